This is an optimization exercise on Yosys and OpenROAD, whose aim is a short achievable clock period and few clock cycles, not a production implementation. Only simulation tests tie the RTL to the original design; equivalence was not proved. Runs are listed by start time; runs that overlapped did not see each other's results, and the first one shown may already differ from the original design. Not every run is shown, and edits may drop behaviour that the tests do not exercise.

==> flow/config.mk <==
export PLATFORM = sky130hd
export DESIGN_NAME = black_bean
export DESIGN_NICKNAME = black_bean
export VERILOG_FILES = /design/flow/design.v
export SDC_FILE = /design/flow/constraint.sdc
export NUM_CORES = 4
export LEC_CHECK = 0
export CAP_MARGIN = 20
export CORE_MARGIN = 2
export CORE_UTILIZATION = 40
export SLEW_MARGIN = 20
==> flow/constraint.sdc <==
create_clock -name core_clock -period 5.5 [get_ports {clk}]
set_input_delay 1.1000 -clock core_clock [delete_from_list [all_inputs] [get_ports {clk}]]
set_output_delay 1.1000 -clock core_clock [all_outputs]
set_load 0.01 [all_outputs]
==> flow/design.v <==
`timescale 1ns/1ps
module mem_controller(
    clk,
    rst_n,
    i_ren,
    i_wen,
    i_address,
    i_data,
    o_data,
    mem_r_data,
    mem_w_data,
    mem_addr,
    mem_r_en,
    mem_w_en
);
input clk, rst_n;
input i_ren, i_wen;
input [8-1:0] i_address ;
input [8-1:0] i_data ;
output [8-1:0] o_data ;
input [8-1:0] mem_r_data;
output [8-1:0] mem_w_data;
output [8-1:0] mem_addr;
output mem_r_en;
output mem_w_en;
assign mem_r_en = i_ren;
assign mem_w_en = i_wen;
assign mem_w_data = i_data;
assign mem_addr = i_address;
assign o_data = mem_r_data ;
endmodule
`timescale 1ns/1ps
module skin(
    clk,
    rst_n,
    i_mem_oen,
    i_mem_ien,
    i_mem_addr,
    i_mem_pc,
    i_mem_data,
    o_mem_data,
    o_mem_interrupt,
    i_mem_r_data,
    o_mem_w_data,
    o_mem_addr,
    o_mem_r_en,
    o_mem_w_en
);
input  clk, rst_n;
input  [1:0] i_mem_oen;
input  [1:0] i_mem_ien;
input  [8-1:0] i_mem_addr;
input  [8-1:0] i_mem_pc  ;
input  [8-1:0] i_mem_data;
output [8-1:0] o_mem_data;
output [8-1:0] o_mem_interrupt;
input  [8-1:0] i_mem_r_data;
output [8-1:0] o_mem_w_data;
output [8-1:0] o_mem_addr;
output o_mem_r_en;
output o_mem_w_en;
wire [8-1:0] mem_addr;
assign o_mem_interrupt = 8'h0;
assign mem_addr = (i_mem_ien[0]|i_mem_oen[0]) ? i_mem_pc:i_mem_addr;
mem_controller mem_controller_0(
    .clk (clk),
    .rst_n (rst_n),
    .i_ren (|i_mem_oen),
    .i_wen (|i_mem_ien),
    .i_address (mem_addr),
    .i_data (i_mem_data),
    .o_data (o_mem_data),
    .mem_r_data (i_mem_r_data),
    .mem_w_data (o_mem_w_data),
    .mem_addr   (o_mem_addr  ),
    .mem_r_en   (o_mem_r_en  ),
    .mem_w_en   (o_mem_w_en  )
);
endmodule
`timescale 1ns/1ps
module adder(
    clk,
    rst_n,
    i_operand0,
    i_operand1,
    o_adder_sum,
    o_adder_carry
);
input  clk, rst_n;
input [8-1:0] i_operand0, i_operand1;
output [8-1:0] o_adder_sum, o_adder_carry;
assign {o_adder_carry, o_adder_sum} = i_operand0+i_operand1;
endmodule
`timescale 1ns/1ps
module comparer(
    clk,
    rst_n,
    i_data0,
    i_data1,
    o_relation
);
input clk, rst_n;
input [8-1:0] i_data0;
input [8-1:0] i_data1;
output [8-1:0] o_relation;
assign o_relation = 
    ((i_data0 <  i_data1) ? 8'h3c : 8'h00) |
    ((i_data0 == i_data1) ? 8'h3d : 8'h00) |
    ((i_data0 >  i_data1) ? 8'h3e : 8'h00) ;
endmodule
`timescale 1ns/1ps
module jump_condition(
    clk,
    rst_n,
    i_operand0,
    i_operand1,
    i_direct_addr,
    i_program_addr,
    o_addr
);
input clk, rst_n;
input [8-1:0] i_operand0, i_operand1, i_direct_addr, i_program_addr;
output [8-1:0] o_addr;
assign o_addr = (i_operand0 == i_operand1) ? i_direct_addr : i_program_addr;
endmodule
`timescale 1ns/1ps
module alu(
    clk,
    rst_n,
    i_alu_re_oen,
    i_alu_ad_oen,
    i_operand0,
    i_operand1,
    i_address_reg,
    i_program_count,
    i_config,
    o_alu_result
);
input clk, rst_n;
input i_alu_re_oen, i_alu_ad_oen;
input [8-1:0] i_operand0, i_operand1, i_address_reg, i_program_count, i_config;
output [8-1:0] o_alu_result;
wire [8-1:0] adder_result, comparer_result, jump_result;
wire [8-1:0] adder_except, comparer_except, jump_except;
reg [8-1:0] o_result, o_except;
assign comparer_except = 8'h0;
assign jump_except = 8'h0;
always @(*) begin
    case (i_config)
        8'h11: begin
            o_result = adder_result;
            o_except = adder_except;
        end
        8'h01: begin
            o_result = comparer_result;
            o_except = comparer_except;
        end
        8'h10: begin
            o_result = jump_result;
            o_except = jump_except;
        end
        default: begin
            o_result = 8'h0;
            o_except = 8'h0;
        end
    endcase
end
assign o_alu_result = (i_alu_re_oen ? o_result : 8'h0) |
        (i_alu_ad_oen ? o_except : 8'h0);
adder adder_0(
    .clk    (clk),
    .rst_n    (rst_n),
    .i_operand0    (i_operand0),
    .i_operand1    (i_operand1),
    .o_adder_sum    (adder_result),
    .o_adder_carry    (adder_except)
);
comparer comparer_0(
    .clk (clk),
    .rst_n (rst_n),
    .i_data0 (i_operand0),
    .i_data1 (i_operand1),
    .o_relation (comparer_result)
);
jump_condition jump_condition_0(
    .clk (clk),
    .rst_n (rst_n),
    .i_operand0 (i_operand0),
    .i_operand1 (i_operand1),
    .i_direct_addr (i_address_reg),
    .i_program_addr (i_program_count),
    .o_addr (jump_result)
);
endmodule
`timescale 1ns/1ps
module brancher(
    clk,
    rst_n,
    i_program_count,
    i_address_reg,
    i_operand0,
    i_operand1,
    i_config_reg,
    o_branch_addr
);
input  clk, rst_n;
input [8-1:0] i_program_count, i_address_reg, i_operand0, i_operand1, i_config_reg;
output [8-1:0] o_branch_addr;
reg [8-1:0] o_branch_addr;
always @(*) begin
    case (i_config_reg)
        8'h01: begin
            o_branch_addr = (i_operand0< i_operand1) ? i_program_count:i_address_reg;
        end                                                                         
        8'h02: begin                                                               
            o_branch_addr = (i_operand0==i_operand1) ? i_program_count:i_address_reg;
        end                                                                         
        8'h03: begin                                                              
            o_branch_addr = (i_operand0> i_operand1) ? i_program_count:i_address_reg;
        end                                                                         
        8'h04: begin                                                            
            o_branch_addr = !(i_operand0<i_operand1) ? i_program_count:i_address_reg;
        end                                                                         
        8'h05: begin                                                              
            o_branch_addr = (i_operand0!=i_operand1) ? i_program_count:i_address_reg;
        end                                                                         
        8'h06: begin                                                             
            o_branch_addr = !(i_operand0>i_operand1) ? i_program_count:i_address_reg;
        end
        default: begin
            o_branch_addr = i_program_count;
        end
    endcase
end
endmodule
`timescale 1ns/1ps
module decoder(
    clk,
    rst_n,
    i_ins,
    o_unit_ien,
    o_unit_oen
);
input clk, rst_n;
input [8-1:0] i_ins;
output [15:0] o_unit_ien, o_unit_oen;
reg [4:0] reg_state;
reg [4:0] next_state;
reg [3:0] unit_source, unit_target;
reg [15:0] n_unit_ien, n_unit_oen;
always @(posedge clk) begin
    if (!rst_n) begin
        reg_state       <= 5'b00000;
    end else begin
        reg_state       <= next_state;
    end
end
always @(reg_state, unit_source, unit_target) begin
    case (reg_state)
        5'h00: begin
            next_state = 5'h02;
        end
        5'h01: begin
            next_state = 5'h01;
        end
        5'h03: begin
            next_state = 5'h02;
        end
        5'h02: begin
            if (unit_source == 4'h0 && unit_target == 4'h0) begin
                next_state = 5'h01;
            end else if (unit_target == 4'h1) begin
                next_state = 5'h02;
            end else begin
                next_state = 5'h03;
            end
        end
        default: begin
            next_state = 5'h01;
        end
    endcase
end
always @(reg_state, i_ins) begin
    case (reg_state)
        5'h00: begin
            unit_source = 4'hc;
            unit_target = 4'h1;
        end
        5'h01: begin
            unit_source = 4'hc;
            unit_target = 4'h1;
        end
        5'h02: begin
            unit_source = i_ins[7:4];
            unit_target = i_ins[3:0];
        end
        5'h03: begin
            unit_source = 4'hc;
            unit_target = 4'h1;
        end
        default: begin
            unit_source = 4'h0;
            unit_target = 4'h0;
        end
    endcase
end
always @(unit_target) begin
    case (unit_target)
        4'h0: begin
            n_unit_ien = 16'b0000000000000001;
        end
        4'h1: begin
            n_unit_ien = 16'b0000000000000010;
        end
        4'h2: begin
            n_unit_ien = 16'b0000000000000100;
        end
        4'h3: begin
            n_unit_ien = 16'b0000000000001000;
        end
        4'h4: begin
            n_unit_ien = 16'b0000000000010000;
        end
        4'h5: begin
            n_unit_ien = 16'b0000000000100000;
        end
        4'h6: begin
            n_unit_ien = 16'b0000000001000000;
        end
        4'h7: begin
            n_unit_ien = 16'b0000000010000000;
        end
        4'h8: begin
            n_unit_ien = 16'b0000000100000000;
        end
        4'h9: begin
            n_unit_ien = 16'b0000001000000000;
        end
        4'ha: begin
            n_unit_ien = 16'b0000010000000000;
        end
        4'hb: begin
            n_unit_ien = 16'b0000100000000000;
        end
        4'hc: begin
            n_unit_ien = 16'b0001000000000000;
        end
        4'hd: begin
            n_unit_ien = 16'b0010000000000000;
        end
        4'he: begin
            n_unit_ien = 16'b0100000000000000;
        end
        4'hf: begin
            n_unit_ien = 16'b1000000000000000;
        end
        default: begin
            n_unit_ien = 16'b0000000000000001;
        end
    endcase
end
always @(unit_source) begin
    case (unit_source)
        4'h0: begin
            n_unit_oen = 16'b0000000000000001;
        end
        4'h1: begin
            n_unit_oen = 16'b0000000000000010;
        end
        4'h2: begin
            n_unit_oen = 16'b0000000000000100;
        end
        4'h3: begin
            n_unit_oen = 16'b0000000000001000;
        end
        4'h4: begin
            n_unit_oen = 16'b0000000000010000;
        end
        4'h5: begin
            n_unit_oen = 16'b0000000000100000;
        end
        4'h6: begin
            n_unit_oen = 16'b0000000001000000;
        end
        4'h7: begin
            n_unit_oen = 16'b0000000010000000;
        end
        4'h8: begin
            n_unit_oen = 16'b0000000100000000;
        end
        4'h9: begin
            n_unit_oen = 16'b0000001000000000;
        end
        4'ha: begin
            n_unit_oen = 16'b0000010000000000;
        end
        4'hb: begin
            n_unit_oen = 16'b0000100000000000;
        end
        4'hc: begin
            n_unit_oen = 16'b0001000000000000;
        end
        4'hd: begin
            n_unit_oen = 16'b0010000000000000;
        end
        4'he: begin
            n_unit_oen = 16'b0100000000000000;
        end
        4'hf: begin
            n_unit_oen = 16'b1000000000000000;
        end
        default: begin
            n_unit_oen = 16'b0000000000000001;
        end
    endcase
end
assign o_unit_ien = n_unit_ien;
assign o_unit_oen = n_unit_oen;
endmodule
`timescale 1ns/1ps
module common_register(
    clk,
    rst_n,
    i_skin_data,
    i_core_data,
    i_unit_ien,
    i_unit_oen,
    i_branch_addr,
    o_address_reg,
    o_operand0,
    o_operand1,
    o_config_reg,
    o_program_count,
    o_instruction,
    o_reg_value
);
input clk, rst_n;
input [8-1:0] i_skin_data, i_core_data;
input [15:0] i_unit_ien ;
input [15:0] i_unit_oen;
input [8-1:0] i_branch_addr;
output [8-1:0] o_address_reg, o_operand0, o_operand1, o_config_reg, o_program_count, o_instruction;
output [8-1:0] o_reg_value;
reg [8-1:0] reg_AR, reg_DR0, reg_DR1, reg_CR, reg_DR2, reg_IR, reg_PC;
wire [8-1:0] cr_data_in;  
always @(posedge clk) begin
    if (!rst_n) begin
        reg_AR  <= 8'h0;
        reg_DR0 <= 8'h0;
        reg_DR1 <= 8'h0;
        reg_DR2 <= 8'h0;
        reg_CR  <= 8'h0;
        reg_IR  <= 8'h0;
        reg_PC  <= 8'h0;
    end else begin
        reg_IR  <= i_unit_ien[1] ? cr_data_in : reg_IR ;
        reg_AR  <= i_unit_ien[3] ? cr_data_in : reg_AR ;
        reg_DR0 <= i_unit_ien[4] ? cr_data_in : reg_DR0;
        reg_DR1 <= i_unit_ien[5] ? cr_data_in : reg_DR1;
        reg_CR  <= i_unit_ien[6] ? cr_data_in : reg_CR ;
        reg_DR2 <= i_unit_ien[7] ? cr_data_in : reg_DR2;
        reg_PC  <= i_unit_ien[2] ? cr_data_in :
                (i_unit_oen[12]) ? reg_PC+1 : reg_PC;
    end
end
assign cr_data_in = (|i_unit_oen[14:12]) ? i_skin_data :
        (|i_unit_oen[11:1]) ? i_core_data : 8'h0;
assign o_reg_value = 
    (i_unit_oen[4] ? ( i_unit_ien[4] ? reg_DR0+1     : reg_DR0 ) : 8'h0) |
    (i_unit_oen[6]  ? ( i_unit_ien[2]  ? i_branch_addr : reg_CR  ) : 8'h0) |
    (i_unit_oen[1]  ? reg_IR        : 8'h0) |
    (i_unit_oen[2]  ? reg_PC        : 8'h0) |
    (i_unit_oen[3]  ? reg_AR        : 8'h0) |
    (i_unit_oen[5] ? reg_DR1       : 8'h0) |
    (i_unit_oen[7] ? reg_DR2       : 8'h0) ;
assign o_instruction    = reg_IR;
assign o_program_count  = reg_PC;
assign o_address_reg    = reg_AR;
assign o_operand0       = reg_DR0;
assign o_operand1       = reg_DR1;
assign o_config_reg     = reg_CR;
endmodule
`timescale 1ns/1ps
module bb_core(
    clk,
    rst_n,
    i_mem_data,
    o_mem_oen,
    o_mem_ien,
    o_mem_addr,
    o_mem_pc,
    o_mem_data,
    i_oth_data,
    o_oth_oen,
    o_oth_ien,
    o_oth_addr,
    o_oth_data
);
input  clk,  rst_n;
input  [8-1:0] i_mem_data;
output [1:0] o_mem_oen;
output [1:0] o_mem_ien;
output [8-1:0] o_mem_addr, o_mem_pc;
output [8-1:0] o_mem_data;
input  [8-1:0] i_oth_data;
output o_oth_oen, o_oth_ien;
output [8-1:0] o_oth_addr;
output [8-1:0] o_oth_data;
wire [8-1:0] alu_output, register_output ;
wire [8-1:0] address_reg, config_reg ;
wire [8-1:0] operand0, operand1, program_count;
wire [8-1:0] device_data, ins;
wire [8-1:0] branch_addr;
wire [15:0] unit_oen, unit_ien;
assign device_data = unit_oen[14] ? i_oth_data : i_mem_data;
assign o_mem_oen  = {unit_oen[13], unit_oen[12]};
assign o_mem_ien  = {unit_ien[13], unit_ien[12]};
assign o_mem_data = alu_output | register_output;
assign o_mem_addr = address_reg;
assign o_mem_pc   = program_count;
assign o_oth_oen  = unit_oen[14];
assign o_oth_ien  = unit_ien[14];
assign o_oth_addr = address_reg;
assign o_oth_data = alu_output | register_output;
decoder decoder_0(
    .clk (clk),
    .rst_n (rst_n),
    .i_ins (ins),
    .o_unit_ien (unit_ien),
    .o_unit_oen (unit_oen)
);
brancher brancher_0(
    .clk                (clk),
    .rst_n              (rst_n),
    .i_program_count    (program_count),
    .i_address_reg      (address_reg),
    .i_operand0         (operand0),
    .i_operand1         (operand1),
    .i_config_reg       (config_reg),
    .o_branch_addr      (branch_addr)
);
common_register common_register_0(
    .clk (clk),
    .rst_n (rst_n),
    .i_skin_data (device_data),
    .i_core_data (o_mem_data),
    .i_unit_ien (unit_ien),
    .i_unit_oen (unit_oen),
    .i_branch_addr      (branch_addr),
    .o_address_reg (address_reg),
    .o_operand0 (operand0),
    .o_operand1 (operand1),
    .o_config_reg (config_reg),
    .o_program_count (program_count),
    .o_instruction(ins),
    .o_reg_value (register_output)
);
alu alu_0(
    .clk (clk),
    .rst_n (rst_n),
    .i_alu_re_oen (unit_oen[8]),
    .i_alu_ad_oen (unit_oen[9]),
    .i_operand0 (operand0),
    .i_operand1 (operand1),
    .i_address_reg (address_reg),
    .i_program_count (program_count),
    .i_config (config_reg),
    .o_alu_result (alu_output)
);
endmodule
`timescale 1ns/1ps
module black_bean(
    clk,
    rst_n,
    IO_MEM_R_DATA,
    IO_MEM_W_DATA,
    IO_MEM_ADDR,
    IO_MEM_R_EN,
    IO_MEM_W_EN
);
input clk, rst_n;
input  [8-1:0]   IO_MEM_R_DATA;
output [8-1:0]   IO_MEM_W_DATA;
output [8-1:0]   IO_MEM_ADDR;
output    IO_MEM_R_EN;
output    IO_MEM_W_EN;
wire [8-1:0] mem_address, mem_data_read_in, mem_data_to_write;
wire [1:0] mem_oen;
wire [1:0] mem_ien;
wire [8-1:0] mem_interrupt;
wire [8-1:0] mem_addr, mem_pc, data_to_mem, data_from_mem;
wire mem_sc_oen, mem_sc_ien;
wire [8-1:0] mem_sc_in_data, mem_sc_addr, mem_sc_out_data;
wire [8-1:0] mem_sc_interrupt;
wire oth_oen, oth_ien;
wire [8-1:0] oth_in_data, oth_addr, oth_out_data;
assign oth_out_data = 8'h0;  
wire mem_r_en_unused;
assign IO_MEM_R_EN = 1'b1;  
bb_core bb_core_0(
    .clk (clk),
    .rst_n (rst_n),
    .i_mem_data (data_from_mem),
    .o_mem_oen (mem_oen),
    .o_mem_ien (mem_ien),
    .o_mem_addr (mem_addr),
    .o_mem_pc   (mem_pc  ),
    .o_mem_data (data_to_mem),
    .i_oth_data (oth_out_data),
    .o_oth_oen (oth_oen),
    .o_oth_ien (oth_ien),
    .o_oth_addr (oth_addr),
    .o_oth_data (oth_in_data)
);
skin skin_0(
    .clk    (clk),
    .rst_n    (rst_n),
    .i_mem_oen    (mem_oen),
    .i_mem_ien    (mem_ien),
    .i_mem_addr    (mem_addr),
    .i_mem_pc    (mem_pc),
    .i_mem_data    (data_to_mem),
    .o_mem_data    (data_from_mem),
    .o_mem_interrupt    (mem_interrupt),
    .i_mem_r_data  (IO_MEM_R_DATA),
    .o_mem_w_data  (IO_MEM_W_DATA),
    .o_mem_addr    (IO_MEM_ADDR),
    .o_mem_r_en    (mem_r_en_unused),
    .o_mem_w_en    (IO_MEM_W_EN)
);
endmodule
==> flow/run.sh <==
#!/bin/bash
# synth_recipe.tcl (not shown) runs the flow's synth.tcl, then flattens the netlist and writes it again
# the make line also repeats each setting of config.mk as NAME=value (left out here)
make -C /OpenROAD-flow-scripts/flow DESIGN_CONFIG=/design/flow/config.mk WORK_HOME=/design/flow/orfs CLKGATE_MAP_FILE= SYNTH_SCRIPT=/design/flow/synth_recipe.tcl finish
==> results of run 1 <==
-- metal layers --
| layer | vias up | global-route usage (%) | wire, um |
|---|---|---|---|
| li1 | 2225 | - | - |
| met1 | 2231 | 39.4 | 7650 |
| met4 | 0 | 15.3 | 873 |
| met3 | 57 | 6.04 | 1580 |
| met5 | - | 0 | 0 |
| met2 | 255 | 43.9 | 7670 |
-- through the flow --
| step | hold slack (ns) | utilization [%] | cell area, um^2 | instances |
|---|---|---|---|---|
| floorplan | 0.473 | - | 4550 | 592 |
| global placement | 0.498 | 44.6 | 4900 | 728 |
| detailed placement | 0.516 | 44.6 | 4900 | 728 |
| CTS | 0.537 | 47.1 | 5180 | 744 |
| global route | 0.562 | 47.2 | 5180 | 744 |
| finish | 0.536 | 47.2 | 5180 | 745 |
-- worst reg2reg max path, stage by stage, from the launching register on --
cell and delay, ns:
dfxtp_1 0.44, inv_1 0.08, ha_1 0.33, nor2b_1 0.15, o211ai_1 0.29, a21o_1 0.40
nand4b_1 0.26, a21o_2 0.31, a31o_2 0.27, a2111oi_4 0.80, a211oi_1 0.17
-- placed cells by master, fill, tap and decap left out, drive strengths merged, types with 9 or more instances in the layout --
| cell | netlist | final |
|---|---|---|
| o21ai | 73 | 73 |
| dfxtp | 58 | 58 |
| a21oi | 55 | 55 |
| nand2 | 47 | 47 |
| nor2 | 45 | 45 |
| inv | 30 | 31 |
| clkdlybuf4s50 | 0 | 26 |
| ha | 20 | 20 |
| a31oi | 16 | 16 |
| nor3 | 14 | 14 |
| a211oi | 13 | 13 |
| xnor2 | 11 | 11 |
| mux2 | 10 | 10 |
| buf | 9 | 10 |
| clkbuf | 31 | 10 |
| nand3 | 9 | 9 |
| nand4 | 9 | 9 |
-- layout make-up --
type | count | area [um^2] | share of cell area, %
diodes | 1 | 2.50 | 0.0483
repair buffers | 36 | 335 | 6.47
clock buffers | 10 | 239 | 4.61
well taps | 140 | 175 | 3.38
multi-input cells | 463 | 3110 | 60.0
inverters | 31 | 116 | 2.25
clock inverters | 6 | 41.3 | 0.797
flip-flops and latches | 58 | 1160 | 22.4
-- logic make-up after synthesis --
kind of cell             count (synthesis)
flip-flops                              58
AO/OA/AOI/OAI                          225
AND/OR/NAND/NOR                        176
adder cells (fa/ha/maj)                 21
XOR/XNOR                                19
multiplexers                            21
other                                    1
buffers and inverters                   71
-- path summary, 6_finish.rpt --
path                                                    endpoint  slack (ns)  depth (start not counted)
min          bb_core_0.common_register_0.reg_DR2[0]$_SDFFE_PN0P_        0.54                          2
max                                             IO_MEM_W_DATA[5]        0.52                         12
max reg2reg   bb_core_0.common_register_0.reg_IR[1]$_SDFFE_PN0P_        1.85                         10
min reg2reg  bb_core_0.common_register_0.reg_DR2[0]$_SDFFE_PN0P_        0.54                          2
==> metrics.cfg, run 1 <==
[critical_path]
crit_buf_inv=4
rr_startpoint=bb_core_0.common_register_0.reg_DR1[1]$_SDFFE_PN0P_
max_stage_delay_ns=0.47
cp.arrival_ns=3.88
critPathKind=register to output pin
critical_path_required_ns=4.40
worst_path_most_repeated_cell=inv_1
cp_slowest_cell=clkdlybuf4s50_1
path_cells=inv_1, ha_1, nor2b_1, o211ai_1, a21o_1, nand4b_1, a211o_2, a221o_1, a21oi_2, buf_4, inv_1, clkdlybuf4s50_1
startpoint=bb_core_0.common_register_0.reg_DR1[1]$_SDFFE_PN0P_
cp-start-kind=register
cp-end-kind=output pin
cp_top_family=compound AO/OA/AOI/OAI gates
crit_path_max_fanout=11

[clocking]
htree_num_levels=3
root_buffer=clkbuf_16
clk_latency_ns=0.34
cts.sink_count=58
post-cts-setup-buffers=0
holdBufCountCts=0
cts_buffer_depth=2
clk_pin_slew_ns=0.06
cts_buffers=9
cts_tree=built
cts.repair.resized=0

[drt]
post-route-drc-count=0
ant_nets=0
drtIter0Drc=465
wl_mm=17.8
routed_via_density=6.40
drt-wirelength-per-cell_um=23.8
dr.pass1.iters=8
vias=4768

[logic_synthesis]
yosys.area_share.xor_xnor_pct=3.66
synth-main-ff-cell=dfxtp_1
synth-compound-area-share_pct=32.4
synth-edff-count=0
synth_fa_ha_area_share_pct=5.94
synth_area_leaders=dfxtp_1 26%, o21ai_0 7.7%, a21oi_1 5.9%
synthCells=592
ys_seq_area_share_pct=25.5
synthMuxAreaShare_pct=6.00
syn_area_um2=4550
synth_seq_cells=58
synth_area_leader_cell=dfxtp_1
synthArstFlopShare_pct=0
yosys_warnings=4
yosysMostFrequentCell=o21ai_0
ys_types=85
synth-simple-area-share_pct=20.2
synth_common_cells=70 x o21ai_0, 58 x dfxtp_1, 54 x a21oi_1
syn_area_per_cell_um2=7.68
synth_top_area_share_pct=25.5
synth_top_family_by_area=compound AO/OA/AOI/OAI gates

[timing]
drv_slew=0
setup_slack_ns=0.516
finalHoldViolations=0
relSlewSlack_pct=36.9
worst_pin_slew_ns=0.942
setup_viol=0
fin_crit_sh_pct=90.6
finalCriticalPeriod_ns=4.98
finalClockSkew_ns=0.00893
fmax_mhz=201
final.setup.tns_ns=0
rsz0062_at_grt=false

[min_path]
hp-start=bb_core_0.common_register_0.reg_DR2[0]$_SDFFE_PN0P_
hold_path_class=register to register

[job]
cap_violations=0

[place]
gp_congestion=0.966
place_ws_ns=0.976
dp_hpwl_mm=13.0
port_buffers=26

[die]
coreArea_um2=11000
rows=38
ios=28
die_area_um2=12200
start_util_pct=41.4
die_y_um=111
die_x_um=111

[layout]
nFillCells=1098
drive_above_1_share_pct=10.1
layout.nets=630
area_delta_synth_final_pct=13.9

[grt]
grt_pass1_wl_mm=27.6
antenna_found_initial=1
grt_max_degree=50
grt_pass1_vias=4661
grt_remaining_overflow=0
grt_usage_pct=29.2

[outcome]
outcome=no timing/DRC/antenna violations

Power of run 1 is not shown: the default activity estimate is doubtful for this run.
==> run 2, diff against run 1 <==
==> flow/design.v (replaced) <==
`timescale 1ns/1ps
module black_bean(
    clk,
    rst_n,
    IO_MEM_R_DATA,
    IO_MEM_W_DATA,
    IO_MEM_ADDR,
    IO_MEM_R_EN,
    IO_MEM_W_EN
);
input clk, rst_n;
input  [7:0] IO_MEM_R_DATA;
output [7:0] IO_MEM_W_DATA;
output [7:0] IO_MEM_ADDR;
output       IO_MEM_R_EN;
output       IO_MEM_W_EN;
reg [7:0] pc;     
reg [7:0] ar, dr0, dr1, dr2, cr, ir;
reg [7:0] addr_q, wdata_q;
reg       wen_q;
reg       m_mem;    
reg       m_irx;    
reg       m_halt;   
reg [3:0] mt;       
reg       msc;      
assign IO_MEM_R_EN   = 1'b1;
assign IO_MEM_ADDR   = addr_q;
assign IO_MEM_W_DATA = wdata_q;
assign IO_MEM_W_EN   = wen_q;
wire [7:0] rd = IO_MEM_R_DATA;
wire [7:0] pc1 = pc + 8'd1;
wire [7:0] pc2 = pc + 8'd2;
wire [7:0] pcx = m_irx ? pc : pc1;         
wire [7:0] pcx1 = m_irx ? pc1 : pc2;       
wire [8:0] sum = {1'b0, dr0} + {1'b0, dr1};
wire       lt = dr0 < dr1;
wire       eq = dr0 == dr1;
wire       gt = dr0 > dr1;
reg  [7:0] re;
always @(*) begin
    case (cr)
        8'h11: re = sum[7:0];
        8'h01: re = lt ? 8'h3c : eq ? 8'h3d : 8'h3e;
        8'h10: re = eq ? ar : pcx;
        default: re = 8'h00;
    endcase
end
wire [7:0] ad = (cr == 8'h11) ? {7'd0, sum[8]} : 8'h00;
reg br_hold;   
always @(*) begin
    case (cr)
        8'h01: br_hold = lt;
        8'h02: br_hold = eq;
        8'h03: br_hold = gt;
        8'h04: br_hold = !lt;
        8'h05: br_hold = !eq;
        8'h06: br_hold = !gt;
        default: br_hold = 1'b1;
    endcase
end
wire [7:0] br = br_hold ? pcx : ar;
wire [7:0] dr0_inc = dr0 + 8'd1;
wire [7:0] b = m_irx ? ir : rd;
wire [3:0] s = b[7:4];
wire [3:0] t = b[3:0];
reg [7:0] v;   
always @(*) begin
    case (s)
        4'h1: v = b;
        4'h2: v = pcx;
        4'h3: v = ar;
        4'h4: v = (t == 4'h4) ? dr0_inc : dr0;
        4'h5: v = dr1;
        4'h6: v = (t == 4'h2) ? br : cr;
        4'h7: v = dr2;
        4'h8: v = re;
        4'h9: v = ad;
        default: v = 8'h00;
    endcase
end
wire s_c    = (s == 4'hc);
wire s_mem  = (s == 4'hc) || (s == 4'hd);
wire t_mem  = (t == 4'hc) || (t == 4'hd);
wire t_reg  = (t != 4'h0) && (t[3] == 1'b0);    
wire halt   = (b == 8'h00);
wire needbus = t_mem || (s_mem && t_reg);
wire exec   = !m_mem && !m_halt;
wire ex_wr  = exec && !s_mem;
always @(posedge clk) begin
    if (!rst_n) begin
        pc      <= 8'h00;
        ar      <= 8'h00;
        dr0     <= 8'h00;
        dr1     <= 8'h00;
        dr2     <= 8'h00;
        cr      <= 8'h00;
        ir      <= 8'h00;
        addr_q  <= 8'h00;
        wdata_q <= 8'h00;
        wen_q   <= 1'b0;
        m_mem   <= 1'b0;
        m_irx   <= 1'b0;
        m_halt  <= 1'b0;
        mt      <= 4'h0;
        msc     <= 1'b0;
    end else if (m_halt) begin
        wen_q   <= 1'b0;
    end else if (m_mem) begin
        wen_q <= 1'b0;
        if (mt == 4'h1) ir  <= rd;
        if (mt == 4'h3) ar  <= rd;
        if (mt == 4'h4) dr0 <= rd;
        if (mt == 4'h5) dr1 <= rd;
        if (mt == 4'h6) cr  <= rd;
        if (mt == 4'h7) dr2 <= rd;
        m_mem <= 1'b0;
        m_irx <= (mt == 4'h1);
        if (mt == 4'h2) begin
            pc     <= rd;
            addr_q <= rd;
        end else if (msc) begin
            pc     <= pc1;
            addr_q <= pc1;
        end else begin
            addr_q <= pc;
        end
    end else begin
        if (ex_wr && t == 4'h3) ar  <= v;
        if (ex_wr && t == 4'h4) dr0 <= v;
        if (ex_wr && t == 4'h5) dr1 <= v;
        if (ex_wr && t == 4'h6) cr  <= v;
        if (ex_wr && t == 4'h7) dr2 <= v;
        if (ex_wr && t == 4'h1) ir  <= v;
        wdata_q <= v;
        mt      <= t;
        msc     <= s_c;
        if (halt) begin
            m_halt <= 1'b1;
            m_irx  <= 1'b0;
            wen_q  <= 1'b0;
        end else if (needbus) begin
            m_mem  <= 1'b1;
            m_irx  <= 1'b0;
            wen_q  <= t_mem;
            pc     <= pcx;
            addr_q <= (s_c || t == 4'hc) ? pcx : ar;
        end else begin
            wen_q  <= 1'b0;
            m_irx  <= (t == 4'h1);
            if (t == 4'h2) begin
                pc     <= v;
                addr_q <= v;
            end else if (s_c) begin
                pc     <= pcx1;
                addr_q <= pcx1;
            end else begin
                pc     <= pcx;
                addr_q <= pcx;
            end
        end
    end
end
endmodule
==> run 2 against run 1 <==
Still clean on timing, DRC and antenna. Register-to-register slack got worse by 0.48 ns. Critical endpoint is now ar[5]$_SDFFE_PN0P_. Fmax rose by 21%. Final cell count up 42%. Clock skew grew 0.0042 ns.
==> metrics.cfg, run 2 <==
[timing]
worst_pin_slew_ns=1.07  ; was 0.942 ns
final.setup.tns_ns=0  ; unchanged
relSlewSlack_pct=28.3  ; was 36.9%
finalClockSkew_ns=0.0131  ; was 0.00893 ns
finalHoldViolations=0  ; unchanged
rsz0062_at_grt=false  ; unchanged
fin_crit_sh_pct=75.1  ; was 90.6%
finalCriticalPeriod_ns=4.13  ; was 4.98 ns
setup_viol=0  ; unchanged
fmax_mhz=242  ; was 201 MHz
drv_slew=0  ; unchanged

[layout]
num_antenna_cells=0  ; was 1
final_cell_mix=105 x nand2_1, 85 x nor2_1, 80 x dfxtp_1  ; was 70 x o21ai_0, 58 x dfxtp_1, 54 x a21oi_1
area_delta_synth_final_pct=11.1  ; was 13.9%
layout.nets=874  ; was 630
seq_area_um2=1620  ; was 1160 um^2
fin_cells=1060  ; was 745
final_common_cell=nand2_1  ; was o21ai_0
drive_above_1_share_pct=6.36  ; was 10.1%
nFillCells=1559  ; was 1098
multi_input_area_um2=4300  ; was 3110 um^2

[logic_synthesis]
synthCells=850  ; was 592
ys_seq_area_share_pct=26.0  ; was 25.5%
synth_area_leader_cell=dfxtp_1  ; unchanged
yosysMostFrequentCell=nand2_1  ; was o21ai_0
syn_area_um2=6250  ; was 4550 um^2
synth_top_area_share_pct=26.0  ; was 25.5%
yosys_warnings=1  ; was 4
synth_seq_cells=81  ; was 58
synth-main-ff-cell=dfxtp_1  ; unchanged
syn_area_per_cell_um2=7.35  ; was 7.68 um^2
synth_area_leaders=dfxtp_1 26%, nand2_1 6.3%, o21ai_0 5.2%  ; was dfxtp_1 26%, o21ai_0 7.7%, a21oi_1 5.9%
ys_types=76  ; was 85
synth_common_cells=105 x nand2_1, 85 x nor2_1, 81 x dfxtp_1  ; was 70 x o21ai_0, 58 x dfxtp_1, 54 x a21oi_1
synthArstFlopShare_pct=0  ; unchanged
synth-edff-count=0  ; unchanged

[critical_path]
rr_startpoint=dr1[5]$_SDFFE_PN0P_  ; was bb_core_0.common_register_0.reg_DR1[1]$_SDFFE_PN0P_
cp-start-kind=register  ; unchanged
critical_path_required_ns=5.80  ; was 4.40 ns
startpoint=dr1[5]$_SDFFE_PN0P_  ; was bb_core_0.common_register_0.reg_DR1[1]$_SDFFE_PN0P_
cp_slowest_cell=nor3_1  ; was clkdlybuf4s50_1
cp.arrival_ns=4.43  ; was 3.88 ns
path_cells=inv_1, ha_1, nand4_1, nor3_1, nor2_1, o311a_1, a211oi_1, o31ai_1, a31oi_1, a22o_1  ; was inv_1, ha_1, nor2b_1, o211ai_1, a21o_1, nand4b_1, a211o_2, a221o_1, a21oi_2, buf_4, inv_1, clkdlybuf4s50_1
max_stage_delay_ns=0.74  ; was 0.47 ns
crit_path_max_fanout=9  ; was 11
critPathKind=register to register  ; was register to output pin
cp-end-kind=register  ; was output pin

[clocking]
cts_buffers=9  ; unchanged
root_buffer=clkbuf_16  ; unchanged
htree_num_levels=3  ; unchanged
cts.sink_count=81  ; was 58
post-cts-setup-buffers=0  ; unchanged
clk_latency_ns=0.36  ; was 0.34 ns
clk_pin_slew_ns=0.07  ; was 0.06 ns
cts_buffer_depth=2  ; unchanged
cts.repair.resized=0  ; unchanged
cts_tree=built  ; unchanged
holdBufCountCts=0  ; unchanged

[drt]
ant_nets=0  ; unchanged
vias=6964  ; was 4768
dr.pass1.iters=8  ; unchanged
drtIter0Drc=905  ; was 465
post-route-drc-count=0  ; unchanged
wl_mm=24.5  ; was 17.8 mm
routed_via_density=6.57  ; was 6.40
drt-wirelength-per-cell_um=23.1  ; was 23.8 um

[die]
start_util_pct=41.0  ; was 41.4%
coreArea_um2=15300  ; was 11000 um^2
ios=28  ; unchanged
die_area_um2=16600  ; was 12200 um^2
rows=45  ; was 38
die_y_um=129  ; was 111 um
die_x_um=129  ; was 111 um

[place]
dp_hpwl_mm=18.1  ; was 13.0 mm
placed_cells=1044  ; was 728
port_buffers=26  ; unchanged
gp_congestion=0.994  ; was 0.966

[grt]
grt_usage_pct=29.6  ; was 29.2%
grt_pass1_wl_mm=37.3  ; was 27.6 mm
grt_pass1_vias=6177  ; was 4661
grt_remaining_overflow=0  ; unchanged
antenna_found_initial=0  ; was 1
grt_max_degree=54  ; was 50

[outcome]
outcome=no timing/DRC/antenna violations  ; unchanged

[min_path]
hold_path_class=register to register  ; unchanged
hp-start=dr2[7]$_SDFFE_PN0P_  ; was bb_core_0.common_register_0.reg_DR2[0]$_SDFFE_PN0P_

[job]
cap_violations=0  ; unchanged

[run 2: logic make-up after synthesis]
| family | count (synthesis) | share of synthesized area (%) |
|---|---|---|
| buf+inv | 81 | 5.27 |
| fa+ha+maj | 22 | 4.45 |
| simple gates | 340 | 26.1 |
| other cells | 1 | 0.0600 |
| mux | 15 | 2.52 |
| flops | 81 | 26.0 |
| compound gates | 281 | 31.6 |
| xor+xnor | 29 | 4.06 |
[run 2: layout make-up]
class	count	share of cell area, %
well taps	211	3.80
clock buffers	9	3.24
inverters	26	1.41
flip-flops and latches	81	23.4
clock inverters	7	1.14
multi-input cells	688	62.0
repair buffers	38	5.05
[run 2: worst max-delay path: cells and delay by family (launching register included)]
kind                       cells  cell delay [ns]
and+or+nand+nor                3             1.16
buffers and inverters          1             0.07
adders and majority gates      1             0.38
AOI/OAI and AO/OA              5             2.03
DFF                            1             0.45
[run 2: routing by layer]
layer	track usage [%]	vias to the layer above	routed length, um	share of wire [%]
li1	-	3168	-	-
met1	41.5	3270	10600	43
met2	45.0	464	10600	43
met3	7.15	59	2610	11
met4	8.31	3	653	2.7
met5	2.65	-	57	0.23
[run 2: final timing paths]
check	to	slack [ns]	cells past startpoint
max	ar[5]$_SDFFE_PN0P_	1.37	10
min	dr2[7]$_SDFFE_PN0P_	0.48	2
max reg2reg	ar[5]$_SDFFE_PN0P_	1.37	10
min reg2reg	dr2[7]$_SDFFE_PN0P_	0.48	2
[run 2: metrics by stage]
| step | util [%] | hold WS [ns] | area, um^2 | worst slack, ns |
|---|---|---|---|---|
| floorplan | - | 0.425 | 6250 | 2.05 |
| global placement | 43.5 | 0.457 | 6640 | 1.16 |
| detailed placement | 43.5 | 0.460 | 6640 | 1.14 |
| CTS | 45.5 | 0.477 | 6940 | 1.47 |
| global route | 45.5 | 0.520 | 6940 | 1.19 |
| finish | 45.5 | 0.478 | 6940 | 1.37 |
Testbench counts for the RTL of run 2, summed over its fixed seeds: cycles 318,156.
Power of run 2 is not shown: the default activity estimate is doubtful for this run.
==> run 3, diff against run 2 <==
--- a/flow/config.mk
+++ b/flow/config.mk
@@ -7,2 +7,3 @@
 export LEC_CHECK = 0
+export ABC_CLOCK_PERIOD_IN_PS = 1500
 export CAP_MARGIN = 20
@@ -10,2 +11,4 @@
 export CORE_UTILIZATION = 40
+export SETUP_SLACK_MARGIN = 4
 export SLEW_MARGIN = 20
+export TNS_END_PERCENT = 100
==> run 3 against run 2 <==
Synthesized cell count is the same. Count of clock-buffer cells in the layout stayed put. Worst setup slack gained 0.89 ns. Core utilization is 14 points higher. Fmax rose by 27%. Highest routed layer is now met4. Global-route usage grew 5.1 points. Final area rose by 30%. Via count rose by 11%. Non-clock buffer count is 89 higher. Register-to-register slack better by 1.0 ns.
==> metrics.cfg, run 3 <==
[outcome]
outcome=no timing/DRC/antenna violations  ; unchanged

[drt]
wl_mm=29.1  ; was 24.5 mm
drtIter0Drc=963  ; was 905
dr.pass1.iters=5  ; was 8
ant_nets=0  ; unchanged
routed_via_density=6.72  ; was 6.57
vias=7723  ; was 6964
drt-wirelength-per-cell_um=25.3  ; was 23.1 um
post-route-drc-count=0  ; unchanged

[min_path]
hp-start=dr2[0]$_SDFFE_PN0P_  ; was dr2[7]$_SDFFE_PN0P_
hold_path_class=register to register  ; unchanged
hold_depth=2  ; unchanged
hold-path-endpoint=dr2[0]$_SDFFE_PN0P_  ; was dr2[7]$_SDFFE_PN0P_

[logic_synthesis]
synth-edff-count=0  ; unchanged
syn_area_um2=6250  ; unchanged
synthCells=850  ; unchanged
yosys_warnings=1  ; unchanged
synth_area_leaders=dfxtp_1 26%, nand2_1 6.3%, o21ai_0 5.2%  ; unchanged
synth_seq_cells=81  ; unchanged
synth_common_cells=105 x nand2_1, 85 x nor2_1, 81 x dfxtp_1  ; unchanged
ys_seq_area_share_pct=26.0  ; unchanged
synth-main-ff-cell=dfxtp_1  ; unchanged
synth_top_area_share_pct=26.0  ; unchanged
ys_types=76  ; unchanged
synthArstFlopShare_pct=0  ; unchanged
syn_area_per_cell_um2=7.35  ; unchanged
synth_area_leader_cell=dfxtp_1  ; unchanged
yosysMostFrequentCell=nand2_1  ; unchanged

[layout]
num_antenna_cells=0  ; unchanged
drive_above_1_share_pct=35.6  ; was 6.36%
multi_input_area_um2=5340  ; was 4300 um^2
area_delta_synth_final_pct=44.2  ; was 11.1%
layout.nets=964  ; was 874
nFillCells=1362  ; was 1559
seq_area_um2=1690  ; was 1620 um^2
final_cell_mix=99 x nand2_1, 73 x nor2_1, 65 x buf_4  ; was 105 x nand2_1, 85 x nor2_1, 80 x dfxtp_1
final_common_cell=nand2_1  ; unchanged

[die]
die_y_um=129  ; unchanged
die_area_um2=16600  ; unchanged
die_x_um=129  ; unchanged
coreArea_um2=15300  ; unchanged
start_util_pct=41.0  ; unchanged
ios=28  ; unchanged
rows=45  ; unchanged

[timing]
finalHoldViolations=0  ; unchanged
fin_crit_sh_pct=59.0  ; was 75.1%
final.setup.tns_ns=0  ; unchanged
fmax_mhz=308  ; was 242 MHz
relSlewSlack_pct=44.7  ; was 28.3%
rsz0062_at_grt=true  ; was false
finalClockSkew_ns=0.0128  ; was 0.0131 ns
setup_viol=0  ; unchanged
drv_slew=0  ; unchanged
worst_pin_slew_ns=0.826  ; was 1.07 ns
finalCriticalPeriod_ns=3.24  ; was 4.13 ns

[critical_path]
critPathKind=input port to register  ; was register to register
startpoint=IO_MEM_R_DATA[3]  ; was dr1[5]$_SDFFE_PN0P_
ff2ff_setup_slack_ns=2.39  ; was 1.37 ns
cp_slowest_cell=a222oi_1  ; was nor3_1
worst-path-stages=10  ; unchanged
r2r_end=cr[0]$_SDFFE_PN0P_  ; was ar[5]$_SDFFE_PN0P_
critical_path_required_ns=5.72  ; was 5.80 ns
cp.arrival_ns=3.46  ; was 4.43 ns
worstRegToRegCells=11  ; was 10
crit_buf_inv=2  ; was 1
cp_top_family=compound AO/OA/AOI/OAI gates  ; unchanged
path_cells=buf_12, or3b_4, o2bb2ai_4, xnor2_2, a222oi_1, o31ai_1, a311o_2, a221oi_4, buf_12, o22ai_2  ; was inv_1, ha_1, nand4_1, nor3_1, nor2_1, o311a_1, a211oi_1, o31ai_1, a31oi_1, a22o_1
crit_path_max_fanout=6  ; was 9
cp-start-kind=input port  ; was register
max_stage_delay_ns=0.42  ; was 0.74 ns
worst_path_most_repeated_cell=buf_12
cp-end-kind=register  ; unchanged
rr_startpoint=dr0[0]$_SDFFE_PN0P_  ; was dr1[5]$_SDFFE_PN0P_

[job]
cap_violations=0  ; unchanged

[clocking]
cts.sink_count=81  ; unchanged
root_buffer=clkbuf_16  ; unchanged
clk_pin_slew_ns=0.06  ; was 0.07 ns
cts_buffer_depth=2  ; unchanged
htree_num_levels=3  ; unchanged
clk_latency_ns=0.36  ; about the same
holdBufCountCts=0  ; unchanged
cts_buffers=9  ; unchanged
cts_tree=built  ; unchanged

[place]
gp_congestion=1.02  ; was 0.994
dp_hpwl_mm=19.6  ; was 18.1 mm
port_buffers=26  ; unchanged

[grt]
antenna_found_initial=0  ; unchanged
grt_pass1_vias=7139  ; was 6177
grt_pass1_wl_mm=43.4  ; was 37.3 mm
grt_max_degree=30  ; was 54
grt_usage_pct=34.7  ; was 29.6%
grt_remaining_overflow=0  ; unchanged

[run 3: cell types whose count changed in the layout (fill, tap and decap cells not counted), moves of 9 or more]
| cell | previous run | this run |
|---|---|---|
| o21ai_0 | 65 | 46 |
| clkdlybuf4s50_1 | 26 | 0 |
| nor2_1 | 85 | 73 |
| buf_4 | 12 | 65 |
| buf_12 | 0 | 9 |
| dfxtp_1 | 80 | 43 |
| o21ai_1 | 5 | 17 |
| buf_6 | 0 | 45 |
| nor3_1 | 33 | 24 |
| dfxtp_2 | 1 | 31 |
[run 3: logic make-up after synthesis]
logic type / Yosys count / synth area share (%)
flops: 81 / 26.0
compound gates: 281 / 31.6
simple gates: 340 / 26.1
other cells: 1 / 0.0600
buf+inv: 81 / 5.27
mux: 15 / 2.52
xor+xnor: 29 / 4.06
fa+ha+maj: 22 / 4.45
[run 3: stage by stage]
step                util [%]  instances  area (um^2)  worst slack, ns  hold slack (ns)
floorplan                  -        850         6580             2.31            0.426
global placement        45.0       1041         6860            0.947            0.440
detailed placement      45.0       1041         6860            0.841            0.445
CTS                     56.7       1130         8660             2.23            0.454
global route            59.1       1150         9010             2.21            0.471
finish                  59.1       1150         9010             2.26            0.454
[run 3: layout make-up]
class                      instances  share of cell area [%]
multi-input combinational        689                    59.3
sequential                        81                    18.7
timing repair buffer             127                    14.6
tap                              211                    2.93
clock buffer                       9                    2.50
inverter                          26                    1.26
clock inverter                     7                   0.680
[run 3: worst max-delay path by stage]
stage	slack (ns)	to
2_1_floorplan	2.31	cr[0]$_SDFFE_PN0P_
3_3_place_gp	0.95	ar[1]$_SDFFE_PN0P_
3_5_place_dp	0.84	ar[1]$_SDFFE_PN0P_
4_1_cts	2.23	cr[0]$_SDFFE_PN0P_
5_1_grt	2.21	cr[0]$_SDFFE_PN0P_
6_report	2.26	cr[0]$_SDFFE_PN0P_
[run 3: worst min-delay path, delay by kind of cell, from the launching register on]
kind / cells / cell delay (ns)
AOI/OAI and AO/OA: 1 / 0.05
DFF: 1 / 0.31
and+or+nand+nor: 1 / 0.05
[run 3: repair_timing]
| item | 4_1_cts | 5_1_grt |
|---|---|---|
| gates resized for setup | 343 | 47 |
| pin swaps | 58 | 39 |
| setup endpoints to repair | 98 | 98 |
| setup buffers | 70 | 20 |
| gates cloned | 3 | 0 |
[run 3: layer usage]
metal  GRT usage, %  vias up  wire length (um)
li1               -     3364                 -
met4           12.5        0              1050
met2           54.1      482             13000
met1           47.8     3786             12100
met5              0        -                 0
met3           6.69       91              2900
Power of run 3 is not shown: the default activity estimate is doubtful for this run.
==> run 4, diff against run 3 <==
--- a/flow/design.v
+++ b/flow/design.v
@@ -34,6 +34,5 @@
 wire [7:0] pcx1 = m_irx ? pc1 : pc2;       
-wire [8:0] sum = {1'b0, dr0} + {1'b0, dr1};
-wire       lt = dr0 < dr1;
-wire       eq = dr0 == dr1;
-wire       gt = dr0 > dr1;
+reg  [8:0] sum;
+reg        lt, eq, gt;
+reg        alu_stale;    
 reg  [7:0] re;
@@ -86,4 +85,19 @@
 wire needbus = t_mem || (s_mem && t_reg);
+wire stall  = alu_stale && ((s == 4'h8) || (s == 4'h9) || (s == 4'h6 && t == 4'h2));
 wire exec   = !m_mem && !m_halt;
 wire ex_wr  = exec && !s_mem;
+always @(posedge clk) begin
+    sum <= {1'b0, dr0} + {1'b0, dr1};
+    lt  <= dr0 < dr1;
+    eq  <= dr0 == dr1;
+    gt  <= dr0 > dr1;
+    if (!rst_n)
+        alu_stale <= 1'b1;
+    else if (m_halt)
+        alu_stale <= 1'b0;
+    else if (m_mem)
+        alu_stale <= (mt == 4'h4) || (mt == 4'h5);
+    else
+        alu_stale <= !stall && !s_mem && ((t == 4'h4) || (t == 4'h5));
+end
 always @(posedge clk) begin
@@ -126,2 +140,4 @@
         end
+    end else if (stall) begin
+        wen_q <= 1'b0;
     end else begin
==> run 4 against run 3 <==
Count of clock-buffer cells in the layout unchanged. Fmax increased by 5.0%. Sequential share of layout area increased by 1.7 points. First-iteration DRC count decreased by 12%. Still clean on timing, DRC and antenna. Die area increased by 4.0%. Routed wire length decreased by 2.8%. Register-to-register slack improved by 0.13 ns. Critical endpoint is now cr[6]$_SDFFE_PN0P_. Clock skew about the same. Final cell count increased by 0.52%. Highest routed layer unchanged. Area after synthesis increased by 4.1%.
==> metrics.cfg, run 4 <==
[outcome]
outcome=no timing/DRC/antenna violations  ; unchanged

[place]
placed_cells=1035  ; was 1041
gp_congestion=1.01  ; was 1.02
dp_hpwl_mm=18.3  ; was 19.6 mm
port_buffers=26  ; unchanged
place_ws_ns=1.09  ; was 0.841 ns

[timing]
setup_slack_ns=2.41  ; was 2.26 ns
fmax_mhz=324  ; was 308 MHz
finalHoldViolations=0  ; unchanged
finalCriticalPeriod_ns=3.09  ; was 3.24 ns
fin_crit_sh_pct=56.2  ; was 59.0%
worst_pin_slew_ns=1.22  ; was 0.826 ns
setup_viol=0  ; unchanged
final.setup.tns_ns=0  ; unchanged
drv_slew=0  ; unchanged
rsz0062_at_grt=true  ; unchanged
relSlewSlack_pct=18.3  ; was 44.7%
finalClockSkew_ns=0.0126  ; was 0.0128 ns

[critical_path]
r2r_end=addr_q[7]$_SDFFE_PN0P_  ; was cr[0]$_SDFFE_PN0P_
cp-start-kind=input port  ; unchanged
critPathKind=input port to register  ; unchanged
worstRegToRegCells=11  ; unchanged
path_cells=buf_12, or4b_4, a2111o_1, nand2b_4, a21oi_2, a211o_1, buf_6, buf_6, o311ai_4, buf_12, mux2i_1  ; was buf_12, or3b_4, o2bb2ai_4, xnor2_2, a222oi_1, o31ai_1, a311o_2, a221oi_4, buf_12, o22ai_2
cp_slowest_cell=or4b_4  ; was a222oi_1
startpoint=IO_MEM_R_DATA[5]  ; was IO_MEM_R_DATA[3]
cp.arrival_ns=3.39  ; was 3.46 ns
ff2ff_setup_slack_ns=2.52  ; was 2.39 ns
critical_path_required_ns=5.80  ; was 5.72 ns
max_stage_delay_ns=0.54  ; was 0.42 ns
cp-end-kind=register  ; unchanged
crit_path_max_fanout=6  ; unchanged
rr_startpoint=m_irx$_SDFFE_PN0P_  ; was dr0[0]$_SDFFE_PN0P_

[layout]
drive_above_1_share_pct=39.8  ; was 35.6%
final_common_cell=buf_4  ; was nand2_1
final_util_pct=59.7  ; was 59.1%
final_cell_mix=79 x buf_4, 67 x dfxtp_1, 64 x nand2_1  ; was 99 x nand2_1, 73 x nor2_1, 65 x buf_4
largest_register=sum
layout.nets=965  ; was 964
num_antenna_cells=0  ; unchanged
largest_reg_flops=9
area_delta_synth_final_pct=45.7  ; was 44.2%
fin_cells=1156  ; was 1150

[clocking]
cts_buffers=9  ; unchanged
cts.sink_count=94  ; was 81
cts_tree=built  ; unchanged
clk_latency_ns=0.37  ; was 0.36 ns
cts_buffer_depth=2  ; unchanged
clk_pin_slew_ns=0.08  ; was 0.06 ns
htree_num_levels=3  ; unchanged
root_buffer=clkbuf_16  ; unchanged

[logic_synthesis]
synthCells=836  ; was 850
synth-edff-count=0  ; unchanged
synth_area_leaders=dfxtp_1 29%, mux2i_1 5.4%, nor2_1 4.5%  ; was dfxtp_1 26%, nand2_1 6.3%, o21ai_0 5.2%
ys_types=79  ; was 76
synth_seq_cells=94  ; was 81
syn_area_um2=6500  ; was 6250 um^2
syn_area_per_cell_um2=7.78  ; was 7.35 um^2
ys_seq_area_share_pct=28.9  ; was 26.0%
synth_common_cells=94 x dfxtp_1, 78 x nor2_1, 73 x nand2_1  ; was 105 x nand2_1, 85 x nor2_1, 81 x dfxtp_1
synth-main-ff-cell=dfxtp_1  ; unchanged
yosys_warnings=1  ; unchanged
yosysMostFrequentCell=dfxtp_1  ; was nand2_1
synth_top_area_share_pct=28.9  ; was 26.0%
synthArstFlopShare_pct=0  ; unchanged
synth_area_leader_cell=dfxtp_1  ; unchanged

[grt]
grt_pass1_wl_mm=42.4  ; was 43.4 mm
grt_remaining_overflow=0  ; unchanged
grt_usage_pct=31.8  ; was 34.7%
antenna_found_initial=0  ; unchanged
grt_pass1_vias=7064  ; was 7139
grt_max_degree=53  ; was 30

[min_path]
hold_depth=2  ; unchanged
hold-path-endpoint=dr2[7]$_SDFFE_PN0P_  ; was dr2[0]$_SDFFE_PN0P_
hp-start=dr2[7]$_SDFFE_PN0P_  ; was dr2[0]$_SDFFE_PN0P_
hold_path_class=register to register  ; unchanged

[drt]
routed_via_density=6.35  ; was 6.72
drt-wirelength-per-cell_um=24.5  ; was 25.3 um
wl_mm=28.3  ; was 29.1 mm
drtIter0Drc=849  ; was 963
dr.pass1.iters=6  ; was 5
vias=7345  ; was 7723
ant_nets=0  ; unchanged
post-route-drc-count=0  ; unchanged

[die]
die_area_um2=17300  ; was 16600 um^2
rows=46  ; was 45
coreArea_um2=15900  ; was 15300 um^2
ios=28  ; unchanged
start_util_pct=40.9  ; was 41.0%
die_x_um=132  ; was 129 um
die_y_um=132  ; was 129 um

[job]
cap_violations=0  ; unchanged

==> run 4: kinds of logic (layout without fill, tap and decap cells) <==
logic type      Yosys count  count (layout)  synth area share, %
compound gates          246             247                 25.7
xor+xnor                 28              28                 3.77
fa+ha+maj                20              20                 3.96
buf+inv                  88             191                 5.37
flops                    94              94                 28.9
mux                      45              45                 7.12
other cells               1               1               0.0577
simple gates            314             314                 25.1
==> run 4: what timing repair did <==
| action | in CTS | in global routing |
|---|---|---|
| hold buffers | 0 | 0 |
| pin swaps | 70 | 57 |
| gates cloned | 7 | 0 |
| setup buffers | 69 | 29 |
| gates resized for setup | 273 | 75 |
| endpoints found under the setup margin | 106 | 106 |
==> run 4: layout make-up <==
class                      instances  area, um^2
clock buffer                       9         225
clock inverter                     7        73.8
fill                            1368        6410
inverter                          28         109
multi-input combinational        655        5400
sequential                        94        1930
tap                              216         270
timing repair buffer             147        1470
==> run 4: per-layer routing <==
layer | routed length (um) | global-route usage, % | up-vias
met5 | 0 | 0 | -
li1 | - | - | 3302
met2 | 12700 | 49.7 | 428
met3 | 2210 | 5.05 | 106
met1 | 11600 | 41.7 | 3509
met4 | 1730 | 17.7 | 0
==> run 4: worst max path at each step <==
stage	to	slack, ns	cells after the start
5_1_grt	dr2[6]$_SDFFE_PN0P_	2.35	11
6_report	cr[6]$_SDFFE_PN0P_	2.41	11
2_1_floorplan	addr_q[6]$_SDFFE_PN0P_	2.33	9
3_5_place_dp	pc[1]$_SDFFE_PN0P_	1.09	9
3_3_place_gp	dr0[1]$_SDFFE_PN0P_	1.18	9
4_1_cts	addr_q[5]$_SDFFE_PN0P_	2.44	9
==> run 4: critical path, delay by kind of cell <==
family	cells	cell delay, ns
and+or+nand+nor	2	0.75
buffers and inverters	4	0.53
AOI/OAI and AO/OA	4	0.88
muxes	1	0.13
==> run 4: per-stage QoR <==
stage               area, um^2  hold WS (ns)
floorplan                 7120         0.434
global placement          7390         0.458
detailed placement        7390         0.470
CTS                       8920         0.482
global route              9480         0.500
finish                    9480         0.490
Testbench counts for the RTL of run 4, summed over its fixed seeds: cycles 318,900.
Power of run 4 is not shown: the default activity estimate is doubtful for this run.
==> run 5, diff against run 4 <==
==> flow/design.v (replaced) <==
`timescale 1ns/1ps
module black_bean(
    clk,
    rst_n,
    IO_MEM_R_DATA,
    IO_MEM_W_DATA,
    IO_MEM_ADDR,
    IO_MEM_R_EN,
    IO_MEM_W_EN
);
input clk, rst_n;
input  [7:0] IO_MEM_R_DATA;
output [7:0] IO_MEM_W_DATA;
output [7:0] IO_MEM_ADDR;
output       IO_MEM_R_EN;
output       IO_MEM_W_EN;
reg [7:0] pc;     
reg [7:0] ar, dr0, dr1, dr2, cr;
reg [7:0] ir;     
reg [7:0] v_q;
reg       wb_ar, wb_dr0, wb_dr1, wb_cr, wb_dr2;
reg [7:0] addr_q, wdata_q;
reg       wen_q;
reg       m_mem;    
reg       m_irx;    
reg       m_jmp;    
reg       m_halt;   
reg [3:0] mt;       
reg       msc;      
assign IO_MEM_R_EN   = 1'b1;
assign IO_MEM_ADDR   = addr_q;
assign IO_MEM_W_DATA = wdata_q;
assign IO_MEM_W_EN   = wen_q;
wire [7:0] rd = IO_MEM_R_DATA;
wire [7:0] ar_e  = wb_ar  ? v_q : ar;
wire [7:0] dr0_e = wb_dr0 ? v_q : dr0;
wire [7:0] dr1_e = wb_dr1 ? v_q : dr1;
wire [7:0] cr_e  = wb_cr  ? v_q : cr;
wire [7:0] dr2_e = wb_dr2 ? v_q : dr2;
wire [7:0] pc1 = pc + 8'd1;
wire [7:0] pc2 = pc + 8'd2;
wire [7:0] pcx  = m_irx ? pc : pc1;        
wire [7:0] pcx1 = m_irx ? pc1 : pc2;       
wire [7:0] dr0_inc = wb_dr0 ? (v_q + 8'd1) : (dr0 + 8'd1);
reg  [8:0] sum;
reg        lt, eq, gt;
reg        alu_stale;
reg  [7:0] re;
always @(*) begin
    case (cr_e)
        8'h11: re = sum[7:0];
        8'h01: re = lt ? 8'h3c : eq ? 8'h3d : 8'h3e;
        8'h10: re = eq ? ar_e : pcx;
        default: re = 8'h00;
    endcase
end
wire [7:0] ad = (cr_e == 8'h11) ? {7'd0, sum[8]} : 8'h00;
reg br_hold;   
always @(*) begin
    case (cr_e)
        8'h01: br_hold = lt;
        8'h02: br_hold = eq;
        8'h03: br_hold = gt;
        8'h04: br_hold = !lt;
        8'h05: br_hold = !eq;
        8'h06: br_hold = !gt;
        default: br_hold = 1'b1;
    endcase
end
wire [7:0] br = br_hold ? pcx : ar_e;
wire [7:0] b = m_irx ? ir : rd;
wire [3:0] s = b[7:4];
wire [3:0] t = b[3:0];
reg [7:0] v;   
always @(*) begin
    case (s)
        4'h1: v = b;
        4'h2: v = pcx;
        4'h3: v = ar_e;
        4'h4: v = (t == 4'h4) ? dr0_inc : dr0_e;
        4'h5: v = dr1_e;
        4'h6: v = (t == 4'h2) ? br : cr_e;
        4'h7: v = dr2_e;
        4'h8: v = re;
        4'h9: v = ad;
        default: v = 8'h00;
    endcase
end
wire s_c     = (s == 4'hc);
wire s_mem   = (s == 4'hc) || (s == 4'hd);
wire t_mem   = (t == 4'hc) || (t == 4'hd);
wire t_reg   = (t != 4'h0) && (t[3] == 1'b0);    
wire halt    = (b == 8'h00);
wire needbus = t_mem || (s_mem && t_reg);
wire is_br   = (s == 4'h6) && (t == 4'h2);
wire stall   = alu_stale && ((s == 4'h8) || (s == 4'h9) || is_br);
wire exec    = !m_mem && !m_halt && !m_jmp;
wire go      = exec && !stall && !halt && !needbus;
always @(posedge clk) begin
    sum <= {1'b0, dr0_e} + {1'b0, dr1_e};
    lt  <= dr0_e < dr1_e;
    eq  <= dr0_e == dr1_e;
    gt  <= dr0_e > dr1_e;
    v_q <= v;
    wdata_q <= v;
    if (!rst_n) begin
        alu_stale <= 1'b1;
        wb_ar  <= 1'b0;
        wb_dr0 <= 1'b0;
        wb_dr1 <= 1'b0;
        wb_cr  <= 1'b0;
        wb_dr2 <= 1'b0;
    end else begin
        alu_stale <= m_mem ? ((mt == 4'h4) || (mt == 4'h5))
                           : (go && ((t == 4'h4) || (t == 4'h5)));
        wb_ar  <= go && (t == 4'h3);
        wb_dr0 <= go && (t == 4'h4);
        wb_dr1 <= go && (t == 4'h5);
        wb_cr  <= go && (t == 4'h6);
        wb_dr2 <= go && (t == 4'h7);
    end
end
always @(posedge clk) begin
    if (!rst_n) begin
        ar  <= 8'h00;
        dr0 <= 8'h00;
        dr1 <= 8'h00;
        dr2 <= 8'h00;
        cr  <= 8'h00;
    end else begin
        if (m_mem && mt == 4'h3) ar <= rd; else if (wb_ar) ar <= v_q;
        if (m_mem && mt == 4'h4) dr0 <= rd; else if (wb_dr0) dr0 <= v_q;
        if (m_mem && mt == 4'h5) dr1 <= rd; else if (wb_dr1) dr1 <= v_q;
        if (m_mem && mt == 4'h6) cr <= rd; else if (wb_cr) cr <= v_q;
        if (m_mem && mt == 4'h7) dr2 <= rd; else if (wb_dr2) dr2 <= v_q;
    end
end
always @(posedge clk) begin
    if (!rst_n) begin
        pc      <= 8'h00;
        ir      <= 8'h00;
        addr_q  <= 8'h00;
        wen_q   <= 1'b0;
        m_mem   <= 1'b0;
        m_irx   <= 1'b0;
        m_jmp   <= 1'b0;
        m_halt  <= 1'b0;
        mt      <= 4'h0;
        msc     <= 1'b0;
    end else if (m_halt) begin
        wen_q   <= 1'b0;
    end else if (m_jmp) begin
        m_jmp  <= 1'b0;
        pc     <= v_q;
        addr_q <= v_q;
    end else if (m_mem) begin
        wen_q <= 1'b0;
        ir    <= rd;
        m_mem <= 1'b0;
        m_irx <= (mt == 4'h1);
        if (mt == 4'h2) begin
            pc     <= rd;
            addr_q <= rd;
        end else if (msc) begin
            pc     <= pc1;
            addr_q <= pc1;
        end else begin
            addr_q <= pc;
        end
    end else if (stall) begin
        wen_q <= 1'b0;
    end else begin
        ir  <= v;
        mt  <= t;
        msc <= s_c;
        if (halt) begin
            m_halt <= 1'b1;
            m_irx  <= 1'b0;
            wen_q  <= 1'b0;
        end else if (needbus) begin
            m_mem  <= 1'b1;
            m_irx  <= 1'b0;
            wen_q  <= t_mem;
            pc     <= pcx;
            addr_q <= (s_c || t == 4'hc) ? pcx : ar_e;
        end else begin
            wen_q  <= 1'b0;
            m_irx  <= (t == 4'h1);
            if (is_br) begin
                pc     <= br;
                addr_q <= br;
            end else if (t == 4'h2) begin
                m_jmp  <= 1'b1;
            end else if (s_c) begin
                pc     <= pcx1;
                addr_q <= pcx1;
            end else begin
                pc     <= pcx;
                addr_q <= pcx;
            end
        end
    end
end
endmodule
==> run 5 against run 4 <==
Still clean. Synthesized cell count rose by 11%. Via count rose by 24%. Final area rose by 24%. Sequential share of layout area fell by 2.8 points. Critical path depth fell by 2. Final cell count rose by 16%. Register-to-register slack improved by 0.21 ns. Die area rose by 14%. Non-clock buffer count rose by 92. Largest cell class unchanged.
==> metrics.cfg, run 5 <==
[outcome]
outcome=no timing/DRC/antenna violations  ; unchanged

[die]
rows=49  ; was 46
coreArea_um2=18100  ; was 15900 um^2
die_y_um=140  ; was 132 um
start_util_pct=41.1  ; was 40.9%
die_x_um=140  ; was 132 um
die_area_um2=19700  ; was 17300 um^2
ios=28  ; unchanged

[timing]
finalCriticalPeriod_ns=2.85  ; was 3.09 ns
fmax_mhz=350  ; was 324 MHz
finalClockSkew_ns=0.0196  ; was 0.0126 ns
fin_crit_sh_pct=51.9  ; was 56.2%
worst_pin_slew_ns=0.900  ; was 1.22 ns
drv_slew=0  ; unchanged
relSlewSlack_pct=39.9  ; was 18.3%
finalHoldViolations=0  ; unchanged
setup_viol=0  ; unchanged
rsz0062_at_grt=true  ; unchanged
final.setup.tns_ns=0  ; unchanged

[critical_path]
worstRegToRegCells=8  ; was 11
cp-end-kind=register  ; unchanged
critical_path_required_ns=5.77  ; was 5.80 ns
cp.arrival_ns=3.13  ; was 3.39 ns
ff2ff_setup_slack_ns=2.73  ; was 2.52 ns
cp-start-kind=input port  ; unchanged
critPathKind=input port to register  ; unchanged
startpoint=IO_MEM_R_DATA[2]  ; was IO_MEM_R_DATA[5]
crit_path_max_fanout=5  ; was 6
rr_startpoint=wb_cr$_SDFF_PN0_  ; was m_irx$_SDFFE_PN0P_

[grt]
grt_pass1_vias=8187  ; was 7064
antenna_found_initial=0  ; unchanged
grt_max_degree=56  ; was 53
grt_usage_pct=33.2  ; was 31.8%
grt_pass1_wl_mm=49.6  ; was 42.4 mm
grt_remaining_overflow=0  ; unchanged

[drt]
routed_via_density=6.78  ; was 6.35
ant_nets=0  ; unchanged
dr.pass1.iters=8  ; was 6
drtIter0Drc=1245  ; was 849
wl_mm=35.3  ; was 28.3 mm
post-route-drc-count=0  ; unchanged
vias=9101  ; was 7345
drt-wirelength-per-cell_um=26.3  ; was 24.5 um

[logic_synthesis]
yosysMostFrequentCell=dfxtp_1  ; unchanged
ys_seq_area_share_pct=26.9  ; was 28.9%
synthCells=924  ; was 836
syn_area_per_cell_um2=8.05  ; was 7.78 um^2
synth_seq_cells=100  ; was 94
syn_area_um2=7440  ; was 6500 um^2
synth_area_leader_cell=dfxtp_1  ; unchanged
synth-main-ff-cell=dfxtp_1  ; unchanged
synthMuxAreaShare_pct=9.73  ; was 7.12%
synth-compound-area-share_pct=26.7  ; was 25.7%
synth-edff-count=0  ; unchanged
synth_area_leaders=dfxtp_1 27%, mux2i_1 7.3%, nor2_1 4.9%  ; was dfxtp_1 29%, mux2i_1 5.4%, nor2_1 4.5%
yosys.area_share.xor_xnor_pct=3.06  ; was 3.77%
yosys_warnings=1  ; unchanged
ys_types=99  ; was 79
synth_top_family_by_area=compound AO/OA/AOI/OAI gates  ; unchanged
synth_fa_ha_area_share_pct=3.47  ; was 3.96%
synth_top_area_share_pct=26.9  ; was 28.9%
synthArstFlopShare_pct=0  ; unchanged
synth_common_cells=100 x dfxtp_1, 97 x nor2_1, 54 x mux2i_1  ; was 94 x dfxtp_1, 78 x nor2_1, 73 x nand2_1
synth-simple-area-share_pct=23.8  ; was 25.1%

[layout]
num_antenna_cells=0  ; unchanged
final_util_pct=64.9  ; was 59.7%
final_cell_mix=142 x buf_4, 73 x dfxtp_1, 71 x nor2_1, 71 x buf_6, 47 x nand2_1  ; was 79 x buf_4, 67 x dfxtp_1, 64 x nand2_1
multi_input_area_um2=6500  ; was 5400 um^2
area_delta_synth_final_pct=57.8  ; was 45.7%
largest_reg_flops=9  ; unchanged
layout.nets=1138  ; was 965
fin_cells=1342  ; was 1156
final_common_cell=buf_4  ; unchanged
drive_above_1_share_pct=49.1  ; was 39.8%
nFillCells=1364  ; was 1368
largest_register=sum  ; unchanged
seq_area_um2=2060  ; was 1930 um^2

[clocking]
cts_tree=built  ; unchanged
cts.sink_count=100  ; was 94
cts_buffers=9  ; unchanged
cts_buffer_depth=2  ; unchanged
clk_latency_ns=0.38  ; was 0.37 ns
clk_pin_slew_ns=0.08  ; about the same
root_buffer=clkbuf_16  ; unchanged
htree_num_levels=3  ; unchanged

[place]
gp_congestion=0.939  ; was 1.01
placed_cells=1129  ; was 1035
port_buffers=26  ; unchanged
dp_hpwl_mm=20.9  ; was 18.3 mm

[min_path]
hold_path_class=register to register  ; unchanged
hp-start=addr_q[2]$_SDFFE_PN0P_  ; was dr2[7]$_SDFFE_PN0P_
hold_depth=2  ; unchanged

[job]
cap_violations=0  ; unchanged

==> run 5: cell types whose count changed in the layout (fill, tap and decap cells not counted), sizes merged, moves of 17 or more <==
cell | previous run | this run
mux2i | 35 | 55
nor2 | 78 | 101
a211oi | 21 | 43
nand2 | 73 | 50
nand2b | 22 | 5
buf | 145 | 235
==> run 5: path summary, 6_finish.rpt <==
kind | end
worst max-delay path | ir[4]$_SDFFE_PN0P_
worst min-delay path | addr_q[2]$_SDFFE_PN0P_
worst max register to register | ir[6]$_SDFFE_PN0P_
worst min register to register | addr_q[2]$_SDFFE_PN0P_
==> run 5: what timing repair did <==
| item | 4_1_cts | 5_1_grt |
|---|---|---|
| hold endpoints to repair | 0 | 0 |
| hold buffers | 0 | 0 |
| buffers inserted | 141 | 46 |
| cloned | 6 | 4 |
| endpoints found under the setup margin | 117 | 117 |
| pin swaps | 75 | 73 |
| resized for setup | 345 | 142 |
==> run 5: routing by layer <==
metal,track usage [%],up-vias,part of all wire (%)
li1,-,3865,-
met1,43.7,4380,39
met2,50.9,657,44
met3,8.58,199,11
met4,15.9,0,6.3
met5,0,-,0
==> run 5: area by class of cell <==
class	instances	area share (%)
Inverter	36	1.48
Sequential cell	100	17.6
Multi-Input combinational cell	721	55.4
Clock inverter	7	0.704
Clock buffer	9	1.92
Timing Repair inverter	1	0.139
Timing Repair Buffer	239	20.3
Tap cell	229	2.44
==> run 5: through the flow <==
step,hold slack [ns],area (um^2),setup WS (ns)
floorplan,0.467,8060,2.36
global placement,0.490,8220,1.05
detailed placement,0.492,8220,0.935
CTS,0.506,10700,2.73
global route,0.564,11700,2.59
finish,0.536,11700,2.65
==> run 5: cell families after synthesis <==
kind of cell	after synthesis
muxes	70
and+or+nand+nor	332
other	1
AOI/OAI and AO/OA	268
buffers and inverters	107
adders and majority gates	20
xor gates and xnor gates	26
DFF	100
==> run 5: worst max-delay path, cell delays in order <==
cell,delay (ns)
buf_12,0.11
buf_6,0.12
nor3b_2,0.17
o22ai_1,0.52
nor3_2,0.11
xnor2_1,0.29
nor2_1,0.08
or3_4,0.43
a21o_1,0.17
Testbench counts for the RTL of run 5, summed over its fixed seeds: cycles 318,900.
Power of run 5 is not shown: the default activity estimate is doubtful for this run.
==> run 6, diff against run 5 <==
==> flow/design.v (replaced) <==
`timescale 1ns/1ps
module bb_dec(
    input  [7:0] b,
    input        en,          
    input        m_irx,
    input        alu_stale,
    output       vs1, vs2, vs3, vs4i, vs4, vs5, vs6b, vs6, vs7, vs8, vs9,
    output       a_hold, a_pcx, a_pcx1, a_ar, a_br,
    output       p_pcx,
    output       mem_n, halt_n, jmp_n, irx_n, wen_n, stale_n,
    output       wb3, wb4, wb5, wb6, wb7
);
wire [3:0] s = b[7:4];
wire [3:0] t = b[3:0];
wire s_c     = (s == 4'hc);
wire s_mem   = (s == 4'hc) || (s == 4'hd);
wire t_c     = (t == 4'hc);
wire t_mem   = (t == 4'hc) || (t == 4'hd);
wire t_reg   = (t != 4'h0) && (t[3] == 1'b0);    
wire halt    = (b == 8'h00);
wire needbus = t_mem || (s_mem && t_reg);
wire is_br   = (s == 4'h6) && (t == 4'h2);
wire stall   = alu_stale && ((s == 4'h8) || (s == 4'h9) || is_br);
wire go      = !stall && !halt && !needbus;
wire jo      = (t == 4'h2) && !is_br;            
wire seq     = go && !is_br && !jo;              
assign vs1  = (s == 4'h1);
assign vs2  = (s == 4'h2);
assign vs3  = (s == 4'h3);
assign vs4i = (s == 4'h4) && (t == 4'h4);
assign vs4  = (s == 4'h4) && (t != 4'h4);
assign vs5  = (s == 4'h5);
assign vs6b = is_br;
assign vs6  = (s == 4'h6) && (t != 4'h2);
assign vs7  = (s == 4'h7);
assign vs8  = (s == 4'h8);
assign vs9  = (s == 4'h9);
assign a_hold = en && (stall || halt || (go && jo));
assign a_pcx  = en && ((!stall && needbus && (s_c || t_c)) || (seq && !s_c));
assign a_pcx1 = en && seq && s_c;
assign a_ar   = en && !stall && needbus && !(s_c || t_c);
assign a_br   = en && go && is_br;
assign p_pcx  = en && ((!stall && needbus) || (seq && !s_c));
assign mem_n   = en && !stall && needbus;
assign halt_n  = en && halt;
assign jmp_n   = en && go && jo;
assign irx_n   = en && go && (t == 4'h1);
assign wen_n   = en && !stall && t_mem;
assign stale_n = en && go && ((t == 4'h4) || (t == 4'h5));
assign wb3 = en && go && (t == 4'h3);
assign wb4 = en && go && (t == 4'h4);
assign wb5 = en && go && (t == 4'h5);
assign wb6 = en && go && (t == 4'h6);
assign wb7 = en && go && (t == 4'h7);
endmodule
module bb_vsel(
    input        vs1, vs2, vs3, vs4i, vs4, vs5, vs6b, vs6, vs7, vs8, vs9,
    input  [3:0] t,
    input  [7:0] pcx, ar, dr0_inc, dr0, dr1, br, cr, dr2, re, ad,
    output [7:0] v
);
assign v = ({8{vs1 }} & {4'h1, t}) |
           ({8{vs2 }} & pcx)       |
           ({8{vs3 }} & ar)        |
           ({8{vs4i}} & dr0_inc)   |
           ({8{vs4 }} & dr0)       |
           ({8{vs5 }} & dr1)       |
           ({8{vs6b}} & br)        |
           ({8{vs6 }} & cr)        |
           ({8{vs7 }} & dr2)       |
           ({8{vs8 }} & re)        |
           ({8{vs9 }} & ad);
endmodule
module bb_asel(
    input        s0, s1, s2, s3, s4, s5, s6, s7, s8, s9, s10,
    input  [7:0] d0, d1, d2, d3, d4, d5, d6, d7, d8, d9, d10,
    output [7:0] y
);
assign y = ({8{s0}} & d0) | ({8{s1}} & d1) | ({8{s2}} & d2) |
           ({8{s3}} & d3) | ({8{s4}} & d4) | ({8{s5}} & d5) |
           ({8{s6}} & d6) | ({8{s7}} & d7) | ({8{s8}} & d8) |
           ({8{s9}} & d9) | ({8{s10}} & d10);
endmodule
module black_bean(
    clk,
    rst_n,
    IO_MEM_R_DATA,
    IO_MEM_W_DATA,
    IO_MEM_ADDR,
    IO_MEM_R_EN,
    IO_MEM_W_EN
);
input clk, rst_n;
input  [7:0] IO_MEM_R_DATA;
output [7:0] IO_MEM_W_DATA;
output [7:0] IO_MEM_ADDR;
output       IO_MEM_R_EN;
output       IO_MEM_W_EN;
reg [7:0] pc;     
reg [7:0] ar, dr0, dr1, dr2, cr;
reg [7:0] ir_m;   
reg [7:0] v_q;
reg       wb_ar, wb_dr0, wb_dr1, wb_cr, wb_dr2;
reg [7:0] addr_q, wdata_q;
reg       wen_q;
reg       m_mem;    
reg       m_irx;    
reg       m_irm;    
reg       m_jmp;    
reg       m_halt;   
reg [3:0] mt;       
reg       msc;      
assign IO_MEM_R_EN   = 1'b1;
assign IO_MEM_ADDR   = addr_q;
assign IO_MEM_W_DATA = wdata_q;
assign IO_MEM_W_EN   = wen_q;
wire [7:0] rd = IO_MEM_R_DATA;
wire [7:0] ar_e  = wb_ar  ? v_q : ar;
wire [7:0] dr0_e = wb_dr0 ? v_q : dr0;
wire [7:0] dr1_e = wb_dr1 ? v_q : dr1;
wire [7:0] cr_e  = wb_cr  ? v_q : cr;
wire [7:0] dr2_e = wb_dr2 ? v_q : dr2;
wire [7:0] pc1 = pc + 8'd1;
wire [7:0] pc2 = pc + 8'd2;
wire [7:0] pcx  = m_irx ? pc : pc1;        
wire [7:0] pcx1 = m_irx ? pc1 : pc2;       
wire [7:0] dr0_inc = wb_dr0 ? (v_q + 8'd1) : (dr0 + 8'd1);
reg  [8:0] sum;
reg        lt, eq, gt;
reg        alu_stale;
reg  [7:0] re;
always @(*) begin
    case (cr_e)
        8'h11: re = sum[7:0];
        8'h01: re = lt ? 8'h3c : eq ? 8'h3d : 8'h3e;
        8'h10: re = eq ? ar_e : pcx;
        default: re = 8'h00;
    endcase
end
wire [7:0] ad = (cr_e == 8'h11) ? {7'd0, sum[8]} : 8'h00;
reg br_hold;   
always @(*) begin
    case (cr_e)
        8'h01: br_hold = lt;
        8'h02: br_hold = eq;
        8'h03: br_hold = gt;
        8'h04: br_hold = !lt;
        8'h05: br_hold = !eq;
        8'h06: br_hold = !gt;
        default: br_hold = 1'b1;
    endcase
end
wire [7:0] br = br_hold ? pcx : ar_e;
wire [7:0] b = m_irx ? (m_irm ? ir_m : v_q) : rd;
wire exec = !m_mem && !m_halt && !m_jmp;
wire vs1, vs2, vs3, vs4i, vs4, vs5, vs6b, vs6, vs7, vs8, vs9;
wire a_hold, a_pcx, a_pcx1, a_ar, a_br, p_pcx;
wire mem_n, halt_n, jmp_n, irx_n, wen_n, stale_n;
wire wb3, wb4, wb5, wb6, wb7;
bb_dec dec(
    .b(b), .en(exec && rst_n), .m_irx(m_irx), .alu_stale(alu_stale),
    .vs1(vs1), .vs2(vs2), .vs3(vs3), .vs4i(vs4i), .vs4(vs4), .vs5(vs5),
    .vs6b(vs6b), .vs6(vs6), .vs7(vs7), .vs8(vs8), .vs9(vs9),
    .a_hold(a_hold), .a_pcx(a_pcx), .a_pcx1(a_pcx1), .a_ar(a_ar), .a_br(a_br),
    .p_pcx(p_pcx),
    .mem_n(mem_n), .halt_n(halt_n), .jmp_n(jmp_n), .irx_n(irx_n),
    .wen_n(wen_n), .stale_n(stale_n),
    .wb3(wb3), .wb4(wb4), .wb5(wb5), .wb6(wb6), .wb7(wb7)
);
wire [7:0] v;
bb_vsel vsel(
    .vs1(vs1), .vs2(vs2), .vs3(vs3), .vs4i(vs4i), .vs4(vs4), .vs5(vs5),
    .vs6b(vs6b), .vs6(vs6), .vs7(vs7), .vs8(vs8), .vs9(vs9),
    .t(b[3:0]),
    .pcx(pcx), .ar(ar_e), .dr0_inc(dr0_inc), .dr0(dr0_e), .dr1(dr1_e),
    .br(br), .cr(cr_e), .dr2(dr2_e), .re(re), .ad(ad),
    .v(v)
);
wire live    = rst_n;
wire k_jmp   = live && m_jmp;
wire k_halt  = live && m_halt;
wire mem_rd  = live && m_mem && (mt == 4'h2);
wire mem_pc1 = live && m_mem && (mt != 4'h2) && msc;
wire mem_pc  = live && m_mem && (mt != 4'h2) && !msc;
wire [7:0] addr_n, pc_n;
bb_asel asel(
    .s0(a_hold),           .d0(addr_q),
    .s1(a_pcx),            .d1(pcx),
    .s2(a_pcx1),           .d2(pcx1),
    .s3(a_ar),             .d3(ar_e),
    .s4(a_br),             .d4(br),
    .s5(k_jmp),            .d5(v_q),
    .s6(mem_rd),           .d6(rd),
    .s7(mem_pc1),          .d7(pc1),
    .s8(mem_pc),           .d8(pc),
    .s9(k_halt),           .d9(addr_q),
    .s10(1'b0),            .d10(8'h00),
    .y(addr_n)
);
bb_asel psel(
    .s0(a_hold),           .d0(pc),
    .s1(p_pcx),            .d1(pcx),
    .s2(a_pcx1),           .d2(pcx1),
    .s3(1'b0),             .d3(ar_e),
    .s4(a_br),             .d4(br),
    .s5(k_jmp),            .d5(v_q),
    .s6(mem_rd),           .d6(rd),
    .s7(mem_pc1),          .d7(pc1),
    .s8(mem_pc),           .d8(pc),
    .s9(k_halt),           .d9(pc),
    .s10(1'b0),            .d10(8'h00),
    .y(pc_n)
);
always @(posedge clk) begin
    sum <= {1'b0, dr0_e} + {1'b0, dr1_e};
    lt  <= dr0_e < dr1_e;
    eq  <= dr0_e == dr1_e;
    gt  <= dr0_e > dr1_e;
    v_q     <= v;
    wdata_q <= v;
    ir_m    <= rd;
    addr_q  <= addr_n;
    pc      <= pc_n;
    mt      <= b[3:0];
    msc     <= (b[7:4] == 4'hc);
    wb_ar   <= wb3;
    wb_dr0  <= wb4;
    wb_dr1  <= wb5;
    wb_cr   <= wb6;
    wb_dr2  <= wb7;
    wen_q   <= wen_n;
    m_mem   <= mem_n;
    m_jmp   <= jmp_n;
    m_halt  <= halt_n || k_halt;
    m_irx   <= irx_n || (live && m_mem && (mt == 4'h1));
    m_irm   <= live && m_mem && (mt == 4'h1);
    alu_stale <= !live || stale_n || (m_mem && ((mt == 4'h4) || (mt == 4'h5)));
end
always @(posedge clk) begin
    if (!rst_n) begin
        ar  <= 8'h00;
        dr0 <= 8'h00;
        dr1 <= 8'h00;
        dr2 <= 8'h00;
        cr  <= 8'h00;
    end else begin
        if (m_mem && mt == 4'h3) ar <= rd; else if (wb_ar) ar <= v_q;
        if (m_mem && mt == 4'h4) dr0 <= rd; else if (wb_dr0) dr0 <= v_q;
        if (m_mem && mt == 4'h5) dr1 <= rd; else if (wb_dr1) dr1 <= v_q;
        if (m_mem && mt == 4'h6) cr <= rd; else if (wb_cr) cr <= v_q;
        if (m_mem && mt == 4'h7) dr2 <= rd; else if (wb_dr2) dr2 <= v_q;
    end
end
endmodule
--- a/flow/config.mk
+++ b/flow/config.mk
@@ -13,2 +13,4 @@
 export SLEW_MARGIN = 20
+export SYNTH_HIERARCHICAL = 1
+export SYNTH_MINIMUM_KEEP_SIZE = 0
 export TNS_END_PERCENT = 100
==> run 6 against run 5 <==
Worst setup slack got worse by 0.032 ns. Critical path depth is 5 higher. Clock skew fell by 0.0049 ns. First-iteration DRC count down 3.7%. Routed wire length fell by 15%. Final area decreased by 14%. Still clean. Via count down 18%. Core utilization decreased by 5.9 points. Sequential share of layout area rose by 3.1 points.
==> metrics.cfg, run 6 <==
[drt]
post-route-drc-count=0  ; unchanged
dr.pass1.iters=9  ; was 8
routed_via_density=6.42  ; was 6.78
drtIter0Drc=1199  ; was 1245
wl_mm=29.9  ; was 35.3 mm
ant_nets=0  ; unchanged
vias=7423  ; was 9101
drt-wirelength-per-cell_um=25.8  ; was 26.3 um

[clocking]
clk_pin_slew_ns=0.08  ; about the same
cts_buffer_depth=2  ; unchanged
cts.sink_count=101  ; was 100
htree_num_levels=3  ; unchanged
cts_buffers=9  ; unchanged
root_buffer=clkbuf_16  ; unchanged
clk_latency_ns=0.37  ; was 0.38 ns
cts_tree=built  ; unchanged

[logic_synthesis]
yosysMostFrequentCell=dfxtp_1  ; unchanged
synth_common_cells=101 x dfxtp_1, 55 x nand2_1, 53 x mux2i_1  ; was 100 x dfxtp_1, 97 x nor2_1, 54 x mux2i_1
yosys_warnings=7  ; was 1
syn_area_per_cell_um2=8.88  ; was 8.05 um^2
synth_area_leader_cell=dfxtp_1  ; unchanged
synthArstFlopShare_pct=0  ; unchanged
syn_area_um2=6920  ; was 7440 um^2
synth-main-ff-cell=dfxtp_1  ; unchanged
synth-edff-count=0  ; unchanged
ys_types=73  ; was 99
ys_seq_area_share_pct=29.2  ; was 26.9%
synthCells=779  ; was 924
synth_area_leaders=dfxtp_1 29%, mux2i_1 7.7%, a22o_1 4.9%  ; was dfxtp_1 27%, mux2i_1 7.3%, nor2_1 4.9%
synth_seq_cells=101  ; was 100
synth_top_area_share_pct=29.2  ; was 26.9%

[layout]
multi_input_area_um2=5440  ; was 6500 um^2
largest_reg_flops=9  ; unchanged
final_util_pct=59.0  ; was 64.9%
area_delta_synth_final_pct=45.9  ; was 57.8%
largest_register=sum  ; unchanged
layout.nets=956  ; was 1138
final_common_cell=buf_4  ; unchanged
nFillCells=1390  ; was 1364
final_cell_mix=93 x buf_4, 75 x dfxtp_1, 61 x buf_6  ; was 142 x buf_4, 73 x dfxtp_1, 71 x nor2_1, 71 x buf_6, 47 x nand2_1
num_antenna_cells=0  ; unchanged
seq_area_um2=2080  ; was 2060 um^2
drive_above_1_share_pct=42.2  ; was 49.1%

[place]
port_buffers=26  ; unchanged
place_ws_ns=1.06  ; was 0.935 ns
gp_congestion=0.955  ; was 0.939
dp_hpwl_mm=17.8  ; was 20.9 mm

[die]
die_x_um=136  ; was 140 um
die_area_um2=18400  ; was 19700 um^2
coreArea_um2=17100  ; was 18100 um^2
die_y_um=136  ; was 140 um
ios=28  ; unchanged
start_util_pct=40.4  ; was 41.1%
rows=48  ; was 49

[timing]
rsz0062_at_grt=true  ; unchanged
fmax_mhz=346  ; was 350 MHz
setup_viol=0  ; unchanged
relSlewSlack_pct=41.5  ; was 39.9%
fin_crit_sh_pct=52.5  ; was 51.9%
finalClockSkew_ns=0.0148  ; was 0.0196 ns
drv_slew=0  ; unchanged
setup_slack_ns=2.61  ; was 2.65 ns
finalHoldViolations=0  ; unchanged
worst_pin_slew_ns=0.870  ; was 0.900 ns
holdWs_ns=0.557  ; was 0.536 ns
finalCriticalPeriod_ns=2.89  ; was 2.85 ns
final.setup.tns_ns=0  ; unchanged

[min_path]
hold_depth=3  ; was 2
hold_path_class=register to register  ; unchanged

[critical_path]
r2r_end=addr_q[6]$_DFF_P_  ; was ir[6]$_SDFFE_PN0P_
critPathKind=input port to register  ; unchanged
cp-end-kind=register  ; unchanged
rr_startpoint=m_irm$_DFF_P_  ; was wb_cr$_SDFF_PN0_
endpoint=pc[6]$_DFF_P_  ; was ir[4]$_SDFFE_PN0P_
startpoint=IO_MEM_R_DATA[7]  ; was IO_MEM_R_DATA[2]
ff2ff_setup_slack_ns=2.72  ; was 2.73 ns
cp-start-kind=input port  ; unchanged
cp.arrival_ns=3.13  ; about the same
worstRegToRegCells=9  ; was 8
critical_path_required_ns=5.74  ; was 5.77 ns
crit_path_max_fanout=8  ; was 5

[grt]
grt_pass1_wl_mm=43.4  ; was 49.6 mm
grt_pass1_vias=7048  ; was 8187
grt_max_degree=27  ; was 56
grt_util_met3_pct=9.54  ; was 8.58%
use_met1_pct=40.3  ; was 43.7%
grt_usage_pct=32.1  ; was 33.2%
grt.busiest_layer=met2  ; unchanged
grtUsageMet2_pct=51.0  ; was 50.9%
grt_remaining_overflow=0  ; unchanged
antenna_found_initial=1  ; was 0

[outcome]
outcome=no timing/DRC/antenna violations  ; unchanged

[job]
cap_violations=0  ; unchanged

[run 6: cell count changes in the layout (fill, tap and decap cells not counted), sizes merged, moves of 19 or more]
cell,change
o21ai,-41
conb,+26
a221oi,+32
a222oi,+19
buf,-59
a22o,+44
a211oi,-42
nor2,-57
[run 6: cell families after synthesis]
group | Yosys count | share of synthesized area [%]
AOI/OAI and AO/OA | 204 | 25.4
xor gates and xnor gates | 30 | 3.80
adders and majority gates | 20 | 3.72
buffers and inverters | 112 | 7.86
DFF | 101 | 29.2
muxes | 76 | 11.4
other | 2 | 0.109
and+or+nand+nor | 234 | 18.5
[run 6: per-module statistics from Yosys, one instance, submodules excluded]
module / area [um^2] / cells inside / times used
bb_dec: 454 / 70 / 1
bb_vsel: 510 / 58 / 1
black_bean: 5010 / 531 / 1
bb_asel: 474 / 60 / 2
[run 6: worst max-delay path: stages]
cell      delay [ns]
buf_6           0.09
buf_6           0.12
nor2_4          0.15
a21oi_4         0.07
buf_12          0.16
nor4_4          0.19
buf_4           0.19
nand2_4         0.08
a31oi_4         0.25
nor2_4          0.12
a22o_1          0.20
a221oi_2        0.17
and3_1          0.18
nand2_1         0.06
[run 6: worst min path at each step]
stage,from,end,slack [ns]
2_1_floorplan,mt[3]$_DFF_P_,m_irm$_DFF_P_,0.48
3_3_place_gp,addr_q[4]$_DFF_P_,addr_q[4]$_DFF_P_,0.50
3_5_place_dp,addr_q[6]$_DFF_P_,addr_q[6]$_DFF_P_,0.50
4_1_cts,addr_q[1]$_DFF_P_,addr_q[1]$_DFF_P_,0.53
5_1_grt,addr_q[5]$_DFF_P_,addr_q[5]$_DFF_P_,0.59
6_report,mt[2]$_DFF_P_,m_irm$_DFF_P_,0.56
[run 6: final cells by class]
cell class	instances	area share, %
clock buffer	12	2.64
timing repair buffer	178	17.9
multi-input combinational	594	53.9
inverter	42	1.59
sequential	101	20.6
clock inverter	4	0.545
tap	225	2.79
[run 6: per-layer routing]
metal  up-vias  part of all wire (%)
li1       3222                     -
met1      3557                    38
met2       520                    45
met3       122                    11
met4         2                   5.8
met5         -                 0.054
[run 6: through the flow]
| step | cell area (um^2) | instances |
|---|---|---|
| final | 10100 | 1156 |
| after detailed placement | 7680 | 1005 |
| after floorplan | 7540 | 804 |
| after global routing | 10100 | 1156 |
| after global placement | 7680 | 1005 |
| after CTS | 9720 | 1132 |
[run 6: what timing repair did]
action,in CTS,in global routing
endpoints found under the setup margin,116,95
pin swaps,62,35
hold buffers,0,0
cloned,7,0
setup buffers,104,24
gates resized for setup,295,47
Testbench counts for the RTL of run 6, summed over its fixed seeds: cycles 318,900.
Power of run 6 is not shown: the default activity estimate is doubtful for this run.
==> run 7, diff against run 6 <==
--- a/flow/design.v
+++ b/flow/design.v
@@ -6,4 +6,5 @@
     input        alu_stale,
-    output       vs1, vs2, vs3, vs4i, vs4, vs5, vs6b, vs6, vs7, vs8, vs9,
-    output       a_hold, a_pcx, a_pcx1, a_ar, a_br,
+    input        imm_hit,     
+    output       vsc, vs1, vs2, vs3, vs4i, vs4, vs5, vs6b, vs6, vs7, vs8, vs9,
+    output       a_hold, a_pcx, a_pcx1, a_ar, a_br, a_imm,
     output       p_pcx,
@@ -20,3 +21,4 @@
 wire halt    = (b == 8'h00);
-wire needbus = t_mem || (s_mem && t_reg);
+wire cimm    = s_c && imm_hit;
+wire needbus = t_mem || (s_mem && t_reg && !cimm);
 wire is_br   = (s == 4'h6) && (t == 4'h2);
@@ -24,4 +26,6 @@
 wire go      = !stall && !halt && !needbus;
-wire jo      = (t == 4'h2) && !is_br;            
-wire seq     = go && !is_br && !jo;              
+wire jimm    = cimm && (t == 4'h2);              
+wire jo      = (t == 4'h2) && !is_br && !jimm;   
+wire seq     = go && !is_br && !jo && !jimm;     
+assign vsc  = cimm && !t_mem;
 assign vs1  = (s == 4'h1);
@@ -42,2 +46,3 @@
 assign a_br   = en && go && is_br;
+assign a_imm  = en && go && jimm;
 assign p_pcx  = en && ((!stall && needbus) || (seq && !s_c));
@@ -56,8 +61,9 @@
 module bb_vsel(
-    input        vs1, vs2, vs3, vs4i, vs4, vs5, vs6b, vs6, vs7, vs8, vs9,
+    input        vsc, vs1, vs2, vs3, vs4i, vs4, vs5, vs6b, vs6, vs7, vs8, vs9,
     input  [3:0] t,
-    input  [7:0] pcx, ar, dr0_inc, dr0, dr1, br, cr, dr2, re, ad,
+    input  [7:0] imm, pcx, ar, dr0_inc, dr0, dr1, br, cr, dr2, re, ad,
     output [7:0] v
 );
-assign v = ({8{vs1 }} & {4'h1, t}) |
+assign v = ({8{vsc }} & imm)       |
+           ({8{vs1 }} & {4'h1, t}) |
            ({8{vs2 }} & pcx)       |
@@ -153,6 +159,40 @@
 wire [7:0] br = br_hold ? pcx : ar_e;
+localparam NIC = 8;
+reg  [7:0] ic_tag [0:NIC-1];    
+reg  [7:0] ic_op  [0:NIC-1];    
+reg  [7:0] ic_val [0:NIC-1];
+reg  [NIC-1:0] ic_v;
+reg  [2:0] ic_rr;               
+reg        imm_hit;
+reg  [7:0] imm_val;
+integer ie;
+always @(*) begin
+    imm_hit = 1'b0;
+    imm_val = 8'h00;
+    for (ie = 0; ie < NIC; ie = ie + 1) begin
+        if (ic_v[ie] && ic_op[ie] == pc) begin
+            imm_hit = !m_irx;
+            imm_val = imm_val | ic_val[ie];
+        end
+    end
+end
+always @(posedge clk) begin
+    if (!rst_n) begin
+        ic_v  <= {NIC{1'b0}};
+        ic_rr <= 3'd0;
+    end else if (m_mem && msc && !wen_q) begin
+        ic_tag[ic_rr] <= addr_q;
+        ic_op[ic_rr]  <= addr_q - 8'd1;
+        ic_val[ic_rr] <= rd;
+        ic_v[ic_rr]   <= 1'b1;
+        ic_rr         <= ic_rr + 3'd1;
+    end else if (wen_q) begin
+        for (ie = 0; ie < NIC; ie = ie + 1)
+            if (ic_tag[ie] == addr_q) ic_val[ie] <= wdata_q;
+    end
+end
 wire [7:0] b = m_irx ? (m_irm ? ir_m : v_q) : rd;
 wire exec = !m_mem && !m_halt && !m_jmp;
-wire vs1, vs2, vs3, vs4i, vs4, vs5, vs6b, vs6, vs7, vs8, vs9;
-wire a_hold, a_pcx, a_pcx1, a_ar, a_br, p_pcx;
+wire vsc, vs1, vs2, vs3, vs4i, vs4, vs5, vs6b, vs6, vs7, vs8, vs9;
+wire a_hold, a_pcx, a_pcx1, a_ar, a_br, a_imm, p_pcx;
 wire mem_n, halt_n, jmp_n, irx_n, wen_n, stale_n;
@@ -161,5 +201,7 @@
     .b(b), .en(exec && rst_n), .m_irx(m_irx), .alu_stale(alu_stale),
-    .vs1(vs1), .vs2(vs2), .vs3(vs3), .vs4i(vs4i), .vs4(vs4), .vs5(vs5),
+    .imm_hit(imm_hit),
+    .vsc(vsc), .vs1(vs1), .vs2(vs2), .vs3(vs3), .vs4i(vs4i), .vs4(vs4), .vs5(vs5),
     .vs6b(vs6b), .vs6(vs6), .vs7(vs7), .vs8(vs8), .vs9(vs9),
     .a_hold(a_hold), .a_pcx(a_pcx), .a_pcx1(a_pcx1), .a_ar(a_ar), .a_br(a_br),
+    .a_imm(a_imm),
     .p_pcx(p_pcx),
@@ -171,6 +213,6 @@
 bb_vsel vsel(
-    .vs1(vs1), .vs2(vs2), .vs3(vs3), .vs4i(vs4i), .vs4(vs4), .vs5(vs5),
+    .vsc(vsc), .vs1(vs1), .vs2(vs2), .vs3(vs3), .vs4i(vs4i), .vs4(vs4), .vs5(vs5),
     .vs6b(vs6b), .vs6(vs6), .vs7(vs7), .vs8(vs8), .vs9(vs9),
     .t(b[3:0]),
-    .pcx(pcx), .ar(ar_e), .dr0_inc(dr0_inc), .dr0(dr0_e), .dr1(dr1_e),
+    .imm(imm_val), .pcx(pcx), .ar(ar_e), .dr0_inc(dr0_inc), .dr0(dr0_e), .dr1(dr1_e),
     .br(br), .cr(cr_e), .dr2(dr2_e), .re(re), .ad(ad),
@@ -196,3 +238,3 @@
     .s9(k_halt),           .d9(addr_q),
-    .s10(1'b0),            .d10(8'h00),
+    .s10(a_imm),           .d10(imm_val),
     .y(addr_n)
@@ -210,3 +252,3 @@
     .s9(k_halt),           .d9(pc),
-    .s10(1'b0),            .d10(8'h00),
+    .s10(a_imm),           .d10(imm_val),
     .y(pc_n)
==> run 7 against run 6 <==
Sequential share of layout area grew 13 points. Count of clock-buffer cells in the layout grew 36. Final area increased by 140%. Register-to-register slack worse by 0.29 ns. Critical path depth grew 2. Non-clock buffer count grew 212. Critical endpoint unchanged. Largest cell class unchanged. Final cell count rose by 100%. Worst setup slack got worse by 0.18 ns. Worst hold slack about the same. Clock skew increased by 0.0088 ns.
==> metrics.cfg, run 7 <==
[clocking]
clk_pin_slew_ns=0.06  ; was 0.08 ns
cts_buffer_depth=3  ; was 2
cts_tree=built  ; unchanged
root_buffer=clkbuf_16  ; unchanged
cts_buffers=35  ; was 9
cts.sink_count=304  ; was 101
htree_num_levels=2  ; was 3
clk_latency_ns=0.57  ; was 0.37 ns

[logic_synthesis]
ys_types=74  ; was 73
synth-edff-count=192  ; was 0
synth_common_cells=192 x edfxtp_1, 140 x xnor2_1, 112 x dfxtp_1  ; was 101 x dfxtp_1, 55 x nand2_1, 53 x mux2i_1
ys_seq_area_share_pct=49.4  ; was 29.2%
syn_area_um2=16200  ; was 6920 um^2
yosysMostFrequentCell=edfxtp_1  ; was dfxtp_1
synth_area_leader_cell=edfxtp_1  ; was dfxtp_1
synth_top_area_share_pct=35.6  ; was 29.2%
synth_area_leaders=edfxtp_1 36%, dfxtp_1 14%, xnor2_1 7.6%  ; was dfxtp_1 29%, mux2i_1 7.7%, a22o_1 4.9%
synth_seq_cells=304  ; was 101
synthCells=1431  ; was 779
yosys_warnings=7  ; unchanged
syn_area_per_cell_um2=11.3  ; was 8.88 um^2
synthArstFlopShare_pct=0  ; unchanged
synth-main-ff-cell=edfxtp_1  ; was dfxtp_1

[place]
dp_hpwl_mm=33.7  ; was 17.8 mm
port_buffers=26  ; unchanged
gp_congestion=0.931  ; was 0.955

[timing]
fin_crit_sh_pct=55.8  ; was 52.5%
fmax_mhz=326  ; was 346 MHz
rsz0062_at_grt=true  ; unchanged
finalHoldViolations=0  ; unchanged
final.setup.tns_ns=0  ; unchanged
finalClockSkew_ns=0.0236  ; was 0.0148 ns
setup_viol=0  ; unchanged
drv_slew=0  ; unchanged
worst_pin_slew_ns=0.830  ; was 0.870 ns
finalCriticalPeriod_ns=3.07  ; was 2.89 ns
relSlewSlack_pct=44.3  ; was 41.5%

[grt]
grtUsageMet2_pct=44.3  ; was 51.0%
grt_pass1_vias=13223  ; was 7048
grt_usage_pct=28.6  ; was 32.1%
grt_pass1_wl_mm=88.4  ; was 43.4 mm
grt_util_met3_pct=6.19  ; was 9.54%
grt.busiest_layer=met2  ; unchanged
grt_remaining_overflow=0  ; unchanged
grt_max_degree=18  ; was 27
use_met1_pct=38.7  ; was 40.3%
antenna_found_initial=0  ; was 1

[critical_path]
rr_startpoint=pc[1]$_DFF_P_  ; was m_irm$_DFF_P_
cp.arrival_ns=3.55  ; was 3.13 ns
worst_path_most_repeated_cell=buf_4
cp_slowest_cell=dfxtp_4  ; was a31oi_4
cp-start-kind=register  ; was input port
worstRegToRegCells=16  ; was 9
startpoint=pc[1]$_DFF_P_  ; was IO_MEM_R_DATA[7]
path_cells=buf_6, xnor2_2, nand2_2, nor3_2, buf_4, nor4_2, a21oi_2, inv_2, o211ai_4, nand4_1, buf_4, a21oi_4, a22o_1, a221oi_2, and3_1, nand2_1  ; was buf_6, buf_6, nor2_4, a21oi_4, buf_12, nor4_4, buf_4, nand2_4, a31oi_4, nor2_4, a22o_1, a221oi_2, and3_1, nand2_1
crit_path_max_fanout=7  ; was 8
max_stage_delay_ns=0.36  ; was 0.25 ns
r2r_end=pc[6]$_DFF_P_  ; was addr_q[6]$_DFF_P_
ff2ff_setup_slack_ns=2.43  ; was 2.72 ns
cp-end-kind=register  ; unchanged
critPathKind=register to register  ; was input port to register
critical_path_required_ns=5.98  ; was 5.74 ns

[min_path]
hold-path-endpoint=ic_v[0]$_SDFFE_PN0P_  ; was m_irm$_DFF_P_
hold_depth=2  ; was 3
hp-start=ic_v[0]$_SDFFE_PN0P_  ; was mt[2]$_DFF_P_
hold_path_class=register to register  ; unchanged

[layout]
final_common_cell=buf_4  ; unchanged
reg.largest.list=ic_op (64), ic_tag (64), ic_val (64)
final_cell_mix=210 x buf_4, 192 x edfxtp_1, 106 x buf_6  ; was 93 x buf_4, 75 x dfxtp_1, 61 x buf_6
area_delta_synth_final_pct=49.2  ; was 45.9%
layout.nets=1796  ; was 956
drive_above_1_share_pct=49.4  ; was 42.2%
num_antenna_cells=0  ; unchanged

[drt]
vias=14163  ; was 7423
drtIter0Drc=2037  ; was 1199
post-route-drc-count=0  ; unchanged
routed_via_density=6.13  ; was 6.42
drt-wirelength-per-cell_um=27.4  ; was 25.8 um
ant_nets=0  ; unchanged
dr.pass1.iters=9  ; unchanged
wl_mm=63.2  ; was 29.9 mm

[die]
die_y_um=205  ; was 136 um
start_util_pct=40.7  ; was 40.4%
ios=28  ; unchanged
die_x_um=205  ; was 136 um
coreArea_um2=39800  ; was 17100 um^2
die_area_um2=42100  ; was 18400 um^2
rows=73  ; was 48

[job]
cap_violations=0  ; unchanged

[outcome]
outcome=no timing/DRC/antenna violations  ; unchanged

[run 7: cell count changes after synthesis, sizes merged, moves of 26 or more]
cell	delta
edfxtp	+192
nand4	+29
mux2	+67
xnor2	+121
inv	+26
[run 7: per-module statistics from Yosys (local to each module, per instance)]
module,copies in the design,flip-flops and latches,cells inside
bb_dec,1,0,73
black_bean,1,304,1172
bb_vsel,1,0,66
bb_asel,2,0,60
[run 7: worst max path at each step]
stage,cells past startpoint,endpoint,slack [ns]
after CTS,15,addr_q[6]$_DFF_P_,2.57
after global placement,10,addr_q[6]$_DFF_P_,1.02
after detailed placement,11,addr_q[5]$_DFF_P_,0.98
after floorplan,12,addr_q[7]$_DFF_P_,2.16
final,16,pc[6]$_DFF_P_,2.43
after global routing,16,pc[6]$_DFF_P_,2.38
[run 7: worst max-delay path, delay by kind of cell, from the launching register on]
kind            cells  cell delay (ns)
simple gates        6             0.88
compound gates      5             0.87
buf+inv             4             0.63
flops               1             0.36
xor+xnor            1             0.27
[run 7: area by class of cell]
type,instances,area [um^2]
inverter,68,262
multi-input combinational,962,9830
fill,2998,15600
clock buffer,48,1030
clock inverter,14,85.1
timing repair buffer,390,4180
tap,525,657
sequential,304,8130
[run 7: through the flow]
stage	worst slack (ns)	instance area [um^2]	utilization [%]	hold WS, ns	cells
2_1_floorplan	2.16	17100	-	0.440	1438
3_3_place_gp	1.02	17600	44.2	0.472	1927
3_5_place_dp	0.980	17600	44.2	0.476	1927
4_1_cts	2.57	22900	57.5	0.512	2244
5_1_grt	2.38	24200	60.7	0.575	2311
6_report	2.43	24200	60.7	0.557	2311
[run 7: what timing repair did]
item	4_1_cts	5_1_grt
buffers inserted	249	63
pin swaps	112	83
gates cloned	6	4
hold buffers	0	0
resized for setup	516	156
setup endpoints to repair	434	395
[run 7: logic make-up (layout without fill, tap and decap cells)]
group                      Yosys count  count (layout)  share of synthesized area (%)
buffers and inverters              172             520                           4.83
DFF                                304             304                           49.4
other                                2               9                         0.0463
AOI/OAI and AO/OA                  256             256                           13.0
muxes                              142             142                           9.73
xor gates and xnor gates           167             167                           9.02
and+or+nand+nor                    363             363                           12.0
adders and majority gates           25              25                           1.98
[run 7: routing by layer]
| layer | wire length (um) | vias to the layer above | part of all wire (%) |
|---|---|---|---|
| met5 | 0 | - | 0 |
| met4 | 3550 | 0 | 5.6 |
| met3 | 6870 | 257 | 11 |
| met2 | 28300 | 928 | 45 |
| met1 | 24500 | 6940 | 39 |
| li1 | - | 6038 | - |
Testbench counts for the RTL of run 7, summed over its fixed seeds: cycles 270,027.
Power of run 7 is not shown: the default activity estimate is doubtful for this run.
==> run 8, diff against run 7 <==
==> flow/design.v (replaced) <==
`timescale 1ns/1ps
module black_bean(
    clk,
    rst_n,
    IO_MEM_R_DATA,
    IO_MEM_W_DATA,
    IO_MEM_ADDR,
    IO_MEM_R_EN,
    IO_MEM_W_EN
);
input clk, rst_n;
input  [7:0] IO_MEM_R_DATA;
output [7:0] IO_MEM_W_DATA;
output [7:0] IO_MEM_ADDR;
output       IO_MEM_R_EN;
output       IO_MEM_W_EN;
reg [7:0] ar, dr0, dr1, dr2, cr;
reg [7:0] ir;
reg       ir_v;      
reg [7:0] ir_pcx;    
reg       ir_sk;     
reg       ir_jc;     
reg       ir_ih;     
reg [7:0] ir_iv;
reg       ph;        
reg [7:0] ir2;
reg       ir2_v;
reg [7:0] ir2_a;     
reg [7:0] addr_q, wdata_q;
reg       wen_q;
reg       halted;
assign IO_MEM_R_EN   = 1'b1;
assign IO_MEM_ADDR   = addr_q;
assign IO_MEM_W_DATA = wdata_q;
assign IO_MEM_W_EN   = wen_q;
wire [7:0] rd = IO_MEM_R_DATA;
wire [7:0] fa = addr_q;         
reg  [8:0] sum;
reg        lt, eq, gt;
reg        alu_stale;
reg  [7:0] re;
always @(*) begin
    case (cr)
        8'h11: re = sum[7:0];
        8'h01: re = lt ? 8'h3c : eq ? 8'h3d : 8'h3e;
        8'h10: re = eq ? ar : ir_pcx;
        default: re = 8'h00;
    endcase
end
wire [7:0] ad = (cr == 8'h11) ? {7'd0, sum[8]} : 8'h00;
reg br_hold;   
always @(*) begin
    case (cr)
        8'h01: br_hold = lt;
        8'h02: br_hold = eq;
        8'h03: br_hold = gt;
        8'h04: br_hold = !lt;
        8'h05: br_hold = !eq;
        8'h06: br_hold = !gt;
        default: br_hold = 1'b1;
    endcase
end
wire [7:0] br = br_hold ? ir_pcx : ar;
localparam NIC = 8;
reg  [7:0] ic_tag [0:NIC-1];    
reg  [7:0] ic_op  [0:NIC-1];    
reg  [7:0] ic_val [0:NIC-1];
reg  [NIC-1:0] ic_v;
reg  [2:0] ic_rr;               
reg        ins_v;               
reg  [7:0] ins_tag, ins_val;
reg        hit_f, hit_2;
reg  [7:0] hv_f, hv_2;
integer ie;
always @(*) begin
    hit_f = 1'b0; hv_f = 8'h00;
    hit_2 = 1'b0; hv_2 = 8'h00;
    for (ie = 0; ie < NIC; ie = ie + 1) begin
        if (ic_v[ie] && ic_op[ie] == fa) begin
            hit_f = 1'b1;
            hv_f  = hv_f | ic_val[ie];
        end
        if (ic_v[ie] && ic_op[ie] == ir2_a) begin
            hit_2 = 1'b1;
            hv_2  = hv_2 | ic_val[ie];
        end
    end
end
wire [3:0] s = ir[7:4];
wire [3:0] t = ir[3:0];
wire s_c    = (s == 4'hc);
wire s_d    = (s == 4'hd);
wire t_c    = (t == 4'hc);
wire t_mem  = (t == 4'hc) || (t == 4'hd);
wire t_reg  = (t != 4'h0) && (t[3] == 1'b0);    
wire i_halt = (ir == 8'h00);
wire is_br  = (s == 4'h6) && (t == 4'h2);
wire stall  = alu_stale && ((s == 4'h8) || (s == 4'h9) || is_br);
wire i_load = s_d && t_reg;                      
wire i_wr   = t_mem;                             
wire i_imm  = s_c && t_reg && !ir_ih;            
wire [7:0] npc = s_c ? ir_pcx + 8'd1 : ir_pcx;   
wire [7:0] imm = ir_ih ? ir_iv : rd;
reg [7:0] v;   
always @(*) begin
    case (s)
        4'h1: v = ir;
        4'h2: v = ir_pcx;
        4'h3: v = ar;
        4'h4: v = (t == 4'h4) ? dr0 + 8'd1 : dr0;
        4'h5: v = dr1;
        4'h6: v = (t == 4'h2) ? br : cr;
        4'h7: v = dr2;
        4'h8: v = re;
        4'h9: v = ad;
        4'hc: v = imm;
        default: v = 8'h00;
    endcase
end
wire [7:0] wv = (s[3:2] == 2'b11) ? 8'h00 : v;   
wire run    = !halted && !ph && ir_v && !stall && !i_halt;
wire go_b   = run && (i_load || i_wr);           
wire go_a   = run && !(i_load || i_wr);          
wire jump   = (t == 4'h2) && !(is_br && br_hold) && !ir_jc;
wire a_jump = go_a && jump;
wire a_irx  = go_a && (t == 4'h1);
wire a_imm  = go_a && i_imm && !jump && (t != 4'h1);    
wire a_seq  = go_a && !jump && (t != 4'h1) && !i_imm &&
              !(s_c && !ir_sk);                   
wire a_skp  = go_a && !jump && (t != 4'h1) && !i_imm && (s_c && !ir_sk);
wire b_ld   = ph && !wen_q;
wire b_wr   = ph && wen_q;
wire b_jump = b_ld && (t == 4'h2);
wire b_irx  = b_ld && (t == 4'h1);
wire b_next = ph && !b_jump && !b_irx;
wire i2_ok  = ir2_v && !(b_wr && fa == ir2_a);   
wire [7:0] ir2_a1 = ir2_a + 8'd1;
wire hit_2ok = hit_2 && !(b_wr && fa == ir2_a1);
wire bubble = !halted && !ph && !ir_v;
wire fetch  = bubble || a_seq;
wire xfer   = b_next && i2_ok;
wire refetch = b_next && !i2_ok;
wire [7:0] nb  = xfer ? ir2 : rd;
wire [7:0] na  = xfer ? ir2_a : fa;
wire       nh  = xfer ? hit_2ok : hit_f;
wire [7:0] nhv = xfer ? hv_2 : hv_f;
wire n_sc  = (nb[7:4] == 4'hc);
wire n_tr  = (nb[3:0] != 4'h0) && (nb[3] == 1'b0);
wire n_sk  = n_sc && (!n_tr || nh);
wire n_jc  = n_sc && (nb[3:0] == 4'h2) && nh;
wire [7:0] na1 = xfer ? ir2_a1 : fa + 8'd1;
wire [7:0] na2 = xfer ? ir2_a + 8'd2 : fa + 8'd2;
wire [7:0] jtarget = s_c ? imm : v;
always @(posedge clk) begin
    sum <= {1'b0, dr0} + {1'b0, dr1};
    lt  <= dr0 < dr1;
    eq  <= dr0 == dr1;
    gt  <= dr0 > dr1;
    if (!rst_n) begin
        ar <= 8'h00; dr0 <= 8'h00; dr1 <= 8'h00; dr2 <= 8'h00; cr <= 8'h00;
        ir_v    <= 1'b0;
        ph      <= 1'b0;
        ir2_v   <= 1'b0;
        addr_q  <= 8'h00;
        wen_q   <= 1'b0;
        halted  <= 1'b0;
        alu_stale <= 1'b1;
        ic_v    <= {NIC{1'b0}};
        ic_rr   <= 3'd0;
        ins_v   <= 1'b0;
    end else begin
        alu_stale <= 1'b0;
        if (go_a && t_reg) begin
            if (t == 4'h3) ar  <= v;
            if (t == 4'h4) dr0 <= v;
            if (t == 4'h5) dr1 <= v;
            if (t == 4'h6) cr  <= v;
            if (t == 4'h7) dr2 <= v;
            alu_stale <= (t == 4'h4) || (t == 4'h5);
        end
        if (b_ld) begin
            if (t == 4'h3) ar  <= rd;
            if (t == 4'h4) dr0 <= rd;
            if (t == 4'h5) dr1 <= rd;
            if (t == 4'h6) cr  <= rd;
            if (t == 4'h7) dr2 <= rd;
            alu_stale <= (t == 4'h4) || (t == 4'h5);
        end
        if (run && i_halt)
            halted <= 1'b1;
        if (!halted && !ph && ir_v && !stall && i_halt)
            halted <= 1'b1;
        ins_v   <= !halted && !ph && ir_v && i_imm;
        ins_tag <= fa;
        ins_val <= rd;
        if (ins_v) begin
            ic_tag[ic_rr] <= ins_tag;
            ic_op[ic_rr]  <= ins_tag - 8'd1;
            ic_val[ic_rr] <= ins_val;
            ic_v[ic_rr]   <= 1'b1;
            ic_rr         <= ic_rr + 3'd1;
        end
        if (b_wr) begin
            for (ie = 0; ie < NIC; ie = ie + 1)
                if (ic_tag[ie] == fa) ic_val[ie] <= wdata_q;
        end
        wen_q <= go_b && i_wr;
        ph    <= go_b;
        if (go_b) begin
            ir2    <= rd;
            ir2_a  <= npc;
            ir2_v  <= !(s_c && !ir_sk);
            wdata_q <= wv;
            addr_q <= i_load ? ar : (s_c || t_c) ? ir_pcx : ar;
        end
        if (fetch || xfer) begin
            ir     <= nb;
            ir_v   <= 1'b1;
            ir_pcx <= na1;
            ir_sk  <= n_sk;
            ir_jc  <= n_jc;
            ir_ih  <= nh;
            ir_iv  <= nhv;
            addr_q <= n_jc ? nhv : n_sk ? na2 : na1;
        end
        if (a_jump || b_jump) begin
            ir_v   <= 1'b0;
            addr_q <= b_jump ? rd : jtarget;
        end
        if (a_irx || b_irx) begin
            ir     <= b_irx ? rd : (s_c ? imm : v);
            ir_v   <= 1'b1;
            ir_pcx <= npc;
            ir_sk  <= 1'b0;
            ir_jc  <= 1'b0;
            ir_ih  <= 1'b0;
            addr_q <= npc;
        end
        if (a_imm || a_skp) begin
            ir_v   <= 1'b0;
            addr_q <= npc;
        end
        if (refetch) begin
            ir_v   <= 1'b0;
            addr_q <= ir2_a;
        end
    end
end
endmodule
--- a/flow/config.mk
+++ b/flow/config.mk
@@ -13,4 +13,2 @@
 export SLEW_MARGIN = 20
-export SYNTH_HIERARCHICAL = 1
-export SYNTH_MINIMUM_KEEP_SIZE = 0
 export TNS_END_PERCENT = 100
==> run 8 against run 7 <==
Global-route usage is 0.39 points higher. Routed wire length is 21% higher. Final area is 17% higher. Largest cell class unchanged. Count of clock-buffer cells in the layout stayed put. Sequential share of layout area is 0.46 points lower. Clock skew is 0.0087 ns higher. Fmax is 9.1% lower. Register-to-register slack worse by 0.31 ns. Critical path depth is 7 lower.
==> metrics.cfg, run 8 <==
[clocking]
clk_latency_ns=0.58  ; was 0.57 ns
htree_num_levels=2  ; unchanged
root_buffer=clkbuf_16  ; unchanged
cts_buffers=40  ; was 35
cts_buffer_depth=3  ; unchanged
cts.sink_count=337  ; was 304
clk_pin_slew_ns=0.06  ; about the same
holdBufCountCts=0  ; unchanged
cts_tree=built  ; unchanged

[place]
port_buffers=26  ; unchanged
dp_hpwl_mm=44.2  ; was 33.7 mm
gp_congestion=0.945  ; was 0.931

[die]
coreArea_um2=47500  ; was 39800 um^2
rows=80  ; was 73
ios=28  ; unchanged
die_area_um2=49800  ; was 42100 um^2
die_x_um=223  ; was 205 um
start_util_pct=40.4  ; was 40.7%
die_y_um=223  ; was 205 um

[timing]
finalClockSkew_ns=0.0323  ; was 0.0236 ns
final.setup.tns_ns=0  ; unchanged
finalHoldViolations=0  ; unchanged
holdWs_ns=0.501  ; was 0.557 ns
rsz0062_at_grt=true  ; unchanged
setup_viol=0  ; unchanged
fmax_mhz=296  ; was 326 MHz
relSlewSlack_pct=29.3  ; was 44.3%
finalCriticalPeriod_ns=3.38  ; was 3.07 ns
drv_slew=0  ; unchanged
fin_crit_sh_pct=61.4  ; was 55.8%
worst_pin_slew_ns=1.05  ; was 0.830 ns

[logic_synthesis]
synthArstFlopShare_pct=0  ; unchanged
syn_area_per_cell_um2=10.7  ; was 11.3 um^2
yosys_warnings=1  ; was 7
synth_top_family_by_area=simple AND/OR/NAND/NOR gates  ; was compound AO/OA/AOI/OAI gates
synthCells=1802  ; was 1431
synth_common_cells=259 x edfxtp_1, 179 x xnor2_1, 149 x nor2_1  ; was 192 x edfxtp_1, 140 x xnor2_1, 112 x dfxtp_1
ys_types=87  ; was 74
synth_area_leaders=edfxtp_1 41%, xnor2_1 8.2%, dfxtp_1 8.1%  ; was edfxtp_1 36%, dfxtp_1 14%, xnor2_1 7.6%
synth_top_area_share_pct=40.5  ; was 35.6%
ys_seq_area_share_pct=48.6  ; was 49.4%
yosysMostFrequentCell=edfxtp_1  ; unchanged
synthMuxAreaShare_pct=7.46  ; was 9.73%
synth-edff-count=259  ; was 192
syn_area_um2=19200  ; was 16200 um^2
yosys.area_share.xor_xnor_pct=11.4  ; was 9.02%
synth-compound-area-share_pct=13.0  ; about the same
synth-simple-area-share_pct=14.3  ; was 12.0%
synth_seq_cells=337  ; was 304
synth_fa_ha_area_share_pct=1.86  ; was 1.98%
synth-main-ff-cell=edfxtp_1  ; unchanged
synth_area_leader_cell=edfxtp_1  ; unchanged

[grt]
grt_remaining_overflow=0  ; unchanged
grt_pass1_vias=16942  ; was 13.2k
grt_pass1_wl_mm=109  ; was 88.4 mm
antenna_found_initial=1  ; was 0
grt_max_degree=55  ; was 18
grt_usage_pct=29.0  ; was 28.6%

[layout]
final_common_cell=edfxtp_1  ; was buf_4
area_delta_synth_final_pct=47.6  ; was 49.2%
drive_above_1_share_pct=41.5  ; was 49.4%
num_antenna_cells=0  ; unchanged
layout.nets=2189  ; was 1796
reg.largest.list=ic_op (64), ic_tag (64), ic_val (64)  ; unchanged
final_cell_mix=259 x edfxtp_1, 206 x buf_4, 153 x xnor2_1  ; was 210 x buf_4, 192 x edfxtp_1, 106 x buf_6
nFillCells=3600  ; was 2998

[drt]
drt-wirelength-per-cell_um=27.4  ; about the same
wl_mm=76.6  ; was 63.2 mm
routed_via_density=6.25  ; was 6.13
vias=17483  ; was 14.2k
drtIter0Drc=2492  ; was 2037
ant_nets=0  ; unchanged
post-route-drc-count=0  ; unchanged
dr.pass1.iters=6  ; was 9

[critical_path]
r2r_end=addr_q[6]$_SDFFE_PN0P_  ; was pc[6]$_DFF_P_
critical_path_required_ns=5.94  ; was 5.98 ns
cp.arrival_ns=3.81  ; was 3.55 ns
crit_path_max_fanout=5  ; was 7
critPathKind=register to register  ; unchanged
ff2ff_setup_slack_ns=2.12  ; was 2.43 ns
worstRegToRegCells=9  ; was 16
cp-start-kind=register  ; unchanged
rr_startpoint=cr[6]$_SDFF_PN0_  ; was pc[1]$_DFF_P_
cp-end-kind=register  ; unchanged

[min_path]
hold_depth=1  ; was 2
hp-start=halted$_SDFFE_PN0P_  ; was ic_v[0]$_SDFFE_PN0P_
hold_path_class=register to register  ; unchanged
hold-path-endpoint=halted$_SDFFE_PN0P_  ; was ic_v[0]$_SDFFE_PN0P_

[job]
cap_violations=0  ; unchanged

[outcome]
outcome=no timing/DRC/antenna violations  ; unchanged

run 8: how the worst max path moves through the flow:
| stage | from | to | depth (start not counted) |
|---|---|---|---|
| after floorplan | ir2_a[1]$_DFFE_PP_ | addr_q[7]$_SDFFE_PN0P_ | 17 |
| after global placement | IO_MEM_R_DATA[7] | addr_q[7]$_SDFFE_PN0P_ | 11 |
| after detailed placement | ir2_a[1]$_DFFE_PP_ | addr_q[4]$_SDFFE_PN0P_ | 11 |
| after CTS | ir2_a[1]$_DFFE_PP_ | addr_q[2]$_SDFFE_PN0P_ | 12 |
| after global routing | cr[6]$_SDFF_PN0_ | addr_q[6]$_SDFFE_PN0P_ | 9 |
| final | cr[6]$_SDFF_PN0_ | addr_q[6]$_SDFFE_PN0P_ | 9 |
run 8: critical path: stages, from the launching register on:
cell and delay, ns:
dfxtp_2 0.32, or4_4 0.58, or4_4 0.52, a21o_4 0.26
a2111oi_4 0.50, or2_2 0.24, nor3_2 0.09, a221o_1 0.38
o211ai_1 0.25, o31ai_1 0.11
run 8: through the flow:
step                      setup WS [ns]  cell area (um^2)  cells  util, %
after floorplan                    2.02             20600   1802        -
after global placement             1.25             21100   2373     44.4
after detailed placement           1.29             21100   2374     44.4
after CTS                          2.20             26500   2699     55.8
after global routing               2.03             28300   2798     59.6
final                              2.12             28300   2798     59.6
run 8: final cells by class:
type / instances / area (um^2) / share of cell area, %
clock buffer: 48 / 1060 / 3.75
clock inverter: 26 / 354 / 1.25
inverter: 43 / 183 / 0.645
multi-input combinational: 1311 / 11800 / 41.8
sequential: 337 / 9400 / 33.2
tap: 615 / 769 / 2.72
timing repair buffer: 418 / 4720 / 16.7
run 8: routing by layer:
| layer | share of wire [%] | track usage (%) | vias to the layer above |
|---|---|---|---|
| met5 | 0 | 0 | - |
| met4 | 5.8 | 14.7 | 0 |
| met3 | 10 | 4.62 | 304 |
| met2 | 44 | 45.0 | 1162 |
| met1 | 39 | 39.4 | 8576 |
| li1 | - | - | 7441 |
run 8: cells by family after synthesis:
family / count (synthesis)
AND/OR/NAND/NOR: 540
AO/OA/AOI/OAI: 356
flip-flops: 337
XOR/XNOR: 249
buffers and inverters: 158
multiplexers: 133
adder cells (fa/ha/maj): 28
other: 1
run 8: timing repair:
item | CTS | global route
pin swaps | 113 | 103
setup endpoints to repair | 509 | 483
buffers inserted | 236 | 86
cloned | 15 | 12
gates resized for setup | 419 | 185
endpoints found under the hold margin | 0 | 0
Testbench counts for the RTL of run 8, summed over its fixed seeds: cycles 285,767.
Power of run 8 is not shown: the default activity estimate is doubtful for this run.
==> run 9, diff against run 8 <==
--- a/flow/design.v
+++ b/flow/design.v
@@ -153,2 +153,19 @@
 wire [7:0] jtarget = s_c ? imm : v;
+reg p_hold;
+always @(*) begin
+    case (cr)
+        8'h01: p_hold = dr0 < dr1;
+        8'h02: p_hold = dr0 == dr1;
+        8'h03: p_hold = dr0 > dr1;
+        8'h04: p_hold = !(dr0 < dr1);
+        8'h05: p_hold = dr0 != dr1;
+        8'h06: p_hold = !(dr0 > dr1);
+        default: p_hold = 1'b1;
+    endcase
+end
+wire w_cdd   = go_a && ((t == 4'h4) || (t == 4'h5) || (t == 4'h6));
+wire w_ar    = go_a && (t == 4'h3);
+wire p_known = fetch && !w_cdd;
+wire [7:0] ar_next = w_ar ? v : ar;
+wire p_take  = p_known && (rd == 8'h62) && !p_hold;
 always @(posedge clk) begin
@@ -220,6 +237,6 @@
             ir_sk  <= n_sk;
-            ir_jc  <= n_jc;
+            ir_jc  <= n_jc || p_take;
             ir_ih  <= nh;
             ir_iv  <= nhv;
-            addr_q <= n_jc ? nhv : n_sk ? na2 : na1;
+            addr_q <= p_take ? ar_next : n_jc ? nhv : n_sk ? na2 : na1;
         end
==> run 9 against run 8 <==
Critical path depth is 5 higher. Critical path type unchanged. Routed wire length is 5.5% higher. Global-route usage is 1.6 points higher. Worst setup slack better by 0.12 ns. Fmax is 3.7% higher. Still clean. Core utilization is 1.3 points higher.
==> metrics.cfg, run 9 <==
[drt]
dr_wl_met3_mm=7.59  ; was 7.86 mm
routed_via_density=6.27  ; was 6.25
wl_mm=80.9  ; was 76.6 mm
ant_nets=0  ; unchanged
drt-wirelength-per-cell_um=28.0  ; was 27.4 um
post-route-drc-count=0  ; unchanged
dr.pass1.iters=8  ; was 6
met1_length_mm=32.0  ; was 30.2 mm
top_layer=met4  ; unchanged
drtIter0Drc=2457  ; was 2492
routed-wl-met2_mm=35.7  ; was 34.1 mm
vias=18094  ; was 17.5k

[die]
rows=81  ; was 80
die_y_um=225  ; was 223 um
start_util_pct=40.2  ; was 40.4%
die_x_um=225  ; was 223 um
die_area_um2=50700  ; was 49800 um^2
coreArea_um2=48600  ; was 47500 um^2
ios=28  ; unchanged

[layout]
nFillCells=3585  ; was 3600
multi_input_area_um2=12700  ; was 11800 um^2
seq_area_um2=9430  ; was 9400 um^2
layout.nets=2272  ; was 2189
reg.largest.list=ic_op (64), ic_tag (64), ic_val (64)  ; unchanged
final_cell_mix=259 x edfxtp_1, 235 x buf_4, 124 x buf_6  ; was 259 x edfxtp_1, 206 x buf_4, 153 x xnor2_1
final_common_cell=edfxtp_1  ; unchanged
drive_above_1_share_pct=46.3  ; was 41.5%
area_delta_synth_final_pct=51.5  ; was 47.6%
num_antenna_cells=0  ; unchanged

[grt]
grt_pass1_wl_mm=115  ; was 109 mm
grt_max_degree=52  ; was 55
antenna_found_initial=0  ; was 1
grt_pass1_vias=17555  ; was 16.9k
grt_usage_pct=30.6  ; was 29.0%
grt_remaining_overflow=0  ; unchanged

[timing]
fin_crit_sh_pct=59.2  ; was 61.4%
worst_pin_slew_ns=1.13  ; was 1.05 ns
finalHoldViolations=0  ; unchanged
finalClockSkew_ns=0.0242  ; was 0.0323 ns
setup_viol=0  ; unchanged
rsz0062_at_grt=true  ; unchanged
finalCriticalPeriod_ns=3.25  ; was 3.38 ns
final.setup.tns_ns=0  ; unchanged
relSlewSlack_pct=24.5  ; was 29.3%
fmax_mhz=307  ; was 296 MHz
drv_slew=0  ; unchanged

[logic_synthesis]
synth_fa_ha_area_share_pct=1.77  ; was 1.86%
ys_types=94  ; was 87
synthArstFlopShare_pct=0  ; unchanged
synth-compound-area-share_pct=12.4  ; was 13.0%
synth_common_cells=259 x edfxtp_1, 175 x nor2_1, 151 x xor2_1  ; was 259 x edfxtp_1, 179 x xnor2_1, 149 x nor2_1
yosysMostFrequentCell=edfxtp_1  ; unchanged
synth_top_family_by_area=simple AND/OR/NAND/NOR gates  ; unchanged
synth_area_leader_cell=edfxtp_1  ; unchanged
synth_area_leaders=edfxtp_1 40%, dfxtp_1 8.0%, xor2_1 6.8%  ; was edfxtp_1 41%, xnor2_1 8.2%, dfxtp_1 8.1%
yosys_warnings=1  ; unchanged
synth_top_area_share_pct=39.8  ; was 40.5%
synthMuxAreaShare_pct=7.34  ; was 7.46%
synthCells=1852  ; was 1802
syn_area_um2=19600  ; was 19200 um^2
synth_seq_cells=337  ; unchanged
synth-main-ff-cell=edfxtp_1  ; unchanged
yosys.area_share.xor_xnor_pct=11.3  ; was 11.4%
ys_seq_area_share_pct=47.8  ; was 48.6%
synth-edff-count=259  ; unchanged
synth-simple-area-share_pct=15.4  ; was 14.3%
syn_area_per_cell_um2=10.6  ; was 10.7 um^2

[clocking]
cts.sink_count=337  ; unchanged
htree_num_levels=2  ; unchanged
root_buffer=clkbuf_16  ; unchanged
cts_tree=built  ; unchanged
cts_buffer_depth=3  ; unchanged
cts_buffers=39  ; was 40
clk_latency_ns=0.58  ; about the same
clk_pin_slew_ns=0.06  ; about the same
holdBufCountCts=0  ; unchanged

[job]
cap_violations=0  ; unchanged

[min_path]
hp-start=halted$_SDFFE_PN0P_  ; unchanged
hold_path_class=register to register  ; unchanged

[place]
gp_congestion=0.956  ; was 0.945
port_buffers=26  ; unchanged
dp_hpwl_mm=47.1  ; was 44.2 mm

[critical_path]
critPathKind=register to register  ; unchanged
path_cells=buf_4, buf_4, buf_4, buf_4, and4_4, a22oi_2, nand4_1, nor4_4, o21bai_4, nand3_4, and2_4, mux2_4, a211o_1, a31oi_1  ; was or4_4, or4_4, a21o_4, a2111oi_4, or2_2, nor3_2, a221o_1, o211ai_1, o31ai_1
critical_path_required_ns=5.98  ; was 5.94 ns
cp_top_family=simple AND/OR/NAND/NOR gates  ; was compound AO/OA/AOI/OAI gates
startpoint=ir2_a[4]$_DFFE_PP_  ; was cr[6]$_SDFF_PN0_
rr_startpoint=ir2_a[4]$_DFFE_PP_  ; was cr[6]$_SDFF_PN0_
worst_path_most_repeated_cell=buf_4  ; was or4_4
crit_path_max_fanout=8  ; was 5
cp-start-kind=register  ; unchanged
cp-end-kind=register  ; unchanged
cp.arrival_ns=3.74  ; was 3.81 ns
crit_buf_inv=4  ; was 0
cp_slowest_cell=edfxtp_1  ; was or4_4
max_stage_delay_ns=0.42  ; was 0.58 ns

[outcome]
outcome=no timing/DRC/antenna violations  ; unchanged

## run 9: cell type report
class                      instances  share of cell area [%]
clock buffer                      45                    3.44
clock inverter                    27                   0.933
inverter                          35                   0.587
multi-input combinational       1354                    43.0
sequential                       337                    31.8
tap                              622                    2.63
timing repair buffer             468                    17.6
## run 9: through the flow
stage	hold WS [ns]	utilization, %	cells	setup WS (ns)	area, um^2
after global routing	0.560	60.9	2888	2.13	29600
final	0.513	60.9	2888	2.25	29600
after detailed placement	0.498	43.9	2406	1.38	21300
after floorplan	0.456	-	1852	2.21	21100
after global placement	0.485	43.9	2406	1.34	21300
after CTS	0.513	57.9	2820	2.37	28200
## run 9: timing repair
| item | CTS | global route |
|---|---|---|
| resized for setup | 600 | 169 |
| endpoints found under the hold margin | 0 | 0 |
| pin swaps | 163 | 115 |
| setup endpoints to repair | 525 | 485 |
| cloned | 15 | 4 |
| setup buffers | 327 | 64 |
## run 9: path summary, 6_finish.rpt
| check | depth (start not counted) | slack [ns] | end |
|---|---|---|---|
| worst min register to register | 1 | 0.51 | halted$_SDFFE_PN0P_ |
| worst max register to register | 14 | 2.25 | addr_q[5]$_SDFFE_PN0P_ |
| worst min-delay path | 1 | 0.51 | halted$_SDFFE_PN0P_ |
| worst max-delay path | 14 | 2.25 | addr_q[5]$_SDFFE_PN0P_ |
## run 9: per-layer routing
| layer | track usage (%) | vias up |
|---|---|---|
| met3 | 5.32 | 359 |
| met5 | 0 | - |
| met4 | 17.9 | 0 |
| li1 | - | 7616 |
| met2 | 47.1 | 1193 |
| met1 | 40.7 | 8926 |
## run 9: logic make-up after synthesis
logic type               Yosys count
buffers and inverters            165
other                              1
AO/OA/AOI/OAI                    359
XOR/XNOR                         252
flip-flops                       337
adder cells (fa/ha/maj)           27
multiplexers                     134
AND/OR/NAND/NOR                  577
Testbench counts for the RTL of run 9, summed over its fixed seeds: cycles 271,563.
Power of run 9 is not shown: the default activity estimate is doubtful for this run.
==> run 10, diff against run 9 <==
--- a/flow/design.v
+++ b/flow/design.v
@@ -37,2 +37,4 @@
 wire [7:0] fa = addr_q;         
+wire [7:0] fa1 = fa + 8'd1;
+wire [7:0] ir2_a1 = ir2_a + 8'd1;
 reg  [8:0] sum;
@@ -40,24 +42,10 @@
 reg        alu_stale;
-reg  [7:0] re;
-always @(*) begin
-    case (cr)
-        8'h11: re = sum[7:0];
-        8'h01: re = lt ? 8'h3c : eq ? 8'h3d : 8'h3e;
-        8'h10: re = eq ? ar : ir_pcx;
-        default: re = 8'h00;
-    endcase
-end
-wire [7:0] ad = (cr == 8'h11) ? {7'd0, sum[8]} : 8'h00;
-reg br_hold;   
-always @(*) begin
-    case (cr)
-        8'h01: br_hold = lt;
-        8'h02: br_hold = eq;
-        8'h03: br_hold = gt;
-        8'h04: br_hold = !lt;
-        8'h05: br_hold = !eq;
-        8'h06: br_hold = !gt;
-        default: br_hold = 1'b1;
-    endcase
-end
+reg        c_add, c_cmp, c_jc, c_lt, c_eq, c_gt, c_ge, c_ne, c_le;
+wire [7:0] re = ({8{c_add}} & sum[7:0]) |
+                ({8{c_cmp}} & (lt ? 8'h3c : eq ? 8'h3d : 8'h3e)) |
+                ({8{c_jc}}  & (eq ? ar : ir_pcx));
+wire [7:0] ad = {7'd0, c_add & sum[8]};
+wire br_take = (c_lt & !lt) | (c_eq & !eq) | (c_gt & !gt) |
+               (c_ge & lt)  | (c_ne & eq)  | (c_le & gt);
+wire br_hold = !br_take;
 wire [7:0] br = br_hold ? ir_pcx : ar;
@@ -65,3 +53,2 @@
 reg  [7:0] ic_tag [0:NIC-1];    
-reg  [7:0] ic_op  [0:NIC-1];    
 reg  [7:0] ic_val [0:NIC-1];
@@ -78,3 +65,3 @@
     for (ie = 0; ie < NIC; ie = ie + 1) begin
-        if (ic_v[ie] && ic_op[ie] == fa) begin
+        if (ic_v[ie] && ic_tag[ie] == fa1) begin
             hit_f = 1'b1;
@@ -82,3 +69,3 @@
         end
-        if (ic_v[ie] && ic_op[ie] == ir2_a) begin
+        if (ic_v[ie] && ic_tag[ie] == ir2_a1) begin
             hit_2 = 1'b1;
@@ -136,3 +123,2 @@
 wire i2_ok  = ir2_v && !(b_wr && fa == ir2_a);   
-wire [7:0] ir2_a1 = ir2_a + 8'd1;
 wire hit_2ok = hit_2 && !(b_wr && fa == ir2_a1);
@@ -150,20 +136,13 @@
 wire n_jc  = n_sc && (nb[3:0] == 4'h2) && nh;
-wire [7:0] na1 = xfer ? ir2_a1 : fa + 8'd1;
+wire [7:0] na1 = xfer ? ir2_a1 : fa1;
 wire [7:0] na2 = xfer ? ir2_a + 8'd2 : fa + 8'd2;
 wire [7:0] jtarget = s_c ? imm : v;
-reg p_hold;
-always @(*) begin
-    case (cr)
-        8'h01: p_hold = dr0 < dr1;
-        8'h02: p_hold = dr0 == dr1;
-        8'h03: p_hold = dr0 > dr1;
-        8'h04: p_hold = !(dr0 < dr1);
-        8'h05: p_hold = dr0 != dr1;
-        8'h06: p_hold = !(dr0 > dr1);
-        default: p_hold = 1'b1;
-    endcase
-end
-wire w_cdd   = go_a && ((t == 4'h4) || (t == 4'h5) || (t == 4'h6));
+wire cr_imm = go_a && (t == 4'h6) && s_c;
+wire cr_ld  = b_ld && (t == 4'h6);
+wire cr_reg = go_a && (t == 4'h6) && !s_c;
+wire [7:0] crn = cr_imm ? imm : cr_ld ? rd : cr;
+wire p_hold = br_hold;
+wire w_cdd   = go_a && ((t == 4'h4) || (t == 4'h5) || (t == 4'h6));   
 wire w_ar    = go_a && (t == 4'h3);
-wire p_known = fetch && !w_cdd;
+wire p_known = fetch && !w_cdd && !alu_stale;
 wire [7:0] ar_next = w_ar ? v : ar;
@@ -175,2 +154,11 @@
     gt  <= dr0 > dr1;
+    c_add <= crn == 8'h11;
+    c_cmp <= crn == 8'h01;
+    c_jc  <= crn == 8'h10;
+    c_lt  <= crn == 8'h01;
+    c_eq  <= crn == 8'h02;
+    c_gt  <= crn == 8'h03;
+    c_ge  <= crn == 8'h04;
+    c_ne  <= crn == 8'h05;
+    c_le  <= crn == 8'h06;
     if (!rst_n) begin
@@ -195,3 +183,3 @@
             if (t == 4'h7) dr2 <= v;
-            alu_stale <= (t == 4'h4) || (t == 4'h5);
+            alu_stale <= (t == 4'h4) || (t == 4'h5) || cr_reg;
         end
@@ -214,3 +202,2 @@
             ic_tag[ic_rr] <= ins_tag;
-            ic_op[ic_rr]  <= ins_tag - 8'd1;
             ic_val[ic_rr] <= ins_val;
==> run 10 against run 9 <==
Final cell count shrank 1.1%. Synthesized cell count up 0.86%. Final area down 8.7%. Still clean on timing, DRC and antenna. Via count down 0.13%.
==> metrics.cfg, run 10 <==
[outcome]
outcome=no timing/DRC/antenna violations  ; unchanged

[logic_synthesis]
synth-simple-area-share_pct=17.2  ; was 15.4%
synth-edff-count=195  ; was 259
ys_types=102  ; was 94
synth_area_leaders=edfxtp_1 32%, dfxtp_1 9.3%, xnor2_1 5.7%  ; was edfxtp_1 40%, dfxtp_1 8.0%, xor2_1 6.8%
yosysMostFrequentCell=edfxtp_1  ; unchanged
synthArstFlopShare_pct=0  ; unchanged
synth_fa_ha_area_share_pct=1.86  ; was 1.77%
synth_common_cells=195 x edfxtp_1, 169 x nor2_1, 147 x nand2_1  ; was 259 x edfxtp_1, 175 x nor2_1, 151 x xor2_1
synth_area_leader_cell=edfxtp_1  ; unchanged
synth_top_family_by_area=simple AND/OR/NAND/NOR gates  ; unchanged
syn_area_per_cell_um2=9.88  ; was 10.6 um^2
synth_top_area_share_pct=31.7  ; was 39.8%
yosys.area_share.xor_xnor_pct=12.5  ; was 11.3%
ys_seq_area_share_pct=41.1  ; was 47.8%
synth-compound-area-share_pct=15.3  ; was 12.4%
syn_area_um2=18500  ; was 19600 um^2
synth_seq_cells=281  ; was 337
yosys_warnings=1  ; unchanged
synthMuxAreaShare_pct=8.38  ; was 7.34%
synthCells=1868  ; was 1852
synth-main-ff-cell=edfxtp_1  ; unchanged

[timing]
finalHoldViolations=0  ; unchanged
setup_viol=0  ; unchanged
fin_crit_sh_pct=63.6  ; was 59.2%
relSlewSlack_pct=27.7  ; was 24.5%
rsz0062_at_grt=true  ; unchanged
fmax_mhz=286  ; was 307 MHz
worst_pin_slew_ns=1.08  ; was 1.13 ns
finalClockSkew_ns=0.0426  ; was 0.0242 ns
drv_slew=0  ; unchanged
finalCriticalPeriod_ns=3.50  ; was 3.25 ns
final.setup.tns_ns=0  ; unchanged

[critical_path]
max_stage_delay_ns=0.53  ; was 0.42 ns
crit_buf_inv=1  ; was 4
path_cells=ha_4, and4_4, and2_4, xnor2_4, buf_4, xnor2_2, nor4_4, or4_4, nor4_4, nor3_4, a31oi_1, o2111ai_1, o22ai_2  ; was buf_4, buf_4, buf_4, buf_4, and4_4, a22oi_2, nand4_1, nor4_4, o21bai_4, nand3_4, and2_4, mux2_4, a211o_1, a31oi_1
critical_path_required_ns=6.00  ; was 5.98 ns
cp_top_family=simple AND/OR/NAND/NOR gates  ; unchanged
cp.arrival_ns=3.99  ; was 3.74 ns
worst_path_most_repeated_cell=nor4_4  ; was buf_4
crit_path_max_fanout=7  ; was 8
cp-start-kind=register  ; unchanged
cp_slowest_cell=or4_4  ; was edfxtp_1
cp-end-kind=register  ; unchanged
critPathKind=register to register  ; unchanged

[die]
die_x_um=219  ; was 225 um
start_util_pct=40.6  ; was 40.2%
rows=78  ; was 81
coreArea_um2=45500  ; was 48600 um^2
ios=28  ; unchanged
die_area_um2=47900  ; was 50700 um^2
die_y_um=219  ; was 225 um

[layout]
final_common_cell=buf_4  ; was edfxtp_1
final_cell_mix=233 x buf_4, 195 x edfxtp_1, 132 x buf_6  ; was 259 x edfxtp_1, 235 x buf_4, 124 x buf_6
layout.nets=2265  ; was 2272
drive_above_1_share_pct=43.2  ; was 46.3%
area_delta_synth_final_pct=46.5  ; was 51.5%
reg.largest.list=ic_tag (64), ic_val (64), sum (9)  ; was ic_op (64), ic_tag (64), ic_val (64)

[clocking]
htree_num_levels=2  ; unchanged
cts.sink_count=281  ; was 337
cts_buffer_depth=3  ; unchanged
holdBufCountCts=0  ; unchanged
clk_pin_slew_ns=0.07  ; was 0.06 ns
cts_tree=built  ; unchanged
root_buffer=clkbuf_16  ; unchanged
clk_latency_ns=0.58  ; about the same
cts_buffers=34  ; was 39

[grt]
grt_max_degree=47  ; was 52
grt_usage_pct=33.2  ; was 30.6%
grt_pass1_vias=17473  ; was 17.6k
antenna_found_initial=1  ; was 0
grt_pass1_wl_mm=117  ; was 115 mm
grt_remaining_overflow=0  ; unchanged

[place]
gp_congestion=0.987  ; was 0.956
port_buffers=26  ; unchanged
dp_hpwl_mm=50.6  ; was 47.1 mm

[drt]
post-route-drc-count=0  ; unchanged
routed_via_density=6.33  ; was 6.27
drt-wirelength-per-cell_um=28.4  ; was 28.0 um
drtIter0Drc=2444  ; was 2457
dr.pass1.iters=6  ; was 8
ant_nets=0  ; unchanged
wl_mm=81.1  ; was 80.9 mm
vias=18070  ; about the same

[min_path]
hold_path_class=register to register  ; unchanged

[job]
cap_violations=0  ; unchanged

==> run 10: final timing paths <==
kind	slack [ns]	cells past startpoint	to	start
max	2.00	13	addr_q[0]$_SDFFE_PN0P_	addr_q[1]$_SDFFE_PN0P_
min	0.53	2	halted$_SDFFE_PN0P_	halted$_SDFFE_PN0P_
max reg2reg	2.00	13	addr_q[0]$_SDFFE_PN0P_	addr_q[1]$_SDFFE_PN0P_
min reg2reg	0.53	2	halted$_SDFFE_PN0P_	halted$_SDFFE_PN0P_
==> run 10: logic make-up after synthesis <==
logic type,Yosys count
xor+xnor,237
fa+ha+maj,27
other cells,1
buf+inv,158
flops,281
mux,143
compound gates,415
simple gates,606
==> run 10: repair_timing <==
item	CTS	global route
pin swaps	159	104
endpoints found under the setup margin	411	382
buffers inserted	286	75
gates cloned	16	1
resized for setup	523	135
==> run 10: cell type report <==
cell class,instances,area [um^2]
Inverter,35,156
Tap cell,600,751
Antenna cell,1,2.50
Clock buffer,41,887
Timing Repair Buffer,439,4490
Multi-Input combinational cell,1438,12900
Sequential cell,281,7640
Fill cell,3728,18400
Clock inverter,21,238
==> run 10: worst min-delay path, cell delays in order (launching register included) <==
cell and delay [ns]:
dfxtp_1 0.33, a21oi_2 0.10, nor2_1 0.04
==> run 10: per-stage QoR <==
step                      cells  cell area [um^2]  utilization, %  hold slack (ns)  worst slack (ns)
after detailed placement   2415             20100            44.2            0.520              1.20
final                      2856             27000            59.5            0.527              2.00
after floorplan            1868             19800               -            0.454              2.32
after CTS                  2779             25800            56.8            0.524              2.13
after global routing       2856             27000            59.5            0.552              1.87
after global placement     2415             20100            44.2            0.503              1.15
==> run 10: layer usage <==
metal	vias up	part of all wire, %	track usage, %	wire length, um
met4	0	6.2	17.5	5030
li1	7707	-	-	-
met3	328	10	6.11	8230
met2	1219	44	51.3	35900
met1	8816	39	44.1	32000
met5	-	0	0	0
Testbench counts for the RTL of run 10, summed over its fixed seeds: cycles 272,325.
Power of run 10 is not shown: the default activity estimate is doubtful for this run.
==> run 11, diff against run 10 <==
--- a/flow/design.v
+++ b/flow/design.v
@@ -38,2 +38,3 @@
 wire [7:0] fa1 = fa + 8'd1;
+wire [7:0] fa_m1 = fa - 8'd1;
 wire [7:0] ir2_a1 = ir2_a + 8'd1;
@@ -52,3 +53,3 @@
 localparam NIC = 8;
-reg  [7:0] ic_tag [0:NIC-1];    
+reg  [7:0] ic_op  [0:NIC-1];    
 reg  [7:0] ic_val [0:NIC-1];
@@ -57,3 +58,3 @@
 reg        ins_v;               
-reg  [7:0] ins_tag, ins_val;
+reg  [7:0] ins_op, ins_val;
 reg        hit_f, hit_2;
@@ -65,3 +66,3 @@
     for (ie = 0; ie < NIC; ie = ie + 1) begin
-        if (ic_v[ie] && ic_tag[ie] == fa1) begin
+        if (ic_v[ie] && ic_op[ie] == fa) begin
             hit_f = 1'b1;
@@ -69,3 +70,3 @@
         end
-        if (ic_v[ie] && ic_tag[ie] == ir2_a1) begin
+        if (ic_v[ie] && ic_op[ie] == ir2_a) begin
             hit_2 = 1'b1;
@@ -198,6 +199,6 @@
         ins_v   <= !halted && !ph && ir_v && i_imm;
-        ins_tag <= fa;
+        ins_op  <= fa - 8'd1;
         ins_val <= rd;
         if (ins_v) begin
-            ic_tag[ic_rr] <= ins_tag;
+            ic_op[ic_rr]  <= ins_op;
             ic_val[ic_rr] <= ins_val;
@@ -208,3 +209,3 @@
             for (ie = 0; ie < NIC; ie = ie + 1)
-                if (ic_tag[ie] == fa) ic_val[ie] <= wdata_q;
+                if (ic_op[ie] == fa_m1) ic_val[ie] <= wdata_q;
         end
==> run 11 against run 10 <==
Still clean on timing, DRC and antenna. Sequential share of layout area increased by 0.68 points. Worst setup slack improved by 0.25 ns. Final area decreased by 2.2%. Worst hold slack improved by 0.011 ns. Area after synthesis decreased by 4.4%. Sequential cell count unchanged. Non-clock buffer count increased by 20. Routed wire length decreased by 5.0%. Core utilization increased by 1.7 points. Synthesized cell count decreased by 7.2%. Via count decreased by 3.3%. Final cell count decreased by 4.4%. Critical path type unchanged. Critical endpoint is now addr_q[1]$_SDFFE_PN0P_.
==> metrics.cfg, run 11 <==
[logic_synthesis]
synthArstFlopShare_pct=0  ; unchanged
synth_area_leader_cell=edfxtp_1  ; unchanged
synth-edff-count=195  ; unchanged
synthCells=1734  ; was 1868
synth-main-ff-cell=edfxtp_1  ; unchanged
synth_area_leaders=edfxtp_1 33%, dfxtp_1 9.8%, xnor2_1 6.6%  ; was edfxtp_1 32%, dfxtp_1 9.3%, xnor2_1 5.7%
synth_common_cells=195 x edfxtp_1, 162 x nor2_1, 133 x xnor2_1  ; was 195 x edfxtp_1, 169 x nor2_1, 147 x nand2_1
ys_seq_area_share_pct=43.0  ; was 41.1%
syn_area_per_cell_um2=10.2  ; was 9.88 um^2
yosysMostFrequentCell=edfxtp_1  ; unchanged
yosys_warnings=1  ; unchanged
ys_types=95  ; was 102
synth_top_area_share_pct=33.2  ; was 31.7%
synth_seq_cells=281  ; unchanged
syn_area_um2=17600  ; was 18500 um^2

[die]
die_x_um=214  ; was 219 um
start_util_pct=40.8  ; was 40.6%
die_area_um2=45800  ; was 47900 um^2
rows=76  ; was 78
die_y_um=214  ; was 219 um
ios=28  ; unchanged
coreArea_um2=43300  ; was 45500 um^2

[timing]
worst_pin_slew_ns=0.974  ; was 1.08 ns
setup_viol=0  ; unchanged
final.setup.tns_ns=0  ; unchanged
fmax_mhz=308  ; was 286 MHz
drv_slew=0  ; unchanged
finalClockSkew_ns=0.0163  ; was 0.0426 ns
finalHoldViolations=0  ; unchanged
relSlewSlack_pct=35.1  ; was 27.7%
fin_crit_sh_pct=59.1  ; was 63.6%
finalCriticalPeriod_ns=3.25  ; was 3.50 ns
rsz0062_at_grt=true  ; unchanged

[critical_path]
cp_top_family=simple AND/OR/NAND/NOR gates  ; unchanged
cp.arrival_ns=3.68  ; was 3.99 ns
rr_startpoint=ir[6]$_DFFE_PP_  ; was addr_q[1]$_SDFFE_PN0P_
crit_path_max_fanout=5  ; was 7
crit_buf_inv=2  ; was 1
critPathKind=register to register  ; unchanged
critical_path_required_ns=5.93  ; was 6.00 ns
path_cells=nor4bb_4, buf_4, a2bb2oi_4, o21ai_4, or3_4, nor4_4, buf_6, mux2_4, o211a_1, o31a_1, a211oi_2, nor2_1  ; was ha_4, and4_4, and2_4, xnor2_4, buf_4, xnor2_2, nor4_4, or4_4, nor4_4, nor3_4, a31oi_1, o2111ai_1, o22ai_2
cp_slowest_cell=edfxtp_1  ; was or4_4
cp-end-kind=register  ; unchanged
max_stage_delay_ns=0.53  ; about the same
worstRegToRegCells=12  ; was 13
r2r_end=addr_q[1]$_SDFFE_PN0P_  ; was addr_q[0]$_SDFFE_PN0P_
cp-start-kind=register  ; unchanged
ff2ff_setup_slack_ns=2.25  ; was 2.00 ns

[grt]
grt_max_degree=50  ; was 47
grt_remaining_overflow=0  ; unchanged
grtUsageMet2_pct=48.5  ; was 51.3%
grt_pass1_vias=16550  ; was 17.5k
use_met1_pct=37.6  ; was 44.1%
grt.busiest_layer=met2  ; unchanged
grt_util_met3_pct=7.10  ; was 6.11%
grt_usage_pct=30.7  ; was 33.2%
antenna_found_initial=2  ; was 1
grt_pass1_wl_mm=106  ; was 117 mm

[layout]
area_delta_synth_final_pct=50.0  ; was 46.5%
drive_above_1_share_pct=45.7  ; was 43.2%
final_cell_mix=246 x buf_4, 195 x edfxtp_1, 128 x nor2_1  ; was 233 x buf_4, 195 x edfxtp_1, 132 x buf_6
fin_area_um2=26500  ; was 27000 um^2
layout.nets=2155  ; was 2265
reg.largest.list=ic_op (64), ic_val (64), sum (9)  ; was ic_tag (64), ic_val (64), sum (9)
final_common_cell=buf_4  ; unchanged

[drt]
routed_via_density=6.40  ; was 6.33
post-route-drc-count=0  ; unchanged
wl_mm=77.1  ; was 81.1 mm
ant_nets=0  ; unchanged
drtIter0Drc=2446  ; was 2444
drt-wirelength-per-cell_um=28.2  ; was 28.4 um
vias=17482  ; was 18.1k
dr.pass1.iters=7  ; was 6

[clocking]
clk_pin_slew_ns=0.06  ; was 0.07 ns
clk_latency_ns=0.55  ; was 0.58 ns
holdBufCountCts=0  ; unchanged
cts.sink_count=281  ; unchanged
cts_buffer_depth=3  ; unchanged
htree_num_levels=2  ; unchanged
cts_buffers=34  ; unchanged
root_buffer=clkbuf_16  ; unchanged
cts_tree=built  ; unchanged

[place]
place_area_um2=19100  ; was 20100 um^2
gp_congestion=1.04  ; was 0.987
port_buffers=26  ; unchanged
dp_hpwl_mm=42.5  ; was 50.6 mm

[min_path]
hold-path-endpoint=ic_v[3]$_SDFFE_PN0P_  ; was halted$_SDFFE_PN0P_
hold_path_class=register to register  ; unchanged
hold_depth=2  ; unchanged
hp-start=ic_v[3]$_SDFFE_PN0P_  ; was halted$_SDFFE_PN0P_

[job]
cap_violations=0  ; unchanged

[outcome]
outcome=no timing/DRC/antenna violations  ; unchanged

## run 11: cell types whose count changed after synthesis, moves of 11 or more
cell      previous run  this run
clkbuf_1            72        60
nand2_1            147        89
a21oi_1             91        70
nand3_1             52        35
nand4_1             28        39
xnor2_1            120       133
a221oi_1            19        30
o21ai_0             84        53
a211oi_1            29        15
a22o_1              11        34
## run 11: layout make-up
cell class / instances / area [um^2]
repair buffers: 459 / 4710
multi-input cells: 1301 / 12000
clock buffers: 47 / 985
clock inverters: 14 / 153
flip-flops and latches: 281 / 7650
inverters: 41 / 186
fillers: 3259 / 16800
diodes: 2 / 5.00
well taps: 585 / 732
## run 11: worst register-to-register path: cells and delay by family (launching register included)
family | cells | cell delay, ns
DFF | 1 | 0.53
muxes | 1 | 0.32
and+or+nand+nor | 4 | 1.13
buffers and inverters | 2 | 0.37
AOI/OAI and AO/OA | 5 | 0.78
## run 11: how the worst max path moves through the flow
stage / start / to / slack, ns / cells past startpoint
after floorplan: IO_MEM_R_DATA[6] / addr_q[6]$_SDFFE_PN0P_ / 2.26 / 11
after CTS: ir2_a[1]$_DFFE_PP_ / addr_q[1]$_SDFFE_PN0P_ / 2.35 / 12
after detailed placement: IO_MEM_R_DATA[6] / addr_q[6]$_SDFFE_PN0P_ / 1.44 / 11
after global routing: ir[2]$_DFFE_PP_ / addr_q[0]$_SDFFE_PN0P_ / 2.19 / 11
final: ir[6]$_DFFE_PP_ / addr_q[1]$_SDFFE_PN0P_ / 2.25 / 12
after global placement: IO_MEM_R_DATA[6] / addr_q[6]$_SDFFE_PN0P_ / 1.49 / 11
## run 11: metal layers
layer | vias to the layer above | share of wire (%)
li1 | 7225 | -
met1 | 8418 | 36
met2 | 1344 | 45
met3 | 495 | 11
met4 | 0 | 8.2
met5 | - | 0
## run 11: metrics by stage
step | cells | setup slack, ns | hold WS [ns] | utilization (%)
6_report | 2730 | 2.25 | 0.538 | 61.1
5_1_grt | 2729 | 2.19 | 0.577 | 61.1
4_1_cts | 2596 | 2.35 | 0.532 | 55.9
3_5_place_dp | 2264 | 1.44 | 0.518 | 44.1
3_3_place_gp | 2264 | 1.49 | 0.500 | 44.1
2_1_floorplan | 1734 | 2.26 | 0.454 | -
## run 11: repair_timing
item | CTS | global route
pin swaps | 90 | 124
gates cloned | 10 | 4
resized for setup | 409 | 258
endpoints found under the setup margin | 409 | 390
buffers inserted | 261 | 128
## run 11: kinds of logic after synthesis
family / count (synthesis) / share of synthesized area [%]
AO/OA/AOI/OAI: 358 / 14.4
adder cells (fa/ha/maj): 27 / 1.96
buffers and inverters: 160 / 4.12
multiplexers: 143 / 8.72
XOR/XNOR: 242 / 12.1
AND/OR/NAND/NOR: 522 / 15.7
flip-flops: 281 / 43.0
other: 1 / 0.0213
Testbench counts for the RTL of run 11, summed over its fixed seeds: cycles 272,325.
Power of run 11 is not shown: the default activity estimate is doubtful for this run.
==> run 12, diff against run 11 <==
--- a/flow/design.v
+++ b/flow/design.v
@@ -28,2 +28,4 @@
 reg [7:0] ir2_a;     
+reg       ir2_h;     
+reg [7:0] ir2_hv;
 reg [7:0] addr_q, wdata_q;
@@ -52,2 +54,3 @@
 wire [7:0] br = br_hold ? ir_pcx : ar;
+wire [7:0] npc = (ir[7:4] == 4'hc) ? ir_pcx + 8'd1 : ir_pcx;
 localparam NIC = 8;
@@ -70,3 +73,3 @@
         end
-        if (ic_v[ie] && ic_op[ie] == ir2_a) begin
+        if (ic_v[ie] && ic_op[ie] == npc) begin
             hit_2 = 1'b1;
@@ -89,3 +92,2 @@
 wire i_imm  = s_c && t_reg && !ir_ih;            
-wire [7:0] npc = s_c ? ir_pcx + 8'd1 : ir_pcx;   
 wire [7:0] imm = ir_ih ? ir_iv : rd;
@@ -124,3 +126,3 @@
 wire i2_ok  = ir2_v && !(b_wr && fa == ir2_a);   
-wire hit_2ok = hit_2 && !(b_wr && fa == ir2_a1);
+wire hit_2ok = ir2_h && !(b_wr && fa == ir2_a1);
 wire bubble = !halted && !ph && !ir_v;
@@ -132,3 +134,3 @@
 wire       nh  = xfer ? hit_2ok : hit_f;
-wire [7:0] nhv = xfer ? hv_2 : hv_f;
+wire [7:0] nhv = xfer ? ir2_hv : hv_f;
 wire n_sc  = (nb[7:4] == 4'hc);
@@ -217,2 +219,4 @@
             ir2_v  <= !(s_c && !ir_sk);
+            ir2_h  <= hit_2;
+            ir2_hv <= hv_2;
             wdata_q <= wv;
==> run 12 against run 11 <==
Still clean on timing, DRC and antenna. Clock skew is 0.0040 ns higher. Final area is 6.1% higher. Routed wire length grew 5.5%. Core utilization rose by 2.2 points. Via count increased by 3.4%. Count of clock-buffer cells in the layout unchanged. Worst hold slack worse by 0.011 ns. Sequential share of layout area down 0.73 points. Synthesized cell count rose by 0.69%.
==> metrics.cfg, run 12 <==
[outcome]
outcome=no timing/DRC/antenna violations  ; unchanged

[critical_path]
cp-start-kind=register  ; unchanged
crit_path_max_fanout=6  ; was 5
critPathKind=register to register  ; unchanged
cp.arrival_ns=3.70  ; was 3.68 ns
r2r_end=addr_q[5]$_SDFFE_PN0P_  ; was addr_q[1]$_SDFFE_PN0P_
worstRegToRegCells=11  ; was 12
rr_startpoint=ir[3]$_DFFE_PP_  ; was ir[6]$_DFFE_PP_
ff2ff_setup_slack_ns=2.27  ; was 2.25 ns
critical_path_required_ns=5.97  ; was 5.93 ns
startpoint=ir[3]$_DFFE_PP_  ; was ir[6]$_DFFE_PP_
cp-end-kind=register  ; unchanged

[drt]
drt-wirelength-per-cell_um=28.8  ; was 28.2 um
dr_wl_met3_mm=9.63  ; was 8.61 mm
ant_nets=0  ; unchanged
post-route-drc-count=0  ; unchanged
dr.pass1.iters=8  ; was 7
vias=18084  ; was 17.5k
top_layer=met4  ; unchanged
routed-wl-met2_mm=36.0  ; was 34.4 mm
met1_length_mm=29.7  ; was 27.8 mm
routed_via_density=6.41  ; was 6.40
wl_mm=81.3  ; was 77.1 mm
drtIter0Drc=2740  ; was 2446

[die]
die_y_um=216  ; was 214 um
ios=28  ; unchanged
start_util_pct=40.6  ; was 40.8%
rows=77  ; was 76
die_area_um2=46700  ; was 45800 um^2
coreArea_um2=44300  ; was 43300 um^2
die_x_um=216  ; was 214 um

[clocking]
clk_pin_slew_ns=0.07  ; was 0.06 ns
htree_num_levels=2  ; unchanged
cts_buffer_depth=3  ; unchanged
root_buffer=clkbuf_16  ; unchanged
cts.sink_count=290  ; was 281
holdBufCountCts=0  ; unchanged
cts_buffers=35  ; was 34
cts_tree=built  ; unchanged
clk_latency_ns=0.58  ; was 0.55 ns

[timing]
fin_crit_sh_pct=58.8  ; was 59.1%
fmax_mhz=309  ; was 308 MHz
worst_pin_slew_ns=1.06  ; was 0.974 ns
final.setup.tns_ns=0  ; unchanged
relSlewSlack_pct=28.7  ; was 35.1%
rsz0062_at_grt=true  ; unchanged
finalHoldViolations=0  ; unchanged
drv_slew=0  ; unchanged
finalCriticalPeriod_ns=3.23  ; was 3.25 ns
finalClockSkew_ns=0.0203  ; was 0.0163 ns
setup_viol=0  ; unchanged

[layout]
nFillCells=3245  ; was 3259
final_cell_mix=251 x buf_4, 204 x edfxtp_1, 155 x buf_6  ; was 246 x buf_4, 195 x edfxtp_1, 128 x nor2_1
drive_above_1_share_pct=48.9  ; was 45.7%
final_common_cell=buf_4  ; unchanged
reg.largest.list=ic_op (64), ic_val (64), sum (9)  ; unchanged
area_delta_synth_final_pct=56.2  ; was 50.0%
num_antenna_cells=0  ; was 2
layout.nets=2241  ; was 2155

[min_path]
hold-path-endpoint=cr[3]$_SDFF_PN0_  ; was ic_v[3]$_SDFFE_PN0P_
hold_path_class=register to register  ; unchanged
hp-start=cr[3]$_SDFF_PN0_  ; was ic_v[3]$_SDFFE_PN0P_
hold_depth=2  ; unchanged

[grt]
grt_remaining_overflow=0  ; unchanged
grt_pass1_wl_mm=115  ; was 106 mm
antenna_found_initial=2  ; unchanged
grt_max_degree=54  ; was 50
grt_usage_pct=33.0  ; was 30.7%
grt_pass1_vias=17390  ; was 16.6k

[logic_synthesis]
synth-edff-count=204  ; was 195
yosys_warnings=1  ; unchanged
synth_area_leader_cell=edfxtp_1  ; unchanged
synth-main-ff-cell=edfxtp_1  ; unchanged
ys_types=96  ; was 95
synth_area_leaders=edfxtp_1 34%, dfxtp_1 9.6%, xnor2_1 7.2%  ; was edfxtp_1 33%, dfxtp_1 9.8%, xnor2_1 6.6%
yosysMostFrequentCell=edfxtp_1  ; unchanged
syn_area_per_cell_um2=10.3  ; was 10.2 um^2
syn_area_um2=18000  ; was 17600 um^2
synthArstFlopShare_pct=0  ; unchanged
synth_common_cells=204 x edfxtp_1, 188 x nor2_1, 147 x xnor2_1  ; was 195 x edfxtp_1, 162 x nor2_1, 133 x xnor2_1
synth_seq_cells=290  ; was 281
synth_top_area_share_pct=34.1  ; was 33.2%
ys_seq_area_share_pct=43.6  ; was 43.0%
synthCells=1746  ; was 1734

[place]
port_buffers=26  ; unchanged
gp_congestion=1.02  ; was 1.04
dp_hpwl_mm=46.5  ; was 42.5 mm

[job]
cap_violations=0  ; unchanged

run 12: critical path, stage by stage, from the launching register on:
cell and delay (ns):
edfxtp_1 0.46, buf_6 0.16, buf_6 0.11, or4b_4 0.51
a211o_1 0.34, a41oi_4 0.40, buf_4 0.19, nor4_4 0.05
o211a_1 0.17, a211oi_2 0.26, o221ai_1 0.17, a31oi_1 0.29
run 12: per-layer routing:
layer / vias up / GRT usage (%)
met5: - / 0
met2: 1462 / 52.3
met1: 8718 / 42.0
met4: 0 / 16.4
met3: 459 / 8.33
li1: 7445 / -
run 12: final cells by class:
type	count	area, um^2	area share (%)
Sequential cell	290	7910	28.2
Tap cell	592	741	2.64
Timing Repair Buffer	520	5610	20.0
Multi-Input combinational cell	1302	12400	44.2
Clock buffer	47	992	3.53
Inverter	54	238	0.847
Clock inverter	16	176	0.628
run 12: worst max path at each step:
stage	slack [ns]	to
after floorplan	2.63	addr_q[7]$_SDFFE_PN0P_
after global placement	0.94	addr_q[5]$_SDFFE_PN0P_
after detailed placement	1.0	addr_q[5]$_SDFFE_PN0P_
after CTS	2.49	addr_q[0]$_SDFFE_PN0P_
after global routing	2.23	addr_q[5]$_SDFFE_PN0P_
final	2.27	addr_q[5]$_SDFFE_PN0P_
run 12: stage by stage:
| step | utilization [%] | hold WS [ns] | cells | setup slack, ns | instance area [um^2] |
|---|---|---|---|---|---|
| finish | 63.4 | 0.527 | 2821 | 2.27 | 28100 |
| global route | 63.4 | 0.538 | 2821 | 2.23 | 28100 |
| CTS | 59.4 | 0.510 | 2714 | 2.49 | 26300 |
| detailed placement | 44.7 | 0.501 | 2293 | 0.998 | 19800 |
| global placement | 44.7 | 0.501 | 2293 | 0.943 | 19800 |
| floorplan | - | 0.444 | 1746 | 2.63 | 19400 |
run 12: cell families after synthesis:
| family | count (synthesis) | share of synthesized area (%) |
|---|---|---|
| flops | 290 | 43.6 |
| other cells | 1 | 0.0209 |
| fa+ha+maj | 28 | 1.99 |
| xor+xnor | 247 | 12.5 |
| mux | 138 | 8.39 |
| compound gates | 365 | 14.5 |
| buf+inv | 158 | 3.79 |
| simple gates | 519 | 15.2 |
run 12: what timing repair did:
action | 4_1_cts | 5_1_grt
endpoints found under the setup margin | 435 | 400
resized for setup | 548 | 212
gates cloned | 15 | 4
setup buffers | 343 | 103
pin swaps | 173 | 137
Testbench counts for the RTL of run 12, summed over its fixed seeds: cycles 272,325.
Power of run 12 is not shown: the default activity estimate is doubtful for this run.
==> run 13, diff against run 12 <==
==> flow/design.v (replaced) <==
`timescale 1ns/1ps
module black_bean(
    clk,
    rst_n,
    IO_MEM_R_DATA,
    IO_MEM_W_DATA,
    IO_MEM_ADDR,
    IO_MEM_R_EN,
    IO_MEM_W_EN
);
input clk, rst_n;
input  [7:0] IO_MEM_R_DATA;
output [7:0] IO_MEM_W_DATA;
output [7:0] IO_MEM_ADDR;
output       IO_MEM_R_EN;
output       IO_MEM_W_EN;
reg [7:0] ar, dr0, dr1, dr2, cr;
reg [7:0] ir;
reg       ir_v;      
reg       ir_raw;    
reg [7:0] ir_pcx;    
reg       ir_sk;     
reg       ir_jc;     
reg       ir_ih;     
reg [7:0] ir_iv;
reg       ph;        
reg k_s1, k_s2, k_s3, k_s4i, k_s4, k_s5, k_s6b, k_s6, k_s7, k_s8, k_s9, k_sc;
reg k_sz;            
reg k_t1, k_t2, k_t3, k_t4, k_t5, k_t6, k_t7, k_tc;
reg k_halt, k_rdalu, k_is62, k_load, k_wr, k_imm, k_nsk;
reg [7:0] ir2;
reg       ir2_v;
reg [7:0] ir2_a;     
reg       ir2_h;     
reg [7:0] ir2_hv;
reg [7:0] addr_q, wdata_q;
reg       wen_q;
reg       halted;
assign IO_MEM_R_EN   = 1'b1;
assign IO_MEM_ADDR   = addr_q;
assign IO_MEM_W_DATA = wdata_q;
assign IO_MEM_W_EN   = wen_q;
wire [7:0] rd = IO_MEM_R_DATA;
wire [7:0] fa = addr_q;         
wire [7:0] fa1 = fa + 8'd1;
wire [7:0] fa2 = fa + 8'd2;
wire [7:0] fa_m1 = fa - 8'd1;
wire [7:0] ir2_a1 = ir2_a + 8'd1;
wire [7:0] ir2_a2 = ir2_a + 8'd2;
wire [7:0] npc = k_sc ? ir_pcx + 8'd1 : ir_pcx;
reg  [8:0] sum;
reg        lt, eq, gt;
reg        alu_stale;
reg        c_add, c_cmp, c_jc, c_lt, c_eq, c_gt, c_ge, c_ne, c_le;
wire [7:0] re = ({8{c_add}} & sum[7:0]) |
                ({8{c_cmp}} & (lt ? 8'h3c : eq ? 8'h3d : 8'h3e)) |
                ({8{c_jc}}  & (eq ? ar : ir_pcx));
wire [7:0] ad = {7'd0, c_add & sum[8]};
wire br_take = (c_lt & !lt) | (c_eq & !eq) | (c_gt & !gt) |
               (c_ge & lt)  | (c_ne & eq)  | (c_le & gt);
wire br_hold = !br_take;
wire [7:0] br = br_hold ? ir_pcx : ar;
localparam NIC = 8;
reg  [7:0] ic_op  [0:NIC-1];
reg  [7:0] ic_val [0:NIC-1];
reg  [NIC-1:0] ic_v;
reg  [2:0] ic_rr;               
reg        ins_v;               
reg  [7:0] ins_op, ins_val;
reg        hit_f, hit_2;
reg  [7:0] hv_f, hv_2;
integer ie;
always @(*) begin
    hit_f = 1'b0; hv_f = 8'h00;
    hit_2 = 1'b0; hv_2 = 8'h00;
    for (ie = 0; ie < NIC; ie = ie + 1) begin
        if (ic_v[ie] && ic_op[ie] == fa) begin
            hit_f = 1'b1;
            hv_f  = hv_f | ic_val[ie];
        end
        if (ic_v[ie] && ic_op[ie] == npc) begin
            hit_2 = 1'b1;
            hv_2  = hv_2 | ic_val[ie];
        end
    end
end
wire [7:0] imm = ir_ih ? ir_iv : rd;
wire [7:0] v = ({8{k_s1 }} & ir)         |
               ({8{k_s2 }} & ir_pcx)     |
               ({8{k_s3 }} & ar)         |
               ({8{k_s4i}} & (dr0 + 8'd1)) |
               ({8{k_s4 }} & dr0)        |
               ({8{k_s5 }} & dr1)        |
               ({8{k_s6b}} & br)         |
               ({8{k_s6 }} & cr)         |
               ({8{k_s7 }} & dr2)        |
               ({8{k_s8 }} & re)         |
               ({8{k_s9 }} & ad)         |
               ({8{k_sc }} & imm);
wire [7:0] wv = k_sz ? 8'h00 : v;    
wire live   = !halted && !ph && ir_v && !ir_raw;
wire stall  = alu_stale && k_rdalu;
wire run    = live && !stall && !k_halt;
wire go_b   = run && (k_load || k_wr);          
wire go_a   = run && !(k_load || k_wr);         
wire jump   = k_t2 && !ir_jc && !(k_is62 && br_hold);
wire a_jump = go_a && jump;
wire a_irx  = go_a && k_t1;
wire a_imm  = go_a && k_imm && !k_t1 && !k_t2;   
wire a_skp  = go_a && k_nsk && !k_imm && !k_t1 && !jump;
wire a_seq  = go_a && !jump && !k_t1 && !k_imm && !k_nsk;
wire a_dec  = !halted && !ph && ir_v && ir_raw;   
wire b_ld   = ph && !wen_q;
wire b_wr   = ph && wen_q;
wire b_jump = b_ld && k_t2;
wire b_irx  = b_ld && k_t1;
wire b_next = ph && !b_jump && !b_irx;
wire i2_ok  = ir2_v && !(b_wr && fa == ir2_a);   
wire hit_2ok = ir2_h && !(b_wr && fa == ir2_a1);
wire bubble  = !halted && !ph && !ir_v;
wire fetch   = bubble || a_seq;
wire xfer    = b_next && i2_ok;
wire refetch = b_next && !i2_ok;
wire f_sc  = (rd[7:4] == 4'hc);
wire f_tr  = (rd[3:0] != 4'h0) && (rd[3] == 1'b0);
wire f_sk  = f_sc && (!f_tr || hit_f);
wire f_jc  = f_sc && (rd[3:0] == 4'h2) && hit_f;
wire x_sc  = (ir2[7:4] == 4'hc);
wire x_tr  = (ir2[3:0] != 4'h0) && (ir2[3] == 1'b0);
wire x_sk  = x_sc && (!x_tr || hit_2ok);
wire x_jc  = x_sc && (ir2[3:0] == 4'h2) && hit_2ok;
wire w_cdd   = go_a && (k_t4 || k_t5 || k_t6);
wire [7:0] ar_next = (go_a && k_t3) ? v : ar;
wire p_take  = fetch && !w_cdd && !alu_stale && (rd == 8'h62) && br_take;
wire cr_imm = go_a && k_t6 && k_sc;
wire cr_ld  = b_ld && k_t6;
wire cr_reg = go_a && k_t6 && !k_sc;
wire [7:0] crn = cr_imm ? imm : cr_ld ? rd : cr;
wire [7:0] nb = xfer ? ir2 : a_dec ? ir : rd;
wire       nh = xfer ? hit_2ok : a_dec ? 1'b0 : hit_f;
wire       nsk = xfer ? x_sk : a_dec ? 1'b0 : f_sk;
wire [3:0] ns = nb[7:4];
wire [3:0] nt = nb[3:0];
wire       ntr = (nt != 4'h0) && (nt[3] == 1'b0);
reg [7:0] addr_e;
always @(*) begin
    if (go_b)
        addr_e = k_load ? ar : (k_sc || k_tc) ? ir_pcx : ar;
    else if (xfer)
        addr_e = x_jc ? ir2_hv : x_sk ? ir2_a2 : ir2_a1;
    else if (a_jump)
        addr_e = k_sc ? imm : v;
    else if (b_jump)
        addr_e = rd;
    else if (a_irx || b_irx || a_imm || a_skp)
        addr_e = npc;
    else if (refetch)
        addr_e = ir2_a;
    else if (fetch)
        addr_e = fa1;
    else
        addr_e = fa;
end
wire [7:0] addr_n = (fetch && p_take) ? ar_next :
                    (fetch && f_jc)   ? hv_f :
                    (fetch && f_sk)   ? fa2 : addr_e;
always @(posedge clk) begin
    sum <= {1'b0, dr0} + {1'b0, dr1};
    lt  <= dr0 < dr1;
    eq  <= dr0 == dr1;
    gt  <= dr0 > dr1;
    c_add <= crn == 8'h11;
    c_cmp <= crn == 8'h01;
    c_jc  <= crn == 8'h10;
    c_lt  <= crn == 8'h01;
    c_eq  <= crn == 8'h02;
    c_gt  <= crn == 8'h03;
    c_ge  <= crn == 8'h04;
    c_ne  <= crn == 8'h05;
    c_le  <= crn == 8'h06;
    addr_q <= addr_n;
    if (!rst_n) begin
        ar <= 8'h00; dr0 <= 8'h00; dr1 <= 8'h00; dr2 <= 8'h00; cr <= 8'h00;
        ir_v    <= 1'b0;
        ph      <= 1'b0;
        ir2_v   <= 1'b0;
        addr_q  <= 8'h00;
        wen_q   <= 1'b0;
        halted  <= 1'b0;
        alu_stale <= 1'b1;
        ic_v    <= {NIC{1'b0}};
        ic_rr   <= 3'd0;
        ins_v   <= 1'b0;
    end else begin
        if (go_a) begin
            if (k_t3) ar  <= v;
            if (k_t4) dr0 <= v;
            if (k_t5) dr1 <= v;
            if (k_t6) cr  <= v;
            if (k_t7) dr2 <= v;
        end
        if (b_ld) begin
            if (k_t3) ar  <= rd;
            if (k_t4) dr0 <= rd;
            if (k_t5) dr1 <= rd;
            if (k_t6) cr  <= rd;
            if (k_t7) dr2 <= rd;
        end
        alu_stale <= (go_a && (k_t4 || k_t5 || cr_reg)) || (b_ld && (k_t4 || k_t5));
        if (live && !stall && k_halt)
            halted <= 1'b1;
        ins_v   <= live && k_imm;
        ins_op  <= fa_m1;
        ins_val <= rd;
        if (ins_v) begin
            ic_op[ic_rr]  <= ins_op;
            ic_val[ic_rr] <= ins_val;
            ic_v[ic_rr]   <= 1'b1;
            ic_rr         <= ic_rr + 3'd1;
        end
        if (b_wr) begin
            for (ie = 0; ie < NIC; ie = ie + 1)
                if (ic_op[ie] == fa_m1) ic_val[ie] <= wdata_q;
        end
        wen_q <= go_b && k_wr;
        ph    <= go_b;
        if (go_b) begin
            ir2    <= rd;
            ir2_a  <= npc;
            ir2_v  <= !k_nsk;
            ir2_h  <= hit_2;
            ir2_hv <= hv_2;
            wdata_q <= wv;
        end
        if (fetch || xfer || a_dec) begin
            ir     <= nb;
            ir_v   <= 1'b1;
            ir_raw <= 1'b0;
            if (!a_dec) begin
                ir_pcx <= xfer ? ir2_a1 : fa1;
                ir_sk  <= nsk;
                ir_jc  <= xfer ? x_jc : (f_jc || p_take);
                ir_ih  <= nh;
                ir_iv  <= xfer ? ir2_hv : hv_f;
            end
            k_s1  <= ns == 4'h1;
            k_s2  <= ns == 4'h2;
            k_s3  <= ns == 4'h3;
            k_s4i <= ns == 4'h4 && nt == 4'h4;
            k_s4  <= ns == 4'h4 && nt != 4'h4;
            k_s5  <= ns == 4'h5;
            k_s6b <= ns == 4'h6 && nt == 4'h2;
            k_s6  <= ns == 4'h6 && nt != 4'h2;
            k_s7  <= ns == 4'h7;
            k_s8  <= ns == 4'h8;
            k_s9  <= ns == 4'h9;
            k_sc  <= ns == 4'hc;
            k_sz  <= ns == 4'hc || ns == 4'hd || ns == 4'he;
            k_t1  <= nt == 4'h1;
            k_t2  <= nt == 4'h2;
            k_t3  <= nt == 4'h3;
            k_t4  <= nt == 4'h4;
            k_t5  <= nt == 4'h5;
            k_t6  <= nt == 4'h6;
            k_t7  <= nt == 4'h7;
            k_tc  <= nt == 4'hc;
            k_halt  <= nb == 8'h00;
            k_rdalu <= ns == 4'h8 || ns == 4'h9 || (ns == 4'h6 && nt == 4'h2);
            k_is62  <= ns == 4'h6 && nt == 4'h2;
            k_load  <= ns == 4'hd && ntr;
            k_wr    <= nt == 4'hc || nt == 4'hd;
            k_imm   <= ns == 4'hc && ntr && !nh;
            k_nsk   <= ns == 4'hc && !nsk;
        end
        if (a_jump || b_jump)
            ir_v   <= 1'b0;
        if (a_irx || b_irx) begin
            ir     <= b_irx ? rd : (k_sc ? imm : v);
            ir_v   <= 1'b1;
            ir_raw <= 1'b1;
            ir_pcx <= npc;
            ir_sk  <= 1'b0;
            ir_jc  <= 1'b0;
            ir_ih  <= 1'b0;
        end
        if (a_imm || a_skp || refetch)
            ir_v   <= 1'b0;
    end
end
endmodule
==> run 13 against run 12 <==
Count of clock-buffer cells in the layout up 2. Final area up 2.8%. Clock skew grew 0.025 ns. Via count grew 3.4%. Final cell count increased by 2.1%. Register-to-register slack improved by 0.03 ns. Worst setup slack improved by 0.030 ns.
==> metrics.cfg, run 13 <==
[drt]
routed-wl-met2_mm=39.2  ; was 36.0 mm
dr.pass1.iters=17  ; was 8
met1_length_mm=31.2  ; was 29.7 mm
dr_wl_met3_mm=9.57  ; was 9.63 mm
top_layer=met5  ; was met4
drtIter0Drc=2710  ; was 2740
drt-wirelength-per-cell_um=30.4  ; was 28.8 um
wl_mm=87.4  ; was 81.3 mm
ant_nets=0  ; unchanged
vias=18707  ; was 18.1k
post-route-drc-count=0  ; unchanged
routed_via_density=6.50  ; was 6.41

[place]
gp_congestion=0.954  ; was 1.02
place_ws_ns=1.58  ; was 0.998 ns
dp_hpwl_mm=50.3  ; was 46.5 mm
port_buffers=26  ; unchanged

[layout]
final_common_cell=buf_4  ; unchanged
drive_above_1_share_pct=47.0  ; was 48.9%
reg.largest.list=ic_op (64), ic_val (64), sum (9)  ; unchanged
final_cell_mix=262 x buf_4, 231 x edfxtp_1, 148 x xnor2_1  ; was 251 x buf_4, 204 x edfxtp_1, 155 x buf_6
final_util_pct=61.9  ; was 63.4%
layout.nets=2281  ; was 2241
nFillCells=3476  ; was 3245
area_delta_synth_final_pct=52.1  ; was 56.2%

[critical_path]
path_cells=ha_4, xor2_4, o221a_1, o2111ai_4, o31a_1, o31a_4, buf_4, o21a_4, mux2i_2, a22oi_1, o211ai_1  ; was buf_6, buf_6, or4b_4, a211o_1, a41oi_4, buf_4, nor4_4, o211a_1, a211oi_2, o221ai_1, a31oi_1
startpoint=ir2_a[1]$_DFFE_PP_  ; was ir[3]$_DFFE_PP_
r2r_end=addr_q[5]$_SDFFE_PN0P_  ; unchanged
cp-start-kind=register  ; unchanged
cp_slowest_cell=edfxtp_1  ; was or4b_4
crit_buf_inv=1  ; was 3
cp.arrival_ns=3.68  ; was 3.70 ns
rr_startpoint=ir2_a[1]$_DFFE_PP_  ; was ir[3]$_DFFE_PP_
critPathKind=register to register  ; unchanged
max_stage_delay_ns=0.54  ; was 0.51 ns
worstRegToRegCells=11  ; unchanged
critical_path_required_ns=5.97  ; about the same
crit_path_max_fanout=6  ; unchanged
cp-end-kind=register  ; unchanged
cp_top_family=compound AO/OA/AOI/OAI gates  ; unchanged
ff2ff_setup_slack_ns=2.30  ; was 2.27 ns

[die]
die_area_um2=49200  ; was 46700 um^2
die_y_um=222  ; was 216 um
rows=79  ; was 77
start_util_pct=40.7  ; was 40.6%
die_x_um=222  ; was 216 um
ios=28  ; unchanged
coreArea_um2=46700  ; was 44300 um^2

[logic_synthesis]
ys_seq_area_share_pct=45.6  ; was 43.6%
synthArstFlopShare_pct=0  ; unchanged
yosysMostFrequentCell=edfxtp_1  ; unchanged
synth-main-ff-cell=edfxtp_1  ; unchanged
ys_types=102  ; was 96
syn_area_per_cell_um2=10.6  ; was 10.3 um^2
synth_area_leaders=edfxtp_1 37%, dfxtp_1 9.1%, xnor2_1 7.9%  ; was edfxtp_1 34%, dfxtp_1 9.6%, xnor2_1 7.2%
synth_area_leader_cell=edfxtp_1  ; unchanged
yosys_warnings=1  ; unchanged
syn_area_um2=19000  ; was 18000 um^2
synth-edff-count=231  ; was 204
synth_common_cells=231 x edfxtp_1, 172 x xnor2_1, 132 x nor2_1  ; was 204 x edfxtp_1, 188 x nor2_1, 147 x xnor2_1
synth_seq_cells=317  ; was 290
synth_top_area_share_pct=36.6  ; was 34.1%
synthCells=1797  ; was 1746

[clocking]
cts_buffer_depth=3  ; unchanged
cts_tree=built  ; unchanged
htree_num_levels=2  ; unchanged
clk_latency_ns=0.59  ; was 0.58 ns
cts.sink_count=317  ; was 290
cts_buffers=37  ; was 35
root_buffer=clkbuf_16  ; unchanged
clk_pin_slew_ns=0.07  ; about the same

[job]
cap_violations=0  ; unchanged

[min_path]
hold_depth=2  ; unchanged
hp-start=ic_v[7]$_SDFFE_PN0P_  ; was cr[3]$_SDFF_PN0_
hold-path-endpoint=ic_v[7]$_SDFFE_PN0P_  ; was cr[3]$_SDFF_PN0_
hold_path_class=register to register  ; unchanged

[grt]
antenna_found_initial=2  ; unchanged
grt_max_degree=37  ; was 54
grt_pass1_wl_mm=123  ; was 115 mm
grt_remaining_overflow=0  ; unchanged
grt_usage_pct=33.7  ; was 33.0%
grt_pass1_vias=17781  ; was 17.4k

[timing]
finalHoldViolations=0  ; unchanged
finalCriticalPeriod_ns=3.20  ; was 3.23 ns
setup_viol=0  ; unchanged
relSlewSlack_pct=15.4  ; was 28.7%
rsz0062_at_grt=true  ; unchanged
worst_pin_slew_ns=1.25  ; was 1.06 ns
fin_crit_sh_pct=58.3  ; was 58.8%
setup_slack_ns=2.30  ; was 2.27 ns
drv_slew=0  ; unchanged
fmax_mhz=312  ; was 309 MHz
final.setup.tns_ns=0  ; unchanged
holdWs_ns=0.539  ; was 0.527 ns
finalClockSkew_ns=0.0451  ; was 0.0203 ns

[outcome]
outcome=no timing/DRC/antenna violations  ; unchanged

==> run 13: how the worst max path moves through the flow <==
| stage | endpoint | slack [ns] | cells after the start |
|---|---|---|---|
| after floorplan | addr_q[4]$_SDFFE_PN0P_ | 2.68 | 5 |
| after global placement | addr_q[3]$_SDFFE_PN0P_ | 1.54 | 11 |
| after detailed placement | addr_q[4]$_SDFFE_PN0P_ | 1.58 | 7 |
| after CTS | addr_q[7]$_SDFFE_PN0P_ | 2.38 | 10 |
| after global routing | addr_q[5]$_SDFFE_PN0P_ | 2.23 | 11 |
| final | addr_q[5]$_SDFFE_PN0P_ | 2.30 | 11 |
==> run 13: stage by stage <==
step                      cells  area [um^2]
after global routing       2878        28900
after detailed placement   2364        20700
final                      2880        28900
after floorplan            1797        20200
after CTS                  2763        27000
after global placement     2364        20700
==> run 13: cells by family after synthesis <==
logic type      share of synthesized area [%]
compound gates                           15.6
xor+xnor                                 11.8
fa+ha+maj                                1.95
buf+inv                                  3.99
flops                                    45.6
mux                                      6.78
other cells                            0.0198
simple gates                             14.2
==> run 13: metal layers <==
layer	vias up	GRT usage (%)
met3	480	6.85
met4	2	21.1
met1	9066	42.2
met2	1500	53.6
li1	7659	-
met5	-	0
==> run 13: worst register-to-register path: stages, from the launching register on <==
cell	delay (ns)
edfxtp_1	0.54
ha_4	0.27
xor2_4	0.18
o221a_1	0.25
o2111ai_4	0.18
o31a_1	0.33
o31a_4	0.44
buf_4	0.17
o21a_4	0.22
mux2i_2	0.21
a22oi_1	0.12
o211ai_1	0.20
==> run 13: layout make-up <==
class | instances | area, um^2 | area share [%]
Multi-Input combinational cell | 1332 | 12400 | 42.9
Sequential cell | 317 | 8730 | 30.2
Timing Repair Buffer | 501 | 5450 | 18.9
Clock buffer | 49 | 1050 | 3.65
Tap cell | 607 | 759 | 2.63
Inverter | 53 | 268 | 0.928
Clock inverter | 19 | 223 | 0.772
Antenna cell | 2 | 5.00 | 0.0173
==> run 13: repair_timing <==
item | 4_1_cts | 5_1_grt
setup endpoints to repair | 480 | 454
buffers inserted | 309 | 112
hold buffers | 0 | 0
pin swaps | 151 | 122
cloned | 22 | 3
gates resized for setup | 515 | 186
Testbench counts for the RTL of run 13, summed over its fixed seeds: cycles 272,325.
Power of run 13 is not shown: the default activity estimate is doubtful for this run.
==> run 14, diff against run 13 <==
--- a/flow/design.v
+++ b/flow/design.v
@@ -21,2 +21,3 @@
 reg [7:0] ir_pcx;    
+reg [7:0] ir_pcx1;   
 reg       ir_sk;     
@@ -30,2 +31,3 @@
 reg k_halt, k_rdalu, k_is62, k_load, k_wr, k_imm, k_nsk;
+reg k_war, k_wpc;    
 reg [7:0] ir2;
@@ -35,2 +37,6 @@
 reg [7:0] ir2_hv;
+reg [7:0] ir2_a1;    
+reg [7:0] ir2_nx;    
+reg       ir2_sk, ir2_jc;
+reg [7:0] wa_m1;     
 reg [7:0] addr_q, wdata_q;
@@ -47,5 +53,5 @@
 wire [7:0] fa_m1 = fa - 8'd1;
-wire [7:0] ir2_a1 = ir2_a + 8'd1;
-wire [7:0] ir2_a2 = ir2_a + 8'd2;
-wire [7:0] npc = k_sc ? ir_pcx + 8'd1 : ir_pcx;
+wire [7:0] npc  = k_sc ? ir_pcx1 : ir_pcx;
+wire [7:0] npc1 = npc + 8'd1;
+wire [7:0] npc2 = npc + 8'd2;
 reg  [8:0] sum;
@@ -117,4 +123,3 @@
 wire b_next = ph && !b_jump && !b_irx;
-wire i2_ok  = ir2_v && !(b_wr && fa == ir2_a);   
-wire hit_2ok = ir2_h && !(b_wr && fa == ir2_a1);
+wire i2_ok  = ir2_v && !(b_wr && (fa == ir2_a || (ir2_h && fa == ir2_a1)));
 wire bubble  = !halted && !ph && !ir_v;
@@ -127,6 +132,4 @@
 wire f_jc  = f_sc && (rd[3:0] == 4'h2) && hit_f;
-wire x_sc  = (ir2[7:4] == 4'hc);
-wire x_tr  = (ir2[3:0] != 4'h0) && (ir2[3] == 1'b0);
-wire x_sk  = x_sc && (!x_tr || hit_2ok);
-wire x_jc  = x_sc && (ir2[3:0] == 4'h2) && hit_2ok;
+wire x_sk  = f_sc && (!f_tr || hit_2);
+wire x_jc  = f_sc && (rd[3:0] == 4'h2) && hit_2;
 wire w_cdd   = go_a && (k_t4 || k_t5 || k_t6);
@@ -139,4 +142,4 @@
 wire [7:0] nb = xfer ? ir2 : a_dec ? ir : rd;
-wire       nh = xfer ? hit_2ok : a_dec ? 1'b0 : hit_f;
-wire       nsk = xfer ? x_sk : a_dec ? 1'b0 : f_sk;
+wire       nh = xfer ? ir2_h : a_dec ? 1'b0 : hit_f;
+wire       nsk = xfer ? ir2_sk : a_dec ? 1'b0 : f_sk;
 wire [3:0] ns = nb[7:4];
@@ -144,24 +147,21 @@
 wire       ntr = (nt != 4'h0) && (nt[3] == 1'b0);
-reg [7:0] addr_e;
-always @(*) begin
-    if (go_b)
-        addr_e = k_load ? ar : (k_sc || k_tc) ? ir_pcx : ar;
-    else if (xfer)
-        addr_e = x_jc ? ir2_hv : x_sk ? ir2_a2 : ir2_a1;
-    else if (a_jump)
-        addr_e = k_sc ? imm : v;
-    else if (b_jump)
-        addr_e = rd;
-    else if (a_irx || b_irx || a_imm || a_skp)
-        addr_e = npc;
-    else if (refetch)
-        addr_e = ir2_a;
-    else if (fetch)
-        addr_e = fa1;
-    else
-        addr_e = fa;
-end
-wire [7:0] addr_n = (fetch && p_take) ? ar_next :
-                    (fetch && f_jc)   ? hv_f :
-                    (fetch && f_sk)   ? fa2 : addr_e;
+wire hold   = halted || (!ph && ir_v && (ir_raw || stall || k_halt));
+wire s_fpt  = fetch && p_take;
+wire s_fjc  = fetch && f_jc;
+wire s_fsk  = fetch && f_sk && !f_jc;
+wire s_f1   = fetch && !f_sk && !p_take;
+wire s_npc  = a_irx || b_irx || a_imm || a_skp;
+wire [7:0] addr_n = ({8{go_b && k_war}}     & ar)      |
+                    ({8{go_b && k_wpc}}     & ir_pcx)  |
+                    ({8{xfer}}              & ir2_nx)  |
+                    ({8{a_jump && k_sc}}    & imm)     |
+                    ({8{a_jump && !k_sc}}   & v)       |
+                    ({8{b_jump}}            & rd)      |
+                    ({8{s_npc}}             & npc)     |
+                    ({8{refetch}}           & ir2_a)   |
+                    ({8{s_fpt}}             & ar_next) |
+                    ({8{s_fjc}}             & hv_f)    |
+                    ({8{s_fsk}}             & fa2)     |
+                    ({8{s_f1}}              & fa1)     |
+                    ({8{hold}}              & fa);
 always @(posedge clk) begin
@@ -222,3 +222,3 @@
             for (ie = 0; ie < NIC; ie = ie + 1)
-                if (ic_op[ie] == fa_m1) ic_val[ie] <= wdata_q;
+                if (ic_op[ie] == wa_m1) ic_val[ie] <= wdata_q;
         end
@@ -229,2 +229,3 @@
             ir2_a  <= npc;
+            ir2_a1 <= npc1;
             ir2_v  <= !k_nsk;
@@ -232,3 +233,7 @@
             ir2_hv <= hv_2;
+            ir2_sk <= x_sk;
+            ir2_jc <= x_jc;
+            ir2_nx <= x_jc ? hv_2 : x_sk ? npc2 : npc1;
             wdata_q <= wv;
+            wa_m1  <= k_wpc ? ir_pcx - 8'd1 : ar - 8'd1;
         end
@@ -240,4 +245,5 @@
                 ir_pcx <= xfer ? ir2_a1 : fa1;
+                ir_pcx1 <= xfer ? ir2_a1 + 8'd1 : fa2;
                 ir_sk  <= nsk;
-                ir_jc  <= xfer ? x_jc : (f_jc || p_take);
+                ir_jc  <= xfer ? ir2_jc : (f_jc || p_take);
                 ir_ih  <= nh;
@@ -273,2 +279,5 @@
             k_nsk   <= ns == 4'hc && !nsk;
+            k_war   <= (ns == 4'hd && ntr) ||
+                       ((nt == 4'hd) && (ns != 4'hc));
+            k_wpc   <= (nt == 4'hc) || ((nt == 4'hd) && (ns == 4'hc));
         end
@@ -281,2 +290,3 @@
             ir_pcx <= npc;
+            ir_pcx1 <= npc1;
             ir_sk  <= 1'b0;
==> run 14 against run 13 <==
Core utilization down 0.79 points. Worst hold slack got worse by 0.059 ns. Sequential cell count is 35 higher. Register-to-register slack improved by 0.14 ns. Worst setup slack gained 0.14 ns. Still clean. Die area is 4.8% higher. Clock skew shrank 0.019 ns. First-iteration DRC count rose by 23%. Routed wire length increased by 3.4%. Fmax rose by 4.5%. Highest routed layer is now met4. Synthesized cell count rose by 4.5%. Area after synthesis grew 4.9%.
==> metrics.cfg, run 14 <==
[drt]
post-route-drc-count=0  ; unchanged
drt-wirelength-per-cell_um=30.3  ; was 30.4 um
wl_mm=90.4  ; was 87.4 mm
drtIter0Drc=3331  ; was 2710
ant_nets=0  ; unchanged
vias=19158  ; was 18.7k
routed_via_density=6.43  ; was 6.50
dr.pass1.iters=10  ; was 17

[min_path]
hp-start=k_wr$_DFFE_PP_  ; was ic_v[7]$_SDFFE_PN0P_
hold_path_class=register to register  ; unchanged

[layout]
drive_above_1_share_pct=44.9  ; was 47.0%
area_delta_synth_final_pct=50.4  ; was 52.1%
layout.nets=2322  ; was 2281
final_common_cell=edfxtp_1  ; was buf_4
final_cell_mix=266 x edfxtp_1, 210 x buf_4, 149 x xnor2_1  ; was 262 x buf_4, 231 x edfxtp_1, 148 x xnor2_1

[grt]
antenna_found_initial=2  ; unchanged
grt_pass1_vias=17925  ; was 17.8k
grt_pass1_wl_mm=123  ; about the same
grt_max_degree=61  ; was 37
grt_usage_pct=33.2  ; was 33.7%
grt_remaining_overflow=0  ; unchanged

[logic_synthesis]
synth_area_leader_cell=edfxtp_1  ; unchanged
syn_area_um2=19900  ; was 19000 um^2
synthCells=1877  ; was 1797
syn_area_per_cell_um2=10.6  ; about the same
ys_seq_area_share_pct=48.8  ; was 45.6%
synth_area_leaders=edfxtp_1 40%, dfxtp_1 8.6%, xnor2_1 8.1%  ; was edfxtp_1 37%, dfxtp_1 9.1%, xnor2_1 7.9%
yosys_warnings=1  ; unchanged
synth_common_cells=266 x edfxtp_1, 185 x xnor2_1, 162 x nand2_1  ; was 231 x edfxtp_1, 172 x xnor2_1, 132 x nor2_1
synth-main-ff-cell=edfxtp_1  ; unchanged
ys_types=77  ; was 102
synthArstFlopShare_pct=0  ; unchanged
yosysMostFrequentCell=edfxtp_1  ; unchanged
synth-edff-count=266  ; was 231
synth_seq_cells=352  ; was 317
synth_top_area_share_pct=40.1  ; was 36.6%

[timing]
fmax_mhz=326  ; was 312 MHz
finalClockSkew_ns=0.0265  ; was 0.0451 ns
finalHoldViolations=0  ; unchanged
drv_slew=0  ; unchanged
fin_crit_sh_pct=55.8  ; was 58.3%
setup_viol=0  ; unchanged
rsz0062_at_grt=true  ; unchanged
relSlewSlack_pct=38.7  ; was 15.4%
finalCriticalPeriod_ns=3.07  ; was 3.20 ns
final.setup.tns_ns=0  ; unchanged
worst_pin_slew_ns=0.917  ; was 1.25 ns

[job]
cap_violations=0  ; unchanged

[die]
coreArea_um2=49100  ; was 46700 um^2
die_x_um=227  ; was 222 um
start_util_pct=40.6  ; was 40.7%
rows=81  ; was 79
die_area_um2=51600  ; was 49200 um^2
die_y_um=227  ; was 222 um
ios=28  ; unchanged

[clocking]
htree_num_levels=2  ; unchanged
holdBufCountCts=0  ; unchanged
cts.sink_count=352  ; was 317
cts_tree=built  ; unchanged
cts_buffers=41  ; was 37
cts_buffer_depth=3  ; unchanged
clk_latency_ns=0.58  ; was 0.59 ns
root_buffer=clkbuf_16  ; unchanged
clk_pin_slew_ns=0.07  ; about the same

[critical_path]
startpoint=k_sc$_DFFE_PP_  ; was ir2_a[1]$_DFFE_PP_
rr_startpoint=k_sc$_DFFE_PP_  ; was ir2_a[1]$_DFFE_PP_
cp.arrival_ns=3.50  ; was 3.68 ns
critical_path_required_ns=5.94  ; was 5.97 ns
critPathKind=register to register  ; unchanged
cp-start-kind=register  ; unchanged
cp-end-kind=register  ; unchanged
ff2ff_setup_slack_ns=2.43  ; was 2.30 ns
crit_path_max_fanout=8  ; was 6

[place]
gp_congestion=1.00  ; was 0.954
port_buffers=26  ; unchanged
dp_hpwl_mm=53.3  ; was 50.3 mm

[outcome]
outcome=no timing/DRC/antenna violations  ; unchanged

-- run 14: cell families (layout without fill, tap and decap cells) --
kind of cell | after synthesis | after routing | synth area share, %
DFF | 352 | 352 | 48.8
and+or+nand+nor | 540 | 549 | 13.7
muxes | 123 | 123 | 6.92
xor gates and xnor gates | 262 | 262 | 11.5
adders and majority gates | 31 | 31 | 1.99
other | 1 | 4 | 0.0188
AOI/OAI and AO/OA | 409 | 411 | 13.6
buffers and inverters | 159 | 583 | 3.49
-- run 14: cell type report --
| type | count | area, um^2 |
|---|---|---|
| fillers | 3704 | 19100 |
| multi-input cells | 1377 | 12500 |
| flip-flops and latches | 352 | 9790 |
| repair buffers | 455 | 5120 |
| clock buffers | 55 | 1200 |
| well taps | 664 | 831 |
| inverters | 52 | 295 |
| clock inverters | 19 | 196 |
| repair inverters | 2 | 36.3 |
| diodes | 3 | 7.51 |
-- run 14: critical path, cell delays in order, from the launching register on --
cell and delay [ns]:
edfxtp_1 0.40, buf_12 0.18, mux2i_4 0.30, buf_4 0.24
xor2_1 0.19, nand3_1 0.16, nor3_4 0.37, nor4_2 0.12
a31o_4 0.26, inv_4 0.07, mux2_4 0.30, a211o_1 0.25
nand3_1 0.06
-- run 14: repair_timing --
action | CTS | global route
pin swaps | 170 | 162
buffers inserted | 300 | 88
setup endpoints to repair | 553 | 476
gates resized for setup | 529 | 224
gates cloned | 23 | 5
-- run 14: final timing paths --
check	cells after the start	end
worst max-delay path	12	ir2_nx[4]$_DFFE_PP_
worst min-delay path	1	wen_q$_SDFF_PN0_
worst max register to register	12	ir2_nx[4]$_DFFE_PP_
worst min register to register	1	wen_q$_SDFF_PN0_
-- run 14: layer usage --
layer,part of all wire (%),up-vias,global-route usage [%],routed length [um]
li1,-,7795,-,-
met1,38,9422,45.3,34500
met2,43,1550,49.5,38800
met3,13,391,8.74,11800
met4,5.8,0,14.9,5230
met5,0,-,0,0
-- run 14: stage by stage --
step | utilization (%) | worst slack, ns | hold slack, ns | instance area (um^2) | instances
2_1_floorplan | - | 2.63 | 0.449 | 21400 | 1877
3_5_place_dp | 44.7 | 1.51 | 0.467 | 21900 | 2486
3_3_place_gp | 44.7 | 1.50 | 0.461 | 21900 | 2486
5_1_grt | 61.1 | 2.32 | 0.514 | 30000 | 2977
4_1_cts | 57.3 | 2.52 | 0.480 | 28100 | 2883
6_report | 61.1 | 2.43 | 0.480 | 30000 | 2979
Testbench counts for the RTL of run 14, summed over its fixed seeds: cycles 272,325.
Power of run 14 is not shown: the default activity estimate is doubtful for this run.
==> run 15, diff against run 14 <==
--- a/flow/design.v
+++ b/flow/design.v
@@ -104,3 +104,3 @@
                ({8{k_s9 }} & ad)         |
-               ({8{k_sc }} & imm);
+               ({8{k_sc }} & ir_iv);
 wire [7:0] wv = k_sz ? 8'h00 : v;    
@@ -135,3 +135,3 @@
 wire w_cdd   = go_a && (k_t4 || k_t5 || k_t6);
-wire [7:0] ar_next = (go_a && k_t3) ? v : ar;
+wire [7:0] ar_next = (go_a && k_t3) ? v : ar;    
 wire p_take  = fetch && !w_cdd && !alu_stale && (rd == 8'h62) && br_take;
@@ -194,3 +194,3 @@
     end else begin
-        if (go_a) begin
+        if (go_a && !k_imm) begin
             if (k_t3) ar  <= v;
@@ -201,3 +201,3 @@
         end
-        if (b_ld) begin
+        if (b_ld || (go_a && k_imm)) begin
             if (k_t3) ar  <= rd;
@@ -286,3 +286,3 @@
         if (a_irx || b_irx) begin
-            ir     <= b_irx ? rd : (k_sc ? imm : v);
+            ir     <= (b_irx || k_imm) ? rd : v;
             ir_v   <= 1'b1;
==> run 15 against run 14 <==
Area after synthesis rose by 2.7%. Worst hold slack improved by 0.0090 ns. Highest routed layer unchanged. Clock skew rose by 0.00081 ns.
==> metrics.cfg, run 15 <==
[critical_path]
cp_slowest_cell=edfxtp_1  ; unchanged
rr_startpoint=k_sc$_DFFE_PP_  ; unchanged
path_cells=buf_4, buf_6, mux2i_4, inv_2, xnor2_2, nand3_2, nor4_4, nor4_4, and3_4, nor2_4, mux2_4, mux2_4  ; was buf_12, mux2i_4, buf_4, xor2_1, nand3_1, nor3_4, nor4_2, a31o_4, inv_4, mux2_4, a211o_1, nand3_1
worstRegToRegCells=12  ; unchanged
critPathKind=register to register  ; unchanged
r2r_end=ir2_nx[6]$_DFFE_PP_  ; was ir2_nx[4]$_DFFE_PP_
critical_path_required_ns=5.83  ; was 5.94 ns
ff2ff_setup_slack_ns=2.29  ; was 2.43 ns
crit_path_max_fanout=5  ; was 8
cp.arrival_ns=3.54  ; was 3.50 ns
endpoint=ir2_nx[6]$_DFFE_PP_  ; was ir2_nx[4]$_DFFE_PP_
cp-end-kind=register  ; unchanged
max_stage_delay_ns=0.44  ; was 0.40 ns
startpoint=k_sc$_DFFE_PP_  ; unchanged
cp-start-kind=register  ; unchanged

[die]
die_area_um2=53000  ; was 51600 um^2
rows=82  ; was 81
coreArea_um2=50300  ; was 49100 um^2
die_x_um=230  ; was 227 um
die_y_um=230  ; was 227 um
ios=28  ; unchanged
start_util_pct=40.7  ; was 40.6%

[timing]
relSlewSlack_pct=52.3  ; was 38.7%
drv_slew=0  ; unchanged
finalHoldViolations=0  ; unchanged
finalClockSkew_ns=0.0273  ; was 0.0265 ns
fmax_mhz=312  ; was 326 MHz
setup_viol=0  ; unchanged
worst_pin_slew_ns=0.714  ; was 0.917 ns
final.setup.tns_ns=0  ; unchanged
fin_crit_sh_pct=58.3  ; was 55.8%
rsz0062_at_grt=true  ; unchanged
finalCriticalPeriod_ns=3.21  ; was 3.07 ns

[logic_synthesis]
synth_seq_cells=352  ; unchanged
synth_common_cells=266 x edfxtp_1, 202 x xnor2_1, 166 x nor2_1  ; was 266 x edfxtp_1, 185 x xnor2_1, 162 x nand2_1
synthCells=1951  ; was 1877
synth-edff-count=266  ; unchanged
synth_top_area_share_pct=39.1  ; was 40.1%
ys_types=86  ; was 77
yosysMostFrequentCell=edfxtp_1  ; unchanged
syn_area_per_cell_um2=10.5  ; was 10.6 um^2
ys_seq_area_share_pct=47.5  ; was 48.8%
synth_area_leader_cell=edfxtp_1  ; unchanged
synthArstFlopShare_pct=0  ; unchanged
yosys_warnings=1  ; unchanged
syn_area_um2=20500  ; was 19900 um^2
synth_area_leaders=edfxtp_1 39%, xnor2_1 8.7%, dfxtp_1 8.4%  ; was edfxtp_1 40%, dfxtp_1 8.6%, xnor2_1 8.1%
synth-main-ff-cell=edfxtp_1  ; unchanged

[layout]
final_cell_mix=266 x edfxtp_1, 208 x buf_4, 157 x xnor2_1  ; was 266 x edfxtp_1, 210 x buf_4, 149 x xnor2_1
final_common_cell=edfxtp_1  ; unchanged
area_delta_synth_final_pct=53.3  ; was 50.4%
reg.largest.list=ic_op (64), ic_val (64), sum (9)
nFillCells=3702  ; was 3704
drive_above_1_share_pct=47.4  ; was 44.9%
num_antenna_cells=0  ; was 3
layout.nets=2408  ; was 2322

[grt]
grtUsageMet2_pct=48.6  ; was 49.5%
grt_pass1_wl_mm=125  ; was 123 mm
grt_max_degree=31  ; was 61
grt_remaining_overflow=0  ; unchanged
antenna_found_initial=1  ; was 2
grt_usage_pct=32.2  ; was 33.2%
use_met1_pct=42.8  ; was 45.3%
grt_pass1_vias=18453  ; was 17.9k
grt.busiest_layer=met2  ; unchanged
grt_util_met3_pct=8.73  ; was 8.74%

[drt]
dr.pass1.iters=6  ; was 10
routed_via_density=6.35  ; was 6.43
ant_nets=0  ; unchanged
post-route-drc-count=0  ; unchanged
drtIter0Drc=2547  ; was 3331
wl_mm=92.0  ; was 90.4 mm
vias=19494  ; was 19.2k
drt-wirelength-per-cell_um=30.0  ; was 30.3 um

[clocking]
clk_latency_ns=0.59  ; was 0.58 ns
cts_buffers=41  ; unchanged
cts_buffer_depth=3  ; unchanged
cts.sink_count=352  ; unchanged
root_buffer=clkbuf_16  ; unchanged
clk_pin_slew_ns=0.06  ; was 0.07 ns
htree_num_levels=2  ; unchanged
cts_tree=built  ; unchanged

[outcome]
outcome=no timing/DRC/antenna violations  ; unchanged

[place]
port_buffers=26  ; unchanged
gp_congestion=0.964  ; was 1.00
dp_hpwl_mm=52.3  ; was 53.3 mm

[min_path]
hold_path_class=register to register  ; unchanged

[job]
cap_violations=0  ; unchanged

==> run 15: cell count changes after synthesis, sizes merged, moves of 18 or more <==
cell,delta
a211oi,+18
a21oi,+36
a22o,+22
a22oi,-23
a31oi,-32
nand2,-30
nor2,+65
o21ai,-25
xnor2,+21
xor2,-24
==> run 15: area by class of cell <==
type	instances	area, um^2	share of cell area (%)
repair buffers	487	5740	18.3
well taps	672	841	2.68
clock buffers	54	1190	3.79
inverters	57	307	0.977
flip-flops and latches	352	9780	31.2
multi-input cells	1426	13300	42.3
repair inverters	2	40.0	0.128
clock inverters	18	203	0.646
==> run 15: worst min-delay path by stage <==
stage,startpoint,to,slack (ns),cells after the start
3_3_place_gp,ic_v[6]$_SDFFE_PN0P_,ic_v[6]$_SDFFE_PN0P_,0.46,2
3_5_place_dp,ic_v[6]$_SDFFE_PN0P_,ic_v[6]$_SDFFE_PN0P_,0.47,2
2_1_floorplan,ic_v[6]$_SDFFE_PN0P_,ic_v[6]$_SDFFE_PN0P_,0.44,2
6_report,ic_v[6]$_SDFFE_PN0P_,ic_v[6]$_SDFFE_PN0P_,0.49,2
5_1_grt,k_nsk$_DFFE_PP_,ir2_v$_SDFFE_PN0P_,0.52,1
4_1_cts,ic_v[6]$_SDFFE_PN0P_,ic_v[6]$_SDFFE_PN0P_,0.49,2
==> run 15: repair_timing <==
action                                  4_1_cts  5_1_grt
gates resized for setup                     568      298
hold buffers                                  0        0
pin swaps                                   150      188
buffers inserted                            285      123
endpoints found under the setup margin      548      516
gates cloned                                 25       10
==> run 15: cell families (layout without fill, tap and decap cells) <==
family | after synthesis | in the layout | share of synthesized area (%)
simple gates | 585 | 592 | 14.6
compound gates | 422 | 422 | 14.1
flops | 352 | 352 | 47.5
xor+xnor | 259 | 259 | 11.2
buf+inv | 180 | 618 | 3.86
mux | 121 | 121 | 6.84
fa+ha+maj | 31 | 31 | 1.93
other cells | 1 | 1 | 0.0183
==> run 15: critical path: cells and delay by family (launching register included) <==
kind | cells | cell delay, ns
flops | 1 | 0.44
simple gates | 5 | 0.91
mux | 3 | 0.93
xor+xnor | 1 | 0.19
buf+inv | 3 | 0.46
==> run 15: per-stage QoR <==
step	util, %	cells	worst slack, ns	area [um^2]	hold WS, ns
detailed placement	44.5	2553	1.24	22400	0.474
finish	62.4	3068	2.29	31400	0.489
CTS	57.6	2935	2.39	28900	0.490
global placement	44.5	2553	1.36	22400	0.457
global route	62.4	3068	2.25	31400	0.519
floorplan	-	1951	2.05	22100	0.437
==> run 15: layer usage <==
layer,share of wire [%],up-vias
met3,13,412
met5,0,-
met4,6.2,0
met1,37,9585
li1,-,8045
met2,43,1452
Testbench counts for the RTL of run 15, summed over its fixed seeds: cycles 272,325.
Power of run 15 is not shown: the default activity estimate is doubtful for this run.
==> run 16, diff against run 15 <==
--- a/flow/design.v
+++ b/flow/design.v
@@ -180,3 +180,79 @@
     c_le  <= crn == 8'h06;
-    addr_q <= addr_n;
+    ins_op  <= fa_m1;
+    ins_val <= rd;
+    if (ins_v) begin
+        ic_op[ic_rr]  <= ins_op;
+        ic_val[ic_rr] <= ins_val;
+    end
+    if (b_wr) begin
+        for (ie = 0; ie < NIC; ie = ie + 1)
+            if (ic_op[ie] == wa_m1) ic_val[ie] <= wdata_q;
+    end
+    if (!ph) begin
+        ir2    <= rd;
+        ir2_a  <= npc;
+        ir2_a1 <= npc1;
+        ir2_v  <= !k_nsk;
+        ir2_h  <= hit_2;
+        ir2_hv <= hv_2;
+        ir2_sk <= x_sk;
+        ir2_jc <= x_jc;
+        ir2_nx <= x_jc ? hv_2 : x_sk ? npc2 : npc1;
+        wdata_q <= wv;
+        wa_m1  <= k_wpc ? ir_pcx - 8'd1 : ar - 8'd1;
+    end
+    if (fetch || xfer || a_dec) begin
+        ir     <= nb;
+        ir_raw <= 1'b0;
+        if (!a_dec) begin
+            ir_pcx  <= xfer ? ir2_a1 : fa1;
+            ir_pcx1 <= xfer ? ir2_a1 + 8'd1 : fa2;
+            ir_sk   <= nsk;
+            ir_jc   <= xfer ? ir2_jc : (f_jc || p_take);
+            ir_ih   <= nh;
+            ir_iv   <= xfer ? ir2_hv : hv_f;
+        end
+        k_s1  <= ns == 4'h1;
+        k_s2  <= ns == 4'h2;
+        k_s3  <= ns == 4'h3;
+        k_s4i <= ns == 4'h4 && nt == 4'h4;
+        k_s4  <= ns == 4'h4 && nt != 4'h4;
+        k_s5  <= ns == 4'h5;
+        k_s6b <= ns == 4'h6 && nt == 4'h2;
+        k_s6  <= ns == 4'h6 && nt != 4'h2;
+        k_s7  <= ns == 4'h7;
+        k_s8  <= ns == 4'h8;
+        k_s9  <= ns == 4'h9;
+        k_sc  <= ns == 4'hc;
+        k_sz  <= ns == 4'hc || ns == 4'hd || ns == 4'he;
+        k_t1  <= nt == 4'h1;
+        k_t2  <= nt == 4'h2;
+        k_t3  <= nt == 4'h3;
+        k_t4  <= nt == 4'h4;
+        k_t5  <= nt == 4'h5;
+        k_t6  <= nt == 4'h6;
+        k_t7  <= nt == 4'h7;
+        k_tc  <= nt == 4'hc;
+        k_halt  <= nb == 8'h00;
+        k_rdalu <= ns == 4'h8 || ns == 4'h9 || (ns == 4'h6 && nt == 4'h2);
+        k_is62  <= ns == 4'h6 && nt == 4'h2;
+        k_load  <= ns == 4'hd && ntr;
+        k_wr    <= nt == 4'hc || nt == 4'hd;
+        k_imm   <= ns == 4'hc && ntr && !nh;
+        k_nsk   <= ns == 4'hc && !nsk;
+        k_war   <= (ns == 4'hd && ntr) ||
+                   ((nt == 4'hd) && (ns != 4'hc));
+        k_wpc   <= (nt == 4'hc) || ((nt == 4'hd) && (ns == 4'hc));
+    end
+    if (a_irx || b_irx) begin
+        ir      <= (b_irx || k_imm) ? rd : v;
+        ir_raw  <= 1'b1;
+        ir_pcx  <= npc;
+        ir_pcx1 <= npc1;
+        ir_sk   <= 1'b0;
+        ir_jc   <= 1'b0;
+        ir_ih   <= 1'b0;
+    end
+end
+always @(posedge clk) begin
     if (!rst_n) begin
@@ -185,3 +261,2 @@
         ph      <= 1'b0;
-        ir2_v   <= 1'b0;
         addr_q  <= 8'h00;
@@ -211,88 +286,14 @@
             halted <= 1'b1;
-        ins_v   <= live && k_imm;
-        ins_op  <= fa_m1;
-        ins_val <= rd;
+        ins_v <= live && k_imm;
         if (ins_v) begin
-            ic_op[ic_rr]  <= ins_op;
-            ic_val[ic_rr] <= ins_val;
-            ic_v[ic_rr]   <= 1'b1;
-            ic_rr         <= ic_rr + 3'd1;
-        end
-        if (b_wr) begin
-            for (ie = 0; ie < NIC; ie = ie + 1)
-                if (ic_op[ie] == wa_m1) ic_val[ie] <= wdata_q;
-        end
-        wen_q <= go_b && k_wr;
-        ph    <= go_b;
-        if (go_b) begin
-            ir2    <= rd;
-            ir2_a  <= npc;
-            ir2_a1 <= npc1;
-            ir2_v  <= !k_nsk;
-            ir2_h  <= hit_2;
-            ir2_hv <= hv_2;
-            ir2_sk <= x_sk;
-            ir2_jc <= x_jc;
-            ir2_nx <= x_jc ? hv_2 : x_sk ? npc2 : npc1;
-            wdata_q <= wv;
-            wa_m1  <= k_wpc ? ir_pcx - 8'd1 : ar - 8'd1;
-        end
-        if (fetch || xfer || a_dec) begin
-            ir     <= nb;
-            ir_v   <= 1'b1;
-            ir_raw <= 1'b0;
-            if (!a_dec) begin
-                ir_pcx <= xfer ? ir2_a1 : fa1;
-                ir_pcx1 <= xfer ? ir2_a1 + 8'd1 : fa2;
-                ir_sk  <= nsk;
-                ir_jc  <= xfer ? ir2_jc : (f_jc || p_take);
-                ir_ih  <= nh;
-                ir_iv  <= xfer ? ir2_hv : hv_f;
-            end
-            k_s1  <= ns == 4'h1;
-            k_s2  <= ns == 4'h2;
-            k_s3  <= ns == 4'h3;
-            k_s4i <= ns == 4'h4 && nt == 4'h4;
-            k_s4  <= ns == 4'h4 && nt != 4'h4;
-            k_s5  <= ns == 4'h5;
-            k_s6b <= ns == 4'h6 && nt == 4'h2;
-            k_s6  <= ns == 4'h6 && nt != 4'h2;
-            k_s7  <= ns == 4'h7;
-            k_s8  <= ns == 4'h8;
-            k_s9  <= ns == 4'h9;
-            k_sc  <= ns == 4'hc;
-            k_sz  <= ns == 4'hc || ns == 4'hd || ns == 4'he;
-            k_t1  <= nt == 4'h1;
-            k_t2  <= nt == 4'h2;
-            k_t3  <= nt == 4'h3;
-            k_t4  <= nt == 4'h4;
-            k_t5  <= nt == 4'h5;
-            k_t6  <= nt == 4'h6;
-            k_t7  <= nt == 4'h7;
-            k_tc  <= nt == 4'hc;
-            k_halt  <= nb == 8'h00;
-            k_rdalu <= ns == 4'h8 || ns == 4'h9 || (ns == 4'h6 && nt == 4'h2);
-            k_is62  <= ns == 4'h6 && nt == 4'h2;
-            k_load  <= ns == 4'hd && ntr;
-            k_wr    <= nt == 4'hc || nt == 4'hd;
-            k_imm   <= ns == 4'hc && ntr && !nh;
-            k_nsk   <= ns == 4'hc && !nsk;
-            k_war   <= (ns == 4'hd && ntr) ||
-                       ((nt == 4'hd) && (ns != 4'hc));
-            k_wpc   <= (nt == 4'hc) || ((nt == 4'hd) && (ns == 4'hc));
-        end
-        if (a_jump || b_jump)
-            ir_v   <= 1'b0;
-        if (a_irx || b_irx) begin
-            ir     <= (b_irx || k_imm) ? rd : v;
-            ir_v   <= 1'b1;
-            ir_raw <= 1'b1;
-            ir_pcx <= npc;
-            ir_pcx1 <= npc1;
-            ir_sk  <= 1'b0;
-            ir_jc  <= 1'b0;
-            ir_ih  <= 1'b0;
+            ic_v[ic_rr] <= 1'b1;
+            ic_rr       <= ic_rr + 3'd1;
         end
-        if (a_imm || a_skp || refetch)
-            ir_v   <= 1'b0;
+        addr_q <= addr_n;
+        wen_q  <= go_b && k_wr;
+        ph     <= go_b;
+        if (fetch || xfer || a_dec || a_irx || b_irx)
+            ir_v <= 1'b1;
+        if (a_jump || b_jump || a_imm || a_skp || refetch)
+            ir_v <= 1'b0;
     end
==> run 16 against run 15 <==
Final area fell by 5.0%. First-iteration DRC count fell by 6.6%. Routed wire length fell by 5.8%. Sequential share of layout area rose by 1.1 points. Area after synthesis fell by 1.3%. Non-clock buffer count rose by 1. Sequential cell count did not move. Register-to-register slack improved by 0.12 ns. Die area fell by 1.3%. Global-route usage fell by 0.82 points. Critical path type unchanged. Largest cell class unchanged.
==> metrics.cfg, run 16 <==
[grt]
grt_util_met3_pct=5.96  ; was 8.73%
grt_max_degree=56  ; was 31
grt_usage_pct=31.3  ; was 32.2%
grt_remaining_overflow=0  ; unchanged
antenna_found_initial=0  ; was 1
use_met1_pct=41.8  ; was 42.8%
grt_pass1_vias=17889  ; was 18.5k
grtUsageMet2_pct=49.1  ; was 48.6%
grt_pass1_wl_mm=122  ; was 125 mm
grt.busiest_layer=met2  ; unchanged

[logic_synthesis]
synth-simple-area-share_pct=13.8  ; was 14.6%
yosys.area_share.xor_xnor_pct=11.3  ; was 11.2%
synth-edff-count=248  ; was 266
synth_fa_ha_area_share_pct=1.90  ; was 1.93%
syn_area_per_cell_um2=10.6  ; was 10.5 um^2
ys_seq_area_share_pct=47.2  ; was 47.5%
synth_area_leaders=edfxtp_1 37%, dfxtp_1 10%, xnor2_1 7.2%  ; was edfxtp_1 39%, xnor2_1 8.7%, dfxtp_1 8.4%
yosysMostFrequentCell=edfxtp_1  ; unchanged
synth_seq_cells=352  ; unchanged
synth_area_leader_cell=edfxtp_1  ; unchanged
ys_types=80  ; was 86
synthCells=1910  ; was 1951
synth_top_area_share_pct=36.9  ; was 39.1%
synth-compound-area-share_pct=14.1  ; about the same
syn_area_um2=20200  ; was 20500 um^2
synth_top_family_by_area=compound AO/OA/AOI/OAI gates  ; was simple AND/OR/NAND/NOR gates
synth_common_cells=248 x edfxtp_1, 181 x nor2_1, 165 x xnor2_1  ; was 266 x edfxtp_1, 202 x xnor2_1, 166 x nor2_1
synthArstFlopShare_pct=0  ; unchanged
yosys_warnings=1  ; unchanged
synthMuxAreaShare_pct=8.14  ; was 6.84%
synth-main-ff-cell=edfxtp_1  ; unchanged

[layout]
final_common_cell=buf_4  ; was edfxtp_1
fin_cells=3034  ; was 3068
layout.nets=2369  ; was 2408
final_cell_mix=253 x buf_4, 248 x edfxtp_1, 145 x xnor2_1  ; was 266 x edfxtp_1, 208 x buf_4, 157 x xnor2_1
reg.largest.list=ic_op (64), ic_val (64), sum (9)  ; unchanged
drive_above_1_share_pct=44.9  ; was 47.4%
num_antenna_cells=0  ; unchanged
area_delta_synth_final_pct=47.5  ; was 53.3%

[clocking]
clk_pin_slew_ns=0.07  ; was 0.06 ns
cts_buffer_depth=3  ; unchanged
htree_num_levels=2  ; unchanged
cts.sink_count=352  ; unchanged
cts_buffers=41  ; unchanged
root_buffer=clkbuf_16  ; unchanged
cts_tree=built  ; unchanged
clk_latency_ns=0.58  ; was 0.59 ns

[timing]
finalClockSkew_ns=0.0187  ; was 0.0273 ns
rsz0062_at_grt=true  ; unchanged
finalHoldViolations=0  ; unchanged
setup_viol=0  ; unchanged
worst_pin_slew_ns=0.761  ; was 0.714 ns
finalCriticalPeriod_ns=3.08  ; was 3.21 ns
drv_slew=0  ; unchanged
relSlewSlack_pct=49.3  ; was 52.3%
final.setup.tns_ns=0  ; unchanged
fmax_mhz=324  ; was 312 MHz
fin_crit_sh_pct=56.1  ; was 58.3%

[die]
start_util_pct=40.4  ; was 40.7%
coreArea_um2=50000  ; was 50300 um^2
die_area_um2=52300  ; was 53000 um^2
ios=28  ; unchanged
rows=82  ; unchanged
die_y_um=229  ; was 230 um
die_x_um=229  ; was 230 um

[place]
port_buffers=26  ; unchanged
dp_hpwl_mm=53.3  ; was 52.3 mm
placed_cells=2515  ; was 2553
gp_congestion=0.934  ; was 0.964

[drt]
wl_mm=86.7  ; was 92.0 mm
drt-wirelength-per-cell_um=28.6  ; was 30.0 um
ant_nets=0  ; unchanged
routed_via_density=6.18  ; was 6.35
drtIter0Drc=2379  ; was 2547
vias=18735  ; was 19.5k
post-route-drc-count=0  ; unchanged
dr.pass1.iters=9  ; was 6

[critical_path]
ff2ff_setup_slack_ns=2.42  ; was 2.29 ns
cp-start-kind=register  ; unchanged
path_cells=buf_12, mux2i_4, clkinvlp_4, buf_4, buf_4, xnor2_1, and4_4, nor4_4, buf_4, a211oi_4, buf_4, mux2_2  ; was buf_4, buf_6, mux2i_4, inv_2, xnor2_2, nand3_2, nor4_4, nor4_4, and3_4, nor2_4, mux2_4, mux2_4
critPathKind=register to register  ; unchanged
cp_top_family=buffers and inverters  ; was multiplexers
cp-end-kind=register  ; unchanged
cp_slowest_cell=edfxtp_1  ; unchanged
cp.arrival_ns=3.42  ; was 3.54 ns
crit_path_max_fanout=8  ; was 5
critical_path_required_ns=5.84  ; was 5.83 ns
max_stage_delay_ns=0.41  ; was 0.44 ns
crit_buf_inv=6  ; was 3
worst_path_most_repeated_cell=buf_4

[outcome]
outcome=no timing/DRC/antenna violations  ; unchanged

[job]
cap_violations=0  ; unchanged

[min_path]
hold_path_class=register to register  ; unchanged

## run 16: cell count changes after synthesis, sizes merged, moves of 17 or more
cell | previous run | this run
nand3 | 64 | 43
a22o | 36 | 10
mux2 | 78 | 95
xor2 | 53 | 95
a21oi | 100 | 77
dfxtp | 86 | 104
xnor2 | 206 | 165
edfxtp | 266 | 248
a22oi | 50 | 79
o21ai | 71 | 48
a211oi | 22 | 42
## run 16: layout make-up
class	count	area, um^2
Clock buffer	58	1200
Clock inverter	18	200
Fill cell	3950	20200
Inverter	50	269
Multi-Input combinational cell	1394	12500
Sequential cell	352	9610
Tap cell	672	841
Timing Repair Buffer	488	5130
Timing Repair inverter	2	15.0
## run 16: worst reg2reg max path: stages, from the launching register on
cell,delay (ns)
edfxtp_1,0.41
buf_12,0.19
mux2i_4,0.33
clkinvlp_4,0.16
buf_4,0.16
buf_4,0.13
xnor2_1,0.15
and4_4,0.29
nor4_4,0.07
buf_4,0.16
a211oi_4,0.31
buf_4,0.17
mux2_2,0.31
## run 16: kinds of logic after synthesis
group	count (synthesis)
multiplexers	142
buffers and inverters	167
XOR/XNOR	260
flip-flops	352
other	1
adder cells (fa/ha/maj)	30
AND/OR/NAND/NOR	561
AO/OA/AOI/OAI	397
## run 16: through the flow
step | utilization, % | setup WS [ns] | cell area [um^2] | hold slack, ns
after floorplan | - | 2.50 | 21800 | 0.451
after global placement | 44.1 | 1.25 | 22000 | 0.507
after detailed placement | 44.1 | 1.16 | 22000 | 0.506
after CTS | 55.7 | 2.54 | 27900 | 0.523
after global routing | 59.6 | 2.34 | 29800 | 0.536
final | 59.6 | 2.42 | 29800 | 0.520
## run 16: routing by layer
layer	wire [um]	vias to the layer above
li1	-	7954
met2	39000	1174
met3	8350	321
met4	5130	0
met1	34200	9286
met5	0	-
## run 16: final timing paths
kind,startpoint,to,cells after the start
worst max-delay path,k_sc$_DFFE_PP_,ir2_nx[6]$_DFFE_PN_,12
worst max register to register,k_sc$_DFFE_PP_,ir2_nx[6]$_DFFE_PN_,12
worst min register to register,ir2_hv[4]$_DFFE_PN_,ir_iv[4]$_DFFE_PP_,2
worst min-delay path,ir2_hv[4]$_DFFE_PN_,ir_iv[4]$_DFFE_PP_,2
## run 16: timing repair
item                       4_1_cts  5_1_grt
pin swaps                      132      111
buffers inserted               315      111
gates cloned                     9        8
resized for setup              473      226
setup endpoints to repair      508      427
hold buffers                     0        0
Testbench counts for the RTL of run 16, summed over its fixed seeds: cycles 272,325.
Power of run 16 is not shown: the default activity estimate is doubtful for this run.
==> run 17, diff against run 16 <==
--- a/flow/design.v
+++ b/flow/design.v
@@ -41,3 +41,5 @@
 reg [7:0] wa_m1;     
+reg       ir2_bad;   
 reg [7:0] addr_q, wdata_q;
+reg [7:0] fl;        
 reg       wen_q;
@@ -52,3 +54,3 @@
 wire [7:0] fa2 = fa + 8'd2;
-wire [7:0] fa_m1 = fa - 8'd1;
+wire [7:0] fa_m1 = fl - 8'd1;
 wire [7:0] npc  = k_sc ? ir_pcx1 : ir_pcx;
@@ -56,2 +58,4 @@
 wire [7:0] npc2 = npc + 8'd2;
+wire       hit_2 = k_sc ? hit_b : hit_a;
+wire [7:0] hv_2  = k_sc ? hv_b : hv_a;
 reg  [8:0] sum;
@@ -75,4 +79,4 @@
 reg  [7:0] ins_op, ins_val;
-reg        hit_f, hit_2;
-reg  [7:0] hv_f, hv_2;
+reg        hit_f, hit_a, hit_b;
+reg  [7:0] hv_f, hv_a, hv_b;
 integer ie;
@@ -80,5 +84,6 @@
     hit_f = 1'b0; hv_f = 8'h00;
-    hit_2 = 1'b0; hv_2 = 8'h00;
+    hit_a = 1'b0; hv_a = 8'h00;
+    hit_b = 1'b0; hv_b = 8'h00;
     for (ie = 0; ie < NIC; ie = ie + 1) begin
-        if (ic_v[ie] && ic_op[ie] == fa) begin
+        if (ic_v[ie] && ic_op[ie] == fl) begin
             hit_f = 1'b1;
@@ -86,5 +91,9 @@
         end
-        if (ic_v[ie] && ic_op[ie] == npc) begin
-            hit_2 = 1'b1;
-            hv_2  = hv_2 | ic_val[ie];
+        if (ic_v[ie] && ic_op[ie] == ir_pcx) begin
+            hit_a = 1'b1;
+            hv_a  = hv_a | ic_val[ie];
+        end
+        if (ic_v[ie] && ic_op[ie] == ir_pcx1) begin
+            hit_b = 1'b1;
+            hv_b  = hv_b | ic_val[ie];
         end
@@ -123,3 +132,3 @@
 wire b_next = ph && !b_jump && !b_irx;
-wire i2_ok  = ir2_v && !(b_wr && (fa == ir2_a || (ir2_h && fa == ir2_a1)));
+wire i2_ok  = ir2_v && !(b_wr && ir2_bad);
 wire bubble  = !halted && !ph && !ir_v;
@@ -202,2 +211,4 @@
         wa_m1  <= k_wpc ? ir_pcx - 8'd1 : ar - 8'd1;
+        ir2_bad <= k_wpc ? (ir_pcx == npc || (hit_2 && ir_pcx == npc1))
+                         : (ar == npc || (hit_2 && ar == npc1));
     end
@@ -262,2 +273,3 @@
         addr_q  <= 8'h00;
+        fl      <= 8'h01;
         wen_q   <= 1'b0;
@@ -292,2 +304,3 @@
         addr_q <= addr_n;
+        fl     <= addr_n;
         wen_q  <= go_b && k_wr;
==> run 17 against run 16 <==
Clock skew grew 0.015 ns. Routed wire length grew 26%. Critical path depth shrank 3. Core utilization grew 3.8 points. Fmax grew 5.0%. Die area grew 9.5%. Sequential share of layout area shrank 4.4 points. Final area grew 17%.
==> metrics.cfg, run 17 <==
[outcome]
outcome=no timing/DRC/antenna violations  ; unchanged

[clocking]
cts_buffer_depth=3  ; unchanged
cts_tree=built  ; unchanged
clk_latency_ns=0.60  ; was 0.58 ns
clk_pin_slew_ns=0.06  ; was 0.07 ns
cts.sink_count=354  ; was 352
htree_num_levels=2  ; unchanged
root_buffer=clkbuf_16  ; unchanged
cts_buffers=41  ; unchanged
holdBufCountCts=0  ; unchanged

[critical_path]
endpoint=ir2_nx[2]$_DFFE_PN_  ; was ir2_nx[6]$_DFFE_PN_
critical_path_required_ns=5.85  ; was 5.84 ns
crit_path_max_fanout=10  ; was 8
rr_startpoint=ir_pcx1[5]$_DFFE_PP_  ; was k_sc$_DFFE_PP_
cp-end-kind=register  ; unchanged
startpoint=ir_pcx1[5]$_DFFE_PP_  ; was k_sc$_DFFE_PP_
cp.arrival_ns=3.29  ; was 3.42 ns
critPathKind=register to register  ; unchanged
ff2ff_setup_slack_ns=2.56  ; was 2.42 ns
cp-start-kind=register  ; unchanged
r2r_end=ir2_nx[2]$_DFFE_PN_  ; was ir2_nx[6]$_DFFE_PN_
worstRegToRegCells=9  ; was 12

[logic_synthesis]
ys_seq_area_share_pct=43.3  ; was 47.2%
synthCells=2233  ; was 1910
yosys_warnings=1  ; unchanged
yosys.area_share.xor_xnor_pct=13.2  ; was 11.3%
synth_area_leaders=edfxtp_1 34%, xnor2_1 12%, dfxtp_1 9.5%  ; was edfxtp_1 37%, dfxtp_1 10%, xnor2_1 7.2%
synth_area_leader_cell=edfxtp_1  ; unchanged
syn_area_per_cell_um2=9.92  ; was 10.6 um^2
ys_types=91  ; was 80
syn_area_um2=22100  ; was 20200 um^2
synth-simple-area-share_pct=14.9  ; was 13.8%
synthArstFlopShare_pct=0  ; unchanged
synth-compound-area-share_pct=14.7  ; was 14.1%
synth_fa_ha_area_share_pct=1.79  ; was 1.90%
synth_seq_cells=354  ; was 352
synth-main-ff-cell=edfxtp_1  ; unchanged
synthMuxAreaShare_pct=7.10  ; was 8.14%
synth-edff-count=249  ; was 248
yosysMostFrequentCell=xnor2_1  ; was edfxtp_1
synth_common_cells=292 x xnor2_1, 249 x edfxtp_1, 182 x nor2_1  ; was 248 x edfxtp_1, 181 x nor2_1, 165 x xnor2_1
synth_top_family_by_area=simple AND/OR/NAND/NOR gates  ; was compound AO/OA/AOI/OAI gates
synth_top_area_share_pct=33.8  ; was 36.9%

[die]
die_x_um=239  ; was 229 um
die_area_um2=57300  ; was 52300 um^2
coreArea_um2=54900  ; was 50000 um^2
start_util_pct=40.4  ; about the same
rows=86  ; was 82
die_y_um=239  ; was 229 um
ios=28  ; unchanged

[drt]
drtIter0Drc=3614  ; was 2379
ant_nets=0  ; unchanged
post-route-drc-count=0  ; unchanged
dr.pass1.iters=7  ; was 9
vias=22992  ; was 18.7k
wl_mm=110  ; was 86.7 mm
routed_via_density=6.58  ; was 6.18
drt-wirelength-per-cell_um=31.3  ; was 28.6 um

[layout]
final_common_cell=buf_4  ; unchanged
final_cell_mix=354 x buf_4, 249 x edfxtp_1, 228 x xnor2_1  ; was 253 x buf_4, 248 x edfxtp_1, 145 x xnor2_1
area_delta_synth_final_pct=57.0  ; was 47.5%
reg.largest.list=ic_op (64), ic_val (64), sum (9)  ; unchanged
layout.nets=2800  ; was 2369
num_antenna_cells=0  ; unchanged
drive_above_1_share_pct=50.1  ; was 44.9%

[min_path]
hold_path_class=register to register  ; unchanged
hold_depth=2  ; unchanged

[job]
cap_violations=0  ; unchanged

[timing]
setup_viol=0  ; unchanged
rsz0062_at_grt=true  ; unchanged
finalHoldViolations=0  ; unchanged
finalCriticalPeriod_ns=2.94  ; was 3.08 ns
finalClockSkew_ns=0.0335  ; was 0.0187 ns
drv_slew=0  ; unchanged
fmax_mhz=340  ; was 324 MHz
fin_crit_sh_pct=53.4  ; was 56.1%
final.setup.tns_ns=0  ; unchanged
worst_pin_slew_ns=0.809  ; was 0.761 ns
relSlewSlack_pct=46.0  ; was 49.3%

[grt]
grt_usage_pct=35.9  ; was 31.3%
antenna_found_initial=2  ; was 0
grt_pass1_vias=21401  ; was 17.9k
grt_pass1_wl_mm=149  ; was 122 mm
grt_remaining_overflow=0  ; unchanged
grt_max_degree=63  ; was 56

[place]
gp_congestion=0.973  ; was 0.934
dp_hpwl_mm=61.1  ; was 53.3 mm
port_buffers=26  ; unchanged

==> run 17: worst min path at each step <==
stage	startpoint	to	slack [ns]
2_1_floorplan	k_wr$_DFFE_PP_	wen_q$_SDFF_PN0_	0.44
3_3_place_gp	k_wr$_DFFE_PP_	wen_q$_SDFF_PN0_	0.48
3_5_place_dp	k_wr$_DFFE_PP_	wen_q$_SDFF_PN0_	0.48
4_1_cts	k_wr$_DFFE_PP_	wen_q$_SDFF_PN0_	0.50
5_1_grt	ir_jc$_SDFFE_PN0P_	ir_jc$_SDFFE_PN0P_	0.54
6_report	ir_jc$_SDFFE_PN0P_	ir_jc$_SDFFE_PN0P_	0.53
==> run 17: cell families after synthesis <==
group / count (synthesis)
AO/OA/AOI/OAI: 457
XOR/XNOR: 333
adder cells (fa/ha/maj): 31
buffers and inverters: 264
flip-flops: 354
multiplexers: 144
other: 1
AND/OR/NAND/NOR: 649
==> run 17: cell type report <==
class                   instances  area (um^2)
clock inverters                24          229
inverters                      60          294
fillers                      3985        20100
multi-input cells            1626        15400
repair inverters                2         25.0
clock buffers                  51         1100
repair buffers                674         7190
flip-flops and latches        354         9670
well taps                     704          881
==> run 17: critical path, stage by stage, from the launching register on <==
cell and delay [ns]:
edfxtp_1 0.42, buf_12 0.18, xnor2_1 0.27, nand3_1 0.18, nor3_4 0.40, or4_4 0.21
nor4_4 0.05, nor3_4 0.38, mux2_4 0.35, mux2_4 0.25
==> run 17: stage by stage <==
| stage | setup slack (ns) | cells | hold WS [ns] | util [%] | instance area, um^2 |
|---|---|---|---|---|---|
| after floorplan | 2.51 | 2233 | 0.438 | - | 24500 |
| after global placement | 1.55 | 2790 | 0.480 | 44.2 | 24300 |
| after detailed placement | 1.57 | 2790 | 0.478 | 44.2 | 24300 |
| after CTS | 2.68 | 3330 | 0.504 | 58.5 | 32100 |
| after global routing | 2.57 | 3495 | 0.544 | 63.4 | 34800 |
| final | 2.56 | 3495 | 0.534 | 63.4 | 34800 |
==> run 17: layer usage <==
layer | routed length (um) | vias to the layer above | part of all wire, % | GRT usage, %
met5 | 17 | - | 0.016 | 0
met4 | 7880 | 2 | 7.2 | 18.4
met3 | 15700 | 578 | 14 | 12.3
met2 | 45000 | 1943 | 41 | 51.8
met1 | 40900 | 11200 | 37 | 47.6
li1 | - | 9269 | - | -
==> run 17: what timing repair did <==
item,in CTS,in global routing
gates cloned,19,4
buffers inserted,446,161
setup endpoints to repair,535,437
gates resized for setup,582,303
pin swaps,180,149
Testbench counts for the RTL of run 17, summed over its fixed seeds: cycles 272,325.
Power of run 17 is not shown: the default activity estimate is doubtful for this run.
==> run 18, diff against run 17 <==
--- a/flow/design.v
+++ b/flow/design.v
@@ -38,4 +38,3 @@
 reg [7:0] ir2_a1;    
-reg [7:0] ir2_nx;    
-reg       ir2_sk, ir2_jc;
+reg [7:0] ir2_a2;    
 reg [7:0] wa_m1;     
@@ -141,4 +140,7 @@
 wire f_jc  = f_sc && (rd[3:0] == 4'h2) && hit_f;
-wire x_sk  = f_sc && (!f_tr || hit_2);
-wire x_jc  = f_sc && (rd[3:0] == 4'h2) && hit_2;
+wire x_sc  = (ir2[7:4] == 4'hc);
+wire x_tr  = (ir2[3:0] != 4'h0) && (ir2[3] == 1'b0);
+wire x_sk  = x_sc && (!x_tr || ir2_h);
+wire x_jc  = x_sc && (ir2[3:0] == 4'h2) && ir2_h;
+wire [7:0] ir2_nx = x_jc ? ir2_hv : x_sk ? ir2_a2 : ir2_a1;
 wire w_cdd   = go_a && (k_t4 || k_t5 || k_t6);
@@ -152,3 +154,3 @@
 wire       nh = xfer ? ir2_h : a_dec ? 1'b0 : hit_f;
-wire       nsk = xfer ? ir2_sk : a_dec ? 1'b0 : f_sk;
+wire       nsk = xfer ? x_sk : a_dec ? 1'b0 : f_sk;
 wire [3:0] ns = nb[7:4];
@@ -206,5 +208,3 @@
         ir2_hv <= hv_2;
-        ir2_sk <= x_sk;
-        ir2_jc <= x_jc;
-        ir2_nx <= x_jc ? hv_2 : x_sk ? npc2 : npc1;
+        ir2_a2 <= npc2;
         wdata_q <= wv;
@@ -219,5 +219,5 @@
             ir_pcx  <= xfer ? ir2_a1 : fa1;
-            ir_pcx1 <= xfer ? ir2_a1 + 8'd1 : fa2;
+            ir_pcx1 <= xfer ? ir2_a2 : fa2;
             ir_sk   <= nsk;
-            ir_jc   <= xfer ? ir2_jc : (f_jc || p_take);
+            ir_jc   <= xfer ? x_jc : (f_jc || p_take);
             ir_ih   <= nh;
==> run 18 against run 17 <==
Final cell count decreased by 5.8%. Final area decreased by 6.0%. Non-clock buffer count decreased by 109. Clock skew increased by 0.0027 ns. Sequential cell count decreased by 3. Core utilization decreased by 2.5 points. Largest cell class unchanged. Highest routed layer unchanged. Global-route usage decreased by 2.4 points. Critical path depth decreased by 1. Sequential share of layout area increased by 1.5 points. Register-to-register slack improved by 0.18 ns. Fmax increased by 6.6%.
==> metrics.cfg, run 18 <==
[critical_path]
worstRegToRegCells=8  ; was 9
endpoint=addr_q[5]$_SDFF_PN0_  ; was ir2_nx[2]$_DFFE_PN_
startpoint=ir2[1]$_DFFE_PN_  ; was ir_pcx1[5]$_DFFE_PP_
cp-end-kind=register  ; unchanged
rr_startpoint=ir2[1]$_DFFE_PN_  ; was ir_pcx1[5]$_DFFE_PP_
critical_path_required_ns=5.98  ; was 5.85 ns
cp.arrival_ns=3.24  ; was 3.29 ns
ff2ff_setup_slack_ns=2.74  ; was 2.56 ns
critPathKind=register to register  ; unchanged
r2r_end=addr_q[5]$_SDFF_PN0_  ; was ir2_nx[2]$_DFFE_PN_
cp-start-kind=register  ; unchanged
crit_path_max_fanout=11  ; was 10

[logic_synthesis]
synth_area_leaders=edfxtp_1 34%, xnor2_1 10%, dfxtp_1 9.7%  ; was edfxtp_1 34%, xnor2_1 12%, dfxtp_1 9.5%
ys_types=93  ; was 91
synth-main-ff-cell=edfxtp_1  ; unchanged
synth_top_area_share_pct=34.1  ; was 33.8%
synth_area_leader_cell=edfxtp_1  ; unchanged
syn_area_um2=21600  ; was 22100 um^2
ys_seq_area_share_pct=43.8  ; was 43.3%
synth_common_cells=251 x xnor2_1, 246 x edfxtp_1, 198 x nor2_1  ; was 292 x xnor2_1, 249 x edfxtp_1, 182 x nor2_1
yosysMostFrequentCell=xnor2_1  ; unchanged
synth-edff-count=246  ; was 249
yosys_warnings=1  ; unchanged
synth_seq_cells=351  ; was 354
synthArstFlopShare_pct=0  ; unchanged
synthCells=2131  ; was 2233
syn_area_per_cell_um2=10.2  ; was 9.92 um^2

[place]
gp_congestion=0.953  ; was 0.973
port_buffers=26  ; unchanged
dp_hpwl_mm=56.5  ; was 61.1 mm

[drt]
dr.pass1.iters=7  ; unchanged
routed_via_density=6.51  ; was 6.58
drt-wirelength-per-cell_um=30.3  ; was 31.3 um
drtIter0Drc=3347  ; was 3614
post-route-drc-count=0  ; unchanged
ant_nets=0  ; unchanged
vias=21453  ; was 23.0k
wl_mm=99.9  ; was 110 mm

[grt]
grt_usage_pct=33.6  ; was 35.9%
antenna_found_initial=1  ; was 2
grt_pass1_vias=20085  ; was 21.4k
grt_pass1_wl_mm=138  ; was 149 mm
grt_max_degree=59  ; was 63
grt_remaining_overflow=0  ; unchanged

[layout]
multi_input_area_um2=14300  ; was 15400 um^2
reg.largest.list=ic_op (64), ic_val (64), sum (9)  ; unchanged
area_delta_synth_final_pct=51.0  ; was 57.0%
layout.nets=2605  ; was 2800
final_common_cell=buf_4  ; unchanged
final_cell_mix=276 x buf_4, 246 x edfxtp_1, 213 x xnor2_1  ; was 354 x buf_4, 249 x edfxtp_1, 228 x xnor2_1
nFillCells=4016  ; was 3985
seq_area_um2=9580  ; was 9670 um^2
drive_above_1_share_pct=45.6  ; was 50.1%

[timing]
rsz0062_at_grt=true  ; unchanged
final.setup.tns_ns=0  ; unchanged
finalHoldViolations=0  ; unchanged
worst_pin_slew_ns=0.800  ; was 0.809 ns
fmax_mhz=363  ; was 340 MHz
relSlewSlack_pct=46.5  ; was 46.0%
setup_viol=0  ; unchanged
finalClockSkew_ns=0.0362  ; was 0.0335 ns
fin_crit_sh_pct=50.1  ; was 53.4%
finalCriticalPeriod_ns=2.76  ; was 2.94 ns
drv_slew=0  ; unchanged

[clocking]
root_buffer=clkbuf_16  ; unchanged
clk_latency_ns=0.59  ; was 0.60 ns
cts.sink_count=351  ; was 354
cts_buffer_depth=3  ; unchanged
htree_num_levels=2  ; unchanged
cts_buffers=42  ; was 41
clk_pin_slew_ns=0.07  ; was 0.06 ns
cts_tree=built  ; unchanged
holdBufCountCts=0  ; unchanged

[die]
coreArea_um2=53700  ; was 54900 um^2
rows=85  ; was 86
die_x_um=237  ; was 239 um
die_area_um2=56000  ; was 57300 um^2
start_util_pct=40.3  ; was 40.4%
die_y_um=237  ; was 239 um
ios=28  ; unchanged

[outcome]
outcome=no timing/DRC/antenna violations  ; unchanged

[min_path]
hold_path_class=register to register  ; unchanged

[job]
cap_violations=0  ; unchanged

## run 18: changes by cell type after synthesis, sizes merged, moves of 10 or more
| cell | delta |
|---|---|
| xnor2 | -40 |
| a21oi | +12 |
| buf | +12 |
| nor2 | +19 |
| nand2 | -33 |
| mux2 | -17 |
| clkbuf | -33 |
| xor2 | +36 |
| a22oi | -14 |
| nor3 | -20 |
| nand3 | -10 |
## run 18: cell type report
cell class	instances	share of cell area, %
antenna	1	0.00766
clock buffer	58	3.65
clock inverter	18	0.605
inverter	51	0.777
multi-input combinational	1552	43.7
sequential	351	29.3
tap	696	2.66
timing repair buffer	565	19.3
timing repair inverter	2	0.0574
## run 18: per-stage QoR
step	utilization (%)	instances	area, um^2	setup WS [ns]	hold slack [ns]
after CTS	56.5	3170	30400	2.84	0.504
after global routing	60.8	3293	32700	2.72	0.575
after detailed placement	43.2	2702	23200	1.71	0.466
final	60.9	3294	32700	2.74	0.559
after floorplan	-	2131	23200	2.58	0.444
after global placement	43.1	2701	23200	1.73	0.471
## run 18: cell families after synthesis
| logic type | after synthesis | synth area share (%) |
|---|---|---|
| adders and majority gates | 30 | 1.77 |
| muxes | 128 | 6.48 |
| AOI/OAI and AO/OA | 467 | 15.6 |
| xor gates and xnor gates | 329 | 13.3 |
| and+or+nand+nor | 591 | 14.0 |
| other | 1 | 0.0173 |
| buffers and inverters | 234 | 4.96 |
| DFF | 351 | 43.8 |
## run 18: how the worst min path moves through the flow
stage	slack [ns]	start	endpoint	depth (start not counted)
after floorplan	0.44	ir_jc$_SDFFE_PN0P_	ir_jc$_SDFFE_PN0P_	2
after global placement	0.47	k_wr$_DFFE_PP_	wen_q$_SDFF_PN0_	1
after detailed placement	0.47	k_wr$_DFFE_PP_	wen_q$_SDFF_PN0_	1
after CTS	0.50	k_wr$_DFFE_PP_	wen_q$_SDFF_PN0_	1
after global routing	0.57	k_wr$_DFFE_PP_	wen_q$_SDFF_PN0_	1
final	0.56	k_wr$_DFFE_PP_	wen_q$_SDFF_PN0_	1
## run 18: routing by layer
metal  up-vias  track usage, %  part of all wire [%]
met5         -               0                 0.017
met4         2            15.5                   6.0
met3       434            7.74                    14
met2      1740            50.4                    43
met1     10526            45.9                    37
li1       8751               -                     -
## run 18: repair_timing
action / CTS / global route
resized for setup: 547 / 281
pin swaps: 132 / 139
endpoints found under the setup margin: 526 / 414
cloned: 15 / 5
buffers inserted: 377 / 118
## run 18: critical path, cell delays in order, from the launching register on
cell and delay [ns]:
edfxtp_1 0.50, or3_1 0.40, a21oi_2 0.21, buf_12 0.21, mux2i_1 0.44, o21ai_1 0.10, a221oi_1 0.29, o221ai_1 0.21
o31a_1 0.26
Testbench counts for the RTL of run 18, summed over its fixed seeds: cycles 272,325.
Power of run 18 is not shown: the default activity estimate is doubtful for this run.
==> run 19, diff against run 18 <==
--- a/flow/design.v
+++ b/flow/design.v
@@ -32,2 +32,11 @@
 reg k_war, k_wpc;    
+reg k_ldwr;          
+reg k_seq;           
+reg k_br;            
+reg k_jmp;           
+reg k_irx;           
+reg k_imma;          
+reg k_skp;           
+reg k_w3, k_w4, k_w5, k_w6, k_w7;   
+reg [7:0] ir_npc;    
 reg [7:0] ir2;
@@ -54,3 +63,3 @@
 wire [7:0] fa_m1 = fl - 8'd1;
-wire [7:0] npc  = k_sc ? ir_pcx1 : ir_pcx;
+wire [7:0] npc  = ir_npc;
 wire [7:0] npc1 = npc + 8'd1;
@@ -116,11 +125,10 @@
 wire stall  = alu_stale && k_rdalu;
-wire run    = live && !stall && !k_halt;
-wire go_b   = run && (k_load || k_wr);          
-wire go_a   = run && !(k_load || k_wr);         
-wire jump   = k_t2 && !ir_jc && !(k_is62 && br_hold);
-wire a_jump = go_a && jump;
-wire a_irx  = go_a && k_t1;
-wire a_imm  = go_a && k_imm && !k_t1 && !k_t2;   
-wire a_skp  = go_a && k_nsk && !k_imm && !k_t1 && !jump;
-wire a_seq  = go_a && !jump && !k_t1 && !k_imm && !k_nsk;
+wire go     = live && !stall;
+wire go_b   = go && k_ldwr;                     
+wire br_j   = k_br && br_take;
+wire a_jump = go && (k_jmp || br_j);
+wire a_irx  = go && k_irx;
+wire a_imm  = go && k_imma;                     
+wire a_skp  = go && k_skp;                      
+wire a_seq  = go && k_seq && !br_j;
 wire a_dec  = !halted && !ph && ir_v && ir_raw;   
@@ -145,8 +153,8 @@
 wire [7:0] ir2_nx = x_jc ? ir2_hv : x_sk ? ir2_a2 : ir2_a1;
-wire w_cdd   = go_a && (k_t4 || k_t5 || k_t6);
-wire [7:0] ar_next = (go_a && k_t3) ? v : ar;    
+wire w_cdd   = go && (k_w4 || k_w5 || k_w6);
+wire [7:0] ar_next = (go && k_w3) ? v : ar;      
 wire p_take  = fetch && !w_cdd && !alu_stale && (rd == 8'h62) && br_take;
-wire cr_imm = go_a && k_t6 && k_sc;
+wire cr_imm = go && k_w6 && k_sc;
 wire cr_ld  = b_ld && k_t6;
-wire cr_reg = go_a && k_t6 && !k_sc;
+wire cr_reg = go && k_w6 && !k_sc;
 wire [7:0] crn = cr_imm ? imm : cr_ld ? rd : cr;
@@ -158,2 +166,7 @@
 wire       ntr = (nt != 4'h0) && (nt[3] == 1'b0);
+wire       njc = xfer ? x_jc : a_dec ? 1'b0 : (f_jc || p_take);
+wire       n_ldwr = ((ns == 4'hd) && ntr) || (nt == 4'hc) || (nt == 4'hd);
+wire       n_imm = (ns == 4'hc) && ntr && !nh;
+wire       n_nsk = (ns == 4'hc) && !nsk;
+wire       n_jmp = (nt == 4'h2) && !n_ldwr && !(ns == 4'h6) && !njc;
 wire hold   = halted || (!ph && ir_v && (ir_raw || stall || k_halt));
@@ -256,2 +269,18 @@
         k_wpc   <= (nt == 4'hc) || ((nt == 4'hd) && (ns == 4'hc));
+        k_ldwr  <= n_ldwr;
+        k_seq   <= !n_ldwr && !(nb == 8'h00) && !(nt == 4'h1) && !n_imm &&
+                   !n_nsk && !n_jmp;
+        k_br    <= (ns == 4'h6) && (nt == 4'h2) && !njc;
+        k_jmp   <= n_jmp;
+        k_irx   <= (nt == 4'h1) && !n_ldwr;
+        k_imma  <= n_imm && (nt != 4'h1) && (nt != 4'h2);
+        k_skp   <= n_nsk && !n_imm && (nt != 4'h1) && !n_ldwr;
+        k_w3    <= (nt == 4'h3) && !n_ldwr;
+        k_w4    <= (nt == 4'h4) && !n_ldwr;
+        k_w5    <= (nt == 4'h5) && !n_ldwr;
+        k_w6    <= (nt == 4'h6) && !n_ldwr;
+        k_w7    <= (nt == 4'h7) && !n_ldwr;
+        ir_npc  <= a_dec ? ((ns == 4'hc) ? ir_pcx1 : ir_pcx) :
+                   xfer  ? ((ns == 4'hc) ? ir2_a2 : ir2_a1) :
+                           ((ns == 4'hc) ? fa2 : fa1);
     end
@@ -262,2 +291,3 @@
         ir_pcx1 <= npc1;
+        ir_npc  <= npc;      
         ir_sk   <= 1'b0;
@@ -281,10 +311,17 @@
     end else begin
-        if (go_a && !k_imm) begin
-            if (k_t3) ar  <= v;
-            if (k_t4) dr0 <= v;
-            if (k_t5) dr1 <= v;
-            if (k_t6) cr  <= v;
-            if (k_t7) dr2 <= v;
+        if (go && !k_imm) begin
+            if (k_w3) ar  <= v;
+            if (k_w4) dr0 <= v;
+            if (k_w5) dr1 <= v;
+            if (k_w6) cr  <= v;
+            if (k_w7) dr2 <= v;
         end
-        if (b_ld || (go_a && k_imm)) begin
+        if (go && k_imm) begin
+            if (k_w3) ar  <= rd;
+            if (k_w4) dr0 <= rd;
+            if (k_w5) dr1 <= rd;
+            if (k_w6) cr  <= rd;
+            if (k_w7) dr2 <= rd;
+        end
+        if (b_ld) begin
             if (k_t3) ar  <= rd;
@@ -295,4 +332,4 @@
         end
-        alu_stale <= (go_a && (k_t4 || k_t5 || cr_reg)) || (b_ld && (k_t4 || k_t5));
-        if (live && !stall && k_halt)
+        alu_stale <= (go && (k_w4 || k_w5 || cr_reg)) || (b_ld && (k_t4 || k_t5));
+        if (live && k_halt)
             halted <= 1'b1;
==> run 19 against run 18 <==
Synthesized cell count rose by 4.5%. Count of clock-buffer cells in the layout fell by 3. Final cell count rose by 4.6%. Die area rose by 3.8%. Worst hold slack got worse by 0.061 ns. Highest routed layer is now met4.
==> metrics.cfg, run 19 <==
[timing]
relSlewSlack_pct=41.7  ; was 46.5%
finalCriticalPeriod_ns=2.88  ; was 2.76 ns
final.setup.tns_ns=0  ; unchanged
holdWs_ns=0.498  ; was 0.559 ns
drv_slew=0  ; unchanged
setup_viol=0  ; unchanged
worst_pin_slew_ns=0.873  ; was 0.800 ns
rsz0062_at_grt=true  ; unchanged
fin_crit_sh_pct=52.3  ; was 50.1%
setup_slack_ns=2.62  ; was 2.74 ns
fmax_mhz=348  ; was 363 MHz
finalClockSkew_ns=0.0358  ; was 0.0362 ns
finalHoldViolations=0  ; unchanged

[drt]
ant_nets=0  ; unchanged
post-route-drc-count=0  ; unchanged
dr.pass1.iters=12  ; was 7
drtIter0Drc=3457  ; was 3347
wl_mm=102  ; was 99.9 mm
vias=21795  ; was 21.5k
routed_via_density=6.32  ; was 6.51
drt-wirelength-per-cell_um=29.5  ; was 30.3 um

[clocking]
cts_tree=built  ; unchanged
clk_pin_slew_ns=0.06  ; was 0.07 ns
holdBufCountCts=0  ; unchanged
clk_latency_ns=0.61  ; was 0.59 ns
cts_buffers=43  ; was 42
root_buffer=clkbuf_16  ; unchanged
cts_buffer_depth=3  ; unchanged
htree_num_levels=2  ; unchanged
cts.sink_count=369  ; was 351

[layout]
final_util_pct=60.8  ; was 60.9%
final_cell_mix=278 x buf_4, 265 x edfxtp_1, 215 x xnor2_1  ; was 276 x buf_4, 246 x edfxtp_1, 213 x xnor2_1
area_delta_synth_final_pct=49.5  ; was 51.0%
multi_input_area_um2=14600  ; was 14300 um^2
nFillCells=4307  ; was 4016
final_common_cell=buf_4  ; unchanged
layout.nets=2705  ; was 2605
drive_above_1_share_pct=44.7  ; was 45.6%
num_antenna_cells=0  ; was 1
seq_area_um2=10100  ; was 9580 um^2
reg.largest.list=ic_op (64), ic_val (64), sum (9)  ; unchanged

[logic_synthesis]
synth-main-ff-cell=edfxtp_1  ; unchanged
synth_area_leader_cell=edfxtp_1  ; unchanged
syn_area_per_cell_um2=10.1  ; was 10.2 um^2
syn_area_um2=22500  ; was 21600 um^2
synthArstFlopShare_pct=0  ; unchanged
synth_seq_cells=369  ; was 351
synth_common_cells=265 x edfxtp_1, 250 x xnor2_1, 162 x nor2_1  ; was 251 x xnor2_1, 246 x edfxtp_1, 198 x nor2_1
synth_top_area_share_pct=35.4  ; was 34.1%
ys_seq_area_share_pct=44.7  ; was 43.8%
synth-edff-count=265  ; was 246
ys_types=90  ; was 93
yosys_warnings=1  ; unchanged
synth_area_leaders=edfxtp_1 35%, xnor2_1 9.7%, dfxtp_1 9.3%  ; was edfxtp_1 34%, xnor2_1 10%, dfxtp_1 9.7%
yosysMostFrequentCell=edfxtp_1  ; was xnor2_1
synthCells=2227  ; was 2131

[die]
coreArea_um2=55300  ; was 53700 um^2
ios=28  ; unchanged
start_util_pct=40.6  ; was 40.3%
die_x_um=241  ; was 237 um
die_y_um=241  ; was 237 um
rows=86  ; was 85
die_area_um2=58100  ; was 56000 um^2

[grt]
grt_usage_pct=33.0  ; was 33.6%
antenna_found_initial=1  ; unchanged
grt_pass1_wl_mm=140  ; was 138 mm
grt_max_degree=61  ; was 59
grt_remaining_overflow=0  ; unchanged
grt_pass1_vias=20469  ; was 20.1k

[place]
dp_hpwl_mm=61.2  ; was 56.5 mm
port_buffers=26  ; unchanged
place_ws_ns=1.41  ; was 1.71 ns
gp_congestion=0.989  ; was 0.953

[critical_path]
critical_path_required_ns=5.97  ; was 5.98 ns
crit_buf_inv=2  ; was 1
critPathKind=register to register  ; unchanged
path_cells=buf_4, xor2_1, nor4_2, and3_4, buf_4, nor4_4, a211oi_2, or4b_1, a211oi_2, nand2_1  ; was or3_1, a21oi_2, buf_12, mux2i_1, o21ai_1, a221oi_1, o221ai_1, o31a_1
cp-start-kind=register  ; unchanged
cp_slowest_cell=or4b_1  ; was edfxtp_1
crit_path_max_fanout=4  ; was 11
cp-end-kind=register  ; unchanged
cp.arrival_ns=3.35  ; was 3.24 ns
cp_top_family=simple AND/OR/NAND/NOR gates  ; was compound AO/OA/AOI/OAI gates
max_stage_delay_ns=0.55  ; was 0.50 ns

[min_path]
hold_path_class=register to register  ; unchanged

[outcome]
outcome=no timing/DRC/antenna violations  ; unchanged

[job]
cap_violations=0  ; unchanged

-- run 19: cell count changes after synthesis, moves of 27 or more --
| cell | delta |
|---|---|
| nor2_1 | -36 |
| nand2_1 | +53 |
| mux2i_1 | +40 |
| a21oi_1 | -27 |
| clkbuf_1 | +33 |
-- run 19: kinds of logic after synthesis --
family | count (synthesis) | synth area share [%]
buffers and inverters | 246 | 4.58
adder cells (fa/ha/maj) | 30 | 1.70
other | 1 | 0.0167
AND/OR/NAND/NOR | 629 | 13.8
AO/OA/AOI/OAI | 444 | 13.8
multiplexers | 177 | 8.48
flip-flops | 369 | 44.7
XOR/XNOR | 331 | 12.9
-- run 19: worst paths after layout --
path,startpoint,end,slack [ns],cells past startpoint
setup / recovery,addr_q[4]$_SDFF_PN0_,fl[0]$_SDFF_PN1_,2.62,10
hold / removal,k_wr$_DFFE_PP_,wen_q$_SDFF_PN0_,0.50,1
setup reg to reg,addr_q[4]$_SDFF_PN0_,fl[0]$_SDFF_PN1_,2.62,10
hold reg to reg,k_wr$_DFFE_PP_,wen_q$_SDFF_PN0_,0.50,1
-- run 19: timing repair --
item	4_1_cts	5_1_grt
gates resized for setup	589	293
cloned	17	4
setup buffers	365	137
endpoints found under the setup margin	555	438
pin swaps	150	154
-- run 19: final cells by class --
type	count	share of cell area, %
clock inverters	24	0.674
flip-flops and latches	369	30.1
well taps	748	2.79
clock buffers	55	3.34
repair buffers	579	18.6
repair inverters	4	0.0894
multi-input cells	1614	43.6
inverters	54	0.793
-- run 19: routing by layer --
layer | vias up | track usage [%] | share of wire (%)
li1 | 9070 | - | -
met1 | 10701 | 44.5 | 38
met2 | 1622 | 50.1 | 44
met3 | 402 | 6.59 | 12
met4 | 0 | 17.2 | 6.0
met5 | - | 0 | 0
-- run 19: worst register-to-register path: stages (launching register included) --
cell and delay, ns:
dfxtp_4 0.37, buf_4 0.15, xor2_1 0.20, nor4_2 0.09
and3_4 0.22, buf_4 0.15, nor4_4 0.48, a211oi_2 0.16
or4b_1 0.55, a211oi_2 0.30, nand2_1 0.08
-- run 19: metrics by stage --
| step | area (um^2) | cells |
|---|---|---|
| final | 33600 | 3447 |
| after global routing | 33600 | 3447 |
| after CTS | 31300 | 3306 |
| after detailed placement | 24300 | 2845 |
| after global placement | 24300 | 2845 |
| after floorplan | 24300 | 2227 |
Testbench counts for the RTL of run 19, summed over its fixed seeds: cycles 272,325.
Power of run 19 is not shown: the default activity estimate is doubtful for this run.
==> run 20, diff against run 19 <==
--- a/flow/design.v
+++ b/flow/design.v
@@ -20,2 +20,3 @@
 reg       ir_raw;    
+reg [7:0] irxv;
 reg [7:0] ir_pcx;    
@@ -48,2 +49,3 @@
 reg [7:0] ir2_a2;    
+reg       ir2_sc, ir2_nt, ir2_t2;   
 reg [7:0] wa_m1;     
@@ -148,6 +150,4 @@
 wire f_jc  = f_sc && (rd[3:0] == 4'h2) && hit_f;
-wire x_sc  = (ir2[7:4] == 4'hc);
-wire x_tr  = (ir2[3:0] != 4'h0) && (ir2[3] == 1'b0);
-wire x_sk  = x_sc && (!x_tr || ir2_h);
-wire x_jc  = x_sc && (ir2[3:0] == 4'h2) && ir2_h;
+wire x_sk  = ir2_sc && (ir2_nt || ir2_h);
+wire x_jc  = ir2_sc && ir2_t2 && ir2_h;
 wire [7:0] ir2_nx = x_jc ? ir2_hv : x_sk ? ir2_a2 : ir2_a1;
@@ -160,3 +160,3 @@
 wire [7:0] crn = cr_imm ? imm : cr_ld ? rd : cr;
-wire [7:0] nb = xfer ? ir2 : a_dec ? ir : rd;
+wire [7:0] nb = xfer ? ir2 : a_dec ? irxv : rd;
 wire       nh = xfer ? ir2_h : a_dec ? 1'b0 : hit_f;
@@ -222,2 +222,5 @@
         ir2_a2 <= npc2;
+        ir2_sc <= f_sc;
+        ir2_nt <= !f_tr;
+        ir2_t2 <= (rd[3:0] == 4'h2);
         wdata_q <= wv;
@@ -227,2 +230,3 @@
     end
+    irxv <= (b_irx || k_imm) ? rd : v;
     if (fetch || xfer || a_dec) begin
@@ -287,3 +291,2 @@
     if (a_irx || b_irx) begin
-        ir      <= (b_irx || k_imm) ? rd : v;
         ir_raw  <= 1'b1;
==> run 20 against run 19 <==
Still clean on timing, DRC and antenna. Sequential share of layout area increased by 0.41 points. Routed wire length about the same. Worst hold slack got worse by 0.018 ns. Final cell count down 0.58%. Via count is 0.58% lower. Critical path type unchanged.
==> metrics.cfg, run 20 <==
[clocking]
clk_pin_slew_ns=0.06  ; about the same
holdBufCountCts=0  ; unchanged
cts_tree=built  ; unchanged
cts.sink_count=380  ; was 369
htree_num_levels=2  ; unchanged
clk_latency_ns=0.60  ; was 0.61 ns
cts_buffers=43  ; unchanged
root_buffer=clkbuf_16  ; unchanged
cts_buffer_depth=3  ; unchanged

[grt]
grt_usage_pct=33.7  ; was 33.0%
grt_pass1_vias=20845  ; was 20.5k
antenna_found_initial=1  ; unchanged
grt_max_degree=53  ; was 61
grt_pass1_wl_mm=142  ; was 140 mm
grt_remaining_overflow=0  ; unchanged

[logic_synthesis]
synth_seq_cells=380  ; was 369
synth_common_cells=268 x edfxtp_1, 237 x xnor2_1, 174 x nor2_1  ; was 265 x edfxtp_1, 250 x xnor2_1, 162 x nor2_1
syn_area_per_cell_um2=10.3  ; was 10.1 um^2
synthCells=2181  ; was 2227
ys_seq_area_share_pct=45.7  ; was 44.7%
synthArstFlopShare_pct=0  ; unchanged
synth_area_leaders=edfxtp_1 36%, dfxtp_1 10%, xnor2_1 9.2%  ; was edfxtp_1 35%, xnor2_1 9.7%, dfxtp_1 9.3%
synth_area_leader_cell=edfxtp_1  ; unchanged
yosysMostFrequentCell=edfxtp_1  ; unchanged
yosys_warnings=1  ; unchanged
synth-main-ff-cell=edfxtp_1  ; unchanged
ys_types=95  ; was 90
syn_area_um2=22500  ; about the same
synth_top_area_share_pct=35.8  ; was 35.4%
synth-edff-count=268  ; was 265

[layout]
final_common_cell=buf_4  ; unchanged
area_delta_synth_final_pct=50.8  ; was 49.5%
num_antenna_cells=0  ; unchanged
layout.nets=2685  ; was 2705
final_cell_mix=283 x buf_4, 268 x edfxtp_1, 200 x xnor2_1  ; was 278 x buf_4, 265 x edfxtp_1, 215 x xnor2_1
fin_area_um2=33900  ; was 33600 um^2
reg.largest.list=ic_op (64), ic_val (64), sum (9)  ; unchanged
drive_above_1_share_pct=48.8  ; was 44.7%

[timing]
fin_crit_sh_pct=51.8  ; was 52.3%
relSlewSlack_pct=40.5  ; was 41.7%
finalClockSkew_ns=0.0272  ; was 0.0358 ns
worst_pin_slew_ns=0.892  ; was 0.873 ns
drv_slew=0  ; unchanged
finalCriticalPeriod_ns=2.85  ; was 2.88 ns
rsz0062_at_grt=true  ; unchanged
fmax_mhz=351  ; was 348 MHz
setup_slack_ns=2.65  ; was 2.62 ns
finalHoldViolations=0  ; unchanged
setup_viol=0  ; unchanged
final.setup.tns_ns=0  ; unchanged

[drt]
ant_nets=0  ; unchanged
vias=21668  ; was 21.8k
drtIter0Drc=2892  ; was 3457
dr.pass1.iters=6  ; was 12
post-route-drc-count=0  ; unchanged
drt-wirelength-per-cell_um=29.6  ; was 29.5 um
wl_mm=101  ; was 102 mm
routed_via_density=6.32  ; about the same

[critical_path]
crit_path_max_fanout=9  ; was 4
max_stage_delay_ns=0.52  ; was 0.55 ns
critPathKind=register to register  ; unchanged
cp-start-kind=register  ; unchanged
path_cells=buf_6, xor2_1, nor4_1, and3_2, or4_1, nor3_1, a21oi_4, a311oi_1, a21oi_1  ; was buf_4, xor2_1, nor4_2, and3_4, buf_4, nor4_4, a211oi_2, or4b_1, a211oi_2, nand2_1
cp_slowest_cell=edfxtp_1  ; was or4b_1
critical_path_required_ns=5.82  ; was 5.97 ns
cp-end-kind=register  ; unchanged
cp.arrival_ns=3.16  ; was 3.35 ns

[die]
die_area_um2=58200  ; was 58100 um^2
ios=28  ; unchanged
rows=86  ; unchanged
die_y_um=241  ; about the same
coreArea_um2=55300  ; unchanged
die_x_um=241  ; about the same
start_util_pct=40.7  ; was 40.6%

[place]
gp_congestion=0.948  ; was 0.989
dp_hpwl_mm=58.3  ; was 61.2 mm
place_ws_ns=1.60  ; was 1.41 ns
port_buffers=26  ; unchanged
place_area_um2=24200  ; was 24300 um^2

[job]
cap_violations=0  ; unchanged

[outcome]
outcome=no timing/DRC/antenna violations  ; unchanged

[min_path]
hold_path_class=register to register  ; unchanged

==> run 20: layout make-up <==
| type | instances | area, um^2 |
|---|---|---|
| Timing Repair Buffer | 591 | 6440 |
| Multi-Input combinational cell | 1565 | 14400 |
| Clock inverter | 16 | 170 |
| Sequential cell | 380 | 10400 |
| Timing Repair inverter | 7 | 65.1 |
| Fill cell | 4180 | 21400 |
| Clock buffer | 63 | 1230 |
| Tap cell | 748 | 936 |
| Inverter | 57 | 268 |
==> run 20: logic make-up after synthesis <==
group | synth area share, %
and+or+nand+nor | 12.7
AOI/OAI and AO/OA | 14.6
DFF | 45.7
xor gates and xnor gates | 13.0
buffers and inverters | 4.67
muxes | 7.50
adders and majority gates | 1.70
other | 0.0167
==> run 20: worst max-delay path, delay by kind of cell (launching register included) <==
| kind | cells | cell delay [ns] |
|---|---|---|
| simple gates | 4 | 1.22 |
| flops | 1 | 0.52 |
| buf+inv | 1 | 0.20 |
| compound gates | 3 | 0.47 |
| xor+xnor | 1 | 0.15 |
==> run 20: through the flow <==
step | std cells | hold WS (ns) | utilization [%]
2_1_floorplan | 2181 | 0.421 | -
3_3_place_gp | 2805 | 0.458 | 43.7
5_1_grt | 3427 | 0.535 | 61.3
6_report | 3427 | 0.479 | 61.3
4_1_cts | 3302 | 0.484 | 57.4
3_5_place_dp | 2805 | 0.469 | 43.7
==> run 20: final timing paths <==
check                 startpoint                 to  slack (ns)  depth (start not counted)
max          ir_pcx[6]$_DFFE_PP_  ir2_bad$_DFFE_PN_        2.65                          9
min               k_wr$_DFFE_PP_   wen_q$_SDFF_PN0_        0.48                          1
max reg2reg  ir_pcx[6]$_DFFE_PP_  ir2_bad$_DFFE_PN_        2.65                          9
min reg2reg       k_wr$_DFFE_PP_   wen_q$_SDFF_PN0_        0.48                          1
==> run 20: layer usage <==
metal | part of all wire, % | track usage (%) | vias up | wire length, um
met5 | 0 | 0 | - | 0
met2 | 44 | 52.1 | 1717 | 44600
met1 | 36 | 43.1 | 10513 | 36000
li1 | - | - | 8941 | -
met3 | 12 | 7.23 | 497 | 12500
met4 | 8.2 | 20.9 | 0 | 8300
==> run 20: timing repair <==
| action | CTS | global route |
|---|---|---|
| pin swaps | 195 | 128 |
| gates cloned | 18 | 5 |
| resized for setup | 706 | 250 |
| setup buffers | 400 | 120 |
| endpoints found under the setup margin | 563 | 478 |
Testbench counts for the RTL of run 20, summed over its fixed seeds: cycles 272,325.
Power of run 20 is not shown: the default activity estimate is doubtful for this run.
==> run 21, diff against run 20 <==
--- a/flow/design.v
+++ b/flow/design.v
@@ -214,18 +214,16 @@
     end
-    if (!ph) begin
-        ir2    <= rd;
-        ir2_a  <= npc;
-        ir2_a1 <= npc1;
-        ir2_v  <= !k_nsk;
-        ir2_h  <= hit_2;
-        ir2_hv <= hv_2;
-        ir2_a2 <= npc2;
-        ir2_sc <= f_sc;
-        ir2_nt <= !f_tr;
-        ir2_t2 <= (rd[3:0] == 4'h2);
-        wdata_q <= wv;
-        wa_m1  <= k_wpc ? ir_pcx - 8'd1 : ar - 8'd1;
-        ir2_bad <= k_wpc ? (ir_pcx == npc || (hit_2 && ir_pcx == npc1))
-                         : (ar == npc || (hit_2 && ar == npc1));
-    end
+    ir2    <= rd;
+    ir2_a  <= npc;
+    ir2_a1 <= npc1;
+    ir2_v  <= !k_nsk;
+    ir2_h  <= hit_2;
+    ir2_hv <= hv_2;
+    ir2_a2 <= npc2;
+    ir2_sc <= f_sc;
+    ir2_nt <= !f_tr;
+    ir2_t2 <= (rd[3:0] == 4'h2);
+    wdata_q <= wv;
+    wa_m1  <= k_wpc ? ir_pcx - 8'd1 : ar - 8'd1;
+    ir2_bad <= k_wpc ? (ir_pcx == npc || (hit_2 && ir_pcx == npc1))
+                     : (ar == npc || (hit_2 && ar == npc1));
     irxv <= (b_irx || k_imm) ? rd : v;
==> run 21 against run 20 <==
Worst hold slack worse by 0.0089 ns. Critical path depth is 4 higher. Final area is 2.4% lower. Register-to-register slack worse by 0.05 ns.
==> metrics.cfg, run 21 <==
[timing]
final.setup.tns_ns=0  ; unchanged
holdWs_ns=0.471  ; was 0.479 ns
drv_slew=0  ; unchanged
setup_viol=0  ; unchanged
rsz0062_at_grt=true  ; unchanged
finalHoldViolations=0  ; unchanged
finalCriticalPeriod_ns=2.90  ; was 2.85 ns
fin_crit_sh_pct=52.6  ; was 51.8%
worst_pin_slew_ns=0.944  ; was 0.892 ns
relSlewSlack_pct=37.1  ; was 40.5%
finalClockSkew_ns=0.0198  ; was 0.0272 ns
fmax_mhz=345  ; was 351 MHz

[clocking]
htree_num_levels=2  ; unchanged
cts.sink_count=372  ; was 380
clk_latency_ns=0.59  ; was 0.60 ns
clk_pin_slew_ns=0.07  ; was 0.06 ns
root_buffer=clkbuf_16  ; unchanged
cts_buffers=44  ; was 43
cts_buffer_depth=3  ; unchanged
cts_tree=built  ; unchanged
holdBufCountCts=0  ; unchanged

[place]
place_area_um2=23400  ; was 24200 um^2
gp_congestion=0.962  ; was 0.948
port_buffers=26  ; unchanged
dp_hpwl_mm=57.1  ; was 58.3 mm
placed_cells=2768  ; was 2805

[grt]
grt_remaining_overflow=0  ; unchanged
grt_max_degree=44  ; was 53
antenna_found_initial=1  ; unchanged
grt_usage_pct=33.1  ; was 33.7%
grt_pass1_vias=20257  ; was 20.8k
grt_pass1_wl_mm=137  ; was 142 mm

[logic_synthesis]
ys_seq_area_share_pct=43.8  ; was 45.7%
yosysMostFrequentCell=xnor2_1  ; was edfxtp_1
synth_top_area_share_pct=28.6  ; was 35.8%
synth_common_cells=235 x xnor2_1, 207 x edfxtp_1, 174 x nor2_1  ; was 268 x edfxtp_1, 237 x xnor2_1, 174 x nor2_1
synth-main-ff-cell=edfxtp_1  ; unchanged
synth_seq_cells=372  ; was 380
synth_area_leaders=edfxtp_1 29%, dfxtp_1 15%, xnor2_1 9.5%  ; was edfxtp_1 36%, dfxtp_1 10%, xnor2_1 9.2%
synth-edff-count=207  ; was 268
synth_area_leader_cell=edfxtp_1  ; unchanged
syn_area_um2=21700  ; was 22500 um^2
ys_types=86  ; was 95
yosys_warnings=1  ; unchanged
synthArstFlopShare_pct=0  ; unchanged
synthCells=2196  ; was 2181
syn_area_per_cell_um2=9.90  ; was 10.3 um^2

[critical_path]
cp-end-kind=register  ; unchanged
cp.arrival_ns=3.24  ; was 3.16 ns
worst_path_most_repeated_cell=buf_6
crit_path_max_fanout=5  ; was 9
crit_buf_inv=5  ; was 1
critical_path_required_ns=5.84  ; was 5.82 ns
critPathKind=register to register  ; unchanged
cp-start-kind=register  ; unchanged
max_stage_delay_ns=0.39  ; was 0.52 ns
path_cells=nor4bb_4, buf_4, buf_6, buf_6, nand3_4, a21oi_4, a31oi_4, nor2_4, buf_12, buf_6, xor2_1, nor2_1, o31a_1  ; was buf_6, xor2_1, nor4_1, and3_2, or4_1, nor3_1, a21oi_4, a311oi_1, a21oi_1
cp_top_family=simple AND/OR/NAND/NOR gates  ; unchanged
cp_slowest_cell=nor4bb_4  ; was edfxtp_1

[drt]
wl_mm=102  ; was 101 mm
drtIter0Drc=3250  ; was 2892
dr.pass1.iters=12  ; was 6
ant_nets=0  ; unchanged
routed_via_density=6.44  ; was 6.32
vias=21797  ; was 21.7k
drt-wirelength-per-cell_um=30.1  ; was 29.6 um
post-route-drc-count=0  ; unchanged

[die]
ios=28  ; unchanged
die_area_um2=56200  ; was 58200 um^2
rows=85  ; was 86
die_x_um=237  ; was 241 um
coreArea_um2=53800  ; was 55300 um^2
start_util_pct=40.4  ; was 40.7%
die_y_um=237  ; was 241 um

[layout]
drive_above_1_share_pct=46.7  ; was 48.8%
fin_area_um2=33100  ; was 33900 um^2
final_cell_mix=290 x buf_4, 214 x xnor2_1, 207 x edfxtp_1  ; was 283 x buf_4, 268 x edfxtp_1, 200 x xnor2_1
fin_cells=3384  ; was 3427
reg.largest.list=ic_op (64), ic_val (64), sum (9)  ; unchanged
nFillCells=3942  ; was 4180
layout.nets=2691  ; was 2685
final_common_cell=buf_4  ; unchanged
num_antenna_cells=0  ; unchanged
area_delta_synth_final_pct=52.2  ; was 50.8%

[outcome]
outcome=no timing/DRC/antenna violations  ; unchanged

[job]
cap_violations=0  ; unchanged

[min_path]
hold_path_class=register to register  ; unchanged

-- run 21: cells by family (layout without fill, tap and decap cells) --
kind of cell    count (synthesis)  in the layout  synth area share, %
simple gates                  603            609                 13.8
other cells                     1              1               0.0172
compound gates                460            460                 14.4
xor+xnor                      333            333                 13.4
fa+ha+maj                      29             29                 1.70
buf+inv                       233            719                 4.69
mux                           165            165                 8.22
flops                         372            372                 43.8
-- run 21: layout make-up --
| class | instances | area, um^2 | area share [%] |
|---|---|---|---|
| multi-input combinational | 1597 | 14400 | 43.6 |
| sequential | 372 | 9670 | 29.2 |
| timing repair buffer | 584 | 6320 | 19.1 |
| clock buffer | 68 | 1410 | 4.26 |
| tap | 696 | 871 | 2.63 |
| inverter | 50 | 251 | 0.760 |
| clock inverter | 14 | 135 | 0.408 |
| timing repair inverter | 3 | 22.5 | 0.0681 |
-- run 21: stage by stage --
stage               utilization [%]  setup WS [ns]
floorplan                         -           2.57
global placement               43.5           1.27
detailed placement             43.5           1.26
CTS                            57.0           2.73
global route                   61.5           2.55
finish                         61.5           2.60
-- run 21: what timing repair did --
item	in CTS	in global routing
setup buffers	385	129
pin swaps	160	154
gates cloned	13	7
gates resized for setup	599	288
endpoints found under the setup margin	501	458
-- run 21: routing by layer --
metal	part of all wire [%]	vias up	GRT usage (%)
li1	-	8905	-
met1	36	10502	43.8
met2	43	1841	50.6
met3	13	549	7.58
met4	7.6	0	17.2
met5	0	-	0
-- run 21: worst paths after layout --
path	slack, ns	start	end	cells past startpoint
hold / removal	0.47	k_nsk$_DFFE_PP_	ir2_v$_DFF_P_	1
setup reg to reg	2.60	ir_raw$_SDFFE_PN1P_	ir_npc[0]$_DFFE_PP_	13
hold reg to reg	0.47	k_nsk$_DFFE_PP_	ir2_v$_DFF_P_	1
setup / recovery	2.60	ir_raw$_SDFFE_PN1P_	ir_npc[0]$_DFFE_PP_	13
-- run 21: worst register-to-register path: cells and delay by family, from the launching register on --
family                    cells  cell delay (ns)
DFF                           1             0.37
and+or+nand+nor               4             0.89
buffers and inverters         5             0.70
AOI/OAI and AO/OA             3             0.51
xor gates and xnor gates      1             0.20
Testbench counts for the RTL of run 21, summed over its fixed seeds: cycles 272,325.
Power of run 21 is not shown: the default activity estimate is doubtful for this run.
==> run 22, diff against run 21 <==
--- a/flow/design.v
+++ b/flow/design.v
@@ -153,5 +153,5 @@
 wire [7:0] ir2_nx = x_jc ? ir2_hv : x_sk ? ir2_a2 : ir2_a1;
-wire w_cdd   = go && (k_w4 || k_w5 || k_w6);
+wire w_cdd   = live && (k_w4 || k_w5 || k_w6);
 wire [7:0] ar_next = (go && k_w3) ? v : ar;      
-wire p_take  = fetch && !w_cdd && !alu_stale && (rd == 8'h62) && br_take;
+wire p_take  = !w_cdd && !alu_stale && (rd == 8'h62) && br_take;
 wire cr_imm = go && k_w6 && k_sc;
==> run 22 against run 21 <==
Core utilization up 0.32 points. Synthesized cell count up 0.27%. First-iteration DRC count up 16%. Via count grew 1.6%. Routed wire length is 1.6% higher. Die area increased by 0.82%. Area after synthesis rose by 0.83%. Final cell count grew 0.41%. Non-clock buffer count up 23. Worst hold slack lost 0.076 ns. Sequential share of layout area fell by 0.27 points. Worst setup slack worse by 0.023 ns.
==> metrics.cfg, run 22 <==
[clocking]
cts_tree=built  ; unchanged
cts.sink_count=372  ; unchanged
htree_num_levels=2  ; unchanged
root_buffer=clkbuf_16  ; unchanged
clk_pin_slew_ns=0.06  ; was 0.07 ns
clk_latency_ns=0.61  ; was 0.59 ns
cts_buffers=43  ; was 44
cts_buffer_depth=3  ; unchanged

[timing]
worst_pin_slew_ns=0.931  ; was 0.944 ns
finalCriticalPeriod_ns=2.92  ; was 2.90 ns
holdWs_ns=0.395  ; was 0.471 ns
finalClockSkew_ns=0.0333  ; was 0.0198 ns
setup_viol=0  ; unchanged
relSlewSlack_pct=37.8  ; was 37.1%
fmax_mhz=343  ; was 345 MHz
rsz0062_at_grt=true  ; unchanged
fin_crit_sh_pct=53.1  ; was 52.6%
finalHoldViolations=0  ; unchanged
final.setup.tns_ns=0  ; unchanged
drv_slew=0  ; unchanged

[layout]
nFillCells=3891  ; was 3942
multi_input_area_um2=14600  ; was 14400 um^2
final_cell_mix=291 x buf_4, 248 x xnor2_1, 208 x buf_6  ; was 290 x buf_4, 214 x xnor2_1, 207 x edfxtp_1
area_delta_synth_final_pct=52.3  ; was 52.2%
drive_above_1_share_pct=48.1  ; was 46.7%
final_common_cell=buf_4  ; unchanged
reg.largest.list=ic_op (64), ic_val (64), sum (9)  ; unchanged
seq_area_um2=9670  ; about the same
layout.nets=2706  ; was 2691

[job]
cap_violations=0  ; unchanged

[critical_path]
cp_top_family=simple AND/OR/NAND/NOR gates  ; unchanged
path_cells=nor4bb_4, buf_4, buf_6, buf_6, mux2_4, mux2i_4, buf_4, buf_6, nand4_1, or3_4, buf_4, inv_2  ; was nor4bb_4, buf_4, buf_6, buf_6, nand3_4, a21oi_4, a31oi_4, nor2_4, buf_12, buf_6, xor2_1, nor2_1, o31a_1
worstRegToRegCells=12  ; was 13
startpoint=ir_raw$_SDFFE_PN1P_  ; unchanged
cp_slowest_cell=or3_4  ; was nor4bb_4
r2r_end=k_s6b$_DFFE_PP_  ; was ir_npc[0]$_DFFE_PP_
crit_buf_inv=7  ; was 5
critical_path_required_ns=5.99  ; was 5.84 ns
crit_path_max_fanout=3  ; was 5
cp-end-kind=register  ; unchanged
cp-start-kind=register  ; unchanged
worst-path-stages=12  ; was 13
max_stage_delay_ns=0.51  ; was 0.39 ns
endpoint=k_s6b$_DFFE_PP_  ; was ir_npc[0]$_DFFE_PP_
rr_startpoint=ir_raw$_SDFFE_PN1P_  ; unchanged
cp.arrival_ns=3.41  ; was 3.24 ns
critPathKind=register to register  ; unchanged
ff2ff_setup_slack_ns=2.58  ; was 2.60 ns

[grt]
grt_pass1_wl_mm=141  ; was 137 mm
antenna_found_initial=0  ; was 1
grt_usage_pct=33.9  ; was 33.1%
grt_pass1_vias=20709  ; was 20.3k
grt_max_degree=42  ; was 44
grt_remaining_overflow=0  ; unchanged

[logic_synthesis]
synth-main-ff-cell=edfxtp_1  ; unchanged
synth_top_area_share_pct=28.4  ; was 28.6%
syn_area_um2=21900  ; was 21700 um^2
yosys_warnings=1  ; unchanged
syn_area_per_cell_um2=9.96  ; was 9.90 um^2
synthArstFlopShare_pct=0  ; unchanged
synth-edff-count=207  ; unchanged
synth_area_leaders=edfxtp_1 28%, dfxtp_1 15%, xnor2_1 11%  ; was edfxtp_1 29%, dfxtp_1 15%, xnor2_1 9.5%
synth_area_leader_cell=edfxtp_1  ; unchanged
ys_seq_area_share_pct=43.4  ; was 43.8%
synth_seq_cells=372  ; unchanged
synthCells=2202  ; was 2196
synth_common_cells=280 x xnor2_1, 207 x edfxtp_1, 165 x dfxtp_1  ; was 235 x xnor2_1, 207 x edfxtp_1, 174 x nor2_1
ys_types=90  ; was 86
yosysMostFrequentCell=xnor2_1  ; unchanged

[drt]
ant_nets=0  ; unchanged
vias=22139  ; was 21.8k
drtIter0Drc=3780  ; was 3250
wl_mm=103  ; was 102 mm
drt-wirelength-per-cell_um=30.4  ; was 30.1 um
routed_via_density=6.52  ; was 6.44
post-route-drc-count=0  ; unchanged
dr.pass1.iters=9  ; was 12

[die]
die_x_um=238  ; was 237 um
die_area_um2=56700  ; was 56200 um^2
rows=85  ; unchanged
die_y_um=238  ; was 237 um
coreArea_um2=54000  ; was 53800 um^2
start_util_pct=40.6  ; was 40.4%
ios=28  ; unchanged

[outcome]
outcome=no timing/DRC/antenna violations  ; unchanged

[place]
dp_hpwl_mm=57.5  ; was 57.1 mm
port_buffers=26  ; unchanged
gp_congestion=0.982  ; was 0.962

[min_path]
hold_path_class=register to register  ; unchanged

==> run 22: cell types whose count changed after synthesis, moves of 11 or more <==
cell and delta:
nor2_1 -18, clkbuf_2 +15, xnor2_1 +45, a31oi_1 +11, a21oi_1 -23, nand4_1 +15
o21ai_0 -15, inv_1 +12, nor3_1 +14, xor2_1 -43
==> run 22: layout make-up <==
type / instances / area share (%)
multi-input combinational: 1580 / 43.6
sequential: 372 / 29.0
timing repair buffer: 607 / 19.6
clock buffer: 60 / 3.69
tap: 696 / 2.61
inverter: 59 / 0.862
clock inverter: 19 / 0.600
timing repair inverter: 4 / 0.101
antenna: 1 / 0.00749
==> run 22: logic make-up after synthesis <==
family | share of synthesized area (%)
simple gates | 13.7
compound gates | 14.1
flops | 43.4
xor+xnor | 13.4
buf+inv | 5.30
mux | 8.36
fa+ha+maj | 1.69
other cells | 0.0171
==> run 22: through the flow <==
stage / setup WS [ns] / cell area (um^2) / utilization (%) / std cells
finish: 2.58 / 33400 / 61.8 / 3398
global route: 2.54 / 33400 / 61.8 / 3397
CTS: 2.73 / 31200 / 57.8 / 3267
global placement: 1.56 / 23500 / 43.5 / 2759
floorplan: 2.51 / 23800 / - / 2202
detailed placement: 1.52 / 23500 / 43.5 / 2760
==> run 22: per-layer routing <==
layer | routed length [um] | up-vias | part of all wire (%) | GRT usage [%]
met5 | 0 | - | 0 | 0
met4 | 8860 | 0 | 8.6 | 17.1
met3 | 15000 | 661 | 14 | 10.5
met2 | 43200 | 2003 | 42 | 51.4
met1 | 36400 | 10506 | 35 | 43.8
li1 | - | 8969 | - | -
==> run 22: how the worst min path moves through the flow <==
stage | from | endpoint | slack [ns] | depth (start not counted)
floorplan | ir_npc[4]$_DFFE_PP_ | ir2_a[4]$_DFF_P_ | 0.35 | 0
global placement | k_nsk$_DFFE_PP_ | ir2_v$_DFF_P_ | 0.39 | 1
detailed placement | k_nsk$_DFFE_PP_ | ir2_v$_DFF_P_ | 0.39 | 1
CTS | k_nsk$_DFFE_PP_ | ir2_v$_DFF_P_ | 0.40 | 1
global route | k_nsk$_DFFE_PP_ | ir2_v$_DFF_P_ | 0.43 | 1
finish | k_nsk$_DFFE_PP_ | ir2_v$_DFF_P_ | 0.39 | 1
==> run 22: what timing repair did <==
item,CTS,global route
gates cloned,19,2
pin swaps,180,120
setup endpoints to repair,501,444
gates resized for setup,665,271
hold buffers,0,0
buffers inserted,409,127
==> run 22: worst register-to-register path: stages, from the launching register on <==
cell	delay, ns
dfxtp_4	0.36
nor4bb_4	0.27
buf_4	0.18
buf_6	0.12
buf_6	0.10
mux2_4	0.31
mux2i_4	0.19
buf_4	0.15
buf_6	0.12
nand4_1	0.29
or3_4	0.51
buf_4	0.16
inv_2	0.04
Testbench counts for the RTL of run 22, summed over its fixed seeds: cycles 272,325.
Power of run 22 is not shown: the default activity estimate is doubtful for this run.
==> run 23, diff against run 22 <==
--- a/flow/design.v
+++ b/flow/design.v
@@ -68,2 +68,3 @@
 wire [7:0] npc2 = npc + 8'd2;
+wire [7:0] ar_m1 = ar - 8'd1;
 wire       hit_2 = k_sc ? hit_b : hit_a;
@@ -225,5 +226,4 @@
     wdata_q <= wv;
-    wa_m1  <= k_wpc ? ir_pcx - 8'd1 : ar - 8'd1;
-    ir2_bad <= k_wpc ? (ir_pcx == npc || (hit_2 && ir_pcx == npc1))
-                     : (ar == npc || (hit_2 && ar == npc1));
+    wa_m1  <= k_wpc ? ir_pcx - 8'd1 : ar_m1;
+    ir2_bad <= k_wpc ? !k_sc : (ar == npc || (hit_2 && ar_m1 == npc));
     irxv <= (b_irx || k_imm) ? rd : v;
==> run 23 against run 22 <==
Area after synthesis fell by 0.65%. Critical path depth is 1 lower. Sequential cell count unchanged. Fmax down 1.7%. Worst setup slack worse by 0.052 ns. Count of clock-buffer cells in the layout shrank 1. Sequential share of layout area increased by 0.96 points. Final area decreased by 3.2%. First-iteration DRC count fell by 18%. Global-route usage fell by 0.29 points. Routed wire length shrank 2.9%. Critical path type unchanged.
==> metrics.cfg, run 23 <==
[outcome]
outcome=no timing/DRC/antenna violations  ; unchanged

[place]
dp_hpwl_mm=58.0  ; was 57.5 mm
place_ws_ns=1.47  ; was 1.52 ns
port_buffers=26  ; unchanged
gp_congestion=0.957  ; was 0.982

[logic_synthesis]
ys_seq_area_share_pct=43.7  ; was 43.4%
synth_area_leaders=edfxtp_1 29%, dfxtp_1 15%, xnor2_1 11%  ; was edfxtp_1 28%, dfxtp_1 15%, xnor2_1 11%
synth-edff-count=207  ; unchanged
synthCells=2194  ; was 2202
synth_area_leader_cell=edfxtp_1  ; unchanged
synth_top_area_share_pct=28.5  ; was 28.4%
synth_seq_cells=372  ; unchanged
synth_common_cells=271 x xnor2_1, 207 x edfxtp_1, 190 x nor2_1  ; was 280 x xnor2_1, 207 x edfxtp_1, 165 x dfxtp_1
syn_area_per_cell_um2=9.93  ; was 9.96 um^2
yosys_warnings=1  ; unchanged
synthArstFlopShare_pct=0  ; unchanged
ys_types=90  ; unchanged
synth-main-ff-cell=edfxtp_1  ; unchanged
yosysMostFrequentCell=xnor2_1  ; unchanged
syn_area_um2=21800  ; was 21900 um^2

[drt]
post-route-drc-count=0  ; unchanged
met1_length_mm=38.2  ; was 36.4 mm
ant_nets=0  ; unchanged
drtIter0Drc=3102  ; was 3780
routed-wl-met2_mm=43.6  ; was 43.2 mm
top_layer=met5  ; was met4
vias=21310  ; was 22.1k
dr_wl_met3_mm=12.4  ; was 15.0 mm
drt-wirelength-per-cell_um=30.1  ; was 30.4 um
wl_mm=100  ; was 103 mm
routed_via_density=6.39  ; was 6.52
dr.pass1.iters=10  ; was 9

[critical_path]
critPathKind=register to register  ; unchanged
rr_startpoint=k_t2$_DFFE_PP_  ; was ir_raw$_SDFFE_PN1P_
cp-end-kind=register  ; unchanged
critical_path_required_ns=5.92  ; was 5.99 ns
ff2ff_setup_slack_ns=2.53  ; was 2.58 ns
r2r_end=k_seq$_DFFE_PP_  ; was k_s6b$_DFFE_PP_
worstRegToRegCells=11  ; was 12
cp-start-kind=register  ; unchanged
crit_path_max_fanout=5  ; was 3
cp.arrival_ns=3.39  ; was 3.41 ns

[min_path]
hp-start=k_nsk$_DFFE_PP_  ; unchanged
hold_path_class=register to register  ; unchanged
hold-path-endpoint=ir2_v$_DFF_P_  ; unchanged
hold_depth=1  ; unchanged

[timing]
relSlewSlack_pct=51.6  ; was 37.8%
finalHoldViolations=0  ; unchanged
finalClockSkew_ns=0.0306  ; was 0.0333 ns
setup_viol=0  ; unchanged
setup_slack_ns=2.53  ; was 2.58 ns
rsz0062_at_grt=true  ; unchanged
worst_pin_slew_ns=0.724  ; was 0.931 ns
fin_crit_sh_pct=54.0  ; was 53.1%
drv_slew=0  ; unchanged
finalCriticalPeriod_ns=2.97  ; was 2.92 ns
holdWs_ns=0.410  ; was 0.395 ns
fmax_mhz=337  ; was 343 MHz
final.setup.tns_ns=0  ; unchanged

[grt]
grt_pass1_vias=20109  ; was 20.7k
grt_max_degree=44  ; was 42
grt_remaining_overflow=0  ; unchanged
grt_pass1_wl_mm=139  ; was 141 mm
antenna_found_initial=2  ; was 0
grt_usage_pct=33.6  ; was 33.9%

[die]
die_y_um=237  ; was 238 um
rows=85  ; unchanged
coreArea_um2=53800  ; was 54000 um^2
start_util_pct=40.5  ; was 40.6%
ios=28  ; unchanged
die_area_um2=56300  ; was 56700 um^2
die_x_um=237  ; was 238 um

[clocking]
htree_num_levels=2  ; unchanged
clk_pin_slew_ns=0.07  ; was 0.06 ns
cts_tree=built  ; unchanged
clk_latency_ns=0.60  ; was 0.61 ns
cts.sink_count=372  ; unchanged
holdBufCountCts=0  ; unchanged
root_buffer=clkbuf_16  ; unchanged
cts_buffer_depth=3  ; unchanged
cts_buffers=43  ; unchanged

[layout]
drive_above_1_share_pct=46.7  ; was 48.1%
final_cell_mix=288 x buf_4, 239 x xnor2_1, 207 x edfxtp_1  ; was 291 x buf_4, 248 x xnor2_1, 208 x buf_6
num_antenna_cells=0  ; was 1
reg.largest.list=ic_op (64), ic_val (64), sum (9)  ; unchanged
final_util_pct=60.0  ; was 61.8%
final_common_cell=buf_4  ; unchanged
area_delta_synth_final_pct=48.4  ; was 52.3%
layout.nets=2646  ; was 2706

[job]
cap_violations=0  ; unchanged

## run 23: cell types whose count changed in the layout (fill, tap and decap cells not counted), moves of 8 or more
| cell | before | now |
|---|---|---|
| a221oi_2 | 7 | 15 |
| xnor2_1 | 248 | 239 |
| nor2_1 | 94 | 143 |
| a222oi_1 | 21 | 8 |
| nand4_1 | 61 | 53 |
| nand3_4 | 12 | 2 |
| a22oi_2 | 24 | 15 |
| buf_6 | 208 | 175 |
| a31oi_1 | 26 | 15 |
| buf_12 | 63 | 47 |
| nand2_1 | 115 | 94 |
| buf_16 | 9 | 1 |
| nor2_4 | 38 | 28 |
## run 23: layout make-up
cell class | count | area, um^2
sequential | 372 | 9670
tap | 696 | 871
clock buffer | 59 | 1230
multi-input combinational | 1591 | 14500
timing repair buffer | 545 | 5600
fill | 4187 | 21500
clock inverter | 20 | 199
inverter | 52 | 254
## run 23: worst max-delay path: stages, from the launching register on
cell and delay [ns]:
edfxtp_1 0.43, or3_4 0.40, a21o_4 0.28, mux2i_4 0.22, inv_4 0.11, buf_4 0.12
buf_6 0.09, nand4_1 0.20, or2_4 0.33, a21oi_4 0.26, nor3_4 0.07, nor4_2 0.26
## run 23: stage by stage
| stage | instances | instance area [um^2] |
|---|---|---|
| 3_5_place_dp | 2755 | 23400 |
| 6_report | 3335 | 32300 |
| 4_1_cts | 3216 | 30300 |
| 5_1_grt | 3335 | 32300 |
| 2_1_floorplan | 2194 | 23700 |
| 3_3_place_gp | 2754 | 23400 |
## run 23: routing by layer
metal	up-vias	track usage (%)
met3	424	8.44
met2	1624	51.3
met4	4	15.2
met1	10421	45.1
li1	8837	-
met5	-	0
## run 23: kinds of logic (layout without fill, tap and decap cells)
family | Yosys count | count (layout) | share of synthesized area [%]
other | 1 | 1 | 0.0172
AOI/OAI and AO/OA | 449 | 455 | 14.3
buffers and inverters | 246 | 676 | 4.75
xor gates and xnor gates | 319 | 319 | 12.8
and+or+nand+nor | 601 | 610 | 13.5
DFF | 372 | 372 | 43.7
adders and majority gates | 31 | 31 | 1.82
muxes | 175 | 175 | 9.04
## run 23: how the worst max path moves through the flow
stage	end	from	cells past startpoint
final	k_seq$_DFFE_PP_	k_t2$_DFFE_PP_	11
after CTS	ir_npc[7]$_DFFE_PP_	ph$_SDFF_PN0_	9
after detailed placement	k_seq$_DFFE_PP_	IO_MEM_R_DATA[2]	9
after global placement	k_seq$_DFFE_PP_	IO_MEM_R_DATA[1]	9
after floorplan	ir_npc[3]$_DFFE_PP_	IO_MEM_R_DATA[5]	5
after global routing	k_seq$_DFFE_PP_	k_t2$_DFFE_PP_	11
## run 23: what timing repair did
item	CTS	global route
cloned	17	4
resized for setup	617	253
pin swaps	150	149
endpoints found under the setup margin	502	449
buffers inserted	365	115
Testbench counts for the RTL of run 23, summed over its fixed seeds: cycles 272,325.
Power of run 23 is not shown: the default activity estimate is doubtful for this run.
==> run 24, diff against run 23 <==
--- a/flow/design.v
+++ b/flow/design.v
@@ -161,13 +161,69 @@
 wire [7:0] crn = cr_imm ? imm : cr_ld ? rd : cr;
-wire [7:0] nb = xfer ? ir2 : a_dec ? irxv : rd;
-wire       nh = xfer ? ir2_h : a_dec ? 1'b0 : hit_f;
-wire       nsk = xfer ? x_sk : a_dec ? 1'b0 : f_sk;
-wire [3:0] ns = nb[7:4];
-wire [3:0] nt = nb[3:0];
-wire       ntr = (nt != 4'h0) && (nt[3] == 1'b0);
-wire       njc = xfer ? x_jc : a_dec ? 1'b0 : (f_jc || p_take);
-wire       n_ldwr = ((ns == 4'hd) && ntr) || (nt == 4'hc) || (nt == 4'hd);
-wire       n_imm = (ns == 4'hc) && ntr && !nh;
-wire       n_nsk = (ns == 4'hc) && !nsk;
-wire       n_jmp = (nt == 4'h2) && !n_ldwr && !(ns == 4'h6) && !njc;
+function [41:0] kdec(input [7:0] x, input h, input sk, input jc);
+    reg [3:0] xs, xt;
+    reg tr, ldwr, imm, nsk, jmp;
+    begin
+        xs = x[7:4];
+        xt = x[3:0];
+        tr   = (xt != 4'h0) && (xt[3] == 1'b0);
+        ldwr = ((xs == 4'hd) && tr) || (xt == 4'hc) || (xt == 4'hd);
+        imm  = (xs == 4'hc) && tr && !h;
+        nsk  = (xs == 4'hc) && !sk;
+        jmp  = (xt == 4'h2) && !ldwr && !(xs == 4'h6) && !jc;
+        kdec = {
+            xs == 4'h1,                                   
+            xs == 4'h2,                                   
+            xs == 4'h3,                                   
+            xs == 4'h4 && xt == 4'h4,                     
+            xs == 4'h4 && xt != 4'h4,                     
+            xs == 4'h5,                                   
+            xs == 4'h6 && xt == 4'h2,                     
+            xs == 4'h6 && xt != 4'h2,                     
+            xs == 4'h7,                                   
+            xs == 4'h8,                                   
+            xs == 4'h9,                                   
+            xs == 4'hc,                                   
+            xs == 4'hc || xs == 4'hd || xs == 4'he,       
+            xt == 4'h1,                                   
+            xt == 4'h2,                                   
+            xt == 4'h3,                                   
+            xt == 4'h4,                                   
+            xt == 4'h5,                                   
+            xt == 4'h6,                                   
+            xt == 4'h7,                                   
+            xt == 4'hc,                                   
+            x == 8'h00,                                   
+            xs == 4'h8 || xs == 4'h9 || (xs == 4'h6 && xt == 4'h2),  
+            xs == 4'h6 && xt == 4'h2,                     
+            xs == 4'hd && tr,                             
+            xt == 4'hc || xt == 4'hd,                     
+            imm,                                          
+            nsk,                                          
+            (xs == 4'hd && tr) || ((xt == 4'hd) && (xs != 4'hc)),  
+            (xt == 4'hc) || ((xt == 4'hd) && (xs == 4'hc)),       
+            ldwr,                                         
+            !ldwr && !(x == 8'h00) && !(xt == 4'h1) && !imm && !nsk && !jmp,  
+            (xs == 4'h6) && (xt == 4'h2) && !jc,          
+            jmp,                                          
+            (xt == 4'h1) && !ldwr,                        
+            imm && (xt != 4'h1) && (xt != 4'h2),          
+            nsk && !imm && (xt != 4'h1) && !ldwr,         
+            (xt == 4'h3) && !ldwr,                        
+            (xt == 4'h4) && !ldwr,                        
+            (xt == 4'h5) && !ldwr,                        
+            (xt == 4'h6) && !ldwr,                        
+            (xt == 4'h7) && !ldwr                         
+        };
+    end
+endfunction
+wire [41:0] kd_f = kdec(rd, hit_f, f_sk, f_jc || p_take);
+wire [41:0] kd_x = kdec(ir2, ir2_h, x_sk, x_jc);
+wire [41:0] kd_a = kdec(irxv, 1'b0, 1'b0, 1'b0);
+wire [41:0] kd   = xfer ? kd_x : a_dec ? kd_a : kd_f;
+wire [7:0]  nb   = xfer ? ir2 : a_dec ? irxv : rd;
+wire        nsk  = xfer ? x_sk : a_dec ? 1'b0 : f_sk;
+wire        nh   = xfer ? ir2_h : a_dec ? 1'b0 : hit_f;
+wire [7:0]  npc_n = xfer  ? (ir2_sc ? ir2_a2 : ir2_a1) :
+                    a_dec ? ((irxv[7:4] == 4'hc) ? ir_pcx1 : ir_pcx) :
+                            (f_sc ? fa2 : fa1);
 wire hold   = halted || (!ph && ir_v && (ir_raw || stall || k_halt));
@@ -240,49 +296,8 @@
         end
-        k_s1  <= ns == 4'h1;
-        k_s2  <= ns == 4'h2;
-        k_s3  <= ns == 4'h3;
-        k_s4i <= ns == 4'h4 && nt == 4'h4;
-        k_s4  <= ns == 4'h4 && nt != 4'h4;
-        k_s5  <= ns == 4'h5;
-        k_s6b <= ns == 4'h6 && nt == 4'h2;
-        k_s6  <= ns == 4'h6 && nt != 4'h2;
-        k_s7  <= ns == 4'h7;
-        k_s8  <= ns == 4'h8;
-        k_s9  <= ns == 4'h9;
-        k_sc  <= ns == 4'hc;
-        k_sz  <= ns == 4'hc || ns == 4'hd || ns == 4'he;
-        k_t1  <= nt == 4'h1;
-        k_t2  <= nt == 4'h2;
-        k_t3  <= nt == 4'h3;
-        k_t4  <= nt == 4'h4;
-        k_t5  <= nt == 4'h5;
-        k_t6  <= nt == 4'h6;
-        k_t7  <= nt == 4'h7;
-        k_tc  <= nt == 4'hc;
-        k_halt  <= nb == 8'h00;
-        k_rdalu <= ns == 4'h8 || ns == 4'h9 || (ns == 4'h6 && nt == 4'h2);
-        k_is62  <= ns == 4'h6 && nt == 4'h2;
-        k_load  <= ns == 4'hd && ntr;
-        k_wr    <= nt == 4'hc || nt == 4'hd;
-        k_imm   <= ns == 4'hc && ntr && !nh;
-        k_nsk   <= ns == 4'hc && !nsk;
-        k_war   <= (ns == 4'hd && ntr) ||
-                   ((nt == 4'hd) && (ns != 4'hc));
-        k_wpc   <= (nt == 4'hc) || ((nt == 4'hd) && (ns == 4'hc));
-        k_ldwr  <= n_ldwr;
-        k_seq   <= !n_ldwr && !(nb == 8'h00) && !(nt == 4'h1) && !n_imm &&
-                   !n_nsk && !n_jmp;
-        k_br    <= (ns == 4'h6) && (nt == 4'h2) && !njc;
-        k_jmp   <= n_jmp;
-        k_irx   <= (nt == 4'h1) && !n_ldwr;
-        k_imma  <= n_imm && (nt != 4'h1) && (nt != 4'h2);
-        k_skp   <= n_nsk && !n_imm && (nt != 4'h1) && !n_ldwr;
-        k_w3    <= (nt == 4'h3) && !n_ldwr;
-        k_w4    <= (nt == 4'h4) && !n_ldwr;
-        k_w5    <= (nt == 4'h5) && !n_ldwr;
-        k_w6    <= (nt == 4'h6) && !n_ldwr;
-        k_w7    <= (nt == 4'h7) && !n_ldwr;
-        ir_npc  <= a_dec ? ((ns == 4'hc) ? ir_pcx1 : ir_pcx) :
-                   xfer  ? ((ns == 4'hc) ? ir2_a2 : ir2_a1) :
-                           ((ns == 4'hc) ? fa2 : fa1);
+        {k_s1, k_s2, k_s3, k_s4i, k_s4, k_s5, k_s6b, k_s6, k_s7, k_s8, k_s9,
+         k_sc, k_sz, k_t1, k_t2, k_t3, k_t4, k_t5, k_t6, k_t7, k_tc,
+         k_halt, k_rdalu, k_is62, k_load, k_wr, k_imm, k_nsk, k_war, k_wpc,
+         k_ldwr, k_seq, k_br, k_jmp, k_irx, k_imma, k_skp,
+         k_w3, k_w4, k_w5, k_w6, k_w7} <= kd;
+        ir_npc  <= npc_n;
     end
==> run 24 against run 23 <==
Still clean on timing, DRC and antenna. Worst setup slack better by 0.17 ns. Clock skew shrank 0.0024 ns. Synthesized cell count grew 8.3%. Sequential share of layout area down 1.4 points. Critical path depth rose by 2. Non-clock buffer count rose by 15. Area after synthesis rose by 3.8%. Sequential cell count unchanged. Final cell count grew 7.0%. Count of clock-buffer cells in the layout grew 4. Final area grew 5.4%. Global-route usage increased by 1.2 points. Highest routed layer is now met4.
==> metrics.cfg, run 24 <==
[outcome]
outcome=no timing/DRC/antenna violations  ; unchanged

[critical_path]
worstRegToRegCells=13  ; was 11
cp-end-kind=register  ; unchanged
cp-start-kind=register  ; unchanged
crit_path_max_fanout=5  ; unchanged
r2r_end=addr_q[5]$_SDFF_PN0_  ; was k_seq$_DFFE_PP_
cp.arrival_ns=3.32  ; was 3.39 ns
rr_startpoint=addr_q[2]$_SDFF_PN0_  ; was k_t2$_DFFE_PP_
critPathKind=register to register  ; unchanged
ff2ff_setup_slack_ns=2.70  ; was 2.53 ns
critical_path_required_ns=6.02  ; was 5.92 ns

[die]
ios=28  ; unchanged
coreArea_um2=56200  ; was 53800 um^2
rows=87  ; was 85
start_util_pct=40.2  ; was 40.5%
die_y_um=242  ; was 237 um
die_x_um=242  ; was 237 um
die_area_um2=58400  ; was 56300 um^2

[grt]
antenna_found_initial=0  ; was 2
grt_usage_pct=34.9  ; was 33.6%
grt_pass1_wl_mm=152  ; was 139 mm
grt_pass1_vias=22329  ; was 20.1k
grt_max_degree=49  ; was 44
grt_remaining_overflow=0  ; unchanged

[layout]
reg.largest.list=ic_op (64), ic_val (64), sum (9)  ; unchanged
drive_above_1_share_pct=46.2  ; was 46.7%
area_delta_synth_final_pct=50.6  ; was 48.4%
nFillCells=4312  ; was 4187
layout.nets=2822  ; was 2646
final_cell_mix=282 x buf_4, 226 x xnor2_1, 207 x edfxtp_1  ; was 288 x buf_4, 239 x xnor2_1, 207 x edfxtp_1
final_common_cell=buf_4  ; unchanged
num_antenna_cells=0  ; unchanged

[min_path]
hp-start=k_nsk$_DFFE_PP_  ; unchanged
hold-path-endpoint=ir2_v$_DFF_P_  ; unchanged
hold_path_class=register to register  ; unchanged
hold_depth=1  ; unchanged

[timing]
setup_viol=0  ; unchanged
finalClockSkew_ns=0.0282  ; was 0.0306 ns
drv_slew=0  ; unchanged
fmax_mhz=357  ; was 337 MHz
finalHoldViolations=0  ; unchanged
fin_crit_sh_pct=51.0  ; was 54.0%
holdWs_ns=0.484  ; was 0.410 ns
setup_slack_ns=2.70  ; was 2.53 ns
finalCriticalPeriod_ns=2.80  ; was 2.97 ns
worst_pin_slew_ns=0.930  ; was 0.724 ns
final.setup.tns_ns=0  ; unchanged
rsz0062_at_grt=true  ; unchanged
relSlewSlack_pct=38.0  ; was 51.6%

[clocking]
htree_num_levels=2  ; unchanged
cts_buffers=43  ; unchanged
clk_pin_slew_ns=0.07  ; about the same
cts_tree=built  ; unchanged
root_buffer=clkbuf_16  ; unchanged
cts.sink_count=372  ; unchanged
cts_buffer_depth=3  ; unchanged
holdBufCountCts=0  ; unchanged
clk_latency_ns=0.59  ; was 0.60 ns

[job]
cap_violations=0  ; unchanged

[logic_synthesis]
synthCells=2377  ; was 2194
yosys.area_share.xor_xnor_pct=12.5  ; was 12.8%
synth-main-ff-cell=edfxtp_1  ; unchanged
ys_seq_area_share_pct=42.1  ; was 43.7%
syn_area_per_cell_um2=9.51  ; was 9.93 um^2
synth_area_leader_cell=edfxtp_1  ; unchanged
synth_top_area_share_pct=27.5  ; was 28.5%
yosysMostFrequentCell=xnor2_1  ; unchanged
synth_seq_cells=372  ; unchanged
syn_area_um2=22600  ; was 21800 um^2
synth_common_cells=259 x xnor2_1, 207 x edfxtp_1, 202 x nor2_1  ; was 271 x xnor2_1, 207 x edfxtp_1, 190 x nor2_1
synth-compound-area-share_pct=15.3  ; was 14.3%
yosys_warnings=1  ; unchanged
synthMuxAreaShare_pct=7.65  ; was 9.04%
synth_area_leaders=edfxtp_1 28%, dfxtp_1 15%, xnor2_1 10%  ; was edfxtp_1 29%, dfxtp_1 15%, xnor2_1 11%
synth_fa_ha_area_share_pct=1.69  ; was 1.82%
synth_top_family_by_area=simple AND/OR/NAND/NOR gates  ; was compound AO/OA/AOI/OAI gates
synth-edff-count=207  ; unchanged
ys_types=91  ; was 90
synth-simple-area-share_pct=15.9  ; was 13.5%
synthArstFlopShare_pct=0  ; unchanged

[drt]
ant_nets=0  ; unchanged
routed_via_density=6.63  ; was 6.39
vias=23671  ; was 21.3k
post-route-drc-count=0  ; unchanged
drtIter0Drc=4020  ; was 3102
dr.pass1.iters=9  ; was 10
drt-wirelength-per-cell_um=31.1  ; was 30.1 um
wl_mm=111  ; was 100 mm

[place]
gp_congestion=0.967  ; was 0.957
dp_hpwl_mm=62.8  ; was 58.0 mm
place_ws_ns=1.37  ; was 1.47 ns
port_buffers=26  ; unchanged

run 24: cell count changes after synthesis, moves of 13 or more:
cell | before | now
nand2_1 | 131 | 183
nand3_1 | 58 | 76
a31oi_1 | 19 | 37
xor2_1 | 48 | 62
a21oi_1 | 96 | 109
run 24: kinds of logic (layout without fill, tap and decap cells):
family / after synthesis / in the layout
multiplexers: 161 / 161
AO/OA/AOI/OAI: 499 / 499
XOR/XNOR: 322 / 322
flip-flops: 372 / 372
adder cells (fa/ha/maj): 30 / 30
buffers and inverters: 257 / 693
other: 1 / 1
AND/OR/NAND/NOR: 735 / 736
run 24: layer usage:
layer / up-vias / share of wire [%] / GRT usage (%)
li1: 9506 / - / -
met1: 11309 / 35 / 42.8
met5: - / 0 / 0
met3: 788 / 13 / 9.91
met4: 0 / 9.5 / 23.8
met2: 2068 / 42 / 53.2
run 24: worst max-delay path by stage:
stage          cells past startpoint  slack [ns]                    to                 start
6_report                          13        2.70  addr_q[5]$_SDFF_PN0_  addr_q[2]$_SDFF_PN0_
5_1_grt                           11        2.67      k_imma$_DFFE_PP_  addr_q[4]$_SDFF_PN0_
4_1_cts                           10        2.77      k_imma$_DFFE_PP_  addr_q[2]$_SDFF_PN0_
3_5_place_dp                       9        1.37  addr_q[2]$_SDFF_PN0_      IO_MEM_R_DATA[1]
3_3_place_gp                       9        1.44  addr_q[2]$_SDFF_PN0_      IO_MEM_R_DATA[1]
2_1_floorplan                      9        2.54      fl[0]$_SDFF_PN1_      IO_MEM_R_DATA[4]
run 24: metrics by stage:
stage | utilization [%] | instance area (um^2) | instances
after detailed placement | 43.2 | 24200 | 2982
final | 60.6 | 34000 | 3570
after global placement | 43.2 | 24200 | 2982
after CTS | 56.6 | 31800 | 3449
after global routing | 60.6 | 34000 | 3570
after floorplan | - | 24500 | 2377
run 24: timing repair:
item,CTS,global route
gates cloned,24,5
gates resized for setup,727,281
setup endpoints to repair,498,452
buffers inserted,366,116
pin swaps,200,157
run 24: layout make-up:
cell class,count,area [um^2],share of cell area [%]
multi-input cells,1749,15500,45.5
flip-flops and latches,372,9700,28.5
repair buffers,560,6150,18.1
clock buffers,63,1270,3.74
well taps,756,946,2.78
inverters,48,278,0.816
clock inverters,14,128,0.375
repair inverters,8,85.1,0.250
run 24: critical path, stage by stage, from the launching register on:
cell and delay, ns:
dfxtp_4 0.37, buf_12 0.15, buf_6 0.12, buf_6 0.11
xnor2_2 0.11, nand4_1 0.13, buf_6 0.15, nor3_4 0.27
or4_4 0.26, nor3_4 0.07, buf_6 0.13, or4b_4 0.58
o21ai_4 0.10, a32o_1 0.19
Testbench counts for the RTL of run 24, summed over its fixed seeds: cycles 272,325.
Power of run 24 is not shown: the default activity estimate is doubtful for this run.
==> run 25, diff against run 24 <==
==> flow/design.v: back to that of run 18 <==
--- a/flow/config.mk
+++ b/flow/config.mk
@@ -10,3 +10,4 @@
 export CORE_MARGIN = 2
-export CORE_UTILIZATION = 40
+export CORE_UTILIZATION = 50
+export PLACE_DENSITY = 0.7
 export SETUP_SLACK_MARGIN = 4
==> run 25 against run 24 <==
Still clean. Clock skew increased by 0.018 ns. Worst setup slack worse by 0.21 ns. Synthesized cell count decreased by 10%. First-iteration DRC count grew 9.4%. Final area decreased by 4.1%. Worst hold slack improved by 0.079 ns. Area after synthesis down 4.2%. Non-clock buffer count grew 46. Via count decreased by 2.5%. Final cell count is 9.7% lower. Count of clock-buffer cells in the layout is 10 lower. Critical path type unchanged.
==> metrics.cfg, run 25 <==
[critical_path]
path_cells=buf_6, buf_12, buf_6, buf_4, mux2i_4, inv_4, ha_4, xnor2_4, buf_4, o21ai_0, o32ai_1, nand4_1, o21ai_1, and3_1  ; was buf_12, buf_6, buf_6, xnor2_2, nand4_1, buf_6, nor3_4, or4_4, nor3_4, buf_6, or4b_4, o21ai_4, a32o_1
cp_slowest_cell=mux2i_4  ; was or4b_4
critPathKind=register to register  ; unchanged
max_stage_delay_ns=0.39  ; was 0.58 ns
crit_path_max_fanout=5  ; unchanged
cp-end-kind=register  ; unchanged
cp-start-kind=register  ; unchanged
cp.arrival_ns=3.46  ; was 3.32 ns
critical_path_required_ns=5.95  ; was 6.02 ns

[logic_synthesis]
syn_area_per_cell_um2=10.2  ; was 9.51 um^2
yosysMostFrequentCell=xnor2_1  ; unchanged
synth_area_leaders=edfxtp_1 34%, xnor2_1 10%, dfxtp_1 9.7%  ; was edfxtp_1 28%, dfxtp_1 15%, xnor2_1 10%
synth-main-ff-cell=edfxtp_1  ; unchanged
synth_common_cells=251 x xnor2_1, 246 x edfxtp_1, 198 x nor2_1  ; was 259 x xnor2_1, 207 x edfxtp_1, 202 x nor2_1
ys_seq_area_share_pct=43.8  ; was 42.1%
ys_types=93  ; was 91
synthArstFlopShare_pct=0  ; unchanged
syn_area_um2=21600  ; was 22600 um^2
synth_seq_cells=351  ; was 372
yosys_warnings=1  ; unchanged
synth_area_leader_cell=edfxtp_1  ; unchanged
synth-edff-count=246  ; was 207
synthCells=2131  ; was 2377
synth_top_area_share_pct=34.1  ; was 27.5%

[grt]
grt_remaining_overflow=0  ; unchanged
grt_usage_pct=43.3  ; was 34.9%
antenna_found_initial=1  ; was 0
grt_pass1_wl_mm=141  ; was 152 mm
grt_max_degree=59  ; was 49
grt_pass1_vias=21174  ; was 22.3k

[layout]
reg.largest.list=ic_op (64), ic_val (64), sum (9)  ; unchanged
area_delta_synth_final_pct=50.8  ; was 50.6%
num_antenna_cells=0  ; unchanged
final_cell_mix=315 x buf_4, 246 x edfxtp_1, 216 x xnor2_1  ; was 282 x buf_4, 226 x xnor2_1, 207 x edfxtp_1
layout.nets=2648  ; was 2822
drive_above_1_share_pct=47.1  ; was 46.2%
final_common_cell=buf_4  ; unchanged

[clocking]
cts.sink_count=351  ; was 372
clk_latency_ns=0.63  ; was 0.59 ns
cts_buffers=40  ; was 43
root_buffer=clkbuf_16  ; unchanged
cts_buffer_depth=3  ; unchanged
cts_tree=built  ; unchanged
htree_num_levels=2  ; unchanged
holdBufCountCts=0  ; unchanged
clk_pin_slew_ns=0.07  ; about the same

[timing]
finalHoldViolations=0  ; unchanged
setup_slack_ns=2.49  ; was 2.70 ns
finalCriticalPeriod_ns=3.01  ; was 2.80 ns
setup_viol=0  ; unchanged
relSlewSlack_pct=28.6  ; was 38.0%
rsz0062_at_grt=true  ; unchanged
final.setup.tns_ns=0  ; unchanged
worst_pin_slew_ns=1.07  ; was 0.930 ns
drv_slew=0  ; unchanged
fin_crit_sh_pct=54.8  ; was 51.0%
fmax_mhz=332  ; was 357 MHz
finalClockSkew_ns=0.0466  ; was 0.0282 ns

[drt]
post-route-drc-count=0  ; unchanged
drtIter0Drc=4399  ; was 4020
dr.pass1.iters=9  ; unchanged
vias=23091  ; was 23.7k
drt-wirelength-per-cell_um=33.7  ; was 31.1 um
routed_via_density=7.16  ; was 6.63
ant_nets=0  ; unchanged
wl_mm=109  ; was 111 mm

[die]
coreArea_um2=42900  ; was 56200 um^2
ios=28  ; unchanged
die_y_um=212  ; was 242 um
die_area_um2=45000  ; was 58400 um^2
rows=76  ; was 87
die_x_um=212  ; was 242 um
start_util_pct=50.5  ; was 40.2%

[place]
place_ws_ns=1.72  ; was 1.37 ns
dp_hpwl_mm=54.7  ; was 62.8 mm
port_buffers=26  ; unchanged
gp_congestion=0.986  ; was 0.967

[job]
cap_violations=0  ; unchanged

[outcome]
outcome=no timing/DRC/antenna violations  ; unchanged

[min_path]
hold_path_class=register to register  ; unchanged

-- run 25: changes by cell type in the layout (fill, tap and decap cells not counted), moves of 20 or more --
cell,previous run,this run
xor2_1,49,71
a21oi_1,61,81
buf_4,282,315
dfxtp_1,108,73
a21oi_2,40,16
mux2i_1,64,26
nand3_1,58,34
nand2_1,140,73
edfxtp_1,207,246
dfxtp_4,43,22
-- run 25: kinds of logic (layout without fill, tap and decap cells) --
kind of cell / Yosys count / count (layout) / synth area share, %
simple gates: 591 / 598 / 14.0
compound gates: 467 / 470 / 15.6
flops: 351 / 351 / 43.8
xor+xnor: 329 / 329 / 13.3
buf+inv: 234 / 733 / 4.96
mux: 128 / 128 / 6.48
fa+ha+maj: 30 / 30 / 1.77
other cells: 1 / 1 / 0.0173
-- run 25: final timing paths --
| path | end | slack [ns] | startpoint | cells past startpoint |
|---|---|---|---|---|
| worst max register to register | ir2_bad$_DFFE_PN_ | 2.49 | k_sc$_DFFE_PP_ | 14 |
| worst min register to register | wen_q$_SDFF_PN0_ | 0.56 | k_wr$_DFFE_PP_ | 1 |
| worst max-delay path | ir2_bad$_DFFE_PN_ | 2.49 | k_sc$_DFFE_PP_ | 14 |
| worst min-delay path | wen_q$_SDFF_PN0_ | 0.56 | k_wr$_DFFE_PP_ | 1 |
-- run 25: worst max-delay path: cells and delay by family, from the launching register on --
kind                       cells  cell delay, ns
buffers and inverters          6            0.84
AOI/OAI and AO/OA              3            0.38
DFF                            1            0.38
xor gates and xnor gates       1            0.29
adders and majority gates      1            0.20
muxes                          1            0.39
and+or+nand+nor                2            0.36
-- run 25: stage by stage --
stage	cells	hold slack (ns)	util [%]	area, um^2
finish	3225	0.563	76.1	32600
floorplan	2131	0.444	-	23200
CTS	3063	0.542	70.1	30100
detailed placement	2587	0.500	53.6	23000
global placement	2587	0.462	53.6	23000
global route	3225	0.584	76.1	32600
-- run 25: area by class of cell --
cell class	instances	area, um^2
Clock buffer	53	1130
Clock inverter	21	214
Fill cell	2388	10300
Inverter	51	251
Multi-Input combinational cell	1556	14300
Sequential cell	351	9580
Tap cell	585	732
Timing Repair Buffer	606	6400
Timing Repair inverter	2	16.3
-- run 25: what timing repair did --
action | 4_1_cts | 5_1_grt
resized for setup | 575 | 277
endpoints found under the setup margin | 526 | 407
gates cloned | 12 | 5
pin swaps | 149 | 136
buffers inserted | 390 | 157
hold endpoints to repair | 0 | 0
-- run 25: layer usage --
layer  global-route usage [%]  vias to the layer above  part of all wire (%)
met5                        0                        -                     0
met4                     24.0                        0                   9.2
met3                     14.6                      874                    17
met2                     62.8                     2575                    41
met1                     56.8                    10806                    33
li1                         -                     8836                     -
Testbench counts for the RTL of run 25, summed over its fixed seeds: cycles 272,325.
Power of run 25 is not shown: the default activity estimate is doubtful for this run.
==> run 26, diff against run 25 <==
--- a/flow/design.v
+++ b/flow/design.v
@@ -20,2 +20,3 @@
 reg       ir_raw;    
+reg [7:0] irxv;
 reg [7:0] ir_pcx;    
@@ -32,4 +33,12 @@
 reg k_war, k_wpc;    
+reg k_ldwr;          
+reg k_seq;           
+reg k_br;            
+reg k_jmp;           
+reg k_irx;           
+reg k_imma;          
+reg k_skp;           
+reg k_w3, k_w4, k_w5, k_w6, k_w7;   
+reg [7:0] ir_npc;    
 reg [7:0] ir2;
-reg       ir2_v;
 reg [7:0] ir2_a;     
@@ -39,4 +48,5 @@
 reg [7:0] ir2_a2;    
+reg       ir2_sc, ir2_nt, ir2_t2;   
 reg [7:0] wa_m1;     
-reg       ir2_bad;   
+reg       ir2_go;    
 reg [7:0] addr_q, wdata_q;
@@ -54,5 +64,6 @@
 wire [7:0] fa_m1 = fl - 8'd1;
-wire [7:0] npc  = k_sc ? ir_pcx1 : ir_pcx;
+wire [7:0] npc  = ir_npc;
 wire [7:0] npc1 = npc + 8'd1;
 wire [7:0] npc2 = npc + 8'd2;
+wire [7:0] ar_m1 = ar - 8'd1;
 wire       hit_2 = k_sc ? hit_b : hit_a;
@@ -116,11 +127,10 @@
 wire stall  = alu_stale && k_rdalu;
-wire run    = live && !stall && !k_halt;
-wire go_b   = run && (k_load || k_wr);          
-wire go_a   = run && !(k_load || k_wr);         
-wire jump   = k_t2 && !ir_jc && !(k_is62 && br_hold);
-wire a_jump = go_a && jump;
-wire a_irx  = go_a && k_t1;
-wire a_imm  = go_a && k_imm && !k_t1 && !k_t2;   
-wire a_skp  = go_a && k_nsk && !k_imm && !k_t1 && !jump;
-wire a_seq  = go_a && !jump && !k_t1 && !k_imm && !k_nsk;
+wire go     = live && !stall;
+wire go_b   = go && k_ldwr;                     
+wire br_j   = k_br && br_take;
+wire a_jump = go && (k_jmp || br_j);
+wire a_irx  = go && k_irx;
+wire a_imm  = go && k_imma;                     
+wire a_skp  = go && k_skp;                      
+wire a_seq  = go && k_seq && !br_j;
 wire a_dec  = !halted && !ph && ir_v && ir_raw;   
@@ -131,7 +141,6 @@
 wire b_next = ph && !b_jump && !b_irx;
-wire i2_ok  = ir2_v && !(b_wr && ir2_bad);
 wire bubble  = !halted && !ph && !ir_v;
 wire fetch   = bubble || a_seq;
-wire xfer    = b_next && i2_ok;
-wire refetch = b_next && !i2_ok;
+wire xfer    = ph && ir2_go;
+wire refetch = b_next && !ir2_go;
 wire f_sc  = (rd[7:4] == 4'hc);
@@ -140,20 +149,79 @@
 wire f_jc  = f_sc && (rd[3:0] == 4'h2) && hit_f;
-wire x_sc  = (ir2[7:4] == 4'hc);
-wire x_tr  = (ir2[3:0] != 4'h0) && (ir2[3] == 1'b0);
-wire x_sk  = x_sc && (!x_tr || ir2_h);
-wire x_jc  = x_sc && (ir2[3:0] == 4'h2) && ir2_h;
+wire x_sk  = ir2_sc && (ir2_nt || ir2_h);
+wire x_jc  = ir2_sc && ir2_t2 && ir2_h;
 wire [7:0] ir2_nx = x_jc ? ir2_hv : x_sk ? ir2_a2 : ir2_a1;
-wire w_cdd   = go_a && (k_t4 || k_t5 || k_t6);
-wire [7:0] ar_next = (go_a && k_t3) ? v : ar;    
-wire p_take  = fetch && !w_cdd && !alu_stale && (rd == 8'h62) && br_take;
-wire cr_imm = go_a && k_t6 && k_sc;
+wire w_cdd   = live && (k_w4 || k_w5 || k_w6);
+wire [7:0] ar_next = (go && k_w3) ? v : ar;      
+wire p_take  = !w_cdd && !alu_stale && (rd == 8'h62) && br_take;
+wire cr_imm = go && k_w6 && k_sc;
 wire cr_ld  = b_ld && k_t6;
-wire cr_reg = go_a && k_t6 && !k_sc;
+wire cr_reg = go && k_w6 && !k_sc;
 wire [7:0] crn = cr_imm ? imm : cr_ld ? rd : cr;
-wire [7:0] nb = xfer ? ir2 : a_dec ? ir : rd;
-wire       nh = xfer ? ir2_h : a_dec ? 1'b0 : hit_f;
-wire       nsk = xfer ? x_sk : a_dec ? 1'b0 : f_sk;
-wire [3:0] ns = nb[7:4];
-wire [3:0] nt = nb[3:0];
-wire       ntr = (nt != 4'h0) && (nt[3] == 1'b0);
+function [41:0] kdec(input [7:0] x, input h, input sk, input jc);
+    reg [3:0] xs, xt;
+    reg tr, ldwr, imm, nsk, jmp;
+    begin
+        xs = x[7:4];
+        xt = x[3:0];
+        tr   = (xt != 4'h0) && (xt[3] == 1'b0);
+        ldwr = ((xs == 4'hd) && tr) || (xt == 4'hc) || (xt == 4'hd);
+        imm  = (xs == 4'hc) && tr && !h;
+        nsk  = (xs == 4'hc) && !sk;
+        jmp  = (xt == 4'h2) && !ldwr && !(xs == 4'h6) && !jc;
+        kdec = {
+            xs == 4'h1,                                   
+            xs == 4'h2,                                   
+            xs == 4'h3,                                   
+            xs == 4'h4 && xt == 4'h4,                     
+            xs == 4'h4 && xt != 4'h4,                     
+            xs == 4'h5,                                   
+            xs == 4'h6 && xt == 4'h2,                     
+            xs == 4'h6 && xt != 4'h2,                     
+            xs == 4'h7,                                   
+            xs == 4'h8,                                   
+            xs == 4'h9,                                   
+            xs == 4'hc,                                   
+            xs == 4'hc || xs == 4'hd || xs == 4'he,       
+            xt == 4'h1,                                   
+            xt == 4'h2,                                   
+            xt == 4'h3,                                   
+            xt == 4'h4,                                   
+            xt == 4'h5,                                   
+            xt == 4'h6,                                   
+            xt == 4'h7,                                   
+            xt == 4'hc,                                   
+            x == 8'h00,                                   
+            xs == 4'h8 || xs == 4'h9 || (xs == 4'h6 && xt == 4'h2),  
+            xs == 4'h6 && xt == 4'h2,                     
+            xs == 4'hd && tr,                             
+            xt == 4'hc || xt == 4'hd,                     
+            imm,                                          
+            nsk,                                          
+            (xs == 4'hd && tr) || ((xt == 4'hd) && (xs != 4'hc)),  
+            (xt == 4'hc) || ((xt == 4'hd) && (xs == 4'hc)),       
+            ldwr,                                         
+            !ldwr && !(x == 8'h00) && !(xt == 4'h1) && !imm && !nsk && !jmp,  
+            (xs == 4'h6) && (xt == 4'h2) && !jc,          
+            jmp,                                          
+            (xt == 4'h1) && !ldwr,                        
+            imm && (xt != 4'h1) && (xt != 4'h2),          
+            nsk && !imm && (xt != 4'h1) && !ldwr,         
+            (xt == 4'h3) && !ldwr,                        
+            (xt == 4'h4) && !ldwr,                        
+            (xt == 4'h5) && !ldwr,                        
+            (xt == 4'h6) && !ldwr,                        
+            (xt == 4'h7) && !ldwr                         
+        };
+    end
+endfunction
+wire [41:0] kd_f = kdec(rd, hit_f, f_sk, f_jc || p_take);
+wire [41:0] kd_x = kdec(ir2, ir2_h, x_sk, x_jc);
+wire [41:0] kd_a = kdec(irxv, 1'b0, 1'b0, 1'b0);
+wire [41:0] kd   = xfer ? kd_x : a_dec ? kd_a : kd_f;
+wire [7:0]  nb   = xfer ? ir2 : a_dec ? irxv : rd;
+wire        nsk  = xfer ? x_sk : a_dec ? 1'b0 : f_sk;
+wire        nh   = xfer ? ir2_h : a_dec ? 1'b0 : hit_f;
+wire [7:0]  npc_n = xfer  ? (ir2_sc ? ir2_a2 : ir2_a1) :
+                    a_dec ? ((irxv[7:4] == 4'hc) ? ir_pcx1 : ir_pcx) :
+                            (f_sc ? fa2 : fa1);
 wire hold   = halted || (!ph && ir_v && (ir_raw || stall || k_halt));
@@ -201,15 +269,16 @@
     end
-    if (!ph) begin
-        ir2    <= rd;
-        ir2_a  <= npc;
-        ir2_a1 <= npc1;
-        ir2_v  <= !k_nsk;
-        ir2_h  <= hit_2;
-        ir2_hv <= hv_2;
-        ir2_a2 <= npc2;
-        wdata_q <= wv;
-        wa_m1  <= k_wpc ? ir_pcx - 8'd1 : ar - 8'd1;
-        ir2_bad <= k_wpc ? (ir_pcx == npc || (hit_2 && ir_pcx == npc1))
-                         : (ar == npc || (hit_2 && ar == npc1));
-    end
+    ir2    <= rd;
+    ir2_a  <= npc;
+    ir2_a1 <= npc1;
+    ir2_h  <= hit_2;
+    ir2_hv <= hv_2;
+    ir2_a2 <= npc2;
+    ir2_sc <= f_sc;
+    ir2_nt <= !f_tr;
+    ir2_t2 <= (rd[3:0] == 4'h2);
+    wdata_q <= wv;
+    wa_m1  <= k_wpc ? ir_pcx - 8'd1 : ar_m1;
+    ir2_go <= !k_nsk && !(k_load && (k_t1 || k_t2)) &&
+              !(k_wr && (k_wpc ? !k_sc : (ar == npc || (hit_2 && ar_m1 == npc))));
+    irxv <= (b_irx || k_imm) ? rd : v;
     if (fetch || xfer || a_dec) begin
@@ -225,36 +294,10 @@
         end
-        k_s1  <= ns == 4'h1;
-        k_s2  <= ns == 4'h2;
-        k_s3  <= ns == 4'h3;
-        k_s4i <= ns == 4'h4 && nt == 4'h4;
-        k_s4  <= ns == 4'h4 && nt != 4'h4;
-        k_s5  <= ns == 4'h5;
-        k_s6b <= ns == 4'h6 && nt == 4'h2;
-        k_s6  <= ns == 4'h6 && nt != 4'h2;
-        k_s7  <= ns == 4'h7;
-        k_s8  <= ns == 4'h8;
-        k_s9  <= ns == 4'h9;
-        k_sc  <= ns == 4'hc;
-        k_sz  <= ns == 4'hc || ns == 4'hd || ns == 4'he;
-        k_t1  <= nt == 4'h1;
-        k_t2  <= nt == 4'h2;
-        k_t3  <= nt == 4'h3;
-        k_t4  <= nt == 4'h4;
-        k_t5  <= nt == 4'h5;
-        k_t6  <= nt == 4'h6;
-        k_t7  <= nt == 4'h7;
-        k_tc  <= nt == 4'hc;
-        k_halt  <= nb == 8'h00;
-        k_rdalu <= ns == 4'h8 || ns == 4'h9 || (ns == 4'h6 && nt == 4'h2);
-        k_is62  <= ns == 4'h6 && nt == 4'h2;
-        k_load  <= ns == 4'hd && ntr;
-        k_wr    <= nt == 4'hc || nt == 4'hd;
-        k_imm   <= ns == 4'hc && ntr && !nh;
-        k_nsk   <= ns == 4'hc && !nsk;
-        k_war   <= (ns == 4'hd && ntr) ||
-                   ((nt == 4'hd) && (ns != 4'hc));
-        k_wpc   <= (nt == 4'hc) || ((nt == 4'hd) && (ns == 4'hc));
+        {k_s1, k_s2, k_s3, k_s4i, k_s4, k_s5, k_s6b, k_s6, k_s7, k_s8, k_s9,
+         k_sc, k_sz, k_t1, k_t2, k_t3, k_t4, k_t5, k_t6, k_t7, k_tc,
+         k_halt, k_rdalu, k_is62, k_load, k_wr, k_imm, k_nsk, k_war, k_wpc,
+         k_ldwr, k_seq, k_br, k_jmp, k_irx, k_imma, k_skp,
+         k_w3, k_w4, k_w5, k_w6, k_w7} <= kd;
+        ir_npc  <= npc_n;
     end
     if (a_irx || b_irx) begin
-        ir      <= (b_irx || k_imm) ? rd : v;
         ir_raw  <= 1'b1;
@@ -262,2 +305,3 @@
         ir_pcx1 <= npc1;
+        ir_npc  <= npc;      
         ir_sk   <= 1'b0;
@@ -281,10 +325,17 @@
     end else begin
-        if (go_a && !k_imm) begin
-            if (k_t3) ar  <= v;
-            if (k_t4) dr0 <= v;
-            if (k_t5) dr1 <= v;
-            if (k_t6) cr  <= v;
-            if (k_t7) dr2 <= v;
+        if (go && !k_imm) begin
+            if (k_w3) ar  <= v;
+            if (k_w4) dr0 <= v;
+            if (k_w5) dr1 <= v;
+            if (k_w6) cr  <= v;
+            if (k_w7) dr2 <= v;
+        end
+        if (go && k_imm) begin
+            if (k_w3) ar  <= rd;
+            if (k_w4) dr0 <= rd;
+            if (k_w5) dr1 <= rd;
+            if (k_w6) cr  <= rd;
+            if (k_w7) dr2 <= rd;
         end
-        if (b_ld || (go_a && k_imm)) begin
+        if (b_ld) begin
             if (k_t3) ar  <= rd;
@@ -295,4 +346,4 @@
         end
-        alu_stale <= (go_a && (k_t4 || k_t5 || cr_reg)) || (b_ld && (k_t4 || k_t5));
-        if (live && !stall && k_halt)
+        alu_stale <= (go && (k_w4 || k_w5 || cr_reg)) || (b_ld && (k_t4 || k_t5));
+        if (live && k_halt)
             halted <= 1'b1;
--- a/flow/config.mk
+++ b/flow/config.mk
@@ -10,4 +10,3 @@
 export CORE_MARGIN = 2
-export CORE_UTILIZATION = 50
-export PLACE_DENSITY = 0.7
+export CORE_UTILIZATION = 40
 export SETUP_SLACK_MARGIN = 4
==> run 26 against run 25 <==
Critical path type unchanged. First-iteration DRC count down 19%. Area after synthesis up 4.0%. Synthesized cell count up 11%.
==> metrics.cfg, run 26 <==
[logic_synthesis]
ys_types=88  ; was 93
synth_seq_cells=372  ; was 351
synthCells=2372  ; was 2131
yosysMostFrequentCell=xnor2_1  ; unchanged
synthArstFlopShare_pct=0  ; unchanged
synth-main-ff-cell=edfxtp_1  ; unchanged
synth_top_area_share_pct=27.8  ; was 34.1%
synth_area_leaders=edfxtp_1 28%, dfxtp_1 15%, xnor2_1 9.6%  ; was edfxtp_1 34%, xnor2_1 10%, dfxtp_1 9.7%
synth_common_cells=247 x xnor2_1, 208 x edfxtp_1, 190 x nor2_1  ; was 251 x xnor2_1, 246 x edfxtp_1, 198 x nor2_1
yosys_warnings=1  ; unchanged
syn_area_per_cell_um2=9.48  ; was 10.2 um^2
ys_seq_area_share_pct=42.4  ; was 43.8%
synth-edff-count=208  ; was 246
synth_area_leader_cell=edfxtp_1  ; unchanged
syn_area_um2=22500  ; was 21600 um^2

[clocking]
cts_buffers=43  ; was 40
cts.sink_count=372  ; was 351
clk_pin_slew_ns=0.06  ; was 0.07 ns
cts_buffer_depth=3  ; unchanged
cts_tree=built  ; unchanged
root_buffer=clkbuf_16  ; unchanged
clk_latency_ns=0.62  ; was 0.63 ns
htree_num_levels=2  ; unchanged

[timing]
rsz0062_at_grt=true  ; unchanged
setup_viol=0  ; unchanged
drv_slew=0  ; unchanged
finalHoldViolations=0  ; unchanged
relSlewSlack_pct=41.0  ; was 28.6%
final.setup.tns_ns=0  ; unchanged
fmax_mhz=353  ; was 332 MHz
finalClockSkew_ns=0.0299  ; was 0.0466 ns
fin_crit_sh_pct=51.5  ; was 54.8%
finalCriticalPeriod_ns=2.84  ; was 3.01 ns
worst_pin_slew_ns=0.879  ; was 1.07 ns

[grt]
antenna_found_initial=5  ; was 1
grt_pass1_wl_mm=156  ; was 141 mm
grt_remaining_overflow=0  ; unchanged
grt_usage_pct=37.4  ; was 43.3%
grt_pass1_vias=22382  ; was 21.2k
grt_max_degree=32  ; was 59

[critical_path]
path_cells=buf_12, xor2_1, nor4_4, and3_1, or4_4, or3_4, or3_4, buf_4, a31oi_1  ; was buf_6, buf_12, buf_6, buf_4, mux2i_4, inv_4, ha_4, xnor2_4, buf_4, o21ai_0, o32ai_1, nand4_1, o21ai_1, and3_1
rr_startpoint=addr_q[2]$_SDFF_PN0_  ; was k_sc$_DFFE_PP_
critPathKind=register to register  ; unchanged
endpoint=k_imm$_DFFE_PP_  ; was ir2_bad$_DFFE_PN_
crit_path_max_fanout=5  ; unchanged
worst_path_most_repeated_cell=or3_4
startpoint=addr_q[2]$_SDFF_PN0_  ; was k_sc$_DFFE_PP_
cp-end-kind=register  ; unchanged
cp.arrival_ns=3.29  ; was 3.46 ns
cp-start-kind=register  ; unchanged
ff2ff_setup_slack_ns=2.66  ; was 2.49 ns
r2r_end=k_imm$_DFFE_PP_  ; was ir2_bad$_DFFE_PN_
critical_path_required_ns=5.95  ; about the same
cp_slowest_cell=or4_4  ; was mux2i_4
worstRegToRegCells=9  ; was 14
max_stage_delay_ns=0.48  ; was 0.39 ns

[layout]
reg.largest.list=ic_op (64), ic_val (64), sum (9)  ; unchanged
final_common_cell=buf_4  ; unchanged
drive_above_1_share_pct=45.3  ; was 47.1%
layout.nets=2859  ; was 2648
area_delta_synth_final_pct=51.6  ; was 50.8%
final_cell_mix=321 x buf_4, 225 x xnor2_1, 208 x edfxtp_1  ; was 315 x buf_4, 246 x edfxtp_1, 216 x xnor2_1

[drt]
ant_nets=0  ; unchanged
post-route-drc-count=0  ; unchanged
drt-wirelength-per-cell_um=31.4  ; was 33.7 um
wl_mm=113  ; was 109 mm
routed_via_density=6.59  ; was 7.16
vias=23727  ; was 23.1k
drtIter0Drc=3560  ; was 4399
dr.pass1.iters=10  ; was 9

[outcome]
outcome=no timing/DRC/antenna violations  ; unchanged

[die]
rows=86  ; was 76
die_area_um2=58200  ; was 45000 um^2
die_y_um=241  ; was 212 um
die_x_um=241  ; was 212 um
coreArea_um2=55300  ; was 42900 um^2
ios=28  ; unchanged
start_util_pct=40.7  ; was 50.5%

[place]
port_buffers=26  ; unchanged
dp_hpwl_mm=64.2  ; was 54.7 mm
gp_congestion=0.983  ; was 0.986

[min_path]
hp-start=addr_q[1]$_SDFF_PN0_  ; was k_wr$_DFFE_PP_
hold_path_class=register to register  ; unchanged

[job]
cap_violations=0  ; unchanged

-- run 26: cell families (layout without fill, tap and decap cells) --
| group | after synthesis | count (layout) | share of synthesized area [%] |
|---|---|---|---|
| compound gates | 519 | 519 | 15.9 |
| xor+xnor | 320 | 320 | 12.5 |
| fa+ha+maj | 31 | 31 | 1.76 |
| buf+inv | 265 | 735 | 4.93 |
| flops | 372 | 372 | 42.4 |
| mux | 152 | 152 | 7.22 |
| other cells | 1 | 4 | 0.0167 |
| simple gates | 712 | 722 | 15.4 |
-- run 26: worst max-delay path, delay by kind of cell, from the launching register on --
family	cells	cell delay [ns]
flops	1	0.41
simple gates	5	1.52
compound gates	1	0.18
buf+inv	2	0.31
xor+xnor	1	0.26
-- run 26: cell type report --
class                      count  area [um^2]
inverter                      54          268
fill                        4245        21200
sequential                   372         9720
clock inverter                20          185
tap                          748          936
clock buffer                  59         1210
timing repair buffer         593         6400
antenna                        3         7.51
timing repair inverter         9          113
multi-input combinational   1745        15300
-- run 26: per-stage QoR --
stage                     cells  setup slack, ns  hold WS, ns  util (%)  instance area (um^2)
after floorplan            2372             2.68        0.346         -                 24400
after global placement     2968             1.69        0.509      43.6                 24100
after detailed placement   2968             1.66        0.505      43.6                 24100
after CTS                  3472             2.72        0.515      57.6                 31900
after global routing       3601             2.66        0.527      61.7                 34100
final                      3603             2.66        0.526      61.7                 34100
-- run 26: worst min-delay path by stage --
stage / endpoint / slack [ns] / cells past startpoint
2_1_floorplan: ir2_a[4]$_DFF_P_ / 0.35 / 0
3_3_place_gp: ir2_go$_DFF_P_ / 0.51 / 1
3_5_place_dp: ir2_go$_DFF_P_ / 0.50 / 1
4_1_cts: ir2_go$_DFF_P_ / 0.52 / 1
5_1_grt: ir2_go$_DFF_P_ / 0.53 / 1
6_report: addr_q[1]$_SDFF_PN0_ / 0.53 / 1
-- run 26: what timing repair did --
item	CTS	global route
setup buffers	396	126
endpoints found under the setup margin	499	453
pin swaps	205	170
gates resized for setup	753	253
cloned	29	2
hold buffers	0	0
-- run 26: routing by layer --
metal  part of all wire [%]  routed length [um]  GRT usage, %
met1                     35               39100          43.4
met2                     42               47700          56.5
met3                     13               14700          13.1
met5                  0.023                  26             0
met4                     10               11500          28.8
Testbench counts for the RTL of run 26, summed over its fixed seeds: cycles 272,325.
Power of run 26 is not shown: the default activity estimate is doubtful for this run.
==> run 27, diff against run 26 <==
==> flow/design.v: back to that of run 18 <==
--- a/flow/config.mk
+++ b/flow/config.mk
@@ -7,7 +7,8 @@
 export LEC_CHECK = 0
-export ABC_CLOCK_PERIOD_IN_PS = 1500
+export ABC_CLOCK_PERIOD_IN_PS = 1200
 export CAP_MARGIN = 20
 export CORE_MARGIN = 2
-export CORE_UTILIZATION = 40
-export SETUP_SLACK_MARGIN = 4
+export CORE_UTILIZATION = 45
+export PLACE_DENSITY = 0.65
+export SETUP_SLACK_MARGIN = 3
 export SLEW_MARGIN = 20
==> run 27 against run 26 <==
Synthesized cell count down 10%. Register-to-register slack better by 0.03 ns. Sequential cell count shrank 21. Still clean on timing, DRC and antenna. First-iteration DRC count is 13% lower.
==> metrics.cfg, run 27 <==
[outcome]
outcome=no timing/DRC/antenna violations  ; unchanged

[critical_path]
cp-end-kind=register  ; unchanged
cp-start-kind=register  ; unchanged
cp.arrival_ns=3.23  ; was 3.29 ns
ff2ff_setup_slack_ns=2.70  ; was 2.66 ns
crit_path_max_fanout=5  ; unchanged
r2r_end=ir2_bad$_DFFE_PN_  ; was k_imm$_DFFE_PP_
rr_startpoint=k_sc$_DFFE_PP_  ; was addr_q[2]$_SDFF_PN0_
endpoint=ir2_bad$_DFFE_PN_  ; was k_imm$_DFFE_PP_
startpoint=k_sc$_DFFE_PP_  ; was addr_q[2]$_SDFF_PN0_
critical_path_required_ns=5.93  ; was 5.95 ns
worstRegToRegCells=12  ; was 9
critPathKind=register to register  ; unchanged

[drt]
routed_via_density=6.67  ; was 6.59
vias=19314  ; was 23.7k
drtIter0Drc=3103  ; was 3560
dr.pass1.iters=10  ; unchanged
drt-wirelength-per-cell_um=29.3  ; was 31.4 um
post-route-drc-count=0  ; unchanged
wl_mm=84.8  ; was 113 mm
ant_nets=0  ; unchanged

[clocking]
cts_buffers=42  ; was 43
cts_buffer_depth=3  ; unchanged
clk_pin_slew_ns=0.06  ; about the same
holdBufCountCts=0  ; unchanged
clk_latency_ns=0.58  ; was 0.62 ns
cts_tree=built  ; unchanged
root_buffer=clkbuf_16  ; unchanged
htree_num_levels=2  ; unchanged
cts.sink_count=351  ; was 372

[layout]
reg.largest.list=ic_op (64), ic_val (64), sum (9)  ; unchanged
num_antenna_cells=0  ; was 3
drive_above_1_share_pct=25.3  ; was 45.3%
final_cell_mix=246 x xnor2_1, 246 x edfxtp_1, 188 x nor2_1  ; was 321 x buf_4, 225 x xnor2_1, 208 x edfxtp_1
layout.nets=2289  ; was 2859
area_delta_synth_final_pct=22.0  ; was 51.6%

[place]
dp_hpwl_mm=54.5  ; was 64.2 mm
port_buffers=26  ; unchanged
gp_congestion=0.976  ; was 0.983

[timing]
finalCriticalPeriod_ns=2.80  ; was 2.84 ns
fmax_mhz=357  ; was 353 MHz
final.setup.tns_ns=0  ; unchanged
fin_crit_sh_pct=50.9  ; was 51.5%
drv_slew=0  ; unchanged
finalClockSkew_ns=0.0314  ; was 0.0299 ns
setup_viol=0  ; unchanged
rsz0062_at_grt=true  ; unchanged
finalHoldViolations=0  ; unchanged
relSlewSlack_pct=24.1  ; was 41.0%
worst_pin_slew_ns=1.13  ; was 0.879 ns

[logic_synthesis]
synthArstFlopShare_pct=0  ; unchanged
synth_common_cells=251 x xnor2_1, 246 x edfxtp_1, 198 x nor2_1  ; was 247 x xnor2_1, 208 x edfxtp_1, 190 x nor2_1
yosysMostFrequentCell=xnor2_1  ; unchanged
syn_area_um2=21600  ; was 22500 um^2
synth_area_leader_cell=edfxtp_1  ; unchanged
synth_area_leaders=edfxtp_1 34%, xnor2_1 10%, dfxtp_1 9.7%  ; was edfxtp_1 28%, dfxtp_1 15%, xnor2_1 9.6%
synth_seq_cells=351  ; was 372
synth-main-ff-cell=edfxtp_1  ; unchanged
ys_types=93  ; was 88
yosys_warnings=1  ; unchanged
synth_top_area_share_pct=34.1  ; was 27.8%
synth-edff-count=246  ; was 208
synthCells=2131  ; was 2372
ys_seq_area_share_pct=43.8  ; was 42.4%
syn_area_per_cell_um2=10.2  ; was 9.48 um^2

[die]
coreArea_um2=47600  ; was 55300 um^2
rows=80  ; was 86
start_util_pct=45.4  ; was 40.7%
die_x_um=223  ; was 241 um
die_area_um2=49900  ; was 58200 um^2
die_y_um=223  ; was 241 um
ios=28  ; unchanged

[grt]
grt_pass1_wl_mm=122  ; was 156 mm
grt_remaining_overflow=0  ; unchanged
grt_pass1_vias=18285  ; was 22.4k
antenna_found_initial=0  ; was 5
grt_usage_pct=33.1  ; was 37.4%
grt_max_degree=61  ; was 32

[min_path]
hold_path_class=register to register  ; unchanged

[job]
cap_violations=0  ; unchanged

run 27: cell count changes in the layout (fill, tap and decap cells not counted), sizes merged, moves of 27 or more:
cell / delta
o21ai: -40
nand3: -27
buf: -355
dfxtp: -59
edfxtp: +38
nand2: -79
run 27: timing repair:
item	CTS	global route
pin swaps	45	44
endpoints found under the setup margin	354	137
setup buffers	148	37
endpoints found under the hold margin	0	0
resized for setup	226	93
gates cloned	2	2
run 27: worst max-delay path: stages, from the launching register on:
cell and delay [ns]:
edfxtp_1 0.42, buf_12 0.17, buf_6 0.13, mux2i_4 0.20, inv_2 0.12, ha_4 0.13
or3b_4 0.37, nand2b_4 0.19, xnor2_2 0.20, inv_1 0.08, a221o_1 0.33, o21ai_1 0.13
and3_1 0.18
run 27: routing by layer:
layer,global-route usage [%],vias to the layer above,wire [um]
li1,-,8098,-
met1,46.4,9334,32800
met2,48.4,1541,35300
met3,7.74,341,12000
met4,15.5,0,4610
met5,0,-,0
run 27: kinds of logic (layout without fill, tap and decap cells):
kind of cell	Yosys count	count (layout)	share of synthesized area, %
flip-flops	351	351	43.8
multiplexers	128	128	6.48
other	1	1	0.0173
XOR/XNOR	329	329	13.3
AND/OR/NAND/NOR	591	592	14.0
AO/OA/AOI/OAI	467	468	15.6
buffers and inverters	234	382	4.96
adder cells (fa/ha/maj)	30	30	1.77
run 27: through the flow:
stage | hold slack [ns] | cell area [um^2] | utilization (%) | instances | setup WS [ns]
floorplan | 0.444 | 21700 | - | 2131 | 2.58
global placement | 0.463 | 22200 | 46.6 | 2631 | 1.64
global route | 0.520 | 26400 | 55.4 | 2896 | 2.64
detailed placement | 0.466 | 22200 | 46.6 | 2631 | 1.62
CTS | 0.499 | 25600 | 53.7 | 2857 | 2.59
finish | 0.497 | 26400 | 55.4 | 2896 | 2.70
run 27: worst min path at each step:
stage	from	end	slack, ns	cells after the start
2_1_floorplan	ir_jc$_SDFFE_PN0P_	ir_jc$_SDFFE_PN0P_	0.44	2
3_3_place_gp	k_wr$_DFFE_PP_	wen_q$_SDFF_PN0_	0.46	1
3_5_place_dp	k_wr$_DFFE_PP_	wen_q$_SDFF_PN0_	0.47	1
4_1_cts	k_wr$_DFFE_PP_	wen_q$_SDFF_PN0_	0.50	1
5_1_grt	k_wr$_DFFE_PP_	wen_q$_SDFF_PN0_	0.52	1
6_report	k_wr$_DFFE_PP_	wen_q$_SDFF_PN0_	0.50	1
run 27: cell type report:
cell class / instances / area, um^2
Clock buffer: 54 / 1130
Clock inverter: 22 / 154
Fill cell: 4103 / 21200
Inverter: 51 / 198
Multi-Input combinational cell: 1548 / 12100
Sequential cell: 351 / 9540
Tap cell: 615 / 769
Timing Repair Buffer: 255 / 2530
Testbench counts for the RTL of run 27, summed over its fixed seeds: cycles 272,325.
Power of run 27 is not shown: the default activity estimate is doubtful for this run.
==> run 28, diff against run 27 <==
--- a/flow/design.v
+++ b/flow/design.v
@@ -20,2 +20,3 @@
 reg       ir_raw;    
+reg [7:0] irxv;
 reg [7:0] ir_pcx;    
@@ -32,4 +33,12 @@
 reg k_war, k_wpc;    
+reg k_ldwr;          
+reg k_seq;           
+reg k_br;            
+reg k_jmp;           
+reg k_irx;           
+reg k_imma;          
+reg k_skp;           
+reg k_w3, k_w4, k_w5, k_w6, k_w7;   
+reg [7:0] ir_npc;    
 reg [7:0] ir2;
-reg       ir2_v;
 reg [7:0] ir2_a;     
@@ -39,4 +48,8 @@
 reg [7:0] ir2_a2;    
+reg [7:0] ir2_a3, ir2_a4;   
+reg [7:0] fa1_q, fa2_q;
+reg       fa_ok;
+reg       ir2_sc, ir2_nt, ir2_t2;   
 reg [7:0] wa_m1;     
-reg       ir2_bad;   
+reg       ir2_go;    
 reg [7:0] addr_q, wdata_q;
@@ -51,8 +64,10 @@
 wire [7:0] fa = addr_q;         
-wire [7:0] fa1 = fa + 8'd1;
-wire [7:0] fa2 = fa + 8'd2;
+wire [7:0] fa1 = fa1_q;
+wire [7:0] fa2 = fa2_q;
+wire fix = !fa_ok;
 wire [7:0] fa_m1 = fl - 8'd1;
-wire [7:0] npc  = k_sc ? ir_pcx1 : ir_pcx;
+wire [7:0] npc  = ir_npc;
 wire [7:0] npc1 = npc + 8'd1;
 wire [7:0] npc2 = npc + 8'd2;
+wire [7:0] ar_m1 = ar - 8'd1;
 wire       hit_2 = k_sc ? hit_b : hit_a;
@@ -114,13 +129,12 @@
 wire [7:0] wv = k_sz ? 8'h00 : v;    
-wire live   = !halted && !ph && ir_v && !ir_raw;
+wire live   = !halted && !ph && ir_v && !ir_raw && fa_ok;
 wire stall  = alu_stale && k_rdalu;
-wire run    = live && !stall && !k_halt;
-wire go_b   = run && (k_load || k_wr);          
-wire go_a   = run && !(k_load || k_wr);         
-wire jump   = k_t2 && !ir_jc && !(k_is62 && br_hold);
-wire a_jump = go_a && jump;
-wire a_irx  = go_a && k_t1;
-wire a_imm  = go_a && k_imm && !k_t1 && !k_t2;   
-wire a_skp  = go_a && k_nsk && !k_imm && !k_t1 && !jump;
-wire a_seq  = go_a && !jump && !k_t1 && !k_imm && !k_nsk;
+wire go     = live && !stall;
+wire go_b   = go && k_ldwr;                     
+wire br_j   = k_br && br_take;
+wire a_jump = go && (k_jmp || br_j);
+wire a_irx  = go && k_irx;
+wire a_imm  = go && k_imma;                     
+wire a_skp  = go && k_skp;                      
+wire a_seq  = go && k_seq && !br_j;
 wire a_dec  = !halted && !ph && ir_v && ir_raw;   
@@ -131,7 +145,6 @@
 wire b_next = ph && !b_jump && !b_irx;
-wire i2_ok  = ir2_v && !(b_wr && ir2_bad);
-wire bubble  = !halted && !ph && !ir_v;
+wire bubble  = !halted && !ph && !ir_v && fa_ok;
 wire fetch   = bubble || a_seq;
-wire xfer    = b_next && i2_ok;
-wire refetch = b_next && !i2_ok;
+wire xfer    = ph && ir2_go;
+wire refetch = b_next && !ir2_go;
 wire f_sc  = (rd[7:4] == 4'hc);
@@ -140,21 +153,81 @@
 wire f_jc  = f_sc && (rd[3:0] == 4'h2) && hit_f;
-wire x_sc  = (ir2[7:4] == 4'hc);
-wire x_tr  = (ir2[3:0] != 4'h0) && (ir2[3] == 1'b0);
-wire x_sk  = x_sc && (!x_tr || ir2_h);
-wire x_jc  = x_sc && (ir2[3:0] == 4'h2) && ir2_h;
+wire x_sk  = ir2_sc && (ir2_nt || ir2_h);
+wire x_jc  = ir2_sc && ir2_t2 && ir2_h;
 wire [7:0] ir2_nx = x_jc ? ir2_hv : x_sk ? ir2_a2 : ir2_a1;
-wire w_cdd   = go_a && (k_t4 || k_t5 || k_t6);
-wire [7:0] ar_next = (go_a && k_t3) ? v : ar;    
-wire p_take  = fetch && !w_cdd && !alu_stale && (rd == 8'h62) && br_take;
-wire cr_imm = go_a && k_t6 && k_sc;
+wire w_cdd   = live && (k_w4 || k_w5 || k_w6);
+wire [7:0] ar_next = (live && k_w3) ? ir_iv : ar;
+wire p_take  = !w_cdd && !(live && k_w3 && !k_sc) && !alu_stale &&
+               (rd == 8'h62) && br_take;
+wire cr_imm = go && k_w6 && k_sc;
 wire cr_ld  = b_ld && k_t6;
-wire cr_reg = go_a && k_t6 && !k_sc;
+wire cr_reg = go && k_w6 && !k_sc;
 wire [7:0] crn = cr_imm ? imm : cr_ld ? rd : cr;
-wire [7:0] nb = xfer ? ir2 : a_dec ? ir : rd;
-wire       nh = xfer ? ir2_h : a_dec ? 1'b0 : hit_f;
-wire       nsk = xfer ? x_sk : a_dec ? 1'b0 : f_sk;
-wire [3:0] ns = nb[7:4];
-wire [3:0] nt = nb[3:0];
-wire       ntr = (nt != 4'h0) && (nt[3] == 1'b0);
-wire hold   = halted || (!ph && ir_v && (ir_raw || stall || k_halt));
+function [41:0] kdec(input [7:0] x, input h, input sk, input jc);
+    reg [3:0] xs, xt;
+    reg tr, ldwr, imm, nsk, jmp;
+    begin
+        xs = x[7:4];
+        xt = x[3:0];
+        tr   = (xt != 4'h0) && (xt[3] == 1'b0);
+        ldwr = ((xs == 4'hd) && tr) || (xt == 4'hc) || (xt == 4'hd);
+        imm  = (xs == 4'hc) && tr && !h;
+        nsk  = (xs == 4'hc) && !sk;
+        jmp  = (xt == 4'h2) && !ldwr && !(xs == 4'h6) && !jc;
+        kdec = {
+            xs == 4'h1,                                   
+            xs == 4'h2,                                   
+            xs == 4'h3,                                   
+            xs == 4'h4 && xt == 4'h4,                     
+            xs == 4'h4 && xt != 4'h4,                     
+            xs == 4'h5,                                   
+            xs == 4'h6 && xt == 4'h2,                     
+            xs == 4'h6 && xt != 4'h2,                     
+            xs == 4'h7,                                   
+            xs == 4'h8,                                   
+            xs == 4'h9,                                   
+            xs == 4'hc,                                   
+            xs == 4'hc || xs == 4'hd || xs == 4'he,       
+            xt == 4'h1,                                   
+            xt == 4'h2,                                   
+            xt == 4'h3,                                   
+            xt == 4'h4,                                   
+            xt == 4'h5,                                   
+            xt == 4'h6,                                   
+            xt == 4'h7,                                   
+            xt == 4'hc,                                   
+            x == 8'h00,                                   
+            xs == 4'h8 || xs == 4'h9 || (xs == 4'h6 && xt == 4'h2),  
+            xs == 4'h6 && xt == 4'h2,                     
+            xs == 4'hd && tr,                             
+            xt == 4'hc || xt == 4'hd,                     
+            imm,                                          
+            nsk,                                          
+            (xs == 4'hd && tr) || ((xt == 4'hd) && (xs != 4'hc)),  
+            (xt == 4'hc) || ((xt == 4'hd) && (xs == 4'hc)),       
+            ldwr,                                         
+            !ldwr && !(x == 8'h00) && !(xt == 4'h1) && !imm && !nsk && !jmp,  
+            (xs == 4'h6) && (xt == 4'h2) && !jc,          
+            jmp,                                          
+            (xt == 4'h1) && !ldwr,                        
+            imm && (xt != 4'h1) && (xt != 4'h2),          
+            nsk && !imm && (xt != 4'h1) && !ldwr,         
+            (xt == 4'h3) && !ldwr,                        
+            (xt == 4'h4) && !ldwr,                        
+            (xt == 4'h5) && !ldwr,                        
+            (xt == 4'h6) && !ldwr,                        
+            (xt == 4'h7) && !ldwr                         
+        };
+    end
+endfunction
+wire [41:0] kd_f = kdec(rd, hit_f, f_sk, f_jc || p_take);
+wire [41:0] kd_x = kdec(ir2, ir2_h, x_sk, x_jc);
+wire [41:0] kd_a = kdec(irxv, 1'b0, 1'b0, 1'b0);
+wire [41:0] kd   = xfer ? kd_x : a_dec ? kd_a : kd_f;
+wire [7:0]  nb   = xfer ? ir2 : a_dec ? irxv : rd;
+wire        nsk  = xfer ? x_sk : a_dec ? 1'b0 : f_sk;
+wire        nh   = xfer ? ir2_h : a_dec ? 1'b0 : hit_f;
+wire [7:0]  npc_n = xfer  ? (ir2_sc ? ir2_a2 : ir2_a1) :
+                    a_dec ? ((irxv[7:4] == 4'hc) ? ir_pcx1 : ir_pcx) :
+                            (f_sc ? fa2 : fa1);
+wire hold   = halted || fix || (!ph && ir_v && (ir_raw || stall || k_halt));
 wire s_fpt  = fetch && p_take;
@@ -177,2 +250,34 @@
                     ({8{hold}}              & fa);
+wire [7:0] rd1 = rd + 8'd1;
+wire [7:0] rd2 = rd + 8'd2;
+wire [7:0] hv_f1 = hv_f + 8'd1;
+wire [7:0] hv_f2 = hv_f + 8'd2;
+wire [7:0] ir2_hv1 = ir2_hv + 8'd1;
+wire [7:0] ir2_hv2 = ir2_hv + 8'd2;
+wire [7:0] an1 = (live && k_w3) ? ir_iv + 8'd1 : ar + 8'd1;
+wire [7:0] an2 = (live && k_w3) ? ir_iv + 8'd2 : ar + 8'd2;
+wire [7:0] fa3 = fa2_q + 8'd1;
+wire [7:0] fa4 = fa2_q + 8'd2;
+wire [7:0] addr_n1 = ({8{xfer}}              & (x_jc ? ir2_hv1 : x_sk ? ir2_a3 : ir2_a2)) |
+                     ({8{a_jump && k_sc}}    & rd1)     |
+                     ({8{b_jump}}            & rd1)     |
+                     ({8{s_npc}}             & npc1)    |
+                     ({8{refetch}}           & ir2_a1)  |
+                     ({8{s_fpt}}             & an1)     |
+                     ({8{s_fjc}}             & hv_f1)   |
+                     ({8{s_fsk}}             & fa3)     |
+                     ({8{s_f1}}              & fa2_q)   |
+                     ({8{hold && !fix}}      & fa1_q)   |
+                     ({8{fix}}               & (fa + 8'd1));
+wire [7:0] addr_n2 = ({8{xfer}}              & (x_jc ? ir2_hv2 : x_sk ? ir2_a4 : ir2_a3)) |
+                     ({8{a_jump && k_sc}}    & rd2)     |
+                     ({8{b_jump}}            & rd2)     |
+                     ({8{s_npc}}             & npc2)    |
+                     ({8{refetch}}           & ir2_a2)  |
+                     ({8{s_fpt}}             & an2)     |
+                     ({8{s_fjc}}             & hv_f2)   |
+                     ({8{s_fsk}}             & fa4)     |
+                     ({8{s_f1}}              & fa3)     |
+                     ({8{hold && !fix}}      & fa2_q)   |
+                     ({8{fix}}               & (fa + 8'd2));
 always @(posedge clk) begin
@@ -201,15 +306,18 @@
     end
-    if (!ph) begin
-        ir2    <= rd;
-        ir2_a  <= npc;
-        ir2_a1 <= npc1;
-        ir2_v  <= !k_nsk;
-        ir2_h  <= hit_2;
-        ir2_hv <= hv_2;
-        ir2_a2 <= npc2;
-        wdata_q <= wv;
-        wa_m1  <= k_wpc ? ir_pcx - 8'd1 : ar - 8'd1;
-        ir2_bad <= k_wpc ? (ir_pcx == npc || (hit_2 && ir_pcx == npc1))
-                         : (ar == npc || (hit_2 && ar == npc1));
-    end
+    ir2    <= rd;
+    ir2_a  <= npc;
+    ir2_a1 <= npc1;
+    ir2_h  <= hit_2;
+    ir2_hv <= hv_2;
+    ir2_a2 <= npc2;
+    ir2_a3 <= npc + 8'd3;
+    ir2_a4 <= npc + 8'd4;
+    ir2_sc <= f_sc;
+    ir2_nt <= !f_tr;
+    ir2_t2 <= (rd[3:0] == 4'h2);
+    wdata_q <= wv;
+    wa_m1  <= k_wpc ? ir_pcx - 8'd1 : ar_m1;
+    ir2_go <= !k_nsk && !(k_load && (k_t1 || k_t2)) &&
+              !(k_wr && (k_wpc ? !k_sc : (ar == npc || (hit_2 && ar_m1 == npc))));
+    irxv <= (b_irx || k_imm) ? rd : v;
     if (fetch || xfer || a_dec) begin
@@ -225,36 +333,10 @@
         end
-        k_s1  <= ns == 4'h1;
-        k_s2  <= ns == 4'h2;
-        k_s3  <= ns == 4'h3;
-        k_s4i <= ns == 4'h4 && nt == 4'h4;
-        k_s4  <= ns == 4'h4 && nt != 4'h4;
-        k_s5  <= ns == 4'h5;
-        k_s6b <= ns == 4'h6 && nt == 4'h2;
-        k_s6  <= ns == 4'h6 && nt != 4'h2;
-        k_s7  <= ns == 4'h7;
-        k_s8  <= ns == 4'h8;
-        k_s9  <= ns == 4'h9;
-        k_sc  <= ns == 4'hc;
-        k_sz  <= ns == 4'hc || ns == 4'hd || ns == 4'he;
-        k_t1  <= nt == 4'h1;
-        k_t2  <= nt == 4'h2;
-        k_t3  <= nt == 4'h3;
-        k_t4  <= nt == 4'h4;
-        k_t5  <= nt == 4'h5;
-        k_t6  <= nt == 4'h6;
-        k_t7  <= nt == 4'h7;
-        k_tc  <= nt == 4'hc;
-        k_halt  <= nb == 8'h00;
-        k_rdalu <= ns == 4'h8 || ns == 4'h9 || (ns == 4'h6 && nt == 4'h2);
-        k_is62  <= ns == 4'h6 && nt == 4'h2;
-        k_load  <= ns == 4'hd && ntr;
-        k_wr    <= nt == 4'hc || nt == 4'hd;
-        k_imm   <= ns == 4'hc && ntr && !nh;
-        k_nsk   <= ns == 4'hc && !nsk;
-        k_war   <= (ns == 4'hd && ntr) ||
-                   ((nt == 4'hd) && (ns != 4'hc));
-        k_wpc   <= (nt == 4'hc) || ((nt == 4'hd) && (ns == 4'hc));
+        {k_s1, k_s2, k_s3, k_s4i, k_s4, k_s5, k_s6b, k_s6, k_s7, k_s8, k_s9,
+         k_sc, k_sz, k_t1, k_t2, k_t3, k_t4, k_t5, k_t6, k_t7, k_tc,
+         k_halt, k_rdalu, k_is62, k_load, k_wr, k_imm, k_nsk, k_war, k_wpc,
+         k_ldwr, k_seq, k_br, k_jmp, k_irx, k_imma, k_skp,
+         k_w3, k_w4, k_w5, k_w6, k_w7} <= kd;
+        ir_npc  <= npc_n;
     end
     if (a_irx || b_irx) begin
-        ir      <= (b_irx || k_imm) ? rd : v;
         ir_raw  <= 1'b1;
@@ -262,2 +344,3 @@
         ir_pcx1 <= npc1;
+        ir_npc  <= npc;      
         ir_sk   <= 1'b0;
@@ -274,2 +357,5 @@
         fl      <= 8'h01;
+        fa1_q   <= 8'h01;
+        fa2_q   <= 8'h02;
+        fa_ok   <= 1'b1;
         wen_q   <= 1'b0;
@@ -281,10 +367,17 @@
     end else begin
-        if (go_a && !k_imm) begin
-            if (k_t3) ar  <= v;
-            if (k_t4) dr0 <= v;
-            if (k_t5) dr1 <= v;
-            if (k_t6) cr  <= v;
-            if (k_t7) dr2 <= v;
+        if (go && !k_imm) begin
+            if (k_w3) ar  <= v;
+            if (k_w4) dr0 <= v;
+            if (k_w5) dr1 <= v;
+            if (k_w6) cr  <= v;
+            if (k_w7) dr2 <= v;
+        end
+        if (go && k_imm) begin
+            if (k_w3) ar  <= rd;
+            if (k_w4) dr0 <= rd;
+            if (k_w5) dr1 <= rd;
+            if (k_w6) cr  <= rd;
+            if (k_w7) dr2 <= rd;
         end
-        if (b_ld || (go_a && k_imm)) begin
+        if (b_ld) begin
             if (k_t3) ar  <= rd;
@@ -295,4 +388,4 @@
         end
-        alu_stale <= (go_a && (k_t4 || k_t5 || cr_reg)) || (b_ld && (k_t4 || k_t5));
-        if (live && !stall && k_halt)
+        alu_stale <= (go && (k_w4 || k_w5 || cr_reg)) || (b_ld && (k_t4 || k_t5));
+        if (live && k_halt)
             halted <= 1'b1;
@@ -305,2 +398,5 @@
         fl     <= addr_n;
+        fa1_q  <= addr_n1;
+        fa2_q  <= addr_n2;
+        fa_ok  <= !(a_jump && !k_sc);
         wen_q  <= go_b && k_wr;
--- a/flow/config.mk
+++ b/flow/config.mk
@@ -7,8 +7,7 @@
 export LEC_CHECK = 0
-export ABC_CLOCK_PERIOD_IN_PS = 1200
+export ABC_CLOCK_PERIOD_IN_PS = 1500
 export CAP_MARGIN = 20
 export CORE_MARGIN = 2
-export CORE_UTILIZATION = 45
-export PLACE_DENSITY = 0.65
-export SETUP_SLACK_MARGIN = 3
+export CORE_UTILIZATION = 40
+export SETUP_SLACK_MARGIN = 4
 export SLEW_MARGIN = 20
==> run 28 against run 27 <==
Global-route usage up 4.5 points. Count of clock-buffer cells in the layout up 10. Die area up 32%. Synthesized cell count up 30%. Fmax down 9.0%. First-iteration DRC count up 46%. Sequential cell count up 51. Critical path depth up 2. Register-to-register slack worse by 0.28 ns. Via count up 41%. Critical endpoint is now addr_q[0]$_SDFF_PN0_. Highest routed layer unchanged.
==> metrics.cfg, run 28 <==
[outcome]
outcome=no timing/DRC/antenna violations  ; unchanged

[clocking]
cts_buffers=48  ; was 42
cts_buffer_depth=3  ; unchanged
cts_tree=built  ; unchanged
root_buffer=clkbuf_16  ; unchanged
clk_pin_slew_ns=0.07  ; was 0.06 ns
cts.sink_count=402  ; was 351
htree_num_levels=2  ; unchanged
clk_latency_ns=0.62  ; was 0.58 ns

[timing]
fin_crit_sh_pct=56.0  ; was 50.9%
final.setup.tns_ns=0  ; unchanged
setup_viol=0  ; unchanged
rsz0062_at_grt=true  ; unchanged
finalCriticalPeriod_ns=3.08  ; was 2.80 ns
drv_slew=0  ; unchanged
relSlewSlack_pct=42.1  ; was 24.1%
finalClockSkew_ns=0.0276  ; was 0.0314 ns
fmax_mhz=325  ; was 357 MHz
finalHoldViolations=0  ; unchanged
worst_pin_slew_ns=0.869  ; was 1.13 ns

[grt]
grt_pass1_vias=25703  ; was 18.3k
grt_max_degree=64  ; was 61
antenna_found_initial=1  ; was 0
grt_remaining_overflow=0  ; unchanged
grt_usage_pct=37.6  ; was 33.1%
grt_pass1_wl_mm=182  ; was 122 mm

[drt]
post-route-drc-count=0  ; unchanged
top_layer=met4  ; unchanged
dr_wl_met3_mm=19.0  ; was 12.0 mm
routed_via_density=6.63  ; was 6.67
vias=27183  ; was 19.3k
wl_mm=131  ; was 84.8 mm
routed-wl-met2_mm=53.4  ; was 35.3 mm
drtIter0Drc=4525  ; was 3103
met1_length_mm=47.6  ; was 32.8 mm
drt-wirelength-per-cell_um=32.0  ; was 29.3 um
ant_nets=0  ; unchanged
dr.pass1.iters=9  ; was 10

[critical_path]
cp.arrival_ns=3.56  ; was 3.23 ns
crit_buf_inv=5  ; was 4
cp_slowest_cell=dfxtp_4  ; was edfxtp_1
cp-start-kind=register  ; unchanged
critical_path_required_ns=5.98  ; was 5.93 ns
worst_path_most_repeated_cell=buf_12
crit_path_max_fanout=7  ; was 5
critPathKind=register to register  ; unchanged
max_stage_delay_ns=0.42  ; about the same
path_cells=buf_12, buf_12, xor2_4, nor4_4, and3_4, nor4_4, buf_4, buf_6, a21oi_4, nor3_4, buf_12, a221o_1, a211oi_2, nor2_1  ; was buf_12, buf_6, mux2i_4, inv_2, ha_4, or3b_4, nand2b_4, xnor2_2, inv_1, a221o_1, o21ai_1, and3_1
cp-end-kind=register  ; unchanged
cp_top_family=compound AO/OA/AOI/OAI gates  ; was simple AND/OR/NAND/NOR gates

[logic_synthesis]
synthArstFlopShare_pct=0  ; unchanged
yosysMostFrequentCell=nand2_1  ; was xnor2_1
synth_area_leaders=edfxtp_1 24%, dfxtp_1 15%, xnor2_1 8.7%  ; was edfxtp_1 34%, xnor2_1 10%, dfxtp_1 9.7%
synthCells=2767  ; was 2131
synth-main-ff-cell=edfxtp_1  ; unchanged
synth_common_cells=261 x nand2_1, 253 x xnor2_1, 213 x nor2_1  ; was 251 x xnor2_1, 246 x edfxtp_1, 198 x nor2_1
synth-edff-count=208  ; was 246
synth_top_area_share_pct=24.4  ; was 34.1%
synth_seq_cells=402  ; was 351
ys_seq_area_share_pct=39.6  ; was 43.8%
syn_area_per_cell_um2=9.24  ; was 10.2 um^2
synth_area_leader_cell=edfxtp_1  ; unchanged
ys_types=83  ; was 93
syn_area_um2=25600  ; was 21600 um^2
yosys_warnings=1  ; unchanged

[die]
die_area_um2=66000  ; was 49900 um^2
die_y_um=257  ; was 223 um
die_x_um=257  ; was 223 um
rows=92  ; was 80
coreArea_um2=63200  ; was 47600 um^2
ios=28  ; unchanged
start_util_pct=40.5  ; was 45.4%

[layout]
fin_cells=4098  ; was 2896
final_common_cell=buf_4
drive_above_1_share_pct=42.4  ; was 25.3%
fin_area_um2=38000  ; was 26400 um^2
area_delta_synth_final_pct=48.4  ; was 22.0%
final_util_pct=60.1  ; was 55.4%
final_cell_mix=295 x buf_4, 227 x xnor2_1, 215 x nand2_1  ; was 246 x xnor2_1, 246 x edfxtp_1, 188 x nor2_1
layout.nets=3269  ; was 2289
reg.largest.list=ic_op (64), ic_val (64), sum (9)  ; unchanged

[min_path]
hold_path_class=register to register  ; unchanged

[place]
gp_congestion=1.01  ; was 0.976
port_buffers=26  ; unchanged
placed_cells=3465  ; was 2631
dp_hpwl_mm=80.5  ; was 54.5 mm
place_area_um2=27500  ; was 22200 um^2

[job]
cap_violations=0  ; unchanged

run 28: final cells by class:
type                       instances  area (um^2)
timing repair inverter             3         22.5
tap                              846         1060
fill                            5006        25200
multi-input combinational       2081        17900
timing repair buffer             622         6890
inverter                          54          256
antenna                            2         5.00
sequential                       402        10300
clock inverter                    24          189
clock buffer                      64         1330
run 28: path summary, 6_finish.rpt:
check,from,endpoint,slack [ns],cells past startpoint
setup / recovery,addr_q[7]$_SDFF_PN0_,addr_q[0]$_SDFF_PN0_,2.42,14
hold / removal,k_nsk$_DFFE_PP_,ir2_go$_DFF_P_,0.44,1
setup reg to reg,addr_q[7]$_SDFF_PN0_,addr_q[0]$_SDFF_PN0_,2.42,14
hold reg to reg,k_nsk$_DFFE_PP_,ir2_go$_DFF_P_,0.44,1
run 28: worst reg2reg max path, cell delays in order, from the launching register on:
cell	delay [ns]
dfxtp_4	0.42
buf_12	0.18
buf_12	0.13
xor2_4	0.15
nor4_4	0.26
and3_4	0.31
nor4_4	0.06
buf_4	0.16
buf_6	0.13
a21oi_4	0.17
nor3_4	0.09
buf_12	0.15
a221o_1	0.40
a211oi_2	0.29
nor2_1	0.08
run 28: cell families (layout without fill, tap and decap cells):
group / after synthesis / count (layout) / share of synthesized area [%]
xor gates and xnor gates: 376 / 376 / 12.9
and+or+nand+nor: 876 / 880 / 16.6
AOI/OAI and AO/OA: 582 / 582 / 15.8
DFF: 402 / 402 / 39.6
adders and majority gates: 47 / 47 / 2.33
other: 1 / 3 / 0.0147
buffers and inverters: 288 / 767 / 4.67
muxes: 195 / 195 / 8.13
run 28: repair_timing:
action | CTS | global route
cloned | 20 | 0
pin swaps | 202 | 156
resized for setup | 812 | 270
endpoints found under the setup margin | 533 | 479
hold buffers | 0 | 0
setup buffers | 416 | 107
run 28: per-layer routing:
layer,global-route usage [%],vias to the layer above
met3,11.6,686
met5,0,-
li1,-,11044
met4,24.1,0
met2,54.1,2371
met1,48.9,13082
run 28: metrics by stage:
stage / setup WS, ns / hold WS [ns]
2_1_floorplan: 2.43 / 0.346
6_report: 2.42 / 0.440
3_3_place_gp: 1.07 / 0.443
3_5_place_dp: 1.32 / 0.436
4_1_cts: 2.56 / 0.428
5_1_grt: 2.42 / 0.433
Testbench counts for the RTL of run 28, summed over its fixed seeds: cycles 272,325.
Power of run 28 is not shown: the default activity estimate is doubtful for this run.
==> run 29, diff against run 28 <==
--- a/flow/config.mk
+++ b/flow/config.mk
@@ -7,7 +7,8 @@
 export LEC_CHECK = 0
-export ABC_CLOCK_PERIOD_IN_PS = 1500
+export ABC_CLOCK_PERIOD_IN_PS = 1200
 export CAP_MARGIN = 20
 export CORE_MARGIN = 2
-export CORE_UTILIZATION = 40
-export SETUP_SLACK_MARGIN = 4
+export CORE_UTILIZATION = 45
+export PLACE_DENSITY = 0.65
+export SETUP_SLACK_MARGIN = 3
 export SLEW_MARGIN = 20
==> run 29 against run 28 <==
Clock skew is 0.0012 ns lower. Synthesized cell count stayed put. Global-route usage is 1.4 points higher. Final cell count is 7.4% lower. Critical path type unchanged.
==> metrics.cfg, run 29 <==
[layout]
layout.nets=3057  ; was 3269
drive_above_1_share_pct=27.7  ; was 42.4%
nFillCells=4955  ; was 5006
reg.largest.list=ic_op (64), ic_val (64), sum (9)  ; unchanged
seq_area_um2=10200  ; was 10300 um^2
area_delta_synth_final_pct=27.4  ; was 48.4%
multi_input_area_um2=15700  ; was 17900 um^2
final_common_cell=buf_4  ; unchanged
final_cell_mix=258 x buf_4, 250 x nand2_1, 247 x xnor2_1  ; was 295 x buf_4, 227 x xnor2_1, 215 x nand2_1

[critical_path]
r2r_end=fl[0]$_SDFF_PN1_  ; was addr_q[0]$_SDFF_PN0_
path_cells=buf_8, xor2_1, nor4_4, and3_4, nor4_4, buf_6, and3_4, nor3_4, buf_4, a221o_1, a211oi_2, nand2_1  ; was buf_12, buf_12, xor2_4, nor4_4, and3_4, nor4_4, buf_4, buf_6, a21oi_4, nor3_4, buf_12, a221o_1, a211oi_2, nor2_1
crit_path_max_fanout=5  ; was 7
rr_startpoint=addr_q[3]$_SDFF_PN0_  ; was addr_q[7]$_SDFF_PN0_
cp-start-kind=register  ; unchanged
worstRegToRegCells=12  ; was 14
cp.arrival_ns=3.43  ; was 3.56 ns
cp-end-kind=register  ; unchanged
critical_path_required_ns=5.93  ; was 5.98 ns
cp_slowest_cell=dfxtp_4  ; unchanged
ff2ff_setup_slack_ns=2.50  ; was 2.42 ns
max_stage_delay_ns=0.41  ; was 0.42 ns
critPathKind=register to register  ; unchanged

[timing]
setup_viol=0  ; unchanged
finalCriticalPeriod_ns=3.00  ; was 3.08 ns
final.setup.tns_ns=0  ; unchanged
relSlewSlack_pct=24.5  ; was 42.1%
drv_slew=0  ; unchanged
finalHoldViolations=0  ; unchanged
fin_crit_sh_pct=54.6  ; was 56.0%
worst_pin_slew_ns=1.13  ; was 0.869 ns
rsz0062_at_grt=true  ; unchanged
fmax_mhz=333  ; was 325 MHz
finalClockSkew_ns=0.0263  ; was 0.0276 ns

[clocking]
htree_num_levels=2  ; unchanged
holdBufCountCts=0  ; unchanged
root_buffer=clkbuf_16  ; unchanged
clk_pin_slew_ns=0.06  ; was 0.07 ns
clk_latency_ns=0.61  ; was 0.62 ns
cts.sink_count=402  ; unchanged
cts_buffer_depth=3  ; unchanged
cts_tree=built  ; unchanged
cts_buffers=47  ; was 48

[die]
rows=87  ; was 92
coreArea_um2=56300  ; was 63200 um^2
die_y_um=242  ; was 257 um
ios=28  ; unchanged
start_util_pct=45.4  ; was 40.5%
die_x_um=242  ; was 257 um
die_area_um2=58800  ; was 66000 um^2

[drt]
vias=25223  ; was 27.2k
drtIter0Drc=3644  ; was 4525
wl_mm=119  ; was 131 mm
dr.pass1.iters=6  ; was 9
routed_via_density=6.65  ; was 6.63
post-route-drc-count=0  ; unchanged
ant_nets=0  ; unchanged
drt-wirelength-per-cell_um=31.3  ; was 32.0 um

[place]
dp_hpwl_mm=80.1  ; was 80.5 mm
port_buffers=26  ; unchanged
gp_congestion=1.02  ; was 1.01

[logic_synthesis]
synth_top_area_share_pct=24.4  ; unchanged
synth_area_leaders=edfxtp_1 24%, dfxtp_1 15%, xnor2_1 8.7%  ; unchanged
synth_area_leader_cell=edfxtp_1  ; unchanged
syn_area_per_cell_um2=9.24  ; unchanged
synth_common_cells=261 x nand2_1, 253 x xnor2_1, 213 x nor2_1  ; unchanged
yosysMostFrequentCell=nand2_1  ; unchanged
synth-main-ff-cell=edfxtp_1  ; unchanged
syn_area_um2=25600  ; unchanged
yosys_warnings=1  ; unchanged
synthArstFlopShare_pct=0  ; unchanged
ys_seq_area_share_pct=39.6  ; unchanged
synth_seq_cells=402  ; unchanged
synth-edff-count=208  ; unchanged
synthCells=2767  ; unchanged
ys_types=83  ; unchanged

[min_path]
hold_depth=1  ; unchanged
hold_path_class=register to register  ; unchanged
hold-path-endpoint=ir2_go$_DFF_P_  ; unchanged
hp-start=k_nsk$_DFFE_PP_  ; unchanged

[grt]
grt_pass1_wl_mm=168  ; was 182 mm
grt_remaining_overflow=0  ; unchanged
antenna_found_initial=1  ; unchanged
grt_pass1_vias=23568  ; was 25.7k
grt_max_degree=64  ; unchanged
grt_usage_pct=39.0  ; was 37.6%

[outcome]
outcome=no timing/DRC/antenna violations  ; unchanged

[job]
cap_violations=0  ; unchanged

-- run 29: how the worst max path moves through the flow --
stage,start,end,slack [ns]
6_report,addr_q[3]$_SDFF_PN0_,fl[0]$_SDFF_PN1_,2.50
5_1_grt,ic_op[2][5]$_DFFE_PP_,fl[0]$_SDFF_PN1_,2.48
4_1_cts,addr_q[5]$_SDFF_PN0_,fl[0]$_SDFF_PN1_,2.57
3_3_place_gp,IO_MEM_R_DATA[5],fa2_q[5]$_SDFF_PN0_,1.38
3_5_place_dp,IO_MEM_R_DATA[5],fa2_q[6]$_SDFF_PN0_,1.38
2_1_floorplan,IO_MEM_R_DATA[0],fa1_q[4]$_SDFF_PN0_,2.43
-- run 29: cells by family (layout without fill, tap and decap cells) --
| logic type | Yosys count | in the layout | synth area share (%) |
|---|---|---|---|
| simple gates | 876 | 877 | 16.6 |
| xor+xnor | 376 | 376 | 12.9 |
| compound gates | 582 | 582 | 15.8 |
| fa+ha+maj | 47 | 47 | 2.33 |
| other cells | 1 | 2 | 0.0147 |
| buf+inv | 288 | 557 | 4.67 |
| mux | 195 | 195 | 8.13 |
| flops | 402 | 402 | 39.6 |
-- run 29: final cells by class --
cell class | count | share of cell area, %
diodes | 1 | 0.00768
multi-input cells | 2078 | 48.1
repair buffers | 414 | 12.1
repair inverters | 3 | 0.0691
clock buffers | 70 | 4.26
well taps | 756 | 2.90
inverters | 54 | 0.718
flip-flops and latches | 402 | 31.4
clock inverters | 16 | 0.399
-- run 29: critical path: cells and delay by family, from the launching register on --
kind | cells | cell delay, ns
and+or+nand+nor | 6 | 0.99
AOI/OAI and AO/OA | 2 | 0.65
buffers and inverters | 3 | 0.49
xor gates and xnor gates | 1 | 0.28
DFF | 1 | 0.41
-- run 29: layer usage --
| metal | track usage (%) | share of wire (%) | vias to the layer above |
|---|---|---|---|
| met5 | 0 | 0.010 | - |
| met4 | 20.5 | 6.1 | 2 |
| met3 | 10.1 | 12 | 426 |
| met2 | 57.3 | 42 | 1875 |
| met1 | 52.6 | 40 | 12329 |
| li1 | - | - | 10591 |
-- run 29: stage by stage --
| stage | std cells | util (%) | setup slack (ns) | hold slack [ns] | cell area (um^2) |
|---|---|---|---|---|---|
| floorplan | 2767 | - | 2.43 | 0.346 | 25800 |
| global placement | 3396 | 47.3 | 1.38 | 0.402 | 26600 |
| detailed placement | 3399 | 47.4 | 1.38 | 0.412 | 26700 |
| CTS | 3740 | 56.3 | 2.57 | 0.412 | 31700 |
| global route | 3793 | 57.9 | 2.48 | 0.450 | 32600 |
| finish | 3794 | 57.9 | 2.50 | 0.418 | 32600 |
-- run 29: what timing repair did --
action	CTS	global route
endpoints found under the setup margin	373	143
pin swaps	95	47
gates cloned	5	1
buffers inserted	250	52
gates resized for setup	403	105
Power of run 29 is not shown: the default activity estimate is doubtful for this run.
==> run 30, diff against run 29 <==
==> flow/design.v: back to that of run 18 <==
--- a/flow/config.mk
+++ b/flow/config.mk
@@ -7,8 +7,8 @@
 export LEC_CHECK = 0
-export ABC_CLOCK_PERIOD_IN_PS = 1200
+export ABC_CLOCK_PERIOD_IN_PS = 1500
 export CAP_MARGIN = 20
 export CORE_MARGIN = 2
-export CORE_UTILIZATION = 45
-export PLACE_DENSITY = 0.65
-export SETUP_SLACK_MARGIN = 3
+export CORE_UTILIZATION = 35
+export GPL_ROUTABILITY_DRIVEN = 0
+export SETUP_SLACK_MARGIN = 4
 export SLEW_MARGIN = 20
==> run 30 against run 29 <==
Worst setup slack better by 0.21 ns. Clock skew up 0.019 ns. Critical path type unchanged. Critical endpoint is now addr_q[7]$_SDFF_PN0_. First-iteration DRC count up 3.5%.
==> metrics.cfg, run 30 <==
[timing]
finalClockSkew_ns=0.0449  ; was 0.0263 ns
fmax_mhz=358  ; was 333 MHz
worst_pin_slew_ns=1.00  ; was 1.13 ns
rsz0062_at_grt=true  ; unchanged
final.setup.tns_ns=0  ; unchanged
relSlewSlack_pct=33.2  ; was 24.5%
finalHoldViolations=0  ; unchanged
finalCriticalPeriod_ns=2.79  ; was 3.00 ns
drv_slew=0  ; unchanged
setup_viol=0  ; unchanged
fin_crit_sh_pct=50.8  ; was 54.6%
holdWs_ns=0.528  ; was 0.418 ns

[logic_synthesis]
synth_top_area_share_pct=34.1  ; was 24.4%
yosysMostFrequentCell=xnor2_1  ; was nand2_1
yosys_warnings=1  ; unchanged
syn_area_um2=21600  ; was 25600 um^2
ys_seq_area_share_pct=43.8  ; was 39.6%
ys_types=93  ; was 83
synth_area_leader_cell=edfxtp_1  ; unchanged
synth_area_leaders=edfxtp_1 34%, xnor2_1 10%, dfxtp_1 9.7%  ; was edfxtp_1 24%, dfxtp_1 15%, xnor2_1 8.7%
synth_common_cells=251 x xnor2_1, 246 x edfxtp_1, 198 x nor2_1  ; was 261 x nand2_1, 253 x xnor2_1, 213 x nor2_1
syn_area_per_cell_um2=10.2  ; was 9.24 um^2
synth-main-ff-cell=edfxtp_1  ; unchanged
synth-edff-count=246  ; was 208
synthCells=2131  ; was 2767
synthArstFlopShare_pct=0  ; unchanged
synth_seq_cells=351  ; was 402

[drt]
drt-wirelength-per-cell_um=30.3  ; was 31.3 um
dr.pass1.iters=8  ; was 6
post-route-drc-count=0  ; unchanged
wl_mm=104  ; was 119 mm
routed_via_density=6.55  ; was 6.65
ant_nets=0  ; unchanged
drtIter0Drc=3773  ; was 3644
vias=22524  ; was 25.2k

[die]
rows=91  ; was 87
start_util_pct=35.3  ; was 45.4%
die_area_um2=63800  ; was 58800 um^2
die_y_um=253  ; was 242 um
ios=28  ; unchanged
die_x_um=253  ; was 242 um
coreArea_um2=61400  ; was 56300 um^2

[clocking]
root_buffer=clkbuf_16  ; unchanged
cts.sink_count=351  ; was 402
cts_buffers=41  ; was 47
cts_buffer_depth=3  ; unchanged
clk_pin_slew_ns=0.07  ; was 0.06 ns
cts_tree=built  ; unchanged
clk_latency_ns=0.60  ; was 0.61 ns
holdBufCountCts=0  ; unchanged
htree_num_levels=2  ; unchanged

[critical_path]
critPathKind=register to register  ; unchanged
rr_startpoint=k_sc$_DFFE_PP_  ; was addr_q[3]$_SDFF_PN0_
crit_path_max_fanout=4  ; was 5
startpoint=k_sc$_DFFE_PP_  ; was addr_q[3]$_SDFF_PN0_
cp-end-kind=register  ; unchanged
critical_path_required_ns=5.95  ; was 5.93 ns
cp.arrival_ns=3.25  ; was 3.43 ns
cp-start-kind=register  ; unchanged

[grt]
grt_max_degree=59  ; was 64
grt_remaining_overflow=0  ; unchanged
grt_pass1_vias=20800  ; was 23.6k
grt_usage_pct=29.7  ; was 39.0%
grt_pass1_wl_mm=140  ; was 168 mm
antenna_found_initial=4  ; was 1

[layout]
multi_input_area_um2=14500  ; was 15700 um^2
seq_area_um2=9580  ; was 10200 um^2
final_common_cell=buf_4  ; unchanged
layout.nets=2655  ; was 3057
drive_above_1_share_pct=48.1  ; was 27.7%
final_cell_mix=315 x buf_4, 246 x edfxtp_1, 208 x xnor2_1  ; was 258 x buf_4, 250 x nand2_1, 247 x xnor2_1
area_delta_synth_final_pct=53.4  ; was 27.4%
nFillCells=4747  ; was 4955
reg.largest.list=ic_op (64), ic_val (64), sum (9)  ; unchanged

[place]
dp_hpwl_mm=55.5  ; was 80.1 mm
port_buffers=26  ; unchanged

[min_path]
hp-start=k_wr$_DFFE_PP_  ; was k_nsk$_DFFE_PP_
hold_path_class=register to register  ; unchanged

[outcome]
outcome=no timing/DRC/antenna violations  ; unchanged

[job]
cap_violations=0  ; unchanged

## run 30: final timing paths
check | end | slack [ns] | depth (start not counted)
setup / recovery | addr_q[7]$_SDFF_PN0_ | 2.71 | 11
hold / removal | wen_q$_SDFF_PN0_ | 0.53 | 1
setup reg to reg | addr_q[7]$_SDFF_PN0_ | 2.71 | 11
hold reg to reg | wen_q$_SDFF_PN0_ | 0.53 | 1
## run 30: cells by family (layout without fill, tap and decap cells)
group	after synthesis	after routing	share of synthesized area, %
flops	351	351	43.8
simple gates	591	598	14.0
mux	128	128	6.48
other cells	1	2	0.0173
fa+ha+maj	30	30	1.77
xor+xnor	329	329	13.3
buf+inv	234	742	4.96
compound gates	467	467	15.6
## run 30: metal layers
metal	part of all wire (%)	GRT usage, %
met1	34	38.2
met2	42	44.5
met3	15	8.17
met4	9.2	17.8
met5	0.025	0
## run 30: critical path: stages, from the launching register on
cell and delay, ns:
edfxtp_1 0.47, buf_4 0.18, buf_6 0.11, buf_12 0.13
a22oi_2 0.25, o211ai_1 0.17, a311oi_2 0.27, o221a_4 0.35
a21oi_1 0.09, or3_1 0.38, a21oi_2 0.15, o32ai_2 0.10
## run 30: per-stage QoR
step,std cells,utilization (%),instance area (um^2),setup slack [ns]
after CTS,3281,49.7,30500,2.85
after global placement,2789,37.9,23200,1.74
final,3437,54.1,33200,2.71
after global routing,3436,54.1,33200,2.66
after floorplan,2131,-,23200,2.58
after detailed placement,2789,37.9,23200,1.71
## run 30: final cells by class
class | count | area share, %
inverters | 51 | 0.765
well taps | 790 | 2.98
diodes | 1 | 0.00754
repair buffers | 617 | 19.7
clock inverters | 19 | 0.550
clock buffers | 55 | 3.50
flip-flops and latches | 351 | 28.9
multi-input cells | 1553 | 43.7
## run 30: what timing repair did
action / CTS / global route
buffers inserted: 409 / 148
cloned: 9 / 7
resized for setup: 592 / 297
setup endpoints to repair: 526 / 431
pin swaps: 170 / 146
endpoints found under the hold margin: 0 / 0
Testbench counts for the RTL of run 30, summed over its fixed seeds: cycles 272,325.
Power of run 30 is not shown: the default activity estimate is doubtful for this run.
==> run 31, diff against run 30 <==
==> flow/design.v: back to that of run 24 <==
--- a/flow/config.mk
+++ b/flow/config.mk
@@ -10,5 +10,4 @@
 export CORE_MARGIN = 2
-export CORE_UTILIZATION = 35
-export GPL_ROUTABILITY_DRIVEN = 0
-export SETUP_SLACK_MARGIN = 4
+export CORE_UTILIZATION = 40
+export SETUP_SLACK_MARGIN = 5
 export SLEW_MARGIN = 20
==> run 31 against run 30 <==
Still clean. Core utilization is 8.2 points higher. Fmax rose by 2.9%. Final area increased by 5.3%. Via count increased by 4.3%. Worst setup slack improved by 0.078 ns. Critical path depth fell by 2. Register-to-register slack better by 0.08 ns. Critical endpoint is now k_imma$_DFFE_PP_.
==> metrics.cfg, run 31 <==
[logic_synthesis]
ys_seq_area_share_pct=42.1  ; was 43.8%
synth_seq_cells=372  ; was 351
synth-compound-area-share_pct=15.3  ; was 15.6%
synth_common_cells=259 x xnor2_1, 207 x edfxtp_1, 202 x nor2_1  ; was 251 x xnor2_1, 246 x edfxtp_1, 198 x nor2_1
ys_types=91  ; was 93
synth-simple-area-share_pct=15.9  ; was 14.0%
synth_area_leader_cell=edfxtp_1  ; unchanged
synth_top_family_by_area=simple AND/OR/NAND/NOR gates  ; was compound AO/OA/AOI/OAI gates
synthArstFlopShare_pct=0  ; unchanged
yosys.area_share.xor_xnor_pct=12.5  ; was 13.3%
syn_area_per_cell_um2=9.51  ; was 10.2 um^2
synth_fa_ha_area_share_pct=1.69  ; was 1.77%
yosysMostFrequentCell=xnor2_1  ; unchanged
synthCells=2377  ; was 2131
syn_area_um2=22600  ; was 21600 um^2
yosys_warnings=1  ; unchanged
synth_top_area_share_pct=27.5  ; was 34.1%
synthMuxAreaShare_pct=7.65  ; was 6.48%
synth-edff-count=207  ; was 246
synth-main-ff-cell=edfxtp_1  ; unchanged
synth_area_leaders=edfxtp_1 28%, dfxtp_1 15%, xnor2_1 10%  ; was edfxtp_1 34%, xnor2_1 10%, dfxtp_1 9.7%

[layout]
final_cell_mix=302 x buf_4, 223 x xnor2_1, 207 x edfxtp_1  ; was 315 x buf_4, 246 x edfxtp_1, 208 x xnor2_1
layout.nets=2857  ; was 2655
drive_above_1_share_pct=48.5  ; was 48.1%
area_delta_synth_final_pct=54.8  ; was 53.4%
seq_area_um2=9740  ; was 9580 um^2
nFillCells=4270  ; was 4747
final_common_cell=buf_4  ; unchanged
multi_input_area_um2=15800  ; was 14500 um^2
reg.largest.list=ic_op (64), ic_val (64), sum (9)  ; unchanged

[grt]
grt_remaining_overflow=0  ; unchanged
grt_pass1_wl_mm=153  ; was 140 mm
grt_pass1_vias=22066  ; was 20.8k
use_met1_pct=45.9  ; was 38.2%
grt_util_met3_pct=8.41  ; was 8.17%
antenna_found_initial=3  ; was 4
grt_max_degree=33  ; was 59
grtUsageMet2_pct=53.3  ; was 44.5%
grt_usage_pct=35.2  ; was 29.7%
grt.busiest_layer=met2  ; unchanged

[timing]
setup_viol=0  ; unchanged
fmax_mhz=368  ; was 358 MHz
worst_pin_slew_ns=0.953  ; was 1.00 ns
drv_slew=0  ; unchanged
rsz0062_at_grt=true  ; unchanged
finalCriticalPeriod_ns=2.72  ; was 2.79 ns
final.setup.tns_ns=0  ; unchanged
finalClockSkew_ns=0.0247  ; was 0.0449 ns
finalHoldViolations=0  ; unchanged
fin_crit_sh_pct=49.4  ; was 50.8%
relSlewSlack_pct=36.3  ; was 33.2%

[die]
start_util_pct=40.2  ; was 35.3%
rows=87  ; was 91
die_area_um2=58400  ; was 63800 um^2
die_y_um=242  ; was 253 um
ios=28  ; unchanged
die_x_um=242  ; was 253 um
coreArea_um2=56200  ; was 61400 um^2

[critical_path]
path_cells=buf_12, xor2_2, nor4_2, and3_4, or4_4, nor3_4, nand2_2, o32a_1, o22ai_2  ; was buf_4, buf_6, buf_12, a22oi_2, o211ai_1, a311oi_2, o221a_4, a21oi_1, or3_1, a21oi_2, o32ai_2
cp_slowest_cell=or4_4  ; was edfxtp_1
max_stage_delay_ns=0.58  ; was 0.47 ns
critPathKind=register to register  ; unchanged
cp-start-kind=register  ; unchanged
cp-end-kind=register  ; unchanged
crit_path_max_fanout=5  ; was 4
cp.arrival_ns=3.15  ; was 3.25 ns
critical_path_required_ns=5.94  ; was 5.95 ns

[clocking]
clk_pin_slew_ns=0.07  ; about the same
cts_buffers=44  ; was 41
htree_num_levels=2  ; unchanged
cts_buffer_depth=3  ; unchanged
holdBufCountCts=0  ; unchanged
root_buffer=clkbuf_16  ; unchanged
cts.sink_count=372  ; was 351
clk_latency_ns=0.60  ; about the same
cts_tree=built  ; unchanged

[place]
port_buffers=26  ; unchanged
gp_congestion=0.951
dp_hpwl_mm=63.5  ; was 55.5 mm

[outcome]
outcome=no timing/DRC/antenna violations  ; unchanged

[drt]
routed_via_density=6.50  ; was 6.55
dr.pass1.iters=8  ; unchanged
drt-wirelength-per-cell_um=30.2  ; was 30.3 um
wl_mm=109  ; was 104 mm
ant_nets=0  ; unchanged
post-route-drc-count=0  ; unchanged
drtIter0Drc=3130  ; was 3773
vias=23484  ; was 22.5k

[min_path]
hold_path_class=register to register  ; unchanged

[job]
cap_violations=0  ; unchanged

## run 31: cell types whose count changed after synthesis, moves of 24 or more
cell | before | now
clkbuf_1 | 100 | 144
dfxtp_1 | 105 | 165
edfxtp_1 | 246 | 207
mux2i_1 | 44 | 68
nand2_1 | 105 | 183
nand3_1 | 50 | 76
o21ai_0 | 43 | 74
## run 31: worst max-delay path: cells and delay by family (launching register included)
| kind | cells | cell delay, ns |
|---|---|---|
| xor gates and xnor gates | 1 | 0.14 |
| and+or+nand+nor | 5 | 1.27 |
| DFF | 1 | 0.44 |
| AOI/OAI and AO/OA | 2 | 0.52 |
| buffers and inverters | 1 | 0.16 |
## run 31: cell type report
| cell class | instances | share of cell area, % |
|---|---|---|
| clock inverter | 27 | 0.952 |
| inverter | 48 | 0.855 |
| clock buffer | 55 | 3.51 |
| antenna | 4 | 0.0286 |
| timing repair inverter | 5 | 0.240 |
| sequential | 372 | 27.8 |
| tap | 756 | 2.70 |
| multi-input combinational | 1751 | 45.2 |
| timing repair buffer | 595 | 18.7 |
## run 31: logic make-up after synthesis
| logic type | Yosys count |
|---|---|
| simple gates | 735 |
| compound gates | 499 |
| flops | 372 |
| xor+xnor | 322 |
| buf+inv | 257 |
| mux | 161 |
| fa+ha+maj | 30 |
| other cells | 1 |
## run 31: repair_timing
item                       4_1_cts  5_1_grt
pin swaps                      224      130
gates cloned                    15        4
resized for setup              737      253
setup buffers                  370      151
setup endpoints to repair      595      596
## run 31: per-layer routing
metal	vias to the layer above	part of all wire, %	wire (um)
met1	11394	38	41000
met4	2	7.2	7920
li1	9600	-	-
met5	-	0.012	13
met2	1908	43	47000
met3	580	12	13300
## run 31: stage by stage
stage,setup slack (ns),util [%],std cells,instance area (um^2),hold WS [ns]
6_report,2.78,62.3,3613,35000,0.432
5_1_grt,2.77,62.2,3609,35000,0.453
3_3_place_gp,1.51,44.0,2987,24700,0.407
3_5_place_dp,1.50,44.0,2987,24700,0.396
4_1_cts,2.83,57.8,3454,32400,0.430
2_1_floorplan,2.54,-,2377,25100,0.346
## run 31: final timing paths
path / cells after the start / slack, ns / end / startpoint
worst max-delay path: 9 / 2.78 / k_imma$_DFFE_PP_ / addr_q[2]$_SDFF_PN0_
worst min register to register: 1 / 0.43 / ir2_v$_DFF_P_ / k_nsk$_DFFE_PP_
worst min-delay path: 1 / 0.43 / ir2_v$_DFF_P_ / k_nsk$_DFFE_PP_
worst max register to register: 9 / 2.78 / k_imma$_DFFE_PP_ / addr_q[2]$_SDFF_PN0_
Testbench counts for the RTL of run 31, summed over its fixed seeds: cycles 272,325.
Power of run 31 is not shown: the default activity estimate is doubtful for this run.
==> run 32, diff against run 31 <==
==> flow/design.v: back to that of run 18 <==
==> run 32 against run 31 <==
Still clean. Count of clock-buffer cells in the layout increased by 7. Sequential share of layout area increased by 0.30 points. Final area decreased by 2.2%. Register-to-register slack got worse by 0.05 ns.
==> metrics.cfg, run 32 <==
[clocking]
cts_buffer_depth=3  ; unchanged
root_buffer=clkbuf_16  ; unchanged
clk_latency_ns=0.63  ; was 0.60 ns
cts_tree=built  ; unchanged
clk_pin_slew_ns=0.06  ; was 0.07 ns
htree_num_levels=2  ; unchanged
cts.sink_count=351  ; was 372
cts_buffers=42  ; was 44

[logic_synthesis]
synth-simple-area-share_pct=14.0  ; was 15.9%
synth-main-ff-cell=edfxtp_1  ; unchanged
synth_top_family_by_area=compound AO/OA/AOI/OAI gates  ; was simple AND/OR/NAND/NOR gates
yosys_warnings=1  ; unchanged
synth_seq_cells=351  ; was 372
synth_area_leaders=edfxtp_1 34%, xnor2_1 10%, dfxtp_1 9.7%  ; was edfxtp_1 28%, dfxtp_1 15%, xnor2_1 10%
synthArstFlopShare_pct=0  ; unchanged
syn_area_per_cell_um2=10.2  ; was 9.51 um^2
yosysMostFrequentCell=xnor2_1  ; unchanged
ys_types=93  ; was 91
synth-edff-count=246  ; was 207
synth_fa_ha_area_share_pct=1.77  ; was 1.69%
synth_common_cells=251 x xnor2_1, 246 x edfxtp_1, 198 x nor2_1  ; was 259 x xnor2_1, 207 x edfxtp_1, 202 x nor2_1
synth-compound-area-share_pct=15.6  ; was 15.3%
synth_top_area_share_pct=34.1  ; was 27.5%
ys_seq_area_share_pct=43.8  ; was 42.1%
synth_area_leader_cell=edfxtp_1  ; unchanged
syn_area_um2=21600  ; was 22600 um^2
synthMuxAreaShare_pct=6.48  ; was 7.65%
yosys.area_share.xor_xnor_pct=13.3  ; was 12.5%
synthCells=2131  ; was 2377

[critical_path]
critPathKind=register to register  ; unchanged
worstRegToRegCells=9  ; unchanged
cp_top_family=compound AO/OA/AOI/OAI gates  ; was simple AND/OR/NAND/NOR gates
cp-end-kind=register  ; unchanged
crit_path_max_fanout=5  ; unchanged
cp_slowest_cell=edfxtp_1  ; was or4_4
cp.arrival_ns=3.25  ; was 3.15 ns
rr_startpoint=ir2[2]$_DFFE_PN_  ; was addr_q[2]$_SDFF_PN0_
critical_path_required_ns=5.98  ; was 5.94 ns
max_stage_delay_ns=0.46  ; was 0.58 ns
path_cells=or3_4, a21oi_4, buf_8, buf_12, mux2i_1, o21ai_1, a221oi_2, o221ai_1, o31a_1  ; was buf_12, xor2_2, nor4_2, and3_4, or4_4, nor3_4, nand2_2, o32a_1, o22ai_2
r2r_end=addr_q[5]$_SDFF_PN0_  ; was k_imma$_DFFE_PP_
startpoint=ir2[2]$_DFFE_PN_  ; was addr_q[2]$_SDFF_PN0_
ff2ff_setup_slack_ns=2.73  ; was 2.78 ns
crit_buf_inv=2  ; was 1
cp-start-kind=register  ; unchanged

[drt]
routed_via_density=6.63  ; was 6.50
wl_mm=109  ; about the same
post-route-drc-count=0  ; unchanged
ant_nets=0  ; unchanged
drt-wirelength-per-cell_um=32.2  ; was 30.2 um
dr.pass1.iters=9  ; was 8
vias=22416  ; was 23.5k
drtIter0Drc=3650  ; was 3130

[timing]
rsz0062_at_grt=true  ; unchanged
drv_slew=0  ; unchanged
relSlewSlack_pct=36.9  ; was 36.3%
finalCriticalPeriod_ns=2.77  ; was 2.72 ns
finalClockSkew_ns=0.0695  ; was 0.0247 ns
fin_crit_sh_pct=50.3  ; was 49.4%
setup_viol=0  ; unchanged
finalHoldViolations=0  ; unchanged
final.setup.tns_ns=0  ; unchanged
worst_pin_slew_ns=0.943  ; was 0.953 ns
fmax_mhz=361  ; was 368 MHz

[job]
cap_violations=0  ; unchanged

[layout]
nFillCells=3789  ; was 4270
drive_above_1_share_pct=50.1  ; was 48.5%
area_delta_synth_final_pct=58.1  ; was 54.8%
final_common_cell=buf_4  ; unchanged
final_util_pct=63.7  ; was 62.3%
reg.largest.list=ic_op (64), ic_val (64), sum (9)  ; unchanged
layout.nets=2688  ; was 2857
final_cell_mix=284 x buf_4, 246 x edfxtp_1, 208 x xnor2_1  ; was 302 x buf_4, 223 x xnor2_1, 207 x edfxtp_1
multi_input_area_um2=14600  ; was 15800 um^2
seq_area_um2=9630  ; was 9740 um^2

[grt]
grt_max_degree=45  ; was 33
grt_pass1_wl_mm=144  ; was 153 mm
grt_pass1_vias=20615  ; was 22.1k
antenna_found_initial=1  ; was 3
grt_usage_pct=35.1  ; was 35.2%
grt_remaining_overflow=0  ; unchanged

[die]
start_util_pct=40.3  ; was 40.2%
ios=28  ; unchanged
die_y_um=237  ; was 242 um
die_area_um2=56000  ; was 58400 um^2
die_x_um=237  ; was 242 um
rows=85  ; was 87
coreArea_um2=53700  ; was 56200 um^2

[min_path]
hold_depth=1  ; unchanged
hold-path-endpoint=wen_q$_SDFF_PN0_  ; was ir2_v$_DFF_P_
hp-start=k_wr$_DFFE_PP_  ; was k_nsk$_DFFE_PP_
hold_path_class=register to register  ; unchanged

[place]
dp_hpwl_mm=57.5  ; was 63.5 mm
gp_congestion=0.935  ; was 0.951
port_buffers=26  ; unchanged

[outcome]
outcome=no timing/DRC/antenna violations  ; unchanged

[run 32: repair_timing]
action / CTS / global route
cloned: 15 / 15
gates resized for setup: 669 / 322
endpoints found under the setup margin: 614 / 614
pin swaps: 159 / 165
buffers inserted: 408 / 160
hold buffers: 0 / 0
[run 32: cell families after synthesis]
logic type,after synthesis
xor gates and xnor gates,329
DFF,351
muxes,128
AOI/OAI and AO/OA,467
other,1
buffers and inverters,234
and+or+nand+nor,591
adders and majority gates,30
[run 32: worst reg2reg max path, delay by kind of cell, from the launching register on]
kind	cells	cell delay (ns)
AO/OA/AOI/OAI	5	1.03
buffers and inverters	2	0.33
flip-flops	1	0.46
multiplexers	1	0.39
AND/OR/NAND/NOR	1	0.43
[run 32: through the flow]
step                      hold WS [ns]  instance area [um^2]  setup slack [ns]  cells
after floorplan                  0.444                 23600              2.58   2131
after global placement           0.470                 23400              1.71   2702
after detailed placement         0.479                 23400              1.70   2702
after CTS                        0.503                 31300              2.81   3203
after global routing             0.520                 34200              2.73   3378
final                            0.486                 34200              2.73   3379
[run 32: worst max-delay path by stage]
stage                           endpoint  slack, ns  cells past startpoint
finish              addr_q[5]$_SDFF_PN0_       2.73                      9
global route        addr_q[7]$_SDFF_PN0_       2.73                      8
CTS                 addr_q[5]$_SDFF_PN0_       2.81                     11
detailed placement  addr_q[5]$_SDFF_PN0_       1.70                     10
global placement    addr_q[0]$_SDFF_PN0_       1.71                     10
floorplan           addr_q[5]$_SDFF_PN0_       2.58                      9
[run 32: metal layers]
metal  GRT usage (%)  share of wire [%]  vias up
li1                -                  -     8942
met1            46.5                 36    10897
met2            51.6                 42     2000
met3            10.0                 14      577
met4            19.4                7.7        0
met5               0                  0        -
[run 32: cell type report]
cell class / count / area share (%)
multi-input combinational: 1553 / 42.7
sequential: 351 / 28.1
timing repair buffer: 646 / 21.6
clock buffer: 62 / 3.65
tap: 696 / 2.55
inverter: 51 / 0.808
clock inverter: 16 / 0.336
timing repair inverter: 3 / 0.165
antenna: 1 / 0.00731
Testbench counts for the RTL of run 32, summed over its fixed seeds: cycles 272,325.
Power of run 32 is not shown: the default activity estimate is doubtful for this run.
==> run 33, diff against run 32 <==
==> flow/design.v: back to that of run 24 <==
--- a/flow/config.mk
+++ b/flow/config.mk
@@ -7,3 +7,3 @@
 export LEC_CHECK = 0
-export ABC_CLOCK_PERIOD_IN_PS = 1500
+export ABC_CLOCK_PERIOD_IN_PS = 1000
 export CAP_MARGIN = 20
==> run 33 against run 32 <==
Still clean on timing, DRC and antenna. Register-to-register slack better by 0.05 ns. Clock skew is 0.045 ns lower. Die area is 4.3% higher. Final cell count is 6.9% higher. Global-route usage is 0.064 points higher. First-iteration DRC count is 14% lower. Count of clock-buffer cells in the layout is 7 lower. Worst setup slack better by 0.052 ns. Fmax is 1.9% higher. Core utilization is 1.4 points lower. Via count is 4.8% higher. Final area is 2.2% higher.
==> metrics.cfg, run 33 <==
[outcome]
outcome=no timing/DRC/antenna violations  ; unchanged

[drt]
ant_nets=0  ; unchanged
drt-wirelength-per-cell_um=30.2  ; was 32.2 um
drtIter0Drc=3130  ; was 3650
wl_mm=109  ; about the same
dr.pass1.iters=8  ; was 9
vias=23484  ; was 22.4k
post-route-drc-count=0  ; unchanged
routed_via_density=6.50  ; was 6.63

[clocking]
clk_pin_slew_ns=0.07  ; was 0.06 ns
cts_buffer_depth=3  ; unchanged
cts_buffers=44  ; was 42
root_buffer=clkbuf_16  ; unchanged
clk_latency_ns=0.60  ; was 0.63 ns
htree_num_levels=2  ; unchanged
cts.sink_count=372  ; was 351
cts_tree=built  ; unchanged

[timing]
setup_viol=0  ; unchanged
rsz0062_at_grt=true  ; unchanged
final.setup.tns_ns=0  ; unchanged
drv_slew=0  ; unchanged
fmax_mhz=368  ; was 361 MHz
finalClockSkew_ns=0.0247  ; was 0.0695 ns
finalCriticalPeriod_ns=2.72  ; was 2.77 ns
finalHoldViolations=0  ; unchanged
fin_crit_sh_pct=49.4  ; was 50.3%
worst_pin_slew_ns=0.953  ; was 0.943 ns
relSlewSlack_pct=36.3  ; was 36.9%

[logic_synthesis]
ys_seq_area_share_pct=42.1  ; was 43.8%
synth_area_leaders=edfxtp_1 28%, dfxtp_1 15%, xnor2_1 10%  ; was edfxtp_1 34%, xnor2_1 10%, dfxtp_1 9.7%
synth_common_cells=259 x xnor2_1, 207 x edfxtp_1, 202 x nor2_1  ; was 251 x xnor2_1, 246 x edfxtp_1, 198 x nor2_1
synth-edff-count=207  ; was 246
synth_top_area_share_pct=27.5  ; was 34.1%
syn_area_per_cell_um2=9.51  ; was 10.2 um^2
ys_types=91  ; was 93
synthCells=2377  ; was 2131
synth_area_leader_cell=edfxtp_1  ; unchanged
yosysMostFrequentCell=xnor2_1  ; unchanged
syn_area_um2=22600  ; was 21600 um^2
yosys_warnings=1  ; unchanged
synthArstFlopShare_pct=0  ; unchanged
synth-main-ff-cell=edfxtp_1  ; unchanged
synth_seq_cells=372  ; was 351

[critical_path]
critPathKind=register to register  ; unchanged
cp-end-kind=register  ; unchanged
cp.arrival_ns=3.15  ; was 3.25 ns
critical_path_required_ns=5.94  ; was 5.98 ns
ff2ff_setup_slack_ns=2.78  ; was 2.73 ns
crit_path_max_fanout=5  ; unchanged
cp-start-kind=register  ; unchanged

[grt]
grt_usage_pct=35.2  ; was 35.1%
grt_pass1_wl_mm=153  ; was 144 mm
grt_pass1_vias=22066  ; was 20.6k
grt_remaining_overflow=0  ; unchanged
antenna_found_initial=3  ; was 1
grt_max_degree=33  ; was 45

[layout]
area_delta_synth_final_pct=54.8  ; was 58.1%
seq_area_um2=9740  ; was 9630 um^2
drive_above_1_share_pct=48.5  ; was 50.1%
final_common_cell=buf_4  ; unchanged
final_cell_mix=302 x buf_4, 223 x xnor2_1, 207 x edfxtp_1  ; was 284 x buf_4, 246 x edfxtp_1, 208 x xnor2_1
multi_input_area_um2=15800  ; was 14600 um^2
layout.nets=2857  ; was 2688
nFillCells=4270  ; was 3789
reg.largest.list=ic_op (64), ic_val (64), sum (9)  ; unchanged

[die]
die_area_um2=58400  ; was 56000 um^2
ios=28  ; unchanged
die_x_um=242  ; was 237 um
die_y_um=242  ; was 237 um
coreArea_um2=56200  ; was 53700 um^2
start_util_pct=40.2  ; was 40.3%
rows=87  ; was 85

[place]
dp_hpwl_mm=63.5  ; was 57.5 mm
gp_congestion=0.951  ; was 0.935
port_buffers=26  ; unchanged

[job]
cap_violations=0  ; unchanged

[min_path]
hold_path_class=register to register  ; unchanged

==> run 33: changes by cell type after synthesis, moves of 19 or more <==
| cell | before | now |
|---|---|---|
| nand2_1 | 105 | 183 |
| dfxtp_1 | 105 | 165 |
| clkbuf_1 | 100 | 144 |
| edfxtp_1 | 246 | 207 |
| o21ai_0 | 43 | 74 |
| nand3_1 | 50 | 76 |
| mux2i_1 | 44 | 68 |
| a211oi_1 | 40 | 21 |
| a31oi_1 | 18 | 37 |
| nor3_1 | 44 | 63 |
==> run 33: final timing paths <==
check | from | to | cells past startpoint
max | addr_q[2]$_SDFF_PN0_ | k_imma$_DFFE_PP_ | 9
min | k_nsk$_DFFE_PP_ | ir2_v$_DFF_P_ | 1
max reg2reg | addr_q[2]$_SDFF_PN0_ | k_imma$_DFFE_PP_ | 9
min reg2reg | k_nsk$_DFFE_PP_ | ir2_v$_DFF_P_ | 1
==> run 33: layout make-up <==
type / instances / share of cell area [%]
timing repair inverter: 5 / 0.240
antenna: 4 / 0.0286
timing repair buffer: 595 / 18.7
sequential: 372 / 27.8
multi-input combinational: 1751 / 45.2
clock buffer: 55 / 3.51
clock inverter: 27 / 0.952
inverter: 48 / 0.855
tap: 756 / 2.70
==> run 33: routing by layer <==
| metal | track usage, % | vias to the layer above | routed length (um) |
|---|---|---|---|
| met1 | 45.9 | 11394 | 41000 |
| met5 | 0 | - | 13 |
| met4 | 20.0 | 2 | 7920 |
| met2 | 53.3 | 1908 | 47000 |
| met3 | 8.41 | 580 | 13300 |
| li1 | - | 9600 | - |
==> run 33: timing repair <==
action | 4_1_cts | 5_1_grt
gates resized for setup | 737 | 253
gates cloned | 15 | 4
buffers inserted | 370 | 151
hold buffers | 0 | 0
setup endpoints to repair | 595 | 596
pin swaps | 224 | 130
==> run 33: metrics by stage <==
| stage | instance area [um^2] | hold WS [ns] | util [%] | instances | setup slack, ns |
|---|---|---|---|---|---|
| 2_1_floorplan | 25100 | 0.346 | - | 2377 | 2.54 |
| 3_3_place_gp | 24700 | 0.407 | 44.0 | 2987 | 1.51 |
| 3_5_place_dp | 24700 | 0.396 | 44.0 | 2987 | 1.50 |
| 4_1_cts | 32400 | 0.430 | 57.8 | 3454 | 2.83 |
| 5_1_grt | 35000 | 0.453 | 62.2 | 3609 | 2.77 |
| 6_report | 35000 | 0.432 | 62.3 | 3613 | 2.78 |
==> run 33: cell families (layout without fill, tap and decap cells) <==
logic type	after synthesis	after routing	share of synthesized area, %
flip-flops	372	372	42.1
buffers and inverters	257	730	4.83
AND/OR/NAND/NOR	735	737	15.9
other	1	5	0.0166
multiplexers	161	161	7.65
XOR/XNOR	322	322	12.5
AO/OA/AOI/OAI	499	500	15.3
adder cells (fa/ha/maj)	30	30	1.69
==> run 33: critical path: stages (launching register included) <==
cell     delay, ns
dfxtp_4       0.44
buf_12        0.16
xor2_2        0.14
nor4_2        0.07
and3_4        0.20
or4_4         0.58
nor3_4        0.31
nand2_2       0.11
o32a_1        0.37
o22ai_2       0.15
Testbench counts for the RTL of run 33, summed over its fixed seeds: cycles 272,325.
Power of run 33 is not shown: the default activity estimate is doubtful for this run.
==> run 34, diff against run 33 <==
--- a/flow/design.v
+++ b/flow/design.v
@@ -43,3 +43,2 @@
 reg [7:0] ir2;
-reg       ir2_v;
 reg [7:0] ir2_a;     
@@ -51,3 +50,3 @@
 reg [7:0] wa_m1;     
-reg       ir2_bad;   
+reg       ir2_go;    
 reg [7:0] addr_q, wdata_q;
@@ -142,7 +141,6 @@
 wire b_next = ph && !b_jump && !b_irx;
-wire i2_ok  = ir2_v && !(b_wr && ir2_bad);
 wire bubble  = !halted && !ph && !ir_v;
 wire fetch   = bubble || a_seq;
-wire xfer    = b_next && i2_ok;
-wire refetch = b_next && !i2_ok;
+wire xfer    = ph && ir2_go;
+wire refetch = b_next && !ir2_go;
 wire f_sc  = (rd[7:4] == 4'hc);
@@ -274,3 +272,2 @@
     ir2_a1 <= npc1;
-    ir2_v  <= !k_nsk;
     ir2_h  <= hit_2;
@@ -283,3 +280,4 @@
     wa_m1  <= k_wpc ? ir_pcx - 8'd1 : ar_m1;
-    ir2_bad <= k_wpc ? !k_sc : (ar == npc || (hit_2 && ar_m1 == npc));
+    ir2_go <= !k_nsk && !(k_load && (k_t1 || k_t2)) &&
+              !(k_wr && (k_wpc ? !k_sc : (ar == npc || (hit_2 && ar_m1 == npc))));
     irxv <= (b_irx || k_imm) ? rd : v;
--- a/flow/config.mk
+++ b/flow/config.mk
@@ -7,3 +7,3 @@
 export LEC_CHECK = 0
-export ABC_CLOCK_PERIOD_IN_PS = 1000
+export ABC_CLOCK_PERIOD_IN_PS = 1500
 export CAP_MARGIN = 20
==> run 34 against run 33 <==
Area after synthesis decreased by 0.45%. Die area decreased by 0.45%. Highest routed layer unchanged. Worst setup slack worse by 0.13 ns. Still clean. Core utilization increased by 0.44 points. Critical endpoint is now addr_q[7]$_SDFF_PN0_. Via count down 0.19%. Sequential share of layout area rose by 0.31 points. Clock skew is 0.00064 ns higher. Final area down 0.84%. Sequential cell count did not move. Critical path type unchanged.
==> metrics.cfg, run 34 <==
[logic_synthesis]
yosys_warnings=1  ; unchanged
synth_area_leaders=edfxtp_1 28%, dfxtp_1 15%, xnor2_1 9.6%  ; was edfxtp_1 28%, dfxtp_1 15%, xnor2_1 10%
syn_area_per_cell_um2=9.48  ; was 9.51 um^2
synth_area_leader_cell=edfxtp_1  ; unchanged
synth-main-ff-cell=edfxtp_1  ; unchanged
synthArstFlopShare_pct=0  ; unchanged
ys_types=88  ; was 91
synthCells=2372  ; was 2377
syn_area_um2=22500  ; was 22600 um^2
ys_seq_area_share_pct=42.4  ; was 42.1%
synth-edff-count=208  ; was 207
synth_common_cells=247 x xnor2_1, 208 x edfxtp_1, 190 x nor2_1  ; was 259 x xnor2_1, 207 x edfxtp_1, 202 x nor2_1
synth_top_area_share_pct=27.8  ; was 27.5%
synth_seq_cells=372  ; unchanged
yosysMostFrequentCell=xnor2_1  ; unchanged

[critical_path]
cp.arrival_ns=3.35  ; was 3.15 ns
rr_startpoint=addr_q[6]$_SDFF_PN0_  ; was addr_q[2]$_SDFF_PN0_
worst_path_most_repeated_cell=buf_4
path_cells=buf_12, xnor2_1, nand4_1, nor3_1, buf_4, or4_4, buf_4, o31ai_4, nand3_4, o21a_1, o32ai_2  ; was buf_12, xor2_2, nor4_2, and3_4, or4_4, nor3_4, nand2_2, o32a_1, o22ai_2
crit_buf_inv=3  ; was 1
cp-end-kind=register  ; unchanged
cp_slowest_cell=or4_4  ; unchanged
startpoint=addr_q[6]$_SDFF_PN0_  ; was addr_q[2]$_SDFF_PN0_
critPathKind=register to register  ; unchanged
cp-start-kind=register  ; unchanged
max_stage_delay_ns=0.59  ; was 0.58 ns
critical_path_required_ns=6.00  ; was 5.94 ns
crit_path_max_fanout=6  ; was 5
cp_top_family=simple AND/OR/NAND/NOR gates  ; unchanged

[drt]
drtIter0Drc=3532  ; was 3130
routed_via_density=6.54  ; was 6.50
wl_mm=110  ; was 109 mm
vias=23439  ; was 23.5k
post-route-drc-count=0  ; unchanged
dr.pass1.iters=10  ; was 8
ant_nets=0  ; unchanged
drt-wirelength-per-cell_um=30.7  ; was 30.2 um

[die]
ios=28  ; unchanged
die_area_um2=58200  ; was 58400 um^2
die_y_um=241  ; was 242 um
start_util_pct=40.7  ; was 40.2%
die_x_um=241  ; was 242 um
rows=86  ; was 87
coreArea_um2=55300  ; was 56200 um^2

[clocking]
clk_pin_slew_ns=0.07  ; about the same
cts_buffer_depth=3  ; unchanged
clk_latency_ns=0.60  ; about the same
cts.sink_count=372  ; unchanged
cts_buffers=43  ; was 44
holdBufCountCts=0  ; unchanged
htree_num_levels=2  ; unchanged
cts_tree=built  ; unchanged
root_buffer=clkbuf_16  ; unchanged

[timing]
worst_pin_slew_ns=1.03  ; was 0.953 ns
setup_viol=0  ; unchanged
drv_slew=0  ; unchanged
fmax_mhz=352  ; was 368 MHz
finalCriticalPeriod_ns=2.84  ; was 2.72 ns
fin_crit_sh_pct=51.7  ; was 49.4%
finalHoldViolations=0  ; unchanged
relSlewSlack_pct=31.5  ; was 36.3%
finalClockSkew_ns=0.0253  ; was 0.0247 ns
rsz0062_at_grt=true  ; unchanged
final.setup.tns_ns=0  ; unchanged

[layout]
layout.nets=2841  ; was 2857
area_delta_synth_final_pct=54.2  ; was 54.8%
final_cell_mix=272 x buf_4, 222 x xnor2_1, 208 x edfxtp_1  ; was 302 x buf_4, 223 x xnor2_1, 207 x edfxtp_1
final_util_pct=62.7  ; was 62.3%
final_common_cell=buf_4  ; unchanged
drive_above_1_share_pct=48.4  ; was 48.5%
reg.largest.list=ic_op (64), ic_val (64), sum (9)  ; unchanged

[grt]
grt_usage_pct=35.6  ; was 35.2%
grt_pass1_vias=22080  ; about the same
grt_max_degree=41  ; was 33
grt_remaining_overflow=0  ; unchanged
grt_pass1_wl_mm=150  ; was 153 mm
antenna_found_initial=3  ; unchanged

[place]
gp_congestion=0.993  ; was 0.951
dp_hpwl_mm=62.6  ; was 63.5 mm
port_buffers=26  ; unchanged

[job]
cap_violations=0  ; unchanged

[min_path]
hp-start=k_nsk$_DFFE_PP_  ; unchanged
hold_path_class=register to register  ; unchanged

[outcome]
outcome=no timing/DRC/antenna violations  ; unchanged

run 34: layout make-up:
| cell class | instances | area (um^2) |
|---|---|---|
| Timing Repair inverter | 8 | 104 |
| Fill cell | 4108 | 20600 |
| Timing Repair Buffer | 582 | 6400 |
| Clock inverter | 24 | 204 |
| Clock buffer | 54 | 1220 |
| Antenna cell | 3 | 7.51 |
| Tap cell | 748 | 936 |
| Multi-Input combinational cell | 1739 | 15700 |
| Sequential cell | 372 | 9760 |
| Inverter | 54 | 300 |
run 34: stage by stage:
| stage | hold slack (ns) | setup slack (ns) | area, um^2 | std cells |
|---|---|---|---|---|
| 2_1_floorplan | 0.346 | 2.68 | 24900 | 2372 |
| 3_3_place_gp | 0.498 | 1.64 | 24500 | 2971 |
| 3_5_place_dp | 0.496 | 1.59 | 24500 | 2971 |
| 4_1_cts | 0.508 | 2.72 | 32100 | 3452 |
| 5_1_grt | 0.519 | 2.60 | 34700 | 3583 |
| 6_report | 0.514 | 2.66 | 34700 | 3584 |
run 34: cells by family (layout without fill, tap and decap cells):
family | after synthesis | in the layout | share of synthesized area, %
AO/OA/AOI/OAI | 519 | 519 | 15.9
adder cells (fa/ha/maj) | 31 | 31 | 1.76
buffers and inverters | 265 | 722 | 4.93
AND/OR/NAND/NOR | 712 | 716 | 15.4
flip-flops | 372 | 372 | 42.4
XOR/XNOR | 320 | 320 | 12.5
multiplexers | 152 | 152 | 7.22
other | 1 | 4 | 0.0167
run 34: final timing paths:
kind | endpoint | slack (ns) | cells past startpoint
worst max-delay path | addr_q[7]$_SDFF_PN0_ | 2.66 | 11
worst min-delay path | ir2_go$_DFF_P_ | 0.51 | 1
worst max register to register | addr_q[7]$_SDFF_PN0_ | 2.66 | 11
worst min register to register | ir2_go$_DFF_P_ | 0.51 | 1
run 34: layer usage:
metal  vias to the layer above  wire length, um  track usage (%)  share of wire [%]
met4                         4             9910             22.6                9.0
met5                         -               87                0              0.079
met2                      1908            47700             55.6                 43
met3                       712            13900             8.65                 13
met1                     11251            38400             44.0                 35
li1                       9564                -                -                  -
run 34: worst reg2reg max path, stage by stage, from the launching register on:
cell and delay (ns):
dfxtp_4 0.39, buf_12 0.15, xnor2_1 0.12, nand4_1 0.12, nor3_1 0.06, buf_4 0.14, or4_4 0.59, buf_4 0.19
o31ai_4 0.34, nand3_4 0.17, o21a_1 0.23, o32ai_2 0.25
run 34: repair_timing:
action | in CTS | in global routing
cloned | 17 | 5
resized for setup | 755 | 335
setup endpoints to repair | 597 | 597
buffers inserted | 386 | 124
pin swaps | 174 | 177
Testbench counts for the RTL of run 34, summed over its fixed seeds: cycles 272,325.
Power of run 34 is not shown: the default activity estimate is doubtful for this run.
==> run 35, diff against run 34 <==
--- a/flow/design.v
+++ b/flow/design.v
@@ -43,2 +43,3 @@
 reg [7:0] ir2;
+reg       ir2_v;
 reg [7:0] ir2_a;     
@@ -50,3 +51,3 @@
 reg [7:0] wa_m1;     
-reg       ir2_go;    
+reg       ir2_bad;   
 reg [7:0] addr_q, wdata_q;
@@ -141,6 +142,7 @@
 wire b_next = ph && !b_jump && !b_irx;
+wire i2_ok  = ir2_v && !(b_wr && ir2_bad);
 wire bubble  = !halted && !ph && !ir_v;
 wire fetch   = bubble || a_seq;
-wire xfer    = ph && ir2_go;
-wire refetch = b_next && !ir2_go;
+wire xfer    = b_next && i2_ok;
+wire refetch = b_next && !i2_ok;
 wire f_sc  = (rd[7:4] == 4'hc);
@@ -272,2 +274,3 @@
     ir2_a1 <= npc1;
+    ir2_v  <= !k_nsk;
     ir2_h  <= hit_2;
@@ -280,4 +283,3 @@
     wa_m1  <= k_wpc ? ir_pcx - 8'd1 : ar_m1;
-    ir2_go <= !k_nsk && !(k_load && (k_t1 || k_t2)) &&
-              !(k_wr && (k_wpc ? !k_sc : (ar == npc || (hit_2 && ar_m1 == npc))));
+    ir2_bad <= k_wpc ? !k_sc : (ar == npc || (hit_2 && ar_m1 == npc));
     irxv <= (b_irx || k_imm) ? rd : v;
--- a/flow/config.mk
+++ b/flow/config.mk
@@ -10,3 +10,4 @@
 export CORE_MARGIN = 2
-export CORE_UTILIZATION = 40
+export CORE_UTILIZATION = 45
+export PLACE_DENSITY = 0.65
 export SETUP_SLACK_MARGIN = 5
==> run 35 against run 34 <==
Via count rose by 7.7%. Largest cell class unchanged. Count of clock-buffer cells in the layout rose by 3. Worst setup slack got worse by 0.40 ns. Non-clock buffer count rose by 12. Critical path type unchanged. Critical path depth fell by 3. First-iteration DRC count rose by 32%. Still clean on timing, DRC and antenna. Core utilization rose by 7.3 points.
==> metrics.cfg, run 35 <==
[critical_path]
ff2ff_setup_slack_ns=2.25  ; was 2.66 ns
crit_path_max_fanout=6  ; unchanged
cp_slowest_cell=o211ai_1  ; was or4_4
cp.arrival_ns=3.74  ; was 3.35 ns
critical_path_required_ns=6.00  ; about the same
r2r_end=fl[0]$_SDFF_PN1_  ; was addr_q[7]$_SDFF_PN0_
critPathKind=register to register  ; unchanged
cp_top_family=compound AO/OA/AOI/OAI gates  ; was simple AND/OR/NAND/NOR gates
worstRegToRegCells=8  ; was 11
cp-end-kind=register  ; unchanged
path_cells=buf_6, a222oi_1, nand3_1, a221o_2, o211ai_1, o2111ai_2, a211oi_2, nand2_1  ; was buf_12, xnor2_1, nand4_1, nor3_1, buf_4, or4_4, buf_4, o31ai_4, nand3_4, o21a_1, o32ai_2
rr_startpoint=k_s1$_DFFE_PP_  ; was addr_q[6]$_SDFF_PN0_
max_stage_delay_ns=0.79  ; was 0.59 ns
crit_buf_inv=1  ; was 3
cp-start-kind=register  ; unchanged

[logic_synthesis]
yosys_warnings=1  ; unchanged
synth_common_cells=259 x xnor2_1, 207 x edfxtp_1, 202 x nor2_1  ; was 247 x xnor2_1, 208 x edfxtp_1, 190 x nor2_1
synthArstFlopShare_pct=0  ; unchanged
ys_types=91  ; was 88
yosysMostFrequentCell=xnor2_1  ; unchanged
syn_area_um2=22600  ; was 22500 um^2
synth_area_leader_cell=edfxtp_1  ; unchanged
synth-main-ff-cell=edfxtp_1  ; unchanged
synth_top_area_share_pct=27.5  ; was 27.8%
synth_seq_cells=372  ; unchanged
ys_seq_area_share_pct=42.1  ; was 42.4%
synth_area_leaders=edfxtp_1 28%, dfxtp_1 15%, xnor2_1 10%  ; was edfxtp_1 28%, dfxtp_1 15%, xnor2_1 9.6%
synthCells=2377  ; was 2372
syn_area_per_cell_um2=9.51  ; was 9.48 um^2
synth-edff-count=207  ; was 208

[layout]
final_cell_mix=271 x buf_4, 228 x xnor2_1, 207 x edfxtp_1  ; was 272 x buf_4, 222 x xnor2_1, 208 x edfxtp_1
layout.nets=2863  ; was 2841
drive_above_1_share_pct=48.2  ; was 48.4%
final_common_cell=buf_4  ; unchanged
reg.largest.list=ic_op (64), ic_val (64), sum (9)  ; unchanged
area_delta_synth_final_pct=54.4  ; was 54.2%

[grt]
grt_remaining_overflow=0  ; unchanged
grt_pass1_vias=23323  ; was 22.1k
antenna_found_initial=6  ; was 3
grt_usage_pct=40.6  ; was 35.6%
grt_max_degree=26  ; was 41
grt_pass1_wl_mm=157  ; was 150 mm

[timing]
setup_viol=0  ; unchanged
fin_crit_sh_pct=59.0  ; was 51.7%
relSlewSlack_pct=35.6  ; was 31.5%
finalCriticalPeriod_ns=3.25  ; was 2.84 ns
final.setup.tns_ns=0  ; unchanged
fmax_mhz=308  ; was 352 MHz
finalHoldViolations=0  ; unchanged
worst_pin_slew_ns=0.964  ; was 1.03 ns
finalClockSkew_ns=0.0438  ; was 0.0253 ns
drv_slew=0  ; unchanged
rsz0062_at_grt=true  ; unchanged

[clocking]
clk_latency_ns=0.62  ; was 0.60 ns
htree_num_levels=2  ; unchanged
clk_pin_slew_ns=0.07  ; about the same
cts_tree=built  ; unchanged
cts.sink_count=372  ; unchanged
cts_buffer_depth=3  ; unchanged
holdBufCountCts=0  ; unchanged
cts_buffers=43  ; unchanged
root_buffer=clkbuf_16  ; unchanged

[drt]
ant_nets=0  ; unchanged
vias=25254  ; was 23.4k
dr.pass1.iters=22  ; was 10
drt-wirelength-per-cell_um=33.5  ; was 30.7 um
drtIter0Drc=4669  ; was 3532
post-route-drc-count=0  ; unchanged
routed_via_density=7.15  ; was 6.54
wl_mm=118  ; was 110 mm

[die]
die_area_um2=52000  ; was 58200 um^2
die_y_um=228  ; was 241 um
rows=82  ; was 86
die_x_um=228  ; was 241 um
coreArea_um2=49900  ; was 55300 um^2
ios=28  ; unchanged
start_util_pct=45.3  ; was 40.7%

[min_path]
hold_path_class=register to register  ; unchanged
hold_depth=1  ; unchanged
hold-path-endpoint=ir2_v$_DFF_P_  ; was ir2_go$_DFF_P_
hp-start=k_nsk$_DFFE_PP_  ; unchanged

[outcome]
outcome=no timing/DRC/antenna violations  ; unchanged

[place]
port_buffers=26  ; unchanged
gp_congestion=1.01  ; was 0.993
dp_hpwl_mm=60.8  ; was 62.6 mm

[job]
cap_violations=0  ; unchanged

## run 35: cell types whose count changed in the layout (fill, tap and decap cells not counted), moves of 9 or more
cell     before  now
nand3_4      15    4
xor2_1       65   50
a22o_1       37   23
o22ai_2      15    6
nor2_1      129  145
a31oi_1      16   28
buf_12       72   82
## run 35: area by class of cell
class,count,area [um^2]
multi-input cells,1754,15800
diodes,4,10.0
well taps,672,841
clock buffers,57,1150
repair buffers,594,6710
inverters,48,293
clock inverters,23,230
repair inverters,10,150
flip-flops and latches,372,9750
fillers,3220,15000
## run 35: cells by family after synthesis
kind of cell    synth area share [%]
compound gates                  15.3
xor+xnor                        12.5
fa+ha+maj                       1.69
buf+inv                         4.83
flops                           42.1
mux                             7.65
other cells                   0.0166
simple gates                    15.9
## run 35: worst max path at each step
stage	slack, ns	cells after the start	endpoint	startpoint
after global routing	2.29	8	fl[0]$_SDFF_PN1_	k_s1$_DFFE_PP_
final	2.25	8	fl[0]$_SDFF_PN1_	k_s1$_DFFE_PP_
after detailed placement	1.57	9	addr_q[2]$_SDFF_PN0_	IO_MEM_R_DATA[1]
after floorplan	2.54	9	fl[0]$_SDFF_PN1_	IO_MEM_R_DATA[4]
after CTS	2.84	9	k_imma$_DFFE_PP_	addr_q[3]$_SDFF_PN0_
after global placement	1.58	9	addr_q[2]$_SDFF_PN0_	IO_MEM_R_DATA[1]
## run 35: timing repair
item                                    in CTS  in global routing
buffers inserted                           392                126
gates cloned                                29                  3
pin swaps                                  207                170
endpoints found under the setup margin     595                595
gates resized for setup                    754                255
## run 35: per-layer routing
metal	vias to the layer above	wire length, um	GRT usage, %
li1	9637	-	-
met1	11904	39000	50.1
met2	2651	47200	59.2
met3	1054	19800	15.8
met4	8	12200	26.0
met5	-	169	0
## run 35: through the flow
stage	area [um^2]	instances	utilization (%)	hold slack, ns	setup slack, ns
final	34900	3534	70.0	0.415	2.25
after global routing	34900	3532	70.0	0.423	2.29
after CTS	32500	3401	65.3	0.404	2.84
after detailed placement	24600	2900	49.3	0.398	1.57
after global placement	24600	2900	49.3	0.384	1.58
after floorplan	25100	2377	-	0.346	2.54
Testbench counts for the RTL of run 35, summed over its fixed seeds: cycles 272,325.
Power of run 35 is not shown: the default activity estimate is doubtful for this run.
==> run 36, diff against run 35 <==
--- a/flow/config.mk
+++ b/flow/config.mk
@@ -10,4 +10,3 @@
 export CORE_MARGIN = 2
-export CORE_UTILIZATION = 45
-export PLACE_DENSITY = 0.65
+export CORE_UTILIZATION = 35
 export SETUP_SLACK_MARGIN = 5
==> run 36 against run 35 <==
Final cell count up 6.2%. Synthesized cell count did not move. Still clean. Sequential cell count unchanged.
==> metrics.cfg, run 36 <==
[clocking]
cts_tree=built  ; unchanged
root_buffer=clkbuf_16  ; unchanged
clk_latency_ns=0.64  ; was 0.62 ns
cts_buffers=45  ; was 43
clk_pin_slew_ns=0.06  ; was 0.07 ns
htree_num_levels=2  ; unchanged
cts_buffer_depth=3  ; unchanged
cts.sink_count=372  ; unchanged

[critical_path]
cp_slowest_cell=or4_4  ; was o211ai_1
critical_path_required_ns=5.96  ; was 6.00 ns
cp_top_family=simple AND/OR/NAND/NOR gates  ; was compound AO/OA/AOI/OAI gates
max_stage_delay_ns=0.62  ; was 0.79 ns
cp-start-kind=register  ; unchanged
path_cells=buf_8, xor2_2, nor4_2, and3_4, or4_4, nor3_4, nand2_2, o32a_1, o22ai_2  ; was buf_6, a222oi_1, nand3_1, a221o_2, o211ai_1, o2111ai_2, a211oi_2, nand2_1
worst-path-stages=9  ; was 8
crit_buf_inv=1  ; unchanged
critPathKind=register to register  ; unchanged
cp-end-kind=register  ; unchanged
crit_path_max_fanout=5  ; was 6
cp.arrival_ns=3.22  ; was 3.74 ns
worstRegToRegCells=9  ; was 8

[layout]
reg.largest.list=ic_op (64), ic_val (64), sum (9)  ; unchanged
area_delta_synth_final_pct=58.0  ; was 54.4%
final_cell_mix=300 x buf_4, 228 x xnor2_1, 207 x edfxtp_1  ; was 271 x buf_4, 228 x xnor2_1, 207 x edfxtp_1
final_common_cell=buf_4  ; unchanged
drive_above_1_share_pct=48.7  ; was 48.2%
final_util_pct=55.7  ; was 70.0%
layout.nets=2899  ; was 2863
nFillCells=5068  ; was 3220

[drt]
routed_via_density=6.30  ; was 7.15
drt-wirelength-per-cell_um=30.1  ; was 33.5 um
ant_nets=0  ; unchanged
vias=23646  ; was 25.3k
dr.pass1.iters=8  ; was 22
drtIter0Drc=3932  ; was 4669
post-route-drc-count=0  ; unchanged
wl_mm=113  ; was 118 mm

[min_path]
hold_path_class=register to register  ; unchanged
hold_depth=1  ; unchanged

[place]
port_buffers=26  ; unchanged
place_ws_ns=1.33  ; was 1.57 ns
gp_congestion=0.936  ; was 1.01
dp_hpwl_mm=63.1  ; was 60.8 mm

[logic_synthesis]
ys_seq_area_share_pct=42.1  ; unchanged
yosys_warnings=1  ; unchanged
syn_area_um2=22600  ; unchanged
synth_area_leaders=edfxtp_1 28%, dfxtp_1 15%, xnor2_1 10%  ; unchanged
synth_top_area_share_pct=27.5  ; unchanged
synthCells=2377  ; unchanged
syn_area_per_cell_um2=9.51  ; unchanged
ys_types=91  ; unchanged
synth-main-ff-cell=edfxtp_1  ; unchanged
synth_area_leader_cell=edfxtp_1  ; unchanged
synth-edff-count=207  ; unchanged
synthArstFlopShare_pct=0  ; unchanged
synth_seq_cells=372  ; unchanged
yosysMostFrequentCell=xnor2_1  ; unchanged
synth_common_cells=259 x xnor2_1, 207 x edfxtp_1, 202 x nor2_1  ; unchanged

[die]
coreArea_um2=64100  ; was 49900 um^2
ios=28  ; unchanged
rows=93  ; was 82
die_x_um=258  ; was 228 um
die_y_um=258  ; was 228 um
start_util_pct=35.2  ; was 45.3%
die_area_um2=66600  ; was 52000 um^2

[timing]
fin_crit_sh_pct=50.1  ; was 59.0%
finalCriticalPeriod_ns=2.76  ; was 3.25 ns
finalHoldViolations=0  ; unchanged
holdWs_ns=0.419  ; was 0.415 ns
final.setup.tns_ns=0  ; unchanged
finalClockSkew_ns=0.0520  ; was 0.0438 ns
setup_viol=0  ; unchanged
setup_slack_ns=2.74  ; was 2.25 ns
fmax_mhz=363  ; was 308 MHz
relSlewSlack_pct=49.0  ; was 35.6%
drv_slew=0  ; unchanged
rsz0062_at_grt=true  ; unchanged
worst_pin_slew_ns=0.764  ; was 0.964 ns

[grt]
grt_usage_pct=31.5  ; was 40.6%
grt_pass1_vias=22323  ; was 23.3k
grt_remaining_overflow=0  ; unchanged
grt_max_degree=28  ; was 26
antenna_found_initial=2  ; was 6
grt_pass1_wl_mm=154  ; was 157 mm

[outcome]
outcome=no timing/DRC/antenna violations  ; unchanged

[job]
cap_violations=0  ; unchanged

==> run 36: cell families (layout without fill, tap and decap cells) <==
| group | count (synthesis) | after routing | synth area share [%] |
|---|---|---|---|
| xor+xnor | 322 | 322 | 12.5 |
| fa+ha+maj | 30 | 30 | 1.69 |
| flops | 372 | 372 | 42.1 |
| other cells | 1 | 2 | 0.0166 |
| mux | 161 | 161 | 7.65 |
| simple gates | 735 | 737 | 15.9 |
| compound gates | 499 | 500 | 15.3 |
| buf+inv | 257 | 773 | 4.83 |
==> run 36: cell type report <==
type	count	area [um^2]	area share, %
clock inverter	30	364	1.02
tap	855	1070	3.00
sequential	372	9750	27.3
multi-input combinational	1751	15700	43.8
clock buffer	54	1240	3.48
timing repair inverter	10	165	0.462
antenna	1	2.50	0.00701
inverter	48	297	0.830
timing repair buffer	631	7170	20.1
==> run 36: metal layers <==
metal | vias to the layer above | global-route usage (%) | part of all wire [%]
met5 | - | 0 | 0.012
met4 | 2 | 18.0 | 7.8
met3 | 593 | 7.51 | 13
met2 | 1872 | 47.9 | 43
met1 | 11474 | 41.0 | 37
li1 | 9705 | - | -
==> run 36: repair_timing <==
action	4_1_cts	5_1_grt
setup buffers	391	161
hold buffers	0	0
resized for setup	760	266
setup endpoints to repair	595	596
gates cloned	21	10
pin swaps	194	139
==> run 36: path summary, 6_finish.rpt <==
path	from	to	slack, ns
min	k_nsk$_DFFE_PP_	ir2_v$_DFF_P_	0.42
min reg2reg	k_nsk$_DFFE_PP_	ir2_v$_DFF_P_	0.42
max	addr_q[4]$_SDFF_PN0_	k_imma$_DFFE_PP_	2.74
max reg2reg	addr_q[4]$_SDFF_PN0_	k_imma$_DFFE_PP_	2.74
==> run 36: stage by stage <==
stage | cell area (um^2) | instances
finish | 35700 | 3752
global route | 35700 | 3751
CTS | 33000 | 3580
detailed placement | 24800 | 3084
global placement | 24800 | 3084
floorplan | 25100 | 2377
Power of run 36 is not shown: the default activity estimate is doubtful for this run.
==> run 37, diff against run 36 <==
--- a/flow/config.mk
+++ b/flow/config.mk
@@ -10,3 +10,4 @@
 export CORE_MARGIN = 2
-export CORE_UTILIZATION = 35
+export CORE_UTILIZATION = 40
+export PLACE_DENSITY = 0.7
 export SETUP_SLACK_MARGIN = 5
==> run 37 against run 36 <==
Still clean. First-iteration DRC count increased by 20%. Sequential cell count stayed put. Via count rose by 8.5%. Area after synthesis stayed put. Fmax down 8.9%. Critical path depth increased by 1. Non-clock buffer count up 26. Synthesized cell count unchanged. Register-to-register slack worse by 0.27 ns. Sequential share of layout area decreased by 0.23 points. Critical path type unchanged.
==> metrics.cfg, run 37 <==
[logic_synthesis]
synthArstFlopShare_pct=0  ; unchanged
synth-edff-count=207  ; unchanged
synth_area_leader_cell=edfxtp_1  ; unchanged
syn_area_um2=22600  ; unchanged
synthCells=2377  ; unchanged
synth_area_leaders=edfxtp_1 28%, dfxtp_1 15%, xnor2_1 10%  ; unchanged
synth_top_area_share_pct=27.5  ; unchanged
yosys_warnings=1  ; unchanged
synth-main-ff-cell=edfxtp_1  ; unchanged
ys_seq_area_share_pct=42.1  ; unchanged
yosysMostFrequentCell=xnor2_1  ; unchanged
synth_common_cells=259 x xnor2_1, 207 x edfxtp_1, 202 x nor2_1  ; unchanged
ys_types=91  ; unchanged
synth_seq_cells=372  ; unchanged
syn_area_per_cell_um2=9.51  ; unchanged

[layout]
area_delta_synth_final_pct=59.2  ; was 58.0%
reg.largest.list=ic_op (64), ic_val (64), sum (9)  ; unchanged
layout.nets=2925  ; was 2899
fin_area_um2=36000  ; was 35700 um^2
fin_cells=3679  ; was 3752
drive_above_1_share_pct=50.3  ; was 48.7%
final_common_cell=buf_4  ; unchanged
nFillCells=3810  ; was 5068
final_cell_mix=315 x buf_4, 222 x xnor2_1, 207 x edfxtp_1  ; was 300 x buf_4, 228 x xnor2_1, 207 x edfxtp_1

[place]
place_ws_ns=1.50  ; was 1.33 ns
place_area_um2=24700  ; was 24800 um^2
placed_cells=2984  ; was 3084
dp_hpwl_mm=60.3  ; was 63.1 mm
gp_congestion=0.944  ; was 0.936
port_buffers=26  ; unchanged

[die]
die_area_um2=58400  ; was 66600 um^2
coreArea_um2=56200  ; was 64100 um^2
die_x_um=242  ; was 258 um
start_util_pct=40.2  ; was 35.2%
rows=87  ; was 93
die_y_um=242  ; was 258 um
ios=28  ; unchanged

[critical_path]
rr_startpoint=addr_q[2]$_SDFF_PN0_  ; was addr_q[4]$_SDFF_PN0_
path_cells=buf_12, xnor2_1, nand4_1, nor3_4, or4_4, nor3_4, buf_12, or4b_4, o21ai_4, a32o_1  ; was buf_8, xor2_2, nor4_2, and3_4, or4_4, nor3_4, nand2_2, o32a_1, o22ai_2
critical_path_required_ns=6.02  ; was 5.96 ns
critPathKind=register to register  ; unchanged
max_stage_delay_ns=0.55  ; was 0.62 ns
cp-end-kind=register  ; unchanged
endpoint=addr_q[5]$_SDFF_PN0_  ; was k_imma$_DFFE_PP_
cp_slowest_cell=or4b_4  ; was or4_4
crit_path_max_fanout=5  ; unchanged
worstRegToRegCells=10  ; was 9
cp.arrival_ns=3.55  ; was 3.22 ns
ff2ff_setup_slack_ns=2.47  ; was 2.74 ns
startpoint=addr_q[2]$_SDFF_PN0_  ; was addr_q[4]$_SDFF_PN0_
r2r_end=addr_q[5]$_SDFF_PN0_  ; was k_imma$_DFFE_PP_
cp-start-kind=register  ; unchanged

[drt]
routed_via_density=6.97  ; was 6.30
drtIter0Drc=4714  ; was 3932
wl_mm=124  ; was 113 mm
vias=25649  ; was 23.6k
drt-wirelength-per-cell_um=33.7  ; was 30.1 um
post-route-drc-count=0  ; unchanged
ant_nets=0  ; unchanged
dr.pass1.iters=9  ; was 8

[job]
cap_violations=0  ; unchanged

[clocking]
clk_pin_slew_ns=0.07  ; was 0.06 ns
cts.sink_count=372  ; unchanged
cts_buffers=43  ; was 45
cts_tree=built  ; unchanged
clk_latency_ns=0.62  ; was 0.64 ns
htree_num_levels=2  ; unchanged
cts_buffer_depth=3  ; unchanged
holdBufCountCts=0  ; unchanged
root_buffer=clkbuf_16  ; unchanged

[timing]
final.setup.tns_ns=0  ; unchanged
drv_slew=0  ; unchanged
relSlewSlack_pct=42.1  ; was 49.0%
finalCriticalPeriod_ns=3.03  ; was 2.76 ns
finalClockSkew_ns=0.0493  ; was 0.0520 ns
setup_viol=0  ; unchanged
fin_crit_sh_pct=55.0  ; was 50.1%
setup_slack_ns=2.47  ; was 2.74 ns
fmax_mhz=331  ; was 363 MHz
rsz0062_at_grt=true  ; unchanged
worst_pin_slew_ns=0.867  ; was 0.764 ns
finalHoldViolations=0  ; unchanged

[grt]
grt_pass1_vias=23503  ; was 22.3k
grt_max_degree=20  ; was 28
grt_usage_pct=36.6  ; was 31.5%
antenna_found_initial=4  ; was 2
grt_pass1_wl_mm=159  ; was 154 mm
grt_remaining_overflow=0  ; unchanged

[min_path]
hold_path_class=register to register  ; unchanged

[outcome]
outcome=no timing/DRC/antenna violations  ; unchanged

==> run 37: cell counts after synthesis <==
No cell type changed its count.
==> run 37: worst min path at each step <==
| stage | from | endpoint | slack [ns] | cells after the start |
|---|---|---|---|---|
| floorplan | ir_npc[6]$_DFFE_PP_ | ir2_a[6]$_DFF_P_ | 0.35 | 0 |
| global placement | k_nsk$_DFFE_PP_ | ir2_v$_DFF_P_ | 0.40 | 1 |
| detailed placement | k_nsk$_DFFE_PP_ | ir2_v$_DFF_P_ | 0.39 | 1 |
| CTS | k_nsk$_DFFE_PP_ | ir2_v$_DFF_P_ | 0.41 | 1 |
| global route | k_nsk$_DFFE_PP_ | ir2_v$_DFF_P_ | 0.44 | 1 |
| finish | k_nsk$_DFFE_PP_ | ir2_v$_DFF_P_ | 0.41 | 1 |
==> run 37: what timing repair did <==
| action | CTS | global route |
|---|---|---|
| cloned | 35 | 4 |
| setup buffers | 419 | 154 |
| gates resized for setup | 794 | 307 |
| pin swaps | 228 | 158 |
| setup endpoints to repair | 595 | 596 |
==> run 37: cell families (layout without fill, tap and decap cells) <==
| kind of cell | count (synthesis) | in the layout | share of synthesized area (%) |
|---|---|---|---|
| xor+xnor | 322 | 322 | 12.5 |
| compound gates | 499 | 500 | 15.3 |
| buf+inv | 257 | 797 | 4.83 |
| flops | 372 | 372 | 42.1 |
| other cells | 1 | 4 | 0.0166 |
| simple gates | 735 | 737 | 15.9 |
| mux | 161 | 161 | 7.65 |
| fa+ha+maj | 30 | 30 | 1.69 |
==> run 37: worst max-delay path: cells and delay by family (launching register included) <==
| kind | cells | cell delay (ns) |
|---|---|---|
| simple gates | 5 | 1.69 |
| flops | 1 | 0.40 |
| buf+inv | 2 | 0.30 |
| compound gates | 2 | 0.27 |
| xor+xnor | 1 | 0.25 |
==> run 37: per-layer routing <==
metal  part of all wire [%]  routed length, um  vias up  GRT usage (%)
li1                       -                  -     9760              -
met1                     32              39800    11992           44.5
met2                     40              49300     2791           53.1
met3                     17              21000     1104           13.4
met4                     11              13800        2           26.7
met5                  0.050                 62        -          0.408
==> run 37: metrics by stage <==
step / utilization, % / hold WS (ns)
4_1_cts: 59.2 / 0.415
3_3_place_gp: 44.0 / 0.400
2_1_floorplan: - / 0.346
5_1_grt: 64.1 / 0.439
6_report: 64.1 / 0.415
3_5_place_dp: 44.0 / 0.390
==> run 37: area by class of cell <==
cell class | instances | area, um^2 | area share (%)
multi-input cells | 1751 | 15900 | 44.2
repair inverters | 12 | 185 | 0.515
inverters | 48 | 295 | 0.821
flip-flops and latches | 372 | 9740 | 27.1
clock buffers | 57 | 1190 | 3.31
clock inverters | 23 | 268 | 0.744
repair buffers | 657 | 7460 | 20.7
diodes | 3 | 7.51 | 0.0209
well taps | 756 | 946 | 2.63
Power of run 37 is not shown: the default activity estimate is doubtful for this run.

-- re-timing with driven ports --
In the flow no input, the clock included, has a driving cell. The finished layouts below were timed again as built, in two steps. Step 1 (the two cells are an assumption about what drives the block):
set clk [get_ports {clk}]
set_driving_cell -lib_cell sky130_fd_sc_hd__clkbuf_16 $clk
set_driving_cell -lib_cell sky130_fd_sc_hd__buf_2 [delete_from_list [all_inputs] $clk]
Step 2, shift: input delay + t, output delay - t, t = (earliest + latest rising clock arrival at the registers) / 2. This alone moves slack from input paths to output paths. a / b / c = no drivers / after step 1 / after step 2; a / b = the first two.
run | shift t [ns] | setup slack, ns | worst setup path after step 2
run 1 | 0.377 | 0.516 / 0.474 / 0.850 | register to output
run 2 | 0.393 | 1.370 / 1.370 / 1.014 | input to register
run 3 | 0.400 | 2.257 / 2.255 / 1.856 | input to register
run 4 | 0.406 | 2.410 / 2.407 / 2.001 | input to register
run 5 | 0.419 | 2.645 / 2.648 / 2.228 | input to register
run 6 | 0.406 | 2.613 / 2.628 / 2.222 | input to register
run 7 | 0.613 | 2.433 / 2.433 / 1.880 | input to register
run 8 | 0.622 | 2.124 / 2.124 / 1.561 | input to register
run 9 | 0.623 | 2.246 / 2.246 / 1.856 | input to register
run 10 | 0.625 | 2.003 / 2.003 / 1.557 | input to register
run 11 | 0.603 | 2.250 / 2.250 / 1.878 | input to register
run 12 | 0.627 | 2.266 / 2.266 / 1.963 | input to register
run 13 | 0.633 | 2.296 / 2.296 / 2.019 | input to register
run 14 | 0.628 | 2.433 / 2.433 / 2.220 | input to register
run 15 | 0.643 | 2.291 / 2.291 / 2.053 | input to register
run 16 | 0.629 | 2.415 / 2.415 / 2.226 | input to register
run 17 | 0.646 | 2.561 / 2.561 / 2.125 | input to register
run 18 | 0.635 | 2.744 / 2.744 / 2.284 | input to register
run 19 | 0.645 | 2.624 / 2.624 / 2.151 | input to register
run 20 | 0.643 | 2.651 / 2.651 / 2.402 | input to register
run 21 | 0.646 | 2.604 / 2.604 / 2.223 | input to register
run 22 | 0.653 | 2.582 / 2.582 / 2.096 | input to register
run 23 | 0.649 | 2.530 / 2.530 / 2.189 | input to register
run 24 | 0.643 | 2.696 / 2.696 / 2.140 | input to register
run 25 | 0.668 | 2.488 / 2.488 / 2.272 | input to register
run 26 | 0.669 | 2.665 / 2.665 / 2.274 | input to register
run 27 | 0.627 | 2.698 / 2.698 / 2.154 | input to register
run 28 | 0.676 | 2.420 / 2.420 / 2.054 | input to register
run 29 | 0.654 | 2.499 / 2.499 / 2.022 | input to register
run 30 | 0.637 | 2.706 / 2.706 / 2.137 | input to register
run 31 | 0.655 | 2.784 / 2.784 / 2.273 | input to register
run 32 | 0.660 | 2.732 / 2.732 / 2.248 | input to register
run 33 | 0.655 | 2.784 / 2.784 / 2.273 | input to register
run 34 | 0.643 | 2.656 / 2.656 / 2.362 | input to register
run 35 | 0.665 | 2.255 / 2.255 / 2.072 | input to register
run 36 | 0.678 | 2.744 / 2.744 / 2.257 | input to register
run 37 | 0.662 | 2.474 / 2.474 / 2.162 | input to register
After both steps every run listed still meets setup and hold. The setup slack of run 30, which loses most, moves by 0.000 ns with the drivers and by -0.569 ns with both steps.
